This is an optimization exercise on Yosys and OpenROAD, whose aim is a short achievable clock period and few clock cycles, not a production implementation. At most, simulation tests tie the RTL to the original design; equivalence was not proved. Runs are listed by start time; runs that overlapped did not see each other's results, and the first one shown may already differ from the original design. Not every run is shown, and edits may drop behaviour that the tests do not exercise. No functional check of the RTL was part of runs 2 to 5 and 7. The clock port is modelled as an ideal driver; clocking choices that lean on that would not hold on a real chip. Power and IR drop assume default switching activity.

==> flow/design.v <==
`timescale 1ns / 1ps
module adder(
input [7:0]PC,
input [7:0]B,
output [7:0]BrA);
assign BrA = PC + B;
endmodule
`timescale 1ns / 1ps
module alu(
           input [7:0] A,
           input [7:0] B,   
           input [3:0] FS, 
           input [2:0] sh,  
           output [7:0] F,  
           output C,  
           output N , 
           output V , 
           output Z,  
           output reg [7:0]Y         
    );
reg [7:0] outputreg ; 
reg [8:0] carryreg;
reg zeroflag;
reg overflowflag;
reg carryflag;
reg negativeflag;
parameter nop = 4'b0000;  
parameter add = 4'b0001;  
parameter sub = 4'b0010;  
parameter xor2 = 4'b0011;  
parameter or2 = 4'b0100;  
parameter logicshift_right = 4'b0101;  
parameter logicshift_left = 4'b0110;  
parameter compliment =	4'b0111;  
parameter bypass =	4'b1000;  
parameter and2 = 4'b1001;  
parameter greater_comparison = 4'b1010;  
parameter equality_comparison = 4'b1011;  
parameter not2 = 4'b1100;  
always @ (*)
begin
carryreg = 9'h0;
overflowflag = 1'b0;
case(FS)
    add:
    begin
    outputreg = A + B;  
    carryreg = A + B;
    end
    sub:
    begin
    outputreg = A + ~B + 1;  
    carryreg = A + ~B + 1;
    end
    and2:
    outputreg = A & B;  
    or2:
    outputreg = A | B;  
    xor2:
    outputreg = A ^ B;  
    bypass:
    outputreg = A;  
    not2:
    outputreg = ~A;  
    greater_comparison:
    outputreg = A>B ? 1'b0 : 1'b1 ;  
    equality_comparison:
    outputreg = A==B ? 8'h0 : 8'h1;  
    logicshift_right:
    begin
    outputreg = A >> sh;  
    carryreg = outputreg;
    end
    logicshift_left:
    begin
    outputreg = A << sh;  
    carryreg = outputreg;
    end
    compliment:
    outputreg = ~A;
    default:
    outputreg = 9'h0;
endcase
zeroflag = (outputreg == 0 )? 1'b1: 1'b0; 
negativeflag = outputreg[7]; 
carryflag = carryreg[8]; 
if (FS == 1 | FS == 2)  
   begin
   overflowflag = (negativeflag ^ carryflag) ? 1'b1 : 1'b0;
   end
Y[7:1]= 7'b0000000;
Y[0]=overflowflag;
end
assign F = outputreg[7:0];
assign N = negativeflag;
assign C = carryflag;
assign V = overflowflag;
assign Z = zeroflag;
endmodule
`timescale 1ns / 1ps
module branchpred(
input [1:0] BS,
output B_D);
assign B_D = ~(BS[0] | BS [1]);
endmodule
`timescale 1ns / 1ps
module constant_unit(
input [5:0] IM, 
input CS,
output [7:0] CU_out);
reg [7:0] constantunit;
always@(*)
begin
if (CS==0) 
begin
constantunit[5:0]=IM; 
constantunit[7:6]=2'b00; 
end
else
begin 
constantunit[5:0]=IM; 
constantunit[7]=IM[5]; 
constantunit[6]=IM[5];
end
end
assign CU_out=constantunit; 
endmodule
`timescale 1ns / 1ps
module datahazard(
input [2:0] AA,
input [2:0] BA,
input [2:0] DA,
input RW,
input MA,
input MB,
output DHS
    );
reg or_1,comp_1,comp_2,HA,HB;
always@(*)
begin    
or_1 = DA[0]|DA[1]|DA[2];
if (AA ^ DA)
    comp_1 = 1'b0;
else
    comp_1 = 1'b1;
if (BA ^ DA)
    comp_2 = 1'b0;
else
    comp_2 = 1'b1; 
HA = RW & or_1 & ~MA & comp_1;
HB = RW & or_1 & ~MB & comp_2;    
end  
assign DHS = ~(HA | HB);
endmodule
`timescale 1ns / 1ps
module initlogic(
input [1:0] BS,
input PS,
input z,
output [1:0] BS_out
);
assign BS_out = {BS[1],(BS[0]&(BS[1]|(PS ^ z)))};
endmodule
`timescale 1ns / 1ps
module instruction_decoder(
    input [16:0] instruction,
    output  RW,
    output  [2:0] DA, 
    output [1:0] MD , 
    output [1:0] BS,  
    output PS, 
    output MW, 
    output [3:0] FS, 
    output MA, 
    output MB, 
    output [2:0]AA,  
    output [2:0]BA,  
    output CS,  
    output [2:0] SH,  
    output output_write_enable,
	output input_enable
    );
parameter NOP = 5'b00000;  
parameter SUB = 5'b00001;  
parameter JML = 5'b00010;  
parameter JMP = 5'b00011;  
parameter AIU = 5'b00100;  
parameter ST  = 5'b00101;  
parameter AND = 5'b00110;  
parameter JMR = 5'b00111;  
parameter LSL = 5'b01000;  
parameter ADI = 5'b01001;  
parameter XOR = 5'b01010;  
parameter BZ  = 5'b01011;  
parameter MOV = 5'b01100;  
parameter LD  = 5'b01101;  
parameter SLT = 5'b01110;  
parameter ADD = 5'b01111;  
parameter OUT = 5'b10000;  
parameter NOT = 5'b10001;  
parameter IN  = 5'b10010;  
parameter BNZ = 5'b10011;  
parameter ORI = 5'b10100;  
parameter LSR = 5'b10101;  
reg RW_WIRE;
reg [2:0] DA_WIRE;   
reg [1:0] MD_WIRE ; 
reg [1:0] BS_WIRE;   
reg PS_WIRE ;  
reg MW_WIRE ;  
reg [3:0] FS_WIRE;  
reg MA_WIRE ;  
reg MB_WIRE ;  
reg [2:0]AA_WIRE ;  
reg [2:0]BA_WIRE ;  
reg CS_WIRE ;  
reg [2:0] SH_WIRE;
reg [4:0] opcode;
reg output_write_enable_wire;
reg input_enable_wire;
always@(*) begin
opcode = instruction[16:12]; 
case(opcode)
    NOP:begin     
    RW_WIRE = 1'b0; 
	 DA_WIRE = 3'b000; 
	 MD_WIRE = 2'b00;
	 BS_WIRE = 2'b00;
	 PS_WIRE = 1'b0;
	 MW_WIRE = 1'b0;
	 FS_WIRE = 4'b0000; 
	 MA_WIRE = 1'b0; 
	 MB_WIRE = 1'b0; 
	 AA_WIRE = 3'b000; 
	 BA_WIRE = 3'b000; 
	 CS_WIRE = 1'b0;
	 SH_WIRE=3'h0; 
	 output_write_enable_wire = 1'b0;
	 input_enable_wire = 1'b0;
    end 
    SUB:begin  
    RW_WIRE = 1'b1; 
	 DA_WIRE = instruction[11:9]; 
	 MD_WIRE = 2'b00;
	 BS_WIRE = 2'b00;
	 PS_WIRE = 1'b0;
	 MW_WIRE = 1'b0;
	 FS_WIRE = 4'b0010; 
	 MA_WIRE = 1'b0; 
	 MB_WIRE = 1'b0; 
	 AA_WIRE = instruction[8:6]; 
	 BA_WIRE = instruction[5:3]; 
	 CS_WIRE = 1'b0;
	 SH_WIRE = 3'h0; 
	 output_write_enable_wire = 1'b0; 
	 input_enable_wire = 1'b0;
    end 
    JML:begin    
    RW_WIRE = 1'b1; 
	 DA_WIRE = instruction[11:9]; 
	 MD_WIRE = 2'b00;
	 BS_WIRE = 2'b11;
	 PS_WIRE = 1'b0;
	 MW_WIRE = 1'b0 ;
	 FS_WIRE = 4'b1000; 
	 MA_WIRE = 1'b1; 
	 MB_WIRE = 1'b1; 
	 AA_WIRE = 3'b000; 
	 BA_WIRE = 3'b000; 
	 CS_WIRE = 1'b1;
	 SH_WIRE = 3'h0;
	 SH_WIRE=3'h0; 
	 output_write_enable_wire = 1'b0; 
	 input_enable_wire = 1'b0;
    end 
    JMP:begin  
    RW_WIRE = 1'b0; 
	 DA_WIRE = 3'b000; 
	 MD_WIRE = 2'b00;
	 BS_WIRE = 2'b11;
	 PS_WIRE = 1'b0;
	 MW_WIRE = 1'b0;
	 FS_WIRE = 4'b0000; 
	 MA_WIRE = 1'b0; 
	 MB_WIRE = 1'b1; 
	 AA_WIRE = 3'b000; 
	 BA_WIRE = 3'b000; 
	 CS_WIRE = 1'b1;
	 SH_WIRE = 3'h0;  
	 output_write_enable_wire = 1'b0;
	 input_enable_wire = 1'b0;	 
    end 
    AIU:begin  
    RW_WIRE = 1'b1; 
	 DA_WIRE = instruction[11:9]; 
	 MD_WIRE = 2'b00;
	 BS_WIRE = 2'b00;
	 PS_WIRE = 1'b0;
	 MW_WIRE = 1'b0;
	 FS_WIRE = 4'b0001; 
	 MA_WIRE = 1'b0; 
	 MB_WIRE = 1'b1; 
	 AA_WIRE = instruction[8:6]; 
	 BA_WIRE = 3'b000; 
	 CS_WIRE = 1'b1;
	 SH_WIRE = 3'h0; 
	 output_write_enable_wire = 1'b0; 
	 input_enable_wire = 1'b0;
    end
    ST:begin   
    RW_WIRE = 1'b0; 
	 DA_WIRE = instruction[11:9]; 
	 MD_WIRE = 2'b00;
	 BS_WIRE = 2'b00;
	 PS_WIRE = 1'b0;
	 MW_WIRE = 1'b1;
	 FS_WIRE = 4'b0000; 
	 MA_WIRE = 1'b0; 
	 MB_WIRE = 1'b0; 
	 AA_WIRE = instruction[8:6]; 
	 BA_WIRE = instruction[5:3]; 
	 CS_WIRE = 1'b0; 
	 SH_WIRE = 3'h0;
	 output_write_enable_wire = 1'b0; 
	 input_enable_wire = 1'b0;
    end 
    AND:begin   
    RW_WIRE = 1'b1; 
	 DA_WIRE = instruction[11:9]; 
	 MD_WIRE = 2'b00;
	 BS_WIRE = 2'b00;
	 PS_WIRE = 1'b0;
	 MW_WIRE = 1'b0;
	 FS_WIRE = 4'b1001; 
	 MA_WIRE = 1'b0; 
	 MB_WIRE = 1'b0; 
	 AA_WIRE = instruction[8:6]; 
	 BA_WIRE = instruction[5:3]; 
	 CS_WIRE = 1'b0; 
	 SH_WIRE = 3'h0; 
	 output_write_enable_wire = 1'b0;
	 input_enable_wire = 1'b0;
    end
    JMR:begin   
    RW_WIRE = 1'b0; 
	 DA_WIRE = 3'b000; 
	 MD_WIRE = 2'b00;
	 BS_WIRE = 2'b10;
	 PS_WIRE = 1'b0;
	 MW_WIRE = 1'b0;
	 FS_WIRE = 4'b0000; 
	 MA_WIRE = 1'b0; 
	 MB_WIRE = 1'b0; 
	 AA_WIRE = instruction[8:6]; 
	 BA_WIRE = 3'b000; 
	 CS_WIRE = 1'b0; 
	 SH_WIRE = 3'h0;
	 output_write_enable_wire = 1'b0; 
	 input_enable_wire = 1'b0;
    end 
    LSL:begin   
	 BS_WIRE = 2'b00;
	 PS_WIRE = 1'b0;
	 MW_WIRE = 1'b0;
	 AA_WIRE = instruction[8:6];
	 MA_WIRE = 1'b0;
	 FS_WIRE = 4'b0110;
	 SH_WIRE = instruction[2:0]; 
	 MD_WIRE = 2'b00;
	 RW_WIRE = 1'b1;
	 DA_WIRE = instruction[11:9];
	 MB_WIRE = 1'b0; 
	 BA_WIRE = 3'b000;           
	 CS_WIRE = 1'b0;
	 output_write_enable_wire = 1'b0;
	 input_enable_wire = 1'b0;
	 end 
    ADI:begin   
    RW_WIRE = 1'b1; 
	 DA_WIRE = instruction[11:9]; 
	 MD_WIRE = 2'b00;
	 BS_WIRE = 2'b00;
	 PS_WIRE = 1'b0;
	 MW_WIRE = 1'b0;
	 FS_WIRE = 4'b0001; 
	 MA_WIRE = 1'b0; 
	 MB_WIRE = 1'b1; 
	 AA_WIRE = instruction[8:6]; 
	 BA_WIRE = 3'b000; 
	 CS_WIRE = 1'b1;
	 SH_WIRE=3'h0;
	 output_write_enable_wire = 1'b0;  
    input_enable_wire = 1'b0;
	 end 
	 XOR:begin  
    RW_WIRE = 1'b1; 
	 DA_WIRE = instruction[11:9]; 
	 MD_WIRE = 2'b00;
	 BS_WIRE = 2'b00;
	 PS_WIRE = 1'b0;
	 MW_WIRE = 1'b0;
	 FS_WIRE = 4'b0011; 
	 MA_WIRE = 1'b0; 
	 MB_WIRE = 1'b0; 
	 AA_WIRE = instruction[8:6]; 
	 BA_WIRE = instruction[5:3]; 
	 CS_WIRE = 1'b0;
	 SH_WIRE=3'h0; 
	 output_write_enable_wire = 1'b0; 
	 input_enable_wire = 1'b0;
    end
	 BZ:begin   
    RW_WIRE = 1'b0; 
	 DA_WIRE = 3'b000; 
	 MD_WIRE = 2'b00;
	 BS_WIRE = 2'b01;
	 PS_WIRE = 1'b0;
	 MW_WIRE = 1'b0;
	 FS_WIRE = 4'b1000; 
	 MA_WIRE = 1'b0; 
	 MB_WIRE = 1'b1; 
	 AA_WIRE = instruction[8:6]; 
	 BA_WIRE = 3'b000; 
	 CS_WIRE = 1'b1;
	 SH_WIRE =3'h0;
	 output_write_enable_wire = 1'b0;  
	 input_enable_wire = 1'b0;
    end 
	 MOV:begin  
    RW_WIRE = 1'b1; 
	 DA_WIRE = instruction[11:9]; 
	 MD_WIRE = 2'b00;
	 BS_WIRE = 2'b00;
	 PS_WIRE = 1'b0;
	 MW_WIRE = 1'b0;
	 FS_WIRE = 4'b1000; 
	 MA_WIRE = 1'b0; 
	 MB_WIRE = 1'b0; 
	 AA_WIRE = instruction[8:6]; 
	 BA_WIRE = 3'b000; 
	 CS_WIRE = 1'b0;
	 SH_WIRE = 3'h0; 
	 output_write_enable_wire = 1'b0; 
    input_enable_wire = 1'b0;
	 end 
    LD:begin   
    RW_WIRE = 1'b1; 
	 DA_WIRE = instruction[11:9]; 
	 MD_WIRE = 2'b01;
	 BS_WIRE = 2'b00;
	 PS_WIRE = 1'b0;
	 MW_WIRE = 1'b0;
	 FS_WIRE = 4'b0000; 
	 MA_WIRE = 1'b0; 
	 MB_WIRE = 1'b0; 
	 AA_WIRE = instruction[8:6]; 
	 BA_WIRE = 3'b000; 
	 CS_WIRE = 1'b0;
	 SH_WIRE = 3'h0; 
	 output_write_enable_wire = 1'b0;
	 input_enable_wire = 1'b0;	 
    end
    SLT:begin  
    RW_WIRE = 1'b1; 
	 DA_WIRE = instruction[11:9]; 
	 MD_WIRE = 2'b00;
	 BS_WIRE = 2'b00;
	 PS_WIRE = 1'b0;
	 MW_WIRE = 1'b0;
	 FS_WIRE = 4'b1010; 
	 MA_WIRE = 1'b0; 
	 MB_WIRE = 1'b0; 
	 AA_WIRE = instruction[8:6]; 
	 BA_WIRE = instruction[5:3]; 
	 CS_WIRE = 1'b0;
	 SH_WIRE = 3'h0;  
	 output_write_enable_wire = 1'b0;
	 input_enable_wire = 1'b0;
    end 
	 ADD:begin  
    RW_WIRE = 1'b1; 
	 DA_WIRE = instruction[11:9]; 
	 MD_WIRE = 2'b00;
	 BS_WIRE = 2'b00;
	 PS_WIRE = 1'b0;
	 MW_WIRE = 1'b0;
	 FS_WIRE = 4'b0001; 
	 MA_WIRE = 1'b0; 
	 MB_WIRE = 1'b0; 
	 AA_WIRE = instruction[8:6]; 
	 BA_WIRE = instruction[5:3]; 
	 CS_WIRE = 1'b0;
	 SH_WIRE = 3'h0; 
	 output_write_enable_wire = 1'b0; 
	 input_enable_wire = 1'b0;
    end
	 OUT:begin   
    RW_WIRE = 1'b0; 
	 DA_WIRE = instruction[11:9]; 
	 MD_WIRE = 2'b00;
	 BS_WIRE = 2'b00;
	 PS_WIRE = 1'b0;
	 MW_WIRE = 1'b0;
	 FS_WIRE = 4'b0000; 
	 MA_WIRE = 1'b0; 
	 MB_WIRE = 1'b0; 
	 AA_WIRE = instruction[8:6]; 
	 BA_WIRE = instruction[5:3]; 
	 CS_WIRE = 1'b0;
	 SH_WIRE=3'h0; 
	 output_write_enable_wire = 1'b1; 
	 input_enable_wire = 1'b0;
    end 
    NOT:begin  
    RW_WIRE = 1'b1; 
	 DA_WIRE = instruction[11:9]; 
	 MD_WIRE = 2'b00;
	 BS_WIRE = 2'b00;
	 PS_WIRE = 1'b0;
	 MW_WIRE = 1'b0;
	 FS_WIRE = 4'b1100; 
	 MA_WIRE = 1'b0; 
	 MB_WIRE = 1'b0; 
	 AA_WIRE = instruction[8:6]; 
	 BA_WIRE = 3'b000; 
	 CS_WIRE = 1'b0;
	 SH_WIRE=3'h0; 
	 output_write_enable_wire = 1'b0; 
	 input_enable_wire = 1'b0;
    end 
    IN:begin  
    RW_WIRE = 1'b1; 
	 DA_WIRE = instruction[11:9]; 
	 MD_WIRE = 2'b10;
	 BS_WIRE = 2'b00;
	 PS_WIRE = 1'b0;
	 MW_WIRE = 1'b0;
	 FS_WIRE = 4'b0000; 
	 MA_WIRE = 1'b0; 
	 MB_WIRE = 1'b0; 
	 AA_WIRE = 3'b000;           
	 BA_WIRE = 3'b000; 
	 CS_WIRE = 1'b0;
	 SH_WIRE=3'h0; 
	 output_write_enable_wire = 1'b0; 
	 input_enable_wire = 1'b1;
    end 
	 BNZ:begin  
    RW_WIRE = 1'b0; 
	 DA_WIRE = 3'b000; 
	 MD_WIRE = 2'b00;
	 BS_WIRE = 2'b01;
	 PS_WIRE = 1'b1;
	 MW_WIRE = 1'b0;
	 FS_WIRE = 4'b1000; 
	 MA_WIRE = 1'b0; 
	 MB_WIRE = 1'b1; 
	 AA_WIRE = instruction[8:6]; 
	 BA_WIRE = 3'b000; 
	 CS_WIRE = 1'b1;
	 SH_WIRE= 3'h0; 
	 output_write_enable_wire = 1'b0; 
	 input_enable_wire = 1'b0;
    end 
	 ORI:begin   
    RW_WIRE = 1'b1; 
	 DA_WIRE = instruction[11:9]; 
	 MD_WIRE = 2'b00;
	 BS_WIRE = 2'b00;
	 PS_WIRE = 1'b0;
	 MW_WIRE = 1'b0;
	 FS_WIRE = 4'b0100; 
	 MA_WIRE = 1'b0; 
	 MB_WIRE = 1'b1; 
	 AA_WIRE = instruction[8:6]; 
	 BA_WIRE = 3'b000; 
	 CS_WIRE = 1'b0;
	 SH_WIRE=3'h0; 
	 output_write_enable_wire = 1'b0;  
	 input_enable_wire = 1'b0;
    end 
    LSR:begin   
	 BS_WIRE = 2'b00;
	 PS_WIRE = 1'b0;
	 MW_WIRE = 1'b0;
	 AA_WIRE = instruction[8:6];
	 MA_WIRE = 1'b0;
	 FS_WIRE = 4'b0101;
	 SH_WIRE = instruction[2:0]; 
	 MD_WIRE = 2'b00;
	 RW_WIRE = 1'b1;
	 DA_WIRE = instruction[11:9];
	 MB_WIRE = 1'b0; 
	 BA_WIRE = 3'b000; 
	 CS_WIRE = 1'b0;
	 output_write_enable_wire = 1'b0;
	 input_enable_wire = 1'b0;
    end 
	 default: begin
    RW_WIRE = 1'b0; 
	 DA_WIRE = 3'b000; 
	 MD_WIRE = 2'b00;
	 BS_WIRE = 2'b00;
	 PS_WIRE = 1'b0;
	 MW_WIRE = 1'b0;
	 FS_WIRE = 4'b0000; 
	 MA_WIRE = 1'b0; 
	 MB_WIRE = 1'b0; 
	 AA_WIRE = 3'b000; 
	 BA_WIRE = 3'b000; 
	 CS_WIRE = 1'b0;
	 SH_WIRE=3'h0;
	 output_write_enable_wire = 1'b0;
	 input_enable_wire = 1'b0;
	 end
    endcase
end
assign RW = RW_WIRE;
assign DA = DA_WIRE;
assign MD = MD_WIRE;
assign BS = BS_WIRE;
assign PS = PS_WIRE;
assign MW = MW_WIRE;
assign FS = FS_WIRE;
assign MA = MA_WIRE;
assign MB = MB_WIRE;
assign AA = AA_WIRE;
assign BA = BA_WIRE;
assign CS = CS_WIRE;
assign SH = SH_WIRE;
assign output_write_enable = output_write_enable_wire;
assign input_enable = input_enable_wire;
endmodule
`timescale 1ns / 1ps
module mux_a(PC,a_data,A,MA);
input [7:0]PC;
input [7:0]a_data;
input MA;
output reg [7:0]A;
always @ (*)
begin
	if(MA)
		A = PC;
	else
		A = a_data;
end
endmodule
`timescale 1ns / 1ps
module mux_b(
input MB,  
input [7:0]constantunit_out,   
input [7:0]register_b,  
output [7:0]mux_b_out   
);
reg [7:0]mux_b;   
always@(*)
begin
if (MB)
    mux_b = constantunit_out;
else
    mux_b = register_b;
end
assign mux_b_out = mux_b ;
endmodule
`timescale 1ns / 1ps
module mux_c(
input [1:0] BS_out,  
input [7:0] PC_value,   
input [7:0] RAA,  
input [7:0] BrA,
output [7:0] PC_out
);
parameter PC = 2'b00;
parameter jump = 2'b10;
reg [7:0]mux_c;   
always@(*)
begin
case (BS_out)  
    PC:
    mux_c = PC_value;
    jump:
    mux_c = RAA;
    default:
    mux_c = BrA;
endcase
end
assign PC_out = mux_c ;
endmodule
`timescale 1ns / 1ps
module mux_d(Y,F,data_out,MD,mux_d_out
    );
input [7:0]Y;
input [7:0]F;
input [7:0]data_out;
input [1:0]MD;
output reg [7:0]mux_d_out;
always@(*)
begin
	if(MD==2'b00)
		mux_d_out=F;
	else if(MD==2'b01)
		mux_d_out=data_out;
	else if(MD==2'b10)
		mux_d_out=Y;
	else
		mux_d_out=F;
end
endmodule
`timescale 1ns / 1ps
module muxe (
input [7:0] Bus_D,
input [7:0] data_in,
input ie,
output reg [7:0]mux_e_out
);
always@(*)
begin
	if(ie)
		mux_e_out=data_in;
	else
		mux_e_out=Bus_D;
end
endmodule
module register(
	input clk,
	input [2:0] addr_a,
	input [2:0] addr_b,
	input [2:0] addr_d,
	input [7:0] data_in,
	input wr_en,
	output [7:0] data_a,
	output [7:0] data_b
	);
 reg [7:0] memblk [0:7];
 assign data_a = (addr_a == 3'b000) ? 8'b00000000 : memblk[addr_a];
 assign data_b = (addr_b == 3'b000) ? 8'b00000000 : memblk[addr_b];
always @ (negedge clk)
 begin
 if (wr_en && addr_d != 3'b000)
 memblk[addr_d] <= data_in;
 end
endmodule
`timescale 1ns / 1ps
module microP(
    input clk,
    input reset,
    output [7:0] imem_addr,
    input [16:0] imem_data,
    output [7:0] dmem_addr,
    output [7:0] dmem_wdata,
    output dmem_we,
    input [7:0] dmem_rdata,
    input [7:0] data_in,
    output out_we,
    output [7:0] data_out_col,
    output [7:0] data_out_addr
    );
reg [7:0] PC;
wire [7:0] PC_1 = PC + 8'd1;
assign imem_addr = PC;
reg [16:0] IR;
reg [7:0] PC_1_d;
wire RW_d, PS_d, MW_d, MA_d, MB_d, CS_d, OW_d, IE_d;
wire [2:0] DA_d, AA_d, BA_d, SH_d;
wire [1:0] MD_d, BS_d;
wire [3:0] FS_d;
instruction_decoder DEC(
    .instruction(IR),
    .RW(RW_d), .DA(DA_d), .MD(MD_d), .BS(BS_d), .PS(PS_d), .MW(MW_d),
    .FS(FS_d), .MA(MA_d), .MB(MB_d), .AA(AA_d), .BA(BA_d), .CS(CS_d),
    .SH(SH_d), .output_write_enable(OW_d), .input_enable(IE_d)
    );
wire [7:0] a_data, b_data, reg_d;
wire RW_w;
wire [2:0] DA_w;
register REGFILE(
    .clk(clk), .addr_a(AA_d), .addr_b(BA_d), .addr_d(DA_w),
    .data_in(reg_d), .wr_en(RW_w), .data_a(a_data), .data_b(b_data)
    );
wire [7:0] const_out, bus_a_d, bus_b_d;
constant_unit CONST(.IM(IR[5:0]), .CS(CS_d), .CU_out(const_out));
mux_a MUXA(.PC(PC_1_d), .a_data(a_data), .A(bus_a_d), .MA(MA_d));
mux_b MUXB(.MB(MB_d), .constantunit_out(const_out), .register_b(b_data), .mux_b_out(bus_b_d));
reg RW_e, PS_e, MW_e, OW_e, IE_e;
reg [2:0] DA_e, SH_e;
reg [1:0] MD_e, BS_e;
reg [3:0] FS_e;
reg [7:0] BUS_A, BUS_B, PC_2;
wire DHS;
datahazard HAZ(.AA(AA_d), .BA(BA_d), .DA(DA_e), .RW(RW_e), .MA(MA_d), .MB(MB_d), .DHS(DHS));
wire [7:0] F, Y;
wire C, N, V, Z;
alu ALU(.A(BUS_A), .B(BUS_B), .FS(FS_e), .sh(SH_e), .F(F), .C(C), .N(N), .V(V), .Z(Z), .Y(Y));
wire [7:0] BrA;
adder BRADD(.PC(PC_2), .B(BUS_B), .BrA(BrA));
wire [1:0] BS_out;
initlogic BRLOGIC(.BS(BS_e), .PS(PS_e), .z(Z), .BS_out(BS_out));
wire B_D;   
branchpred BRDET(.BS(BS_out), .B_D(B_D));
wire [7:0] next_pc;
mux_c MUXC(.BS_out(BS_out), .PC_value(PC_1), .RAA(BUS_A), .BrA(BrA), .PC_out(next_pc));
assign dmem_addr = BUS_A;
assign dmem_wdata = BUS_B;
assign dmem_we = MW_e;
assign out_we = OW_e;
assign data_out_col = BUS_A;
assign data_out_addr = BUS_B;
reg RW_w_r, IE_w;
reg [2:0] DA_w_r;
reg [1:0] MD_w;
reg [7:0] F_w, D_w, Y_w;
assign RW_w = RW_w_r;
assign DA_w = DA_w_r;
wire [7:0] bus_d;
mux_d MUXD(.Y(Y_w), .F(F_w), .data_out(D_w), .MD(MD_w), .mux_d_out(bus_d));
muxe MUXE(.Bus_D(bus_d), .data_in(data_in), .ie(IE_w), .mux_e_out(reg_d));
always @(posedge clk) begin
    if (!reset) begin
        PC <= 8'd0;
        IR <= 17'd0;
        PC_1_d <= 8'd0;
        RW_e <= 1'b0; MW_e <= 1'b0; OW_e <= 1'b0; IE_e <= 1'b0;
        BS_e <= 2'b00; PS_e <= 1'b0;
        RW_w_r <= 1'b0; IE_w <= 1'b0;
    end else begin
        RW_w_r <= RW_e;
        DA_w_r <= DA_e;
        MD_w <= MD_e;
        IE_w <= IE_e;
        F_w <= F;
        D_w <= dmem_rdata;
        Y_w <= Y;
        if (!B_D) begin
            PC <= next_pc;
            IR <= 17'd0;
            RW_e <= 1'b0; MW_e <= 1'b0; OW_e <= 1'b0; IE_e <= 1'b0;
            BS_e <= 2'b00; PS_e <= 1'b0;
        end else if (!DHS) begin
            RW_e <= 1'b0; MW_e <= 1'b0; OW_e <= 1'b0; IE_e <= 1'b0;
            BS_e <= 2'b00; PS_e <= 1'b0;
        end else begin
            PC <= next_pc;
            IR <= imem_data;
            PC_1_d <= PC_1;
            RW_e <= RW_d; MW_e <= MW_d; OW_e <= OW_d; IE_e <= IE_d;
            BS_e <= BS_d; PS_e <= PS_d;
        end
        if (B_D && DHS) begin
            DA_e <= DA_d;
            MD_e <= MD_d;
            FS_e <= FS_d;
            SH_e <= SH_d;
            BUS_A <= bus_a_d;
            BUS_B <= bus_b_d;
            PC_2 <= PC_1_d;
        end
    end
end
endmodule
==> flow/run.sh <==
#!/bin/bash
# synth_recipe.tcl (not shown) runs the flow's synth.tcl, then flattens the netlist and writes it again
# the make line also repeats each setting of config.mk as NAME=value (left out here)
make -C /OpenROAD-flow-scripts/flow DESIGN_CONFIG=/design/flow/config.mk WORK_HOME=/design/flow/orfs CLKGATE_MAP_FILE= SYNTH_SCRIPT=/design/flow/synth_recipe.tcl finish
==> flow/config.mk <==
export PLATFORM = sky130hd
export DESIGN_NAME = microP
export DESIGN_NICKNAME = microP
export VERILOG_FILES = /design/flow/design.v
export SDC_FILE = /design/flow/constraint.sdc
export NUM_CORES = 4
export LEC_CHECK = 0
export CAP_MARGIN = 20
export CORE_MARGIN = 2
export CORE_UTILIZATION = 40
export PLACE_DENSITY = 0.6
export SLEW_MARGIN = 20
==> flow/constraint.sdc <==
create_clock -name core_clock -period 5.0 [get_ports {clk}]
set_input_delay 1.0000 -clock core_clock [delete_from_list [all_inputs] [get_ports {clk}]]
set_output_delay 1.0000 -clock core_clock [all_outputs]
set_load 0.01 [all_outputs]
==> results of run 1 <==
## kinds of logic (layout without fill, tap and decap cells)
logic type	count (synthesis)	in the layout
buf+inv	133	251
simple gates	275	275
xor+xnor	25	25
fa+ha+maj	36	36
compound gates	224	224
mux	90	90
flops	156	156
## area by class of cell
cell class	instances	area (um^2)	area share, %
inverters	46	173	1.49
well taps	324	405	3.49
flip-flops and latches	156	4260	36.7
multi-input cells	650	4890	42.1
clock inverters	71	383	3.29
repair buffers	117	1080	9.30
clock buffers	17	425	3.66
## layer usage
metal	wire (um)	global-route usage (%)	vias up	part of all wire, %
met5	0	0	-	0
met4	741	8.03	0	2.5
met3	1960	4.44	48	6.6
met2	14000	37.9	314	47
met1	12900	31.3	3863	44
li1	-	-	3711	-
## worst reg2reg max path, delay by kind of cell (launching register included)
| family | cells | cell delay, ns |
|---|---|---|
| compound gates | 3 | 0.58 |
| fa+ha+maj | 1 | 0.33 |
| flops | 1 | 0.50 |
| simple gates | 6 | 2.29 |
| buf+inv | 3 | 0.65 |
## per-stage QoR
| stage | power [mW] | instances | util, % | setup slack (ns) | hold slack, ns |
|---|---|---|---|---|---|
| 3_5_place_dp | 2.81 | 1294 | 44.9 | 0.189 | 0.405 |
| 6_report | 4.22 | 1381 | 48.2 | 0.386 | 0.422 |
| 3_3_place_gp | 2.80 | 1294 | 44.9 | 0.256 | 0.410 |
| 4_1_cts | 4.23 | 1381 | 48.2 | 0.427 | 0.423 |
| 2_1_floorplan | 2.41 | 939 | - | 0.219 | 0.400 |
| 5_1_grt | 4.42 | 1381 | 48.2 | 0.0946 | 0.445 |
## state kept, by name (all words and copies together), names as in the netlist, 2 cells and up
| name | count |
|---|---|
| D_w | 8 |
| BUS_B | 8 |
| F_w | 8 |
| PC | 8 |
| REGFILE.memblk | 56 |
| FS_e | 4 |
| PC_2 | 8 |
| MD_w | 2 |
| IR | 17 |
| DA_e | 3 |
| SH_e | 3 |
| MD_e | 2 |
| DA_w_r | 3 |
| BUS_A | 8 |
| PC_1_d | 8 |
| BS_e | 2 |
## synth_stat cells (all sizes together) (3+ instances only)
library cell	n	area share [%]
clkbuf	46	1.8
a2111oi	3	0.28
o2111ai	3	0.27
o21ai	41	2.1
inv	44	1.7
nor2	66	2.5
and4	4	0.36
nand2	59	2.3
o211a	5	0.51
ha	33	4.2
mux4	22	5.1
and2	12	0.77
o21a	3	0.23
or4	4	0.38
a211oi	20	1.5
xor2	10	0.90
fa	3	0.62
o22ai	9	0.58
dfxtp	42	8.6
mux2	9	1.0
a21oi	53	2.7
nor3	28	1.4
a311oi	3	0.33
edfxtp	114	35
nand3	15	0.90
nor4bb	4	0.41
o211ai	6	0.46
nand3b	6	0.46
o31a	4	0.36
o21bai	6	0.46
nor2b	22	1.4
xnor2	15	1.3
nor4	5	0.45
nor4b	6	0.54
nor3b	3	0.23
a22oi	16	1.2
o31ai	4	0.31
a31oi	14	1.1
buf	40	2.6
clkinv	3	0.12
nand2b	16	1.0
and3	11	0.71
a21o	5	0.38
mux2i	59	6.1
o311ai	6	0.54
## power groups by stage
stage               sequential, mW  combinational [mW]  clock [mW]
finish                        1.64                1.10        1.49
global route                  1.65                1.18        1.59
CTS                           1.64                1.08        1.50
detailed placement            1.66                1.08      0.0680
global placement              1.66                1.07      0.0680
floorplan                     1.62               0.729      0.0680
## final timing paths
| check | to | slack [ns] |
|---|---|---|
| max | BUS_A[0]$_DFFE_PP_ | 0.39 |
| min | MD_w[0]$_DFFE_PP_ | 0.42 |
| max reg2reg | BUS_A[0]$_DFFE_PP_ | 0.39 |
| min reg2reg | MD_w[0]$_DFFE_PP_ | 0.42 |
==> impl_metrics.toml, run 1 <==
[status]
run_status = "no timing/DRC/antenna violations"

[worst_setup_path]
critical_path.reg2reg.startpoint = "BUS_B[1]$_DFFE_PP_"
ws_path_type = "flop to flop"
launching_element_of_the_worst_setup_path = "BUS_B[1]$_DFFE_PP_"
worst-path-stages = 13
arrival_ns = 4.80
setup.worst_path.start_class = "flop"
critical_path.cell_chain = "inv_1 > ha_1 > nor4_1 > a21oi_1 > a311oi_1 > o22ai_1 > or4_1 > or4_4 > or4_4 > and4_1 > nand2_1 > inv_1 > buf_12"
path_max_fanout = 31
worst-path-buf-inv = 3
critical_path.endpoint_type = "flop"
cpLargestDelayFamily = "simple AND/OR/NAND/NOR gates"
crit_slowest_cell = "or4_4"
worstRegToRegCells = 13
critical_path_required_ns = 5.19
cp_slowest_stage_delay_ns = 0.56

[route]
remaining_drc_errors = 0
drtAntennaViolNets = 0
wl_per_cell_um = 21.4
routed_wl_um = 29600
num_vias = 7936
drt_first_pass_iters = 6
dr.first_iter.drc_count = 810
viasPerCell = 5.75

[synth]
dominantRegCellSynth = "edfxtp_1"
synthXorXnorAreaFrac_pct = 2.24
number_of_enable_flip_flop_cells_after_synthesis = 114
synth-simple-area-share_pct = 15.2
synth_seq_area_share_pct = 43.7
yosysWarnings = 11
ys_ff_latch = 156
synth_mux_area_share_pct = 12.2
syn_inst = 939
synth_compound_gate_area_share_pct = 15.6
asyncSetResetFlopFracSynth_pct = 0
post_synth_fa_ha_maj_area_fraction_pct = 4.85
syn-cell-area_um2 = 9760
syn_area_per_cell_um2 = 10.4
dominant_combinational_cell_family_by_area_after_synthesis = "compound AO/OA/AOI/OAI gates"
ys_types = 81

[run]
maxCapViolations = 0

[power]
switching_power_share_of_the_total_pct = 35.4
vdd.ir_drop.worst_mv = 0.235
p_int_mw = 2.73
power.share.clock_pct = 35.2
p_seq_share_pct = 38.8
power.density_cell_area_nw_per_um2 = 363
relative_contribution_of_combinational_cells_to_total_power_pct = 26.0
p_leak_nw = 4.45
power.switching_mw = 1.50

[finish]
most-common-layout-cells = "edfxtp_1 (114), inv_1 (99), clkdlybuf4s50_1 (76)"
nFillCells = 2258
synthToLayoutAreaGrowth_pct = 19.1
drive_above_1_share_pct = 11.4
antenna_cells = 0
fin_area_um2 = 11600
nets = 1115
mostFrequentLayoutCell = "edfxtp_1"

[sta]
max_slew.worst_pin.slew_ns = 0.936
post-route-period-util_pct = 92.3
finalWorstPathRequiredPeriod_ns = 4.61
slew_viol_final = 0
grt_setup_unrepaired = "false"
clock_skew_ns = 0.0459
fmaxAchievable_mhz = 217
totalNegativeSetupSlack_ns = 0
finalHoldViolCount = 0
maxSlewHeadroom_pct = 37.4
setup-violations-final = 0

[global_routing]
grt_start_max_net_pins = 34
antenna_violations_before_repair = 0
via_count_of_the_first_global_routing_pass = 7733
overflow = 0
gr-usage-all-layers_pct = 23.3
grt_pass1_wl_um = 45400

[clocking]
clock_sinks = 156
cts.repair.resized = 0
postCtsHoldBufs = 0
ctsRootBufferMaster = "clkbuf_16"
worst_skew_pair.late_latency_ns = 0.48
worst_setup_hold_path_clk_slew_ns = 0.08
clockBufferDepth = 2
htree_num_levels = 4
tritoncts = "built"
numCtsBuffers = 17
postCtsSetupRepairBufs = 0

[min_path]
worst_hold_path.num_cells = 0
hold_start = "MD_e[0]$_DFFE_PP_"
worst_hold_path_type = "flop to flop"

[die]
placement_rows = 57
coreArea_um2 = 24100
die_width_um = 160
die_h_um = 160
ioPinCount = 77
floorplan.initialDensity_pct = 40.5
floorplan.die_area_um2 = 25700

[placement]
quantity_of_i_o_buffers_inserted_on_ports = 76
detailed_place_hpwl_um = 21400
globalplace.congestion = 0.902
placed_area_um2 = 10800
Testbench counts, summed over its fixed seeds: cycles 71,692.
==> run 2: changes to the inputs <==
==> flow/design.v (replaced) <==
`timescale 1ns / 1ps
module microP(
    input clk,
    input reset,
    output [7:0] imem_addr,
    input [16:0] imem_data,
    output [7:0] dmem_addr,
    output [7:0] dmem_wdata,
    output dmem_we,
    input [7:0] dmem_rdata,
    input [7:0] data_in,
    output out_we,
    output [7:0] data_out_col,
    output [7:0] data_out_addr
    );
localparam [4:0] OP_SUB = 5'd1,  OP_JML = 5'd2,  OP_JMP = 5'd3,  OP_AIU = 5'd4,
                 OP_ST  = 5'd5,  OP_AND = 5'd6,  OP_JMR = 5'd7,  OP_LSL = 5'd8,
                 OP_ADI = 5'd9,  OP_XOR = 5'd10, OP_BZ  = 5'd11, OP_MOV = 5'd12,
                 OP_LD  = 5'd13, OP_SLT = 5'd14, OP_ADD = 5'd15, OP_OUT = 5'd16,
                 OP_NOT = 5'd17, OP_IN  = 5'd18, OP_BNZ = 5'd19, OP_ORI = 5'd20,
                 OP_LSR = 5'd21;
reg [7:0] A_e, B_e;       
reg cin_e;                
reg s_add, s_slt, s_and, s_or, s_xor, s_a, s_not, s_lsl, s_lsr, s_ld, s_in;
reg RW_e, MW_e, OW_e;
reg [2:0] DR_e;
reg [7:0] R1, R2, R3, R4, R5, R6, R7;
wire [8:0] sum = {1'b0, A_e} + {1'b0, B_e} + {8'd0, cin_e};
wire [7:0] shl = A_e << B_e[2:0];
wire [7:0] shr = A_e >> B_e[2:0];
wire [7:0] res =
      ({8{s_add}} & sum[7:0])
    | ({8{s_slt}} & {7'd0, ~sum[8]})
    | ({8{s_and}} & (A_e & B_e))
    | ({8{s_or }} & (A_e | B_e))
    | ({8{s_xor}} & (A_e ^ B_e))
    | ({8{s_a  }} & A_e)
    | ({8{s_not}} & ~A_e)
    | ({8{s_lsl}} & shl)
    | ({8{s_lsr}} & shr)
    | ({8{s_ld }} & dmem_rdata)
    | ({8{s_in }} & data_in);
wire z_res = (res == 8'd0);
assign dmem_addr = A_e;
assign dmem_wdata = B_e;
assign dmem_we = MW_e;
assign out_we = OW_e;
assign data_out_col = A_e;
assign data_out_addr = B_e;
reg [7:0] PC;
assign imem_addr = PC;
wire [7:0] PC1 = PC + 8'd1;
wire [4:0] op = imem_data[16:12];
wire [2:0] dr = imem_data[11:9];
wire [2:0] sa = imem_data[8:6];
wire [2:0] sb = imem_data[5:3];
wire [5:0] im = imem_data[5:0];
wire [7:0] se_im = {{2{im[5]}}, im};
function [7:0] rd;
    input [2:0] a;
    input [7:0] r1, r2, r3, r4, r5, r6, r7;
    case (a)
        3'd1: rd = r1; 3'd2: rd = r2; 3'd3: rd = r3; 3'd4: rd = r4;
        3'd5: rd = r5; 3'd6: rd = r6; 3'd7: rd = r7;
        default: rd = 8'd0;
    endcase
endfunction
wire [7:0] ra = rd(sa, R1, R2, R3, R4, R5, R6, R7);
wire [7:0] rb = rd(sb, R1, R2, R3, R4, R5, R6, R7);
wire fwd_a = RW_e && (DR_e == sa);
wire fwd_b = RW_e && (DR_e == sb);
wire [7:0] A = fwd_a ? res : ra;
wire [7:0] B = fwd_b ? res : rb;
wire [7:0] zr = {R7 == 8'd0, R6 == 8'd0, R5 == 8'd0, R4 == 8'd0,
                 R3 == 8'd0, R2 == 8'd0, R1 == 8'd0, 1'b1};
wire zA = fwd_a ? z_res : zr[sa];
wire [7:0] target = PC1 + se_im;
wire taken = (op == OP_JMP) || (op == OP_JML) ||
             ((op == OP_BZ) && zA) || ((op == OP_BNZ) && !zA);
wire [7:0] next_pc = (op == OP_JMR) ? A : (taken ? target : PC1);
reg [7:0] A_d, B_d;
reg cin_d;
reg d_add, d_slt, d_and, d_or, d_xor, d_a, d_not, d_lsl, d_lsr, d_ld, d_in;
reg w_d, MW_d, OW_d;
always @(*) begin
    A_d = A; B_d = B; cin_d = 1'b0;
    d_add = 1'b0; d_slt = 1'b0; d_and = 1'b0; d_or = 1'b0; d_xor = 1'b0; d_a = 1'b0;
    d_not = 1'b0; d_lsl = 1'b0; d_lsr = 1'b0; d_ld = 1'b0; d_in = 1'b0;
    w_d = 1'b0; MW_d = 1'b0; OW_d = 1'b0;
    case (op)
        OP_SUB: begin w_d = 1'b1; d_add = 1'b1; B_d = ~B; cin_d = 1'b1; end
        OP_JML: begin w_d = 1'b1; d_a = 1'b1; A_d = PC1; end
        OP_AIU, OP_ADI: begin w_d = 1'b1; d_add = 1'b1; B_d = se_im; end
        OP_ST:  begin MW_d = 1'b1; end
        OP_AND: begin w_d = 1'b1; d_and = 1'b1; end
        OP_LSL: begin w_d = 1'b1; d_lsl = 1'b1; B_d = {5'd0, imem_data[2:0]}; end
        OP_LSR: begin w_d = 1'b1; d_lsr = 1'b1; B_d = {5'd0, imem_data[2:0]}; end
        OP_XOR: begin w_d = 1'b1; d_xor = 1'b1; end
        OP_MOV: begin w_d = 1'b1; d_a = 1'b1; end
        OP_LD:  begin w_d = 1'b1; d_ld = 1'b1; end
        OP_SLT: begin w_d = 1'b1; d_slt = 1'b1; B_d = ~B; end
        OP_ADD: begin w_d = 1'b1; d_add = 1'b1; end
        OP_OUT: begin OW_d = 1'b1; end
        OP_NOT: begin w_d = 1'b1; d_not = 1'b1; end
        OP_IN:  begin w_d = 1'b1; d_in = 1'b1; end
        OP_ORI: begin w_d = 1'b1; d_or = 1'b1; B_d = {2'b00, im}; end
        default: ;
    endcase
end
always @(posedge clk) begin
    if (!reset) begin
        PC <= 8'd0;
        RW_e <= 1'b0; MW_e <= 1'b0; OW_e <= 1'b0;
    end else begin
        PC <= next_pc;
        RW_e <= w_d && (dr != 3'd0);
        MW_e <= MW_d;
        OW_e <= OW_d;
    end
end
always @(posedge clk) begin
    A_e <= A_d; B_e <= B_d; cin_e <= cin_d; DR_e <= dr;
    s_add <= d_add; s_slt <= d_slt; s_and <= d_and; s_or <= d_or; s_xor <= d_xor;
    s_a <= d_a; s_not <= d_not; s_lsl <= d_lsl; s_lsr <= d_lsr; s_ld <= d_ld; s_in <= d_in;
end
always @(posedge clk) begin
    if (RW_e) begin
        case (DR_e)
            3'd1: R1 <= res; 3'd2: R2 <= res; 3'd3: R3 <= res; 3'd4: R4 <= res;
            3'd5: R5 <= res; 3'd6: R6 <= res; 3'd7: R7 <= res;
            default: ;
        endcase
    end
end
endmodule
--- a/flow/config.mk
+++ b/flow/config.mk
@@ -5,8 +5,11 @@
 export SDC_FILE = /design/flow/constraint.sdc
 export NUM_CORES = 4
 export LEC_CHECK = 0
+export ABC_CLOCK_PERIOD_IN_PS = 2000
 export CAP_MARGIN = 20
 export CORE_MARGIN = 2
 export CORE_UTILIZATION = 40
 export PLACE_DENSITY = 0.6
+export SETUP_SLACK_MARGIN = 3.0
 export SLEW_MARGIN = 20
+export TNS_END_PERCENT = 100
==> run 2 against run 1 <==
- first-iteration DRC count fell by 8.9%
- synthesized area fell by 30%
- via count fell by 17%
- clock-buffer cell count fell by 8
- highest routed layer is now met5
- utilization rose by 9.3 points
- fmax rose by 33%
- flip-flop and latch count fell by 58
- largest cell class unchanged
- synthesized cell count fell by 23%
- still clean on timing, DRC and antenna
- worst hold slack improved by 0.095 ns
- final cell count fell by 23%
==> impl_metrics.toml, run 2 <==
[finish]
nets = 906
fin_area_um2 = 9540
nFillCells = 1378
final_core_util_pct = 57.5
mostFrequentLayoutCell = "edfxtp_1"
register_area_um2 = 2570
most-common-layout-cells = "edfxtp_1 (56), nand2_1 (55), nor2_1 (53)"
finalNonFillerCells = 1068
antenna_cells = 0
drive_above_1_share_pct = 34.7
synthToLayoutAreaGrowth_pct = 40.5
multiInputGateArea_um2 = 4470

[power]
p_leak_nw = 3.71
power.density_cell_area_nw_per_um2 = 278
totalPowerFinal_mw = 2.65
vdd.ir_drop.worst_mv = 0.177

[min_path]
hold_start = "PC[0]$_SDFF_PN0_"
worst_hold_path_type = "flop to flop"
hold-path-endpoint = "PC[0]$_SDFF_PN0_"
worst_hold_path.num_cells = 1

[synth]
synthDominantAreaCellType = "edfxtp_1"
number_of_enable_flip_flop_cells_after_synthesis = 56
synth_top_cells_by_area = "edfxtp_1 (25%), dfxtp_1 (12%), mux2i_1 (6.8%)"
syn_area_per_cell_um2 = 9.40
list_of_most_frequent_post_synthesis_cells = "nor2_1 (58), a21oi_1 (56), edfxtp_1 (56)"
syn-cell-area_um2 = 6790
synth_seq_area_share_pct = 37.1
synth_top_area_share_pct = 24.8
yosysWarnings = 1
asyncSetResetFlopFracSynth_pct = 0
ys_ff_latch = 98
syn_inst = 722
dominantRegCellSynth = "edfxtp_1"
ys_types = 70
synthMostInstantiatedCell = "nor2_1"

[route]
remaining_drc_errors = 0
viasPerCell = 6.17
dr.first_iter.drc_count = 738
wl_per_cell_um = 23.1
drtAntennaViolNets = 0
drt_first_pass_iters = 6
num_vias = 6587
routed_wl_um = 24700

[clocking]
clockBufferDepth = 2
postCtsHoldBufs = 0
worst_setup_hold_path_clk_slew_ns = 0.07
clock_sinks = 98
numCtsBuffers = 9
tritoncts = "built"
worst_skew_pair.late_latency_ns = 0.36
htree_num_levels = 3
ctsRootBufferMaster = "clkbuf_16"

[worst_setup_path]
worstRegToRegCells = 12
critical_path.cell_chain = "fa_2 > inv_2 > fa_2 > nand2b_4 > a21oi_4 > mux2i_2 > a2111oi_4 > nand3_1 > o41a_1 > o2111a_2 > or4_1 > o2111a_1"
setup.worst_path.start_class = "flop"
crit_path_frequent_cell = "fa_2"
reg2reg_slack_ns = 1.53
cp_slowest_stage_delay_ns = 0.49
critical_path.reg2reg.startpoint = "cin_e$_DFF_P_"
crit_slowest_cell = "o41a_1"
critical_path.endpoint_type = "flop"
critical_path_required_ns = 5.25
arrival_ns = 3.72
ws_path_type = "flop to flop"
critical_path.reg2reg.endpoint = "PC[1]$_SDFF_PN0_"
path_max_fanout = 2

[status]
run_status = "no timing/DRC/antenna violations"

[sta]
fmaxAchievable_mhz = 288
finalWorstPathRequiredPeriod_ns = 3.47
post-route-period-util_pct = 69.4
setup-violations-final = 0
clock_skew_ns = 0.0140
finalHoldViolCount = 0
slew_viol_final = 0
maxSlewHeadroom_pct = 42.1
grt_setup_unrepaired = "true"
totalNegativeSetupSlack_ns = 0
max_slew.worst_pin.slew_ns = 0.865

[die]
floorplan.die_area_um2 = 18000
die_width_um = 134
floorplan.initialDensity_pct = 40.9
coreArea_um2 = 16600
placement_rows = 47
ioPinCount = 77
die_h_um = 134

[global_routing]
gr-usage-all-layers_pct = 26.8
antenna_violations_before_repair = 1
grt_pass1_wl_um = 37000
overflow = 0
via_count_of_the_first_global_routing_pass = 6509
grt_start_max_net_pins = 27

[run]
maxCapViolations = 0

[placement]
globalplace.congestion = 0.950
dp.cells = 965
detailed_place_hpwl_um = 16000
placed_area_um2 = 7750
quantity_of_i_o_buffers_inserted_on_ports = 76
run 2: cell types whose count changed after synthesis, moves of 10 or more:
| cell | change |
|---|---|
| edfxtp_1 | -58 |
| o21ai_0 | -20 |
| a211oi_1 | -10 |
| mux4_2 | -10 |
| nor3_1 | -12 |
| and2_1 | -11 |
| buf_2 | -13 |
| nor4_1 | +14 |
| mux2i_1 | -13 |
| a31oi_1 | -11 |
run 2: worst max path at each step:
| stage | startpoint | end |
|---|---|---|
| 3_3_place_gp | dmem_rdata[1] | PC[1]$_SDFF_PN0_ |
| 4_1_cts | B_e[0]$_DFF_P_ | PC[1]$_SDFF_PN0_ |
| 5_1_grt | B_e[0]$_DFF_P_ | PC[1]$_SDFF_PN0_ |
| 3_5_place_dp | dmem_rdata[1] | PC[6]$_SDFF_PN0_ |
| 6_report | cin_e$_DFF_P_ | PC[1]$_SDFF_PN0_ |
| 2_1_floorplan | data_in[5] | PC[1]$_SDFF_PN0_ |
run 2: cells by family (layout without fill, tap and decap cells):
kind of cell    Yosys count  count (layout)  share of synthesized area, %
buf+inv                  99             225                          6.49
fa+ha+maj                28              28                          5.49
flops                    98              98                          37.1
mux                      74              74                          13.7
xor+xnor                 20              20                          2.58
simple gates            234             234                          17.3
compound gates          169             169                          17.3
run 2: metal layers:
metal  up-vias  GRT usage, %  routed length [um]
met2       357          42.7               11600
li1       2940             -                   -
met4         2          9.42                 654
met3        62          4.84                1920
met5         -             0                  13
met1      3226          36.7               10500
run 2: cell type report:
type	count	area share, %
Clock inverter	7	0.603
Timing Repair Buffer	171	18.5
Multi-Input combinational cell	525	46.9
Sequential cell	98	27.0
Clock buffer	9	2.36
Tap cell	220	2.89
Inverter	38	1.80
run 2: metrics by stage:
stage | worst slack [ns] | hold slack, ns
6_report | 1.53 | 0.517
2_1_floorplan | 1.64 | 0.571
3_3_place_gp | 0.942 | 0.575
3_5_place_dp | 0.860 | 0.578
4_1_cts | 1.53 | 0.510
5_1_grt | 1.42 | 0.552
run 2: power breakdown:
part | leakage (nW) | switching, mW | total [mW] | internal [mW]
Sequential | 0.870 | 0.0597 | 0.974 | 0.914
Clock | 0.137 | 0.335 | 0.682 | 0.347
Combinational | 2.71 | 0.510 | 0.998 | 0.488
Total | 3.71 | 0.905 | 2.65 | 1.75
run 2: worst max-delay path, delay by kind of cell (launching register included):
family	cells	cell delay (ns)
AOI/OAI and AO/OA	5	1.43
adders and majority gates	2	0.61
buffers and inverters	1	0.05
DFF	1	0.37
muxes	1	0.11
and+or+nand+nor	3	0.79
run 2: timing repair:
action | CTS | global route
setup endpoints to repair | 136 | 111
cloned | 3 | 1
resized for setup | 305 | 59
buffers inserted | 69 | 14
pin swaps | 56 | 30
==> run 3: changes to the inputs <==
==> flow/flow/run.sh (new file) <==
#!/bin/bash
# The standard layout, with the resizer allowed to swap cells of any footprint.
set -euo pipefail
bash standard.sh MATCH_CELL_FOOTPRINT=0 finish > standard_flow.log 2>&1
==> flow/standard.sh (new file) <==
#!/bin/bash
# synth_recipe.tcl (not shown) runs the flow's synth.tcl, then flattens the netlist and writes it again
# the make line also repeats each setting of config.mk as NAME=value (left out here)
make -C /OpenROAD-flow-scripts/flow DESIGN_CONFIG=/design/flow/config.mk WORK_HOME=/design/flow/orfs CLKGATE_MAP_FILE= SYNTH_SCRIPT=/design/flow/synth_recipe.tcl "${@:-finish}"
removed: flow/run.sh
==> run 3 against run 2 <==
- clock skew hardly changed
- register-to-register slack is essentially flat
- critical path depth rose by 2
- global-route usage hardly changed
- first-iteration DRC count decreased by 22%
- still clean
- worst setup slack got worse by 0.0067 ns
- clock power about the same
- critical endpoint unchanged
- die area unchanged
- synthesized cell count unchanged
- synthesized area stayed put
- via count shrank 1.3%
- routed wire length fell by 1.1%
==> impl_metrics.toml, run 3 <==
[status]
run_status = "no timing/DRC/antenna violations"

[route]
drt_first_pass_iters = 6
routed_wl_um = 24400
num_vias = 6501
drtAntennaViolNets = 0
viasPerCell = 6.12
remaining_drc_errors = 0
wl_per_cell_um = 22.9
dr.first_iter.drc_count = 577

[sta]
post-route-period-util_pct = 69.6
max_slew.worst_pin.slew_ns = 0.879
maxSlewHeadroom_pct = 41.2
totalNegativeSetupSlack_ns = 0
slew_viol_final = 0
clock_skew_ns = 0.0144
finalHoldViolCount = 0
grt_setup_unrepaired = "true"
setup-violations-final = 0
fmaxAchievable_mhz = 288
finalWorstPathRequiredPeriod_ns = 3.48

[finish]
most-common-layout-cells = "edfxtp_1 (56), nand2_1 (55), nor2_1 (53)"
finalNonFillerCells = 1063
nets = 901
mostFrequentLayoutCell = "edfxtp_1"
synthToLayoutAreaGrowth_pct = 41.8
antenna_cells = 0
drive_above_1_share_pct = 31.7
nFillCells = 1440

[synth]
syn_area_per_cell_um2 = 9.40
ys_ff_latch = 98
yosysWarnings = 1
ys_types = 70
asyncSetResetFlopFracSynth_pct = 0
dominantRegCellSynth = "edfxtp_1"
number_of_enable_flip_flop_cells_after_synthesis = 56
synthMostInstantiatedCell = "nor2_1"
syn-cell-area_um2 = 6790
synth_seq_area_share_pct = 37.1
synth_top_area_share_pct = 24.8
synth_top_cells_by_area = "edfxtp_1 (25%), dfxtp_1 (12%), mux2i_1 (6.8%)"
syn_inst = 722
list_of_most_frequent_post_synthesis_cells = "nor2_1 (58), a21oi_1 (56), edfxtp_1 (56)"
synthDominantAreaCellType = "edfxtp_1"

[worst_setup_path]
ws_path_type = "flop to flop"
crit_path_frequent_cell = "fa_2"
arrival_ns = 3.73
critical_path.cell_chain = "fa_2 > inv_2 > fa_2 > nand2b_4 > buf_4 > buf_6 > a21oi_2 > xor2_1 > a211oi_2 > nand2_1 > o41a_1 > o2111a_2 > or4_1 > o2111a_1"
crit_slowest_cell = "or4_1"
critical_path.endpoint_type = "flop"
critical_path_required_ns = 5.25
cp_slowest_stage_delay_ns = 0.47
setup.worst_path.start_class = "flop"
path_max_fanout = 5

[clocking]
ctsRootBufferMaster = "clkbuf_16"
clockBufferDepth = 2
tritoncts = "built"
worst_skew_pair.late_latency_ns = 0.36
htree_num_levels = 3
worst_setup_hold_path_clk_slew_ns = 0.07
clock_sinks = 98
numCtsBuffers = 9

[power]
vdd.ir_drop.worst_mv = 0.168
p_leak_nw = 4.15
power.density_cell_area_nw_per_um2 = 275

[placement]
detailed_place_hpwl_um = 16300
dp.cells = 966
globalplace.congestion = 0.929
quantity_of_i_o_buffers_inserted_on_ports = 76

[die]
floorplan.die_area_um2 = 18000
coreArea_um2 = 16600
die_width_um = 134
ioPinCount = 77
floorplan.initialDensity_pct = 40.9
placement_rows = 47
die_h_um = 134

[global_routing]
grt_start_max_net_pins = 27
via_count_of_the_first_global_routing_pass = 6440
antenna_violations_before_repair = 0
grt_pass1_wl_um = 36900
overflow = 0
gr-usage-all-layers_pct = 26.8

[min_path]
worst_hold_path_type = "flop to flop"

[run]
maxCapViolations = 0
==> run 3: what timing repair did <==
item,4_1_cts,5_1_grt
hold buffers,0,0
setup endpoints to repair,134,101
buffers inserted,61,15
pin swaps,54,32
cloned,4,1
gates resized for setup,216,46
==> run 3: routing by layer <==
metal	up-vias	part of all wire, %	global-route usage (%)
met5	-	0	0
met4	0	2.5	9.12
met3	47	8.0	5.18
met2	322	47	43.3
met1	3217	42	36.2
li1	2915	-	-
==> run 3: power by group <==
part	total, mW	internal (mW)	switching [mW]	leakage [nW]
registers	0.975	0.914	0.0618	0.869
logic	0.996	0.489	0.507	3.15
clock network	0.679	0.346	0.333	0.136
==> run 3: path summary, 6_finish.rpt <==
kind	slack (ns)	endpoint	cells after the start	from
worst max-delay path	1.52	PC[1]$_SDFF_PN0_	14	B_e[0]$_DFF_P_
worst min-delay path	0.52	PC[0]$_SDFF_PN0_	1	PC[0]$_SDFF_PN0_
worst max register to register	1.52	PC[1]$_SDFF_PN0_	14	B_e[0]$_DFF_P_
worst min register to register	0.52	PC[0]$_SDFF_PN0_	1	PC[0]$_SDFF_PN0_
==> run 3: stage by stage <==
| stage | setup slack [ns] | util [%] | instance area [um^2] | hold slack [ns] | total power [mW] |
|---|---|---|---|---|---|
| global placement | 0.967 | 47.0 | 7790 | 0.598 | 1.66 |
| global route | 1.38 | 58.1 | 9630 | 0.556 | 2.75 |
| detailed placement | 0.897 | 47.0 | 7790 | 0.595 | 1.68 |
| CTS | 1.47 | 56.2 | 9320 | 0.521 | 2.57 |
| floorplan | 1.63 | - | 7160 | 0.571 | 1.45 |
| finish | 1.52 | 58.1 | 9630 | 0.522 | 2.65 |
==> run 3: logic make-up after synthesis <==
kind of cell	share of synthesized area [%]
and+or+nand+nor	17.3
AOI/OAI and AO/OA	17.3
buffers and inverters	6.49
DFF	37.1
muxes	13.7
adders and majority gates	5.49
xor gates and xnor gates	2.58
==> run 3: critical path: cells and delay by family, from the launching register on <==
kind,cells,cell delay [ns]
and+or+nand+nor,3,0.74
xor gates and xnor gates,1,0.09
adders and majority gates,2,0.59
DFF,1,0.37
buffers and inverters,3,0.28
AOI/OAI and AO/OA,5,1.30
==> run 3: cell type report <==
| cell class | count | area (um^2) | share of cell area (%) |
|---|---|---|---|
| multi-input combinational | 525 | 4510 | 46.8 |
| sequential | 98 | 2570 | 26.7 |
| timing repair buffer | 166 | 1820 | 18.9 |
| tap | 220 | 275 | 2.86 |
| clock buffer | 9 | 225 | 2.34 |
| inverter | 38 | 174 | 1.81 |
| clock inverter | 7 | 57.6 | 0.598 |
==> run 4: changes to the inputs <==
==> flow/design.v (replaced) <==
`timescale 1ns / 1ps
module microP(
    input clk,
    input reset,
    output [7:0] imem_addr,
    input [16:0] imem_data,
    output [7:0] dmem_addr,
    output [7:0] dmem_wdata,
    output dmem_we,
    input [7:0] dmem_rdata,
    input [7:0] data_in,
    output out_we,
    output [7:0] data_out_col,
    output [7:0] data_out_addr
    );
reg [7:0] PC;
reg [7:0] A_e, B_e;       
reg cin_e;                
reg add_e;                
reg [9:0] sel_e;          
reg RW_e, MW_e, OW_e;
reg [2:0] DR_e;
reg [7:0] R1, R2, R3, R4, R5, R6, R7;    
wire [7:0] sum, sumn;
wire cout, coutn;
wire [7:0] p_e;
add8 ADD(.a(A_e), .b(B_e), .cin(cin_e), .s(sum), .sn(sumn), .cout(cout), .coutn(coutn), .p(p_e));
wire [7:0] fast;
alu_fast ALUF(.A(A_e), .B(B_e), .sel(sel_e[8:0]), .ld(dmem_rdata), .din(data_in), .f(fast));
wire slt_e = sel_e[9];
wire [7:0] res;
mux8 RESM(.s(add_e), .a(fast | {7'd0, slt_e & coutn}), .b(sum), .y(res));
wire z_add;
wire [7:0] k_e;
or8 KE(.a(A_e), .b(B_e), .y(k_e));
sum_zero SZ(.t(p_e), .k(k_e), .cin(cin_e), .z(z_add));
assign dmem_addr = A_e;
assign dmem_wdata = B_e;
assign dmem_we = MW_e;
assign out_we = OW_e;
assign data_out_col = A_e;
assign data_out_addr = B_e;
assign imem_addr = PC;
wire [2:0] dr = imem_data[11:9];
wire [2:0] sa = imem_data[8:6];
wire [2:0] sb = imem_data[5:3];
wire [5:0] im = imem_data[5:0];
wire [7:0] PC1, target;
wire unused_c2, unused_c2n;
wire [7:0] unused_n2, unused_p2;
inc8 INC(.a(PC), .y(PC1));
add8 TGT(.a(PC), .b({{2{im[5]}}, im}), .cin(1'b1), .s(target), .sn(unused_n2), .cout(unused_c2), .coutn(unused_c2n), .p(unused_p2));
wire [7:0] ra, rb;
wire zr_an, zr_b_unused, fwd_a, fwd_b;
reg_read RDA(.a(sa), .r1(R1), .r2(R2), .r3(R3), .r4(R4), .r5(R5), .r6(R6), .r7(R7),
             .rw_e(RW_e), .dr_e(DR_e), .q(ra), .nz(zr_an), .fwd(fwd_a));
reg_read RDB(.a(sb), .r1(R1), .r2(R2), .r3(R3), .r4(R4), .r5(R5), .r6(R6), .r7(R7),
             .rw_e(RW_e), .dr_e(DR_e), .q(rb), .nz(zr_b_unused), .fwd(fwd_b));
wire is_jmr, is_jml, b_z1, b_z0, uses_a, w_d, MW_d, OW_d, cin_d, add_d, inv_b, b_imm;
wire [9:0] sel_d;
wire [7:0] imm;
decode DEC(.ins(imem_data), .is_jmr(is_jmr), .is_jml(is_jml), .b_z1(b_z1), .b_z0(b_z0),
           .uses_a(uses_a), .w(w_d), .mw(MW_d), .ow(OW_d), .cin(cin_d), .add(add_d),
           .inv_b(inv_b), .b_imm(b_imm), .sel(sel_d), .imm(imm));
wire [7:0] next_pc;
pc_select PCS(.reset(reset), .fwd_a(fwd_a), .add_e(add_e), .z_add(z_add), .zr_an(zr_an),
              .uses_a(uses_a), .is_jmr(is_jmr), .b_z1(b_z1), .b_z0(b_z0),
              .pc(PC), .sum(sum), .ra(ra), .target(target), .pc1(PC1), .next_pc(next_pc));
wire [7:0] A_d, B_d;
wire [7:0] a_other;
mux8 AOTH(.s(is_jml), .a(ra), .b(PC1), .y(a_other));
opnd_sel OPA(.fwd(fwd_a & ~is_jml), .add_e(add_e), .slt_e(slt_e), .inv(1'b0), .cout(cout),
             .coutn(coutn), .sum(sum), .sumn(sumn),
             .fast(fast), .other(a_other), .q(A_d));
wire [7:0] b_other;
b_other_sel BOTH(.imm_sel(b_imm), .inv(inv_b), .imm(imm), .rb(rb), .y(b_other));
opnd_sel OPB(.fwd(fwd_b & ~b_imm), .add_e(add_e), .slt_e(slt_e), .inv(inv_b), .cout(cout),
             .coutn(coutn), .sum(sum), .sumn(sumn),
             .fast(fast), .other(b_other), .q(B_d));
always @(posedge clk) begin
    if (!reset) begin
        RW_e <= 1'b0; MW_e <= 1'b0; OW_e <= 1'b0;
    end else begin
        RW_e <= w_d && (dr != 3'd0);
        MW_e <= MW_d;
        OW_e <= OW_d;
    end
end
always @(posedge clk) begin
    PC <= next_pc;
end
always @(posedge clk) begin
    A_e <= A_d; B_e <= B_d; cin_e <= cin_d; add_e <= add_d; sel_e <= sel_d; DR_e <= dr;
end
always @(posedge clk) begin
    if (RW_e) begin
        case (DR_e)
            3'd1: R1 <= res; 3'd2: R2 <= res; 3'd3: R3 <= res; 3'd4: R4 <= res;
            3'd5: R5 <= res; 3'd6: R6 <= res; 3'd7: R7 <= res;
            default: ;
        endcase
    end
end
endmodule
module decode(
    input [16:0] ins,
    output is_jmr, output is_jml,
    output b_z1,       
    output b_z0,       
    output uses_a,     
    output reg w, output reg mw, output reg ow, output reg cin, output reg add,
    output reg inv_b, output reg b_imm, output reg [9:0] sel, output reg [7:0] imm
    );
wire [4:0] op = ins[16:12];
wire is_jmp = (op == 5'd2) || (op == 5'd3);
wire is_bz = (op == 5'd11);
wire is_bnz = (op == 5'd19);
assign is_jmr = (op == 5'd7);
assign is_jml = (op == 5'd2);
assign b_z1 = is_jmp | is_bz;
assign b_z0 = is_jmp | is_bnz;
assign uses_a = is_bz | is_bnz | is_jmr;
always @(*) begin
    w = 1'b0; mw = 1'b0; ow = 1'b0; cin = 1'b0; add = 1'b0; inv_b = 1'b0; b_imm = 1'b0;
    sel = 10'd0; imm = {{2{ins[5]}}, ins[5:0]};
    case (op)
        5'd1:  begin w = 1'b1; add = 1'b1; inv_b = 1'b1; cin = 1'b1; end    
        5'd2:  begin w = 1'b1; sel[3] = 1'b1; end                           
        5'd4, 5'd9: begin w = 1'b1; add = 1'b1; b_imm = 1'b1; end           
        5'd5:  begin mw = 1'b1; end                                         
        5'd6:  begin w = 1'b1; sel[0] = 1'b1; end                           
        5'd8:  begin w = 1'b1; sel[5] = 1'b1; b_imm = 1'b1; imm = {5'd0, ins[2:0]}; end   
        5'd10: begin w = 1'b1; sel[2] = 1'b1; end                           
        5'd12: begin w = 1'b1; sel[3] = 1'b1; end                           
        5'd13: begin w = 1'b1; sel[7] = 1'b1; end                           
        5'd14: begin w = 1'b1; sel[9] = 1'b1; inv_b = 1'b1; end             
        5'd15: begin w = 1'b1; add = 1'b1; end                              
        5'd16: begin ow = 1'b1; end                                         
        5'd17: begin w = 1'b1; sel[4] = 1'b1; end                           
        5'd18: begin w = 1'b1; sel[8] = 1'b1; end                           
        5'd20: begin w = 1'b1; sel[1] = 1'b1; b_imm = 1'b1; imm = {2'b00, ins[5:0]}; end  
        5'd21: begin w = 1'b1; sel[6] = 1'b1; b_imm = 1'b1; imm = {5'd0, ins[2:0]}; end   
        default: ;
    endcase
end
endmodule
module alu_fast(
    input [7:0] A, input [7:0] B, input [8:0] sel,
    input [7:0] ld, input [7:0] din,
    output [7:0] f
    );
assign f =
      ({8{sel[0]}} & (A & B))
    | ({8{sel[1]}} & (A | B))
    | ({8{sel[2]}} & (A ^ B))
    | ({8{sel[3]}} & A)
    | ({8{sel[4]}} & ~A)
    | ({8{sel[5]}} & (A << B[2:0]))
    | ({8{sel[6]}} & (A >> B[2:0]))
    | ({8{sel[7]}} & ld)
    | ({8{sel[8]}} & din);
endmodule
module sum_zero(input [7:0] t, input [7:0] k, input cin, output z);
assign z = ~|({t[7:1], t[0]} ^ {k[6:0], cin});
endmodule
module reg_read(
    input [2:0] a,
    input [7:0] r1, input [7:0] r2, input [7:0] r3, input [7:0] r4,
    input [7:0] r5, input [7:0] r6, input [7:0] r7,
    input rw_e, input [2:0] dr_e,
    output reg [7:0] q, output nz, output fwd
    );
always @(*) begin
    case (a)
        3'd1: q = r1; 3'd2: q = r2; 3'd3: q = r3; 3'd4: q = r4;
        3'd5: q = r5; 3'd6: q = r6; 3'd7: q = r7;
        default: q = 8'd0;
    endcase
end
wire [7:0] z = {~|r7, ~|r6, ~|r5, ~|r4, ~|r3, ~|r2, ~|r1, 1'b1};
wire [3:0] l1;
wire [1:0] l2;
mux1i M10(.s(a[0]), .a(z[0]), .b(z[1]), .y(l1[0]));
mux1i M11(.s(a[0]), .a(z[2]), .b(z[3]), .y(l1[1]));
mux1i M12(.s(a[0]), .a(z[4]), .b(z[5]), .y(l1[2]));
mux1i M13(.s(a[0]), .a(z[6]), .b(z[7]), .y(l1[3]));
mux1i M20(.s(a[1]), .a(l1[0]), .b(l1[1]), .y(l2[0]));
mux1i M21(.s(a[1]), .a(l1[2]), .b(l1[3]), .y(l2[1]));
mux1i M3(.s(a[2]), .a(l2[0]), .b(l2[1]), .y(nz));
assign fwd = rw_e && (dr_e == a);
endmodule
module pc_select(
    input reset, input fwd_a, input add_e, input z_add, input zr_an,
    input uses_a, input is_jmr, input b_z1, input b_z0,
    input [7:0] pc, input [7:0] sum, input [7:0] ra, input [7:0] target, input [7:0] pc1,
    output [7:0] next_pc
    );
wire hold, s_sum, s_ra, t1z, t1n, t0z, t0n, p1z, p1n, p0z, p0n;
pc_ctl CTL(.reset(reset), .fwd_a(fwd_a), .add_e(add_e), .uses_a(uses_a), .is_jmr(is_jmr),
           .b_z1(b_z1), .b_z0(b_z0), .hold(hold), .s_sum(s_sum), .s_ra(s_ra),
           .t1z(t1z), .t1n(t1n), .t0z(t0z), .t0n(t0n), .p1z(p1z), .p1n(p1n), .p0z(p0z), .p0n(p0n));
wire t1_n, t0_n, p1_n, p0_n, s_tgt, s_pc1;
mux1i MT1(.s(z_add), .a(t1n), .b(t1z), .y(t1_n));
mux1i MT0(.s(zr_an), .a(t0z), .b(t0n), .y(t0_n));
mux1i MP1(.s(z_add), .a(p1n), .b(p1z), .y(p1_n));
mux1i MP0(.s(zr_an), .a(p0z), .b(p0n), .y(p0_n));
mux1i MT(.s(fwd_a), .a(t0_n), .b(t1_n), .y(s_tgt));
mux1i MP(.s(fwd_a), .a(p0_n), .b(p1_n), .y(s_pc1));
wire [7:0] early;
ao3x8 EARLY(.s0(hold), .d0(pc), .s1(s_sum), .d1(sum), .s2(s_ra), .d2(ra), .y(early));
ao2or8 LATE(.s0(s_tgt), .d0(target), .s1(s_pc1), .d1(pc1), .o(early), .y(next_pc));
endmodule
module pc_ctl(
    input reset, input fwd_a, input add_e, input uses_a, input is_jmr, input b_z1, input b_z0,
    output hold, output s_sum, output s_ra,
    output t1z, output t1n, output t0z, output t0n,
    output p1z, output p1n, output p0z, output p0n
    );
assign hold = reset & uses_a & fwd_a & ~add_e;
assign s_sum = reset & is_jmr & fwd_a & add_e;
assign s_ra = reset & is_jmr & ~fwd_a;
wire en1 = reset & ~is_jmr & (~uses_a | add_e);
wire en0 = reset & ~is_jmr;
assign t1z = en1 & b_z1;  assign t1n = en1 & b_z0;
assign p1z = en1 & ~b_z1; assign p1n = en1 & ~b_z0;
assign t0z = en0 & b_z1;  assign t0n = en0 & b_z0;
assign p0z = en0 & ~b_z1; assign p0n = en0 & ~b_z0;
endmodule
module opnd_sel(
    input fwd, input add_e, input slt_e, input inv, input cout, input coutn,
    input [7:0] sum, input [7:0] sumn, input [7:0] fast, input [7:0] other,
    output [7:0] q
    );
wire s_sum = fwd & add_e & ~inv;
wire s_sumn = fwd & add_e & inv;
wire s_fast = fwd & ~add_e;
wire s_oth = ~fwd;
wire s_slt = fwd & slt_e & ~inv;
wire s_sltn = fwd & slt_e & inv;
wire [7:0] fx = fast ^ {8{inv}};
wire s_fast0 = fwd & ~add_e & ~slt_e;
wire [7:0] early;
ao2x8 EARLY(.s0(s_fast), .d0({fx[7:1], 1'b0}), .s1(s_oth), .d1(other), .y(early[7:0]));
wire early0;
ao2x1 EARLY0(.s0(s_fast0), .d0(fx[0]), .s1(s_oth), .d1(other[0]), .y(early0));
wire e0;
ao2or1 E0(.s0(s_slt), .d0(coutn), .s1(s_sltn), .d1(cout), .o(early0), .y(e0));
ao2or8 LATE(.s0(s_sum), .d0(sum), .s1(s_sumn), .d1(sumn), .o({early[7:1], e0}), .y(q));
endmodule
module b_other_sel(input imm_sel, input inv, input [7:0] imm, input [7:0] rb, output [7:0] y);
assign y = imm_sel ? imm : (rb ^ {8{inv}});
endmodule
module inc8(input [7:0] a, output [7:0] y);
assign y = a + 8'd1;
endmodule
module or8(input [7:0] a, input [7:0] b, output [7:0] y);
genvar i;
generate
    for (i = 0; i < 8; i = i + 1) begin : gb
        or1 U(.a(a[i]), .b(b[i]), .y(y[i]));
    end
endgenerate
endmodule
module or1(input a, input b, output y);
assign y = a | b;
endmodule
module mux1i(input s, input a, input b, output y);    
assign y = ~(s ? b : a);
endmodule
module mux1(input s, input a, input b, output y);
assign y = s ? b : a;
endmodule
module mux8(input s, input [7:0] a, input [7:0] b, output [7:0] y);
assign y = s ? b : a;
endmodule
module ao2x8(input s0, input [7:0] d0, input s1, input [7:0] d1, output [7:0] y);
assign y = ({8{s0}} & d0) | ({8{s1}} & d1);
endmodule
module ao2x1(input s0, input d0, input s1, input d1, output y);
assign y = (s0 & d0) | (s1 & d1);
endmodule
module ao3x8(input s0, input [7:0] d0, input s1, input [7:0] d1, input s2, input [7:0] d2,
             output [7:0] y);
assign y = ({8{s0}} & d0) | ({8{s1}} & d1) | ({8{s2}} & d2);
endmodule
module ao2or8(input s0, input [7:0] d0, input s1, input [7:0] d1, input [7:0] o, output [7:0] y);
genvar i;
generate
    for (i = 0; i < 8; i = i + 1) begin : b
        ao2or1 U(.s0(s0), .d0(d0[i]), .s1(s1), .d1(d1[i]), .o(o[i]), .y(y[i]));
    end
endgenerate
endmodule
module ao2or1(input s0, input d0, input s1, input d1, input o, output y);
wire n;
aoi22 A(.a1(s0), .a2(d0), .b1(s1), .b2(d1), .y(n));
assign y = ~n | o;
endmodule
module aoi22(input a1, input a2, input b1, input b2, output y);
assign y = ~((a1 & a2) | (b1 & b2));
endmodule
module xor1(input a, input b, output y);
assign y = a ^ b;
endmodule
module xnor1(input a, input b, output y);
assign y = ~(a ^ b);
endmodule
module and1(input a, input b, output y);
assign y = a & b;
endmodule
module inv1(input a, output y);
assign y = ~a;
endmodule
module aoi21(input a1, input a2, input b1, output y);    
assign y = ~((a1 & a2) | b1);
endmodule
module oai21(input a1, input a2, input b1, output y);    
assign y = ~((a1 | a2) & b1);
endmodule
module nand1(input a, input b, output y);
assign y = ~(a & b);
endmodule
module nor1(input a, input b, output y);
assign y = ~(a | b);
endmodule
module a21o1(input a1, input a2, input b1, output y);    
assign y = (a1 & a2) | b1;
endmodule
module add8(input [7:0] a, input [7:0] b, input cin,
            output [7:0] s, output [7:0] sn, output cout, output coutn, output [7:0] p);
wire [7:0] g;
genvar i;
generate
    for (i = 0; i < 8; i = i + 1) begin : pg
        xor1 X(.a(a[i]), .b(b[i]), .y(p[i]));
        and1 A(.a(a[i]), .b(b[i]), .y(g[i]));
    end
endgenerate
wire g00;
a21o1 G00(.a1(p[0]), .a2(cin), .b1(g[0]), .y(g00));
wire [7:1] g1n;
wire [7:2] p1n;
aoi21 G11(.a1(p[1]), .a2(g00), .b1(g[1]), .y(g1n[1]));    
generate
    for (i = 2; i < 8; i = i + 1) begin : l1
        aoi21 G(.a1(p[i]), .a2(g[i-1]), .b1(g[i]), .y(g1n[i]));
        nand1 P(.a(p[i]), .b(p[i-1]), .y(p1n[i]));
    end
endgenerate
wire g00n;
inv1 I00(.a(g00), .y(g00n));
wire [7:2] g2;
wire [7:4] p2;
oai21 G22(.a1(p1n[2]), .a2(g00n), .b1(g1n[2]), .y(g2[2]));    
oai21 G23(.a1(p1n[3]), .a2(g1n[1]), .b1(g1n[3]), .y(g2[3]));   
generate
    for (i = 4; i < 8; i = i + 1) begin : l2
        oai21 G(.a1(p1n[i]), .a2(g1n[i-2]), .b1(g1n[i]), .y(g2[i]));
        nor1 P(.a(p1n[i]), .b(p1n[i-2]), .y(p2[i]));
    end
endgenerate
wire c2;
inv1 I11(.a(g1n[1]), .y(c2));
wire [7:4] g3n;
aoi21 G34(.a1(p2[4]), .a2(g00), .b1(g2[4]), .y(g3n[4]));    
aoi21 G35(.a1(p2[5]), .a2(c2), .b1(g2[5]), .y(g3n[5]));     
aoi21 G36(.a1(p2[6]), .a2(g2[2]), .b1(g2[6]), .y(g3n[6]));  
aoi21 G37(.a1(p2[7]), .a2(g2[3]), .b1(g2[7]), .y(g3n[7]));  
inv1 CO(.a(g3n[7]), .y(cout));
assign coutn = g3n[7];
xor1  S0(.a(p[0]), .b(cin), .y(s[0]));      xnor1 N0(.a(p[0]), .b(cin), .y(sn[0]));
xor1  S1(.a(p[1]), .b(g00), .y(s[1]));      xnor1 N1(.a(p[1]), .b(g00), .y(sn[1]));
xnor1 S2(.a(p[2]), .b(g1n[1]), .y(s[2]));   xor1  N2(.a(p[2]), .b(g1n[1]), .y(sn[2]));
xor1  S3(.a(p[3]), .b(g2[2]), .y(s[3]));    xnor1 N3(.a(p[3]), .b(g2[2]), .y(sn[3]));
xor1  S4(.a(p[4]), .b(g2[3]), .y(s[4]));    xnor1 N4(.a(p[4]), .b(g2[3]), .y(sn[4]));
xnor1 S5(.a(p[5]), .b(g3n[4]), .y(s[5]));   xor1  N5(.a(p[5]), .b(g3n[4]), .y(sn[5]));
xnor1 S6(.a(p[6]), .b(g3n[5]), .y(s[6]));   xor1  N6(.a(p[6]), .b(g3n[5]), .y(sn[6]));
xnor1 S7(.a(p[7]), .b(g3n[6]), .y(s[7]));   xor1  N7(.a(p[7]), .b(g3n[6]), .y(sn[7]));
endmodule
==> flow/flow/run.sh (replaced) <==
#!/bin/bash
# The standard layout (standard.sh), with two changes to how it is made:
# the resizer may swap a cell for one of another footprint, and the port
# buffers are buf_4 cells (the standard flow's default is a delay buffer).
set -euo pipefail
bash standard.sh MATCH_CELL_FOOTPRINT=0 "BUFFER_PORTS_ARGS=-buffer_cell sky130_fd_sc_hd__buf_4" finish > standard_flow.log 2>&1
--- a/flow/config.mk
+++ b/flow/config.mk
@@ -5,11 +5,12 @@
 export SDC_FILE = /design/flow/constraint.sdc
 export NUM_CORES = 4
 export LEC_CHECK = 0
-export ABC_CLOCK_PERIOD_IN_PS = 2000
 export CAP_MARGIN = 20
 export CORE_MARGIN = 2
 export CORE_UTILIZATION = 40
 export PLACE_DENSITY = 0.6
 export SETUP_SLACK_MARGIN = 3.0
 export SLEW_MARGIN = 20
+export SYNTH_HIERARCHICAL = 1
+export SYNTH_MINIMUM_KEEP_SIZE = 0
 export TNS_END_PERCENT = 100
==> run 4 against run 3 <==
- critical path type is now primary input to flop
- global-route usage is 4.4 points lower
- final cell count is 18% higher
- routed wire length is 7.8% higher
- die area is 22% higher
- still clean
- utilization is 2.0 points lower
- largest power group unchanged
- clock skew is 0.0031 ns lower
- sequential share of layout area is 4.0 points lower
- first-iteration DRC count is 4.7% lower
- worst hold slack better by 0.12 ns
- highest routed layer unchanged
- power is 19% higher
==> impl_metrics.toml, run 4 <==
[status]
run_status = "no timing/DRC/antenna violations"

[sta]
clock_skew_ns = 0.0113
hold_ws_ns = 0.640
grt_setup_unrepaired = "true"
finalWorstPathRequiredPeriod_ns = 2.40
slew_viol_final = 0
worst_slack_ns = 2.60
fmaxAchievable_mhz = 417
max_slew.worst_pin.slew_ns = 1.04
setup-violations-final = 0
maxSlewHeadroom_pct = 30.6
totalNegativeSetupSlack_ns = 0
post-route-period-util_pct = 47.9
finalHoldViolCount = 0

[clocking]
numCtsBuffers = 9
ctsRootBufferMaster = "clkbuf_16"
clock_sinks = 98
worst_skew_pair.late_latency_ns = 0.36
clockBufferDepth = 2
worst_setup_hold_path_clk_slew_ns = 0.07
postCtsHoldBufs = 0
htree_num_levels = 3
tritoncts = "built"

[finish]
mostFrequentLayoutCell = "buf_4"
synthToLayoutAreaGrowth_pct = 37.0
final_core_util_pct = 56.0
most-common-layout-cells = "buf_4 (133), edfxtp_1 (56), nand2_1 (49)"
drive_above_1_share_pct = 48.1
antenna_cells = 0
registers.top_by_ff_count = "sel_e"
nets = 1030
largest_register_ff_count = 10
fin_area_um2 = 11400

[run]
maxCapViolations = 0

[worst_setup_path]
path_max_fanout = 19
crit_slowest_cell = "mux2i_1"
ws_path_type = "primary input to flop"
critical_path_required_ns = 5.25
cp_slowest_stage_delay_ns = 0.25
arrival_ns = 2.65
critical_path.endpoint_type = "flop"
critical_path.cell_chain = "buf_6 > nand3b_1 > nor3_4 > nand2b_4 > nor3_2 > mux2i_1 > mux2i_4 > buf_12 > a22oi_2 > nand2b_1"
setup.worst_path.start_class = "primary input"

[global_routing]
grt_pass1_wl_um = 38200
antenna_violations_before_repair = 0
gr-usage-all-layers_pct = 22.4
grt_start_max_net_pins = 29
overflow = 0
via_count_of_the_first_global_routing_pass = 6781

[route]
wl_per_cell_um = 21.0
drt_first_pass_iters = 5
routed_wl_um = 26300
viasPerCell = 5.69
remaining_drc_errors = 0
dr.first_iter.drc_count = 550
drtAntennaViolNets = 0
num_vias = 7118

[power]
power.switching_mw = 1.16
power.share.clock_pct = 23.6
switching_power_share_of_the_total_pct = 36.8
relative_contribution_of_combinational_cells_to_total_power_pct = 44.3
power.density_cell_area_nw_per_um2 = 278
p_seq_share_pct = 32.1
vdd.ir_drop.worst_mv = 0.174
p_leak_nw = 4.54
p_int_mw = 2.00

[die]
floorplan.die_area_um2 = 21900
coreArea_um2 = 20300
floorplan.initialDensity_pct = 40.9
die_h_um = 148
die_width_um = 148
ioPinCount = 77
placement_rows = 52

[placement]
globalplace.congestion = 0.871
dpl_worst_slack_ns = 1.53
placed_area_um2 = 8860
quantity_of_i_o_buffers_inserted_on_ports = 76
detailed_place_hpwl_um = 17400

[min_path]
worst_hold_path_type = "flop to flop"

[synth]
syn_inst = 824
syn_area_per_cell_um2 = 10.1
yosysWarnings = 9
syn-cell-area_um2 = 8300
## run 4: final timing paths
| check | cells after the start | slack, ns | start | to |
|---|---|---|---|---|
| setup / recovery | 10 | 2.60 | imem_data[16] | PC[3]$_DFF_P_ |
| hold / removal | 3 | 0.64 | PC[0]$_DFF_P_ | PC[0]$_DFF_P_ |
| setup reg to reg | 10 | 2.63 | R1[4]$_DFFE_PP_ | PC[3]$_DFF_P_ |
| hold reg to reg | 3 | 0.64 | PC[0]$_DFF_P_ | PC[0]$_DFF_P_ |
## run 4: per-stage QoR
| step | cells | power, mW |
|---|---|---|
| global route | 1252 | 3.29 |
| floorplan | 827 | 1.68 |
| finish | 1252 | 3.16 |
| CTS | 1195 | 2.95 |
| detailed placement | 1113 | 1.94 |
| global placement | 1113 | 1.94 |
## run 4: final cells by class
cell class              instances  area, um^2
clock buffers                   9         225
clock inverters                 7        92.6
fillers                      1725        8920
inverters                      47         200
multi-input cells             620        5960
flip-flops and latches         98        2590
well taps                     270         338
repair buffers                201        1970
## run 4: routing by layer
layer	GRT usage [%]	share of wire, %	vias up
met5	0	0	-
met4	8.48	4.0	0
met3	3.80	5.3	60
met2	39.3	50	254
met1	27.7	41	3478
li1	-	-	3326
## run 4: power groups by stage
stage	combinational, mW	sequential (mW)	clock, mW
after floorplan	0.676	1.00	0
final	1.40	1.01	0.745
after detailed placement	0.892	1.05	0
after global routing	1.48	1.02	0.790
after CTS	1.17	1.02	0.759
after global placement	0.891	1.05	0
## run 4: critical path, delay by kind of cell
family | cells | cell delay (ns)
simple gates | 5 | 0.80
buf+inv | 2 | 0.31
mux | 2 | 0.37
compound gates | 1 | 0.17
## run 4: repair_timing
action	CTS	global route
setup buffers	65	56
endpoints found under the setup margin	118	109
gates cloned	1	1
gates resized for setup	179	88
pin swaps	48	45
==> run 5: changes to the inputs <==
==> flow/run.sh (new file) <==
#!/bin/bash
# synth_recipe.tcl (not shown) runs the flow's synth.tcl, then flattens the netlist and writes it again
# the make line also repeats each setting of config.mk as NAME=value (left out here)
make -C /OpenROAD-flow-scripts/flow DESIGN_CONFIG=/design/flow/config.mk WORK_HOME=/design/flow/orfs CLKGATE_MAP_FILE= SYNTH_SCRIPT=/design/flow/synth_recipe.tcl finish
removed: flow/flow/run.sh
removed: flow/standard.sh
==> run 5 against run 4 <==
- global-route usage grew 0.90 points
- critical path depth shrank 2
- register-to-register slack lost 0.03 ns
- power shrank 0.81%
- clock power shrank 3.2%
- worst hold slack gained 0.0081 ns
- final cell count grew 1.2%
- sequential power is essentially flat
- synthesized area is the same
- highest routed layer unchanged
==> impl_metrics.toml, run 5 <==
[status]
run_status = "no timing/DRC/antenna violations"

[finish]
most-common-layout-cells = "buf_4 (92), buf_6 (58), edfxtp_1 (56)"
nFillCells = 1684
final_core_util_pct = 56.9
drive_above_1_share_pct = 46.4
registers.top_by_ff_count = "sel_e"
nets = 1045
synthToLayoutAreaGrowth_pct = 39.1
largest_register_ff_count = 10
mostFrequentLayoutCell = "buf_4"
antenna_cells = 0
fin_area_um2 = 11600

[global_routing]
grt_start_max_net_pins = 24
overflow = 0
via_count_of_the_first_global_routing_pass = 6910
grt_pass1_wl_um = 39400
antenna_violations_before_repair = 0
gr-usage-all-layers_pct = 23.3

[worst_setup_path]
critical_path.endpoint_type = "flop"
critical_path.reg2reg.endpoint = "PC[4]$_DFF_P_"
crit_path_end = "PC[7]$_DFF_P_"
critical_path_required_ns = 5.26
critical_path.cell_chain = "clkdlybuf4s50_1 > xor2_2 > nand2_1 > o21ai_2 > a21oi_2 > xnor2_1 > a22oi_2 > nand2b_1"
worstRegToRegCells = 10
arrival_ns = 2.70
critical_path.reg2reg.startpoint = "R6[7]$_DFFE_PP_"
path_max_fanout = 4
ws_path_type = "primary input to flop"
setup.worst_path.start_class = "primary input"
crit_slowest_cell = "clkdlybuf4s50_1"
launching_element_of_the_worst_setup_path = "imem_data[2]"
reg2reg_slack_ns = 2.60
cp_slowest_stage_delay_ns = 0.62

[sta]
maxSlewHeadroom_pct = 35.4
finalHoldViolCount = 0
finalWorstPathRequiredPeriod_ns = 2.43
worst_slack_ns = 2.57
clock_skew_ns = 0.0155
post-route-period-util_pct = 48.7
grt_setup_unrepaired = "true"
setup-violations-final = 0
slew_viol_final = 0
max_slew.worst_pin.slew_ns = 0.968
fmaxAchievable_mhz = 411
totalNegativeSetupSlack_ns = 0

[route]
num_vias = 7183
routed_wl_um = 27000
wl_per_cell_um = 21.3
drt_first_pass_iters = 6
remaining_drc_errors = 0
drtAntennaViolNets = 0
dr.first_iter.drc_count = 589
viasPerCell = 5.67

[die]
ioPinCount = 77
die_width_um = 148
die_h_um = 148
placement_rows = 52
floorplan.initialDensity_pct = 40.9
coreArea_um2 = 20300
floorplan.die_area_um2 = 21900

[synth]
yosysWarnings = 9
syn_inst = 824
syn_area_per_cell_um2 = 10.1
syn-cell-area_um2 = 8300

[power]
p_leak_nw = 4.72
vdd.ir_drop.worst_mv = 0.194
power.density_cell_area_nw_per_um2 = 271

[clocking]
worst_skew_pair.late_latency_ns = 0.37
worst_setup_hold_path_clk_slew_ns = 0.08
htree_num_levels = 3
clockBufferDepth = 2
tritoncts = "built"
ctsRootBufferMaster = "clkbuf_16"
clock_sinks = 98
numCtsBuffers = 9
postCtsHoldBufs = 0

[placement]
placed_area_um2 = 9140
dpl_worst_slack_ns = 1.06
globalplace.congestion = 0.873
detailed_place_hpwl_um = 18000
quantity_of_i_o_buffers_inserted_on_ports = 76

[run]
maxCapViolations = 0

[min_path]
worst_hold_path_type = "flop to flop"
[run 5: what timing repair did]
item                       in CTS  in global routing
setup endpoints to repair     136                113
pin swaps                      68                 68
resized for setup             354                130
setup buffers                  75                 53
gates cloned                    1                  0
[run 5: report_power, final]
part           total, mW  switching, mW  internal (mW)  leakage [nW]
clock              0.721          0.365          0.357         0.149
sequential          1.00         0.0813          0.921         0.873
combinational       1.41          0.732          0.676          3.70
total               3.13           1.18           1.95          4.72
[run 5: stage by stage]
stage               std cells  total power, mW  hold slack [ns]
CTS                      1214             2.90            0.649
finish                   1267             3.13            0.648
global route             1267             3.26            0.666
detailed placement       1122             1.97            0.692
global placement         1122             1.98            0.690
floorplan                 827             1.68            0.610
[run 5: worst max-delay path, delay by kind of cell]
kind                      cells  cell delay [ns]
buffers and inverters         1             0.62
xor gates and xnor gates      2             0.41
AOI/OAI and AO/OA             3             0.46
and+or+nand+nor               2             0.19
[run 5: how the worst min path moves through the flow]
stage	from	to	slack, ns	cells after the start
floorplan	PC[0]$_DFF_P_	PC[0]$_DFF_P_	0.61	3
global placement	PC[0]$_DFF_P_	PC[0]$_DFF_P_	0.69	3
detailed placement	PC[0]$_DFF_P_	PC[0]$_DFF_P_	0.69	3
CTS	PC[6]$_DFF_P_	PC[6]$_DFF_P_	0.65	3
global route	PC[7]$_DFF_P_	PC[7]$_DFF_P_	0.67	3
finish	PC[7]$_DFF_P_	PC[7]$_DFF_P_	0.65	3
[run 5: cell type report]
| type | count | area, um^2 | share of cell area (%) |
|---|---|---|---|
| clock buffers | 9 | 225 | 1.95 |
| clock inverters | 7 | 76.3 | 0.661 |
| inverters | 47 | 190 | 1.65 |
| multi-input cells | 620 | 5950 | 51.5 |
| flip-flops and latches | 98 | 2610 | 22.6 |
| well taps | 270 | 338 | 2.92 |
| repair buffers | 216 | 2160 | 18.7 |
[run 5: layer usage]
| metal | part of all wire, % | global-route usage (%) |
|---|---|---|
| met1 | 42 | 29.5 |
| met2 | 50 | 39.9 |
| met3 | 5.3 | 4.20 |
| met4 | 3.0 | 8.57 |
| met5 | 0 | 0 |
==> run 6: changes to the inputs <==
--- a/flow/design.v
+++ b/flow/design.v
@@ -24,15 +24,18 @@
 wire [7:0] sum, sumn;
 wire cout, coutn;
 wire [7:0] p_e;
-add8 ADD(.a(A_e), .b(B_e), .cin(cin_e), .s(sum), .sn(sumn), .cout(cout), .coutn(coutn), .p(p_e));
-wire [7:0] fast;
-alu_fast ALUF(.A(A_e), .B(B_e), .sel(sel_e[8:0]), .ld(dmem_rdata), .din(data_in), .f(fast));
+wire [7:0] g_e;
+add8 ADD(.a(A_e), .b(B_e), .cin(cin_e), .s(sum), .sn(sumn), .cout(cout), .coutn(coutn), .p(p_e),
+         .g(g_e));
+wire [7:0] k_e;
+or8 KE(.a(A_e), .b(B_e), .y(k_e));
+wire [7:0] fast, fastn;
+alu_fast ALUF(.A(A_e), .B(B_e), .g(g_e), .k(k_e), .p(p_e), .sel(sel_e[8:0]), .ld(dmem_rdata),
+              .din(data_in), .f(fast), .fn(fastn));
 wire slt_e = sel_e[9];
 wire [7:0] res;
 mux8 RESM(.s(add_e), .a(fast | {7'd0, slt_e & coutn}), .b(sum), .y(res));
 wire z_add;
-wire [7:0] k_e;
-or8 KE(.a(A_e), .b(B_e), .y(k_e));
 sum_zero SZ(.t(p_e), .k(k_e), .cin(cin_e), .z(z_add));
 assign dmem_addr = A_e;
 assign dmem_wdata = B_e;
@@ -47,9 +50,9 @@
 wire [5:0] im = imem_data[5:0];
 wire [7:0] PC1, target;
 wire unused_c2, unused_c2n;
-wire [7:0] unused_n2, unused_p2;
+wire [7:0] unused_n2, unused_p2, unused_g2;
 inc8 INC(.a(PC), .y(PC1));
-add8 TGT(.a(PC), .b({{2{im[5]}}, im}), .cin(1'b1), .s(target), .sn(unused_n2), .cout(unused_c2), .coutn(unused_c2n), .p(unused_p2));
+add8 TGT(.a(PC), .b({{2{im[5]}}, im}), .cin(1'b1), .s(target), .sn(unused_n2), .cout(unused_c2), .coutn(unused_c2n), .p(unused_p2), .g(unused_g2));
 wire [7:0] ra, rb;
 wire zr_an, zr_b_unused, fwd_a, fwd_b;
 reg_read RDA(.a(sa), .r1(R1), .r2(R2), .r3(R3), .r4(R4), .r5(R5), .r6(R6), .r7(R7),
@@ -71,12 +74,12 @@
 mux8 AOTH(.s(is_jml), .a(ra), .b(PC1), .y(a_other));
 opnd_sel OPA(.fwd(fwd_a & ~is_jml), .add_e(add_e), .slt_e(slt_e), .inv(1'b0), .cout(cout),
              .coutn(coutn), .sum(sum), .sumn(sumn),
-             .fast(fast), .other(a_other), .q(A_d));
+             .fast(fast), .fastn(fastn), .other(a_other), .q(A_d));
 wire [7:0] b_other;
 b_other_sel BOTH(.imm_sel(b_imm), .inv(inv_b), .imm(imm), .rb(rb), .y(b_other));
 opnd_sel OPB(.fwd(fwd_b & ~b_imm), .add_e(add_e), .slt_e(slt_e), .inv(inv_b), .cout(cout),
              .coutn(coutn), .sum(sum), .sumn(sumn),
-             .fast(fast), .other(b_other), .q(B_d));
+             .fast(fast), .fastn(fastn), .other(b_other), .q(B_d));
 always @(posedge clk) begin
     if (!reset) begin
         RW_e <= 1'b0; MW_e <= 1'b0; OW_e <= 1'b0;
@@ -145,14 +148,15 @@
 end
 endmodule
 module alu_fast(
-    input [7:0] A, input [7:0] B, input [8:0] sel,
-    input [7:0] ld, input [7:0] din,
-    output [7:0] f
+    input [7:0] A, input [7:0] B, input [7:0] g, input [7:0] k, input [7:0] p,
+    input [8:0] sel, input [7:0] ld, input [7:0] din,
+    output [7:0] f, output [7:0] fn
     );
+assign fn = ~f;
 assign f =
-      ({8{sel[0]}} & (A & B))
-    | ({8{sel[1]}} & (A | B))
-    | ({8{sel[2]}} & (A ^ B))
+      ({8{sel[0]}} & g)
+    | ({8{sel[1]}} & k)
+    | ({8{sel[2]}} & p)
     | ({8{sel[3]}} & A)
     | ({8{sel[4]}} & ~A)
     | ({8{sel[5]}} & (A << B[2:0]))
@@ -206,9 +210,16 @@
 mux1i MP0(.s(zr_an), .a(p0z), .b(p0n), .y(p0_n));
 mux1i MT(.s(fwd_a), .a(t0_n), .b(t1_n), .y(s_tgt));
 mux1i MP(.s(fwd_a), .a(p0_n), .b(p1_n), .y(s_pc1));
-wire [7:0] early;
-ao3x8 EARLY(.s0(hold), .d0(pc), .s1(s_sum), .d1(sum), .s2(s_ra), .d2(ra), .y(early));
-ao2or8 LATE(.s0(s_tgt), .d0(target), .s1(s_pc1), .d1(pc1), .o(early), .y(next_pc));
+wire [7:0] early_n, late_n;
+genvar i;
+generate
+    for (i = 0; i < 8; i = i + 1) begin : gb
+        aoi222 E(.a1(hold), .a2(pc[i]), .b1(s_sum), .b2(sum[i]), .c1(s_ra), .c2(ra[i]),
+                 .y(early_n[i]));
+        aoi22 L(.a1(s_tgt), .a2(target[i]), .b1(s_pc1), .b2(pc1[i]), .y(late_n[i]));
+        nand1 N(.a(early_n[i]), .b(late_n[i]), .y(next_pc[i]));
+    end
+endgenerate
 endmodule
 module pc_ctl(
     input reset, input fwd_a, input add_e, input uses_a, input is_jmr, input b_z1, input b_z0,
@@ -228,24 +239,39 @@
 endmodule
 module opnd_sel(
     input fwd, input add_e, input slt_e, input inv, input cout, input coutn,
-    input [7:0] sum, input [7:0] sumn, input [7:0] fast, input [7:0] other,
+    input [7:0] sum, input [7:0] sumn, input [7:0] fast, input [7:0] fastn, input [7:0] other,
     output [7:0] q
     );
 wire s_sum = fwd & add_e & ~inv;
 wire s_sumn = fwd & add_e & inv;
-wire s_fast = fwd & ~add_e;
+wire s_fast = fwd & ~add_e & ~inv;
+wire s_fastn = fwd & ~add_e & inv;
 wire s_oth = ~fwd;
 wire s_slt = fwd & slt_e & ~inv;
 wire s_sltn = fwd & slt_e & inv;
-wire [7:0] fx = fast ^ {8{inv}};
-wire s_fast0 = fwd & ~add_e & ~slt_e;
-wire [7:0] early;
-ao2x8 EARLY(.s0(s_fast), .d0({fx[7:1], 1'b0}), .s1(s_oth), .d1(other), .y(early[7:0]));
-wire early0;
-ao2x1 EARLY0(.s0(s_fast0), .d0(fx[0]), .s1(s_oth), .d1(other[0]), .y(early0));
-wire e0;
-ao2or1 E0(.s0(s_slt), .d0(coutn), .s1(s_sltn), .d1(cout), .o(early0), .y(e0));
-ao2or8 LATE(.s0(s_sum), .d0(sum), .s1(s_sumn), .d1(sumn), .o({early[7:1], e0}), .y(q));
+wire s_fast0 = s_fast & ~slt_e;
+wire s_fastn0 = s_fastn & ~slt_e;
+wire [7:0] early_n, late_n;
+genvar i;
+generate
+    for (i = 0; i < 8; i = i + 1) begin : gb
+        aoi222 E(.a1(i == 0 ? s_fast0 : s_fast), .a2(fast[i]),
+                 .b1(i == 0 ? s_fastn0 : s_fastn), .b2(fastn[i]),
+                 .c1(s_oth), .c2(other[i]), .y(early_n[i]));
+        aoi22 L(.a1(s_sum), .a2(sum[i]), .b1(s_sumn), .b2(sumn[i]), .y(late_n[i]));
+    end
+endgenerate
+wire slt_n;
+aoi22 S(.a1(s_slt), .a2(coutn), .b1(s_sltn), .b2(cout), .y(slt_n));
+assign q[0] = ~(early_n[0] & late_n[0] & slt_n);
+generate
+    for (i = 1; i < 8; i = i + 1) begin : gq
+        nand1 N(.a(early_n[i]), .b(late_n[i]), .y(q[i]));
+    end
+endgenerate
+endmodule
+module aoi222(input a1, input a2, input b1, input b2, input c1, input c2, output y);
+assign y = ~((a1 & a2) | (b1 & b2) | (c1 & c2));
 endmodule
 module b_other_sel(input imm_sel, input inv, input [7:0] imm, input [7:0] rb, output [7:0] y);
 assign y = imm_sel ? imm : (rb ^ {8{inv}});
@@ -327,8 +353,8 @@
 assign y = (a1 & a2) | b1;
 endmodule
 module add8(input [7:0] a, input [7:0] b, input cin,
-            output [7:0] s, output [7:0] sn, output cout, output coutn, output [7:0] p);
-wire [7:0] g;
+            output [7:0] s, output [7:0] sn, output cout, output coutn, output [7:0] p,
+            output [7:0] g);
 genvar i;
 generate
     for (i = 0; i < 8; i = i + 1) begin : pg
==> flow/flow/run.sh (new file) <==
#!/bin/bash
# The standard layout (standard.sh), with two changes to how it is made:
# the resizer may swap a cell for one of another footprint, and the port
# buffers are buf_4 cells (the standard flow's default is a delay buffer).
set -euo pipefail
bash standard.sh MATCH_CELL_FOOTPRINT=0 "BUFFER_PORTS_ARGS=-buffer_cell sky130_fd_sc_hd__buf_4" finish > standard_flow.log 2>&1
==> flow/standard.sh (new file) <==
#!/bin/bash
# synth_recipe.tcl (not shown) runs the flow's synth.tcl, then flattens the netlist and writes it again
# the make line also repeats each setting of config.mk as NAME=value (left out here)
make -C /OpenROAD-flow-scripts/flow DESIGN_CONFIG=/design/flow/config.mk WORK_HOME=/design/flow/orfs CLKGATE_MAP_FILE= SYNTH_SCRIPT=/design/flow/synth_recipe.tcl "${@:-finish}"
removed: flow/run.sh
==> run 6 against run 5 <==
- final area fell by 11%
- still clean on timing, DRC and antenna
- sequential power barely moved
- clock-buffer cell count rose by 1
- sequential share of layout area rose by 2.3 points
- synthesized area fell by 4.4%
- synthesized cell count fell by 5.9%
==> impl_metrics.toml, run 6 <==
[worst_setup_path]
ws_path_type = "flop to flop"
crit_slowest_cell = "or4_4"
setup.worst_path.start_class = "flop"
cpLargestDelayFamily = "multiplexers"
worst-path-buf-inv = 1
critical_path_required_ns = 5.24
cp_slowest_stage_delay_ns = 0.57
crit_path_frequent_cell = "mux2i_1"
path_max_fanout = 8
arrival_ns = 2.67
critical_path.cell_chain = "or4_4 > nor2_4 > mux2i_1 > mux2i_1 > mux2i_2 > mux2i_1 > mux2i_4 > buf_12 > a22oi_2 > nand2_1"
critical_path.endpoint_type = "flop"

[sta]
maxSlewHeadroom_pct = 54.1
grt_setup_unrepaired = "true"
finalHoldViolCount = 0
finalWorstPathRequiredPeriod_ns = 2.44
max_slew.worst_pin.slew_ns = 0.671
clock_skew_ns = 0.00702
post-route-period-util_pct = 48.7
fmaxAchievable_mhz = 411
totalNegativeSetupSlack_ns = 0
setup-violations-final = 0
slew_viol_final = 0

[die]
coreArea_um2 = 19500
ioPinCount = 77
die_width_um = 145
die_h_um = 145
placement_rows = 51
floorplan.initialDensity_pct = 40.8
floorplan.die_area_um2 = 21000

[clocking]
clockBufferDepth = 2
postCtsHoldBufs = 0
numCtsBuffers = 9
htree_num_levels = 3
worst_setup_hold_path_clk_slew_ns = 0.07
tritoncts = "built"
worst_skew_pair.late_latency_ns = 0.36
ctsRootBufferMaster = "clkbuf_16"
clock_sinks = 98

[global_routing]
grt_pass1_wl_um = 37500
via_count_of_the_first_global_routing_pass = 6589
antenna_violations_before_repair = 0
overflow = 0
gr-usage-all-layers_pct = 23.7
grt_start_max_net_pins = 29

[route]
wl_per_cell_um = 21.8
num_vias = 6953
remaining_drc_errors = 0
drt_first_pass_iters = 7
dr.first_iter.drc_count = 902
viasPerCell = 5.99
routed_wl_um = 25300
drtAntennaViolNets = 0

[finish]
registers.top_by_ff_count = "sel_e"
multiInputGateArea_um2 = 5560
drive_above_1_share_pct = 45.8
synthToLayoutAreaGrowth_pct = 29.7
register_area_um2 = 2570
largest_register_ff_count = 10
fin_area_um2 = 10300
nFillCells = 1700
mostFrequentLayoutCell = "buf_4"
finalNonFillerCells = 1160
nets = 927
antenna_cells = 0
most-common-layout-cells = "buf_4 (113), nand2_1 (77), edfxtp_1 (56)"

[power]
power.density_cell_area_nw_per_um2 = 268
vdd.ir_drop.worst_mv = 0.174
p_leak_nw = 3.85

[run]
maxCapViolations = 0

[placement]
dp.cells = 1069
quantity_of_i_o_buffers_inserted_on_ports = 76
detailed_place_hpwl_um = 17600
placed_area_um2 = 8570
globalplace.congestion = 0.885

[synth]
syn_inst = 775
yosysWarnings = 9
syn-cell-area_um2 = 7940
syn_area_per_cell_um2 = 10.2

[status]
run_status = "no timing/DRC/antenna violations"

[min_path]
worst_hold_path_type = "flop to flop"
-- run 6: cell count changes in the layout (fill, tap and decap cells not counted), moves of 8 or more --
cell and delta:
a222oi_1 +16, a22o_1 -16, buf_4 +21, buf_6 -40, clkdlybuf4s50_1 -8, dfxtp_2 +18
dfxtp_4 -18, dlymetal6s2s_1 -13, ha_1 -9, inv_1 -20, nand2_1 +23, nand2b_1 -25
xor2_1 -12
-- run 6: power by group --
group	leakage (nW)	switching, mW	total (mW)	internal [mW]
registers	0.868	0.100	1.02	0.917
clock network	0.127	0.307	0.646	0.338
logic	2.86	0.601	1.10	0.498
-- run 6: worst reg2reg max path, delay by kind of cell, from the launching register on --
kind                   cells  cell delay (ns)
flip-flops                 1             0.42
AO/OA/AOI/OAI              1             0.17
AND/OR/NAND/NOR            3             0.74
buffers and inverters      1             0.16
multiplexers               5             0.84
-- run 6: routing by layer --
layer / track usage (%) / part of all wire [%]
met4: 9.20 / 2.4
met1: 33.0 / 43
met5: 0 / 0
met3: 4.15 / 6.6
met2: 36.8 / 48
-- run 6: path summary, 6_finish.rpt --
kind,start,end,slack (ns),depth (start not counted)
worst max-delay path,R2[4]$_DFFE_PP_,PC[0]$_DFF_P_,2.57,10
worst min-delay path,PC[6]$_DFF_P_,PC[6]$_DFF_P_,0.62,2
worst max register to register,R2[4]$_DFFE_PP_,PC[0]$_DFF_P_,2.57,10
worst min register to register,PC[6]$_DFF_P_,PC[6]$_DFF_P_,0.62,2
-- run 6: metrics by stage --
step / utilization (%) / setup slack [ns] / total power [mW] / hold slack (ns)
5_1_grt: 52.9 / 2.44 / 2.87 / 0.665
3_3_place_gp: 44.1 / 1.85 / 1.90 / 0.652
3_5_place_dp: 44.1 / 1.81 / 1.90 / 0.646
4_1_cts: 50.6 / 2.56 / 2.69 / 0.624
6_report: 52.9 / 2.57 / 2.76 / 0.618
2_1_floorplan: - / 2.30 / 1.65 / 0.598
-- run 6: final cells by class --
cell class                      count  area share (%)
Clock buffer                       10            2.22
Multi-Input combinational cell    611            54.0
Sequential cell                    98            24.9
Clock inverter                      5           0.401
Tap cell                          265            3.22
Inverter                           17           0.669
Timing Repair Buffer              154            14.5
-- run 6: what timing repair did --
| item | CTS | global route |
|---|---|---|
| endpoints found under the setup margin | 111 | 106 |
| pin swaps | 41 | 34 |
| setup buffers | 42 | 28 |
| resized for setup | 119 | 42 |
| gates cloned | 5 | 1 |
Testbench counts for the RTL of run 6, summed over its fixed seeds: cycles 47,008.
==> run 7: changes to the inputs <==
--- a/flow/design.v
+++ b/flow/design.v
@@ -17,7 +17,8 @@
 reg [7:0] A_e, B_e;       
 reg cin_e;                
 reg add_e;                
-reg [9:0] sel_e;          
+reg [10:0] sel_e;         
+reg [7:0] L_e;            
 reg RW_e, MW_e, OW_e;
 reg [2:0] DR_e;
 reg [7:0] R1, R2, R3, R4, R5, R6, R7;    
@@ -30,7 +31,7 @@
 wire [7:0] k_e;
 or8 KE(.a(A_e), .b(B_e), .y(k_e));
 wire [7:0] fast, fastn;
-alu_fast ALUF(.A(A_e), .B(B_e), .g(g_e), .k(k_e), .p(p_e), .sel(sel_e[8:0]), .ld(dmem_rdata),
+alu_fast ALUF(.A(A_e), .B(B_e), .g(g_e), .k(k_e), .p(p_e), .sel({sel_e[10], sel_e[8:0]}), .link(L_e), .ld(dmem_rdata),
               .din(data_in), .f(fast), .fn(fastn));
 wire slt_e = sel_e[9];
 wire [7:0] res;
@@ -53,33 +54,29 @@
 wire [7:0] unused_n2, unused_p2, unused_g2;
 inc8 INC(.a(PC), .y(PC1));
 add8 TGT(.a(PC), .b({{2{im[5]}}, im}), .cin(1'b1), .s(target), .sn(unused_n2), .cout(unused_c2), .coutn(unused_c2n), .p(unused_p2), .g(unused_g2));
-wire [7:0] ra, rb;
-wire zr_an, zr_b_unused, fwd_a, fwd_b;
+wire [7:0] ra, rb, ran, rbn;
+wire zr_a, zr_b_unused, fwd_a, fwd_b;
 reg_read RDA(.a(sa), .r1(R1), .r2(R2), .r3(R3), .r4(R4), .r5(R5), .r6(R6), .r7(R7),
-             .rw_e(RW_e), .dr_e(DR_e), .q(ra), .nz(zr_an), .fwd(fwd_a));
+             .rw_e(RW_e), .dr_e(DR_e), .q(ra), .qn(ran), .z(zr_a), .fwd(fwd_a));
 reg_read RDB(.a(sb), .r1(R1), .r2(R2), .r3(R3), .r4(R4), .r5(R5), .r6(R6), .r7(R7),
-             .rw_e(RW_e), .dr_e(DR_e), .q(rb), .nz(zr_b_unused), .fwd(fwd_b));
+             .rw_e(RW_e), .dr_e(DR_e), .q(rb), .qn(rbn), .z(zr_b_unused), .fwd(fwd_b));
 wire is_jmr, is_jml, b_z1, b_z0, uses_a, w_d, MW_d, OW_d, cin_d, add_d, inv_b, b_imm;
-wire [9:0] sel_d;
+wire [10:0] sel_d;
 wire [7:0] imm;
 decode DEC(.ins(imem_data), .is_jmr(is_jmr), .is_jml(is_jml), .b_z1(b_z1), .b_z0(b_z0),
            .uses_a(uses_a), .w(w_d), .mw(MW_d), .ow(OW_d), .cin(cin_d), .add(add_d),
            .inv_b(inv_b), .b_imm(b_imm), .sel(sel_d), .imm(imm));
 wire [7:0] next_pc;
-pc_select PCS(.reset(reset), .fwd_a(fwd_a), .add_e(add_e), .z_add(z_add), .zr_an(zr_an),
+pc_select PCS(.reset(reset), .fwd_a(fwd_a), .add_e(add_e), .z_add(z_add), .zr_a(zr_a),
               .uses_a(uses_a), .is_jmr(is_jmr), .b_z1(b_z1), .b_z0(b_z0),
               .pc(PC), .sum(sum), .ra(ra), .target(target), .pc1(PC1), .next_pc(next_pc));
 wire [7:0] A_d, B_d;
-wire [7:0] a_other;
-mux8 AOTH(.s(is_jml), .a(ra), .b(PC1), .y(a_other));
-opnd_sel OPA(.fwd(fwd_a & ~is_jml), .add_e(add_e), .slt_e(slt_e), .inv(1'b0), .cout(cout),
-             .coutn(coutn), .sum(sum), .sumn(sumn),
-             .fast(fast), .fastn(fastn), .other(a_other), .q(A_d));
-wire [7:0] b_other;
-b_other_sel BOTH(.imm_sel(b_imm), .inv(inv_b), .imm(imm), .rb(rb), .y(b_other));
-opnd_sel OPB(.fwd(fwd_b & ~b_imm), .add_e(add_e), .slt_e(slt_e), .inv(inv_b), .cout(cout),
-             .coutn(coutn), .sum(sum), .sumn(sumn),
-             .fast(fast), .fastn(fastn), .other(b_other), .q(B_d));
+opnd_sel OPA(.fwd(fwd_a), .add_e(add_e), .slt_e(slt_e), .inv(1'b0), .use_imm(1'b0),
+             .cout(cout), .coutn(coutn), .sum(sum), .sumn(sumn), .fast(fast), .fastn(fastn),
+             .imm(8'd0), .r(ra), .rn(ran), .q(A_d));
+opnd_sel OPB(.fwd(fwd_b), .add_e(add_e), .slt_e(slt_e), .inv(inv_b), .use_imm(b_imm),
+             .cout(cout), .coutn(coutn), .sum(sum), .sumn(sumn), .fast(fast), .fastn(fastn),
+             .imm(imm), .r(rb), .rn(rbn), .q(B_d));
 always @(posedge clk) begin
     if (!reset) begin
         RW_e <= 1'b0; MW_e <= 1'b0; OW_e <= 1'b0;
@@ -93,7 +90,7 @@
     PC <= next_pc;
 end
 always @(posedge clk) begin
-    A_e <= A_d; B_e <= B_d; cin_e <= cin_d; add_e <= add_d; sel_e <= sel_d; DR_e <= dr;
+    A_e <= A_d; B_e <= B_d; L_e <= PC1; cin_e <= cin_d; add_e <= add_d; sel_e <= sel_d; DR_e <= dr;
 end
 always @(posedge clk) begin
     if (RW_e) begin
@@ -112,7 +109,7 @@
     output b_z0,       
     output uses_a,     
     output reg w, output reg mw, output reg ow, output reg cin, output reg add,
-    output reg inv_b, output reg b_imm, output reg [9:0] sel, output reg [7:0] imm
+    output reg inv_b, output reg b_imm, output reg [10:0] sel, output reg [7:0] imm
     );
 wire [4:0] op = ins[16:12];
 wire is_jmp = (op == 5'd2) || (op == 5'd3);
@@ -125,10 +122,10 @@
 assign uses_a = is_bz | is_bnz | is_jmr;
 always @(*) begin
     w = 1'b0; mw = 1'b0; ow = 1'b0; cin = 1'b0; add = 1'b0; inv_b = 1'b0; b_imm = 1'b0;
-    sel = 10'd0; imm = {{2{ins[5]}}, ins[5:0]};
+    sel = 11'd0; imm = {{2{ins[5]}}, ins[5:0]};
     case (op)
         5'd1:  begin w = 1'b1; add = 1'b1; inv_b = 1'b1; cin = 1'b1; end    
-        5'd2:  begin w = 1'b1; sel[3] = 1'b1; end                           
+        5'd2:  begin w = 1'b1; sel[10] = 1'b1; end                          
         5'd4, 5'd9: begin w = 1'b1; add = 1'b1; b_imm = 1'b1; end           
         5'd5:  begin mw = 1'b1; end                                         
         5'd6:  begin w = 1'b1; sel[0] = 1'b1; end                           
@@ -149,7 +146,7 @@
 endmodule
 module alu_fast(
     input [7:0] A, input [7:0] B, input [7:0] g, input [7:0] k, input [7:0] p,
-    input [8:0] sel, input [7:0] ld, input [7:0] din,
+    input [9:0] sel, input [7:0] link, input [7:0] ld, input [7:0] din,
     output [7:0] f, output [7:0] fn
     );
 assign fn = ~f;
@@ -162,7 +159,8 @@
     | ({8{sel[5]}} & (A << B[2:0]))
     | ({8{sel[6]}} & (A >> B[2:0]))
     | ({8{sel[7]}} & ld)
-    | ({8{sel[8]}} & din);
+    | ({8{sel[8]}} & din)
+    | ({8{sel[9]}} & link);
 endmodule
 module sum_zero(input [7:0] t, input [7:0] k, input cin, output z);
 assign z = ~|({t[7:1], t[0]} ^ {k[6:0], cin});
@@ -172,7 +170,7 @@
     input [7:0] r1, input [7:0] r2, input [7:0] r3, input [7:0] r4,
     input [7:0] r5, input [7:0] r6, input [7:0] r7,
     input rw_e, input [2:0] dr_e,
-    output reg [7:0] q, output nz, output fwd
+    output reg [7:0] q, output [7:0] qn, output z, output fwd
     );
 always @(*) begin
     case (a)
@@ -181,20 +179,40 @@
         default: q = 8'd0;
     endcase
 end
-wire [7:0] z = {~|r7, ~|r6, ~|r5, ~|r4, ~|r3, ~|r2, ~|r1, 1'b1};
+inv8 QN(.a(q), .y(qn));
+wire [7:0] nz;
+assign nz[0] = 1'b0;
+nonzero8 Z1(.a(r1), .y(nz[1]));
+nonzero8 Z2(.a(r2), .y(nz[2]));
+nonzero8 Z3(.a(r3), .y(nz[3]));
+nonzero8 Z4(.a(r4), .y(nz[4]));
+nonzero8 Z5(.a(r5), .y(nz[5]));
+nonzero8 Z6(.a(r6), .y(nz[6]));
+nonzero8 Z7(.a(r7), .y(nz[7]));
 wire [3:0] l1;
 wire [1:0] l2;
-mux1i M10(.s(a[0]), .a(z[0]), .b(z[1]), .y(l1[0]));
-mux1i M11(.s(a[0]), .a(z[2]), .b(z[3]), .y(l1[1]));
-mux1i M12(.s(a[0]), .a(z[4]), .b(z[5]), .y(l1[2]));
-mux1i M13(.s(a[0]), .a(z[6]), .b(z[7]), .y(l1[3]));
+mux1i M10(.s(a[0]), .a(nz[0]), .b(nz[1]), .y(l1[0]));
+mux1i M11(.s(a[0]), .a(nz[2]), .b(nz[3]), .y(l1[1]));
+mux1i M12(.s(a[0]), .a(nz[4]), .b(nz[5]), .y(l1[2]));
+mux1i M13(.s(a[0]), .a(nz[6]), .b(nz[7]), .y(l1[3]));
 mux1i M20(.s(a[1]), .a(l1[0]), .b(l1[1]), .y(l2[0]));
 mux1i M21(.s(a[1]), .a(l1[2]), .b(l1[3]), .y(l2[1]));
-mux1i M3(.s(a[2]), .a(l2[0]), .b(l2[1]), .y(nz));
+mux1i M3(.s(a[2]), .a(l2[0]), .b(l2[1]), .y(z));
 assign fwd = rw_e && (dr_e == a);
 endmodule
+module nonzero8(input [7:0] a, output y);
+wire [3:0] n;
+nor1 N0(.a(a[0]), .b(a[1]), .y(n[0]));
+nor1 N1(.a(a[2]), .b(a[3]), .y(n[1]));
+nor1 N2(.a(a[4]), .b(a[5]), .y(n[2]));
+nor1 N3(.a(a[6]), .b(a[7]), .y(n[3]));
+assign y = ~(n[0] & n[1] & n[2] & n[3]);
+endmodule
+module inv8(input [7:0] a, output [7:0] y);
+assign y = ~a;
+endmodule
 module pc_select(
-    input reset, input fwd_a, input add_e, input z_add, input zr_an,
+    input reset, input fwd_a, input add_e, input z_add, input zr_a,
     input uses_a, input is_jmr, input b_z1, input b_z0,
     input [7:0] pc, input [7:0] sum, input [7:0] ra, input [7:0] target, input [7:0] pc1,
     output [7:0] next_pc
@@ -205,9 +223,9 @@
            .t1z(t1z), .t1n(t1n), .t0z(t0z), .t0n(t0n), .p1z(p1z), .p1n(p1n), .p0z(p0z), .p0n(p0n));
 wire t1_n, t0_n, p1_n, p0_n, s_tgt, s_pc1;
 mux1i MT1(.s(z_add), .a(t1n), .b(t1z), .y(t1_n));
-mux1i MT0(.s(zr_an), .a(t0z), .b(t0n), .y(t0_n));
+mux1i MT0(.s(zr_a), .a(t0n), .b(t0z), .y(t0_n));
 mux1i MP1(.s(z_add), .a(p1n), .b(p1z), .y(p1_n));
-mux1i MP0(.s(zr_an), .a(p0z), .b(p0n), .y(p0_n));
+mux1i MP0(.s(zr_a), .a(p0n), .b(p0z), .y(p0_n));
 mux1i MT(.s(fwd_a), .a(t0_n), .b(t1_n), .y(s_tgt));
 mux1i MP(.s(fwd_a), .a(p0_n), .b(p1_n), .y(s_pc1));
 wire [7:0] early_n, late_n;
@@ -238,44 +256,52 @@
 assign p0z = en0 & ~b_z1; assign p0n = en0 & ~b_z0;
 endmodule
 module opnd_sel(
-    input fwd, input add_e, input slt_e, input inv, input cout, input coutn,
-    input [7:0] sum, input [7:0] sumn, input [7:0] fast, input [7:0] fastn, input [7:0] other,
+    input fwd, input add_e, input slt_e, input inv, input use_imm, input cout, input coutn,
+    input [7:0] sum, input [7:0] sumn, input [7:0] fast, input [7:0] fastn,
+    input [7:0] imm, input [7:0] r, input [7:0] rn,
     output [7:0] q
     );
-wire s_sum = fwd & add_e & ~inv;
-wire s_sumn = fwd & add_e & inv;
-wire s_fast = fwd & ~add_e & ~inv;
-wire s_fastn = fwd & ~add_e & inv;
-wire s_oth = ~fwd;
-wire s_slt = fwd & slt_e & ~inv;
-wire s_sltn = fwd & slt_e & inv;
+wire f = fwd & ~use_imm;
+wire s_sum = f & add_e & ~inv;
+wire s_sumn = f & add_e & inv;
+wire s_fast = f & ~add_e & ~inv;
+wire s_fastn = f & ~add_e & inv;
+wire s_slt = f & slt_e & ~inv;
+wire s_sltn = f & slt_e & inv;
+wire s_imm = use_imm;
+wire s_r = ~f & ~use_imm & ~inv;
+wire s_rn = ~f & ~use_imm & inv;
 wire s_fast0 = s_fast & ~slt_e;
 wire s_fastn0 = s_fastn & ~slt_e;
-wire [7:0] early_n, late_n;
+wire [7:0] n1, n2, n3;
 genvar i;
 generate
     for (i = 0; i < 8; i = i + 1) begin : gb
         aoi222 E(.a1(i == 0 ? s_fast0 : s_fast), .a2(fast[i]),
                  .b1(i == 0 ? s_fastn0 : s_fastn), .b2(fastn[i]),
-                 .c1(s_oth), .c2(other[i]), .y(early_n[i]));
-        aoi22 L(.a1(s_sum), .a2(sum[i]), .b1(s_sumn), .b2(sumn[i]), .y(late_n[i]));
+                 .c1(s_imm), .c2(imm[i]), .y(n1[i]));
+        aoi22 R(.a1(s_r), .a2(r[i]), .b1(s_rn), .b2(rn[i]), .y(n2[i]));
+        aoi22 L(.a1(s_sum), .a2(sum[i]), .b1(s_sumn), .b2(sumn[i]), .y(n3[i]));
     end
 endgenerate
 wire slt_n;
 aoi22 S(.a1(s_slt), .a2(coutn), .b1(s_sltn), .b2(cout), .y(slt_n));
-assign q[0] = ~(early_n[0] & late_n[0] & slt_n);
+nand4m Q0(.a(n1[0]), .b(n2[0]), .c(n3[0]), .d(slt_n), .y(q[0]));
 generate
     for (i = 1; i < 8; i = i + 1) begin : gq
-        nand1 N(.a(early_n[i]), .b(late_n[i]), .y(q[i]));
+        nand3m N(.a(n1[i]), .b(n2[i]), .c(n3[i]), .y(q[i]));
     end
 endgenerate
 endmodule
+module nand3m(input a, input b, input c, output y);
+assign y = ~(a & b & c);
+endmodule
+module nand4m(input a, input b, input c, input d, output y);
+assign y = ~(a & b & c & d);
+endmodule
 module aoi222(input a1, input a2, input b1, input b2, input c1, input c2, output y);
 assign y = ~((a1 & a2) | (b1 & b2) | (c1 & c2));
 endmodule
-module b_other_sel(input imm_sel, input inv, input [7:0] imm, input [7:0] rb, output [7:0] y);
-assign y = imm_sel ? imm : (rb ^ {8{inv}});
-endmodule
 module inc8(input [7:0] a, output [7:0] y);
 assign y = a + 8'd1;
 endmodule
--- a/flow/config.mk
+++ b/flow/config.mk
@@ -7,8 +7,8 @@
 export LEC_CHECK = 0
 export CAP_MARGIN = 20
 export CORE_MARGIN = 2
-export CORE_UTILIZATION = 40
-export PLACE_DENSITY = 0.6
+export CORE_UTILIZATION = 65
+export PLACE_DENSITY = 0.75
 export SETUP_SLACK_MARGIN = 3.0
 export SLEW_MARGIN = 20
 export SYNTH_HIERARCHICAL = 1
==> run 7 against run 6 <==
- now fails the layout checks on max-slew violations
- routed wire length rose by 24%
- via count rose by 18%
- worst setup slack got worse by 0.16 ns
- fmax fell by 6.3%
- clock skew rose by 0.0024 ns
- critical path type unchanged
- critical endpoint is now B_e[7]$_DFF_P_
- highest routed layer unchanged
==> impl_metrics.toml, run 7 <==
[global_routing]
grt_pass1_wl_um = 42000
grt_start_max_net_pins = 29
antenna_violations_before_repair = 2
overflow = 0
via_count_of_the_first_global_routing_pass = 7380
gr-usage-all-layers_pct = 41.3

[finish]
largest_register_ff_count = 11
nets = 991
mostFrequentLayoutCell = "buf_4"
nFillCells = 577
synthToLayoutAreaGrowth_pct = 33.8
fin_area_um2 = 11000
register_area_um2 = 2760
multiInputGateArea_um2 = 5810
drive_above_1_share_pct = 46.1
most-common-layout-cells = "buf_4 (121), nand2_1 (57), edfxtp_1 (56)"
registers.top_by_ff_count = "sel_e"

[worst_setup_path]
path_max_fanout = 8
arrival_ns = 2.81
crit_slowest_cell = "mux4_2"
cpLargestDelayFamily = "multiplexers"
critical_path_required_ns = 5.21
worst-path-buf-inv = 1
launching_element_of_the_worst_setup_path = "B_e[1]$_DFF_P_"
reg2reg_slack_ns = 2.40
crit_path_end = "B_e[7]$_DFF_P_"
worst-path-stages = 6
critical_path.cell_chain = "buf_12 > mux4_2 > mux2_2 > a221o_1 > a222oi_1 > nand3_1"
critical_path.reg2reg.startpoint = "B_e[1]$_DFF_P_"
ws_path_type = "flop to flop"
cp_slowest_stage_delay_ns = 0.58
critical_path.endpoint_type = "flop"
worstRegToRegCells = 6
setup.worst_path.start_class = "flop"
critical_path.reg2reg.endpoint = "B_e[7]$_DFF_P_"

[route]
drtAntennaViolNets = 0
remaining_drc_errors = 0
routed_wl_um = 31300
num_vias = 8220
viasPerCell = 7.26
wl_per_cell_um = 27.7
dr.first_iter.drc_count = 1674
drt_first_pass_iters = 10

[status]
run_status = "finished with violations"
violated_checks = "max-slew violations"

[die]
ioPinCount = 77
floorplan.initialDensity_pct = 65.8
placement_rows = 41
floorplan.die_area_um2 = 13600
die_h_um = 117
coreArea_um2 = 12500
die_width_um = 117

[synth]
syn-cell-area_um2 = 8240
syn_inst = 805
yosysWarnings = 9
syn_area_per_cell_um2 = 10.2

[clocking]
ctsRootBufferMaster = "clkbuf_16"
postCtsHoldBufs = 0
clockBufferDepth = 2
numCtsBuffers = 9
worst_skew_pair.late_latency_ns = 0.36
clock_sinks = 107
htree_num_levels = 3
tritoncts = "built"
worst_setup_hold_path_clk_slew_ns = 0.08

[sta]
worst_slack_ns = 2.40
finalWorstPathRequiredPeriod_ns = 2.60
finalHoldViolCount = 0
setup-violations-final = 0
max_slew.worst_pin.slew_ns = 1.73
post-route-period-util_pct = 52.0
totalNegativeSetupSlack_ns = 0
maxSlewHeadroom_pct = -15.5
grt_setup_unrepaired = "true"
clock_skew_ns = 0.00940
fmaxAchievable_mhz = 385
slew_viol_final = 9
hold_ws_ns = 0.525

[placement]
quantity_of_i_o_buffers_inserted_on_ports = 76
placed_area_um2 = 8820
dpl_worst_slack_ns = 1.66
detailed_place_hpwl_um = 18500
globalplace.congestion = 0.939

[power]
vdd.ir_drop.worst_mv = 0.207
power.density_cell_area_nw_per_um2 = 279
power.switching_mw = 1.17
p_int_mw = 1.90
p_seq_share_pct = 35.7
switching_power_share_of_the_total_pct = 38.2
power.share.clock_pct = 24.3
relative_contribution_of_combinational_cells_to_total_power_pct = 40.0
totalPowerFinal_mw = 3.07
p_leak_nw = 4.20

[min_path]
worst_hold_path_type = "flop to flop"
worst_hold_path.num_cells = 1

[run]
maxCapViolations = 0
==> run 7: cell types whose count changed in the layout (fill, tap and decap cells not counted), moves of 9 or more <==
cell / before / now
a22oi_2: 26 / 53
conb_1: 11 / 24
dfxtp_1: 18 / 28
inv_1: 14 / 26
mux2_4: 24 / 15
nand2_1: 77 / 57
nand3_1: 8 / 19
nand4_1: 2 / 19
nor2_1: 34 / 53
==> run 7: layout make-up <==
type                    instances  area share, %
diodes                          1         0.0227
clock buffers                  10           2.17
repair buffers                177           16.5
well taps                     172           1.95
multi-input cells             631           52.7
clock inverters                 6          0.624
flip-flops and latches        107           25.0
inverters                      29          0.987
==> run 7: worst min-delay path by stage <==
stage | startpoint | to | slack [ns]
3_3_place_gp | PC[0]$_DFF_P_ | L_e[0]$_DFF_P_ | 0.54
6_report | PC[0]$_DFF_P_ | L_e[0]$_DFF_P_ | 0.52
3_5_place_dp | PC[0]$_DFF_P_ | L_e[0]$_DFF_P_ | 0.53
2_1_floorplan | PC[0]$_DFF_P_ | L_e[0]$_DFF_P_ | 0.51
5_1_grt | PC[0]$_DFF_P_ | L_e[0]$_DFF_P_ | 0.53
4_1_cts | PC[0]$_DFF_P_ | L_e[0]$_DFF_P_ | 0.50
==> run 7: metrics by stage <==
stage / cells / utilization (%)
floorplan: 826 / -
global placement: 1017 / 70.5
detailed placement: 1017 / 70.5
CTS: 1095 / 84.0
global route: 1133 / 88.1
finish: 1133 / 88.1
==> run 7: power groups by stage <==
| stage | clock network [mW] | logic [mW] | registers, mW |
|---|---|---|---|
| CTS | 0.726 | 1.03 | 1.09 |
| finish | 0.748 | 1.23 | 1.10 |
| floorplan | 0 | 0.626 | 1.07 |
| global route | 0.771 | 1.27 | 1.10 |
| global placement | 0 | 0.821 | 1.10 |
| detailed placement | 0 | 0.829 | 1.10 |
==> run 7: routing by layer <==
layer  global-route usage [%]  vias up  wire, um
li1                         -     3346         -
met1                     56.7     3855     11100
met2                     64.3      832     14300
met3                     8.82      187      4310
met4                     16.6        0      1670
met5                        0        -         0
==> run 7: repair_timing <==
item                                    4_1_cts  5_1_grt
endpoints found under the hold margin         0        0
cloned                                        5        1
pin swaps                                    59       40
endpoints found under the setup margin      112       98
gates resized for setup                     148       46
buffers inserted                             57       36
==> run 8: changes to the inputs <==
==> flow/design.v (replaced) <==
`timescale 1ns / 1ps
module microP(
    input clk,
    input reset,
    output [7:0] imem_addr,
    input [16:0] imem_data,
    output [7:0] dmem_addr,
    output [7:0] dmem_wdata,
    output dmem_we,
    input [7:0] dmem_rdata,
    input [7:0] data_in,
    output out_we,
    output [7:0] data_out_col,
    output [7:0] data_out_addr
    );
reg [7:0] PC;
reg [16:0] IR;            
reg v_id;                 
reg stall_q;              
reg [7:0] PC_id;          
reg [7:0] P1_id;          
reg [7:0] ALT_id;         
reg [7:0] A_e, B_e;       
reg cin_e;                
reg add_e;                
reg [10:0] sel_e;         
reg [14:0] sd_e;          
reg [7:0] L_e;            
reg RW_e, MW_e, OW_e;
reg [2:0] DR_e;
reg [7:0] R1, R2, R3, R4, R5, R6, R7;    
wire [7:0] sum, sumn;
wire cout, coutn;
wire [7:0] p_e;
wire [7:0] g_e;
add8 ADD(.a(A_e), .b(B_e), .cin(cin_e), .s(sum), .sn(sumn), .cout(cout), .coutn(coutn), .p(p_e),
         .g(g_e));
wire [7:0] k_e;
or8 KE(.a(A_e), .b(B_e), .y(k_e));
wire [7:0] fast, fastn;
wire [7:0] shifted;
shifter SH(.a(A_e), .sd(sd_e), .y(shifted));
alu_fast ALUF(.A(A_e), .g(g_e), .k(k_e), .p(p_e), .sh(shifted), .sel({sel_e[10], sel_e[8:0]}),
              .link(L_e), .ld(dmem_rdata), .din(data_in), .f(fast), .fn(fastn));
wire slt_e = sel_e[9];
wire [7:0] res;
mux8 RESM(.s(add_e), .a(fast | {7'd0, slt_e & coutn}), .b(sum), .y(res));
wire z_add;
sum_zero SZ(.t(p_e), .k(k_e), .cin(cin_e), .z(z_add));
assign dmem_addr = A_e;
assign dmem_wdata = B_e;
assign dmem_we = MW_e;
assign out_we = OW_e;
assign data_out_col = A_e;
assign data_out_addr = B_e;
assign imem_addr = PC;
wire [7:0] PC1, target;
wire unused_c2, unused_c2n;
wire [7:0] unused_n2, unused_p2, unused_g2;
inc8 INC(.a(PC), .y(PC1));
add8 TGT(.a(PC), .b({{2{imem_data[5]}}, imem_data[5:0]}), .cin(1'b1), .s(target),
         .sn(unused_n2), .cout(unused_c2), .coutn(unused_c2n), .p(unused_p2), .g(unused_g2));
wire pred_if;
predict PRD(.op(imem_data[16:12]), .back(imem_data[5]), .taken(pred_if));
wire [7:0] alt_if;
mux8 ALTM(.s(pred_if), .a(target), .b(PC1), .y(alt_if));
wire [2:0] dr = IR[11:9];
wire [2:0] sa = IR[8:6];
wire [2:0] sb = IR[5:3];
wire [7:0] ra, rb, ran, rbn;
wire zr_a, zr_an, zr_b_unused, zr_bn_unused, fwd_a, fwd_b, fwd_an, fwd_bn;
reg_read RDA(.a(sa), .r1(R1), .r2(R2), .r3(R3), .r4(R4), .r5(R5), .r6(R6), .r7(R7),
             .rw_e(RW_e), .dr_e(DR_e), .q(ra), .qn(ran), .z(zr_a), .nz(zr_an), .fwd(fwd_a),
             .fwd_n(fwd_an));
reg_read RDB(.a(sb), .r1(R1), .r2(R2), .r3(R3), .r4(R4), .r5(R5), .r6(R6), .r7(R7),
             .rw_e(RW_e), .dr_e(DR_e), .q(rb), .qn(rbn), .z(zr_b_unused), .nz(zr_bn_unused),
             .fwd(fwd_b), .fwd_n(fwd_bn));
wire w_d, MW_d, OW_d, cin_d, add_d, is_jmr, pred_id;
wire [5:0] pre_r;
wire [10:0] pre_b;
wire [10:0] sel_d;
wire [14:0] sd_d;
wire [7:0] imm;
decode DEC(.ins(IR), .ok(reset & v_id), .add_e(add_e), .slt_e(slt_e),
           .w(w_d), .mw(MW_d), .ow(OW_d), .cin(cin_d), .add(add_d), .is_jmr(is_jmr),
           .pred(pred_id), .sel(sel_d), .sd(sd_d), .imm(imm), .pre_r(pre_r), .pre_b(pre_b));
wire stall = stall_q & v_id & reset;
wire stall_next;
stall_ahead SA(.ins(imem_data), .ir(IR), .ok(reset & v_id & ~stall), .y(stall_next));
wire redirect;
id_ctl CTL(.pre(pre_r), .stall(stall), .fwd_a(fwd_a), .z_add(z_add), .zr_a(zr_a),
           .redirect(redirect));
wire [7:0] rpc_n;
rpc_sel RPC(.jmr_f(is_jmr & fwd_a), .jmr_r(is_jmr & fwd_an), .other(~is_jmr),
            .sum(sum), .ra(ra), .alt(ALT_id), .y_n(rpc_n));
wire [7:0] next_pc;
pc_select PCS(.hold(stall), .t(reset & ~stall & pred_if), .p(reset & ~stall & ~pred_if),
              .redirect(redirect), .pc(PC_id), .target(target), .pc1(PC1), .rpc_n(rpc_n),
              .next_pc(next_pc));
wire [7:0] A_d, B_d;
wire [10:0] pre_a = {add_e, 1'b0, ~add_e, 1'b0, ~add_e & ~slt_e, 1'b0, slt_e, 1'b0, 1'b0, 1'b1, 1'b0};
opnd_sel OPA(.fwd(fwd_a), .fwd_n(fwd_an), .pre(pre_a),
             .cout(cout), .coutn(coutn), .sum(sum), .sumn(sumn), .fast(fast), .fastn(fastn),
             .imm(8'd0), .r(ra), .rn(ran), .q(A_d));
opnd_sel OPB(.fwd(fwd_b), .fwd_n(fwd_bn), .pre(pre_b),
             .cout(cout), .coutn(coutn), .sum(sum), .sumn(sumn), .fast(fast), .fastn(fastn),
             .imm(imm), .r(rb), .rn(rbn), .q(B_d));
always @(posedge clk) begin
    PC <= next_pc;
end
always @(posedge clk) begin
    stall_q <= stall_next;
    v_id <= reset & ~stall & ~redirect;
    IR <= imem_data;
    PC_id <= PC;
    P1_id <= PC1;
    ALT_id <= alt_if;
end
always @(posedge clk) begin
    RW_e <= w_d && (dr != 3'd0);
    MW_e <= MW_d;
    OW_e <= OW_d;
end
always @(posedge clk) begin
    A_e <= A_d; B_e <= B_d; L_e <= P1_id; sd_e <= sd_d; cin_e <= cin_d; add_e <= add_d; sel_e <= sel_d;
    DR_e <= dr;
end
always @(posedge clk) begin
    if (RW_e) begin
        case (DR_e)
            3'd1: R1 <= res; 3'd2: R2 <= res; 3'd3: R3 <= res; 3'd4: R4 <= res;
            3'd5: R5 <= res; 3'd6: R6 <= res; 3'd7: R7 <= res;
            default: ;
        endcase
    end
end
endmodule
module predict(input [4:0] op, input back, output taken);
assign taken = (op == 5'd2) || (op == 5'd3) || (((op == 5'd11) || (op == 5'd19)) && back);
endmodule
module decode(
    input [16:0] ins, input ok, input add_e, input slt_e,
    output w, output mw, output ow, output cin, output add, output is_jmr, output pred,
    output [10:0] sel, output [14:0] sd, output [7:0] imm, output [5:0] pre_r,
    output [10:0] pre_b
    );
wire [3:0] H = 4'b0001 << ins[16:15];
wire [7:0] L = 8'b00000001 << ins[14:12];
wire H0 = H[0], H1 = H[1], H2 = H[2];
wire bz = H1 & L[3], bnz = H2 & L[3];
wire jmr = H0 & L[7];
assign is_jmr = jmr;
assign pred = (H0 & (L[2] | L[3])) | ((bz | bnz) & ins[5]);
wire uses_a = bz | bnz | jmr;
wire hold_pre = ok & uses_a & ~add_e;
wire go = ok & ~(uses_a & ~add_e);       
wire mis1 = (bz & ~pred) | (bnz & pred);
wire mis0 = (bz & pred) | (bnz & ~pred);
assign pre_r = {hold_pre, go & (jmr | mis1), go & (jmr | mis0),
                ok & (jmr | mis1), ok & (jmr | mis0), ok & uses_a};    
wire wv = (H0 & (L[1] | L[2] | L[4] | L[6])) | (H1 & ~L[3]) | (H2 & (L[1] | L[2] | L[4] | L[5]));
wire mwv = H0 & L[5];                                              
wire owv = H2 & L[0];                                              
assign cin = H0 & L[1];                                            
assign add = (H0 & (L[1] | L[4])) | (H1 & (L[1] | L[7]));          
wire inv_b = (H0 & L[1]) | (H1 & L[6]);                            
wire lsl = H1 & L[0], lsr = H2 & L[5], mov = H1 & L[4];
wire ori = H2 & L[4];
wire b_imm = (H0 & L[4]) | (H1 & L[1]) | ori;                      
wire [7:0] amt = 8'b00000001 << ins[2:0];
assign sd = {amt[7:1] & {7{lsl}}, (amt[0] & (lsl | lsr)) | mov,
             amt[1] & lsr, amt[2] & lsr, amt[3] & lsr, amt[4] & lsr, amt[5] & lsr, amt[6] & lsr,
             amt[7] & lsr};
assign sel[0] = H0 & L[6];     
assign sel[1] = ori;           
assign sel[2] = H1 & L[2];     
assign sel[3] = lsl | lsr | mov;     
assign sel[4] = H2 & L[1];     
assign sel[5] = 1'b0;
assign sel[6] = 1'b0;
assign sel[7] = H1 & L[5];     
assign sel[8] = H2 & L[2];     
assign sel[9] = H1 & L[6];     
assign sel[10] = H0 & L[2];    
assign imm[5:0] = ins[5:0];
assign imm[7:6] = ori ? 2'd0 : {2{ins[5]}};
wire f = ~b_imm;
assign pre_b = {f & add_e & ~inv_b, f & add_e & inv_b, f & ~add_e & ~inv_b, f & ~add_e & inv_b,
                f & ~add_e & ~slt_e & ~inv_b, f & ~add_e & ~slt_e & inv_b,
                f & slt_e & ~inv_b, f & slt_e & inv_b, b_imm, f & ~inv_b, f & inv_b};
assign w = ok & wv;
assign mw = ok & mwv;
assign ow = ok & owv;
endmodule
module alu_fast(
    input [7:0] A, input [7:0] g, input [7:0] k, input [7:0] p, input [7:0] sh,
    input [9:0] sel, input [7:0] link, input [7:0] ld, input [7:0] din,
    output [7:0] f, output [7:0] fn
    );
assign fn = ~f;
assign f =
      ({8{sel[0]}} & g)
    | ({8{sel[1]}} & k)
    | ({8{sel[2]}} & p)
    | ({8{sel[3]}} & sh)
    | ({8{sel[4]}} & ~A)
    | ({8{sel[7]}} & ld)
    | ({8{sel[8]}} & din)
    | ({8{sel[9]}} & link);
endmodule
module shifter(input [7:0] a, input [14:0] sd, output [7:0] y);
genvar i, j;
generate
    for (i = 0; i < 8; i = i + 1) begin : gb
        wire [7:0] t;
        for (j = 0; j < 8; j = j + 1) begin : gt
            assign t[j] = sd[i - j + 7] & a[j];
        end
        assign y[i] = |t;
    end
endgenerate
endmodule
module sum_zero(input [7:0] t, input [7:0] k, input cin, output z);
assign z = ~|({t[7:1], t[0]} ^ {k[6:0], cin});
endmodule
module reg_read(
    input [2:0] a,
    input [7:0] r1, input [7:0] r2, input [7:0] r3, input [7:0] r4,
    input [7:0] r5, input [7:0] r6, input [7:0] r7,
    input rw_e, input [2:0] dr_e,
    output reg [7:0] q, output [7:0] qn, output z, output nz, output fwd, output fwd_n
    );
always @(*) begin
    case (a)
        3'd1: q = r1; 3'd2: q = r2; 3'd3: q = r3; 3'd4: q = r4;
        3'd5: q = r5; 3'd6: q = r6; 3'd7: q = r7;
        default: q = 8'd0;
    endcase
end
inv8 QN(.a(q), .y(qn));
wire [7:0] rnz;
assign rnz[0] = 1'b0;
nonzero8 Z1(.a(r1), .y(rnz[1]));
nonzero8 Z2(.a(r2), .y(rnz[2]));
nonzero8 Z3(.a(r3), .y(rnz[3]));
nonzero8 Z4(.a(r4), .y(rnz[4]));
nonzero8 Z5(.a(r5), .y(rnz[5]));
nonzero8 Z6(.a(r6), .y(rnz[6]));
nonzero8 Z7(.a(r7), .y(rnz[7]));
mux8to1i TZ(.s(a), .d(rnz), .y(z));
assign nz = ~z;
assign fwd = rw_e && (dr_e == a);
assign fwd_n = ~fwd;
endmodule
module mux8to1i(input [2:0] s, input [7:0] d, output y);
wire [3:0] l1;
wire [1:0] l2;
mux1i M10(.s(s[0]), .a(d[0]), .b(d[1]), .y(l1[0]));
mux1i M11(.s(s[0]), .a(d[2]), .b(d[3]), .y(l1[1]));
mux1i M12(.s(s[0]), .a(d[4]), .b(d[5]), .y(l1[2]));
mux1i M13(.s(s[0]), .a(d[6]), .b(d[7]), .y(l1[3]));
mux1i M20(.s(s[1]), .a(l1[0]), .b(l1[1]), .y(l2[0]));
mux1i M21(.s(s[1]), .a(l1[2]), .b(l1[3]), .y(l2[1]));
mux1i M3(.s(s[2]), .a(l2[0]), .b(l2[1]), .y(y));
endmodule
module nonzero8(input [7:0] a, output y);
wire [3:0] n;
nor1 N0(.a(a[0]), .b(a[1]), .y(n[0]));
nor1 N1(.a(a[2]), .b(a[3]), .y(n[1]));
nor1 N2(.a(a[4]), .b(a[5]), .y(n[2]));
nor1 N3(.a(a[6]), .b(a[7]), .y(n[3]));
assign y = ~(n[0] & n[1] & n[2] & n[3]);
endmodule
module inv8(input [7:0] a, output [7:0] y);
assign y = ~a;
endmodule
module pc_select(
    input hold, input t, input p, input redirect,
    input [7:0] pc, input [7:0] target, input [7:0] pc1, input [7:0] rpc_n,
    output [7:0] next_pc
    );
wire [7:0] r, x_n;
genvar i;
generate
    for (i = 0; i < 8; i = i + 1) begin : gb
        ao22 R(.a1(hold), .a2(pc[i]), .b1(p), .b2(pc1[i]), .y(r[i]));
        mux1i X(.s(t), .a(r[i]), .b(target[i]), .y(x_n[i]));
        mux1i M(.s(redirect), .a(x_n[i]), .b(rpc_n[i]), .y(next_pc[i]));
    end
endgenerate
endmodule
module id_ctl(input [5:0] pre, input stall, input fwd_a, input z_add, input zr_a,
              output redirect);
wire r1 = pre[2] & ~stall, r0 = pre[1] & ~stall;
wire rf_n, rr_n;
mux1i MF(.s(z_add), .a(r0), .b(r1), .y(rf_n));
mux1i MR(.s(zr_a), .a(r0), .b(r1), .y(rr_n));
mux1i M(.s(fwd_a), .a(rr_n), .b(rf_n), .y(redirect));
endmodule
module stall_ahead(input [16:0] ins, input [16:0] ir, input ok, output y);
wire [4:0] op = ins[16:12];
wire uses_a = (op == 5'd11) || (op == 5'd19) || (op == 5'd7);
wire [4:0] eop = ir[16:12];
wire ew = (eop == 5'd2) || (eop == 5'd6) || (eop == 5'd8) || (eop == 5'd10) || (eop == 5'd12) ||
          (eop == 5'd13) || (eop == 5'd14) || (eop == 5'd17) || (eop == 5'd18) ||
          (eop == 5'd20) || (eop == 5'd21);
assign y = ok & uses_a & ew & (ir[11:9] != 3'd0) & (ir[11:9] == ins[8:6]);
endmodule
module rpc_sel(input jmr_f, input jmr_r, input other,
               input [7:0] sum, input [7:0] ra, input [7:0] alt, output [7:0] y_n);
wire [7:0] q;
genvar i;
generate
    for (i = 0; i < 8; i = i + 1) begin : gb
        ao22 Q(.a1(jmr_r), .a2(ra[i]), .b1(other), .b2(alt[i]), .y(q[i]));
        mux1i A(.s(jmr_f), .a(q[i]), .b(sum[i]), .y(y_n[i]));
    end
endgenerate
endmodule
module opnd_sel(
    input fwd, input fwd_n, input [10:0] pre, input cout, input coutn,
    input [7:0] sum, input [7:0] sumn, input [7:0] fast, input [7:0] fastn,
    input [7:0] imm, input [7:0] r, input [7:0] rn,
    output [7:0] q
    );
wire s_sum = fwd & pre[10];
wire s_sumn = fwd & pre[9];
wire s_fast = fwd & pre[8];
wire s_fastn = fwd & pre[7];
wire s_fast0 = fwd & pre[6];
wire s_fastn0 = fwd & pre[5];
wire s_slt = fwd & pre[4];
wire s_sltn = fwd & pre[3];
wire s_imm = pre[2];
wire s_r = fwd_n & pre[1];
wire s_rn = fwd_n & pre[0];
wire [7:0] n1, n2, n3;
genvar i;
generate
    for (i = 0; i < 8; i = i + 1) begin : gb
        aoi22 E(.a1(i == 0 ? s_fast0 : s_fast), .a2(fast[i]),
                .b1(i == 0 ? s_fastn0 : s_fastn), .b2(fastn[i]), .y(n1[i]));
        aoi222 R(.a1(s_r), .a2(r[i]), .b1(s_rn), .b2(rn[i]), .c1(s_imm), .c2(imm[i]), .y(n2[i]));
        aoi22 L(.a1(s_sum), .a2(sum[i]), .b1(s_sumn), .b2(sumn[i]), .y(n3[i]));
    end
endgenerate
wire slt_n;
aoi22 S(.a1(s_slt), .a2(coutn), .b1(s_sltn), .b2(cout), .y(slt_n));
nand4m Q0(.a(n1[0]), .b(n2[0]), .c(n3[0]), .d(slt_n), .y(q[0]));
generate
    for (i = 1; i < 8; i = i + 1) begin : gq
        nand3m N(.a(n1[i]), .b(n2[i]), .c(n3[i]), .y(q[i]));
    end
endgenerate
endmodule
module nand3m(input a, input b, input c, output y);
assign y = ~(a & b & c);
endmodule
module nand4m(input a, input b, input c, input d, output y);
assign y = ~(a & b & c & d);
endmodule
module aoi222(input a1, input a2, input b1, input b2, input c1, input c2, output y);
assign y = ~((a1 & a2) | (b1 & b2) | (c1 & c2));
endmodule
module inc8(input [7:0] a, output [7:0] y);
assign y = a + 8'd1;
endmodule
module or8(input [7:0] a, input [7:0] b, output [7:0] y);
genvar i;
generate
    for (i = 0; i < 8; i = i + 1) begin : gb
        or1 U(.a(a[i]), .b(b[i]), .y(y[i]));
    end
endgenerate
endmodule
module or1(input a, input b, output y);
assign y = a | b;
endmodule
module mux1i(input s, input a, input b, output y);    
assign y = ~(s ? b : a);
endmodule
module mux1(input s, input a, input b, output y);
assign y = s ? b : a;
endmodule
module mux8(input s, input [7:0] a, input [7:0] b, output [7:0] y);
assign y = s ? b : a;
endmodule
module ao2x8(input s0, input [7:0] d0, input s1, input [7:0] d1, output [7:0] y);
assign y = ({8{s0}} & d0) | ({8{s1}} & d1);
endmodule
module ao2x1(input s0, input d0, input s1, input d1, output y);
assign y = (s0 & d0) | (s1 & d1);
endmodule
module ao3x8(input s0, input [7:0] d0, input s1, input [7:0] d1, input s2, input [7:0] d2,
             output [7:0] y);
assign y = ({8{s0}} & d0) | ({8{s1}} & d1) | ({8{s2}} & d2);
endmodule
module ao2or8(input s0, input [7:0] d0, input s1, input [7:0] d1, input [7:0] o, output [7:0] y);
genvar i;
generate
    for (i = 0; i < 8; i = i + 1) begin : b
        ao2or1 U(.s0(s0), .d0(d0[i]), .s1(s1), .d1(d1[i]), .o(o[i]), .y(y[i]));
    end
endgenerate
endmodule
module ao2or1(input s0, input d0, input s1, input d1, input o, output y);
wire n;
aoi22 A(.a1(s0), .a2(d0), .b1(s1), .b2(d1), .y(n));
assign y = ~n | o;
endmodule
module ao22(input a1, input a2, input b1, input b2, output y);
assign y = (a1 & a2) | (b1 & b2);
endmodule
module aoi22(input a1, input a2, input b1, input b2, output y);
assign y = ~((a1 & a2) | (b1 & b2));
endmodule
module xor1(input a, input b, output y);
assign y = a ^ b;
endmodule
module xnor1(input a, input b, output y);
assign y = ~(a ^ b);
endmodule
module and1(input a, input b, output y);
assign y = a & b;
endmodule
module inv1(input a, output y);
assign y = ~a;
endmodule
module aoi21(input a1, input a2, input b1, output y);    
assign y = ~((a1 & a2) | b1);
endmodule
module oai21(input a1, input a2, input b1, output y);    
assign y = ~((a1 | a2) & b1);
endmodule
module nand1(input a, input b, output y);
assign y = ~(a & b);
endmodule
module nor1(input a, input b, output y);
assign y = ~(a | b);
endmodule
module a21o1(input a1, input a2, input b1, output y);    
assign y = (a1 & a2) | b1;
endmodule
module add8(input [7:0] a, input [7:0] b, input cin,
            output [7:0] s, output [7:0] sn, output cout, output coutn, output [7:0] p,
            output [7:0] g);
genvar i;
generate
    for (i = 0; i < 8; i = i + 1) begin : pg
        xor1 X(.a(a[i]), .b(b[i]), .y(p[i]));
        and1 A(.a(a[i]), .b(b[i]), .y(g[i]));
    end
endgenerate
wire g00;
a21o1 G00(.a1(p[0]), .a2(cin), .b1(g[0]), .y(g00));
wire [7:1] g1n;
wire [7:2] p1n;
aoi21 G11(.a1(p[1]), .a2(g00), .b1(g[1]), .y(g1n[1]));    
generate
    for (i = 2; i < 8; i = i + 1) begin : l1
        aoi21 G(.a1(p[i]), .a2(g[i-1]), .b1(g[i]), .y(g1n[i]));
        nand1 P(.a(p[i]), .b(p[i-1]), .y(p1n[i]));
    end
endgenerate
wire g00n;
inv1 I00(.a(g00), .y(g00n));
wire [7:2] g2;
wire [7:4] p2;
oai21 G22(.a1(p1n[2]), .a2(g00n), .b1(g1n[2]), .y(g2[2]));    
oai21 G23(.a1(p1n[3]), .a2(g1n[1]), .b1(g1n[3]), .y(g2[3]));   
generate
    for (i = 4; i < 8; i = i + 1) begin : l2
        oai21 G(.a1(p1n[i]), .a2(g1n[i-2]), .b1(g1n[i]), .y(g2[i]));
        nor1 P(.a(p1n[i]), .b(p1n[i-2]), .y(p2[i]));
    end
endgenerate
wire c2;
inv1 I11(.a(g1n[1]), .y(c2));
wire [7:4] g3n;
aoi21 G34(.a1(p2[4]), .a2(g00), .b1(g2[4]), .y(g3n[4]));    
aoi21 G35(.a1(p2[5]), .a2(c2), .b1(g2[5]), .y(g3n[5]));     
aoi21 G36(.a1(p2[6]), .a2(g2[2]), .b1(g2[6]), .y(g3n[6]));  
aoi21 G37(.a1(p2[7]), .a2(g2[3]), .b1(g2[7]), .y(g3n[7]));  
inv1 CO(.a(g3n[7]), .y(cout));
assign coutn = g3n[7];
xor1  S0(.a(p[0]), .b(cin), .y(s[0]));      xnor1 N0(.a(p[0]), .b(cin), .y(sn[0]));
xor1  S1(.a(p[1]), .b(g00), .y(s[1]));      xnor1 N1(.a(p[1]), .b(g00), .y(sn[1]));
xnor1 S2(.a(p[2]), .b(g1n[1]), .y(s[2]));   xor1  N2(.a(p[2]), .b(g1n[1]), .y(sn[2]));
xor1  S3(.a(p[3]), .b(g2[2]), .y(s[3]));    xnor1 N3(.a(p[3]), .b(g2[2]), .y(sn[3]));
xor1  S4(.a(p[4]), .b(g2[3]), .y(s[4]));    xnor1 N4(.a(p[4]), .b(g2[3]), .y(sn[4]));
xnor1 S5(.a(p[5]), .b(g3n[4]), .y(s[5]));   xor1  N5(.a(p[5]), .b(g3n[4]), .y(sn[5]));
xnor1 S6(.a(p[6]), .b(g3n[5]), .y(s[6]));   xor1  N6(.a(p[6]), .b(g3n[5]), .y(sn[6]));
xnor1 S7(.a(p[7]), .b(g3n[6]), .y(s[7]));   xor1  N7(.a(p[7]), .b(g3n[6]), .y(sn[7]));
endmodule
--- a/flow/config.mk
+++ b/flow/config.mk
@@ -7,8 +7,8 @@
 export LEC_CHECK = 0
 export CAP_MARGIN = 20
 export CORE_MARGIN = 2
-export CORE_UTILIZATION = 65
-export PLACE_DENSITY = 0.75
+export CORE_UTILIZATION = 40
+export PLACE_DENSITY = 0.6
 export SETUP_SLACK_MARGIN = 3.0
 export SLEW_MARGIN = 20
 export SYNTH_HIERARCHICAL = 1
==> run 8 against run 7 <==
- now clean on timing, DRC and antenna
- worst hold slack worse by 0.20 ns
- sequential power grew 45%
- via count decreased by 0.47%
- critical path type unchanged
- critical endpoint is now PC[0]$_DFF_P_
- largest power group is now sequential cells
==> impl_metrics.toml, run 8 <==
[power]
p_leak_nw = 4.88
totalPowerFinal_mw = 4.12
vdd.ir_drop.worst_mv = 0.222
power.density_cell_area_nw_per_um2 = 319

[worst_setup_path]
ws_path_type = "flop to flop"
path_max_fanout = 9
critical_path_required_ns = 5.31
worstRegToRegCells = 8
critical_path.endpoint_type = "flop"
setup.worst_path.start_class = "flop"
arrival_ns = 2.53
reg2reg_slack_ns = 2.79

[route]
wl_per_cell_um = 21.1
num_vias = 8181
remaining_drc_errors = 0
drt_first_pass_iters = 8
dr.first_iter.drc_count = 813
routed_wl_um = 30200
drtAntennaViolNets = 0
viasPerCell = 5.71

[synth]
syn_inst = 933
syn_area_per_cell_um2 = 10.5
yosysWarnings = 8
syn-cell-area_um2 = 9760

[finish]
multiInputGateArea_um2 = 6030
nets = 1132
registers.top_by_ff_count = "IR"
largestRegisters = "IR (17), sd_e (15), sel_e (9)"
drive_above_1_share_pct = 43.6
finalNonFillerCells = 1433
largest_register_ff_count = 17
most-common-layout-cells = "buf_4 (130), dfxtp_1 (75), a22oi_2 (57)"
register_area_um2 = 3940
synthToLayoutAreaGrowth_pct = 32.5
nFillCells = 2056
antenna_cells = 0
mostFrequentLayoutCell = "buf_4"

[die]
ioPinCount = 77
coreArea_um2 = 24200
die_width_um = 160
die_h_um = 160
floorplan.initialDensity_pct = 40.4
floorplan.die_area_um2 = 25700
placement_rows = 57

[clocking]
clockBufferDepth = 2
htree_num_levels = 4
postCtsHoldBufs = 0
worst_setup_hold_path_clk_slew_ns = 0.06
ctsRootBufferMaster = "clkbuf_16"
worst_skew_pair.late_latency_ns = 0.44
tritoncts = "built"
clock_sinks = 163
numCtsBuffers = 17

[sta]
max_slew.worst_pin.slew_ns = 0.871
worst_slack_ns = 2.79
maxSlewHeadroom_pct = 41.7
clock_skew_ns = 0.0120
finalHoldViolCount = 0
hold_ws_ns = 0.325
finalWorstPathRequiredPeriod_ns = 2.21
totalNegativeSetupSlack_ns = 0
grt_setup_unrepaired = "true"
fmaxAchievable_mhz = 452
setup-violations-final = 0
slew_viol_final = 0
post-route-period-util_pct = 44.2

[global_routing]
via_count_of_the_first_global_routing_pass = 7851
grt_start_max_net_pins = 23
gr-usage-all-layers_pct = 22.8
antenna_violations_before_repair = 0
overflow = 0
grt_pass1_wl_um = 45100

[placement]
quantity_of_i_o_buffers_inserted_on_ports = 76
dpl_worst_slack_ns = 1.62
detailed_place_hpwl_um = 20700
globalplace.congestion = 0.903
dp.cells = 1292

[run]
maxCapViolations = 0

[min_path]
worst_hold_path_type = "flop to flop"
worst_hold_path.num_cells = 0

[status]
run_status = "no timing/DRC/antenna violations"
==> run 8: what timing repair did <==
item	in CTS	in global routing
pin swaps	46	58
gates resized for setup	152	91
endpoints found under the setup margin	127	112
gates cloned	3	1
setup buffers	69	36
==> run 8: worst paths after layout <==
| check | from | end |
|---|---|---|
| worst min-delay path | P1_id[2]$_DFF_P_ | L_e[2]$_DFF_P_ |
| worst max register to register | B_e[0]$_DFF_P_ | PC[0]$_DFF_P_ |
| worst min register to register | P1_id[2]$_DFF_P_ | L_e[2]$_DFF_P_ |
| worst max-delay path | B_e[0]$_DFF_P_ | PC[0]$_DFF_P_ |
==> run 8: per-layer routing <==
layer / vias to the layer above / share of wire, % / GRT usage, %
met5: - / 0 / 0
met4: 0 / 2.2 / 6.59
met3: 52 / 5.9 / 3.48
met2: 334 / 48 / 37.4
met1: 4010 / 44 / 31.3
li1: 3785 / - / -
==> run 8: critical path, cell delays in order, from the launching register on <==
cell and delay, ns:
dfxtp_4 0.37, xor2_4 0.20, xnor2_1 0.32, nand4_1 0.25, nor2_2 0.27, mux2i_2 0.28, mux2i_4 0.11, buf_12 0.16
mux2i_2 0.14
==> run 8: cell type report <==
cell class	count	share of cell area, %
sequential	163	30.4
timing repair buffer	193	14.3
clock inverter	12	0.822
inverter	40	1.18
multi-input combinational	681	46.6
clock buffer	20	3.53
tap	324	3.13
==> run 8: power breakdown <==
part	total [mW]	internal, mW	leakage (nW)	switching, mW
logic	1.27	0.633	3.21	0.633
registers	1.60	1.47	1.40	0.122
clock network	1.26	0.712	0.267	0.550
total	4.12	2.82	4.88	1.30
==> run 8: per-stage QoR <==
stage	cell area (um^2)	util [%]
6_report	12900	53.5
5_1_grt	12900	53.5
4_1_cts	12200	50.6
3_5_place_dp	10500	43.2
3_3_place_gp	10500	43.2
2_1_floorplan	10000	-
Testbench counts for the RTL of run 8, summed over its fixed seeds: cycles 51,042.
==> run 9: changes to the inputs <==
--- a/flow/design.v
+++ b/flow/design.v
@@ -68,12 +68,14 @@
 wire [2:0] sa = IR[8:6];
 wire [2:0] sb = IR[5:3];
 wire [7:0] ra, rb, ran, rbn;
+wire [7:0] rnz, rnz_unused;
 wire zr_a, zr_an, zr_b_unused, zr_bn_unused, fwd_a, fwd_b, fwd_an, fwd_bn;
 reg_read RDA(.a(sa), .r1(R1), .r2(R2), .r3(R3), .r4(R4), .r5(R5), .r6(R6), .r7(R7),
-             .rw_e(RW_e), .dr_e(DR_e), .q(ra), .qn(ran), .z(zr_a), .nz(zr_an), .fwd(fwd_a),
-             .fwd_n(fwd_an));
+             .rw_e(RW_e), .dr_e(DR_e), .q(ra), .qn(ran), .z(zr_a), .nz(zr_an), .rnz(rnz),
+             .fwd(fwd_a), .fwd_n(fwd_an));
 reg_read RDB(.a(sb), .r1(R1), .r2(R2), .r3(R3), .r4(R4), .r5(R5), .r6(R6), .r7(R7),
              .rw_e(RW_e), .dr_e(DR_e), .q(rb), .qn(rbn), .z(zr_b_unused), .nz(zr_bn_unused),
+             .rnz(rnz_unused),
              .fwd(fwd_b), .fwd_n(fwd_bn));
 wire w_d, MW_d, OW_d, cin_d, add_d, is_jmr, pred_id;
 wire [5:0] pre_r;
@@ -88,13 +90,14 @@
 wire stall_next;
 stall_ahead SA(.ins(imem_data), .ir(IR), .ok(reset & v_id & ~stall), .y(stall_next));
 wire redirect;
-id_ctl CTL(.pre(pre_r), .stall(stall), .fwd_a(fwd_a), .z_add(z_add), .zr_a(zr_a),
+id_ctl CTL(.pre(pre_r), .stall(stall), .fwd_a(fwd_a), .z_add(z_add), .sa(sa), .rnz(rnz),
            .redirect(redirect));
 wire [7:0] rpc_n;
 rpc_sel RPC(.jmr_f(is_jmr & fwd_a), .jmr_r(is_jmr & fwd_an), .other(~is_jmr),
             .sum(sum), .ra(ra), .alt(ALT_id), .y_n(rpc_n));
 wire [7:0] next_pc;
-pc_select PCS(.hold(stall), .t(reset & ~stall & pred_if), .p(reset & ~stall & ~pred_if),
+wire en_if = reset & ~stall;
+pc_select PCS(.hold(stall), .t(en_if & pred_if), .p(en_if & ~pred_if),
               .redirect(redirect), .pc(PC_id), .target(target), .pc1(PC1), .rpc_n(rpc_n),
               .next_pc(next_pc));
 wire [7:0] A_d, B_d;
@@ -136,7 +139,15 @@
 end
 endmodule
 module predict(input [4:0] op, input back, output taken);
-assign taken = (op == 5'd2) || (op == 5'd3) || (((op == 5'd11) || (op == 5'd19)) && back);
+wire jg, bg, hx, any;
+nor1 J(.a(op[4]), .b(op[3]), .y(jg));
+xor1 X(.a(op[4]), .b(op[3]), .y(hx));
+and3m B(.a(op[0]), .b(back), .c(hx), .y(bg));
+or1 O(.a(jg), .b(bg), .y(any));
+and3m T(.a(~op[2]), .b(op[1]), .c(any), .y(taken));
+endmodule
+module and3m(input a, input b, input c, output y);
+assign y = a & b & c;
 endmodule
 module decode(
     input [16:0] ins, input ok, input add_e, input slt_e,
@@ -228,7 +239,8 @@
     input [7:0] r1, input [7:0] r2, input [7:0] r3, input [7:0] r4,
     input [7:0] r5, input [7:0] r6, input [7:0] r7,
     input rw_e, input [2:0] dr_e,
-    output reg [7:0] q, output [7:0] qn, output z, output nz, output fwd, output fwd_n
+    output reg [7:0] q, output [7:0] qn, output z, output nz, output [7:0] rnz,
+    output fwd, output fwd_n
     );
 always @(*) begin
     case (a)
@@ -238,7 +250,6 @@
     endcase
 end
 inv8 QN(.a(q), .y(qn));
-wire [7:0] rnz;
 assign rnz[0] = 1'b0;
 nonzero8 Z1(.a(r1), .y(rnz[1]));
 nonzero8 Z2(.a(r2), .y(rnz[2]));
@@ -280,21 +291,31 @@
     output [7:0] next_pc
     );
 wire [7:0] r, x_n;
+wire redirect_n;
+inv1 RN(.a(redirect), .y(redirect_n));
 genvar i;
 generate
     for (i = 0; i < 8; i = i + 1) begin : gb
         ao22 R(.a1(hold), .a2(pc[i]), .b1(p), .b2(pc1[i]), .y(r[i]));
-        mux1i X(.s(t), .a(r[i]), .b(target[i]), .y(x_n[i]));
-        mux1i M(.s(redirect), .a(x_n[i]), .b(rpc_n[i]), .y(next_pc[i]));
+        aoi21 X(.a1(t), .a2(target[i]), .b1(r[i]), .y(x_n[i]));
+        aoi22 M(.a1(redirect), .a2(rpc_n[i]), .b1(redirect_n), .b2(x_n[i]), .y(next_pc[i]));
     end
 endgenerate
 endmodule
-module id_ctl(input [5:0] pre, input stall, input fwd_a, input z_add, input zr_a,
-              output redirect);
+module id_ctl(input [5:0] pre, input stall, input fwd_a, input z_add, input [2:0] sa,
+              input [7:0] rnz, output redirect);
 wire r1 = pre[2] & ~stall, r0 = pre[1] & ~stall;
-wire rf_n, rr_n;
+wire rf_n, rr, rr_n;
 mux1i MF(.s(z_add), .a(r0), .b(r1), .y(rf_n));
-mux1i MR(.s(zr_a), .a(r0), .b(r1), .y(rr_n));
+wire [7:0] leaf_n;
+genvar i;
+generate
+    for (i = 0; i < 8; i = i + 1) begin : gl
+        mux1i L(.s(rnz[i]), .a(r1), .b(r0), .y(leaf_n[i]));
+    end
+endgenerate
+mux8to1i T(.s(sa), .d(leaf_n), .y(rr));
+inv1 I(.a(rr), .y(rr_n));
 mux1i M(.s(fwd_a), .a(rr_n), .b(rf_n), .y(redirect));
 endmodule
 module stall_ahead(input [16:0] ins, input [16:0] ir, input ok, output y);
==> run 9 against run 8 <==
- sequential power is essentially flat
- utilization grew 0.40 points
- synthesized cell count grew 1.4%
- clock skew grew 0.0025 ns
- global-route usage grew 1.1 points
- via count grew 3.2%
- critical path depth grew 6
- clock power grew 8%
==> impl_metrics.toml, run 9 <==
[finish]
most-common-layout-cells = "buf_4 (150), dfxtp_1 (71), a22oi_2 (69)"
largest_register_ff_count = 17
final_core_util_pct = 53.9
mostFrequentLayoutCell = "buf_4"
drive_above_1_share_pct = 44.4
synthToLayoutAreaGrowth_pct = 32.6
largestRegisters = "IR (17), sd_e (15), sel_e (9)"
register_area_um2 = 3950
multiInputGateArea_um2 = 6120
nFillCells = 2122
antenna_cells = 0
nets = 1154
registers.top_by_ff_count = "IR"

[synth]
yosysWarnings = 8
syn_inst = 946
syn_area_per_cell_um2 = 10.4
syn-cell-area_um2 = 9860

[worst_setup_path]
worst-path-stages = 14
arrival_ns = 2.88
crit_slowest_cell = "nor2b_4"
launching_element_of_the_worst_setup_path = "reset"
crit_path_end = "PC[2]$_DFF_P_"
worst-path-buf-inv = 4
critical_path.reg2reg.endpoint = "PC[2]$_DFF_P_"
reg2reg_slack_ns = 2.46
critical_path.reg2reg.startpoint = "IR[16]$_DFF_P_"
cp_slowest_stage_delay_ns = 0.21
cpLargestDelayFamily = "multiplexers"
path_max_fanout = 5
ws_path_type = "primary input to flop"
critical_path.cell_chain = "buf_6 > and2_4 > nand3_4 > nor2_4 > nor2b_4 > mux2i_1 > mux2i_1 > mux2i_1 > mux2i_1 > inv_1 > mux2i_4 > buf_12 > buf_4 > a22oi_2"
crit_path_frequent_cell = "mux2i_1"
critical_path_required_ns = 5.31
setup.worst_path.start_class = "primary input"
worstRegToRegCells = 14
critical_path.endpoint_type = "flop"

[sta]
setup-violations-final = 0
clock_skew_ns = 0.0145
grt_setup_unrepaired = "true"
post-route-period-util_pct = 51.5
slew_viol_final = 0
totalNegativeSetupSlack_ns = 0
finalHoldViolCount = 0
maxSlewHeadroom_pct = 46.8
finalWorstPathRequiredPeriod_ns = 2.57
worst_slack_ns = 2.43
max_slew.worst_pin.slew_ns = 0.795
hold_ws_ns = 0.328
fmaxAchievable_mhz = 388

[clocking]
worst_setup_hold_path_clk_slew_ns = 0.07
postCtsHoldBufs = 0
tritoncts = "built"
htree_num_levels = 4
ctsRootBufferMaster = "clkbuf_16"
worst_skew_pair.late_latency_ns = 0.44
clock_sinks = 163
clockBufferDepth = 2
numCtsBuffers = 17

[die]
floorplan.die_area_um2 = 25900
floorplan.initialDensity_pct = 40.7
ioPinCount = 77
coreArea_um2 = 24200
die_h_um = 161
placement_rows = 57
die_width_um = 161

[power]
p_leak_nw = 5.04
power.density_cell_area_nw_per_um2 = 323
vdd.ir_drop.worst_mv = 0.233
totalPowerFinal_mw = 4.23

[route]
viasPerCell = 5.80
num_vias = 8443
dr.first_iter.drc_count = 971
drt_first_pass_iters = 6
routed_wl_um = 31800
drtAntennaViolNets = 0
remaining_drc_errors = 0
wl_per_cell_um = 21.9

[global_routing]
grtUsageMet3_pct = 4.03
grt_util_met1_pct = 33.4
grt_pass1_wl_um = 47400
gr-usage-met2_pct = 38.0
grt-busiest-layer = "met2"
via_count_of_the_first_global_routing_pass = 7928
antenna_violations_before_repair = 0
overflow = 0
grt_start_max_net_pins = 22
gr-usage-all-layers_pct = 24.0

[placement]
dpl_worst_slack_ns = 1.70
quantity_of_i_o_buffers_inserted_on_ports = 76
detailed_place_hpwl_um = 22100
globalplace.congestion = 0.850

[status]
run_status = "no timing/DRC/antenna violations"

[min_path]
hold_start = "P1_id[2]$_DFF_P_"
worst_hold_path_type = "flop to flop"

[run]
maxCapViolations = 0
[run 9: report_power, final]
| group | leakage, nW | total, mW | switching (mW) | internal, mW |
|---|---|---|---|---|
| Combinational | 3.33 | 1.28 | 0.660 | 0.615 |
| Clock | 0.300 | 1.36 | 0.599 | 0.757 |
| Sequential | 1.40 | 1.60 | 0.118 | 1.48 |
| Total | 5.04 | 4.23 | 1.38 | 2.85 |
[run 9: per-layer routing]
| layer | part of all wire [%] | vias to the layer above |
|---|---|---|
| met5 | 0 | - |
| met4 | 2.8 | 0 |
| met3 | 7.0 | 58 |
| met2 | 46 | 422 |
| met1 | 44 | 4108 |
| li1 | - | 3855 |
[run 9: what timing repair did]
action | 4_1_cts | 5_1_grt
endpoints found under the setup margin | 125 | 119
pin swaps | 27 | 63
gates cloned | 3 | 3
hold endpoints to repair | 0 | 0
gates resized for setup | 152 | 77
setup buffers | 67 | 48
[run 9: worst reg2reg max path, cell delays in order, from the launching register on]
cell	delay, ns
dfxtp_4	0.35
buf_12	0.15
nor3b_4	0.31
a211oi_2	0.09
nor2_4	0.11
nor2b_4	0.21
mux2i_1	0.13
mux2i_1	0.21
mux2i_1	0.10
mux2i_1	0.13
inv_1	0.09
mux2i_4	0.20
buf_12	0.16
buf_4	0.11
a22oi_2	0.07
[run 9: stage by stage]
step	cells	area (um^2)
floorplan	968	10100
global placement	1302	10600
detailed placement	1302	10600
CTS	1404	12300
global route	1455	13100
finish	1455	13100
[run 9: layout make-up]
cell class              count  area share [%]
repair buffers            201            13.9
well taps                 324            3.10
flip-flops and latches    163            30.2
clock buffers              18            3.44
clock inverters            14            1.18
inverters                  43            1.33
multi-input cells         692            46.8
[run 9: worst min path at each step]
stage	to	slack, ns	cells after the start
2_1_floorplan	L_e[0]$_DFF_P_	0.31	0
3_3_place_gp	L_e[4]$_DFF_P_	0.31	0
3_5_place_dp	L_e[2]$_DFF_P_	0.31	0
4_1_cts	L_e[6]$_DFF_P_	0.33	0
5_1_grt	L_e[1]$_DFF_P_	0.34	0
6_report	L_e[2]$_DFF_P_	0.33	0
Testbench counts for the RTL of run 9, summed over its fixed seeds: cycles 51,042.
==> run 10: changes to the inputs <==
--- a/flow/design.v
+++ b/flow/design.v
@@ -14,17 +14,10 @@
     output [7:0] data_out_addr
     );
 reg [7:0] PC;
-reg [16:0] IR;            
-reg v_id;                 
-reg stall_q;              
-reg [7:0] PC_id;          
-reg [7:0] P1_id;          
-reg [7:0] ALT_id;         
 reg [7:0] A_e, B_e;       
 reg cin_e;                
 reg add_e;                
 reg [10:0] sel_e;         
-reg [14:0] sd_e;          
 reg [7:0] L_e;            
 reg RW_e, MW_e, OW_e;
 reg [2:0] DR_e;
@@ -38,10 +31,8 @@
 wire [7:0] k_e;
 or8 KE(.a(A_e), .b(B_e), .y(k_e));
 wire [7:0] fast, fastn;
-wire [7:0] shifted;
-shifter SH(.a(A_e), .sd(sd_e), .y(shifted));
-alu_fast ALUF(.A(A_e), .g(g_e), .k(k_e), .p(p_e), .sh(shifted), .sel({sel_e[10], sel_e[8:0]}),
-              .link(L_e), .ld(dmem_rdata), .din(data_in), .f(fast), .fn(fastn));
+alu_fast ALUF(.A(A_e), .B(B_e), .g(g_e), .k(k_e), .p(p_e), .sel({sel_e[10], sel_e[8:0]}), .link(L_e), .ld(dmem_rdata),
+              .din(data_in), .f(fast), .fn(fastn));
 wire slt_e = sel_e[9];
 wire [7:0] res;
 mux8 RESM(.s(add_e), .a(fast | {7'd0, slt_e & coutn}), .b(sum), .y(res));
@@ -54,51 +45,32 @@
 assign data_out_col = A_e;
 assign data_out_addr = B_e;
 assign imem_addr = PC;
+wire [2:0] dr = imem_data[11:9];
+wire [2:0] sa = imem_data[8:6];
+wire [2:0] sb = imem_data[5:3];
+wire [5:0] im = imem_data[5:0];
 wire [7:0] PC1, target;
 wire unused_c2, unused_c2n;
 wire [7:0] unused_n2, unused_p2, unused_g2;
 inc8 INC(.a(PC), .y(PC1));
-add8 TGT(.a(PC), .b({{2{imem_data[5]}}, imem_data[5:0]}), .cin(1'b1), .s(target),
-         .sn(unused_n2), .cout(unused_c2), .coutn(unused_c2n), .p(unused_p2), .g(unused_g2));
-wire pred_if;
-predict PRD(.op(imem_data[16:12]), .back(imem_data[5]), .taken(pred_if));
-wire [7:0] alt_if;
-mux8 ALTM(.s(pred_if), .a(target), .b(PC1), .y(alt_if));
-wire [2:0] dr = IR[11:9];
-wire [2:0] sa = IR[8:6];
-wire [2:0] sb = IR[5:3];
+add8 TGT(.a(PC), .b({{2{im[5]}}, im}), .cin(1'b1), .s(target), .sn(unused_n2), .cout(unused_c2), .coutn(unused_c2n), .p(unused_p2), .g(unused_g2));
 wire [7:0] ra, rb, ran, rbn;
-wire [7:0] rnz, rnz_unused;
 wire zr_a, zr_an, zr_b_unused, zr_bn_unused, fwd_a, fwd_b, fwd_an, fwd_bn;
 reg_read RDA(.a(sa), .r1(R1), .r2(R2), .r3(R3), .r4(R4), .r5(R5), .r6(R6), .r7(R7),
-             .rw_e(RW_e), .dr_e(DR_e), .q(ra), .qn(ran), .z(zr_a), .nz(zr_an), .rnz(rnz),
-             .fwd(fwd_a), .fwd_n(fwd_an));
+             .rw_e(RW_e), .dr_e(DR_e), .q(ra), .qn(ran), .z(zr_a), .nz(zr_an), .fwd(fwd_a), .fwd_n(fwd_an));
 reg_read RDB(.a(sb), .r1(R1), .r2(R2), .r3(R3), .r4(R4), .r5(R5), .r6(R6), .r7(R7),
-             .rw_e(RW_e), .dr_e(DR_e), .q(rb), .qn(rbn), .z(zr_b_unused), .nz(zr_bn_unused),
-             .rnz(rnz_unused),
-             .fwd(fwd_b), .fwd_n(fwd_bn));
-wire w_d, MW_d, OW_d, cin_d, add_d, is_jmr, pred_id;
-wire [5:0] pre_r;
-wire [10:0] pre_b;
+             .rw_e(RW_e), .dr_e(DR_e), .q(rb), .qn(rbn), .z(zr_b_unused), .nz(zr_bn_unused), .fwd(fwd_b),
+             .fwd_n(fwd_bn));
+wire w_d, MW_d, OW_d, cin_d, add_d;
+wire [10:0] pre_pc, pre_b;
 wire [10:0] sel_d;
-wire [14:0] sd_d;
 wire [7:0] imm;
-decode DEC(.ins(IR), .ok(reset & v_id), .add_e(add_e), .slt_e(slt_e),
-           .w(w_d), .mw(MW_d), .ow(OW_d), .cin(cin_d), .add(add_d), .is_jmr(is_jmr),
-           .pred(pred_id), .sel(sel_d), .sd(sd_d), .imm(imm), .pre_r(pre_r), .pre_b(pre_b));
-wire stall = stall_q & v_id & reset;
-wire stall_next;
-stall_ahead SA(.ins(imem_data), .ir(IR), .ok(reset & v_id & ~stall), .y(stall_next));
-wire redirect;
-id_ctl CTL(.pre(pre_r), .stall(stall), .fwd_a(fwd_a), .z_add(z_add), .sa(sa), .rnz(rnz),
-           .redirect(redirect));
-wire [7:0] rpc_n;
-rpc_sel RPC(.jmr_f(is_jmr & fwd_a), .jmr_r(is_jmr & fwd_an), .other(~is_jmr),
-            .sum(sum), .ra(ra), .alt(ALT_id), .y_n(rpc_n));
+decode DEC(.ins(imem_data), .reset(reset), .add_e(add_e), .slt_e(sel_e[9]),
+           .w(w_d), .mw(MW_d), .ow(OW_d), .cin(cin_d), .add(add_d),
+           .sel(sel_d), .imm(imm), .pre_pc(pre_pc), .pre_b(pre_b));
 wire [7:0] next_pc;
-wire en_if = reset & ~stall;
-pc_select PCS(.hold(stall), .t(en_if & pred_if), .p(en_if & ~pred_if),
-              .redirect(redirect), .pc(PC_id), .target(target), .pc1(PC1), .rpc_n(rpc_n),
+pc_select PCS(.fwd_a(fwd_a), .fwd_an(fwd_an), .z_add(z_add), .zr_a(zr_a), .zr_an(zr_an),
+              .pre(pre_pc), .pc(PC), .sum(sum), .ra(ra), .target(target), .pc1(PC1),
               .next_pc(next_pc));
 wire [7:0] A_d, B_d;
 wire [10:0] pre_a = {add_e, 1'b0, ~add_e, 1'b0, ~add_e & ~slt_e, 1'b0, slt_e, 1'b0, 1'b0, 1'b1, 1'b0};
@@ -109,24 +81,19 @@
              .cout(cout), .coutn(coutn), .sum(sum), .sumn(sumn), .fast(fast), .fastn(fastn),
              .imm(imm), .r(rb), .rn(rbn), .q(B_d));
 always @(posedge clk) begin
-    PC <= next_pc;
-end
-always @(posedge clk) begin
-    stall_q <= stall_next;
-    v_id <= reset & ~stall & ~redirect;
-    IR <= imem_data;
-    PC_id <= PC;
-    P1_id <= PC1;
-    ALT_id <= alt_if;
+    if (!reset) begin
+        RW_e <= 1'b0; MW_e <= 1'b0; OW_e <= 1'b0;
+    end else begin
+        RW_e <= w_d && (dr != 3'd0);
+        MW_e <= MW_d;
+        OW_e <= OW_d;
+    end
 end
 always @(posedge clk) begin
-    RW_e <= w_d && (dr != 3'd0);
-    MW_e <= MW_d;
-    OW_e <= OW_d;
+    PC <= next_pc;
 end
 always @(posedge clk) begin
-    A_e <= A_d; B_e <= B_d; L_e <= P1_id; sd_e <= sd_d; cin_e <= cin_d; add_e <= add_d; sel_e <= sel_d;
-    DR_e <= dr;
+    A_e <= A_d; B_e <= B_d; L_e <= PC1; cin_e <= cin_d; add_e <= add_d; sel_e <= sel_d; DR_e <= dr;
 end
 always @(posedge clk) begin
     if (RW_e) begin
@@ -138,73 +105,53 @@
     end
 end
 endmodule
-module predict(input [4:0] op, input back, output taken);
-wire jg, bg, hx, any;
-nor1 J(.a(op[4]), .b(op[3]), .y(jg));
-xor1 X(.a(op[4]), .b(op[3]), .y(hx));
-and3m B(.a(op[0]), .b(back), .c(hx), .y(bg));
-or1 O(.a(jg), .b(bg), .y(any));
-and3m T(.a(~op[2]), .b(op[1]), .c(any), .y(taken));
-endmodule
-module and3m(input a, input b, input c, output y);
-assign y = a & b & c;
-endmodule
 module decode(
-    input [16:0] ins, input ok, input add_e, input slt_e,
-    output w, output mw, output ow, output cin, output add, output is_jmr, output pred,
-    output [10:0] sel, output [14:0] sd, output [7:0] imm, output [5:0] pre_r,
-    output [10:0] pre_b
+    input [16:0] ins, input reset, input add_e, input slt_e,
+    output w, output mw, output ow, output cin, output add,
+    output [10:0] sel, output [7:0] imm, output [10:0] pre_pc, output [10:0] pre_b
     );
 wire [3:0] H = 4'b0001 << ins[16:15];
 wire [7:0] L = 8'b00000001 << ins[14:12];
 wire H0 = H[0], H1 = H[1], H2 = H[2];
-wire bz = H1 & L[3], bnz = H2 & L[3];
-wire jmr = H0 & L[7];
-assign is_jmr = jmr;
-assign pred = (H0 & (L[2] | L[3])) | ((bz | bnz) & ins[5]);
-wire uses_a = bz | bnz | jmr;
-wire hold_pre = ok & uses_a & ~add_e;
-wire go = ok & ~(uses_a & ~add_e);       
-wire mis1 = (bz & ~pred) | (bnz & pred);
-wire mis0 = (bz & pred) | (bnz & ~pred);
-assign pre_r = {hold_pre, go & (jmr | mis1), go & (jmr | mis0),
-                ok & (jmr | mis1), ok & (jmr | mis0), ok & uses_a};    
-wire wv = (H0 & (L[1] | L[2] | L[4] | L[6])) | (H1 & ~L[3]) | (H2 & (L[1] | L[2] | L[4] | L[5]));
-wire mwv = H0 & L[5];                                              
-wire owv = H2 & L[0];                                              
+wire is_jmr = H0 & L[7];
+wire b_z1 = (H0 & (L[2] | L[3])) | (H1 & L[3]);                  
+wire b_z0 = (H0 & (L[2] | L[3])) | (H2 & L[3]);                  
+wire uses_a = (L[3] & (H1 | H2)) | (H0 & L[7]);                  
+assign w = (H0 & (L[1] | L[2] | L[4] | L[6])) | (H1 & ~L[3]) | (H2 & (L[1] | L[2] | L[4] | L[5]));
+assign mw = H0 & L[5];                                             
+assign ow = H2 & L[0];                                             
 assign cin = H0 & L[1];                                            
 assign add = (H0 & (L[1] | L[4])) | (H1 & (L[1] | L[7]));          
 wire inv_b = (H0 & L[1]) | (H1 & L[6]);                            
-wire lsl = H1 & L[0], lsr = H2 & L[5], mov = H1 & L[4];
+wire sh = (H1 & L[0]) | (H2 & L[5]);                               
 wire ori = H2 & L[4];
-wire b_imm = (H0 & L[4]) | (H1 & L[1]) | ori;                      
-wire [7:0] amt = 8'b00000001 << ins[2:0];
-assign sd = {amt[7:1] & {7{lsl}}, (amt[0] & (lsl | lsr)) | mov,
-             amt[1] & lsr, amt[2] & lsr, amt[3] & lsr, amt[4] & lsr, amt[5] & lsr, amt[6] & lsr,
-             amt[7] & lsr};
+wire b_imm = (H0 & L[4]) | (H1 & L[1]) | sh | ori;                 
 assign sel[0] = H0 & L[6];     
 assign sel[1] = ori;           
 assign sel[2] = H1 & L[2];     
-assign sel[3] = lsl | lsr | mov;     
+assign sel[3] = H1 & L[4];     
 assign sel[4] = H2 & L[1];     
-assign sel[5] = 1'b0;
-assign sel[6] = 1'b0;
+assign sel[5] = H1 & L[0];     
+assign sel[6] = H2 & L[5];     
 assign sel[7] = H1 & L[5];     
 assign sel[8] = H2 & L[2];     
 assign sel[9] = H1 & L[6];     
 assign sel[10] = H0 & L[2];    
-assign imm[5:0] = ins[5:0];
-assign imm[7:6] = ori ? 2'd0 : {2{ins[5]}};
+assign imm[2:0] = ins[2:0];
+assign imm[5:3] = sh ? 3'd0 : ins[5:3];
+assign imm[7:6] = (sh | ori) ? 2'd0 : {2{ins[5]}};
+wire en1 = reset & ~is_jmr & (~uses_a | add_e);
+wire en0 = reset & ~is_jmr;
+assign pre_pc = {en1 & b_z1, en1 & b_z0, en1 & ~b_z1, en1 & ~b_z0,
+                 en0 & b_z1, en0 & b_z0, en0 & ~b_z1, en0 & ~b_z0,
+                 reset & uses_a & ~add_e, reset & is_jmr & add_e, reset & is_jmr};
 wire f = ~b_imm;
 assign pre_b = {f & add_e & ~inv_b, f & add_e & inv_b, f & ~add_e & ~inv_b, f & ~add_e & inv_b,
                 f & ~add_e & ~slt_e & ~inv_b, f & ~add_e & ~slt_e & inv_b,
                 f & slt_e & ~inv_b, f & slt_e & inv_b, b_imm, f & ~inv_b, f & inv_b};
-assign w = ok & wv;
-assign mw = ok & mwv;
-assign ow = ok & owv;
 endmodule
 module alu_fast(
-    input [7:0] A, input [7:0] g, input [7:0] k, input [7:0] p, input [7:0] sh,
+    input [7:0] A, input [7:0] B, input [7:0] g, input [7:0] k, input [7:0] p,
     input [9:0] sel, input [7:0] link, input [7:0] ld, input [7:0] din,
     output [7:0] f, output [7:0] fn
     );
@@ -213,24 +160,14 @@
       ({8{sel[0]}} & g)
     | ({8{sel[1]}} & k)
     | ({8{sel[2]}} & p)
-    | ({8{sel[3]}} & sh)
+    | ({8{sel[3]}} & A)
     | ({8{sel[4]}} & ~A)
+    | ({8{sel[5]}} & (A << B[2:0]))
+    | ({8{sel[6]}} & (A >> B[2:0]))
     | ({8{sel[7]}} & ld)
     | ({8{sel[8]}} & din)
     | ({8{sel[9]}} & link);
 endmodule
-module shifter(input [7:0] a, input [14:0] sd, output [7:0] y);
-genvar i, j;
-generate
-    for (i = 0; i < 8; i = i + 1) begin : gb
-        wire [7:0] t;
-        for (j = 0; j < 8; j = j + 1) begin : gt
-            assign t[j] = sd[i - j + 7] & a[j];
-        end
-        assign y[i] = |t;
-    end
-endgenerate
-endmodule
 module sum_zero(input [7:0] t, input [7:0] k, input cin, output z);
 assign z = ~|({t[7:1], t[0]} ^ {k[6:0], cin});
 endmodule
@@ -239,8 +176,7 @@
     input [7:0] r1, input [7:0] r2, input [7:0] r3, input [7:0] r4,
     input [7:0] r5, input [7:0] r6, input [7:0] r7,
     input rw_e, input [2:0] dr_e,
-    output reg [7:0] q, output [7:0] qn, output z, output nz, output [7:0] rnz,
-    output fwd, output fwd_n
+    output reg [7:0] q, output [7:0] qn, output z, output nz, output fwd, output fwd_n
     );
 always @(*) begin
     case (a)
@@ -250,6 +186,7 @@
     endcase
 end
 inv8 QN(.a(q), .y(qn));
+wire [7:0] rnz;
 assign rnz[0] = 1'b0;
 nonzero8 Z1(.a(r1), .y(rnz[1]));
 nonzero8 Z2(.a(r2), .y(rnz[2]));
@@ -286,55 +223,30 @@
 assign y = ~a;
 endmodule
 module pc_select(
-    input hold, input t, input p, input redirect,
-    input [7:0] pc, input [7:0] target, input [7:0] pc1, input [7:0] rpc_n,
+    input fwd_a, input fwd_an, input z_add, input zr_a, input zr_an, input [10:0] pre,
+    input [7:0] pc, input [7:0] sum, input [7:0] ra, input [7:0] target, input [7:0] pc1,
     output [7:0] next_pc
     );
-wire [7:0] r, x_n;
-wire redirect_n;
-inv1 RN(.a(redirect), .y(redirect_n));
+wire t1z = pre[10], t1n = pre[9], p1z = pre[8], p1n = pre[7];
+wire t0z = pre[6], t0n = pre[5], p0z = pre[4], p0n = pre[3];
+wire hold = fwd_a & pre[2];
+wire s_sum = fwd_a & pre[1];
+wire s_ra = fwd_an & pre[0];
+wire t1_n, t0_n, p1_n, p0_n, s_tgt, s_pc1;
+mux1i MT1(.s(z_add), .a(t1n), .b(t1z), .y(t1_n));
+mux1i MP1(.s(z_add), .a(p1n), .b(p1z), .y(p1_n));
+mux1i MT0(.s(zr_a), .a(t0n), .b(t0z), .y(t0_n));
+mux1i MP0(.s(zr_a), .a(p0n), .b(p0z), .y(p0_n));
+aoi22 MT(.a1(fwd_a), .a2(t1_n), .b1(fwd_an), .b2(t0_n), .y(s_tgt));
+aoi22 MP(.a1(fwd_a), .a2(p1_n), .b1(fwd_an), .b2(p0_n), .y(s_pc1));
+wire [7:0] early_n, late_n;
 genvar i;
 generate
     for (i = 0; i < 8; i = i + 1) begin : gb
-        ao22 R(.a1(hold), .a2(pc[i]), .b1(p), .b2(pc1[i]), .y(r[i]));
-        aoi21 X(.a1(t), .a2(target[i]), .b1(r[i]), .y(x_n[i]));
-        aoi22 M(.a1(redirect), .a2(rpc_n[i]), .b1(redirect_n), .b2(x_n[i]), .y(next_pc[i]));
-    end
-endgenerate
-endmodule
-module id_ctl(input [5:0] pre, input stall, input fwd_a, input z_add, input [2:0] sa,
-              input [7:0] rnz, output redirect);
-wire r1 = pre[2] & ~stall, r0 = pre[1] & ~stall;
-wire rf_n, rr, rr_n;
-mux1i MF(.s(z_add), .a(r0), .b(r1), .y(rf_n));
-wire [7:0] leaf_n;
-genvar i;
-generate
-    for (i = 0; i < 8; i = i + 1) begin : gl
-        mux1i L(.s(rnz[i]), .a(r1), .b(r0), .y(leaf_n[i]));
-    end
-endgenerate
-mux8to1i T(.s(sa), .d(leaf_n), .y(rr));
-inv1 I(.a(rr), .y(rr_n));
-mux1i M(.s(fwd_a), .a(rr_n), .b(rf_n), .y(redirect));
-endmodule
-module stall_ahead(input [16:0] ins, input [16:0] ir, input ok, output y);
-wire [4:0] op = ins[16:12];
-wire uses_a = (op == 5'd11) || (op == 5'd19) || (op == 5'd7);
-wire [4:0] eop = ir[16:12];
-wire ew = (eop == 5'd2) || (eop == 5'd6) || (eop == 5'd8) || (eop == 5'd10) || (eop == 5'd12) ||
-          (eop == 5'd13) || (eop == 5'd14) || (eop == 5'd17) || (eop == 5'd18) ||
-          (eop == 5'd20) || (eop == 5'd21);
-assign y = ok & uses_a & ew & (ir[11:9] != 3'd0) & (ir[11:9] == ins[8:6]);
-endmodule
-module rpc_sel(input jmr_f, input jmr_r, input other,
-               input [7:0] sum, input [7:0] ra, input [7:0] alt, output [7:0] y_n);
-wire [7:0] q;
-genvar i;
-generate
-    for (i = 0; i < 8; i = i + 1) begin : gb
-        ao22 Q(.a1(jmr_r), .a2(ra[i]), .b1(other), .b2(alt[i]), .y(q[i]));
-        mux1i A(.s(jmr_f), .a(q[i]), .b(sum[i]), .y(y_n[i]));
+        aoi222 E(.a1(hold), .a2(pc[i]), .b1(s_sum), .b2(sum[i]), .c1(s_ra), .c2(ra[i]),
+                 .y(early_n[i]));
+        aoi22 L(.a1(s_tgt), .a2(target[i]), .b1(s_pc1), .b2(pc1[i]), .y(late_n[i]));
+        nand1 N(.a(early_n[i]), .b(late_n[i]), .y(next_pc[i]));
     end
 endgenerate
 endmodule
@@ -359,9 +271,10 @@
 genvar i;
 generate
     for (i = 0; i < 8; i = i + 1) begin : gb
-        aoi22 E(.a1(i == 0 ? s_fast0 : s_fast), .a2(fast[i]),
-                .b1(i == 0 ? s_fastn0 : s_fastn), .b2(fastn[i]), .y(n1[i]));
-        aoi222 R(.a1(s_r), .a2(r[i]), .b1(s_rn), .b2(rn[i]), .c1(s_imm), .c2(imm[i]), .y(n2[i]));
+        aoi222 E(.a1(i == 0 ? s_fast0 : s_fast), .a2(fast[i]),
+                 .b1(i == 0 ? s_fastn0 : s_fastn), .b2(fastn[i]),
+                 .c1(s_imm), .c2(imm[i]), .y(n1[i]));
+        aoi22 R(.a1(s_r), .a2(r[i]), .b1(s_rn), .b2(rn[i]), .y(n2[i]));
         aoi22 L(.a1(s_sum), .a2(sum[i]), .b1(s_sumn), .b2(sumn[i]), .y(n3[i]));
     end
 endgenerate
@@ -429,9 +342,6 @@
 aoi22 A(.a1(s0), .a2(d0), .b1(s1), .b2(d1), .y(n));
 assign y = ~n | o;
 endmodule
-module ao22(input a1, input a2, input b1, input b2, output y);
-assign y = (a1 & a2) | (b1 & b2);
-endmodule
 module aoi22(input a1, input a2, input b1, input b2, output y);
 assign y = ~((a1 & a2) | (b1 & b2));
 endmodule
==> run 10 against run 9 <==
- largest cell class unchanged
- via count shrank 13%
- largest power group is now combinational logic
- still clean on timing, DRC and antenna
- global-route usage up 0.35 points
- synthesized cell count down 12%
- combinational power about the same
- final area decreased by 17%
- clock skew decreased by 0.0012 ns
- utilization decreased by 0.18 points
==> impl_metrics.toml, run 10 <==
[status]
run_status = "no timing/DRC/antenna violations"

[finish]
synthToLayoutAreaGrowth_pct = 32.1
antenna_cells = 0
drive_above_1_share_pct = 42.3
nets = 1000
largest_register_ff_count = 11
registers.top_by_ff_count = "sel_e"
fin_area_um2 = 10800
mostFrequentLayoutCell = "buf_4"
nFillCells = 1794
most-common-layout-cells = "buf_4 (103), nor2_1 (64), a22oi_2 (61)"

[route]
dr.first_iter.drc_count = 1088
drt_first_pass_iters = 9
remaining_drc_errors = 0
num_vias = 7367
wl_per_cell_um = 22.3
viasPerCell = 5.96
routed_wl_um = 27500
drtAntennaViolNets = 0

[clocking]
worst_skew_pair.late_latency_ns = 0.36
ctsRootBufferMaster = "clkbuf_16"
worst_setup_hold_path_clk_slew_ns = 0.07
numCtsBuffers = 9
htree_num_levels = 3
postCtsHoldBufs = 0
clockBufferDepth = 2
clock_sinks = 107
tritoncts = "built"

[sta]
finalWorstPathRequiredPeriod_ns = 2.45
grt_setup_unrepaired = "true"
finalHoldViolCount = 0
setup-violations-final = 0
slew_viol_final = 0
max_slew.worst_pin.slew_ns = 0.791
fmaxAchievable_mhz = 408
totalNegativeSetupSlack_ns = 0
maxSlewHeadroom_pct = 47.1
post-route-period-util_pct = 49.0
clock_skew_ns = 0.0133

[die]
floorplan.initialDensity_pct = 40.7
placement_rows = 52
coreArea_um2 = 20200
die_width_um = 147
die_h_um = 147
floorplan.die_area_um2 = 21700
ioPinCount = 77

[power]
p_leak_nw = 4.13
totalPowerFinal_mw = 3.09
power.density_cell_area_nw_per_um2 = 285
vdd.ir_drop.worst_mv = 0.177

[worst_setup_path]
ws_path_type = "primary input to flop"
cp_slowest_stage_delay_ns = 0.29
critical_path.endpoint_type = "flop"
crit_path_frequent_cell = "a22oi_2"
reg2reg_slack_ns = 2.58
cpLargestDelayFamily = "compound AO/OA/AOI/OAI gates"
setup.worst_path.start_class = "primary input"
path_max_fanout = 8
worst-path-buf-inv = 3
critical_path_required_ns = 5.24
critical_path.cell_chain = "buf_8 > clkinvlp_4 > ha_4 > mux2i_4 > o311ai_4 > nor3_1 > mux2i_1 > a22oi_2 > buf_12 > a22oi_2 > nand2_1"
crit_slowest_cell = "ha_4"
arrival_ns = 2.68

[synth]
syn-cell-area_um2 = 8210
yosysWarnings = 8
syn_inst = 828
syn_area_per_cell_um2 = 9.91

[min_path]
worst_hold_path_type = "flop to flop"

[global_routing]
via_count_of_the_first_global_routing_pass = 6627
gr-usage-all-layers_pct = 24.3
overflow = 0
antenna_violations_before_repair = 0
grt_start_max_net_pins = 29
grt_pass1_wl_um = 40600

[placement]
detailed_place_hpwl_um = 19600
placed_area_um2 = 9060
globalplace.congestion = 0.888
quantity_of_i_o_buffers_inserted_on_ports = 76

[run]
maxCapViolations = 0
[run 10: worst paths after layout]
kind,startpoint,cells past startpoint,end
max,imem_data[15],11,PC[1]$_DFF_P_
min,PC[0]$_DFF_P_,1,L_e[0]$_DFF_P_
max reg2reg,A_e[6]$_DFF_P_,9,PC[1]$_DFF_P_
min reg2reg,PC[0]$_DFF_P_,1,L_e[0]$_DFF_P_
[run 10: cell type report]
| cell class | count | area [um^2] | share of cell area (%) |
|---|---|---|---|
| multi-input cells | 650 | 5740 | 53.0 |
| flip-flops and latches | 107 | 2770 | 25.5 |
| repair buffers | 160 | 1560 | 14.4 |
| well taps | 270 | 338 | 3.12 |
| clock buffers | 11 | 233 | 2.15 |
| inverters | 32 | 153 | 1.41 |
| clock inverters | 5 | 37.5 | 0.346 |
| repair inverters | 1 | 7.51 | 0.0693 |
[run 10: worst register-to-register path: stages, from the launching register on]
cell and delay [ns]:
dfxtp_4 0.47, xor2_4 0.38, xnor2_1 0.17, nand4_1 0.14
nor2_2 0.27, mux2i_1 0.33, a22oi_2 0.15, buf_12 0.16
a22oi_2 0.17, nand2_1 0.07
[run 10: metal layers]
layer  track usage (%)  wire length [um]  vias to the layer above
met3              3.01              1910                       34
met5                 0                 0                        -
met1              35.6             12300                     3660
met4              4.71               418                        0
met2              38.9             12900                      311
li1                  -                 -                     3362
[run 10: repair_timing]
action / CTS / global route
setup endpoints to repair: 120 / 102
resized for setup: 140 / 44
gates cloned: 1 / 2
setup buffers: 44 / 37
pin swaps: 43 / 27
[run 10: power breakdown]
part           internal (mW)  total [mW]  switching, mW
registers              0.999        1.12          0.118
logic                  0.603        1.30          0.698
clock network          0.342       0.668          0.326
total                   1.94        3.09           1.14
[run 10: stage by stage]
stage / util [%] / hold slack, ns / instances / setup slack [ns]
final: 53.7 / 0.514 / 1236 / 2.55
after global routing: 53.7 / 0.531 / 1236 / 2.49
after CTS: 51.0 / 0.523 / 1197 / 2.59
after detailed placement: 44.9 / 0.567 / 1136 / 1.79
after global placement: 44.9 / 0.576 / 1136 / 1.82
after floorplan: - / 0.509 / 850 / 2.47
Testbench counts for the RTL of run 10, summed over its fixed seeds: cycles 47,008.
==> run 11: changes to the inputs <==
--- a/flow/design.v
+++ b/flow/design.v
@@ -14,10 +14,17 @@
     output [7:0] data_out_addr
     );
 reg [7:0] PC;
+reg [16:0] IR;            
+reg v_id;                 
+reg stall_q;              
+reg [7:0] PC_id;          
+reg [7:0] P1_id;          
+reg [7:0] ALT_id;         
 reg [7:0] A_e, B_e;       
 reg cin_e;                
 reg add_e;                
 reg [10:0] sel_e;         
+reg [14:0] sd_e;          
 reg [7:0] L_e;            
 reg RW_e, MW_e, OW_e;
 reg [2:0] DR_e;
@@ -31,8 +38,10 @@
 wire [7:0] k_e;
 or8 KE(.a(A_e), .b(B_e), .y(k_e));
 wire [7:0] fast, fastn;
-alu_fast ALUF(.A(A_e), .B(B_e), .g(g_e), .k(k_e), .p(p_e), .sel({sel_e[10], sel_e[8:0]}), .link(L_e), .ld(dmem_rdata),
-              .din(data_in), .f(fast), .fn(fastn));
+wire [7:0] shifted;
+shifter SH(.a(A_e), .sd(sd_e), .y(shifted));
+alu_fast ALUF(.A(A_e), .g(g_e), .k(k_e), .p(p_e), .sh(shifted), .sel({sel_e[10], sel_e[8:0]}),
+              .link(L_e), .ld(dmem_rdata), .din(data_in), .f(fast), .fn(fastn));
 wire slt_e = sel_e[9];
 wire [7:0] res;
 mux8 RESM(.s(add_e), .a(fast | {7'd0, slt_e & coutn}), .b(sum), .y(res));
@@ -45,32 +54,51 @@
 assign data_out_col = A_e;
 assign data_out_addr = B_e;
 assign imem_addr = PC;
-wire [2:0] dr = imem_data[11:9];
-wire [2:0] sa = imem_data[8:6];
-wire [2:0] sb = imem_data[5:3];
-wire [5:0] im = imem_data[5:0];
 wire [7:0] PC1, target;
 wire unused_c2, unused_c2n;
 wire [7:0] unused_n2, unused_p2, unused_g2;
 inc8 INC(.a(PC), .y(PC1));
-add8 TGT(.a(PC), .b({{2{im[5]}}, im}), .cin(1'b1), .s(target), .sn(unused_n2), .cout(unused_c2), .coutn(unused_c2n), .p(unused_p2), .g(unused_g2));
+add8 TGT(.a(PC), .b({{2{imem_data[5]}}, imem_data[5:0]}), .cin(1'b1), .s(target),
+         .sn(unused_n2), .cout(unused_c2), .coutn(unused_c2n), .p(unused_p2), .g(unused_g2));
+wire pred_if;
+predict PRD(.op(imem_data[16:12]), .back(imem_data[5]), .taken(pred_if));
+wire [7:0] alt_if;
+mux8 ALTM(.s(pred_if), .a(target), .b(PC1), .y(alt_if));
+wire [2:0] dr = IR[11:9];
+wire [2:0] sa = IR[8:6];
+wire [2:0] sb = IR[5:3];
 wire [7:0] ra, rb, ran, rbn;
+wire [7:0] rnz, rnz_unused;
 wire zr_a, zr_an, zr_b_unused, zr_bn_unused, fwd_a, fwd_b, fwd_an, fwd_bn;
 reg_read RDA(.a(sa), .r1(R1), .r2(R2), .r3(R3), .r4(R4), .r5(R5), .r6(R6), .r7(R7),
-             .rw_e(RW_e), .dr_e(DR_e), .q(ra), .qn(ran), .z(zr_a), .nz(zr_an), .fwd(fwd_a), .fwd_n(fwd_an));
+             .rw_e(RW_e), .dr_e(DR_e), .q(ra), .qn(ran), .z(zr_a), .nz(zr_an), .rnz(rnz),
+             .fwd(fwd_a), .fwd_n(fwd_an));
 reg_read RDB(.a(sb), .r1(R1), .r2(R2), .r3(R3), .r4(R4), .r5(R5), .r6(R6), .r7(R7),
-             .rw_e(RW_e), .dr_e(DR_e), .q(rb), .qn(rbn), .z(zr_b_unused), .nz(zr_bn_unused), .fwd(fwd_b),
-             .fwd_n(fwd_bn));
-wire w_d, MW_d, OW_d, cin_d, add_d;
-wire [10:0] pre_pc, pre_b;
+             .rw_e(RW_e), .dr_e(DR_e), .q(rb), .qn(rbn), .z(zr_b_unused), .nz(zr_bn_unused),
+             .rnz(rnz_unused),
+             .fwd(fwd_b), .fwd_n(fwd_bn));
+wire w_d, MW_d, OW_d, cin_d, add_d, is_jmr, pred_id;
+wire [5:0] pre_r;
+wire [10:0] pre_b;
 wire [10:0] sel_d;
+wire [14:0] sd_d;
 wire [7:0] imm;
-decode DEC(.ins(imem_data), .reset(reset), .add_e(add_e), .slt_e(sel_e[9]),
-           .w(w_d), .mw(MW_d), .ow(OW_d), .cin(cin_d), .add(add_d),
-           .sel(sel_d), .imm(imm), .pre_pc(pre_pc), .pre_b(pre_b));
+decode DEC(.ins(IR), .ok(reset & v_id), .add_e(add_e), .slt_e(slt_e),
+           .w(w_d), .mw(MW_d), .ow(OW_d), .cin(cin_d), .add(add_d), .is_jmr(is_jmr),
+           .pred(pred_id), .sel(sel_d), .sd(sd_d), .imm(imm), .pre_r(pre_r), .pre_b(pre_b));
+wire stall = stall_q & v_id & reset;
+wire stall_next;
+stall_ahead SA(.ins(imem_data), .ir(IR), .ok(reset & v_id & ~stall), .y(stall_next));
+wire redirect;
+id_ctl CTL(.pre(pre_r), .stall(stall), .fwd_a(fwd_a), .z_add(z_add), .zr_a(zr_a),
+           .redirect(redirect));
+wire [7:0] rpc_n;
+rpc_sel RPC(.jmr_f(is_jmr & fwd_a), .jmr_r(is_jmr & fwd_an), .other(~is_jmr),
+            .sum(sum), .ra(ra), .alt(ALT_id), .y_n(rpc_n));
 wire [7:0] next_pc;
-pc_select PCS(.fwd_a(fwd_a), .fwd_an(fwd_an), .z_add(z_add), .zr_a(zr_a), .zr_an(zr_an),
-              .pre(pre_pc), .pc(PC), .sum(sum), .ra(ra), .target(target), .pc1(PC1),
+wire en_if = reset & ~stall;
+pc_select PCS(.hold(stall), .t(en_if & pred_if), .p(en_if & ~pred_if),
+              .redirect(redirect), .pc(PC_id), .target(target), .pc1(PC1), .rpc_n(rpc_n),
               .next_pc(next_pc));
 wire [7:0] A_d, B_d;
 wire [10:0] pre_a = {add_e, 1'b0, ~add_e, 1'b0, ~add_e & ~slt_e, 1'b0, slt_e, 1'b0, 1'b0, 1'b1, 1'b0};
@@ -81,19 +109,24 @@
              .cout(cout), .coutn(coutn), .sum(sum), .sumn(sumn), .fast(fast), .fastn(fastn),
              .imm(imm), .r(rb), .rn(rbn), .q(B_d));
 always @(posedge clk) begin
-    if (!reset) begin
-        RW_e <= 1'b0; MW_e <= 1'b0; OW_e <= 1'b0;
-    end else begin
-        RW_e <= w_d && (dr != 3'd0);
-        MW_e <= MW_d;
-        OW_e <= OW_d;
-    end
+    PC <= next_pc;
 end
 always @(posedge clk) begin
-    PC <= next_pc;
+    stall_q <= stall_next;
+    v_id <= reset & ~stall & ~redirect;
+    IR <= imem_data;
+    PC_id <= PC;
+    P1_id <= PC1;
+    ALT_id <= alt_if;
+end
+always @(posedge clk) begin
+    RW_e <= w_d && (dr != 3'd0);
+    MW_e <= MW_d;
+    OW_e <= OW_d;
 end
 always @(posedge clk) begin
-    A_e <= A_d; B_e <= B_d; L_e <= PC1; cin_e <= cin_d; add_e <= add_d; sel_e <= sel_d; DR_e <= dr;
+    A_e <= A_d; B_e <= B_d; L_e <= P1_id; sd_e <= sd_d; cin_e <= cin_d; add_e <= add_d; sel_e <= sel_d;
+    DR_e <= dr;
 end
 always @(posedge clk) begin
     if (RW_e) begin
@@ -105,53 +138,73 @@
     end
 end
 endmodule
+module predict(input [4:0] op, input back, output taken);
+wire jg, bg, hx, any;
+nor1 J(.a(op[4]), .b(op[3]), .y(jg));
+xor1 X(.a(op[4]), .b(op[3]), .y(hx));
+and3m B(.a(op[0]), .b(back), .c(hx), .y(bg));
+or1 O(.a(jg), .b(bg), .y(any));
+and3m T(.a(~op[2]), .b(op[1]), .c(any), .y(taken));
+endmodule
+module and3m(input a, input b, input c, output y);
+assign y = a & b & c;
+endmodule
 module decode(
-    input [16:0] ins, input reset, input add_e, input slt_e,
-    output w, output mw, output ow, output cin, output add,
-    output [10:0] sel, output [7:0] imm, output [10:0] pre_pc, output [10:0] pre_b
+    input [16:0] ins, input ok, input add_e, input slt_e,
+    output w, output mw, output ow, output cin, output add, output is_jmr, output pred,
+    output [10:0] sel, output [14:0] sd, output [7:0] imm, output [5:0] pre_r,
+    output [10:0] pre_b
     );
 wire [3:0] H = 4'b0001 << ins[16:15];
 wire [7:0] L = 8'b00000001 << ins[14:12];
 wire H0 = H[0], H1 = H[1], H2 = H[2];
-wire is_jmr = H0 & L[7];
-wire b_z1 = (H0 & (L[2] | L[3])) | (H1 & L[3]);                  
-wire b_z0 = (H0 & (L[2] | L[3])) | (H2 & L[3]);                  
-wire uses_a = (L[3] & (H1 | H2)) | (H0 & L[7]);                  
-assign w = (H0 & (L[1] | L[2] | L[4] | L[6])) | (H1 & ~L[3]) | (H2 & (L[1] | L[2] | L[4] | L[5]));
-assign mw = H0 & L[5];                                             
-assign ow = H2 & L[0];                                             
+wire bz = H1 & L[3], bnz = H2 & L[3];
+wire jmr = H0 & L[7];
+assign is_jmr = jmr;
+assign pred = (H0 & (L[2] | L[3])) | ((bz | bnz) & ins[5]);
+wire uses_a = bz | bnz | jmr;
+wire hold_pre = ok & uses_a & ~add_e;
+wire go = ok & ~(uses_a & ~add_e);       
+wire mis1 = (bz & ~pred) | (bnz & pred);
+wire mis0 = (bz & pred) | (bnz & ~pred);
+assign pre_r = {hold_pre, go & (jmr | mis1), go & (jmr | mis0),
+                ok & (jmr | mis1), ok & (jmr | mis0), ok & uses_a};    
+wire wv = (H0 & (L[1] | L[2] | L[4] | L[6])) | (H1 & ~L[3]) | (H2 & (L[1] | L[2] | L[4] | L[5]));
+wire mwv = H0 & L[5];                                              
+wire owv = H2 & L[0];                                              
 assign cin = H0 & L[1];                                            
 assign add = (H0 & (L[1] | L[4])) | (H1 & (L[1] | L[7]));          
 wire inv_b = (H0 & L[1]) | (H1 & L[6]);                            
-wire sh = (H1 & L[0]) | (H2 & L[5]);                               
+wire lsl = H1 & L[0], lsr = H2 & L[5], mov = H1 & L[4];
 wire ori = H2 & L[4];
-wire b_imm = (H0 & L[4]) | (H1 & L[1]) | sh | ori;                 
+wire b_imm = (H0 & L[4]) | (H1 & L[1]) | ori;                      
+wire [7:0] amt = 8'b00000001 << ins[2:0];
+assign sd = {amt[7:1] & {7{lsl}}, (amt[0] & (lsl | lsr)) | mov,
+             amt[1] & lsr, amt[2] & lsr, amt[3] & lsr, amt[4] & lsr, amt[5] & lsr, amt[6] & lsr,
+             amt[7] & lsr};
 assign sel[0] = H0 & L[6];     
 assign sel[1] = ori;           
 assign sel[2] = H1 & L[2];     
-assign sel[3] = H1 & L[4];     
+assign sel[3] = lsl | lsr | mov;     
 assign sel[4] = H2 & L[1];     
-assign sel[5] = H1 & L[0];     
-assign sel[6] = H2 & L[5];     
+assign sel[5] = 1'b0;
+assign sel[6] = 1'b0;
 assign sel[7] = H1 & L[5];     
 assign sel[8] = H2 & L[2];     
 assign sel[9] = H1 & L[6];     
 assign sel[10] = H0 & L[2];    
-assign imm[2:0] = ins[2:0];
-assign imm[5:3] = sh ? 3'd0 : ins[5:3];
-assign imm[7:6] = (sh | ori) ? 2'd0 : {2{ins[5]}};
-wire en1 = reset & ~is_jmr & (~uses_a | add_e);
-wire en0 = reset & ~is_jmr;
-assign pre_pc = {en1 & b_z1, en1 & b_z0, en1 & ~b_z1, en1 & ~b_z0,
-                 en0 & b_z1, en0 & b_z0, en0 & ~b_z1, en0 & ~b_z0,
-                 reset & uses_a & ~add_e, reset & is_jmr & add_e, reset & is_jmr};
+assign imm[5:0] = ins[5:0];
+assign imm[7:6] = ori ? 2'd0 : {2{ins[5]}};
 wire f = ~b_imm;
 assign pre_b = {f & add_e & ~inv_b, f & add_e & inv_b, f & ~add_e & ~inv_b, f & ~add_e & inv_b,
                 f & ~add_e & ~slt_e & ~inv_b, f & ~add_e & ~slt_e & inv_b,
                 f & slt_e & ~inv_b, f & slt_e & inv_b, b_imm, f & ~inv_b, f & inv_b};
+assign w = ok & wv;
+assign mw = ok & mwv;
+assign ow = ok & owv;
 endmodule
 module alu_fast(
-    input [7:0] A, input [7:0] B, input [7:0] g, input [7:0] k, input [7:0] p,
+    input [7:0] A, input [7:0] g, input [7:0] k, input [7:0] p, input [7:0] sh,
     input [9:0] sel, input [7:0] link, input [7:0] ld, input [7:0] din,
     output [7:0] f, output [7:0] fn
     );
@@ -160,14 +213,24 @@
       ({8{sel[0]}} & g)
     | ({8{sel[1]}} & k)
     | ({8{sel[2]}} & p)
-    | ({8{sel[3]}} & A)
+    | ({8{sel[3]}} & sh)
     | ({8{sel[4]}} & ~A)
-    | ({8{sel[5]}} & (A << B[2:0]))
-    | ({8{sel[6]}} & (A >> B[2:0]))
     | ({8{sel[7]}} & ld)
     | ({8{sel[8]}} & din)
     | ({8{sel[9]}} & link);
 endmodule
+module shifter(input [7:0] a, input [14:0] sd, output [7:0] y);
+genvar i, j;
+generate
+    for (i = 0; i < 8; i = i + 1) begin : gb
+        wire [7:0] t;
+        for (j = 0; j < 8; j = j + 1) begin : gt
+            assign t[j] = sd[i - j + 7] & a[j];
+        end
+        assign y[i] = |t;
+    end
+endgenerate
+endmodule
 module sum_zero(input [7:0] t, input [7:0] k, input cin, output z);
 assign z = ~|({t[7:1], t[0]} ^ {k[6:0], cin});
 endmodule
@@ -176,7 +239,8 @@
     input [7:0] r1, input [7:0] r2, input [7:0] r3, input [7:0] r4,
     input [7:0] r5, input [7:0] r6, input [7:0] r7,
     input rw_e, input [2:0] dr_e,
-    output reg [7:0] q, output [7:0] qn, output z, output nz, output fwd, output fwd_n
+    output reg [7:0] q, output [7:0] qn, output z, output nz, output [7:0] rnz,
+    output fwd, output fwd_n
     );
 always @(*) begin
     case (a)
@@ -186,7 +250,6 @@
     endcase
 end
 inv8 QN(.a(q), .y(qn));
-wire [7:0] rnz;
 assign rnz[0] = 1'b0;
 nonzero8 Z1(.a(r1), .y(rnz[1]));
 nonzero8 Z2(.a(r2), .y(rnz[2]));
@@ -223,30 +286,47 @@
 assign y = ~a;
 endmodule
 module pc_select(
-    input fwd_a, input fwd_an, input z_add, input zr_a, input zr_an, input [10:0] pre,
-    input [7:0] pc, input [7:0] sum, input [7:0] ra, input [7:0] target, input [7:0] pc1,
+    input hold, input t, input p, input redirect,
+    input [7:0] pc, input [7:0] target, input [7:0] pc1, input [7:0] rpc_n,
     output [7:0] next_pc
     );
-wire t1z = pre[10], t1n = pre[9], p1z = pre[8], p1n = pre[7];
-wire t0z = pre[6], t0n = pre[5], p0z = pre[4], p0n = pre[3];
-wire hold = fwd_a & pre[2];
-wire s_sum = fwd_a & pre[1];
-wire s_ra = fwd_an & pre[0];
-wire t1_n, t0_n, p1_n, p0_n, s_tgt, s_pc1;
-mux1i MT1(.s(z_add), .a(t1n), .b(t1z), .y(t1_n));
-mux1i MP1(.s(z_add), .a(p1n), .b(p1z), .y(p1_n));
-mux1i MT0(.s(zr_a), .a(t0n), .b(t0z), .y(t0_n));
-mux1i MP0(.s(zr_a), .a(p0n), .b(p0z), .y(p0_n));
-aoi22 MT(.a1(fwd_a), .a2(t1_n), .b1(fwd_an), .b2(t0_n), .y(s_tgt));
-aoi22 MP(.a1(fwd_a), .a2(p1_n), .b1(fwd_an), .b2(p0_n), .y(s_pc1));
-wire [7:0] early_n, late_n;
+wire [7:0] r, x_n;
+wire redirect_n;
+inv1 RN(.a(redirect), .y(redirect_n));
 genvar i;
 generate
     for (i = 0; i < 8; i = i + 1) begin : gb
-        aoi222 E(.a1(hold), .a2(pc[i]), .b1(s_sum), .b2(sum[i]), .c1(s_ra), .c2(ra[i]),
-                 .y(early_n[i]));
-        aoi22 L(.a1(s_tgt), .a2(target[i]), .b1(s_pc1), .b2(pc1[i]), .y(late_n[i]));
-        nand1 N(.a(early_n[i]), .b(late_n[i]), .y(next_pc[i]));
+        ao22 R(.a1(hold), .a2(pc[i]), .b1(p), .b2(pc1[i]), .y(r[i]));
+        aoi21 X(.a1(t), .a2(target[i]), .b1(r[i]), .y(x_n[i]));
+        aoi22 M(.a1(redirect), .a2(rpc_n[i]), .b1(redirect_n), .b2(x_n[i]), .y(next_pc[i]));
+    end
+endgenerate
+endmodule
+module id_ctl(input [5:0] pre, input stall, input fwd_a, input z_add, input zr_a,
+              output redirect);
+wire r1 = pre[2] & ~stall, r0 = pre[1] & ~stall;
+wire rf_n, rr_n;
+mux1i MF(.s(z_add), .a(r0), .b(r1), .y(rf_n));
+mux1i MR(.s(zr_a), .a(r0), .b(r1), .y(rr_n));
+mux1i M(.s(fwd_a), .a(rr_n), .b(rf_n), .y(redirect));
+endmodule
+module stall_ahead(input [16:0] ins, input [16:0] ir, input ok, output y);
+wire [4:0] op = ins[16:12];
+wire uses_a = (op == 5'd11) || (op == 5'd19) || (op == 5'd7);
+wire [4:0] eop = ir[16:12];
+wire ew = (eop == 5'd2) || (eop == 5'd6) || (eop == 5'd8) || (eop == 5'd10) || (eop == 5'd12) ||
+          (eop == 5'd13) || (eop == 5'd14) || (eop == 5'd17) || (eop == 5'd18) ||
+          (eop == 5'd20) || (eop == 5'd21);
+assign y = ok & uses_a & ew & (ir[11:9] != 3'd0) & (ir[11:9] == ins[8:6]);
+endmodule
+module rpc_sel(input jmr_f, input jmr_r, input other,
+               input [7:0] sum, input [7:0] ra, input [7:0] alt, output [7:0] y_n);
+wire [7:0] q;
+genvar i;
+generate
+    for (i = 0; i < 8; i = i + 1) begin : gb
+        ao22 Q(.a1(jmr_r), .a2(ra[i]), .b1(other), .b2(alt[i]), .y(q[i]));
+        mux1i A(.s(jmr_f), .a(q[i]), .b(sum[i]), .y(y_n[i]));
     end
 endgenerate
 endmodule
@@ -271,10 +351,9 @@
 genvar i;
 generate
     for (i = 0; i < 8; i = i + 1) begin : gb
-        aoi222 E(.a1(i == 0 ? s_fast0 : s_fast), .a2(fast[i]),
-                 .b1(i == 0 ? s_fastn0 : s_fastn), .b2(fastn[i]),
-                 .c1(s_imm), .c2(imm[i]), .y(n1[i]));
-        aoi22 R(.a1(s_r), .a2(r[i]), .b1(s_rn), .b2(rn[i]), .y(n2[i]));
+        aoi22 E(.a1(i == 0 ? s_fast0 : s_fast), .a2(fast[i]),
+                .b1(i == 0 ? s_fastn0 : s_fastn), .b2(fastn[i]), .y(n1[i]));
+        aoi222 R(.a1(s_r), .a2(r[i]), .b1(s_rn), .b2(rn[i]), .c1(s_imm), .c2(imm[i]), .y(n2[i]));
         aoi22 L(.a1(s_sum), .a2(sum[i]), .b1(s_sumn), .b2(sumn[i]), .y(n3[i]));
     end
 endgenerate
@@ -342,6 +421,9 @@
 aoi22 A(.a1(s0), .a2(d0), .b1(s1), .b2(d1), .y(n));
 assign y = ~n | o;
 endmodule
+module ao22(input a1, input a2, input b1, input b2, output y);
+assign y = (a1 & a2) | (b1 & b2);
+endmodule
 module aoi22(input a1, input a2, input b1, input b2, output y);
 assign y = ~((a1 & a2) | (b1 & b2));
 endmodule
==> run 11 against run 10 <==
- synthesized area increased by 19%
- non-clock buffer count is 58 higher
- register-to-register slack better by 0.26 ns
- flip-flop and latch count up 56
- routed wire length grew 15%
- utilization increased by 0.41 points
- power grew 37%
- clock skew hardly changed
- combinational power hardly changed
- sequential share of layout area increased by 4.6 points
==> impl_metrics.toml, run 11 <==
[min_path]
hold_start = "P1_id[1]$_DFF_P_"
worst_hold_path.num_cells = 0
worst_hold_path_type = "flop to flop"

[route]
routed_wl_um = 31700
viasPerCell = 5.70
drtAntennaViolNets = 0
wl_per_cell_um = 21.7
drt_first_pass_iters = 8
num_vias = 8335
remaining_drc_errors = 0
dr.first_iter.drc_count = 873

[worst_setup_path]
arrival_ns = 2.52
worstRegToRegCells = 8
critical_path.endpoint_type = "flop"
cp_slowest_stage_delay_ns = 0.38
ws_path_type = "flop to flop"
cpLargestDelayFamily = "XOR/XNOR gates"
critical_path.reg2reg.startpoint = "A_e[0]$_DFF_P_"
worst-path-buf-inv = 1
launching_element_of_the_worst_setup_path = "A_e[0]$_DFF_P_"
setup.worst_path.start_class = "flop"
worst-path-stages = 8
path_max_fanout = 7
crit_slowest_cell = "dfxtp_4"
critical_path.cell_chain = "xor2_4 > xnor2_1 > nand4_1 > nor2_2 > mux2i_1 > mux2i_4 > buf_12 > a22oi_2"
critical_path_required_ns = 5.36

[power]
p_seq_share_pct = 37.9
p_leak_nw = 5.04
relative_contribution_of_combinational_cells_to_total_power_pct = 30.7
vdd.ir_drop.worst_mv = 0.244
p_int_mw = 2.88
switching_power_share_of_the_total_pct = 32.1
power.density_cell_area_nw_per_um2 = 323
power.switching_mw = 1.36
power.share.clock_pct = 31.4

[clocking]
numCtsBuffers = 17
worst_setup_hold_path_clk_slew_ns = 0.07
ctsRootBufferMaster = "clkbuf_16"
clockBufferDepth = 2
clock_sinks = 163
worst_skew_pair.late_latency_ns = 0.45
postCtsHoldBufs = 0
htree_num_levels = 4
tritoncts = "built"

[finish]
synthToLayoutAreaGrowth_pct = 33.8
mostFrequentLayoutCell = "buf_4"
antenna_cells = 0
most-common-layout-cells = "buf_4 (167), dfxtp_1 (73), a22oi_2 (67)"
nets = 1161
largestRegisters = "IR (17), sd_e (15), sel_e (9)"
drive_above_1_share_pct = 46.0
largest_register_ff_count = 17
registers.top_by_ff_count = "IR"

[global_routing]
via_count_of_the_first_global_routing_pass = 7802
antenna_violations_before_repair = 0
grt_start_max_net_pins = 23
overflow = 0
grt_pass1_wl_um = 46800
gr-usage-all-layers_pct = 23.6

[sta]
worst_slack_ns = 2.84
maxSlewHeadroom_pct = 36.9
setup-violations-final = 0
finalWorstPathRequiredPeriod_ns = 2.16
grt_setup_unrepaired = "true"
fmaxAchievable_mhz = 462
finalHoldViolCount = 0
totalNegativeSetupSlack_ns = 0
post-route-period-util_pct = 43.3
slew_viol_final = 0
clock_skew_ns = 0.0129
max_slew.worst_pin.slew_ns = 0.944

[synth]
yosysWarnings = 8
syn_area_per_cell_um2 = 10.4
syn-cell-area_um2 = 9780
syn_inst = 937

[die]
ioPinCount = 77
die_width_um = 160
placement_rows = 57
coreArea_um2 = 24200
die_h_um = 160
floorplan.initialDensity_pct = 40.5
floorplan.die_area_um2 = 25700

[placement]
detailed_place_hpwl_um = 21500
quantity_of_i_o_buffers_inserted_on_ports = 76
globalplace.congestion = 0.904
dpl_worst_slack_ns = 2.00

[run]
maxCapViolations = 0

[status]
run_status = "no timing/DRC/antenna violations"
[run 11: final timing paths]
check             slack [ns]              to
hold / removal          0.32  L_e[1]$_DFF_P_
hold reg to reg         0.32  L_e[1]$_DFF_P_
setup / recovery        2.84   PC[4]$_DFF_P_
setup reg to reg        2.84   PC[4]$_DFF_P_
[run 11: final cells by class]
| class | count | area (um^2) |
|---|---|---|
| Clock buffer | 19 | 443 |
| Timing Repair Buffer | 218 | 1940 |
| Fill cell | 2026 | 11100 |
| Inverter | 42 | 163 |
| Sequential cell | 163 | 3950 |
| Multi-Input combinational cell | 683 | 6050 |
| Clock inverter | 13 | 149 |
| Tap cell | 324 | 405 |
[run 11: power by group through the flow]
stage	Clock, mW	Combinational, mW	Sequential [mW]
detailed placement	0	0.819	1.64
finish	1.33	1.30	1.60
global placement	0	0.814	1.65
CTS	1.34	1.08	1.61
floorplan	0	0.654	1.58
global route	1.40	1.37	1.62
[run 11: worst register-to-register path: stages (launching register included)]
cell and delay, ns:
dfxtp_4 0.38, xor2_4 0.21, xnor2_1 0.31, nand4_1 0.22
nor2_2 0.18, mux2i_1 0.29, mux2i_4 0.16, buf_12 0.17
a22oi_2 0.16
[run 11: routing by layer]
layer	global-route usage, %	routed length (um)	vias to the layer above
met5	0	0	-
met4	6.63	647	0
met3	3.80	2280	47
met2	37.7	15000	396
met1	33.1	13800	4040
li1	-	-	3852
[run 11: per-stage QoR]
stage	util [%]	hold slack [ns]	cells	area (um^2)	power (mW)
final	54.2	0.324	1462	13100	4.23
after global routing	54.2	0.337	1462	13100	4.38
after CTS	50.6	0.325	1394	12200	4.03
after detailed placement	43.3	0.313	1291	10500	2.46
after global placement	43.3	0.312	1291	10500	2.46
after floorplan	-	0.310	959	10000	2.23
[run 11: repair_timing]
| action | CTS | global route |
|---|---|---|
| setup endpoints to repair | 127 | 108 |
| buffers inserted | 69 | 67 |
| gates cloned | 2 | 1 |
| pin swaps | 55 | 53 |
| gates resized for setup | 146 | 77 |
Testbench counts for the RTL of run 11, summed over its fixed seeds: cycles 51,042.
==> run 12: changes to the inputs <==
--- a/flow/design.v
+++ b/flow/design.v
@@ -45,8 +45,8 @@
 wire slt_e = sel_e[9];
 wire [7:0] res;
 mux8 RESM(.s(add_e), .a(fast | {7'd0, slt_e & coutn}), .b(sum), .y(res));
-wire z_add;
-sum_zero SZ(.t(p_e), .k(k_e), .cin(cin_e), .z(z_add));
+wire z_add, nz_add;
+sum_zero SZ(.t(p_e), .k(k_e), .cin(cin_e), .z(z_add), .nz(nz_add));
 assign dmem_addr = A_e;
 assign dmem_wdata = B_e;
 assign dmem_we = MW_e;
@@ -58,7 +58,7 @@
 wire unused_c2, unused_c2n;
 wire [7:0] unused_n2, unused_p2, unused_g2;
 inc8 INC(.a(PC), .y(PC1));
-add8 TGT(.a(PC), .b({{2{imem_data[5]}}, imem_data[5:0]}), .cin(1'b1), .s(target),
+add8c1 TGT(.a(PC), .b({{2{imem_data[5]}}, imem_data[5:0]}), .s(target),
          .sn(unused_n2), .cout(unused_c2), .coutn(unused_c2n), .p(unused_p2), .g(unused_g2));
 wire pred_if;
 predict PRD(.op(imem_data[16:12]), .back(imem_data[5]), .taken(pred_if));
@@ -89,17 +89,17 @@
 wire stall = stall_q & v_id & reset;
 wire stall_next;
 stall_ahead SA(.ins(imem_data), .ir(IR), .ok(reset & v_id & ~stall), .y(stall_next));
-wire redirect;
-id_ctl CTL(.pre(pre_r), .stall(stall), .fwd_a(fwd_a), .z_add(z_add), .zr_a(zr_a),
-           .redirect(redirect));
+wire redirect, redirect_n;
+id_ctl CTL(.pre(pre_r), .stall(stall), .fwd_a(fwd_a), .z_add(z_add), .nz_add(nz_add),
+           .zr_a(zr_a), .redirect(redirect), .redirect_n(redirect_n));
 wire [7:0] rpc_n;
 rpc_sel RPC(.jmr_f(is_jmr & fwd_a), .jmr_r(is_jmr & fwd_an), .other(~is_jmr),
             .sum(sum), .ra(ra), .alt(ALT_id), .y_n(rpc_n));
 wire [7:0] next_pc;
 wire en_if = reset & ~stall;
-pc_select PCS(.hold(stall), .t(en_if & pred_if), .p(en_if & ~pred_if),
-              .redirect(redirect), .pc(PC_id), .target(target), .pc1(PC1), .rpc_n(rpc_n),
-              .next_pc(next_pc));
+pc_select PCS(.hold(stall), .en(en_if), .en_n(~en_if), .pred(pred_if),
+              .redirect(redirect), .redirect_n(redirect_n), .pc(PC_id), .target(target),
+              .pc1(PC1), .rpc_n(rpc_n), .next_pc(next_pc));
 wire [7:0] A_d, B_d;
 wire [10:0] pre_a = {add_e, 1'b0, ~add_e, 1'b0, ~add_e & ~slt_e, 1'b0, slt_e, 1'b0, 1'b0, 1'b1, 1'b0};
 opnd_sel OPA(.fwd(fwd_a), .fwd_n(fwd_an), .pre(pre_a),
@@ -139,12 +139,9 @@
 end
 endmodule
 module predict(input [4:0] op, input back, output taken);
-wire jg, bg, hx, any;
-nor1 J(.a(op[4]), .b(op[3]), .y(jg));
-xor1 X(.a(op[4]), .b(op[3]), .y(hx));
-and3m B(.a(op[0]), .b(back), .c(hx), .y(bg));
-or1 O(.a(jg), .b(bg), .y(any));
-and3m T(.a(~op[2]), .b(op[1]), .c(any), .y(taken));
+assign taken = (~op[4] & ~op[3] & ~op[2] & op[1]) |
+               (op[4] & ~op[3] & ~op[2] & op[1] & op[0] & back) |
+               (~op[4] & op[3] & ~op[2] & op[1] & op[0] & back);
 endmodule
 module and3m(input a, input b, input c, output y);
 assign y = a & b & c;
@@ -231,8 +228,11 @@
     end
 endgenerate
 endmodule
-module sum_zero(input [7:0] t, input [7:0] k, input cin, output z);
-assign z = ~|({t[7:1], t[0]} ^ {k[6:0], cin});
+module sum_zero(input [7:0] t, input [7:0] k, input cin, output z, output nz);
+wire [7:0] d = {t[7:1], t[0]} ^ {k[6:0], cin};
+wire n0 = ~|d[3:0], n1 = ~|d[7:4];
+assign z = n0 & n1;
+assign nz = ~(n0 & n1);
 endmodule
 module reg_read(
     input [2:0] a,
@@ -286,29 +286,34 @@
 assign y = ~a;
 endmodule
 module pc_select(
-    input hold, input t, input p, input redirect,
+    input hold, input en, input en_n, input pred, input redirect, input redirect_n,
     input [7:0] pc, input [7:0] target, input [7:0] pc1, input [7:0] rpc_n,
     output [7:0] next_pc
     );
-wire [7:0] r, x_n;
-wire redirect_n;
-inv1 RN(.a(redirect), .y(redirect_n));
+wire [7:0] m_n, h_n, x_n;
 genvar i;
 generate
     for (i = 0; i < 8; i = i + 1) begin : gb
-        ao22 R(.a1(hold), .a2(pc[i]), .b1(p), .b2(pc1[i]), .y(r[i]));
-        aoi21 X(.a1(t), .a2(target[i]), .b1(r[i]), .y(x_n[i]));
+        mux1i M1(.s(pred), .a(pc1[i]), .b(target[i]), .y(m_n[i]));
+        nand1 H(.a(hold), .b(pc[i]), .y(h_n[i]));
+        oa21 X(.a1(m_n[i]), .a2(en_n), .b1(h_n[i]), .y(x_n[i]));    
         aoi22 M(.a1(redirect), .a2(rpc_n[i]), .b1(redirect_n), .b2(x_n[i]), .y(next_pc[i]));
     end
 endgenerate
 endmodule
-module id_ctl(input [5:0] pre, input stall, input fwd_a, input z_add, input zr_a,
-              output redirect);
+module oa21(input a1, input a2, input b1, output y);    
+assign y = (a1 | a2) & b1;
+endmodule
+module id_ctl(input [5:0] pre, input stall, input fwd_a, input z_add, input nz_add, input zr_a,
+              output redirect, output redirect_n);
 wire r1 = pre[2] & ~stall, r0 = pre[1] & ~stall;
-wire rf_n, rr_n;
-mux1i MF(.s(z_add), .a(r0), .b(r1), .y(rf_n));
+wire rf_n, rf, rr_n, rr;
+aoi22 F0(.a1(z_add), .a2(r1), .b1(nz_add), .b2(r0), .y(rf_n));
+ao22 F1(.a1(z_add), .a2(r1), .b1(nz_add), .b2(r0), .y(rf));
 mux1i MR(.s(zr_a), .a(r0), .b(r1), .y(rr_n));
+mux1 MR1(.s(zr_a), .a(r0), .b(r1), .y(rr));
 mux1i M(.s(fwd_a), .a(rr_n), .b(rf_n), .y(redirect));
+mux1i MN(.s(fwd_a), .a(rr), .b(rf), .y(redirect_n));
 endmodule
 module stall_ahead(input [16:0] ins, input [16:0] ir, input ok, output y);
 wire [4:0] op = ins[16:12];
@@ -500,6 +505,57 @@
 xor1  S1(.a(p[1]), .b(g00), .y(s[1]));      xnor1 N1(.a(p[1]), .b(g00), .y(sn[1]));
 xnor1 S2(.a(p[2]), .b(g1n[1]), .y(s[2]));   xor1  N2(.a(p[2]), .b(g1n[1]), .y(sn[2]));
 xor1  S3(.a(p[3]), .b(g2[2]), .y(s[3]));    xnor1 N3(.a(p[3]), .b(g2[2]), .y(sn[3]));
+xor1  S4(.a(p[4]), .b(g2[3]), .y(s[4]));    xnor1 N4(.a(p[4]), .b(g2[3]), .y(sn[4]));
+xnor1 S5(.a(p[5]), .b(g3n[4]), .y(s[5]));   xor1  N5(.a(p[5]), .b(g3n[4]), .y(sn[5]));
+xnor1 S6(.a(p[6]), .b(g3n[5]), .y(s[6]));   xor1  N6(.a(p[6]), .b(g3n[5]), .y(sn[6]));
+xnor1 S7(.a(p[7]), .b(g3n[6]), .y(s[7]));   xor1  N7(.a(p[7]), .b(g3n[6]), .y(sn[7]));
+endmodule
+module add8c1(input [7:0] a, input [7:0] b,
+            output [7:0] s, output [7:0] sn, output cout, output coutn, output [7:0] p,
+            output [7:0] g);
+genvar i;
+generate
+    for (i = 0; i < 8; i = i + 1) begin : pg
+        xor1 X(.a(a[i]), .b(b[i]), .y(p[i]));
+        and1 A(.a(a[i]), .b(b[i]), .y(g[i]));
+    end
+endgenerate
+wire g00;
+or1 G00(.a(a[0]), .b(b[0]), .y(g00));    
+wire [7:1] g1n;
+wire [7:2] p1n;
+aoi21 G11(.a1(p[1]), .a2(g00), .b1(g[1]), .y(g1n[1]));    
+generate
+    for (i = 2; i < 8; i = i + 1) begin : l1
+        aoi21 G(.a1(p[i]), .a2(g[i-1]), .b1(g[i]), .y(g1n[i]));
+        nand1 P(.a(p[i]), .b(p[i-1]), .y(p1n[i]));
+    end
+endgenerate
+wire g00n;
+inv1 I00(.a(g00), .y(g00n));
+wire [7:2] g2;
+wire [7:4] p2;
+oai21 G22(.a1(p1n[2]), .a2(g00n), .b1(g1n[2]), .y(g2[2]));    
+oai21 G23(.a1(p1n[3]), .a2(g1n[1]), .b1(g1n[3]), .y(g2[3]));   
+generate
+    for (i = 4; i < 8; i = i + 1) begin : l2
+        oai21 G(.a1(p1n[i]), .a2(g1n[i-2]), .b1(g1n[i]), .y(g2[i]));
+        nor1 P(.a(p1n[i]), .b(p1n[i-2]), .y(p2[i]));
+    end
+endgenerate
+wire c2;
+inv1 I11(.a(g1n[1]), .y(c2));
+wire [7:4] g3n;
+aoi21 G34(.a1(p2[4]), .a2(g00), .b1(g2[4]), .y(g3n[4]));    
+aoi21 G35(.a1(p2[5]), .a2(c2), .b1(g2[5]), .y(g3n[5]));     
+aoi21 G36(.a1(p2[6]), .a2(g2[2]), .b1(g2[6]), .y(g3n[6]));  
+aoi21 G37(.a1(p2[7]), .a2(g2[3]), .b1(g2[7]), .y(g3n[7]));  
+inv1 CO(.a(g3n[7]), .y(cout));
+assign coutn = g3n[7];
+inv1 S0(.a(p[0]), .y(s[0]));      assign sn[0] = p[0];
+xor1  S1(.a(p[1]), .b(g00), .y(s[1]));      xnor1 N1(.a(p[1]), .b(g00), .y(sn[1]));
+xnor1 S2(.a(p[2]), .b(g1n[1]), .y(s[2]));   xor1  N2(.a(p[2]), .b(g1n[1]), .y(sn[2]));
+xor1  S3(.a(p[3]), .b(g2[2]), .y(s[3]));    xnor1 N3(.a(p[3]), .b(g2[2]), .y(sn[3]));
 xor1  S4(.a(p[4]), .b(g2[3]), .y(s[4]));    xnor1 N4(.a(p[4]), .b(g2[3]), .y(sn[4]));
 xnor1 S5(.a(p[5]), .b(g3n[4]), .y(s[5]));   xor1  N5(.a(p[5]), .b(g3n[4]), .y(sn[5]));
 xnor1 S6(.a(p[6]), .b(g3n[5]), .y(s[6]));   xor1  N6(.a(p[6]), .b(g3n[5]), .y(sn[6]));
==> run 12 against run 11 <==
- still clean
- sequential power hardly changed
- register-to-register slack barely moved
- via count is 2.3% higher
- global-route usage is 0.19 points lower
- final area up 2.3%
==> impl_metrics.toml, run 12 <==
[status]
run_status = "no timing/DRC/antenna violations"

[finish]
nFillCells = 2044
registers.top_by_ff_count = "IR"
drive_above_1_share_pct = 47.3
mostFrequentLayoutCell = "buf_4"
nets = 1171
finalNonFillerCells = 1472
fin_area_um2 = 13400
largestRegisters = "IR (17), sd_e (15), sel_e (9)"
antenna_cells = 0
largest_register_ff_count = 17
most-common-layout-cells = "buf_4 (167), dfxtp_1 (74), a22oi_2 (70)"
synthToLayoutAreaGrowth_pct = 36.1

[die]
placement_rows = 57
coreArea_um2 = 24200
floorplan.initialDensity_pct = 40.6
die_width_um = 161
ioPinCount = 77
die_h_um = 161
floorplan.die_area_um2 = 25900

[sta]
finalHoldViolCount = 0
finalWorstPathRequiredPeriod_ns = 2.16
slew_viol_final = 0
post-route-period-util_pct = 43.1
fmaxAchievable_mhz = 464
totalNegativeSetupSlack_ns = 0
setup-violations-final = 0
grt_setup_unrepaired = "true"
clock_skew_ns = 0.00961
max_slew.worst_pin.slew_ns = 0.955
maxSlewHeadroom_pct = 36.2

[worst_setup_path]
critical_path.endpoint_type = "flop"
arrival_ns = 2.44
setup.worst_path.start_class = "flop"
path_max_fanout = 8
critical_path_required_ns = 5.28
ws_path_type = "flop to flop"
reg2reg_slack_ns = 2.84

[power]
power.density_cell_area_nw_per_um2 = 315
totalPowerFinal_mw = 4.22
p_leak_nw = 5.09
vdd.ir_drop.worst_mv = 0.214

[route]
viasPerCell = 5.79
remaining_drc_errors = 0
dr.first_iter.drc_count = 962
routed_wl_um = 32400
num_vias = 8526
wl_per_cell_um = 22.0
drtAntennaViolNets = 0
drt_first_pass_iters = 5

[global_routing]
gr-usage-all-layers_pct = 23.4
via_count_of_the_first_global_routing_pass = 7983
grt_start_max_net_pins = 23
overflow = 0
antenna_violations_before_repair = 0
grt_pass1_wl_um = 46400

[placement]
detailed_place_hpwl_um = 21300
quantity_of_i_o_buffers_inserted_on_ports = 76
placed_area_um2 = 10600
dp.cells = 1300
globalplace.congestion = 0.949

[synth]
syn-cell-area_um2 = 9840
syn_area_per_cell_um2 = 10.4
syn_inst = 943
yosysWarnings = 8

[clocking]
postCtsHoldBufs = 0
clock_sinks = 163
htree_num_levels = 4
clockBufferDepth = 2
tritoncts = "built"
worst_skew_pair.late_latency_ns = 0.44
numCtsBuffers = 17
ctsRootBufferMaster = "clkbuf_16"
worst_setup_hold_path_clk_slew_ns = 0.07

[run]
maxCapViolations = 0

[min_path]
worst_hold_path_type = "flop to flop"
## run 12: metrics by stage
| stage | hold WS (ns) | setup WS [ns] | utilization (%) |
|---|---|---|---|
| after global routing | 0.336 | 2.76 | 55.2 |
| final | 0.329 | 2.84 | 55.2 |
| after floorplan | 0.310 | 2.70 | - |
| after CTS | 0.331 | 2.91 | 51.6 |
| after detailed placement | 0.315 | 1.80 | 43.7 |
| after global placement | 0.311 | 1.79 | 43.7 |
## run 12: repair_timing
action | CTS | global route
cloned | 3 | 1
resized for setup | 169 | 86
buffers inserted | 75 | 61
pin swaps | 43 | 64
setup endpoints to repair | 128 | 103
## run 12: final timing paths
| kind | depth (start not counted) | endpoint | startpoint |
|---|---|---|---|
| setup / recovery | 7 | B_e[4]$_DFF_P_ | IR[13]$_DFF_P_ |
| hold / removal | 0 | L_e[4]$_DFF_P_ | P1_id[4]$_DFF_P_ |
| setup reg to reg | 7 | B_e[4]$_DFF_P_ | IR[13]$_DFF_P_ |
| hold reg to reg | 0 | L_e[4]$_DFF_P_ | P1_id[4]$_DFF_P_ |
## run 12: power breakdown
group / total (mW) / internal, mW / switching [mW]
combinational: 1.33 / 0.648 / 0.686
sequential: 1.60 / 1.48 / 0.118
clock: 1.29 / 0.694 / 0.592
total: 4.22 / 2.82 / 1.40
## run 12: worst max-delay path, cell delays in order (launching register included)
cell and delay (ns):
dfxtp_4 0.35, buf_12 0.13, or3b_4 0.41, a21oi_4 0.15, nor2_2 0.06, and2_4 0.19
a222oi_1 0.53, nand3_1 0.17
## run 12: area by class of cell
class | count | area (um^2) | area share, %
Sequential cell | 163 | 3950 | 29.5
Timing Repair Buffer | 224 | 2060 | 15.4
Clock buffer | 19 | 433 | 3.23
Inverter | 41 | 156 | 1.17
Multi-Input combinational cell | 688 | 6260 | 46.8
Clock inverter | 13 | 126 | 0.944
Tap cell | 324 | 405 | 3.03
## run 12: routing by layer
metal	track usage (%)	vias up	routed length [um]
met5	0	-	0
met4	7.51	0	829
met3	3.02	68	2110
met2	38.8	372	15600
met1	31.8	4197	13800
li1	-	3889	-
Testbench counts for the RTL of run 12, summed over its fixed seeds: cycles 51,042.
==> run 13: changes to the inputs <==
--- a/flow/design.v
+++ b/flow/design.v
@@ -290,13 +290,13 @@
     input [7:0] pc, input [7:0] target, input [7:0] pc1, input [7:0] rpc_n,
     output [7:0] next_pc
     );
-wire [7:0] m_n, h_n, x_n;
+wire t = en & pred;
+wire [7:0] a, x_n;
 genvar i;
 generate
     for (i = 0; i < 8; i = i + 1) begin : gb
-        mux1i M1(.s(pred), .a(pc1[i]), .b(target[i]), .y(m_n[i]));
-        nand1 H(.a(hold), .b(pc[i]), .y(h_n[i]));
-        oa21 X(.a1(m_n[i]), .a2(en_n), .b1(h_n[i]), .y(x_n[i]));    
+        ao22 A(.a1(en), .a2(pc1[i]), .b1(hold), .b2(pc[i]), .y(a[i]));
+        mux1i X(.s(t), .a(a[i]), .b(target[i]), .y(x_n[i]));
         aoi22 M(.a1(redirect), .a2(rpc_n[i]), .b1(redirect_n), .b2(x_n[i]), .y(next_pc[i]));
     end
 endgenerate
@@ -311,7 +311,7 @@
 aoi22 F0(.a1(z_add), .a2(r1), .b1(nz_add), .b2(r0), .y(rf_n));
 ao22 F1(.a1(z_add), .a2(r1), .b1(nz_add), .b2(r0), .y(rf));
 mux1i MR(.s(zr_a), .a(r0), .b(r1), .y(rr_n));
-mux1 MR1(.s(zr_a), .a(r0), .b(r1), .y(rr));
+mux1i MR1(.s(zr_a), .a(~r0), .b(~r1), .y(rr));
 mux1i M(.s(fwd_a), .a(rr_n), .b(rf_n), .y(redirect));
 mux1i MN(.s(fwd_a), .a(rr), .b(rf), .y(redirect_n));
 endmodule
==> run 13 against run 12 <==
- utilization shrank 0.67 points
- clock-buffer cell count up 6
- clock power decreased by 4%
- non-clock buffer count shrank 7
- clock skew rose by 0.0061 ns
- global-route usage increased by 0.16 points
- worst setup slack improved by 0.024 ns
- critical path type is now flop to output pin
- critical path depth is 5 lower
- still clean on timing, DRC and antenna
- routed wire length shrank 1.3%
- sequential power is essentially flat
- largest power group unchanged
==> impl_metrics.toml, run 13 <==
[worst_setup_path]
setup.worst_path.start_class = "flop"
crit_slowest_cell = "dfxtp_4"
launching_element_of_the_worst_setup_path = "A_e[3]$_DFF_P_"
arrival_ns = 1.13
critical_path.cell_chain = "buf_6 > buf_6"
critical_path.endpoint_type = "output pin"
ws_path_type = "flop to output pin"
reg2reg_slack_ns = 2.87
cpLargestDelayFamily = "flip-flops"
cp_slowest_stage_delay_ns = 0.47
worst-path-buf-inv = 2
critical_path.reg2reg.startpoint = "A_e[2]$_DFF_P_"
critical_path_required_ns = 4.00
crit_path_frequent_cell = "buf_6"
path_max_fanout = 8

[clocking]
postCtsHoldBufs = 0
clockBufferDepth = 2
tritoncts = "built"
ctsRootBufferMaster = "clkbuf_16"
worst_setup_hold_path_clk_slew_ns = 0.07
htree_num_levels = 4
worst_skew_pair.late_latency_ns = 0.44
clock_sinks = 163
numCtsBuffers = 17

[route]
routed_wl_um = 32000
drt_first_pass_iters = 8
wl_per_cell_um = 21.9
drtAntennaViolNets = 0
dr.first_iter.drc_count = 966
num_vias = 8383
viasPerCell = 5.74
remaining_drc_errors = 0

[sta]
grt_setup_unrepaired = "true"
finalHoldViolCount = 0
fmaxAchievable_mhz = 469
clock_skew_ns = 0.0157
hold_ws_ns = 0.327
post-route-period-util_pct = 42.6
max_slew.worst_pin.slew_ns = 0.873
setup-violations-final = 0
slew_viol_final = 0
totalNegativeSetupSlack_ns = 0
maxSlewHeadroom_pct = 41.6
finalWorstPathRequiredPeriod_ns = 2.13

[finish]
synthToLayoutAreaGrowth_pct = 34.5
mostFrequentLayoutCell = "buf_4"
registers.top_by_ff_count = "IR"
antenna_cells = 0
drive_above_1_share_pct = 46.7
largestRegisters = "IR (17), sd_e (15), sel_e (9)"
largest_register_ff_count = 17
nets = 1160
fin_area_um2 = 13200
most-common-layout-cells = "buf_4 (165), dfxtp_1 (71), a22oi_2 (68)"

[global_routing]
grt_start_max_net_pins = 22
overflow = 0
gr-usage-met2_pct = 35.7
gr-usage-all-layers_pct = 23.6
via_count_of_the_first_global_routing_pass = 7800
antenna_violations_before_repair = 0
grt_util_met1_pct = 33.7
grtUsageMet3_pct = 4.67
grt_pass1_wl_um = 46300
grt-busiest-layer = "met2"

[die]
ioPinCount = 77
coreArea_um2 = 24200
die_width_um = 161
die_h_um = 161
placement_rows = 57
floorplan.initialDensity_pct = 40.6
floorplan.die_area_um2 = 25900

[placement]
globalplace.congestion = 0.887
quantity_of_i_o_buffers_inserted_on_ports = 76
placed_area_um2 = 10600
detailed_place_hpwl_um = 21300

[power]
p_leak_nw = 5.04
power.density_cell_area_nw_per_um2 = 316
vdd.ir_drop.worst_mv = 0.259

[min_path]
worst_hold_path_type = "flop to flop"
hold_start = "P1_id[5]$_DFF_P_"

[synth]
syn-cell-area_um2 = 9840
syn_area_per_cell_um2 = 10.5
syn_inst = 939
yosysWarnings = 8

[status]
run_status = "no timing/DRC/antenna violations"

[run]
maxCapViolations = 0
## run 13: cell count changes in the layout (fill, tap and decap cells not counted), sizes merged, moves of 2 or more
| cell | before | now |
|---|---|---|
| a22o | 9 | 17 |
| nand2 | 35 | 27 |
| o21a | 8 | 0 |
| buf | 219 | 212 |
| clkbuf | 24 | 30 |
| clkinvlp | 6 | 2 |
| nand2b | 6 | 8 |
## run 13: layer usage
metal,vias to the layer above,wire length [um]
met5,-,0
met4,0,862
li1,3868,-
met1,4072,14400
met3,74,2100
met2,369,14600
## run 13: final timing paths
kind	depth (start not counted)	endpoint
setup / recovery	2	dmem_addr[3]
hold / removal	0	L_e[5]$_DFF_P_
setup reg to reg	9	PC[0]$_DFF_P_
hold reg to reg	0	L_e[5]$_DFF_P_
## run 13: layout make-up
class                           instances  area [um^2]
Fill cell                            2086        11000
Tap cell                              324          405
Sequential cell                       163         3950
Inverter                               42          160
Clock buffer                           25          497
Timing Repair Buffer                  217         1960
Clock inverter                          7         46.3
Multi-Input combinational cell        683         6210
## run 13: timing repair
action | 4_1_cts | 5_1_grt
cloned | 2 | 1
endpoints found under the setup margin | 121 | 116
gates resized for setup | 154 | 80
buffers inserted | 81 | 52
pin swaps | 45 | 55
## run 13: power breakdown
group | leakage, nW | switching, mW | internal [mW]
Sequential | 1.41 | 0.129 | 1.49
Combinational | 3.37 | 0.683 | 0.642
Clock | 0.264 | 0.551 | 0.692
Total | 5.04 | 1.36 | 2.82
## run 13: through the flow
stage	power, mW	std cells	setup WS, ns	util [%]
after detailed placement	2.51	1293	1.88	43.5
after CTS	4.01	1408	2.92	51.2
after floorplan	2.26	959	2.81	-
final	4.18	1461	2.87	54.6
after global routing	4.33	1461	2.83	54.6
after global placement	2.51	1293	1.85	43.5
Testbench counts for the RTL of run 13, summed over its fixed seeds: cycles 51,042.
==> run 14: changes to the inputs <==
--- a/flow/design.v
+++ b/flow/design.v
@@ -21,6 +21,7 @@
 reg [7:0] P1_id;          
 reg [7:0] ALT_id;         
 reg [7:0] A_e, B_e;       
+reg [7:0] AO_e, BO_e;     
 reg cin_e;                
 reg add_e;                
 reg [10:0] sel_e;         
@@ -45,14 +46,14 @@
 wire slt_e = sel_e[9];
 wire [7:0] res;
 mux8 RESM(.s(add_e), .a(fast | {7'd0, slt_e & coutn}), .b(sum), .y(res));
-wire z_add, nz_add;
-sum_zero SZ(.t(p_e), .k(k_e), .cin(cin_e), .z(z_add), .nz(nz_add));
-assign dmem_addr = A_e;
-assign dmem_wdata = B_e;
+wire z_add0, z_add1, nz_add;
+sum_zero SZ(.t(p_e), .k(k_e), .cin(cin_e), .z0(z_add0), .z1(z_add1), .nz(nz_add));
+assign dmem_addr = AO_e;
+assign dmem_wdata = BO_e;
 assign dmem_we = MW_e;
 assign out_we = OW_e;
-assign data_out_col = A_e;
-assign data_out_addr = B_e;
+assign data_out_col = AO_e;
+assign data_out_addr = BO_e;
 assign imem_addr = PC;
 wire [7:0] PC1, target;
 wire unused_c2, unused_c2n;
@@ -90,7 +91,8 @@
 wire stall_next;
 stall_ahead SA(.ins(imem_data), .ir(IR), .ok(reset & v_id & ~stall), .y(stall_next));
 wire redirect, redirect_n;
-id_ctl CTL(.pre(pre_r), .stall(stall), .fwd_a(fwd_a), .z_add(z_add), .nz_add(nz_add),
+id_ctl CTL(.pre(pre_r), .stall(stall), .fwd_a(fwd_a), .z_add0(z_add0), .z_add1(z_add1),
+           .nz_add(nz_add),
            .zr_a(zr_a), .redirect(redirect), .redirect_n(redirect_n));
 wire [7:0] rpc_n;
 rpc_sel RPC(.jmr_f(is_jmr & fwd_a), .jmr_r(is_jmr & fwd_an), .other(~is_jmr),
@@ -100,14 +102,14 @@
 pc_select PCS(.hold(stall), .en(en_if), .en_n(~en_if), .pred(pred_if),
               .redirect(redirect), .redirect_n(redirect_n), .pc(PC_id), .target(target),
               .pc1(PC1), .rpc_n(rpc_n), .next_pc(next_pc));
-wire [7:0] A_d, B_d;
+wire [7:0] A_d, B_d, A_do, B_do;
 wire [10:0] pre_a = {add_e, 1'b0, ~add_e, 1'b0, ~add_e & ~slt_e, 1'b0, slt_e, 1'b0, 1'b0, 1'b1, 1'b0};
 opnd_sel OPA(.fwd(fwd_a), .fwd_n(fwd_an), .pre(pre_a),
              .cout(cout), .coutn(coutn), .sum(sum), .sumn(sumn), .fast(fast), .fastn(fastn),
-             .imm(8'd0), .r(ra), .rn(ran), .q(A_d));
+             .imm(8'd0), .r(ra), .rn(ran), .q(A_d), .q2(A_do));
 opnd_sel OPB(.fwd(fwd_b), .fwd_n(fwd_bn), .pre(pre_b),
              .cout(cout), .coutn(coutn), .sum(sum), .sumn(sumn), .fast(fast), .fastn(fastn),
-             .imm(imm), .r(rb), .rn(rbn), .q(B_d));
+             .imm(imm), .r(rb), .rn(rbn), .q(B_d), .q2(B_do));
 always @(posedge clk) begin
     PC <= next_pc;
 end
@@ -125,7 +127,7 @@
     OW_e <= OW_d;
 end
 always @(posedge clk) begin
-    A_e <= A_d; B_e <= B_d; L_e <= P1_id; sd_e <= sd_d; cin_e <= cin_d; add_e <= add_d; sel_e <= sel_d;
+    A_e <= A_d; B_e <= B_d; AO_e <= A_do; BO_e <= B_do; L_e <= P1_id; sd_e <= sd_d; cin_e <= cin_d; add_e <= add_d; sel_e <= sel_d;
     DR_e <= dr;
 end
 always @(posedge clk) begin
@@ -228,11 +230,11 @@
     end
 endgenerate
 endmodule
-module sum_zero(input [7:0] t, input [7:0] k, input cin, output z, output nz);
+module sum_zero(input [7:0] t, input [7:0] k, input cin, output z0, output z1, output nz);
 wire [7:0] d = {t[7:1], t[0]} ^ {k[6:0], cin};
-wire n0 = ~|d[3:0], n1 = ~|d[7:4];
-assign z = n0 & n1;
-assign nz = ~(n0 & n1);
+assign z0 = ~|d[3:0];
+assign z1 = ~|d[7:4];
+assign nz = ~(z0 & z1);
 endmodule
 module reg_read(
     input [2:0] a,
@@ -304,12 +306,12 @@
 module oa21(input a1, input a2, input b1, output y);    
 assign y = (a1 | a2) & b1;
 endmodule
-module id_ctl(input [5:0] pre, input stall, input fwd_a, input z_add, input nz_add, input zr_a,
-              output redirect, output redirect_n);
+module id_ctl(input [5:0] pre, input stall, input fwd_a, input z_add0, input z_add1,
+              input nz_add, input zr_a, output redirect, output redirect_n);
 wire r1 = pre[2] & ~stall, r0 = pre[1] & ~stall;
 wire rf_n, rf, rr_n, rr;
-aoi22 F0(.a1(z_add), .a2(r1), .b1(nz_add), .b2(r0), .y(rf_n));
-ao22 F1(.a1(z_add), .a2(r1), .b1(nz_add), .b2(r0), .y(rf));
+a32oi F0(.a1(z_add0), .a2(z_add1), .a3(r1), .b1(nz_add), .b2(r0), .y(rf_n));
+a32o F1(.a1(z_add0), .a2(z_add1), .a3(r1), .b1(nz_add), .b2(r0), .y(rf));
 mux1i MR(.s(zr_a), .a(r0), .b(r1), .y(rr_n));
 mux1i MR1(.s(zr_a), .a(~r0), .b(~r1), .y(rr));
 mux1i M(.s(fwd_a), .a(rr_n), .b(rf_n), .y(redirect));
@@ -339,7 +341,7 @@
     input fwd, input fwd_n, input [10:0] pre, input cout, input coutn,
     input [7:0] sum, input [7:0] sumn, input [7:0] fast, input [7:0] fastn,
     input [7:0] imm, input [7:0] r, input [7:0] rn,
-    output [7:0] q
+    output [7:0] q, output [7:0] q2
     );
 wire s_sum = fwd & pre[10];
 wire s_sumn = fwd & pre[9];
@@ -365,12 +367,20 @@
 wire slt_n;
 aoi22 S(.a1(s_slt), .a2(coutn), .b1(s_sltn), .b2(cout), .y(slt_n));
 nand4m Q0(.a(n1[0]), .b(n2[0]), .c(n3[0]), .d(slt_n), .y(q[0]));
+nand4o O0(.a(n1[0]), .b(n2[0]), .c(n3[0]), .d(slt_n), .y(q2[0]));
 generate
     for (i = 1; i < 8; i = i + 1) begin : gq
         nand3m N(.a(n1[i]), .b(n2[i]), .c(n3[i]), .y(q[i]));
+        nand3o O(.a(n1[i]), .b(n2[i]), .c(n3[i]), .y(q2[i]));
     end
 endgenerate
 endmodule
+module nand3o(input a, input b, input c, output y);
+assign y = ~(a & b & c);
+endmodule
+module nand4o(input a, input b, input c, input d, output y);
+assign y = ~(a & b & c & d);
+endmodule
 module nand3m(input a, input b, input c, output y);
 assign y = ~(a & b & c);
 endmodule
@@ -426,6 +436,12 @@
 aoi22 A(.a1(s0), .a2(d0), .b1(s1), .b2(d1), .y(n));
 assign y = ~n | o;
 endmodule
+module a32oi(input a1, input a2, input a3, input b1, input b2, output y);
+assign y = ~((a1 & a2 & a3) | (b1 & b2));
+endmodule
+module a32o(input a1, input a2, input a3, input b1, input b2, output y);
+assign y = (a1 & a2 & a3) | (b1 & b2);
+endmodule
 module ao22(input a1, input a2, input b1, input b2, output y);
 assign y = (a1 & a2) | (b1 & b2);
 endmodule
==> run 14 against run 13 <==
- clock-buffer cell count is the same
- combinational power is 9.8% higher
- utilization increased by 0.98 points
- routed wire length up 5.9%
- critical path depth is 7 higher
- synthesized area rose by 4.1%
- sequential power rose by 9%
- worst hold slack about the same
- clock power grew 12%
- critical path type is now flop to flop
- critical endpoint is now PC[1]$_DFF_P_
- highest routed layer unchanged
==> impl_metrics.toml, run 14 <==
[die]
placement_rows = 58
ioPinCount = 77
die_width_um = 164
coreArea_um2 = 25200
die_h_um = 164
floorplan.die_area_um2 = 26900
floorplan.initialDensity_pct = 40.7

[min_path]
worst_hold_path_type = "flop to flop"
worst_hold_path.num_cells = 0
hold-path-endpoint = "L_e[7]$_DFF_P_"
hold_start = "P1_id[7]$_DFF_P_"

[power]
p_leak_nw = 5.42
vdd.ir_drop.worst_mv = 0.189
power.density_cell_area_nw_per_um2 = 330

[finish]
fin_area_um2 = 14000
most-common-layout-cells = "buf_4 (198), dfxtp_1 (86), a22oi_2 (72)"
antenna_cells = 0
synthToLayoutAreaGrowth_pct = 36.5
nets = 1215
mostFrequentLayoutCell = "buf_4"
largestRegisters = "IR (17), sd_e (15), sel_e (9)"
drive_above_1_share_pct = 48.7
finalNonFillerCells = 1522
nFillCells = 2068
registers.top_by_ff_count = "IR"
largest_register_ff_count = 17

[worst_setup_path]
arrival_ns = 2.49
critical_path.cell_chain = "or2_4 > xor2_2 > nor4_4 > buf_4 > nand2_2 > a32o_2 > mux2i_4 > buf_6 > a22oi_2"
ws_path_type = "flop to flop"
cp_slowest_stage_delay_ns = 0.39
setup.worst_path.start_class = "flop"
reg2reg_slack_ns = 2.82
critical_path.endpoint_type = "flop"
worst-path-buf-inv = 2
critical_path.reg2reg.startpoint = "A_e[4]$_DFF_P_"
crit_slowest_cell = "dfxtp_4"
path_max_fanout = 7
worstRegToRegCells = 9
cpLargestDelayFamily = "simple AND/OR/NAND/NOR gates"
critical_path_required_ns = 5.31
critical_path.reg2reg.endpoint = "PC[1]$_DFF_P_"

[placement]
placed_area_um2 = 10900
dpl_worst_slack_ns = 1.88
globalplace.congestion = 0.890
quantity_of_i_o_buffers_inserted_on_ports = 76
dp.cells = 1329
detailed_place_hpwl_um = 22000

[global_routing]
grt_pass1_wl_um = 46800
antenna_violations_before_repair = 0
overflow = 0
grt_start_max_net_pins = 22
gr-usage-all-layers_pct = 23.3
via_count_of_the_first_global_routing_pass = 7976

[status]
run_status = "no timing/DRC/antenna violations"

[clocking]
worst_setup_hold_path_clk_slew_ns = 0.08
ctsRootBufferMaster = "clkbuf_16"
postCtsHoldBufs = 0
htree_num_levels = 4
numCtsBuffers = 17
clock_sinks = 179
clockBufferDepth = 2
worst_skew_pair.late_latency_ns = 0.44
tritoncts = "built"

[route]
viasPerCell = 5.81
num_vias = 8838
wl_per_cell_um = 22.2
routed_wl_um = 33900
dr.first_iter.drc_count = 843
drt_first_pass_iters = 7
drtAntennaViolNets = 0
remaining_drc_errors = 0

[sta]
totalNegativeSetupSlack_ns = 0
maxSlewHeadroom_pct = 40.7
finalWorstPathRequiredPeriod_ns = 2.18
post-route-period-util_pct = 43.6
finalHoldViolCount = 0
clock_skew_ns = 0.0141
fmaxAchievable_mhz = 459
max_slew.worst_pin.slew_ns = 0.887
hold_ws_ns = 0.327
slew_viol_final = 0
setup-violations-final = 0
worst_slack_ns = 2.82
grt_setup_unrepaired = "true"

[synth]
syn_area_per_cell_um2 = 10.6
syn_inst = 970
syn-cell-area_um2 = 10200
yosysWarnings = 8

[run]
maxCapViolations = 0
==> run 14: final cells by class <==
type,count,area (um^2),share of cell area (%)
inverter,42,163,1.16
clock inverter,7,93.8,0.671
sequential,179,4260,30.5
tap,330,413,2.95
timing repair buffer,241,2070,14.8
multi-input combinational,698,6470,46.2
clock buffer,25,518,3.70
==> run 14: timing repair <==
| item | in CTS | in global routing |
|---|---|---|
| setup endpoints to repair | 113 | 103 |
| gates cloned | 1 | 2 |
| pin swaps | 48 | 68 |
| hold endpoints to repair | 0 | 0 |
| buffers inserted | 84 | 74 |
| resized for setup | 133 | 138 |
==> run 14: how the worst max path moves through the flow <==
stage,start,endpoint,slack (ns),cells past startpoint
2_1_floorplan,reset,PC[0]$_DFF_P_,2.80,7
3_3_place_gp,IR[6]$_DFF_P_,PC[4]$_DFF_P_,1.93,6
3_5_place_dp,IR[6]$_DFF_P_,PC[4]$_DFF_P_,1.88,6
4_1_cts,A_e[1]$_DFF_P_,PC[1]$_DFF_P_,2.90,8
5_1_grt,A_e[5]$_DFF_P_,PC[1]$_DFF_P_,2.76,9
6_report,A_e[4]$_DFF_P_,PC[1]$_DFF_P_,2.82,9
==> run 14: metrics by stage <==
step	power (mW)	utilization, %
floorplan	2.41	-
global placement	2.67	43.4
detailed placement	2.67	43.4
CTS	4.31	50.7
global route	4.77	55.5
finish	4.62	55.5
==> run 14: report_power, final <==
part | switching, mW | leakage, nW | internal [mW]
clock | 0.571 | 0.302 | 0.824
combinational | 0.753 | 3.58 | 0.707
sequential | 0.136 | 1.54 | 1.63
==> run 14: layer usage <==
| metal | vias to the layer above | GRT usage, % | routed length, um |
|---|---|---|---|
| met5 | - | 0 | 0 |
| met4 | 0 | 8.37 | 1210 |
| met3 | 77 | 3.81 | 2570 |
| met2 | 423 | 36.3 | 15600 |
| met1 | 4313 | 32.7 | 14500 |
| li1 | 4025 | - | - |
==> run 14: worst reg2reg max path: stages, from the launching register on <==
cell     delay, ns
dfxtp_4       0.39
or2_4         0.27
xor2_2        0.21
nor4_4        0.29
buf_4         0.18
nand2_2       0.07
a32o_2        0.26
mux2i_4       0.16
buf_6         0.15
a22oi_2       0.06
Testbench counts for the RTL of run 14, summed over its fixed seeds: cycles 51,042.
==> run 15: changes to the inputs <==
--- a/flow/design.v
+++ b/flow/design.v
@@ -24,6 +24,7 @@
 reg [7:0] AO_e, BO_e;     
 reg cin_e;                
 reg add_e;                
+reg [7:0] ZT_e;           
 reg [10:0] sel_e;         
 reg [14:0] sd_e;          
 reg [7:0] L_e;            
@@ -47,7 +48,7 @@
 wire [7:0] res;
 mux8 RESM(.s(add_e), .a(fast | {7'd0, slt_e & coutn}), .b(sum), .y(res));
 wire z_add0, z_add1, nz_add;
-sum_zero SZ(.t(p_e), .k(k_e), .cin(cin_e), .z0(z_add0), .z1(z_add1), .nz(nz_add));
+eq8 SZ(.a(A_e), .b(ZT_e), .z0(z_add0), .z1(z_add1), .nz(nz_add));
 assign dmem_addr = AO_e;
 assign dmem_wdata = BO_e;
 assign dmem_we = MW_e;
@@ -81,6 +82,8 @@
 wire w_d, MW_d, OW_d, cin_d, add_d, is_jmr, pred_id;
 wire [5:0] pre_r;
 wire [10:0] pre_b;
+wire [7:0] zt_d;
+neg8 ZT(.a({{2{IR[5]}}, IR[5:0]}), .y(zt_d));
 wire [10:0] sel_d;
 wire [14:0] sd_d;
 wire [7:0] imm;
@@ -127,7 +130,7 @@
     OW_e <= OW_d;
 end
 always @(posedge clk) begin
-    A_e <= A_d; B_e <= B_d; AO_e <= A_do; BO_e <= B_do; L_e <= P1_id; sd_e <= sd_d; cin_e <= cin_d; add_e <= add_d; sel_e <= sel_d;
+    A_e <= A_d; B_e <= B_d; AO_e <= A_do; BO_e <= B_do; L_e <= P1_id; sd_e <= sd_d; cin_e <= cin_d; add_e <= add_d; ZT_e <= zt_d; sel_e <= sel_d;
     DR_e <= dr;
 end
 always @(posedge clk) begin
@@ -230,6 +233,15 @@
     end
 endgenerate
 endmodule
+module eq8(input [7:0] a, input [7:0] b, output z0, output z1, output nz);
+wire [7:0] d = a ^ b;
+assign z0 = ~|d[3:0];
+assign z1 = ~|d[7:4];
+assign nz = ~(z0 & z1);
+endmodule
+module neg8(input [7:0] a, output [7:0] y);
+assign y = 8'd0 - a;
+endmodule
 module sum_zero(input [7:0] t, input [7:0] k, input cin, output z0, output z1, output nz);
 wire [7:0] d = {t[7:1], t[0]} ^ {k[6:0], cin};
 assign z0 = ~|d[3:0];
@@ -321,7 +333,7 @@
 wire [4:0] op = ins[16:12];
 wire uses_a = (op == 5'd11) || (op == 5'd19) || (op == 5'd7);
 wire [4:0] eop = ir[16:12];
-wire ew = (eop == 5'd2) || (eop == 5'd6) || (eop == 5'd8) || (eop == 5'd10) || (eop == 5'd12) ||
+wire ew = (eop == 5'd1) || (eop == 5'd15) || (eop == 5'd2) || (eop == 5'd6) || (eop == 5'd8) || (eop == 5'd10) || (eop == 5'd12) ||
           (eop == 5'd13) || (eop == 5'd14) || (eop == 5'd17) || (eop == 5'd18) ||
           (eop == 5'd20) || (eop == 5'd21);
 assign y = ok & uses_a & ew & (ir[11:9] != 3'd0) & (ir[11:9] == ins[8:6]);
==> run 15 against run 14 <==
- final cell count rose by 0.99%
- synthesized cell count rose by 2.8%
- flip-flop and latch count rose by 8
- utilization fell by 2.0 points
- first-iteration DRC count rose by 13%
- worst setup slack improved by 0.098 ns
- critical path type unchanged
- largest cell class unchanged
- routed wire length rose by 1.3%
- power fell by 4.1%
- worst hold slack improved by 0.0020 ns
==> impl_metrics.toml, run 15 <==
[global_routing]
via_count_of_the_first_global_routing_pass = 8289
grt_start_max_net_pins = 20
grt_pass1_wl_um = 49200
antenna_violations_before_repair = 0
gr-usage-all-layers_pct = 23.1
overflow = 0

[die]
die_width_um = 166
placement_rows = 59
floorplan.initialDensity_pct = 40.6
floorplan.die_area_um2 = 27700
coreArea_um2 = 26000
die_h_um = 166
ioPinCount = 77

[clocking]
tritoncts = "built"
clockBufferDepth = 2
clock_sinks = 187
ctsRootBufferMaster = "clkbuf_16"
postCtsHoldBufs = 0
htree_num_levels = 4
worst_setup_hold_path_clk_slew_ns = 0.07
numCtsBuffers = 17
worst_skew_pair.late_latency_ns = 0.44

[worst_setup_path]
critical_path.reg2reg.endpoint = "PC[6]$_DFF_P_"
path_max_fanout = 9
critical_path.cell_chain = "nor2_1 > nand4_1 > mux2i_1 > mux2i_1 > mux2i_2 > buf_6 > mux2i_4 > mux2i_4 > buf_12 > a22oi_2"
setup.worst_path.start_class = "flop"
critical_path_required_ns = 5.35
cp_slowest_stage_delay_ns = 0.45
worst-path-buf-inv = 2
arrival_ns = 2.44
ws_path_type = "flop to flop"
cpLargestDelayFamily = "multiplexers"
critical_path.reg2reg.startpoint = "R3[5]$_DFFE_PP_"
crit_slowest_cell = "edfxtp_1"
worstRegToRegCells = 10
reg2reg_slack_ns = 2.92
critical_path.endpoint_type = "flop"
launching_element_of_the_worst_setup_path = "R3[5]$_DFFE_PP_"

[sta]
grt_setup_unrepaired = "true"
post-route-period-util_pct = 41.7
fmaxAchievable_mhz = 480
totalNegativeSetupSlack_ns = 0
finalHoldViolCount = 0
maxSlewHeadroom_pct = 36.4
max_slew.worst_pin.slew_ns = 0.950
clock_skew_ns = 0.0130
setup-violations-final = 0
finalWorstPathRequiredPeriod_ns = 2.08
slew_viol_final = 0

[power]
relative_contribution_of_combinational_cells_to_total_power_pct = 26.9
switching_power_share_of_the_total_pct = 31.3
power.switching_mw = 1.39
p_leak_nw = 5.40
power.density_cell_area_nw_per_um2 = 318
p_int_mw = 3.04
totalPowerFinal_mw = 4.43
power.share.clock_pct = 31.5
p_seq_share_pct = 41.6
vdd.ir_drop.worst_mv = 0.192

[route]
dr.first_iter.drc_count = 952
drtAntennaViolNets = 0
num_vias = 9019
routed_wl_um = 34300
drt_first_pass_iters = 8
viasPerCell = 5.87
remaining_drc_errors = 0
wl_per_cell_um = 22.3

[placement]
detailed_place_hpwl_um = 22800
globalplace.congestion = 0.949
quantity_of_i_o_buffers_inserted_on_ports = 76

[synth]
syn_inst = 997
yosysWarnings = 8
syn-cell-area_um2 = 10600
syn_area_per_cell_um2 = 10.6

[min_path]
worst_hold_path_type = "flop to flop"
worst_hold_path.num_cells = 0
hold-path-endpoint = "L_e[2]$_DFF_P_"
hold_start = "P1_id[2]$_DFF_P_"

[finish]
registers.top_by_ff_count = "IR"
nets = 1226
most-common-layout-cells = "buf_4 (199), dfxtp_1 (94), a22oi_2 (64)"
largestRegisters = "IR (17), sd_e (15), sel_e (9)"
drive_above_1_share_pct = 45.4
antenna_cells = 0
mostFrequentLayoutCell = "buf_4"
largest_register_ff_count = 17
synthToLayoutAreaGrowth_pct = 31.8

[run]
maxCapViolations = 0

[status]
run_status = "no timing/DRC/antenna violations"
-- run 15: cell count changes in the layout (fill, tap and decap cells not counted), sizes merged, moves of 3 or more --
cell    change
buf        -16
inv         +6
dfxtp       +8
xnor2       +4
nor2        +5
clkbuf      -3
-- run 15: power by group through the flow --
stage,logic [mW],registers [mW],clock network [mW]
global placement,0.843,1.88,0
floorplan,0.667,1.81,0
detailed placement,0.849,1.88,0
global route,1.26,1.86,1.47
finish,1.19,1.84,1.40
CTS,1.03,1.85,1.41
-- run 15: layout make-up --
cell class                      count  area [um^2]
Clock buffer                       22          507
Clock inverter                     10         98.8
Fill cell                        2250        12100
Inverter                           45          169
Multi-Input combinational cell    713         6370
Sequential cell                   187         4420
Tap cell                          335          419
Timing Repair Buffer              225         1930
-- run 15: worst max-delay path by stage --
stage	endpoint	slack, ns	depth (start not counted)
after floorplan	PC[0]$_DFF_P_	2.80	7
after global placement	PC[4]$_DFF_P_	2.11	6
after detailed placement	PC[4]$_DFF_P_	1.99	6
after CTS	PC[1]$_DFF_P_	2.96	7
after global routing	PC[6]$_DFF_P_	2.82	10
final	PC[6]$_DFF_P_	2.92	10
-- run 15: what timing repair did --
| action | in CTS | in global routing |
|---|---|---|
| pin swaps | 36 | 59 |
| endpoints found under the setup margin | 109 | 106 |
| setup buffers | 70 | 69 |
| gates resized for setup | 150 | 66 |
| cloned | 4 | 1 |
-- run 15: per-layer routing --
| metal | share of wire [%] | vias to the layer above | GRT usage [%] |
|---|---|---|---|
| met5 | 0 | - | 0 |
| met2 | 44 | 487 | 34.5 |
| met1 | 45 | 4392 | 33.1 |
| li1 | - | 4070 | - |
| met3 | 7.9 | 70 | 4.78 |
| met4 | 3.5 | 0 | 8.51 |
-- run 15: metrics by stage --
| step | hold slack (ns) | setup slack, ns | area [um^2] | utilization [%] | std cells |
|---|---|---|---|---|---|
| floorplan | 0.310 | 2.80 | 10800 | - | 1017 |
| global placement | 0.313 | 2.11 | 11200 | 43.2 | 1361 |
| detailed placement | 0.314 | 1.99 | 11200 | 43.2 | 1361 |
| CTS | 0.328 | 2.96 | 13100 | 50.4 | 1467 |
| global route | 0.333 | 2.82 | 13900 | 53.6 | 1537 |
| finish | 0.329 | 2.92 | 13900 | 53.6 | 1537 |
-- run 15: worst register-to-register path, stage by stage, from the launching register on --
cell and delay, ns:
edfxtp_1 0.45, nor2_1 0.19, nand4_1 0.13, mux2i_1 0.14, mux2i_1 0.11, mux2i_2 0.17, buf_6 0.16, mux2i_4 0.25
mux2i_4 0.10, buf_12 0.16, a22oi_2 0.16
Testbench counts for the RTL of run 15, summed over its fixed seeds: cycles 51,068.
==> run 16: changes to the inputs <==
--- a/flow/design.v
+++ b/flow/design.v
@@ -64,6 +64,8 @@
          .sn(unused_n2), .cout(unused_c2), .coutn(unused_c2n), .p(unused_p2), .g(unused_g2));
 wire pred_if;
 predict PRD(.op(imem_data[16:12]), .back(imem_data[5]), .taken(pred_if));
+wire pred_if_hi;
+predict_b PRD2(.op(imem_data[16:12]), .back(imem_data[5]), .taken(pred_if_hi));
 wire [7:0] alt_if;
 mux8 ALTM(.s(pred_if), .a(target), .b(PC1), .y(alt_if));
 wire [2:0] dr = IR[11:9];
@@ -93,17 +95,18 @@
 wire stall = stall_q & v_id & reset;
 wire stall_next;
 stall_ahead SA(.ins(imem_data), .ir(IR), .ok(reset & v_id & ~stall), .y(stall_next));
-wire redirect, redirect_n;
+wire redirect, redirect_n, redirect_hi, redirect_n_hi;
 id_ctl CTL(.pre(pre_r), .stall(stall), .fwd_a(fwd_a), .z_add0(z_add0), .z_add1(z_add1),
-           .nz_add(nz_add),
+           .nz_add(nz_add), .redirect_hi(redirect_hi), .redirect_n_hi(redirect_n_hi),
            .zr_a(zr_a), .redirect(redirect), .redirect_n(redirect_n));
 wire [7:0] rpc_n;
 rpc_sel RPC(.jmr_f(is_jmr & fwd_a), .jmr_r(is_jmr & fwd_an), .other(~is_jmr),
             .sum(sum), .ra(ra), .alt(ALT_id), .y_n(rpc_n));
 wire [7:0] next_pc;
 wire en_if = reset & ~stall;
-pc_select PCS(.hold(stall), .en(en_if), .en_n(~en_if), .pred(pred_if),
-              .redirect(redirect), .redirect_n(redirect_n), .pc(PC_id), .target(target),
+pc_select PCS(.hold(stall), .en(en_if), .en_n(~en_if), .pred(pred_if), .pred_hi(pred_if_hi),
+              .redirect(redirect), .redirect_n(redirect_n), .redirect_hi(redirect_hi),
+              .redirect_n_hi(redirect_n_hi), .pc(PC_id), .target(target),
               .pc1(PC1), .rpc_n(rpc_n), .next_pc(next_pc));
 wire [7:0] A_d, B_d, A_do, B_do;
 wire [10:0] pre_a = {add_e, 1'b0, ~add_e, 1'b0, ~add_e & ~slt_e, 1'b0, slt_e, 1'b0, 1'b0, 1'b1, 1'b0};
@@ -148,6 +151,11 @@
                (op[4] & ~op[3] & ~op[2] & op[1] & op[0] & back) |
                (~op[4] & op[3] & ~op[2] & op[1] & op[0] & back);
 endmodule
+module predict_b(input [4:0] op, input back, output taken);
+assign taken = (~op[4] & ~op[3] & ~op[2] & op[1]) |
+               (op[4] & ~op[3] & ~op[2] & op[1] & op[0] & back) |
+               (~op[4] & op[3] & ~op[2] & op[1] & op[0] & back);
+endmodule
 module and3m(input a, input b, input c, output y);
 assign y = a & b & c;
 endmodule
@@ -300,18 +308,21 @@
 assign y = ~a;
 endmodule
 module pc_select(
-    input hold, input en, input en_n, input pred, input redirect, input redirect_n,
+    input hold, input en, input en_n, input pred, input pred_hi,
+    input redirect, input redirect_n, input redirect_hi, input redirect_n_hi,
     input [7:0] pc, input [7:0] target, input [7:0] pc1, input [7:0] rpc_n,
     output [7:0] next_pc
     );
-wire t = en & pred;
+wire t_lo = en & pred;
+wire t_hi = en & pred_hi;
 wire [7:0] a, x_n;
 genvar i;
 generate
     for (i = 0; i < 8; i = i + 1) begin : gb
         ao22 A(.a1(en), .a2(pc1[i]), .b1(hold), .b2(pc[i]), .y(a[i]));
-        mux1i X(.s(t), .a(a[i]), .b(target[i]), .y(x_n[i]));
-        aoi22 M(.a1(redirect), .a2(rpc_n[i]), .b1(redirect_n), .b2(x_n[i]), .y(next_pc[i]));
+        mux1i X(.s(i < 4 ? t_lo : t_hi), .a(a[i]), .b(target[i]), .y(x_n[i]));
+        aoi22 M(.a1(i < 4 ? redirect : redirect_hi), .a2(rpc_n[i]),
+                .b1(i < 4 ? redirect_n : redirect_n_hi), .b2(x_n[i]), .y(next_pc[i]));
     end
 endgenerate
 endmodule
@@ -319,7 +330,8 @@
 assign y = (a1 | a2) & b1;
 endmodule
 module id_ctl(input [5:0] pre, input stall, input fwd_a, input z_add0, input z_add1,
-              input nz_add, input zr_a, output redirect, output redirect_n);
+              input nz_add, input zr_a, output redirect, output redirect_n,
+              output redirect_hi, output redirect_n_hi);
 wire r1 = pre[2] & ~stall, r0 = pre[1] & ~stall;
 wire rf_n, rf, rr_n, rr;
 a32oi F0(.a1(z_add0), .a2(z_add1), .a3(r1), .b1(nz_add), .b2(r0), .y(rf_n));
@@ -328,6 +340,8 @@
 mux1i MR1(.s(zr_a), .a(~r0), .b(~r1), .y(rr));
 mux1i M(.s(fwd_a), .a(rr_n), .b(rf_n), .y(redirect));
 mux1i MN(.s(fwd_a), .a(rr), .b(rf), .y(redirect_n));
+mux1i_b M2(.s(fwd_a), .a(rr_n), .b(rf_n), .y(redirect_hi));
+mux1i_b MN2(.s(fwd_a), .a(rr), .b(rf), .y(redirect_n_hi));
 endmodule
 module stall_ahead(input [16:0] ins, input [16:0] ir, input ok, output y);
 wire [4:0] op = ins[16:12];
@@ -419,6 +433,9 @@
 module mux1i(input s, input a, input b, output y);    
 assign y = ~(s ? b : a);
 endmodule
+module mux1i_b(input s, input a, input b, output y);    
+assign y = ~(s ? b : a);
+endmodule
 module mux1(input s, input a, input b, output y);
 assign y = s ? b : a;
 endmodule
==> run 16 against run 15 <==
- global-route usage shrank 0.42 points
- power grew 0.43%
- first-iteration DRC count shrank 9.9%
- flip-flop and latch count is the same
- combinational power grew 3%
- clock power is essentially flat
- sequential share of layout area is essentially flat
- register-to-register slack gained 0.03 ns
- die area grew 0.58%
- utilization shrank 0.21 points
- critical path type unchanged
- largest cell class unchanged
==> impl_metrics.toml, run 16 <==
[finish]
largest_register_ff_count = 17
antenna_cells = 0
drive_above_1_share_pct = 44.1
largestRegisters = "IR (17), sd_e (15), sel_e (9)"
synthToLayoutAreaGrowth_pct = 30.9
mostFrequentLayoutCell = "buf_4"
nFillCells = 2236
fin_area_um2 = 13900
registers.top_by_ff_count = "IR"
most-common-layout-cells = "buf_4 (162), dfxtp_1 (95), nor2_1 (69)"
final_core_util_pct = 53.3
nets = 1200

[global_routing]
grtUsageMet3_pct = 3.64
gr-usage-met2_pct = 34.0
grt_start_max_net_pins = 20
overflow = 0
grt_util_met1_pct = 32.9
grt_pass1_wl_um = 48300
gr-usage-all-layers_pct = 22.7
grt-busiest-layer = "met2"
via_count_of_the_first_global_routing_pass = 8105
antenna_violations_before_repair = 0

[sta]
grt_setup_unrepaired = "true"
slew_viol_final = 0
post-route-period-util_pct = 41.0
maxSlewHeadroom_pct = 36.5
hold_ws_ns = 0.329
setup-violations-final = 0
finalHoldViolCount = 0
max_slew.worst_pin.slew_ns = 0.949
totalNegativeSetupSlack_ns = 0
fmaxAchievable_mhz = 487
clock_skew_ns = 0.00965
finalWorstPathRequiredPeriod_ns = 2.05

[min_path]
worst_hold_path_type = "flop to flop"

[worst_setup_path]
ws_path_type = "flop to flop"
cp_slowest_stage_delay_ns = 0.46
setup.worst_path.start_class = "flop"
critical_path.cell_chain = "buf_12 > mux2_2 > a221oi_2 > a211oi_2 > a222oi_1 > nand3_1"
critical_path.endpoint_type = "flop"
crit_slowest_cell = "a222oi_1"
cpLargestDelayFamily = "compound AO/OA/AOI/OAI gates"
worst-path-buf-inv = 1
critical_path_required_ns = 5.28
arrival_ns = 2.34
path_max_fanout = 12

[clocking]
tritoncts = "built"
worst_skew_pair.late_latency_ns = 0.44
numCtsBuffers = 17
clockBufferDepth = 2
clock_sinks = 187
htree_num_levels = 4
worst_setup_hold_path_clk_slew_ns = 0.08
ctsRootBufferMaster = "clkbuf_16"

[power]
vdd.ir_drop.worst_mv = 0.187
totalPowerFinal_mw = 4.45
p_leak_nw = 5.29
power.density_cell_area_nw_per_um2 = 320

[synth]
yosysWarnings = 8
syn_inst = 1005
syn-cell-area_um2 = 10600
syn_area_per_cell_um2 = 10.6

[placement]
placed_area_um2 = 11300
globalplace.congestion = 0.943
quantity_of_i_o_buffers_inserted_on_ports = 76
detailed_place_hpwl_um = 22900

[die]
coreArea_um2 = 26100
die_h_um = 167
placement_rows = 59
floorplan.initialDensity_pct = 40.8
ioPinCount = 77
floorplan.die_area_um2 = 27900
die_width_um = 167

[route]
routed_wl_um = 33200
wl_per_cell_um = 22.0
drtAntennaViolNets = 0
drt_first_pass_iters = 8
viasPerCell = 5.77
remaining_drc_errors = 0
dr.first_iter.drc_count = 858
num_vias = 8720

[status]
run_status = "no timing/DRC/antenna violations"

[run]
maxCapViolations = 0
==> run 16: cell types whose count changed in the layout (fill, tap and decap cells not counted), moves of 5 or more <==
cell and delta:
nor2_1 +6, nor2_2 -6, buf_4 -37, inv_6 +5
==> run 16: path summary, 6_finish.rpt <==
path,startpoint,end,slack [ns],cells past startpoint
hold reg to reg,P1_id[3]$_DFF_P_,L_e[3]$_DFF_P_,0.33,0
setup reg to reg,IR[3]$_DFF_P_,BO_e[7]$_DFF_P_,2.95,6
hold / removal,P1_id[3]$_DFF_P_,L_e[3]$_DFF_P_,0.33,0
setup / recovery,IR[3]$_DFF_P_,BO_e[7]$_DFF_P_,2.95,6
==> run 16: timing repair <==
item	CTS	global route
endpoints found under the setup margin	117	104
cloned	2	1
buffers inserted	72	36
hold buffers	0	0
resized for setup	145	81
pin swaps	48	60
==> run 16: per-layer routing <==
| layer | part of all wire [%] | vias up | wire (um) |
|---|---|---|---|
| met2 | 45 | 408 | 14900 |
| met5 | 0 | - | 0 |
| met3 | 7.6 | 67 | 2510 |
| li1 | - | 4043 | - |
| met1 | 44 | 4202 | 14700 |
| met4 | 3.2 | 0 | 1050 |
==> run 16: area by class of cell <==
class / instances / area [um^2] / share of cell area (%)
Tap cell: 335 / 419 / 3.02
Clock buffer: 17 / 425 / 3.06
Multi-Input combinational cell: 720 / 6600 / 47.5
Clock inverter: 15 / 169 / 1.22
Inverter: 46 / 176 / 1.27
Sequential cell: 187 / 4420 / 31.8
Timing Repair Buffer: 191 / 1690 / 12.2
==> run 16: power by group <==
group	internal [mW]	leakage, nW	switching, mW
logic	0.582	3.38	0.652
clock network	0.719	0.296	0.660
registers	1.70	1.61	0.141
total	3.00	5.29	1.45
==> run 16: stage by stage <==
stage | std cells | setup slack [ns]
floorplan | 1025 | 2.81
global placement | 1368 | 1.93
detailed placement | 1368 | 1.93
CTS | 1474 | 2.98
global route | 1511 | 2.87
finish | 1511 | 2.95
Testbench counts for the RTL of run 16, summed over its fixed seeds: cycles 51,068.
==> run 17: changes to the inputs <==
--- a/flow/design.v
+++ b/flow/design.v
@@ -109,10 +109,8 @@
               .redirect_n_hi(redirect_n_hi), .pc(PC_id), .target(target),
               .pc1(PC1), .rpc_n(rpc_n), .next_pc(next_pc));
 wire [7:0] A_d, B_d, A_do, B_do;
-wire [10:0] pre_a = {add_e, 1'b0, ~add_e, 1'b0, ~add_e & ~slt_e, 1'b0, slt_e, 1'b0, 1'b0, 1'b1, 1'b0};
-opnd_sel OPA(.fwd(fwd_a), .fwd_n(fwd_an), .pre(pre_a),
-             .cout(cout), .coutn(coutn), .sum(sum), .sumn(sumn), .fast(fast), .fastn(fastn),
-             .imm(8'd0), .r(ra), .rn(ran), .q(A_d), .q2(A_do));
+opnd_sel_a OPA(.fwd(fwd_a), .fwd_n(fwd_an), .add_e(add_e), .slt_e(slt_e), .coutn(coutn),
+               .sum(sum), .fast(fast), .r(ra), .q(A_d), .q2(A_do));
 opnd_sel OPB(.fwd(fwd_b), .fwd_n(fwd_bn), .pre(pre_b),
              .cout(cout), .coutn(coutn), .sum(sum), .sumn(sumn), .fast(fast), .fastn(fastn),
              .imm(imm), .r(rb), .rn(rbn), .q(B_d), .q2(B_do));
@@ -407,6 +405,35 @@
 module nand4o(input a, input b, input c, input d, output y);
 assign y = ~(a & b & c & d);
 endmodule
+module opnd_sel_a(
+    input fwd, input fwd_n, input add_e, input slt_e, input coutn,
+    input [7:0] sum, input [7:0] fast, input [7:0] r,
+    output [7:0] q, output [7:0] q2
+    );
+wire s_sum = fwd & add_e;
+wire s_fast = fwd & ~add_e;
+wire s_fast0 = fwd & ~add_e & ~slt_e;
+wire s_slt = fwd & slt_e;
+wire [7:0] n1, n2, n3;
+genvar i;
+generate
+    for (i = 0; i < 8; i = i + 1) begin : gb
+        nand1 E(.a(i == 0 ? s_fast0 : s_fast), .b(fast[i]), .y(n1[i]));
+        nand1 R(.a(fwd_n), .b(r[i]), .y(n2[i]));
+        nand1 L(.a(s_sum), .b(sum[i]), .y(n3[i]));
+    end
+endgenerate
+wire slt_n;
+nand1 S(.a(s_slt), .b(coutn), .y(slt_n));
+nand4m Q0(.a(n1[0]), .b(n2[0]), .c(n3[0]), .d(slt_n), .y(q[0]));
+nand4o O0(.a(n1[0]), .b(n2[0]), .c(n3[0]), .d(slt_n), .y(q2[0]));
+generate
+    for (i = 1; i < 8; i = i + 1) begin : gq
+        nand3m N(.a(n1[i]), .b(n2[i]), .c(n3[i]), .y(q[i]));
+        nand3o O(.a(n1[i]), .b(n2[i]), .c(n3[i]), .y(q2[i]));
+    end
+endgenerate
+endmodule
 module nand3m(input a, input b, input c, output y);
 assign y = ~(a & b & c);
 endmodule
==> run 17 against run 16 <==
- still clean
- final cell count is 3.8% lower
- utilization decreased by 1.1 points
- via count decreased by 4.0%
- sequential power barely moved
- critical path depth is the same
- highest routed layer unchanged
==> impl_metrics.toml, run 17 <==
[finish]
most-common-layout-cells = "buf_4 (157), dfxtp_1 (97), nor2_1 (65)"
drive_above_1_share_pct = 42.3
synthToLayoutAreaGrowth_pct = 27.7
mostFrequentLayoutCell = "buf_4"
final_core_util_pct = 52.2
nets = 1147
largest_register_ff_count = 17
antenna_cells = 0
largestRegisters = "IR (17), sd_e (15), sel_e (9)"
registers.top_by_ff_count = "IR"
finalNonFillerCells = 1453

[sta]
grt_setup_unrepaired = "true"
post-route-period-util_pct = 41.4
finalHoldViolCount = 0
fmaxAchievable_mhz = 483
max_slew.worst_pin.slew_ns = 0.935
hold_ws_ns = 0.328
finalWorstPathRequiredPeriod_ns = 2.07
setup-violations-final = 0
maxSlewHeadroom_pct = 37.5
totalNegativeSetupSlack_ns = 0
clock_skew_ns = 0.0107
worst_slack_ns = 2.93
slew_viol_final = 0

[placement]
dp.cells = 1325
detailed_place_hpwl_um = 21900
globalplace.congestion = 0.937
quantity_of_i_o_buffers_inserted_on_ports = 76
dpl_worst_slack_ns = 2.04

[global_routing]
overflow = 0
antenna_violations_before_repair = 0
grt_start_max_net_pins = 20
via_count_of_the_first_global_routing_pass = 7738
grt_pass1_wl_um = 46700
gr-usage-all-layers_pct = 23.0

[die]
die_width_um = 165
floorplan.die_area_um2 = 27200
ioPinCount = 77
floorplan.initialDensity_pct = 40.9
coreArea_um2 = 25300
die_h_um = 165
placement_rows = 58

[clocking]
htree_num_levels = 4
tritoncts = "built"
numCtsBuffers = 17
worst_setup_hold_path_clk_slew_ns = 0.08
clock_sinks = 187
clockBufferDepth = 2
worst_skew_pair.late_latency_ns = 0.44
postCtsHoldBufs = 0
ctsRootBufferMaster = "clkbuf_16"

[power]
power.density_cell_area_nw_per_um2 = 318
p_leak_nw = 5.01
vdd.ir_drop.worst_mv = 0.193

[route]
viasPerCell = 5.76
remaining_drc_errors = 0
drtAntennaViolNets = 0
wl_per_cell_um = 21.7
num_vias = 8372
routed_wl_um = 31600
dr.first_iter.drc_count = 899
drt_first_pass_iters = 6

[worst_setup_path]
worstRegToRegCells = 6
critical_path.reg2reg.endpoint = "BO_e[6]$_DFF_P_"
ws_path_type = "flop to flop"
setup.worst_path.start_class = "flop"
cp_slowest_stage_delay_ns = 0.46
critical_path.endpoint_type = "flop"
arrival_ns = 2.36
reg2reg_slack_ns = 2.93
critical_path.reg2reg.startpoint = "IR[14]$_DFF_P_"
worst-path-buf-inv = 0
cpLargestDelayFamily = "simple AND/OR/NAND/NOR gates"
critical_path_required_ns = 5.29
path_max_fanout = 8
crit_slowest_cell = "a222oi_1"
critical_path.cell_chain = "or3b_4 > a21oi_4 > nor2_2 > and2_4 > a222oi_1 > nand3_1"

[status]
run_status = "no timing/DRC/antenna violations"

[synth]
syn-cell-area_um2 = 10400
syn_inst = 987
syn_area_per_cell_um2 = 10.5
yosysWarnings = 8

[min_path]
worst_hold_path.num_cells = 0
worst_hold_path_type = "flop to flop"
hold_start = "P1_id[7]$_DFF_P_"
hold-path-endpoint = "L_e[7]$_DFF_P_"

[run]
maxCapViolations = 0
run 17: how the worst max path moves through the flow:
stage | cells past startpoint | startpoint | to
floorplan | 7 | reset | PC[4]$_DFF_P_
global placement | 6 | imem_data[16] | PC[0]$_DFF_P_
detailed placement | 6 | imem_data[16] | PC[1]$_DFF_P_
CTS | 6 | A_e[0]$_DFF_P_ | R6[7]$_DFFE_PP_
global route | 8 | IR[16]$_DFF_P_ | v_id$_DFF_P_
finish | 6 | IR[14]$_DFF_P_ | BO_e[6]$_DFF_P_
run 17: repair_timing:
item | in CTS | in global routing
pin swaps | 27 | 46
setup endpoints to repair | 115 | 93
gates cloned | 2 | 1
gates resized for setup | 136 | 57
setup buffers | 49 | 44
run 17: stage by stage:
stage                     power [mW]  instance area [um^2]
after floorplan                 2.40                 10500
after global placement          2.62                 11000
after detailed placement        2.63                 11000
after CTS                       4.08                 12600
after global routing            4.36                 13200
final                           4.20                 13200
run 17: area by class of cell:
type                            count  area [um^2]
Tap cell                          330          413
Inverter                           37          144
Timing Repair Buffer              176         1490
Fill cell                        2231        12100
Clock buffer                       19          464
Multi-Input combinational cell    691         6190
Sequential cell                   187         4410
Clock inverter                     13          103
run 17: where the power goes:
group	switching [mW]	total, mW	internal, mW	leakage (nW)
Sequential	0.142	1.83	1.69	1.62
Clock	0.626	1.32	0.690	0.276
Combinational	0.549	1.05	0.501	3.11
Total	1.32	4.20	2.88	5.01
run 17: layer usage:
metal	vias up	global-route usage (%)	wire (um)
met1	4071	32.9	14400
li1	3871	-	-
met2	377	34.9	14200
met5	-	0	0
met3	53	4.37	2170
met4	0	7.31	856
Testbench counts for the RTL of run 17, summed over its fixed seeds: cycles 51,068.
==> run 18: changes to the inputs <==
--- a/flow/design.v
+++ b/flow/design.v
@@ -109,8 +109,10 @@
               .redirect_n_hi(redirect_n_hi), .pc(PC_id), .target(target),
               .pc1(PC1), .rpc_n(rpc_n), .next_pc(next_pc));
 wire [7:0] A_d, B_d, A_do, B_do;
-opnd_sel_a OPA(.fwd(fwd_a), .fwd_n(fwd_an), .add_e(add_e), .slt_e(slt_e), .coutn(coutn),
-               .sum(sum), .fast(fast), .r(ra), .q(A_d), .q2(A_do));
+wire [10:0] pre_a = {add_e, 1'b0, ~add_e, 1'b0, ~add_e & ~slt_e, 1'b0, slt_e, 1'b0, 1'b0, 1'b1, 1'b0};
+opnd_sel OPA(.fwd(fwd_a), .fwd_n(fwd_an), .pre(pre_a),
+             .cout(cout), .coutn(coutn), .sum(sum), .sumn(sumn), .fast(fast), .fastn(fastn),
+             .imm(8'd0), .r(ra), .rn(ran), .q(A_d), .q2(A_do));
 opnd_sel OPB(.fwd(fwd_b), .fwd_n(fwd_bn), .pre(pre_b),
              .cout(cout), .coutn(coutn), .sum(sum), .sumn(sumn), .fast(fast), .fastn(fastn),
              .imm(imm), .r(rb), .rn(rbn), .q(B_d), .q2(B_do));
@@ -405,35 +407,6 @@
 module nand4o(input a, input b, input c, input d, output y);
 assign y = ~(a & b & c & d);
 endmodule
-module opnd_sel_a(
-    input fwd, input fwd_n, input add_e, input slt_e, input coutn,
-    input [7:0] sum, input [7:0] fast, input [7:0] r,
-    output [7:0] q, output [7:0] q2
-    );
-wire s_sum = fwd & add_e;
-wire s_fast = fwd & ~add_e;
-wire s_fast0 = fwd & ~add_e & ~slt_e;
-wire s_slt = fwd & slt_e;
-wire [7:0] n1, n2, n3;
-genvar i;
-generate
-    for (i = 0; i < 8; i = i + 1) begin : gb
-        nand1 E(.a(i == 0 ? s_fast0 : s_fast), .b(fast[i]), .y(n1[i]));
-        nand1 R(.a(fwd_n), .b(r[i]), .y(n2[i]));
-        nand1 L(.a(s_sum), .b(sum[i]), .y(n3[i]));
-    end
-endgenerate
-wire slt_n;
-nand1 S(.a(s_slt), .b(coutn), .y(slt_n));
-nand4m Q0(.a(n1[0]), .b(n2[0]), .c(n3[0]), .d(slt_n), .y(q[0]));
-nand4o O0(.a(n1[0]), .b(n2[0]), .c(n3[0]), .d(slt_n), .y(q2[0]));
-generate
-    for (i = 1; i < 8; i = i + 1) begin : gq
-        nand3m N(.a(n1[i]), .b(n2[i]), .c(n3[i]), .y(q[i]));
-        nand3o O(.a(n1[i]), .b(n2[i]), .c(n3[i]), .y(q2[i]));
-    end
-endgenerate
-endmodule
 module nand3m(input a, input b, input c, output y);
 assign y = ~(a & b & c);
 endmodule
==> flow/flow/run.sh (replaced) <==
#!/bin/bash
# The standard layout (standard.sh), with three changes to how it is made:
# the resizer may swap a cell for one of another footprint, the port buffers
# are buf_4 cells (the standard flow's default is a delay buffer), and after
# clock tree synthesis's setup repair a second repair pass runs
# (flow/post_cts.tcl, through ORFS's POST_CTS_TCL hook).
set -euo pipefail
bash standard.sh MATCH_CELL_FOOTPRINT=0 "BUFFER_PORTS_ARGS=-buffer_cell sky130_fd_sc_hd__buf_4" \
    "POST_CTS_TCL=$(pwd)/flow/post_cts.tcl" finish > standard_flow.log 2>&1
==> flow/flow/post_cts.tcl (new file) <==
# A second setup repair after CTS's own (same margin), then legalize again.
estimate_parasitics -placement
repair_timing -setup -setup_margin $::env(SETUP_SLACK_MARGIN) -repair_tns 100 -verbose
detailed_placement
check_placement -verbose
estimate_parasitics -placement
==> run 18 against run 17 <==
- still clean
- final area grew 4.6%
- register-to-register slack gained 0.02 ns
- first-iteration DRC count grew 0.22%
- final cell count grew 3.9%
- fmax grew 0.80%
- critical path type unchanged
- non-clock buffer count grew 14
- via count grew 4.6%
- clock skew shrank 0.0012 ns
- die area grew 2.6%
- power grew 5.5%
- clock-buffer cell count shrank 2
==> impl_metrics.toml, run 18 <==
[finish]
nets = 1199
drive_above_1_share_pct = 43.8
most-common-layout-cells = "buf_4 (165), dfxtp_1 (95), nor2_1 (67)"
largestRegisters = "IR (17), sd_e (15), sel_e (9)"
antenna_cells = 0
nFillCells = 2240
synthToLayoutAreaGrowth_pct = 30.2
final_core_util_pct = 53.1
mostFrequentLayoutCell = "buf_4"
registers.top_by_ff_count = "IR"
largest_register_ff_count = 17

[sta]
setup-violations-final = 0
fmaxAchievable_mhz = 486
slew_viol_final = 0
finalWorstPathRequiredPeriod_ns = 2.06
maxSlewHeadroom_pct = 33.2
post-route-period-util_pct = 41.1
grt_setup_unrepaired = "true"
max_slew.worst_pin.slew_ns = 0.999
totalNegativeSetupSlack_ns = 0
clock_skew_ns = 0.00952
finalHoldViolCount = 0

[die]
coreArea_um2 = 26100
die_width_um = 167
floorplan.die_area_um2 = 27900
placement_rows = 59
ioPinCount = 77
die_h_um = 167
floorplan.initialDensity_pct = 40.8

[synth]
syn-cell-area_um2 = 10600
syn_inst = 1005
syn_area_per_cell_um2 = 10.6
yosysWarnings = 8

[global_routing]
antenna_violations_before_repair = 0
grtUsageMet3_pct = 3.11
grt_util_met1_pct = 33.3
grt_start_max_net_pins = 20
gr-usage-all-layers_pct = 23.0
gr-usage-met2_pct = 34.8
grt-busiest-layer = "met2"
grt_pass1_wl_um = 49000
overflow = 0
via_count_of_the_first_global_routing_pass = 8196

[clocking]
worst_skew_pair.late_latency_ns = 0.44
clock_sinks = 187
worst_setup_hold_path_clk_slew_ns = 0.08
tritoncts = "built"

[route]
drtAntennaViolNets = 0
viasPerCell = 5.80
routed_wl_um = 33200
num_vias = 8756
drt_first_pass_iters = 8
dr.first_iter.drc_count = 901
remaining_drc_errors = 0
wl_per_cell_um = 22.0

[worst_setup_path]
worstRegToRegCells = 7
worst-path-stages = 7
critical_path.reg2reg.endpoint = "AO_e[5]$_DFF_P_"
cp_slowest_stage_delay_ns = 0.52
worst-path-buf-inv = 2
critical_path.reg2reg.startpoint = "IR[7]$_DFF_P_"
launching_element_of_the_worst_setup_path = "IR[7]$_DFF_P_"
critical_path.cell_chain = "clkbuf_16 > nand2_1 > a211oi_1 > a211oi_4 > a222oi_1 > buf_4 > nand3_2"
crit_slowest_cell = "a211oi_1"
ws_path_type = "flop to flop"
setup.worst_path.start_class = "flop"
reg2reg_slack_ns = 2.94
path_max_fanout = 5
cpLargestDelayFamily = "compound AO/OA/AOI/OAI gates"
critical_path.endpoint_type = "flop"
arrival_ns = 2.38
crit_path_end = "AO_e[5]$_DFF_P_"
critical_path_required_ns = 5.32

[power]
p_seq_share_pct = 41.5
power.switching_mw = 1.45
vdd.ir_drop.worst_mv = 0.189
switching_power_share_of_the_total_pct = 32.8
totalPowerFinal_mw = 4.43
relative_contribution_of_combinational_cells_to_total_power_pct = 27.2
power.share.clock_pct = 31.3
p_int_mw = 2.98
power.density_cell_area_nw_per_um2 = 320
p_leak_nw = 5.26

[placement]
quantity_of_i_o_buffers_inserted_on_ports = 76
detailed_place_hpwl_um = 22900
globalplace.congestion = 0.943

[min_path]
worst_hold_path_type = "flop to flop"

[run]
maxCapViolations = 0

[status]
run_status = "no timing/DRC/antenna violations"
## run 18: cell type report
cell class                 instances  area [um^2]  area share [%]
multi-input combinational        720         6570            47.5
clock buffer                      17          425            3.08
tap                              335          419            3.03
timing repair buffer             190         1650            11.9
clock inverter                    15          169            1.22
inverter                          46          176            1.28
sequential                       187         4420            32.0
## run 18: power groups by stage
stage | clock (mW) | combinational (mW) | sequential [mW]
floorplan | 0 | 0.669 | 1.81
global placement | 0 | 0.855 | 1.88
detailed placement | 0 | 0.857 | 1.88
global route | 1.47 | 1.28 | 1.86
finish | 1.39 | 1.21 | 1.84
## run 18: metrics by stage
| stage | setup slack, ns | hold WS [ns] | instance area [um^2] | instances |
|---|---|---|---|---|
| floorplan | 2.81 | 0.310 | 10900 | 1025 |
| global placement | 1.93 | 0.312 | 11300 | 1368 |
| detailed placement | 1.93 | 0.312 | 11300 | 1368 |
| global route | 2.88 | 0.339 | 13800 | 1510 |
| finish | 2.94 | 0.329 | 13800 | 1510 |
## run 18: how the worst min path moves through the flow
stage / from / endpoint / slack, ns / cells after the start
3_3_place_gp: P1_id[7]$_DFF_P_ / L_e[7]$_DFF_P_ / 0.31 / 0
2_1_floorplan: P1_id[0]$_DFF_P_ / L_e[0]$_DFF_P_ / 0.31 / 0
5_1_grt: P1_id[1]$_DFF_P_ / L_e[1]$_DFF_P_ / 0.34 / 0
3_5_place_dp: P1_id[5]$_DFF_P_ / L_e[5]$_DFF_P_ / 0.31 / 0
6_report: P1_id[3]$_DFF_P_ / L_e[3]$_DFF_P_ / 0.33 / 0
## run 18: worst reg2reg max path: cells and delay by family, from the launching register on
kind	cells	cell delay (ns)
and+or+nand+nor	2	0.18
buffers and inverters	2	0.37
AOI/OAI and AO/OA	3	1.00
DFF	1	0.39
## run 18: metal layers
metal / share of wire, % / routed length (um) / vias to the layer above
met3: 6.7 / 2230 / 67
met5: 0 / 0 / -
li1: - / - / 4039
met4: 3.2 / 1050 / 0
met2: 45 / 14900 / 385
met1: 45 / 14900 / 4265
Testbench counts for the RTL of run 18, summed over its fixed seeds: cycles 51,068.
==> run 19: changes to the inputs <==
==> flow/flow/run.sh (replaced) <==
#!/bin/bash
# The standard layout (standard.sh), with three changes to how it is made:
# the resizer may swap a cell for one of another footprint, the port buffers
# are buf_4 cells (the standard flow's default is a delay buffer), and after
# clock tree synthesis's setup repair more repair passes run
# (flow/post_cts.tcl: two more passes, through ORFS's POST_CTS_TCL hook).
set -euo pipefail
bash standard.sh MATCH_CELL_FOOTPRINT=0 "BUFFER_PORTS_ARGS=-buffer_cell sky130_fd_sc_hd__buf_4" \
    "POST_CTS_TCL=$(pwd)/flow/post_cts.tcl" finish > standard_flow.log 2>&1
==> flow/flow/post_cts.tcl (replaced) <==
# Two more setup repair passes after CTS's own (same margin), the second with
# the full move sequence, then legalize again.
estimate_parasitics -placement
repair_timing -setup -setup_margin $::env(SETUP_SLACK_MARGIN) -repair_tns 100 -verbose
detailed_placement
estimate_parasitics -placement
repair_timing -setup -setup_margin $::env(SETUP_SLACK_MARGIN) -repair_tns 100 \
    -sequence "unbuffer,sizeup,swap,buffer,clone,split" -verbose
detailed_placement
check_placement -verbose
estimate_parasitics -placement
==> run 19 against run 18 <==
- routed wire length grew 0.18%
- via count shrank 0.63%
- non-clock buffer count grew 6
- largest cell class unchanged
==> impl_metrics.toml, run 19 <==
[worst_setup_path]
critical_path.endpoint_type = "flop"
critical_path.cell_chain = "xor2_4 > a21o_4 > a21oi_4 > inv_2 > a21oi_4 > xnor2_4 > mux2_4"
cp_slowest_stage_delay_ns = 0.37
cpLargestDelayFamily = "compound AO/OA/AOI/OAI gates"
crit_slowest_cell = "dfxtp_4"
setup.worst_path.start_class = "flop"
ws_path_type = "flop to flop"
path_max_fanout = 7
crit_path_frequent_cell = "a21oi_4"
critical_path_required_ns = 5.17
arrival_ns = 2.21
worst-path-buf-inv = 1

[synth]
syn-cell-area_um2 = 10600
syn_area_per_cell_um2 = 10.6
yosysWarnings = 8
syn_inst = 1005

[global_routing]
antenna_violations_before_repair = 0
via_count_of_the_first_global_routing_pass = 8244
grt_pass1_wl_um = 49100
grt_start_max_net_pins = 20
gr-usage-all-layers_pct = 23.1
overflow = 0

[route]
remaining_drc_errors = 0
wl_per_cell_um = 21.9
drt_first_pass_iters = 10
routed_wl_um = 33200
num_vias = 8701
viasPerCell = 5.74
dr.first_iter.drc_count = 832
drtAntennaViolNets = 0

[die]
die_width_um = 167
ioPinCount = 77
floorplan.die_area_um2 = 27900
floorplan.initialDensity_pct = 40.8
placement_rows = 59
coreArea_um2 = 26100
die_h_um = 167

[sta]
finalWorstPathRequiredPeriod_ns = 2.04
grt_setup_unrepaired = "true"
maxSlewHeadroom_pct = 39.2
slew_viol_final = 0
clock_skew_ns = 0.00963
fmaxAchievable_mhz = 491
totalNegativeSetupSlack_ns = 0
max_slew.worst_pin.slew_ns = 0.909
finalHoldViolCount = 0
setup-violations-final = 0
post-route-period-util_pct = 40.7

[min_path]
worst_hold_path_type = "flop to flop"

[finish]
nFillCells = 2247
finalNonFillerCells = 1516
registers.top_by_ff_count = "IR"
synthToLayoutAreaGrowth_pct = 31.1
mostFrequentLayoutCell = "buf_4"
largestRegisters = "IR (17), sd_e (15), sel_e (9)"
most-common-layout-cells = "buf_4 (168), dfxtp_1 (95), nor2_1 (67)"
register_area_um2 = 4420
antenna_cells = 0
final_core_util_pct = 53.4
multiInputGateArea_um2 = 6600
drive_above_1_share_pct = 44.1
largest_register_ff_count = 17
nets = 1205

[clocking]
worst_setup_hold_path_clk_slew_ns = 0.07
worst_skew_pair.late_latency_ns = 0.44
clock_sinks = 187
tritoncts = "built"

[placement]
quantity_of_i_o_buffers_inserted_on_ports = 76
detailed_place_hpwl_um = 22900
globalplace.congestion = 0.943
dp.cells = 1368

[power]
vdd.ir_drop.worst_mv = 0.185
power.density_cell_area_nw_per_um2 = 321
totalPowerFinal_mw = 4.47
p_leak_nw = 5.31

[run]
maxCapViolations = 0

[status]
run_status = "no timing/DRC/antenna violations"
-- run 19: worst reg2reg max path: stages, from the launching register on --
cell and delay (ns):
dfxtp_4 0.37, xor2_4 0.18, a21o_4 0.25, a21oi_4 0.22
inv_2 0.07, a21oi_4 0.23, xnor2_4 0.12, mux2_4 0.33
-- run 19: path summary, 6_finish.rpt --
path | start | to | slack, ns | depth (start not counted)
max | B_e[0]$_DFF_P_ | R2[6]$_DFFE_PP_ | 2.96 | 7
min | P1_id[5]$_DFF_P_ | L_e[5]$_DFF_P_ | 0.33 | 0
max reg2reg | B_e[0]$_DFF_P_ | R2[6]$_DFFE_PP_ | 2.96 | 7
min reg2reg | P1_id[5]$_DFF_P_ | L_e[5]$_DFF_P_ | 0.33 | 0
-- run 19: layout make-up --
class	count	share of cell area (%)
multi-input cells	720	47.4
repair buffers	196	12.4
inverters	46	1.27
well taps	335	3.01
flip-flops and latches	187	31.7
clock inverters	15	1.21
clock buffers	17	3.05
-- run 19: per-stage QoR --
stage / setup WS, ns / hold WS [ns] / area (um^2)
finish: 2.96 / 0.329 / 13900
global route: 2.88 / 0.339 / 13900
detailed placement: 1.93 / 0.312 / 11300
global placement: 1.93 / 0.312 / 11300
floorplan: 2.81 / 0.310 / 10900
-- run 19: power breakdown --
part	internal [mW]	total [mW]	switching [mW]
clock network	0.719	1.38	0.663
logic	0.590	1.25	0.656
registers	1.70	1.84	0.142
total	3.01	4.47	1.46
-- run 19: metal layers --
metal,routed length (um),part of all wire [%],global-route usage [%],vias up
li1,-,-,-,4055
met1,14900,45,33.3,4221
met2,14900,45,34.5,356
met3,2310,7.0,3.37,69
met4,1080,3.3,9.67,0
met5,0,0,0,-
==> run 20: changes to the inputs <==
--- a/flow/design.v
+++ b/flow/design.v
@@ -109,10 +109,8 @@
               .redirect_n_hi(redirect_n_hi), .pc(PC_id), .target(target),
               .pc1(PC1), .rpc_n(rpc_n), .next_pc(next_pc));
 wire [7:0] A_d, B_d, A_do, B_do;
-wire [10:0] pre_a = {add_e, 1'b0, ~add_e, 1'b0, ~add_e & ~slt_e, 1'b0, slt_e, 1'b0, 1'b0, 1'b1, 1'b0};
-opnd_sel OPA(.fwd(fwd_a), .fwd_n(fwd_an), .pre(pre_a),
-             .cout(cout), .coutn(coutn), .sum(sum), .sumn(sumn), .fast(fast), .fastn(fastn),
-             .imm(8'd0), .r(ra), .rn(ran), .q(A_d), .q2(A_do));
+opnd_sel_a OPA(.fwd(fwd_a), .fwd_n(fwd_an), .add_e(add_e), .slt_e(slt_e), .coutn(coutn),
+               .sum(sum), .fast(fast), .r(ra), .q(A_d), .q2(A_do));
 opnd_sel OPB(.fwd(fwd_b), .fwd_n(fwd_bn), .pre(pre_b),
              .cout(cout), .coutn(coutn), .sum(sum), .sumn(sumn), .fast(fast), .fastn(fastn),
              .imm(imm), .r(rb), .rn(rbn), .q(B_d), .q2(B_do));
@@ -407,6 +405,35 @@
 module nand4o(input a, input b, input c, input d, output y);
 assign y = ~(a & b & c & d);
 endmodule
+module opnd_sel_a(
+    input fwd, input fwd_n, input add_e, input slt_e, input coutn,
+    input [7:0] sum, input [7:0] fast, input [7:0] r,
+    output [7:0] q, output [7:0] q2
+    );
+wire s_sum = fwd & add_e;
+wire s_fast = fwd & ~add_e;
+wire s_fast0 = fwd & ~add_e & ~slt_e;
+wire s_slt = fwd & slt_e;
+wire [7:0] n1, n2, n3;
+genvar i;
+generate
+    for (i = 0; i < 8; i = i + 1) begin : gb
+        nand1 E(.a(i == 0 ? s_fast0 : s_fast), .b(fast[i]), .y(n1[i]));
+        nand1 R(.a(fwd_n), .b(r[i]), .y(n2[i]));
+        nand1 L(.a(s_sum), .b(sum[i]), .y(n3[i]));
+    end
+endgenerate
+wire slt_n;
+nand1 S(.a(s_slt), .b(coutn), .y(slt_n));
+nand4m Q0(.a(n1[0]), .b(n2[0]), .c(n3[0]), .d(slt_n), .y(q[0]));
+nand4o O0(.a(n1[0]), .b(n2[0]), .c(n3[0]), .d(slt_n), .y(q2[0]));
+generate
+    for (i = 1; i < 8; i = i + 1) begin : gq
+        nand3m N(.a(n1[i]), .b(n2[i]), .c(n3[i]), .y(q[i]));
+        nand3o O(.a(n1[i]), .b(n2[i]), .c(n3[i]), .y(q2[i]));
+    end
+endgenerate
+endmodule
 module nand3m(input a, input b, input c, output y);
 assign y = ~(a & b & c);
 endmodule
==> flow/flow/run.sh (replaced) <==
#!/bin/bash
# The standard layout (standard.sh), with three changes to how it is made:
# the resizer may swap a cell for one of another footprint, the port buffers
# are buf_4 cells (the standard flow's default is a delay buffer), and after
# clock tree synthesis's setup repair a second repair pass runs
# (flow/post_cts.tcl, through ORFS's POST_CTS_TCL hook).
set -euo pipefail
bash standard.sh MATCH_CELL_FOOTPRINT=0 "BUFFER_PORTS_ARGS=-buffer_cell sky130_fd_sc_hd__buf_4" \
    "POST_CTS_TCL=$(pwd)/flow/post_cts.tcl" finish > standard_flow.log 2>&1
==> flow/flow/post_cts.tcl (replaced) <==
# A second setup repair after CTS's own (same margin), then legalize again.
estimate_parasitics -placement
repair_timing -setup -setup_margin $::env(SETUP_SLACK_MARGIN) -repair_tns 100 -verbose
detailed_placement
check_placement -verbose
estimate_parasitics -placement
==> run 20 against run 19 <==
- still clean on timing, DRC and antenna
- combinational power fell by 15%
- fmax fell by 0.53%
- critical path depth rose by 1
- via count fell by 3.8%
- die area fell by 2.5%
- final area fell by 3.9%
- flip-flop and latch count did not move
- utilization fell by 0.59 points
- register-to-register slack barely moved
- worst setup slack got worse by 0.011 ns
- worst hold slack got worse by 0.0013 ns
- clock-buffer cell count rose by 2
==> impl_metrics.toml, run 20 <==
[worst_setup_path]
arrival_ns = 2.34
ws_path_type = "flop to flop"
critical_path.endpoint_type = "flop"
path_max_fanout = 8
reg2reg_slack_ns = 2.95
setup.worst_path.start_class = "flop"
critical_path_required_ns = 5.30

[sta]
finalWorstPathRequiredPeriod_ns = 2.05
fmaxAchievable_mhz = 488
max_slew.worst_pin.slew_ns = 0.941
finalHoldViolCount = 0
clock_skew_ns = 0.0128
post-route-period-util_pct = 40.9
totalNegativeSetupSlack_ns = 0
slew_viol_final = 0
grt_setup_unrepaired = "true"
maxSlewHeadroom_pct = 37.0
setup-violations-final = 0

[finish]
finalNonFillerCells = 1466
mostFrequentLayoutCell = "buf_4"
drive_above_1_share_pct = 43.0
synthToLayoutAreaGrowth_pct = 29.3
most-common-layout-cells = "buf_4 (170), dfxtp_1 (97), nor2_1 (63)"
largestRegisters = "IR (17), sd_e (15), sel_e (9)"
nFillCells = 2207
largest_register_ff_count = 17
nets = 1160
antenna_cells = 0
registers.top_by_ff_count = "IR"

[die]
placement_rows = 58
floorplan.die_area_um2 = 27200
floorplan.initialDensity_pct = 40.9
die_width_um = 165
die_h_um = 165
coreArea_um2 = 25300
ioPinCount = 77

[global_routing]
grt_pass1_wl_um = 47300
grt_start_max_net_pins = 20
gr-usage-all-layers_pct = 23.3
overflow = 0
via_count_of_the_first_global_routing_pass = 7839
antenna_violations_before_repair = 0

[synth]
syn_area_per_cell_um2 = 10.5
syn_inst = 987
syn-cell-area_um2 = 10400
yosysWarnings = 8

[power]
vdd.ir_drop.worst_mv = 0.193
power.density_cell_area_nw_per_um2 = 315
relative_contribution_of_combinational_cells_to_total_power_pct = 25.2
power.share.clock_pct = 31.2
p_seq_share_pct = 43.6
p_int_mw = 2.90
p_leak_nw = 5.11
switching_power_share_of_the_total_pct = 31.3
power.switching_mw = 1.32

[route]
drtAntennaViolNets = 0
num_vias = 8369
remaining_drc_errors = 0
viasPerCell = 5.71
dr.first_iter.drc_count = 943
drt_first_pass_iters = 5
routed_wl_um = 31500
wl_per_cell_um = 21.5

[placement]
dp.cells = 1325
detailed_place_hpwl_um = 21900
quantity_of_i_o_buffers_inserted_on_ports = 76
globalplace.congestion = 0.937

[clocking]
worst_setup_hold_path_clk_slew_ns = 0.07
worst_skew_pair.late_latency_ns = 0.44
tritoncts = "built"
clock_sinks = 187

[run]
maxCapViolations = 0

[status]
run_status = "no timing/DRC/antenna violations"

[min_path]
worst_hold_path_type = "flop to flop"
run 20: cell count changes in the layout (fill, tap and decap cells not counted), sizes merged, moves of 3 or more:
cell	before	now
buf	190	183
nand2	27	52
inv	57	43
conb	23	1
a22oi	106	89
clkinv	2	5
a222oi	16	8
and2	41	33
clkbuf	22	25
run 20: worst paths after layout:
path                                        end  cells past startpoint        startpoint
worst max-delay path            BO_e[1]$_DFF_P_                      8     IR[5]$_DFF_P_
worst min-delay path             L_e[7]$_DFF_P_                      0  P1_id[7]$_DFF_P_
worst max register to register  BO_e[1]$_DFF_P_                      8     IR[5]$_DFF_P_
worst min register to register   L_e[7]$_DFF_P_                      0  P1_id[7]$_DFF_P_
run 20: power groups by stage:
stage / combinational (mW) / clock, mW / sequential, mW
after floorplan: 0.595 / 0 / 1.80
after global placement: 0.755 / 0 / 1.87
after detailed placement: 0.759 / 0 / 1.87
after global routing: 1.14 / 1.39 / 1.85
final: 1.06 / 1.31 / 1.84
run 20: metal layers:
layer  share of wire, %  global-route usage [%]
met3                6.4                    3.97
met5                  0                       0
met4                2.7                    7.67
met1                 46                    33.6
met2                 45                    35.3
run 20: through the flow:
step	util, %	hold slack, ns	setup WS [ns]	area [um^2]	power [mW]
2_1_floorplan	-	0.310	2.81	10500	2.40
6_report	52.9	0.328	2.95	13400	4.21
5_1_grt	52.9	0.334	2.86	13400	4.37
3_5_place_dp	43.3	0.312	2.04	11000	2.63
3_3_place_gp	43.3	0.313	2.07	11000	2.62
run 20: critical path: stages, from the launching register on:
cell and delay [ns]:
dfxtp_4 0.41, buf_8 0.16, nor2b_4 0.25, buf_6 0.14, a221oi_2 0.05, a211oi_2 0.31
inv_1 0.07, a222oi_1 0.32, nand3_1 0.18
run 20: final cells by class:
cell class / count / area (um^2) / area share (%)
Clock inverter: 13 / 103 / 0.766
Sequential cell: 187 / 4410 / 33.0
Multi-Input combinational cell: 691 / 6220 / 46.4
Tap cell: 330 / 413 / 3.08
Inverter: 37 / 144 / 1.07
Clock buffer: 19 / 464 / 3.47
Timing Repair Buffer: 189 / 1630 / 12.2
Testbench counts for the RTL of run 20, summed over its fixed seeds: cycles 51,068.

==> re-timing with driven ports <==
How much do the figures lean on ideal ports? The routed layouts below were timed once more, with nothing changed but the port constraints.
Step 1 sets driving cells, clkbuf_16 on the clock port and buf_2 on the other inputs (assumed; they add their load-dependent delay and slew).
Step 2 times the ports against the registers' clock, not the clock port: input delays grow and output delays shrink by t, the midpoint of the rising clock arrivals with the driver on.
Slacks: no drivers / after step 1 / after step 2; pairs: no drivers / after step 1.
run | t, ns | slack for setup (ns) | cell pins on the clock port's net
run 2 | 0.401 | 1.529 / 1.529 / 1.208 | 1
run 3 | 0.396 | 1.522 / 1.522 / 1.160 | 1
run 4 | 0.400 | 2.604 / 2.602 / 2.202 | 1
run 5 | 0.406 | 2.566 / 2.591 / 2.184 | 1
run 6 | 0.393 | 2.565 / 2.536 / 2.144 | 1
run 7 | 0.404 | 2.402 / 2.402 / 2.065 | 1
run 8 | 0.479 | 2.788 / 2.788 / 2.408 | 1
run 9 | 0.476 | 2.425 / 2.431 / 1.955 | 1
run 10 | 0.396 | 2.551 / 2.544 / 2.149 | 1
run 11 | 0.484 | 2.835 / 2.831 / 2.471 | 1
run 12 | 0.480 | 2.845 / 2.845 / 2.472 | 1
run 13 | 0.484 | 2.869 / 2.821 / 2.474 | 1
run 14 | 0.486 | 2.819 / 2.819 / 2.460 | 1
run 15 | 0.483 | 2.917 / 2.917 / 2.480 | 1
run 16 | 0.483 | 2.948 / 2.948 / 2.568 | 1
run 17 | 0.481 | 2.928 / 2.928 / 2.530 | 1
run 18 | 0.485 | 2.944 / 2.944 / 2.569 | 1
run 19 | 0.486 | 2.964 / 2.964 / 2.571 | 1
run 20 | 0.481 | 2.953 / 2.953 / 2.535 | 1
The setup slack of run 9, which loses most, moves by +0.006 ns with the drivers and by -0.470 ns with both steps.
